This design comes from an exercise in tuning for small area, a short achievable clock period and few clock cycles on the open sky130 flow, not from production work.
Where RTL was checked, it was by simulation tests only, not by an equivalence proof against the original.
The runs stand in the order in which they began. Some may have run side by side, so a run need not build on the results above it, and the first need not be the original design.
Some runs may be left out. An edit can pass the tests and still lose a function that they never use.
No functional check of the RTL was part of runs 4 to 24, 29 to 32, 41 to 46, 48 to 52, 54, 59, 61 to 64, 81 to 87, 93, 94 and 101 to 107.
The clock cells of runs 55 to 107 come from the design's own scripts or RTL, not from TritonCTS.
The clock input has no modelled driver; a real chip could not lean on it and would need a root buffer or a full tree.
Power figures rest on the tool's default switching activity, not on a simulated workload.

--- design/flow/config.mk ---
export PLATFORM = sky130hd
export DESIGN_NAME = ELA
export DESIGN_NICKNAME = ELA
export VERILOG_FILES = /design/flow/design.v
export SDC_FILE = /design/flow/constraint.sdc
export NUM_CORES = 8
export LEC_CHECK = 0
export CAP_MARGIN = 20
export CORE_MARGIN = 2
export CORE_UTILIZATION = 40
export SLEW_MARGIN = 20
--- design/flow/constraint.sdc ---
create_clock -name core_clock -period 7.0 [get_ports {clk}]
set_input_delay 1.4000 -clock core_clock [delete_from_list [all_inputs] [get_ports {clk}]]
set_output_delay 1.4000 -clock core_clock [all_outputs]
set_load 0.01 [all_outputs]
--- design/flow/design.v ---
`timescale 1ns/10ps
module ELA(clk, rst, in_data, data_rd, req, wen, addr, data_wr, done);
	input				clk;
	input				rst;
	input		[7:0]	in_data;
	input		[7:0]	data_rd;
	output				req;
	output		reg		wen;
	output		reg[9:0]addr;
	output		reg[7:0]data_wr;
	output				done;
	reg [2:0]state, next_state;
	reg [7:0]buff[0:31];
	reg [4:0]row, col;
	reg [1:0]cnt;
	reg [7:0]tmp1, tmp2;
	wire [7:0] d1,d2,d3;
	wire [7:0] a,b,c,d,e,f;
	reg [8:0]out_tmp;
	assign a = buff[0];
	assign b = buff[1];
	assign c = buff[4];
	assign d = buff[2];
	assign e = buff[3];
	assign f = buff[5];
	parameter IDLE =    3'd0; 
	parameter ODD_RD_WR=3'd1; 
	parameter EVEN_RD = 3'd2; 
	parameter EVEN_WR = 3'd3; 
	parameter DONE =    3'd4; 
	always @(posedge clk or posedge rst) begin
		if(rst)
			state <= IDLE;
		else 
			state <= next_state;
	end
	always @(*) begin
		case(state)
			IDLE :begin
				next_state = ODD_RD_WR;
			end
			ODD_RD_WR :begin
				if(&col && row == 30)begin
					next_state = EVEN_RD;
				end
				else begin
					next_state = ODD_RD_WR;
				end
			end
			EVEN_RD :begin
				if((col == 0) && cnt == 3)
					next_state = EVEN_WR;
				else if((col != 0) && cnt == 2)
					next_state = EVEN_WR;
				else 
					next_state = EVEN_RD;
			end
			EVEN_WR :begin
				if(col == 31 && row == 30)
					next_state = DONE;
				else
					next_state = EVEN_RD;
			end
			DONE:
				next_state = DONE;
			default: next_state = IDLE;
		endcase
	end
	assign req = (state == ODD_RD_WR && cnt == 0)?1:0;
	always @(posedge clk) begin
		if(next_state == EVEN_RD || next_state == EVEN_WR)begin
			if(!col) begin
				buff[cnt - 1] <= data_rd;
			end
			else if (~col) begin
				buff[cnt + 3] <= data_rd;
				if(col != 1 && !cnt)begin
					buff[0] <= buff[1];
					buff[1] <= buff[4];
					buff[2] <= buff[3];
					buff[3] <= buff[5];
				end
			end
		end
	end
	always @(posedge clk or posedge rst) begin
		if(rst)begin
			cnt <= 0;
		end
		else if(state == EVEN_RD)begin
			cnt <= cnt + 1;
		end
		else if(state == EVEN_WR)begin
			cnt <= 0;
		end
	end
	always @(posedge clk or posedge rst) begin
		if(rst)begin
			addr <= 0;
		end
		else if(state == ODD_RD_WR)begin
			addr <= {row,col};
		end
		else if(state == EVEN_RD)begin
			if(col == 0)begin
				if(cnt == 0 || cnt == 1)
					addr <= {row,3'd0,cnt};
				else
					addr <= {row +5'd2,3'd0,cnt - 2'd2}; 
			end
			else begin
				if(cnt == 0)
					addr <= {row , col + 5'd1};
				else
					addr <= {row +5'd2, col + 5'd1};
			end
		end
		else if (state == EVEN_WR)begin
			addr <= {row + 5'd1,col};
		end
	end
	assign d1 = (a>f)?a-f:f-a;
	assign d2 = (b>e)?b-e:e-b;
	assign d3 = (c>d)?c-d:d-c;
	always @(*) begin
		if(!col) begin
			out_tmp = buff[0] + buff[2];
		end
		else if(&col)begin   
			out_tmp = (buff[4] + buff[5]);
		end
		else begin
			if(d2 <= d1 && d2 <= d3)
				out_tmp = (b+e);
			else if(d1 <= d2 && d1 <= d3)	
				out_tmp = (a+f);
			else
				out_tmp = (c+d);
		end
	end
	always @(posedge clk) begin
		if(state == ODD_RD_WR)
			data_wr <= in_data;
		else if(state == EVEN_WR)
			data_wr <= out_tmp[8:1];
	end
	always @(posedge clk or posedge rst) begin
		if(rst)
			wen <= 0;
		else if(state == ODD_RD_WR || state == EVEN_WR)
			wen <= 1;
		else
			wen <= 0;
	end
	always @(posedge clk or posedge rst) begin
		if(rst)begin  
			row <= 0;
			col <= 0;
		end
		else if(state == ODD_RD_WR)begin 
			if(col == 31 && state == ODD_RD_WR)
				row <= row + 2;
			col <= col +1;
		end
		else if(state == EVEN_WR)begin
			if(col == 31)begin
				row <= row + 2;
			end
			col <= col + 1;
		end
	end
	assign done = (state == DONE)?1:0;
endmodule
--- design/flow/run.sh ---
#!/bin/bash
# synth_recipe.tcl (not shown) runs the flow's synth.tcl, then flattens the netlist and writes it again
# the make line also repeats each setting of config.mk as NAME=value (left out here)
make -C /OpenROAD-flow-scripts/flow DESIGN_CONFIG=/design/flow/config.mk WORK_HOME=/design/flow/orfs CLKGATE_MAP_FILE= SYNTH_SCRIPT=/design/flow/synth_recipe.tcl finish
==> results of run 1 <==
==> worst register-to-register path: cells and delay by family (launching register included) <==
family | cells | cell delay [ns]
muxes | 2 | 0.53
and+or+nand+nor | 2 | 0.57
AOI/OAI and AO/OA | 12 | 2.45
xor gates and xnor gates | 1 | 0.24
DFF | 1 | 0.47
buffers and inverters | 4 | 0.46
adders and majority gates | 3 | 0.88
==> routing by layer <==
layer | vias to the layer above | part of all wire | GRT usage
met5 | - | 0 | 0
met4 | 0 | 0.042 | 0.0985
met3 | 39 | 0.039 | 0.0312
met2 | 158 | 0.47 | 0.370
met1 | 2971 | 0.44 | 0.292
li1 | 3058 | - | -
==> placed cells by master, fill, tap and decap left out, types with 25 or more instances in the layout <==
cell | netlist | layout
ha_1 | 116 | 116
inv_1 | 96 | 95
nand2_1 | 78 | 78
o21ai_0 | 66 | 66
edfxtp_1 | 56 | 56
a21oi_1 | 55 | 55
xnor2_1 | 47 | 47
nor2_1 | 46 | 46
clkdlybuf4s50_1 | 0 | 38
dfrtp_1 | 25 | 25
==> per-stage QoR <==
step | area [µm²] | cells
floorplan | 7690 | 848
global placement | 8300 | 1102
detailed placement | 8300 | 1102
CTS | 8590 | 1118
global route | 8620 | 1119
finish | 8620 | 1119
==> final cells by class <==
| type | instances | area, µm² | share of cell area |
|---|---|---|---|
| Sequential cell | 81 | 2310 | 0.268 |
| Multi-Input combinational cell | 646 | 4910 | 0.569 |
| Inverter | 96 | 360 | 0.0418 |
| Clock buffer | 12 | 256 | 0.0298 |
| Clock inverter | 4 | 35.0 | 0.00406 |
| Timing Repair Buffer | 46 | 460 | 0.0534 |
| Tap cell | 234 | 293 | 0.0340 |
==> path summary, 6_finish.rpt <==
check	slack, ns	depth (start not counted)	from	to
worst max-delay path	1.17	24	buff[0][0]	data_wr[1]
worst min-delay path	0.48	2	addr[9]	addr[9]
worst max register to register	1.17	24	buff[0][0]	data_wr[1]
worst min register to register	0.48	2	addr[9]	addr[9]
max in group asynchronous	5.38	3	rst	state[0]
min in group asynchronous	1.25	2	rst	wen
==> cell families after synthesis <==
| logic type | count (synthesis) | share of synthesized area |
|---|---|---|
| AOI/OAI and AO/OA | 231 | 0.193 |
| xor gates and xnor gates | 56 | 0.0638 |
| adders and majority gates | 129 | 0.220 |
| buffers and inverters | 121 | 0.0612 |
| DFF | 81 | 0.300 |
| muxes | 27 | 0.0374 |
| and+or+nand+nor | 203 | 0.124 |
==> registers in the layout (all words and copies together) (netlist names) <==
name	flops
col	5
row	4
state	3
addr	10
buff	48
cnt	2
data_wr	8
wen	1
==> notes.md, run 1 <==
Final #Nets: 1,025
share of cells above drive strength 1: 0.0554
sequential element share of the synthesized area: 0.300
worst path cell trace: inv_1 -> ha_1 -> inv_1 -> fa_1 -> nand3_1 -> a21oi_1 -> o21ai_1 -> buf_4 -> mux2_2 -> a21oi_1 -> o21ai_0 -> a311oi_1 -> xnor2_1 -> ha_1 -> a21o_1 -> a21o_1 -> a21o_1 -> a211o_1 -> inv_1 -> a21bo_2 -> a31oi_1 -> or2_1 -> mux2i_1 -> o311a_1
Pins Over Slew Limit: 0
dominant synthesized flop cell: edfxtp_1
endpoints failing setup: 0
Yosys top cell by area: edfxtp_1
min Tclk post-route: 5.83 ns
Core Footprint: 18,800 µm²
most common cell in the netlist: ha_1
Post-synth top cells: 116 x ha_1, 96 x inv_1, 78 x nand2_1
Yosys top cell area share: 0.219
Tightest Pin Transition: 0.862 ns
Post-CTS Setup Inserts: 0
post-route setup TNS: 0 ns
utilization after layout: 0.459
WL per Instance: 19.7 µm
CP bufs+invs: 4
Post-CTS Hold Buffers: 0
Worst-path clk slew: 0.07 ns
mean post-synth cell area: 9.06 µm²
root buffer cell: clkbuf_16
Mapped Area: 7690 µm²
largest net degree at the start of global routing: 43
Die Width: 143 µm
placer congestion estimate: 0.994
Die Y: 143 µm
Mapped Cells: 848
number of remaining DRC errors: 0
status: timing/DRC/antenna clean
PortBufs: 38
ANT nets after route: 0
Maximum Capacitance Violations: 0
slowest stage delay, CP: 0.49 ns
DR iter-0 viols: 437
Syn. warnings: 1
full die area: 20,300 µm²
HP Class: flop to flop
Vias per Instance: 5.56
Crit path max-delay family: compound AO/OA/AOI/OAI gates
Arrival @ worst endpoint: 5.94 ns
Netlist cell types: 72
initial antenna violation count: 0
routed vias: 6,226
first-pass GRT wire length: 34,500 µm
hpwl dp: 18,000 µm
Num CTS Buffers: 9
# IOs: 39
Worst Setup End Kind: flop
grt ovf: 0
dpl ws: 1.25 ns
Critical Path RT: 7.11 ns
Final period util: 0.833
Min Hold Slack: 0.479 ns
PostCTS Resize Cnt: 0
CTS sink count: 81
CTS tree: done
slack of the critical path: 1.17 ns
Area Overhead vs Synth: 12.2%
maximum clock rate: 171 MHz
RSZ-0062 raised after global routing: false
GRT Total Usage: 0.224
CP Max Fanout: 9
ys async rst share: 0.309
clock skew: 0.0108 ns
number of global-route vias before repair: 6,149
clk buf depth: 2
final wirelength: 22,100 µm
Post-synth EDFFs: 56
Startpoint Class: flop
CP max stage cell: a311oi_1
Fin. Hold Viols: 0
DR pass1 iterations: 4
Std-Cell Rows: 50
synth top area cells: edfxtp_1 22%, ha_1 19%, dfrtp_1 8.1%
Synth Register Bits: 81
syn_nets: 993
Fillers: 1,833
H-tree Lvls: 3
Initial Utilization: 0.410
antenna cells: 0
worst skew pair latency: 0.36 ns
Rel. slew slack: 0.422
WS Path Type: flop to flop
Testbench counts, summed over its fixed seeds: cycles 82,496.
Power of run 1 is not shown: the default activity estimate is doubtful for this run.
==> run 2: changes to the inputs <==
==> design/flow/design.v (replaced) <==
`timescale 1ns/10ps
module ELA(clk, rst, in_data, data_rd, req, wen, addr, data_wr, done);
	input				clk;
	input				rst;
	input		[7:0]	in_data;
	input		[7:0]	data_rd;
	output				req;
	output	reg			wen;
	output	reg	[9:0]	addr;
	output	reg	[7:0]	data_wr;
	output				done;
	localparam S_W  = 2'd0;
	localparam S_RT = 2'd1;
	localparam S_RB = 2'd2;
	reg			interp, fin;
	reg	[1:0]	slot;
	reg	[8:0]	g;		 
	reg	[7:0]	t0, t1, t2, b0, b1, b2;
	reg	[1:0]	sel;
	assign req  = ~interp & ~fin;
	assign done = fin;
	wire [8:0] p = g - 9'd2;	 
	wire [7:0] d1 = (t0 > b2) ? t0 - b2 : b2 - t0;
	wire [7:0] d2 = (t1 > b1) ? t1 - b1 : b1 - t1;
	wire [7:0] d3 = (t2 > b0) ? t2 - b0 : b0 - t2;
	wire edge_col = (g[4:0] == 5'd1) || (g[4:0] == 5'd2);
	reg [1:0] sel_n;
	always @(*) begin
		if (edge_col || (d2 <= d1 && d2 <= d3))
			sel_n = 2'd0;
		else if (d1 <= d2 && d1 <= d3)
			sel_n = 2'd1;
		else
			sel_n = 2'd2;
	end
	always @(posedge clk)
		sel <= sel_n;
	reg [7:0] x, y;
	always @(*) begin
		case (sel)
			2'd1:    begin x = t0; y = b2; end
			2'd2:    begin x = t2; y = b0; end
			default: begin x = t1; y = b1; end
		endcase
	end
	wire [8:0] sum = x + y;
	always @(posedge clk or posedge rst) begin
		if (rst) begin
			interp <= 1'b0;
			fin <= 1'b0;
			slot <= S_W;
			g <= 9'd0;
			wen <= 1'b0;
		end else if (fin) begin
			wen <= 1'b0;
		end else if (!interp) begin
			wen <= 1'b1;
			g <= g + 9'd1;
			if (&g) begin
				interp <= 1'b1;
				slot <= S_W;
			end
		end else begin
			case (slot)
				S_W: begin
					slot <= S_RT;
					wen <= 1'b0;
				end
				S_RT: begin
					slot <= S_RB;
					wen <= 1'b0;
				end
				default: begin
					slot <= S_W;
					g <= g + 9'd1;
					wen <= ~(&p[8:1]);
					if (p == 9'd479)
						fin <= 1'b1;
				end
			endcase
		end
	end
	always @(posedge clk) begin
		if (!interp)
			addr <= {g[8:5], 1'b0, g[4:0]};
		else if (slot == S_W)
			addr <= {g[8:5], 1'b0, g[4:0]};
		else if (slot == S_RT)
			addr <= {g[8:5] + 4'd1, 1'b0, g[4:0]};
		else
			addr <= {p[8:5], 1'b1, p[4:0]};
	end
	always @(posedge clk) begin
		if (!interp)
			data_wr <= in_data;
		else if (slot == S_RT)
			data_wr <= sum[8:1];
	end
	always @(posedge clk) begin
		if (interp && slot == S_RT) begin
			t0 <= t1; t1 <= t2; t2 <= data_rd;
		end
		if (interp && slot == S_RB) begin
			b0 <= b1; b1 <= b2; b2 <= data_rd;
		end
	end
endmodule
==> run 2 against run 1 <==
Wire length shrank 35%. Via count shrank 27%. Hold slack lost 0.0028 ns. First-iteration DRC count fell by 47%. Sequential share of layout area grew 5.8 points. Count of clock-buffer cells in the layout fell by 1. Utilization is 0.30 points higher. Critical path depth fell by 3. Critical path type unchanged. Critical endpoint is now sel[0].
==> notes.md, run 2 <==
dominant synthesized flop cell: edfxtp_1
Worst Hold Path Cells: 0 (-2)
Multi-input gate area: 3480 µm² (-29%)
endpoints failing setup: 0 (unchanged)
# IOs: 39 (unchanged)
worst skew pair latency: 0.35 ns (about the same)
max reg flops: 10 (-79%)
dpl ws: 1.96 ns (+0.708 ns)
Fillers: 1,405 (-23%)
syn_nets: 717 (-28%)
H-tree Lvls: 3 (unchanged)
Synth Area in XOR/XNOR: 0.0655 (+0.00167)
CP Launch Point: t1[0]
slowest stage delay, CP: 0.53 ns (+0.04 ns)
antenna cells: 0 (unchanged)
min Tclk post-route: 4.78 ns (-1.05 ns)
Min Hold Slack: 0.476 ns (-0.00279 ns)
Critical Path RT: 7.23 ns (+0.12 ns)
Post-CTS Setup Inserts: 0 (unchanged)
Vias per Instance: 5.47 (-1.7%)
commonest non-fill, non-tap cell in the layout: inv_1
mean post-synth cell area: 10.0 µm² (+11%)
status: timing/DRC/antenna clean
number of global-route vias before repair: 4,615 (-25%)
PortBufs: 38 (unchanged)
mux share of post-synthesis cell area: 0.0532 (+0.0158)
placer congestion estimate: 0.879 (-12%)
Fin. Hold Viols: 0 (unchanged)
CP Max Fanout: 12 (+3)
Synth Area in Compound Gates: 0.155 (-0.0379)
DR pass1 iterations: 8 (+4)
Synth Area in Adders: 0.193 (-0.0267)
Post-CTS Hold Buffers: 0 (unchanged)
final non-filler cell total: 837 (-25%)
[run 2: cell types whose count changed in the layout (fill, tap and decap cells not counted), sizes merged, moves of 11 or more]
cell    before  now
o21ai       68   22
nand2       78   34
ha         116   81
nor2        46   28
o21bai      18    4
inv         97   84
dfxtp        0   12
xnor2       47   35
a21oi       57   46
dfrtp       25   14
[run 2: routing by layer]
layer,vias to the layer above,GRT usage,wire length (µm)
met5,-,0,0
met4,0,0.0743,348
met3,23,0.0280,674
met2,137,0.316,6990
met1,2184,0.235,6320
li1,2232,-,-
[run 2: worst min path at each step]
stage,endpoint,slack (ns)
after floorplan,addr[0],0.41
after global placement,b0[7],0.43
after detailed placement,b0[7],0.45
after CTS,b0[7],0.47
after global routing,addr[0],0.49
final,b0[7],0.48
[run 2: layout make-up]
cell class,count,share of cell area
clock inverters,5,0.00556
flip-flops and latches,82,0.326
inverters,84,0.0452
clock buffers,11,0.0348
repair buffers,40,0.0567
multi-input cells,427,0.498
well taps,188,0.0337
Testbench counts for the RTL of run 2, summed over its fixed seeds: cycles 62,688.
Power of run 2 is not shown: the default activity estimate is doubtful for this run.
==> run 3: changes to the inputs <==
--- a/design/flow/config.mk
+++ b/design/flow/config.mk
@@ -10,2 +10,3 @@
 export CORE_UTILIZATION = 40
+export SETUP_SLACK_MARGIN = 3
 export SLEW_MARGIN = 20
==> run 3 against run 2 <==
Still clean on timing, DRC and antenna. First-iteration DRC count up 9.1%. Flip-flop and latch count unchanged. Clock skew down 0.0022 ns. Final area up 11%. Utilization rose by 5.1 points. Non-clock buffer count grew 46. Via count is 7.6% higher. Count of clock-buffer cells in the layout stayed put. Hold slack got worse by 0.022 ns. Global-route usage up 1.6 points. Critical path depth increased by 1. Critical endpoint is now sel[1]. Highest routed layer unchanged.
==> notes.md, run 3 <==
routed wire length on met2: 7840 µm (+12%)
PortBufs: 38 (unchanged)
mux share of post-synthesis cell area: 0.0532 (unchanged)
Worst Hold Path Cells: 0 (unchanged)
Post-CTS Hold Buffers: 0 (unchanged)
Min Hold Slack: 0.454 ns (-0.0220 ns)
status: timing/DRC/antenna clean
# IOs: 39 (unchanged)
Top Metal Used: met4
Critical Path RT: 7.24 ns (about the same)
CP Launch Point: t1[0]
placer congestion estimate: 0.918 (+4.5%)
commonest non-fill, non-tap cell in the layout: inv_1
dominant synthesized flop cell: edfxtp_1
Synth Area in XOR/XNOR: 0.0655 (unchanged)
Syn. warnings: 1
DR pass1 iterations: 5 (-3)
Fin. Hold Viols: 0 (unchanged)
min Tclk post-route: 4.24 ns (-0.534 ns)
Hold Path Sink: b0[7]
number of global-route vias before repair: 4,973 (+7.8%)
met3 WL post-DR: 633 µm (-6.1%)
max reg flops: 10 (unchanged)
endpoints failing setup: 0 (unchanged)
Synth Area in Adders: 0.193 (unchanged)
CP Max Fanout: 3 (-9)
wl on met1: 7100 µm (+12%)
FF-to-FF Start: t1[0]
mean post-synth cell area: 10.0 µm² (unchanged)
antenna cells: 0 (unchanged)
syn_nets: 717 (unchanged)
slowest stage delay, CP: 0.44 ns (-0.09 ns)
Synth Area in Compound Gates: 0.155 (unchanged)
Vias per Instance: 5.56 (+1.8%)
==> run 3: cell counts after synthesis <==
No cell type changed its count.
==> run 3: stage by stage <==
stage	cells	worst slack (ns)
floorplan	611	3.02
global placement	821	2.26
detailed placement	821	2.18
CTS	878	2.79
global route	885	2.58
finish	885	2.76
==> run 3: repair_timing <==
item,4_1_cts,5_1_grt
buffers inserted,39,7
gates cloned,2,0
hold endpoints to repair,0,0
resized for setup,33,41
endpoints found under the setup margin,2,3
pin swaps,22,19
==> run 3: final cells by class <==
| cell class | count | area (µm²) |
|---|---|---|
| multi-input combinational | 429 | 3910 |
| tap | 188 | 235 |
| sequential | 82 | 2270 |
| timing repair buffer | 86 | 753 |
| fill | 1324 | 7340 |
| clock inverter | 5 | 31.3 |
| inverter | 84 | 315 |
| clock buffer | 11 | 233 |
==> run 3: layer usage <==
layer | global-route usage | vias to the layer above
li1 | - | 2336
met1 | 0.265 | 2440
met2 | 0.339 | 128
met3 | 0.0246 | 21
met4 | 0.0724 | 0
met5 | 0 | -
Power of run 3 is not shown: the default activity estimate is doubtful for this run.
==> run 4: changes to the inputs <==
==> design/flow/design.v (replaced) <==
`timescale 1ns/10ps
module ELA(clk, rst, in_data, data_rd, req, wen, addr, data_wr, done);
	input				clk;
	input				rst;
	input		[7:0]	in_data;
	input		[7:0]	data_rd;
	output				req;
	output	reg			wen;
	output	reg	[9:0]	addr;
	output	reg	[7:0]	data_wr;
	output				done;
	localparam S_RT = 2'd0;
	localparam S_RB = 2'd1;
	localparam S_W  = 2'd2;
	reg			interp, fin;
	reg	[1:0]	slot;
	reg	[8:0]	g;		 
	reg	[7:0]	tn;		 
	reg	[7:0]	t0, t1, t2, b0, b1, b2;
	reg	[7:0]	d1, d2, d3;
	reg	[1:0]	sel;
	assign req  = ~interp & ~fin;
	assign done = fin;
	wire [8:0] p = g - 9'd2;	 
	always @(posedge clk) begin
		d1 <= (t0 > b2) ? t0 - b2 : b2 - t0;
		d2 <= (t1 > b1) ? t1 - b1 : b1 - t1;
		d3 <= (t2 > b0) ? t2 - b0 : b0 - t2;
	end
	wire edge_col = (g[4:0] == 5'd1) || (g[4:0] == 5'd2);
	always @(posedge clk) begin
		if (edge_col || (d2 <= d1 && d2 <= d3))
			sel <= 2'd0;
		else if (d1 <= d3)
			sel <= 2'd1;
		else
			sel <= 2'd2;
	end
	reg [7:0] x, y;
	always @(*) begin
		case (sel)
			2'd1:    begin x = t0; y = b2; end
			2'd2:    begin x = t2; y = b0; end
			default: begin x = t1; y = b1; end
		endcase
	end
	wire [8:0] sum = x + y;
	always @(posedge clk) begin
		if (!interp)
			data_wr <= in_data;
		else
			data_wr <= sum[8:1];
	end
	always @(posedge clk or posedge rst) begin
		if (rst) begin
			interp <= 1'b0;
			fin <= 1'b0;
			slot <= S_W;
			g <= 9'd0;
			wen <= 1'b0;
		end else if (fin) begin
			wen <= 1'b0;
		end else if (!interp) begin
			wen <= 1'b1;
			g <= g + 9'd1;
			if (&g)
				interp <= 1'b1;
		end else begin
			case (slot)
				S_RT: begin
					slot <= S_RB;
					wen <= 1'b0;
				end
				S_RB: begin
					slot <= S_W;
					g <= g + 9'd1;
					wen <= ~(&p[8:1]);
					if (p == 9'd479)
						fin <= 1'b1;
				end
				default: begin
					slot <= S_RT;
					wen <= 1'b0;
				end
			endcase
		end
	end
	always @(posedge clk) begin
		if (!interp || slot == S_W)
			addr <= {g[8:5], 1'b0, g[4:0]};
		else if (slot == S_RT)
			addr <= {g[8:5] + 4'd1, 1'b0, g[4:0]};
		else
			addr <= {p[8:5], 1'b1, p[4:0]};
	end
	always @(posedge clk) begin
		tn <= data_rd;
		if (interp && slot == S_RB) begin
			t0 <= t1; t1 <= t2; t2 <= tn;
			b0 <= b1; b1 <= b2; b2 <= data_rd;
		end
	end
endmodule
--- a/design/flow/config.mk
+++ b/design/flow/config.mk
@@ -10,3 +10,2 @@
 export CORE_UTILIZATION = 40
-export SETUP_SLACK_MARGIN = 3
 export SLEW_MARGIN = 20
==> run 4 against run 3 <==
Synthesized cell count increased by 5.7%. Still clean. Sequential share of layout area increased by 6.8 points. Utilization decreased by 3.5 points. Area after synthesis increased by 8.4%. Fmax increased by 28%.
==> notes.md, run 4 <==
slowest stage delay, CP: 0.87 ns (+0.43 ns)
Fin. Hold Viols: 0 (unchanged)
syn_nets: 757 (+5.6%)
max reg flops: 10 (unchanged)
PostCTS Resize Cnt: 0 (-100%)
met3 WL post-DR: 749 µm (+18%)
Syn. warnings: 1 (unchanged)
FF-to-FF Start: sel[0]
Critical Path RT: 7.29 ns (+0.05 ns)
GRT met1 Usage: 0.224 (-0.0410)
placer congestion estimate: 0.920 (+0.13%)
routed wire length on met2: 6730 µm (-14%)
dominant synthesized flop cell: dfxtp_1
CP Launch Point: sel[0]
CP Max Fanout: 31 (+28)
met2 Use GR: 0.282 (-0.0576)
status: timing/DRC/antenna clean
PortBufs: 38 (unchanged)
dpl ws: 3.69 ns (+1.51 ns)
min Tclk post-route: 3.32 ns (-0.921 ns)
commonest non-fill, non-tap cell in the layout: inv_1
endpoints failing setup: 0 (unchanged)
Worst Hold Path Cells: 0 (unchanged)
number of global-route vias before repair: 4,835 (-2.8%)
Post-CTS Hold Buffers: 0 (unchanged)
Vias per Instance: 5.17 (-7.2%)
DR pass1 iterations: 4 (-1)
mean post-synth cell area: 10.3 µm² (+2.6%)
antenna cells: 0 (unchanged)
Num CTS Buffers: 17
final non-filler cell total: 920 (+4.0%)
Top Metal Used: met4
wl on met1: 6850 µm (-3.5%)
Hold Path Sink: t2[0]
==> run 4: cell count changes in the layout (fill, tap and decap cells not counted), moves of 8 or more <==
cell       before  now
a21oi_1        34   46
a21oi_2        11    1
buf_4          47    1
clkbuf_16       9   17
dfxtp_1        12   52
edfxtp_1       56   48
ha_1           68   86
inv_1          83   91
mux2i_2         8    0
nand2_1        33   24
nor2b_1         2   16
o21ai_0        15   26
==> run 4: final cells by class <==
type / count / area, µm²
well taps: 220 / 275
clock inverters: 14 / 178
multi-input cells: 422 / 3390
repair buffers: 39 / 388
clock buffers: 18 / 429
fillers: 1466 / 8560
inverters: 93 / 349
flip-flops and latches: 114 / 2830
==> run 4: logic make-up (layout without fill, tap and decap cells) <==
group                    after synthesis  in the layout  synth area share
AO/OA/AOI/OAI                        152            152             0.146
XOR/XNOR                              40             40            0.0527
adder cells (fa/ha/maj)               93             93             0.183
buffers and inverters                110            164            0.0655
flip-flops                           114            114             0.426
multiplexers                          22             22            0.0356
AND/OR/NAND/NOR                      115            115            0.0916
Power of run 4 is not shown: the default activity estimate is doubtful for this run.
==> run 5: changes to the inputs <==
--- a/design/flow/design.v
+++ b/design/flow/design.v
@@ -21,3 +21,4 @@
 	reg	[1:0]	sel;
-	assign req  = ~interp & ~fin;
+	reg req_r;
+	assign req  = req_r;
 	assign done = fin;
@@ -56,2 +57,3 @@
 			interp <= 1'b0;
+			req_r <= 1'b1;
 			fin <= 1'b0;
@@ -65,4 +67,6 @@
 			g <= g + 9'd1;
-			if (&g)
+			if (&g) begin
 				interp <= 1'b1;
+				req_r <= 1'b0;
+			end
 		end else begin
--- a/design/flow/config.mk
+++ b/design/flow/config.mk
@@ -10,2 +10,5 @@
 export CORE_UTILIZATION = 40
+export CTS_BUF_LIST = sky130_fd_sc_hd__clkbuf_4
+export CTS_CLUSTER_DIAMETER = 100
+export CTS_CLUSTER_SIZE = 40
 export SLEW_MARGIN = 20
==> run 5 against run 4 <==
Die area is 0.44% lower. Via count decreased by 1.6%. Final area down 3.7%. Fmax decreased by 1.4%. Non-clock buffer count stayed put. Sequential share of layout area up 1.7 points. Still clean. Synthesized cell count decreased by 1.5%. Wire length grew 0.91%. Critical path depth stayed put. Clock skew grew 0.010 ns.
==> notes.md, run 5 <==
Fin. Hold Viols: 0 (unchanged)
GRT met1 Usage: 0.238 (+0.0143)
final non-filler cell total: 911 (-0.98%)
CP Launch Point: sel[0]
Pins Over Slew Limit: 0
DR pass1 iterations: 5 (+1)
Vias per Instance: 5.14 (-0.58%)
most common cell in the netlist: inv_1
Worst-path clk slew: 0.11 ns
commonest non-fill, non-tap cell in the layout: inv_1
Tightest Pin Transition: 0.824 ns
max reg flops: 10 (unchanged)
Worst Hold Path Cells: 0 (unchanged)
Syn. warnings: 1 (unchanged)
syn_nets: 747 (-1.3%)
simple-gate share of the synthesized area: 0.0911 (-0.000529)
routed wire length on met2: 6620 µm (-1.6%)
PortBufs: 38 (unchanged)
Top Metal Used: met4
FF-to-FF Start: sel[0]
mux share of post-synthesis cell area: 0.0346 (-0.000973)
Post-CTS Hold Buffers: 0 (unchanged)
Startpoint Class: flop
number of global-route vias before repair: 4,726 (-2.3%)
status: timing/DRC/antenna clean
endpoints failing setup: 0 (unchanged)
Synth Area in Compound Gates: 0.142 (-0.00350)
largest family of logic cells by synthesized area: adder cells
Synth Area in Adders: 0.184 (+0.000830)
PostCTS Resize Cnt: 0 (unchanged)
dominant synthesized flop cell: dfxtp_1
Critical Path RT: 7.41 ns (+0.12 ns)
min Tclk post-route: 3.37 ns (+0.0474 ns)
met3 WL post-DR: 737 µm (-1.6%)
[run 5: changes by cell type after synthesis, moves of 4 or more]
cell / delta
o21ai_1: -9
nor2_1: -8
o21ai_0: +8
nand2b_1: +7
a21oi_1: -6
nand2_1: +5
a211oi_1: +4
inv_1: -4
nand3_1: -4
nor3_1: +4
[run 5: final cells by class]
class | instances | area (µm²)
fillers | 1483 | 8850
repair buffers | 39 | 388
multi-input cells | 416 | 3360
clock buffers | 21 | 158
clock inverters | 11 | 183
flip-flops and latches | 115 | 2860
diodes | 1 | 2.50
inverters | 88 | 330
well taps | 220 | 275
[run 5: through the flow]
step                      setup slack (ns)  cell area [µm²]  hold slack (ns)   util
after global routing                  3.34             7560            0.420  0.461
after global placement                3.91             7220            0.386  0.440
after CTS                             3.66             7560            0.416  0.461
final                                 3.63             7560            0.412  0.461
after floorplan                       3.76             6620            0.386      -
after detailed placement              3.66             7220            0.391  0.440
Power of run 5 is not shown: the default activity estimate is doubtful for this run.
==> run 6: changes to the inputs <==
--- a/design/flow/config.mk
+++ b/design/flow/config.mk
@@ -13,2 +13,3 @@
 export CTS_CLUSTER_SIZE = 40
+export SETUP_SLACK_MARGIN = 4.3
 export SLEW_MARGIN = 20
==> run 6 against run 5 <==
Global-route usage up 0.58 points. Register-to-register slack improved by 0.69 ns. Wire length increased by 4.8%. Die area unchanged. Hold slack worse by 0.010 ns. Final area is 6.2% higher. Critical path depth increased by 2.
==> notes.md, run 6 <==
well tap count: 220 (unchanged)
Seq area share: 0.357 (-0.0216)
largest class: multi-input combinational cells
Critical Path RT: 7.45 ns (+0.04 ns)
Post-CTS Hold Buffers: 0 (unchanged)
Tightest Pin Transition: 0.816 ns (-0.00753 ns)
largest family of logic cells by synthesized area: adder cells
endpoints failing setup: 0 (unchanged)
invs w/o clock: 88 (unchanged)
Multi-input gate area: 3540 µm² (+5.3%)
most common cell in the netlist: inv_1
PortBufs: 38 (unchanged)
Multi-input comb cells: 416 (unchanged)
Worst-path clk slew: 0.11 ns (about the same)
Synth Area in Adders: 0.184 (unchanged)
FFs & Latches: 115 (unchanged)
Worst Hold Path Cells: 0 (unchanged)
Fillers: 1,489 (+0.40%)
min Tclk post-route: 2.68 ns (-0.691 ns)
Synth Area in Compound Gates: 0.142 (unchanged)
CP Launch Point: sel[0]
buffering overhead: 0.0809 (+0.0296)
multi-input logic portion of the cell area: 0.441 (-0.00381)
antenna cells: 1 (unchanged)
Syn. warnings: 1 (unchanged)
DR pass1 iterations: 5 (unchanged)
Pins Over Slew Limit: 0 (unchanged)
commonest non-fill, non-tap cell in the layout: inv_1
FF-to-FF Start: sel[0]
clock buffer count: 21 (unchanged)
simple-gate share of the synthesized area: 0.0911 (unchanged)
status: timing/DRC/antenna clean
Vias per Instance: 5.21 (+1.4%)
syn_nets: 747 (unchanged)
==> run 6: cell types whose count changed in the layout (fill, tap and decap cells not counted), sizes merged <==
| cell | previous run | this run |
|---|---|---|
| buf | 1 | 36 |
| bufinv | 5 | 6 |
| clkinv | 6 | 4 |
| inv | 88 | 87 |
| clkdlybuf4s15 | 0 | 1 |
| clkinvlp | 0 | 2 |
| dlygate4sd2 | 0 | 19 |
| clkbuf | 21 | 22 |
| clkdlybuf4s50 | 38 | 17 |
==> run 6: timing repair <==
| item | in CTS | in global routing |
|---|---|---|
| setup buffers | 8 | 27 |
| pin swaps | 7 | 22 |
| gates resized for setup | 39 | 28 |
| setup endpoints to repair | 31 | 18 |
==> run 6: through the flow <==
step	setup WS (ns)	instances	hold WS, ns	cell area [µm²]	utilization
after CTS	4.14	918	0.411	7700	0.469
after global placement	3.99	878	0.386	7250	0.442
after global routing	4.22	946	0.410	8030	0.489
final	4.32	946	0.402	8030	0.489
after detailed placement	3.79	878	0.389	7250	0.442
after floorplan	4.31	636	0.386	6680	-
Power of run 6 is not shown: the default activity estimate is doubtful for this run.
==> run 7: changes to the inputs <==
--- a/design/flow/config.mk
+++ b/design/flow/config.mk
@@ -10,5 +10,2 @@
 export CORE_UTILIZATION = 40
-export CTS_BUF_LIST = sky130_fd_sc_hd__clkbuf_4
-export CTS_CLUSTER_DIAMETER = 100
-export CTS_CLUSTER_SIZE = 40
 export SETUP_SLACK_MARGIN = 4.3
==> run 7 against run 6 <==
Non-clock buffer count shrank 9. Hold slack lost 0.0011 ns. Flip-flop and latch count unchanged. Global-route usage increased by 0.14 points. Clock skew shrank 0.011 ns. Synthesized cell count did not move. Area after synthesis is the same. Count of clock-buffer cells in the layout grew 5. Worst setup slack worse by 0.059 ns. First-iteration DRC count unchanged. Critical path type unchanged. Largest cell class unchanged.
==> notes.md, run 7 <==
status: timing/DRC/antenna clean
Critical Path RT: 7.30 ns (-0.15 ns)
Vias per Instance: 5.16 (-0.88%)
Worst-path clk slew: 0.05 ns (-0.06 ns)
Tightest Pin Transition: 0.819 ns (+0.00284 ns)
antenna cells: 0 (-1)
Inst Count DP: 878 (unchanged)
final non-filler cell total: 936 (-1.1%)
most common cell in the netlist: inv_1
PostCTS Resize Cnt: 13 (-67%)
number of global-route vias before repair: 4,874
Multi-input gate area: 3520 µm² (-0.49%)
fin area: 8270 µm² (+3.0%)
CP Launch Point: sel[0]
Post-CTS Hold Buffers: 0 (unchanged)
DR pass1 iterations: 6 (+1)
endpoints failing setup: 0 (unchanged)
Syn. warnings: 1 (unchanged)
HP Start: tn[4]
PortBufs: 38 (unchanged)
Worst Hold Path Cells: 0 (unchanged)
first-pass GRT wire length: 24,700 µm
Pins Over Slew Limit: 0 (unchanged)
Fillers: 1,438 (-3.4%)
utilization after layout: 0.504 (+0.0146)
DP Area: 7250 µm² (unchanged)
syn_nets: 747 (unchanged)
WS Path Type: flop to flop
min Tclk post-route: 2.74 ns (+0.0591 ns)
commonest non-fill, non-tap cell in the layout: inv_1
slack of the critical path: 4.26 ns (-0.0591 ns)
Regs by FF count: addr x10, g x9
Min Hold Slack: 0.400 ns (-0.00112 ns)
hpwl dp: 11,400 µm
-- run 7: area by class of cell --
cell class,instances,share of cell area
multi-input combinational,416,0.426
sequential,115,0.346
timing repair buffer,65,0.0750
clock buffer,26,0.0657
inverter,88,0.0399
tap,220,0.0333
clock inverter,6,0.0133
-- run 7: worst max-delay path, stage by stage, from the launching register on --
cell      delay [ns]
dfxtp_4         0.36
inv_2           0.05
ha_4            0.27
buf_4           0.15
a221oi_2        0.16
a21oi_1         0.07
ha_1            0.37
a21oi_2         0.19
nand2_1         0.11
a311oi_2        0.23
a211oi_2        0.09
a31oi_1         0.23
xnor2_1         0.09
mux2_2          0.26
-- run 7: cells by family after synthesis --
| logic type | synth area share |
|---|---|
| muxes | 0.0346 |
| adders and majority gates | 0.184 |
| xor gates and xnor gates | 0.0556 |
| DFF | 0.432 |
| buffers and inverters | 0.0609 |
| AOI/OAI and AO/OA | 0.142 |
| and+or+nand+nor | 0.0911 |
Power of run 7 is not shown: the default activity estimate is doubtful for this run.
==> run 8: changes to the inputs <==
--- a/design/flow/config.mk
+++ b/design/flow/config.mk
@@ -10,3 +10,2 @@
 export CORE_UTILIZATION = 40
-export SETUP_SLACK_MARGIN = 4.3
 export SLEW_MARGIN = 20
==> run 8 against run 7 <==
Still clean. Fmax is 18% lower. Cell count is 2.8% lower. Global-route usage is 0.51 points lower. Wire length is 3.7% lower. Non-clock buffer count is 26 lower. Area after synthesis stayed put. Count of clock-buffer cells in the layout is 1 higher. Hold slack better by 0.0012 ns. Flip-flop and latch count stayed put. Critical path depth is 1 lower. Utilization is 2.6 points lower. Via count is 3.4% lower.
==> notes.md, run 8 <==
PostCTS Resize Cnt: 0 (-13)
routed vias: 4,670
Fillers: 1,453 (+1.0%)
CP max stage cell: ha_1
antenna cells: 0 (unchanged)
mean post-synth cell area: 10.4 µm²
WL per Instance: 16.4 µm
Min Hold Slack: 0.402 ns (+0.00125 ns)
Vias per Instance: 5.13 (-0.59%)
endpoints failing setup: 0 (unchanged)
Pins Over Slew Limit: 0 (unchanged)
HP Start: tn[4]
Inst Count DP: 878 (unchanged)
Std-Cell Rows: 47
first-pass GRT wire length: 24,100 µm (-2.5%)
commonest non-fill, non-tap cell in the layout: inv_1
Tightest Pin Transition: 0.830 ns (+0.0107 ns)
maximum clock rate: 298 MHz
utilization after layout: 0.478 (-0.0261)
status: timing/DRC/antenna clean
DP Area: 7220 µm² (-0.48%)
hpwl dp: 11,600 µm (+2.3%)
number of global-route vias before repair: 4,739 (-2.8%)
WS Path Type: flop to flop
worst path cell trace: inv_1 -> ha_1 -> o41ai_1 -> a31oi_1 -> fa_1 -> nor2b_1 -> o21ai_0 -> nand2b_1 -> a21o_1 -> a21o_1 -> a2111oi_0 -> nor3_1
most common cell in the netlist: inv_1
syn_nets: 747 (unchanged)
fin area: 7840 µm² (-5.2%)
Worst-path clk slew: 0.05 ns (about the same)
cell mode on critical path: a21o_1
CP Launch Point: sel[0]
Syn. warnings: 1 (unchanged)
slack of the critical path: 3.65 ns (-0.611 ns)
Critical Path RT: 7.29 ns (about the same)
-- run 8: cell type report --
class | count | area [µm²] | area share
clock buffer | 27 | 568 | 0.0724
inverter | 88 | 330 | 0.0421
multi-input combinational | 416 | 3360 | 0.429
tap | 220 | 275 | 0.0351
timing repair buffer | 39 | 388 | 0.0495
clock inverter | 5 | 55.1 | 0.00702
sequential | 115 | 2860 | 0.365
-- run 8: worst max-delay path, delay by kind of cell, from the launching register on --
kind,cells,cell delay (ns)
compound gates,6,1.48
flops,1,0.34
buf+inv,1,0.05
simple gates,3,0.26
fa+ha+maj,2,1.09
-- run 8: cell families after synthesis --
kind of cell | count (synthesis) | synth area share
AO/OA/AOI/OAI | 145 | 0.142
XOR/XNOR | 42 | 0.0556
adder cells (fa/ha/maj) | 93 | 0.184
buffers and inverters | 105 | 0.0609
flip-flops | 115 | 0.432
multiplexers | 21 | 0.0346
AND/OR/NAND/NOR | 115 | 0.0911
Power of run 8 is not shown: the default activity estimate is doubtful for this run.
==> run 9: changes to the inputs <==
--- a/design/flow/design.v
+++ b/design/flow/design.v
@@ -14,3 +14,3 @@
 	localparam S_W  = 2'd2;
-	reg			interp, fin;
+	reg			interp, fin, req_r;
 	reg	[1:0]	slot;
@@ -21,10 +21,40 @@
 	reg	[1:0]	sel;
-	reg req_r;
 	assign req  = req_r;
 	assign done = fin;
-	wire [8:0] p = g - 9'd2;	 
+	function [8:0] inc9;
+		input [8:0] v;
+		integer i; reg c;
+		begin
+			c = 1'b1;
+			for (i = 0; i < 9; i = i + 1) begin inc9[i] = v[i] ^ c; c = c & v[i]; end
+		end
+	endfunction
+	function [3:0] inc4;
+		input [3:0] v;
+		integer i; reg c;
+		begin
+			c = 1'b1;
+			for (i = 0; i < 4; i = i + 1) begin inc4[i] = v[i] ^ c; c = c & v[i]; end
+		end
+	endfunction
+	function [8:0] dec2;
+		input [8:0] v;
+		integer i; reg b;
+		begin
+			dec2[0] = v[0];
+			b = 1'b1;
+			for (i = 1; i < 9; i = i + 1) begin dec2[i] = v[i] ^ b; b = b & ~v[i]; end
+		end
+	endfunction
+	wire [8:0] p = dec2(g);		 
+	wire [8:0] g_inc = inc9(g);
+	wire [3:0] r_inc = inc4(g[8:5]);
+	function [7:0] absd;
+		input [7:0] x, y;
+		absd = (x > y) ? x - y : y - x;
+	endfunction
 	always @(posedge clk) begin
-		d1 <= (t0 > b2) ? t0 - b2 : b2 - t0;
-		d2 <= (t1 > b1) ? t1 - b1 : b1 - t1;
-		d3 <= (t2 > b0) ? t2 - b0 : b0 - t2;
+		d1 <= absd(t0, b2);
+		d2 <= absd(t1, b1);
+		d3 <= absd(t2, b0);
 	end
@@ -39,11 +69,6 @@
 	end
-	reg [7:0] x, y;
-	always @(*) begin
-		case (sel)
-			2'd1:    begin x = t0; y = b2; end
-			2'd2:    begin x = t2; y = b0; end
-			default: begin x = t1; y = b1; end
-		endcase
-	end
+	wire [7:0] x = sel == 2'd1 ? t0 : sel == 2'd2 ? t2 : t1;
+	wire [7:0] y = sel == 2'd1 ? b2 : sel == 2'd2 ? b0 : b1;
 	wire [8:0] sum = x + y;
+	wire [7:0] avg = sum[8:1];
 	always @(posedge clk) begin
@@ -52,3 +77,3 @@
 		else
-			data_wr <= sum[8:1];
+			data_wr <= avg;
 	end
@@ -66,3 +91,3 @@
 			wen <= 1'b1;
-			g <= g + 9'd1;
+			g <= g_inc;
 			if (&g) begin
@@ -79,3 +104,3 @@
 					slot <= S_W;
-					g <= g + 9'd1;
+					g <= g_inc;
 					wen <= ~(&p[8:1]);
@@ -95,3 +120,3 @@
 		else if (slot == S_RT)
-			addr <= {g[8:5] + 4'd1, 1'b0, g[4:0]};
+			addr <= {r_inc, 1'b0, g[4:0]};
 		else
--- a/design/flow/config.mk
+++ b/design/flow/config.mk
@@ -10,2 +10,6 @@
 export CORE_UTILIZATION = 40
+export CTS_BUF_LIST = sky130_fd_sc_hd__clkbuf_4
+export CTS_CLUSTER_DIAMETER = 100
+export CTS_CLUSTER_SIZE = 40
+export SETUP_SLACK_MARGIN = 4.3
 export SLEW_MARGIN = 20
==> run 9 against run 8 <==
Highest routed layer unchanged. Fmax is 28% higher. Die area is 4.4% higher. Count of clock-buffer cells in the layout fell by 7. First-iteration DRC count increased by 6.5%. Still clean. Global-route usage about the same. Sequential share of layout area fell by 0.95 points. Largest cell class unchanged.
==> notes.md, run 9 <==
status: timing/DRC/antenna clean
Worst path depth: 1 (-11)
WL per Instance: 15.7 µm (-4.1%)
well tap count: 225 (+2.3%)
slack of the critical path: 4.37 ns (+0.724 ns)
Final period util: 0.375
PostCTS Resize Cnt: 31 (+31)
first-pass GRT wire length: 25,000 µm (+3.8%)
antenna cells: 1 (+1)
clock network share of area: 0.0420 (-0.0375)
invs w/o clock: 85 (-3.4%)
Multi-input comb cells: 467 (+12%)
Non-clk bufs: 59 (+51%)
Core Footprint: 17,100 µm²
Pins Over Slew Limit: 0 (unchanged)
Critical Path RT: 5.60 ns (-1.69 ns)
Seq area share: 0.355 (-0.00953)
hpwl dp: 11,500 µm (-1.0%)
CP bufs+invs: 1 (unchanged)
Syn. warnings: 1 (unchanged)
most common cell in the netlist: ha_1
Std-Cell Rows: 48 (+2.1%)
GRT Total Usage: 0.176
commonest non-fill, non-tap cell in the layout: ha_1
CP max stage cell: dfstp_2
maximum clock rate: 381 MHz (+28%)
largest class: multi-input combinational cells
Vias per Instance: 5.23 (+2.0%)
Min Hold Slack: 0.410 ns (+0.00797 ns)
Worst Hold Path Cells: 0
HP Start: tn[4]
Multi-input gate area: 3700 µm² (+9.9%)
routed vias: 5,150 (+10%)
Worst-path clk slew: 0.11 ns (+0.06 ns)
PortBufs: 38
full die area: 18,400 µm²
Reg area: 2870 µm² (+0.26%)
WS Path Type: flop to output port
worst path cell trace: clkbuf_2
Fillers: 1,593 (+9.6%)
syn_nets: 807 (+8.0%)
Tightest Pin Transition: 0.680 ns (-0.150 ns)
FFs & Latches: 115 (unchanged)
multi-input logic portion of the cell area: 0.458 (+0.0291)
mean post-synth cell area: 10.1 µm² (-3.3%)
CP Launch Point: req_r
endpoints failing setup: 0 (unchanged)
buffering overhead: 0.0699 (+0.0204)
Post-CTS Setup Inserts: 8
==> run 9: logic make-up (layout without fill, tap and decap cells) <==
family	Yosys count	count (layout)	share of synthesized area
AND/OR/NAND/NOR	144	144	0.105
XOR/XNOR	27	27	0.0342
AO/OA/AOI/OAI	159	159	0.142
other	0	1	0
adder cells (fa/ha/maj)	101	101	0.190
multiplexers	36	36	0.0539
flip-flops	115	115	0.413
buffers and inverters	106	176	0.0616
==> run 9: per-stage QoR <==
stage,instances,area (µm²),utilization
4_1_cts,973,7930,0.464
6_report,984,8070,0.472
2_1_floorplan,688,6930,-
3_5_place_dp,932,7500,0.438
3_3_place_gp,932,7500,0.438
5_1_grt,984,8070,0.472
==> run 9: layer usage <==
layer  wire length [µm]  vias up  global-route usage
met2               7200      143               0.281
met5                  0        -                   0
li1                   -     2517                   -
met3                816       22              0.0355
met4                231        0              0.0689
met1               7190     2468               0.234
Power of run 9 is not shown: the default activity estimate is doubtful for this run.
==> run 10: changes to the inputs <==
--- a/design/flow/design.v
+++ b/design/flow/design.v
@@ -20,33 +20,8 @@
 	reg	[7:0]	d1, d2, d3;
-	reg	[1:0]	sel;
+	reg			sel_af, sel_cd;
 	assign req  = req_r;
 	assign done = fin;
-	function [8:0] inc9;
-		input [8:0] v;
-		integer i; reg c;
-		begin
-			c = 1'b1;
-			for (i = 0; i < 9; i = i + 1) begin inc9[i] = v[i] ^ c; c = c & v[i]; end
-		end
-	endfunction
-	function [3:0] inc4;
-		input [3:0] v;
-		integer i; reg c;
-		begin
-			c = 1'b1;
-			for (i = 0; i < 4; i = i + 1) begin inc4[i] = v[i] ^ c; c = c & v[i]; end
-		end
-	endfunction
-	function [8:0] dec2;
-		input [8:0] v;
-		integer i; reg b;
-		begin
-			dec2[0] = v[0];
-			b = 1'b1;
-			for (i = 1; i < 9; i = i + 1) begin dec2[i] = v[i] ^ b; b = b & ~v[i]; end
-		end
-	endfunction
-	wire [8:0] p = dec2(g);		 
-	wire [8:0] g_inc = inc9(g);
-	wire [3:0] r_inc = inc4(g[8:5]);
+	wire [8:0] p = g - 9'd2;	 
+	wire [8:0] g_inc = g + 9'd1;
+	wire [3:0] r_inc = g[8:5] + 4'd1;
 	function [7:0] absd;
@@ -61,12 +36,11 @@
 	wire edge_col = (g[4:0] == 5'd1) || (g[4:0] == 5'd2);
+	wire be = edge_col || (d2 <= d1 && d2 <= d3);
+	wire af = d1 <= d3;
 	always @(posedge clk) begin
-		if (edge_col || (d2 <= d1 && d2 <= d3))
-			sel <= 2'd0;
-		else if (d1 <= d3)
-			sel <= 2'd1;
-		else
-			sel <= 2'd2;
+		sel_af <= ~be & af;
+		sel_cd <= ~be & ~af;
 	end
-	wire [7:0] x = sel == 2'd1 ? t0 : sel == 2'd2 ? t2 : t1;
-	wire [7:0] y = sel == 2'd1 ? b2 : sel == 2'd2 ? b0 : b1;
+	wire sel_be = ~sel_af & ~sel_cd;
+	wire [7:0] x = ({8{sel_af}} & t0) | ({8{sel_cd}} & t2) | ({8{sel_be}} & t1);
+	wire [7:0] y = ({8{sel_af}} & b2) | ({8{sel_cd}} & b0) | ({8{sel_be}} & b1);
 	wire [8:0] sum = x + y;
==> run 10 against run 9 <==
Flip-flop and latch count unchanged. Hold slack is essentially flat. Worst setup slack better by 0.039 ns. Via count decreased by 7.5%. Count of clock-buffer cells in the layout decreased by 1. Synthesized cell count down 5.1%. First-iteration DRC count fell by 2.6%.
==> notes.md, run 10 <==
status: timing/DRC/antenna clean
final non-filler cell total: 932 (-5.3%)
PortBufs: 38 (unchanged)
met3 Resource Use GR: 0.0354 (-0.000152)
GRT met1 Usage: 0.226 (-0.00822)
mean post-synth cell area: 10.2 µm² (+1.8%)
Std-Cell Rows: 47 (-2.1%)
DP Area: 7270 µm² (-3.0%)
Post-CTS Setup Inserts: 1 (-7)
utilization after layout: 0.462 (-0.00971)
met3 WL post-DR: 567 µm (-31%)
commonest non-fill, non-tap cell in the layout: inv_1
routed vias: 4,765 (-7.5%)
global route hottest layer: met2
most common cell in the netlist: inv_1
CP max stage cell: dfrtp_1
GRT Total Usage: 0.172 (-0.00368)
first-pass GRT wire length: 23,800 µm (-4.9%)
WL per Instance: 15.6 µm (-0.50%)
worst path cell trace: dlygate4sd2_1
Critical Path RT: 5.60 ns (about the same)
Fillers: 1,563 (-1.9%)
Pins Over Slew Limit: 0 (unchanged)
wl on met1: 6740 µm (-6.3%)
fin area: 7610 µm² (-5.8%)
syn_nets: 762 (-5.6%)
endpoints failing setup: 0 (unchanged)
Worst path depth: 1 (unchanged)
Worst-path clk slew: 0.11 ns (about the same)
Multi-input gate area: 3420 µm² (-7.5%)
slack of the critical path: 4.41 ns (+0.0385 ns)
routed wire length on met2: 6970 µm (-3.2%)
CP bufs+invs: 1 (unchanged)
Min Hold Slack: 0.410 ns (-0.0000790 ns)
[run 10: changes by cell type after synthesis, sizes merged, moves of 10 or more]
cell	before	now
o21ai	52	26
xnor2	10	22
a22oi	3	15
ha	94	84
a21oi	45	30
nand2	40	55
[run 10: logic make-up (layout without fill, tap and decap cells)]
logic type | after synthesis | count (layout) | share of synthesized area
XOR/XNOR | 38 | 38 | 0.0498
AO/OA/AOI/OAI | 139 | 139 | 0.140
adder cells (fa/ha/maj) | 91 | 91 | 0.178
flip-flops | 115 | 115 | 0.428
AND/OR/NAND/NOR | 136 | 136 | 0.0979
multiplexers | 29 | 29 | 0.0445
other | 0 | 1 | 0
buffers and inverters | 105 | 163 | 0.0619
[run 10: area by class of cell]
| type | count | area share |
|---|---|---|
| clock inverter | 13 | 0.0243 |
| multi-input combinational | 433 | 0.450 |
| sequential | 115 | 0.376 |
| timing repair buffer | 43 | 0.0510 |
| antenna | 1 | 0.000329 |
| clock buffer | 19 | 0.0188 |
| tap | 220 | 0.0362 |
| inverter | 88 | 0.0434 |
Power of run 10 is not shown: the default activity estimate is doubtful for this run.
==> run 11: changes to the inputs <==
--- a/design/flow/design.v
+++ b/design/flow/design.v
@@ -20,3 +20,3 @@
 	reg	[7:0]	d1, d2, d3;
-	reg			sel_af, sel_cd;
+	reg	[1:0]	sel;
 	assign req  = req_r;
@@ -28,3 +28,7 @@
 		input [7:0] x, y;
-		absd = (x > y) ? x - y : y - x;
+		reg [8:0] u;
+		begin
+			u = {1'b0, x} - {1'b0, y};
+			absd = u[8] ? -u[7:0] : u[7:0];
+		end
 	endfunction
@@ -36,11 +40,12 @@
 	wire edge_col = (g[4:0] == 5'd1) || (g[4:0] == 5'd2);
-	wire be = edge_col || (d2 <= d1 && d2 <= d3);
-	wire af = d1 <= d3;
 	always @(posedge clk) begin
-		sel_af <= ~be & af;
-		sel_cd <= ~be & ~af;
+		if (edge_col || (d2 <= d1 && d2 <= d3))
+			sel <= 2'd0;
+		else if (d1 <= d3)
+			sel <= 2'd1;
+		else
+			sel <= 2'd2;
 	end
-	wire sel_be = ~sel_af & ~sel_cd;
-	wire [7:0] x = ({8{sel_af}} & t0) | ({8{sel_cd}} & t2) | ({8{sel_be}} & t1);
-	wire [7:0] y = ({8{sel_af}} & b2) | ({8{sel_cd}} & b0) | ({8{sel_be}} & b1);
+	wire [7:0] x = sel == 2'd1 ? t0 : sel == 2'd2 ? t2 : t1;
+	wire [7:0] y = sel == 2'd1 ? b2 : sel == 2'd2 ? b0 : b1;
 	wire [8:0] sum = x + y;
==> run 11 against run 10 <==
Critical path depth is the same. Clock skew is 0.0047 ns lower. Fmax is 0.37% lower. Still clean. Cell count shrank 4.3%. Wire length is 4.7% lower. Register-to-register slack worse by 0.11 ns. Utilization up 0.50 points. Area after synthesis is 2.1% lower. Global-route usage shrank 0.79 points. Die area shrank 2.1%. Worst setup slack got worse by 0.0095 ns. Hold slack got worse by 0.00067 ns.
==> notes.md, run 11 <==
mux share of post-synthesis cell area: 0.0400 (-0.00457)
Synth Area in Compound Gates: 0.145 (+0.00477)
PortBufs: 38 (unchanged)
simple-gate share of the synthesized area: 0.118 (+0.0197)
buffering overhead: 0.0607 (+0.00969)
largest class: multi-input combinational cells
most common cell in the netlist: ha_1
final non-filler cell total: 892 (-4.3%)
status: timing/DRC/antenna clean
clock buffer count: 20 (+1)
FFs & Latches: 115 (unchanged)
largest family of logic cells by synthesized area: compound AO/OA/AOI/OAI gates
mean post-synth cell area: 10.7 µm² (+4.3%)
Non-clk bufs: 49 (+14%)
Min Hold Slack: 0.409 ns (-0.000674 ns)
Synth Area in XOR/XNOR: 0.0696 (+0.0198)
CP max stage cell: dfstp_2
CP bufs+invs: 1 (unchanged)
routed vias: 4,524 (-5.1%)
antenna cells: 0 (-1)
Multi-input gate area: 3360 µm² (-1.8%)
multi-input logic portion of the cell area: 0.451 (+0.00142)
Pins Over Slew Limit: 0 (unchanged)
Post-CTS Setup Inserts: 2 (+1)
utilization after layout: 0.467 (+0.00495)
Critical Path RT: 5.60 ns (about the same)
endpoints failing setup: 0 (unchanged)
clock network share of area: 0.0358 (-0.00729)
slack of the critical path: 4.40 ns (-0.00953 ns)
syn_nets: 701 (-8.0%)
Std-Cell Rows: 46 (-2.1%)
Worst-path clk slew: 0.11 ns (about the same)
Seq area share: 0.385 (+0.00906)
Multi-input comb cells: 419 (-3.2%)
## run 11: changes by cell type in the layout (fill, tap and decap cells not counted), moves of 6 or more
| cell | previous run | this run |
|---|---|---|
| xnor2_1 | 22 | 36 |
| ha_1 | 84 | 66 |
| mux2i_1 | 23 | 16 |
| nand2_1 | 55 | 25 |
| a21oi_2 | 0 | 6 |
| inv_1 | 87 | 60 |
| a211oi_1 | 5 | 14 |
| a21o_1 | 19 | 10 |
| a22oi_1 | 15 | 2 |
| nor2_1 | 25 | 48 |
## run 11: routing by layer
metal / global-route usage / part of all wire
met5: 0 / 0
met4: 0.0652 / 0.024
met3: 0.0438 / 0.035
met2: 0.269 / 0.48
met1: 0.207 / 0.46
## run 11: path summary, 6_finish.rpt
| kind | cells after the start | endpoint |
|---|---|---|
| max | 1 | req |
| min reg2reg | 0 | t2[0] |
| max reg2reg | 10 | d1[1] |
| min in group asynchronous | 2 | interp |
| max in group asynchronous | 2 | fin |
| min | 0 | t2[0] |
Power of run 11 is not shown: the default activity estimate is doubtful for this run.
==> run 12: changes to the inputs <==
--- a/design/flow/design.v
+++ b/design/flow/design.v
@@ -20,3 +20,3 @@
 	reg	[7:0]	d1, d2, d3;
-	reg	[1:0]	sel;
+	reg			sel_af, sel_cd;
 	assign req  = req_r;
@@ -31,3 +31,3 @@
 			u = {1'b0, x} - {1'b0, y};
-			absd = u[8] ? -u[7:0] : u[7:0];
+			absd = u[8] ? y - x : u[7:0];
 		end
@@ -40,12 +40,11 @@
 	wire edge_col = (g[4:0] == 5'd1) || (g[4:0] == 5'd2);
+	wire be = edge_col || (d2 <= d1 && d2 <= d3);
+	wire af = d1 <= d3;
 	always @(posedge clk) begin
-		if (edge_col || (d2 <= d1 && d2 <= d3))
-			sel <= 2'd0;
-		else if (d1 <= d3)
-			sel <= 2'd1;
-		else
-			sel <= 2'd2;
+		sel_af <= ~be & af;
+		sel_cd <= ~be & ~af;
 	end
-	wire [7:0] x = sel == 2'd1 ? t0 : sel == 2'd2 ? t2 : t1;
-	wire [7:0] y = sel == 2'd1 ? b2 : sel == 2'd2 ? b0 : b1;
+	wire sel_be = ~sel_af & ~sel_cd;
+	wire [7:0] x = ({8{sel_af}} & t0) | ({8{sel_cd}} & t2) | ({8{sel_be}} & t1);
+	wire [7:0] y = ({8{sel_af}} & b2) | ({8{sel_cd}} & b0) | ({8{sel_be}} & b1);
 	wire [8:0] sum = x + y;
==> run 12 against run 11 <==
First-iteration DRC count rose by 37%. Highest routed layer unchanged. Global-route usage grew 0.57 points. Non-clock buffer count shrank 9. Clock skew is essentially flat. Critical endpoint unchanged. Synthesized cell count increased by 8.6%. Still clean on timing, DRC and antenna. Flip-flop and latch count did not move. Wire length is 5.7% higher.
==> notes.md, run 12 <==
Pins Over Slew Limit: 0 (unchanged)
Post-synth EDFFs: 48
Hold Path Sink: t2[5]
largest class: multi-input combinational cells
most common cell in the netlist: inv_1
Std-Cell Rows: 47 (+2.2%)
Non-clk bufs: 40 (-18%)
final non-filler cell total: 943 (+5.7%)
utilization after layout: 0.459 (-0.00834)
clock network share of area: 0.0335 (-0.00228)
Worst-path clk slew: 0.11 ns (about the same)
mean post-synth cell area: 10.1 µm² (-5.5%)
RR Endpoint: data_wr[5]
Min Hold Slack: 0.409 ns (+0.000159 ns)
Worst path depth: 1 (unchanged)
Critical Path RT: 5.60 ns (about the same)
Worst Hold Path Cells: 0 (unchanged)
routed vias: 4,870 (+7.6%)
PortBufs: 38 (unchanged)
clock skew: 0.0192 ns
GRT Total Usage: 0.170
Reg2Reg Depth: 10 (unchanged)
antenna cells: 1 (+1)
slack of the critical path: 4.40 ns (-0.00115 ns)
FFs & Latches: 115 (unchanged)
Seq area share: 0.378 (-0.00764)
multi-input logic portion of the cell area: 0.460 (+0.00904)
Worst Setup EP: req
clock buffer count: 19 (-5.0%)
syn_nets: 775 (+11%)
dominant synthesized flop cell: dfxtp_1
buffering overhead: 0.0484 (-0.0123)
status: timing/DRC/antenna clean
CP max stage cell: dfstp_2
==> run 12: changes by cell type after synthesis, sizes merged, moves of 14 or more <==
cell | before | now
ha | 66 | 84
inv | 61 | 88
nor2 | 49 | 26
xnor2 | 36 | 20
a211oi | 17 | 3
nand2 | 25 | 51
==> run 12: per-layer routing <==
metal / part of all wire / routed length (µm) / vias up / global-route usage
met5: 0 / 0 / - / 0
met4: 0.012 / 178 / 0 / 0.0526
met3: 0.061 / 892 / 15 / 0.0540
met2: 0.46 / 6790 / 142 / 0.275
met1: 0.46 / 6790 / 2315 / 0.217
li1: - / - / 2398 / -
==> run 12: cell families after synthesis <==
family / count (synthesis) / share of synthesized area
adders and majority gates: 91 / 0.177
AOI/OAI and AO/OA: 148 / 0.142
buffers and inverters: 104 / 0.0594
and+or+nand+nor: 148 / 0.111
DFF: 115 / 0.426
xor gates and xnor gates: 35 / 0.0456
muxes: 25 / 0.0387
Power of run 12 is not shown: the default activity estimate is doubtful for this run.
==> run 13: changes to the inputs <==
--- a/design/flow/design.v
+++ b/design/flow/design.v
@@ -31,3 +31,3 @@
 			u = {1'b0, x} - {1'b0, y};
-			absd = u[8] ? y - x : u[7:0];
+			absd = u[8] ? -u[7:0] : u[7:0];
 		end
@@ -46,7 +46,6 @@
 	end
-	wire sel_be = ~sel_af & ~sel_cd;
-	wire [7:0] x = ({8{sel_af}} & t0) | ({8{sel_cd}} & t2) | ({8{sel_be}} & t1);
-	wire [7:0] y = ({8{sel_af}} & b2) | ({8{sel_cd}} & b0) | ({8{sel_be}} & b1);
-	wire [8:0] sum = x + y;
-	wire [7:0] avg = sum[8:1];
+	wire [8:0] s_be = t1 + b1;
+	wire [8:0] s_af = t0 + b2;
+	wire [8:0] s_cd = t2 + b0;
+	wire [7:0] avg = sel_af ? s_af[8:1] : sel_cd ? s_cd[8:1] : s_be[8:1];
 	always @(posedge clk) begin
==> run 13 against run 12 <==
Still clean on timing, DRC and antenna. Global-route usage up 0.086 points. Cell count down 1.7%. Clock skew up 0.017 ns. Critical path depth unchanged. Die area about the same. First-iteration DRC count down 7.8%. Non-clock buffer count up 4. Via count down 4.2%. Utilization up 0.51 points. Register-to-register slack worse by 0.09 ns. Final area up 0.76%. Synthesized cell count down 3.0%.
==> notes.md, run 13 <==
Worst-path clk slew: 0.09 ns (-0.02 ns)
PortBufs: 38 (unchanged)
Crit path max-delay family: flip-flops
routed vias: 4,665 (-4.2%)
Critical Path RT: 5.60 ns (about the same)
Worst Hold Path Cells: 0 (unchanged)
final non-filler cell total: 927 (-1.7%)
met2 Use GR: 0.288 (+0.0132)
most common cell in the netlist: ha_1
slack of the critical path: 4.35 ns (-0.0540 ns)
GRT met1 Usage: 0.215 (-0.00259)
utilization after layout: 0.464 (+0.00513)
clock skew: 0.0365 ns (+0.0173 ns)
status: timing/DRC/antenna clean
Min Hold Slack: 0.414 ns (+0.00443 ns)
Inst Count DP: 889
Synth Area in Compound Gates: 0.134 (-0.00717)
dominant synthesized flop cell: dfxtp_1
Top Metal Used: met4
syn_nets: 753 (-2.8%)
GRT Total Usage: 0.171 (+0.000864)
Synth Area in XOR/XNOR: 0.0822 (+0.0366)
Reg2Reg Depth: 11 (+1)
Hold Path Sink: t2[2]
Post-synth EDFFs: 48 (unchanged)
mux share of post-synthesis cell area: 0.0162 (-0.0225)
routed wire length on met2: 7020 µm (+3.4%)
WL per Instance: 15.4 µm
mean post-synth cell area: 10.4 µm² (+3.0%)
global route hottest layer: met2
met3 Resource Use GR: 0.0361 (-0.0179)
wl on met1: 6580 µm (-3.1%)
Post-CTS Setup Inserts: 0
Pins Over Slew Limit: 0 (unchanged)
-- run 13: cell count changes in the layout (fill, tap and decap cells not counted), sizes merged, moves of 6 or more --
cell	before	now
o22ai	7	1
inv	91	80
nand2	51	16
o21bai	0	6
o21ai	30	36
a21oi	42	35
nor2b	18	11
or2	1	8
nor3	4	10
and3	1	7
nor2	26	46
a22oi	13	3
mux2i	17	3
xnor2	20	49
-- run 13: worst max-delay path by stage --
stage / from / to / slack, ns / cells after the start
finish: fin / done / 4.35 / 1
global route: t1[0] / d2[4] / 4.30 / 11
CTS: req_r / req / 4.21 / 1
detailed placement: t1[0] / d2[6] / 4.45 / 11
global placement: t1[0] / d2[7] / 4.48 / 11
floorplan: t0[0] / d1[1] / 4.73 / 10
-- run 13: final cells by class --
type	count	area, µm²	area share
antenna	1	2.50	0.000328
clock buffer	19	143	0.0187
clock inverter	13	143	0.0187
inverter	81	304	0.0398
multi-input combinational	434	3510	0.460
sequential	115	2860	0.375
tap	220	275	0.0361
timing repair buffer	44	395	0.0518
Power of run 13 is not shown: the default activity estimate is doubtful for this run.
==> run 14: changes to the inputs <==
--- a/design/flow/design.v
+++ b/design/flow/design.v
@@ -46,6 +46,7 @@
 	end
-	wire [8:0] s_be = t1 + b1;
-	wire [8:0] s_af = t0 + b2;
-	wire [8:0] s_cd = t2 + b0;
-	wire [7:0] avg = sel_af ? s_af[8:1] : sel_cd ? s_cd[8:1] : s_be[8:1];
+	wire sel_be = ~sel_af & ~sel_cd;
+	wire [7:0] x = ({8{sel_af}} & t0) | ({8{sel_cd}} & t2) | ({8{sel_be}} & t1);
+	wire [7:0] y = ({8{sel_af}} & b2) | ({8{sel_cd}} & b0) | ({8{sel_be}} & b1);
+	wire [8:0] sum = x + y;
+	wire [7:0] avg = sum[8:1];
 	always @(posedge clk) begin
==> design/flow/flow/run.sh (new file) <==
#!/bin/bash
# Layout flow: the standard ORFS flow, with two changes:
#  - synthesis does not extract full/half adder cells (ADDER_MAP_FILE empty),
#    so ABC maps all of the arithmetic itself;
#  - the port buffers are sky130_fd_sc_hd__buf_2 cells.
set -euo pipefail
bash standard.sh ADDER_MAP_FILE= \
  "BUFFER_PORTS_ARGS=-buffer_cell sky130_fd_sc_hd__buf_2" \
  finish > make_finish.log 2>&1
==> design/flow/standard.sh (new file) <==
#!/bin/bash
# synth_recipe.tcl (not shown) runs the flow's synth.tcl, then flattens the netlist and writes it again
# the make line also repeats each setting of config.mk as NAME=value (left out here)
make -C /OpenROAD-flow-scripts/flow DESIGN_CONFIG=/design/flow/config.mk WORK_HOME=/design/flow/orfs CLKGATE_MAP_FILE= SYNTH_SCRIPT=/design/flow/synth_recipe.tcl "${@:-finish}"
removed: design/flow/run.sh
==> run 14 against run 13 <==
Still clean on timing, DRC and antenna. Fmax is 2.2% higher. Clock skew is 0.020 ns lower. Die area is 14% lower. Final area is 15% lower. Wire length is 10% lower. Worst setup slack better by 0.057 ns. Critical path type unchanged. Critical endpoint is now req.
==> notes.md, run 14 <==
status: timing/DRC/antenna clean
Final period util: 0.371
mux share of post-synthesis cell area: 0.0217 (+0.00552)
Worst path depth: 1 (unchanged)
Seq area share: 0.440 (+0.0652)
routed wire length on met2: 5670 µm (-19%)
FFs & Latches: 115 (unchanged)
buffering overhead: 0.0361 (-0.0156)
Multi-input comb cells: 386 (-11%)
syn_nets: 573 (-24%)
Maximum Capacitance Violations: 0
Worst Hold Path Cells: 0 (unchanged)
GRT met1 Usage: 0.250 (+0.0352)
PortBufs: 38 (unchanged)
Top Metal Used: met4
multi-input logic portion of the cell area: 0.419 (-0.0408)
dominant synthesized flop cell: dfxtp_1
clock skew: 0.0169 ns (-0.0196 ns)
Synth Area in XOR/XNOR: 0.111 (+0.0289)
Non-clk bufs: 44 (unchanged)
Synth Area in Adders: 0.0526
Pins Over Slew Limit: 0 (unchanged)
Critical Path RT: 5.60 ns (about the same)
Reg area: 2860 µm² (about the same)
Inst Count DP: 758 (-15%)
Crit path max-delay family: flip-flops
routed vias: 4,241 (-9.1%)
most common cell in the netlist: dfxtp_1
wl on met1: 6100 µm (-7.4%)
GRT Total Usage: 0.182 (+0.0109)
mean post-synth cell area: 10.4 µm² (-0.20%)
CP Max Fanout: 2
well tap count: 180 (-18%)
WL per Instance: 16.1 µm (+4.3%)
CP bufs+invs: 1
global route hottest layer: met2
Min Hold Slack: 0.402 ns (-0.0118 ns)
Hold Path Sink: t2[6]
antenna cells: 1 (unchanged)
met3 Resource Use GR: 0.0462 (+0.0101)
invs w/o clock: 38 (-53%)
Reg2Reg Depth: 8 (-3)
Worst-path clk slew: 0.10 ns (about the same)
clock buffer count: 20 (+1)
CP Launch Point: req_r
met2 Use GR: 0.269 (-0.0195)
Multi-input gate area: 2730 µm² (-22%)
Post-synth EDFFs: 48 (unchanged)
Most flops, register: addr
[run 14: changes by cell type in the layout (fill, tap and decap cells not counted), moves of 10 or more]
cell | previous run | this run
a22o_1 | 0 | 15
buf_2 | 0 | 38
clkdlybuf4s50_1 | 17 | 0
dlygate4sd2_1 | 20 | 0
ha_1 | 83 | 0
inv_1 | 79 | 38
maj3_1 | 0 | 16
nand2_1 | 16 | 30
nand2b_1 | 9 | 19
nand4_1 | 10 | 0
o21ai_0 | 31 | 11
xor2_1 | 14 | 27
[run 14: stage by stage]
step                       util  worst slack [ns]
after floorplan               -              4.64
after global placement    0.437              4.29
after detailed placement  0.437              4.14
after CTS                 0.460              4.33
after global routing      0.465              4.26
final                     0.465              4.40
[run 14: timing repair]
action	4_1_cts	5_1_grt
setup buffers	0	5
endpoints found under the hold margin	0	0
gates resized for setup	1	9
setup endpoints to repair	4	13
pin swaps	0	2
Power of run 14 is not shown: the default activity estimate is doubtful for this run.
==> run 15: changes to the inputs <==
--- a/design/flow/config.mk
+++ b/design/flow/config.mk
@@ -13,3 +13,3 @@
 export CTS_CLUSTER_SIZE = 40
-export SETUP_SLACK_MARGIN = 4.3
+export SETUP_SLACK_MARGIN = 4.8
 export SLEW_MARGIN = 20
==> run 15 against run 14 <==
Still clean on timing, DRC and antenna. First-iteration DRC count grew 4.7%. Clock skew grew 0.0031 ns. Sequential share of layout area shrank 4.4 points. Flip-flop and latch count is the same. Critical path type unchanged. Largest cell class is now multi-input combinational cells. Highest routed layer unchanged.
==> notes.md, run 15 <==
Non-clk bufs: 92 (+110%)
Worst-path clk slew: 0.10 ns (about the same)
Reg area: 2880 µm² (+0.70%)
mux share of post-synthesis cell area: 0.0217 (unchanged)
most common cell in the netlist: dfxtp_1
Multi-input comb cells: 386 (unchanged)
status: timing/DRC/antenna clean
WL per Instance: 16.9 µm (+5.1%)
Seq area share: 0.396 (-0.0439)
invs w/o clock: 38 (unchanged)
PortBufs: 38 (unchanged)
Synth Area in Adders: 0.0526 (unchanged)
buffering overhead: 0.0919 (+0.0558)
# IOs: 39
Worst Setup End Kind: output port
FFs & Latches: 115 (unchanged)
mean post-synth cell area: 10.4 µm² (unchanged)
worst path cell trace: buf_6
well tap count: 180 (unchanged)
CP Max Fanout: 2 (unchanged)
Critical Path RT: 5.60 ns (about the same)
dominant synthesized flop cell: dfxtp_1
Multi-input gate area: 3100 µm² (+13%)
full die area: 15,400 µm²
Synth Area in XOR/XNOR: 0.111 (unchanged)
syn_nets: 573 (unchanged)
multi-input logic portion of the cell area: 0.425 (+0.00607)
initial antenna violation count: 0
antenna cells: 0 (-1)
CP bufs+invs: 1 (unchanged)
Pins Over Slew Limit: 0 (unchanged)
Post-synth top cells: 52 x dfxtp_1, 48 x edfxtp_1, 46 x xnor2_1
Std-Cell Rows: 43
Area Overhead vs Synth: 26.5%
dpl ws: 4.05 ns (-0.0902 ns)
utilization after layout: 0.520 (+0.0552)
routed vias: 4,502 (+6.2%)
slack of the critical path: 4.42 ns (+0.0143 ns)
GRT Total Usage: 0.192 (+0.00993)
clock buffer count: 20 (unchanged)
Rel. slew slack: 0.390
Inst Count DP: 758 (unchanged)
Min Hold Slack: 0.407 ns (+0.00540 ns)
Maximum Capacitance Violations: 0 (unchanged)
Most flops, register: addr
Final period util: 0.369 (-0.00205)
Crit path max-delay family: flip-flops
Post-synth EDFFs: 48 (unchanged)
min Tclk post-route: 2.58 ns
[run 15: cell counts after synthesis]
Identical to the previous run, type by type.
[run 15: per-layer routing]
layer / up-vias / share of wire / global-route usage
li1: 2167 / - / -
met1: 2160 / 0.43 / 0.252
met2: 142 / 0.47 / 0.284
met3: 33 / 0.067 / 0.0591
met4: 0 / 0.031 / 0.0976
met5: - / 0 / 0
[run 15: worst paths after layout]
kind	start	to	slack, ns	depth (start not counted)
min reg2reg	tn[6]	t2[6]	0.41	0
min	tn[6]	t2[6]	0.41	0
min in group asynchronous	rst	g[3]	0.91	2
max in group asynchronous	rst	fin	5.69	2
max reg2reg	b0[0]	d3[1]	4.50	9
max	req_r	req	4.42	1
[run 15: repair_timing]
item	CTS	global route
hold buffers	0	0
gates cloned	0	0
pin swaps	33	34
setup endpoints to repair	101	92
setup buffers	33	20
gates resized for setup	58	49
Power of run 15 is not shown: the default activity estimate is doubtful for this run.
==> run 16: changes to the inputs <==
--- a/design/flow/config.mk
+++ b/design/flow/config.mk
@@ -10,6 +10,6 @@
 export CORE_UTILIZATION = 40
-export CTS_BUF_LIST = sky130_fd_sc_hd__clkbuf_4
+export CTS_BUF_LIST = sky130_fd_sc_hd__clkbuf_8
 export CTS_CLUSTER_DIAMETER = 100
-export CTS_CLUSTER_SIZE = 40
-export SETUP_SLACK_MARGIN = 4.8
+export CTS_CLUSTER_SIZE = 30
+export SETUP_SLACK_MARGIN = 4.6
 export SLEW_MARGIN = 20
==> run 16 against run 15 <==
Utilization down 1.3 points. Count of clock-buffer cells in the layout unchanged. Non-clock buffer count down 10. Sequential share of layout area up 0.73 points. Hold slack worse by 0.0075 ns. Critical path depth up 9. Area after synthesis unchanged. Cell count down 1.2%. Die area unchanged. Critical path type is now flop to flop. Critical endpoint is now d2[6]. Highest routed layer unchanged.
==> notes.md, run 16 <==
RR Endpoint: d2[6]
Worst-path clk slew: 0.07 ns (-0.03 ns)
well tap count: 180 (unchanged)
CP bufs+invs: 2 (+1)
invs w/o clock: 38 (unchanged)
most common cell in the netlist: dfxtp_1
CP Max Fanout: 5 (+3)
Non-clk bufs: 82 (-11%)
WL per Instance: 16.5 µm (-2.3%)
Post-CTS Hold Buffers: 0 (unchanged)
Final period util: 0.362 (-0.00621)
HP Start: tn[6]
Multi-input gate area: 2890 µm² (-6.7%)
Seq area share: 0.403 (+0.00730)
FFs & Latches: 115 (unchanged)
# IOs: 39 (unchanged)
Area Overhead vs Synth: 23.5%
Reg2Reg Depth: 10 (+1)
Multi-input comb cells: 386 (unchanged)
Post-synth EDFFs: 48 (unchanged)
Most flops, register: addr
status: timing/DRC/antenna clean
Std-Cell Rows: 43 (unchanged)
slack of the critical path: 4.46 ns (+0.0435 ns)
mux share of post-synthesis cell area: 0.0217 (unchanged)
Synth Area in XOR/XNOR: 0.111 (unchanged)
FF-to-FF Start: t1[0]
dpl ws: 4.14 ns (+0.0902 ns)
Inst Count DP: 758 (unchanged)
Synth Area in Adders: 0.0526 (unchanged)
min Tclk post-route: 2.54 ns (-0.0435 ns)
Rel. slew slack: 0.483 (+0.0932)
Critical Path RT: 7.31 ns (+1.71 ns)
Post-synth top cells: 52 x dfxtp_1, 48 x edfxtp_1, 46 x xnor2_1
[run 16: routing by layer]
| metal | up-vias | GRT usage | part of all wire |
|---|---|---|---|
| li1 | 2136 | - | - |
| met1 | 2097 | 0.259 | 0.45 |
| met2 | 152 | 0.292 | 0.46 |
| met3 | 26 | 0.0467 | 0.062 |
| met4 | 0 | 0.0850 | 0.025 |
| met5 | - | 0 | 0 |
[run 16: stage by stage]
step                      instance area (µm²)   util
after floorplan                          5760      -
after global placement                   6120  0.437
after detailed placement                 6120  0.437
after CTS                                6860  0.490
after global routing                     7110  0.508
final                                    7110  0.508
[run 16: cells by family (layout without fill, tap and decap cells)]
kind of cell    count (synthesis)  count (layout)
simple gates                  155             155
flops                         115             115
xor+xnor                       73              73
buf+inv                        54             152
mux                            12              12
fa+ha+maj                      28              28
compound gates                118             118
[run 16: timing repair]
action | 4_1_cts | 5_1_grt
setup endpoints to repair | 27 | 74
pin swaps | 13 | 20
gates cloned | 0 | 0
setup buffers | 25 | 18
resized for setup | 26 | 26
Power of run 16 is not shown: the default activity estimate is doubtful for this run.
==> run 17: changes to the inputs <==
--- a/design/flow/config.mk
+++ b/design/flow/config.mk
@@ -7,2 +7,3 @@
 export LEC_CHECK = 0
+export ABC_AREA = 1
 export CAP_MARGIN = 20
@@ -10,5 +11,5 @@
 export CORE_UTILIZATION = 40
-export CTS_BUF_LIST = sky130_fd_sc_hd__clkbuf_8
+export CTS_BUF_LIST = sky130_fd_sc_hd__clkbuf_4
 export CTS_CLUSTER_DIAMETER = 100
-export CTS_CLUSTER_SIZE = 30
+export CTS_CLUSTER_SIZE = 40
 export SETUP_SLACK_MARGIN = 4.6
==> run 17 against run 16 <==
Still clean on timing, DRC and antenna. Wire length grew 2.7%. Critical path depth shrank 9. Utilization shrank 4.9 points.
==> notes.md, run 17 <==
Critical Path RT: 5.60 ns (-1.71 ns)
CP Max Fanout: 2 (-3)
Seq area share: 0.392 (-0.0108)
FFs & Latches: 115 (unchanged)
Post-CTS Hold Buffers: 0 (unchanged)
PortBufs: 38
most common cell in the netlist: nand2_1
clock network share of area: 0.0468
Reg2Reg Setup Slack: 4.88 ns
clock buffer count: 17
min Tclk post-route: 2.58 ns (+0.0409 ns)
CTS sink count: 115
Most flops, register: addr
PostCTS Resize Cnt: 3 (-88%)
Final period util: 0.368 (+0.00584)
Post-synth top cells: 315 x nand2_1, 132 x inv_1, 84 x nor2_1
Pins Over Slew Limit: 0
Rel. slew slack: 0.487 (+0.00397)
FF-to-FF Start: interp
Worst-path clk slew: 0.11 ns (+0.04 ns)
Fillers: 1,626
mux share of post-synthesis cell area: 0.00173 (-0.0200)
invs w/o clock: 138 (+260%)
Syn. warnings: 1
Non-clk bufs: 40 (-51%)
RSZ-0062 raised after global routing: true
Synth Area in XOR/XNOR: 0.0416 (-0.0695)
Multi-input comb cells: 642 (+66%)
WL per Instance: 11.9 µm (-28%)
Post-synth EDFFs: 48 (unchanged)
antenna cells: 2
Yosys top cell area share: 0.221
well tap count: 216 (+20%)
Area Overhead vs Synth: 11.9%
Multi-input gate area: 3070 µm² (+6.2%)
# IOs: 39 (unchanged)
Reg2Reg Depth: 6 (-4)
status: timing/DRC/antenna clean
Maximum Capacitance Violations: 0
WS Path Type: flop to output port
Std-Cell Rows: 46 (+7.0%)
Regs by FF count: addr x10, g x9
Post-CTS Setup Inserts: 1 (-96%)
RR Endpoint: addr[3]
ys async rst share: 0.130
HP Start: tn[2]
CP bufs+invs: 1 (-1)
Synth Area in Adders: 0.00153 (-0.0511)
hpwl dp: 11,000 µm
[run 17: cell count changes after synthesis, moves of 9 or more]
cell      before  now
a22o_1        15    0
inv_1         38  132
maj3_1        16    1
maj3_2         9    0
nand2_1       30  315
nand2_2        0   21
nand2b_1      19    0
nand3_1       16   58
nand3b_1       0    9
nor2_1        40   84
nor2_2         0   10
nor2b_1       22    0
o21ai_0       11   30
xnor2_1       46    7
[run 17: routing by layer]
metal  track usage  part of all wire  vias to the layer above
met5             0                 0                        -
met4        0.0767             0.027                        0
met3        0.0313             0.034                       26
met2         0.263              0.44                      101
met1         0.237              0.49                     2461
li1              -                 -                     2961
[run 17: metrics by stage]
stage	instances	instance area (µm²)	util	setup WS (ns)	hold slack (ns)
finish	1185	7300	0.459	4.42	0.416
global route	1185	7300	0.459	4.37	0.421
CTS	1183	7280	0.458	4.37	0.420
detailed placement	1150	6920	0.435	4.94	0.394
global placement	1150	6920	0.435	4.96	0.388
floorplan	905	6530	-	4.80	0.386
Power of run 17 is not shown: the default activity estimate is doubtful for this run.
==> run 18: changes to the inputs <==
--- a/design/flow/config.mk
+++ b/design/flow/config.mk
@@ -7,3 +7,2 @@
 export LEC_CHECK = 0
-export ABC_AREA = 1
 export CAP_MARGIN = 20
==> run 18 against run 17 <==
Via count down 20%. Count of clock-buffer cells in the layout up 3. First-iteration DRC count up 11%. Critical path depth unchanged. Hold slack worse by 0.011 ns. Wire length down 2.3%. Clock skew up 0.0023 ns. Worst setup slack worse by 0.013 ns. Register-to-register slack worse by 0.41 ns. Largest cell class unchanged.
==> notes.md, run 18 <==
status: timing/DRC/antenna clean
mux share of post-synthesis cell area: 0.0217 (+0.0200)
Area Overhead vs Synth: 23.3%
Post-CTS Setup Inserts: 31 (+30)
RR Endpoint: d2[2]
routed wire length on met2: 6360 µm (+1.5%)
WS Path Type: flop to output port
Pins Over Slew Limit: 0 (unchanged)
utilization after layout: 0.507 (+0.0476)
hpwl dp: 9600 µm (-13%)
Most flops, register: addr
Reg2Reg Setup Slack: 4.47 ns (-0.41 ns)
Maximum Capacitance Violations: 0 (unchanged)
CP bufs+invs: 1 (unchanged)
most common cell in the netlist: dfxtp_1
wl on met1: 6200 µm (-11%)
Final period util: 0.370 (+0.00180)
HP Start: tn[6]
Reg2Reg Depth: 9 (+3)
final non-filler cell total: 837 (-29%)
FF-to-FF Start: t1[0]
Post-CTS Hold Buffers: 0 (unchanged)
PortBufs: 38 (unchanged)
Yosys top cell area share: 0.250 (+0.0295)
Synth Area in XOR/XNOR: 0.111 (+0.0695)
Inst Count DP: 758 (-34%)
Post-synth top cells: 52 x dfxtp_1, 48 x edfxtp_1, 46 x xnor2_1
DP Area: 6120 µm² (-12%)
Fillers: 1,290 (-21%)
Critical Path RT: 5.60 ns (about the same)
Top Metal Used: met4
met3 Resource Use GR: 0.0453 (+0.0141)
Std-Cell Rows: 43 (-6.5%)
Synth Area in Adders: 0.0526 (+0.0511)
run 18: changes by cell type in the layout (fill, tap and decap cells not counted), sizes merged, moves of 16 or more:
cell    before  now
buf         40   85
inv        138   40
nand2      338   30
maj3         1   28
o21ai       35   19
nor2b        0   22
nor2        95   40
xnor2        7   46
nand2b       0   22
nand3       63   16
run 18: worst max path at each step:
stage	from	slack (ns)	cells after the start	to
floorplan	t1[0]	4.64	8	d2[4]
global placement	sel_af	4.29	8	data_wr[5]
detailed placement	sel_af	4.14	8	data_wr[5]
CTS	req_r	4.38	1	req
global route	req_r	4.34	1	req
finish	req_r	4.41	1	req
run 18: final cells by class:
cell class | count | area (µm²) | share of cell area
Multi-Input combinational cell | 386 | 2930 | 0.413
Sequential cell | 115 | 2870 | 0.405
Timing Repair Buffer | 85 | 612 | 0.0863
Tap cell | 180 | 225 | 0.0318
Clock inverter | 12 | 161 | 0.0228
Clock buffer | 20 | 150 | 0.0212
Inverter | 38 | 143 | 0.0201
Antenna cell | 1 | 2.50 | 0.000353
Power of run 18 is not shown: the default activity estimate is doubtful for this run.
==> run 19: changes to the inputs <==
--- a/design/flow/design.v
+++ b/design/flow/design.v
@@ -21,13 +21,51 @@
 	reg			sel_af, sel_cd;
-	assign req  = req_r;
+	assign req  = ~req_r;
 	assign done = fin;
-	wire [8:0] p = g - 9'd2;	 
-	wire [8:0] g_inc = g + 9'd1;
-	wire [3:0] r_inc = g[8:5] + 4'd1;
+	function [8:0] inc9;
+		input [8:0] v;
+		integer i; reg c;
+		begin
+			c = 1'b1;
+			for (i = 0; i < 9; i = i + 1) begin inc9[i] = v[i] ^ c; c = c & v[i]; end
+		end
+	endfunction
+	function [3:0] inc4;
+		input [3:0] v;
+		integer i; reg c;
+		begin
+			c = 1'b1;
+			for (i = 0; i < 4; i = i + 1) begin inc4[i] = v[i] ^ c; c = c & v[i]; end
+		end
+	endfunction
+	function [8:0] dec2;
+		input [8:0] v;
+		integer i; reg b;
+		begin
+			dec2[0] = v[0];
+			b = 1'b1;
+			for (i = 1; i < 9; i = i + 1) begin dec2[i] = v[i] ^ b; b = b & ~v[i]; end
+		end
+	endfunction
+	wire [8:0] p = dec2(g);		 
+	wire [8:0] g_inc = inc9(g);
+	wire [3:0] r_inc = inc4(g[8:5]);
 	function [7:0] absd;
 		input [7:0] x, y;
-		reg [8:0] u;
+		reg [7:0] g, e, G1, E1, G2, E2, G3, E3, bo, bo2;
+		integer i;
 		begin
-			u = {1'b0, x} - {1'b0, y};
-			absd = u[8] ? -u[7:0] : u[7:0];
+			g = x & ~y;
+			e = ~(x ^ y);
+			for (i = 0; i < 8; i = i + 1)
+				if (i % 2 == 1) begin G1[i] = g[i] | e[i] & g[i-1]; E1[i] = e[i] & e[i-1]; end
+				else begin G1[i] = g[i]; E1[i] = e[i]; end
+			for (i = 0; i < 8; i = i + 1)
+				if (i % 4 >= 2) begin G2[i] = G1[i] | E1[i] & G1[(i/4)*4+1]; E2[i] = E1[i] & E1[(i/4)*4+1]; end
+				else begin G2[i] = G1[i]; E2[i] = E1[i]; end
+			for (i = 0; i < 8; i = i + 1)
+				if (i >= 4) begin G3[i] = G2[i] | E2[i] & G2[3]; E3[i] = E2[i] & E2[3]; end
+				else begin G3[i] = G2[i]; E3[i] = E2[i]; end
+			bo  = {~(G3[6:0] | E3[6:0]), 1'b0};
+			bo2 = {G3[6:0], 1'b0};
+			absd = G3[7] ? (~e ^ bo) : (~e ^ bo2);
 		end
@@ -39,5 +77,21 @@
 	end
+	function le8;
+		input [7:0] a, b;
+		reg [7:0] g, e;
+		reg g10, e10, g32, e32, g54, e54, g76, e76, g30, e30, g74, e74;
+		begin
+			g = a & ~b;
+			e = ~(a ^ b);
+			g10 = g[1] | e[1] & g[0]; e10 = e[1] & e[0];
+			g32 = g[3] | e[3] & g[2]; e32 = e[3] & e[2];
+			g54 = g[5] | e[5] & g[4]; e54 = e[5] & e[4];
+			g76 = g[7] | e[7] & g[6]; e76 = e[7] & e[6];
+			g30 = g32 | e32 & g10; e30 = e32 & e10;
+			g74 = g76 | e76 & g54; e74 = e76 & e54;
+			le8 = ~(g74 | e74 & g30);
+		end
+	endfunction
 	wire edge_col = (g[4:0] == 5'd1) || (g[4:0] == 5'd2);
-	wire be = edge_col || (d2 <= d1 && d2 <= d3);
-	wire af = d1 <= d3;
+	wire be = edge_col || (le8(d2, d1) && le8(d2, d3));
+	wire af = le8(d1, d3);
 	always @(posedge clk) begin
@@ -46,2 +100,20 @@
 	end
+	function [7:0] avg8;
+		input [7:0] x, y;
+		reg [7:0] g, p, G1, P1, G2, P2, G3, P3;
+		integer i;
+		begin
+			g = x & y; p = x ^ y;
+			for (i = 0; i < 8; i = i + 1)
+				if (i % 2 == 1) begin G1[i] = g[i] | p[i] & g[i-1]; P1[i] = p[i] & p[i-1]; end
+				else begin G1[i] = g[i]; P1[i] = p[i]; end
+			for (i = 0; i < 8; i = i + 1)
+				if (i % 4 >= 2) begin G2[i] = G1[i] | P1[i] & G1[(i/4)*4+1]; P2[i] = P1[i] & P1[(i/4)*4+1]; end
+				else begin G2[i] = G1[i]; P2[i] = P1[i]; end
+			for (i = 0; i < 8; i = i + 1)
+				if (i >= 4) begin G3[i] = G2[i] | P2[i] & G2[3]; P3[i] = P2[i] & P2[3]; end
+				else begin G3[i] = G2[i]; P3[i] = P2[i]; end
+			avg8 = {G3[7], p[7:1] ^ G3[6:0]};
+		end
+	endfunction
 	wire sel_be = ~sel_af & ~sel_cd;
@@ -49,4 +121,3 @@
 	wire [7:0] y = ({8{sel_af}} & b2) | ({8{sel_cd}} & b0) | ({8{sel_be}} & b1);
-	wire [8:0] sum = x + y;
-	wire [7:0] avg = sum[8:1];
+	wire [7:0] avg = avg8(x, y);
 	always @(posedge clk) begin
@@ -60,3 +131,3 @@
 			interp <= 1'b0;
-			req_r <= 1'b1;
+			req_r <= 1'b0;
 			fin <= 1'b0;
@@ -72,3 +143,3 @@
 				interp <= 1'b1;
-				req_r <= 1'b0;
+				req_r <= 1'b1;
 			end
--- a/design/flow/config.mk
+++ b/design/flow/config.mk
@@ -13,3 +13,3 @@
 export CTS_CLUSTER_SIZE = 40
-export SETUP_SLACK_MARGIN = 4.6
+export SETUP_SLACK_MARGIN = 4.3
 export SLEW_MARGIN = 20
==> run 19 against run 18 <==
Still clean. Flip-flop and latch count unchanged. Global-route usage down 2.7 points. Count of clock-buffer cells in the layout unchanged. Largest cell class is now sequential cells. Highest routed layer unchanged.
==> notes.md, run 19 <==
worst skew pair latency: 0.52 ns
Critical Path RT: 7.40 ns (+1.80 ns)
Post-CTS Hold Buffers: 0 (unchanged)
status: timing/DRC/antenna clean
Yosys top cell area share: 0.253 (+0.00203)
antenna cells: 0 (-1)
clock buffer count: 20 (unchanged)
Reg area: 2870 µm² (-0.22%)
Pins Over Slew Limit: 0 (unchanged)
PortBufs: 38 (unchanged)
Most flops, register: addr
utilization after layout: 0.461 (-0.0464)
WS Path Type: flop to flop
Post-synth top cells: 52 x dfxtp_1, 48 x edfxtp_1, 48 x nand2_1
multi-input logic portion of the cell area: 0.413 (about the same)
DP Area: 6070 µm² (-0.82%)
clock network share of area: 0.0378 (-0.00611)
Multi-input gate area: 2650 µm² (-9.4%)
most common cell in the netlist: dfxtp_1
Multi-input comb cells: 378 (-2.1%)
Area Overhead vs Synth: 12.5%
buffering overhead: 0.0425 (-0.0438)
Fillers: 1,290 (unchanged)
Reg2Reg Depth: 8 (-1)
CP bufs+invs: 0 (-1)
mux share of post-synthesis cell area: 0.0399 (+0.0182)
Worst path depth: 8 (+7)
Non-clk bufs: 49 (-42%)
Std-Cell Rows: 43 (unchanged)
Synth Area in Adders: 0.0590 (+0.00635)
Post-CTS Setup Inserts: 0 (-100%)
well tap count: 180 (unchanged)
Synth Area in XOR/XNOR: 0.0905 (-0.0206)
hpwl dp: 8740 µm (-9.0%)
==> run 19: changes by cell type after synthesis, sizes merged, moves of 6 or more <==
cell,change
a22oi,+11
nand2,+18
mux2i,+8
xor2,-9
nor2,-11
nor2b,-7
nand3,-8
o32ai,-6
a22o,-6
==> run 19: routing by layer <==
layer  global-route usage  part of all wire
met1                0.217              0.48
met4               0.0597             0.019
met3               0.0530             0.046
met5                    0                 0
met2                0.254              0.45
==> run 19: worst paths after layout <==
path,slack (ns),endpoint,startpoint
max,4.36,d2[6],t1[0]
min,0.41,t2[2],tn[2]
max reg2reg,4.36,d2[6],t1[0]
min reg2reg,0.41,t2[2],tn[2]
max in group asynchronous,5.70,slot[1],rst
min in group asynchronous,0.91,g[6],rst
==> run 19: cells by family after synthesis <==
logic type               after synthesis
AND/OR/NAND/NOR                      151
multiplexers                          22
flip-flops                           115
buffers and inverters                 58
XOR/XNOR                              59
AO/OA/AOI/OAI                        113
adder cells (fa/ha/maj)               33
Power of run 19 is not shown: the default activity estimate is doubtful for this run.
==> run 20: changes to the inputs <==
--- a/design/flow/config.mk
+++ b/design/flow/config.mk
@@ -13,3 +13,3 @@
 export CTS_CLUSTER_SIZE = 40
-export SETUP_SLACK_MARGIN = 4.3
+export SETUP_SLACK_MARGIN = 4.5
 export SLEW_MARGIN = 20
==> run 20 against run 19 <==
Count of clock-buffer cells in the layout stayed put. Register-to-register slack improved by 0.11 ns. Area after synthesis unchanged. Critical endpoint unchanged. Largest cell class unchanged.
==> notes.md, run 20 <==
Top Metal Used: met4
hpwl dp: 8740 µm (unchanged)
global route hottest layer: met2
clock buffer count: 20 (unchanged)
wl on met1: 5850 µm (+3.1%)
DP Area: 6070 µm² (unchanged)
met3 Resource Use GR: 0.0517 (-0.00138)
met3 WL post-DR: 550 µm (+0.36%)
PortBufs: 38 (unchanged)
status: timing/DRC/antenna clean
met2 Use GR: 0.262 (+0.00790)
Critical Path RT: 7.40 ns (about the same)
WS Path Type: flop to flop
Area Overhead vs Synth: 17.7%
CP bufs+invs: 2 (+2)
most common cell in the netlist: dfxtp_1
worst skew pair latency: 0.52 ns (about the same)
well tap count: 180 (unchanged)
Multi-input gate area: 2750 µm² (+3.6%)
largest class: sequential cells
Pins Over Slew Limit: 0 (unchanged)
clock network share of area: 0.0361 (-0.00168)
utilization after layout: 0.482 (+0.0215)
slowest stage delay, CP: 0.43 ns
Reg area: 2870 µm² (about the same)
multi-input logic portion of the cell area: 0.409 (-0.00422)
Post-synth top cells: 52 x dfxtp_1, 48 x edfxtp_1, 48 x nand2_1
GRT met1 Usage: 0.227 (+0.00979)
buffering overhead: 0.0708 (+0.0283)
number of remaining DRC errors: 0
Post-CTS Hold Buffers: 0 (unchanged)
antenna cells: 0 (unchanged)
Non-clk bufs: 72 (+47%)
Multi-input comb cells: 378 (unchanged)
[run 20: changes by cell type in the layout (fill, tap and decap cells not counted), sizes merged]
cell  previous run  this run
buf             49        72
[run 20: kinds of logic after synthesis]
logic type / after synthesis / synth area share
fa+ha+maj: 33 / 0.0590
buf+inv: 58 / 0.0403
compound gates: 113 / 0.139
simple gates: 151 / 0.130
xor+xnor: 59 / 0.0905
mux: 22 / 0.0399
flops: 115 / 0.501
[run 20: path summary, 6_finish.rpt]
| check | cells past startpoint | from | slack, ns | to |
|---|---|---|---|---|
| worst max register to register | 10 | b1[0] | 4.47 | d2[6] |
| min in group asynchronous | 2 | rst | 0.91 | g[4] |
| worst min register to register | 0 | tn[2] | 0.41 | t2[2] |
| worst min-delay path | 0 | tn[2] | 0.41 | t2[2] |
| max in group asynchronous | 2 | rst | 5.69 | fin |
| worst max-delay path | 10 | b1[0] | 4.47 | d2[6] |
Power of run 20 is not shown: the default activity estimate is doubtful for this run.
==> run 21: changes to the inputs <==
==> design/flow/run.sh (new file) <==
#!/bin/bash
# synth_recipe.tcl (not shown) runs the flow's synth.tcl, then flattens the netlist and writes it again
# the make line also repeats each setting of config.mk as NAME=value (left out here)
make -C /OpenROAD-flow-scripts/flow DESIGN_CONFIG=/design/flow/config.mk WORK_HOME=/design/flow/orfs CLKGATE_MAP_FILE= SYNTH_SCRIPT=/design/flow/synth_recipe.tcl finish
--- a/design/flow/config.mk
+++ b/design/flow/config.mk
@@ -13,3 +13,3 @@
 export CTS_CLUSTER_SIZE = 40
-export SETUP_SLACK_MARGIN = 4.5
+export SETUP_SLACK_MARGIN = 4.3
 export SLEW_MARGIN = 20
removed: design/flow/flow/run.sh
removed: design/flow/standard.sh
==> run 21 against run 20 <==
Fmax fell by 3.8%. Flip-flop and latch count did not move. Clock skew fell by 0.00052 ns. Still clean. Hold slack better by 0.00055 ns.
==> notes.md, run 21 <==
number of remaining DRC errors: 0 (unchanged)
worst skew pair latency: 0.54 ns (+0.02 ns)
Synth Area in Adders: 0.157 (+0.0980)
status: timing/DRC/antenna clean
GRT met1 Usage: 0.211 (-0.0160)
met3 WL post-DR: 466 µm (-15%)
CP bufs+invs: 1 (-1)
PortBufs: 38 (unchanged)
mux share of post-synthesis cell area: 0.0347 (-0.00516)
Top Metal Used: met4
DP Area: 6720 µm² (+11%)
WS Path Type: flop to output port
Hold Path Sink: t2[6]
Post-synth top cells: 72 x ha_1, 69 x inv_1, 55 x nand2_1
Reg2Reg Setup Slack: 4.43 ns (-0.04 ns)
clock network share of area: 0.0484 (+0.0123)
slowest stage delay, CP: 0.42 ns (about the same)
Reg area: 2870 µm² (unchanged)
RR Endpoint: data_wr[4]
largest class: multi-input combinational cells
simple-gate share of the synthesized area: 0.0919 (-0.0380)
multi-input logic portion of the cell area: 0.421 (+0.0125)
clock buffer count: 18 (-10%)
Critical Path RT: 5.60 ns (-1.80 ns)
met3 Resource Use GR: 0.0342 (-0.0174)
Area Overhead vs Synth: 16.1%
antenna cells: 1 (+1)
global route hottest layer: met2
met2 Use GR: 0.266 (+0.00344)
FF-to-FF Start: sel_af
most common cell in the netlist: ha_1
Multi-input comb cells: 376 (-0.53%)
utilization after layout: 0.471 (-0.0109)
Multi-input gate area: 2990 µm² (+9.1%)
[run 21: cells by family (layout without fill, tap and decap cells)]
family / after synthesis / after routing
simple gates: 119 / 119
compound gates: 134 / 134
xor+xnor: 28 / 28
buf+inv: 78 / 146
fa+ha+maj: 75 / 75
other cells: 0 / 1
flops: 115 / 115
mux: 20 / 20
[run 21: worst max-delay path by stage]
stage | from | cells after the start | slack (ns) | endpoint
5_1_grt | req_r | 2 | 4.30 | req
4_1_cts | sel_af | 9 | 4.25 | data_wr[4]
2_1_floorplan | sel_af | 11 | 4.33 | data_wr[4]
6_report | fin | 1 | 4.37 | done
3_3_place_gp | sel_cd | 10 | 3.91 | data_wr[4]
3_5_place_dp | sel_cd | 10 | 3.83 | data_wr[4]
[run 21: what timing repair did]
| item | 4_1_cts | 5_1_grt |
|---|---|---|
| pin swaps | 1 | 0 |
| buffers inserted | 3 | 3 |
| resized for setup | 25 | 4 |
| hold buffers | 0 | 0 |
| endpoints found under the setup margin | 27 | 2 |
Power of run 21 is not shown: the default activity estimate is doubtful for this run.
--- run 22: outline of the changes from run 21 ---
design/flow/design.v: 181 -> 174 lines; modules unchanged: 0
  ELA: edited, 180 -> 173 lines, shown in part
==> module ELA, changes in run 22, first 56 of 237 lines <==
@@ -10,14 +10,69 @@
 	output				done;
-	localparam S_RT = 2'd0;
-	localparam S_RB = 2'd1;
-	localparam S_W  = 2'd2;
-	reg			interp, fin, req_r;
-	reg	[1:0]	slot;
-	reg	[8:0]	g;		 
-	reg	[7:0]	tn;		 
-	reg	[7:0]	t0, t1, t2, b0, b1, b2;
-	reg	[7:0]	d1, d2, d3;
-	reg			sel_af, sel_cd;
-	assign req  = ~req_r;
+	reg			interp, fin, reqn;
+	reg			s_rb, s_w;	 
+	reg	[8:0]	g;			 
+	reg	[7:0]	t0, t1, t2;	 
+	reg	[7:0]	b1, b2;		 
+	reg	[7:0]	dreg, areg;	 
+	reg	[7:0]	m, a;		 
+	reg			tag;		 
+	wire s_rt = ~s_rb & ~s_w;
+	assign req  = ~reqn;
 	assign done = fin;
+	function [7:0] absd;
+		input [7:0] x, y;
+		reg [7:0] g, e, G1, E1, G2, E2, G3, E3, bo, bo2;
+		integer i;
+		begin
+			g = x & ~y;
+			e = ~(x ^ y);
+			for (i = 0; i < 8; i = i + 1)
+				if (i % 2 == 1) begin G1[i] = g[i] | e[i] & g[i-1]; E1[i] = e[i] & e[i-1]; end
+				else begin G1[i] = g[i]; E1[i] = e[i]; end
+			for (i = 0; i < 8; i = i + 1)
+				if (i % 4 >= 2) begin G2[i] = G1[i] | E1[i] & G1[(i/4)*4+1]; E2[i] = E1[i] & E1[(i/4)*4+1]; end
+				else begin G2[i] = G1[i]; E2[i] = E1[i]; end
+			for (i = 0; i < 8; i = i + 1)
+				if (i >= 4) begin G3[i] = G2[i] | E2[i] & G2[3]; E3[i] = E2[i] & E2[3]; end
+				else begin G3[i] = G2[i]; E3[i] = E2[i]; end
+			bo  = {~(G3[6:0] | E3[6:0]), 1'b0};
+			bo2 = {G3[6:0], 1'b0};
+			absd = G3[7] ? (~e ^ bo) : (~e ^ bo2);
+		end
+	endfunction
+	function [7:0] avg8;
+		input [7:0] x, y;
+		reg [7:0] g, p, G1, P1, G2, P2, G3, P3;
+		integer i;
+		begin
+			g = x & y; p = x ^ y;
+			for (i = 0; i < 8; i = i + 1)
+				if (i % 2 == 1) begin G1[i] = g[i] | p[i] & g[i-1]; P1[i] = p[i] & p[i-1]; end
+				else begin G1[i] = g[i]; P1[i] = p[i]; end
+			for (i = 0; i < 8; i = i + 1)
+				if (i % 4 >= 2) begin G2[i] = G1[i] | P1[i] & G1[(i/4)*4+1]; P2[i] = P1[i] & P1[(i/4)*4+1]; end
removed: design/flow/run.sh
==> design/flow/flow/run.sh (new file) <==
#!/bin/bash
# Layout flow: the standard ORFS flow, with two changes:
#  - synthesis does not extract full/half adder cells (ADDER_MAP_FILE empty),
#    so ABC maps all of the arithmetic itself;
#  - the port buffers are sky130_fd_sc_hd__buf_2 cells.
set -euo pipefail
bash standard.sh ADDER_MAP_FILE= \
  "BUFFER_PORTS_ARGS=-buffer_cell sky130_fd_sc_hd__buf_2" \
  finish > make_finish.log 2>&1
==> design/flow/standard.sh (new file) <==
#!/bin/bash
# synth_recipe.tcl (not shown) runs the flow's synth.tcl, then flattens the netlist and writes it again
# the make line also repeats each setting of config.mk as NAME=value (left out here)
make -C /OpenROAD-flow-scripts/flow DESIGN_CONFIG=/design/flow/config.mk WORK_HOME=/design/flow/orfs CLKGATE_MAP_FILE= SYNTH_SCRIPT=/design/flow/synth_recipe.tcl "${@:-finish}"
--- a/design/flow/config.mk
+++ b/design/flow/config.mk
@@ -10,5 +10,5 @@
 export CORE_UTILIZATION = 40
-export CTS_BUF_LIST = sky130_fd_sc_hd__clkbuf_4
+export CTS_BUF_LIST = sky130_fd_sc_hd__clkbuf_8
 export CTS_CLUSTER_DIAMETER = 100
-export CTS_CLUSTER_SIZE = 40
+export CTS_CLUSTER_SIZE = 30
 export SETUP_SLACK_MARGIN = 4.3
==> run 22 against run 21 <==
Still clean on timing, DRC and antenna. Via count decreased by 33%. Worst setup slack better by 0.035 ns. Critical path depth grew 7. Flip-flop and latch count is 9 lower. Wire length fell by 36%. Utilization grew 0.15 points. Critical endpoint is now areg[7].
==> notes.md, run 22 <==
status: timing/DRC/antenna clean
FF-to-FF Start: s_w
most frequent cells in the layout: 64 x edfxtp_1, 38 x buf_2, 27 x dfxtp_1
Critical Path RT: 7.29 ns (+1.69 ns)
GRT met1 Usage: 0.180 (-0.0309)
Top Metal Used: met4
worst skew pair latency: 0.37 ns (-0.17 ns)
CP Launch Point: s_w
mux share of post-synthesis cell area: 0.0850 (+0.0503)
global route hottest layer: met2
Worst Setup End Kind: flop
utilization after layout: 0.473 (+0.00146)
Synth Area in XOR/XNOR: 0.0689
total power: 0.00120 W
Netlist cell types: 57
DP Area: 4970 µm² (-26%)
met2 Use GR: 0.208 (-0.0577)
CP Max Fanout: 5
Arrival @ worst endpoint: 2.88 ns
Reg2Reg Setup Slack: 4.41 ns (-0.02 ns)
root buffer cell: clkbuf_8
register share of total power: 0.575
Synth Area in Adders: 0.0129 (-0.144)
PostCTS Resize Cnt: 8 (-68%)
routed vias: 2,842
syn_nets: 383
Maximum Capacitance Violations: 0
met3 WL post-DR: 276 µm (-41%)
Post-CTS Setup Inserts: 3 (unchanged)
HP Start: t1[4]
Post-CTS Hold Buffers: 0 (unchanged)
WS Path Type: flop to flop
final non-filler cell total: 558
clk buf depth: 2
Worst Setup EP: areg[7]
most common cell in the netlist: edfxtp_1
slowest stage delay, CP: 0.67 ns (+0.25 ns)
number of global-route vias before repair: 2,779
number of remaining DRC errors: 0 (unchanged)
antenna cells: 0 (-1)
met3 Resource Use GR: 0.0272 (-0.00701)
CP max stage cell: dfstp_4
Worst path depth: 8 (+7)
PortBufs: 38 (unchanged)
Post-synth top cells: 64 x edfxtp_1, 27 x dfxtp_1, 25 x nor2_1
commonest non-fill, non-tap cell in the layout: edfxtp_1
Area Overhead vs Synth: 15.7%
CP bufs+invs: 1 (unchanged)
RR Endpoint: areg[7]
run 22: cell types whose count changed in the layout (fill, tap and decap cells not counted), sizes merged, moves of 16 or more:
cell           previous run  this run
nand2                    55        20
edfxtp                   48        64
ha                       72         0
dfxtp                    52        27
buf                       7        50
clkdlybuf4s50            17         0
inv                      71        17
a21oi                    29         8
dlygate4sd2              21         0
run 22: power groups by stage:
stage | Sequential (W) | Combinational [W] | Clock, W
finish | 0.000692 | 0.0000691 | 0.000442
global route | 0.000694 | 0.0000784 | 0.000479
CTS | 0.000691 | 0.0000669 | 0.000453
detailed placement | 0.000704 | 0.0000656 | 0
global placement | 0.000703 | 0.0000647 | 0
floorplan | 0.000702 | 0.0000469 | 0
run 22: cell type report:
type,instances,area (µm²)
multi-input combinational,228,1780
clock inverter,7,114
timing repair buffer,50,305
sequential,106,2840
inverter,15,56.3
clock buffer,9,124
tap,143,179
fill,1049,6020
==> run 23: changes to the inputs <==
--- a/design/flow/config.mk
+++ b/design/flow/config.mk
@@ -10,5 +10,2 @@
 export CORE_UTILIZATION = 40
-export CTS_BUF_LIST = sky130_fd_sc_hd__clkbuf_8
-export CTS_CLUSTER_DIAMETER = 100
-export CTS_CLUSTER_SIZE = 30
 export SETUP_SLACK_MARGIN = 4.3
==> run 23 against run 22 <==
Combinational power about the same. Area after synthesis unchanged. Via count increased by 1.4%. Critical path type unchanged. Critical endpoint is now dreg[6]. Largest cell class unchanged.
==> notes.md, run 23 <==
Netlist cell types: 57 (unchanged)
Area Overhead vs Synth: 17.4%
Worst Setup End Kind: flop
comb pwr: 0.0000688 W (about the same)
utilization after layout: 0.480 (+0.00723)
status: timing/DRC/antenna clean
register share of total power: 0.532 (-0.043)
syn_nets: 383 (unchanged)
met2 Use GR: 0.213 (+0.00444)
total power: 0.00130 W (+8.1%)
met3 WL post-DR: 334 µm (+21%)
Reg2Reg Setup Slack: 4.41 ns (about the same)
PortBufs: 38 (unchanged)
HP Start: t1[4]
Clk. pwr: 0.000540 W (+22%)
CP Max Fanout: 6 (+1)
commonest non-fill, non-tap cell in the layout: edfxtp_1
root buffer cell: clkbuf_16
antenna cells: 0 (unchanged)
most common cell in the netlist: edfxtp_1
PostCTS Resize Cnt: 8 (unchanged)
Post-CTS Setup Inserts: 3 (unchanged)
number of remaining DRC errors: 0 (unchanged)
number of global-route vias before repair: 2,755 (-0.86%)
slowest stage delay, CP: 0.68 ns (about the same)
global route hottest layer: met2
most frequent cells in the layout: 64 x edfxtp_1, 38 x buf_2, 27 x dfxtp_1
met3 Resource Use GR: 0.0289 (+0.00163)
final non-filler cell total: 558 (unchanged)
Top Metal Used: met4
Critical Path RT: 7.22 ns (-0.07 ns)
routed vias: 2,882 (+1.4%)
Maximum Capacitance Violations: 0 (unchanged)
WS Path Type: flop to flop
==> run 23: logic make-up after synthesis <==
| logic type | count (synthesis) | share of synthesized area |
|---|---|---|
| buffers and inverters | 31 | 0.0319 |
| xor gates and xnor gates | 35 | 0.0689 |
| DFF | 106 | 0.608 |
| AOI/OAI and AO/OA | 71 | 0.111 |
| adders and majority gates | 6 | 0.0129 |
| muxes | 34 | 0.0850 |
| and+or+nand+nor | 82 | 0.0818 |
==> run 23: worst max-delay path by stage <==
stage | endpoint | slack, ns | cells past startpoint
after floorplan | t0[0] | 4.42 | 4
after CTS | m[5] | 4.35 | 5
after global routing | dreg[4] | 4.29 | 9
final | dreg[6] | 4.41 | 8
after detailed placement | areg[6] | 4.15 | 6
after global placement | areg[6] | 4.14 | 6
==> run 23: final cells by class <==
cell class | instances | share of cell area
inverters | 15 | 0.0103
clock buffers | 11 | 0.0502
well taps | 143 | 0.0327
multi-input cells | 228 | 0.321
flip-flops and latches | 106 | 0.519
repair buffers | 50 | 0.0569
clock inverters | 5 | 0.00982
==> run 24: changes to the inputs <==
--- a/design/flow/config.mk
+++ b/design/flow/config.mk
@@ -10,2 +10,5 @@
 export CORE_UTILIZATION = 40
+export CTS_BUF_LIST = sky130_fd_sc_hd__clkbuf_8
+export CTS_CLUSTER_DIAMETER = 60
+export CTS_CLUSTER_SIZE = 20
 export SETUP_SLACK_MARGIN = 4.3
==> run 24 against run 23 <==
Wire length fell by 0.15%. Register-to-register slack barely moved. Die area did not move. Critical path depth did not move. Non-clock buffer count did not move. Via count fell by 1.4%. Cell count did not move. Combinational power barely moved. Area after synthesis did not move. Flip-flop and latch count did not move. Critical path type unchanged. Clock power fell by 18%. Largest power group unchanged.
==> notes.md, run 24 <==
status: timing/DRC/antenna clean
Synth Area in Adders: 0.0129 (unchanged)
met3 WL post-DR: 276 µm (-17%)
routed vias: 2,842 (-1.4%)
utilization after layout: 0.473 (-0.00723)
Critical Path RT: 7.29 ns (+0.07 ns)
slowest stage delay, CP: 0.67 ns (about the same)
simple-gate share of the synthesized area: 0.0818 (unchanged)
Post-synth EDFFs: 64
global route hottest layer: met2
Post-CTS Setup Inserts: 3 (unchanged)
Reg2Reg Setup Slack: 4.41 ns (about the same)
register share of total power: 0.575 (+0.043)
Area Overhead vs Synth: 15.7%
PostCTS Resize Cnt: 8 (unchanged)
clock skew: 0.0115 ns
Worst Setup End Kind: flop
final non-filler cell total: 558 (unchanged)
number of global-route vias before repair: 2,779 (+0.87%)
largest family of logic cells by synthesized area: compound AO/OA/AOI/OAI gates
PortBufs: 38 (unchanged)
most frequent cells in the layout: 64 x edfxtp_1, 38 x buf_2, 27 x dfxtp_1
antenna cells: 0 (unchanged)
Maximum Capacitance Violations: 0 (unchanged)
comb pwr: 0.0000691 W (about the same)
dominant synthesized flop cell: edfxtp_1
CP Max Fanout: 5 (-1)
DR iter-0 viols: 178
Top Metal Used: met4
most common cell in the netlist: edfxtp_1
Netlist cell types: 57 (unchanged)
WS Path Type: flop to flop
HP Start: t1[4]
met3 Resource Use GR: 0.0272 (-0.00163)
-- run 24: stage by stage --
stage	instance area, µm²	power [W]
after floorplan	4670	0.000749
after global placement	4970	0.000768
after detailed placement	4970	0.000770
after CTS	5270	0.00121
after global routing	5400	0.00125
final	5400	0.00120
-- run 24: how the worst max path moves through the flow --
stage | from | end | slack (ns) | depth (start not counted)
after floorplan | s_rb | t0[0] | 4.42 | 4
after detailed placement | s_w | areg[6] | 4.15 | 6
final | s_w | areg[7] | 4.41 | 8
after global placement | s_w | areg[6] | 4.14 | 6
after global routing | s_w | dreg[4] | 4.23 | 9
after CTS | g[1] | m[5] | 4.35 | 5
-- run 24: cell type report --
type,count,area share
inverters,15,0.0104
well taps,143,0.0332
flip-flops and latches,106,0.527
repair buffers,50,0.0566
clock inverters,7,0.0211
multi-input cells,228,0.329
clock buffers,9,0.0230
==> run 25: changes to the inputs <==
--- a/design/flow/design.v
+++ b/design/flow/design.v
@@ -14,4 +14,7 @@
 	reg	[8:0]	g;			 
-	reg	[7:0]	t0, t1, t2;	 
-	reg	[7:0]	b1, b2;		 
+	reg	[7:0]	x;	 
+	reg	[7:0]	y;	 
+	reg	[7:0]	pp;	 
+	reg	[7:0]	q;	 
+	reg	[7:0]	r;	 
 	reg	[7:0]	dreg, areg;	 
@@ -106,4 +109,2 @@
 	wire [3:0] r_inc = inc4(g[8:5]);
-	wire [7:0] x = s_w ? t0 : t2;
-	wire [7:0] y = s_rb ? b1 : b2;
 	always @(posedge clk) begin
@@ -167,6 +168,7 @@
 		if (s_rt) begin
-			t0 <= t1; t1 <= t2; t2 <= data_rd;
-		end
-		if (s_rb) begin
-			b1 <= b2; b2 <= data_rd;
+			x <= data_rd; y <= q; q <= x; r <= y;
+		end else if (s_rb) begin
+			x <= pp; y <= data_rd; pp <= q; q <= x;
+		end else begin
+			x <= q; q <= r;
 		end
--- a/design/flow/config.mk
+++ b/design/flow/config.mk
@@ -11,5 +11,3 @@
 export CTS_BUF_LIST = sky130_fd_sc_hd__clkbuf_8
-export CTS_CLUSTER_DIAMETER = 60
-export CTS_CLUSTER_SIZE = 20
-export SETUP_SLACK_MARGIN = 4.3
+export SETUP_SLACK_MARGIN = 4.6
 export SLEW_MARGIN = 20
==> run 25 against run 24 <==
Die area decreased by 4.7%. First-iteration DRC count decreased by 32%. Largest cell class unchanged. Critical path type unchanged. Flip-flop and latch count unchanged. Clock power decreased by 8.4%. Area after synthesis decreased by 4.9%. Cell count increased by 2.0%. Critical path depth decreased by 1. Register-to-register slack improved by 0.17 ns. Sequential power increased by 2%.
==> notes.md, run 25 <==
status: timing/DRC/antenna clean
most frequent cells in the layout: 48 x edfxtp_1, 43 x dfxtp_1, 37 x buf_2
antenna cells: 0 (unchanged)
Worst Setup EP: areg[7]
multi-input logic portion of the cell area: 0.319 (-0.00975)
Worst Setup End Kind: flop
slowest stage delay, CP: 0.47 ns (-0.20 ns)
Area Overhead vs Synth: 16.1%
clock buffer count: 12 (+3)
DR iter-0 viols: 121 (-32%)
PortBufs: 38 (unchanged)
buffering overhead: 0.0689 (+0.0124)
most common cell in the netlist: edfxtp_1
Top Metal Used: met4
clock network share of area: 0.0430 (-0.00108)
register share of total power: 0.577 (+0.002)
Reg2Reg Setup Slack: 4.57 ns (+0.17 ns)
routed vias: 2,743 (-3.5%)
Seq area share: 0.520 (-0.00651)
simple-gate share of the synthesized area: 0.0894 (+0.00758)
CP Launch Point: y[0]
FFs & Latches: 106 (unchanged)
met3 Resource Use GR: 0.0379 (+0.0107)
dominant synthesized flop cell: edfxtp_1
Multi-input comb cells: 230 (+0.88%)
Maximum Capacitance Violations: 0 (unchanged)
well tap count: 140 (-2.1%)
global route hottest layer: met2
PostCTS Resize Cnt: 2 (-6)
clock skew: 0.0108 ns (-0.000709 ns)
Worst path depth: 7 (-1)
WS Path Type: flop to flop
final non-filler cell total: 569 (+2.0%)
Critical Path RT: 7.26 ns (-0.03 ns)
-- run 25: cell types whose count changed after synthesis, moves of 7 or more --
cell      change
dfxtp_1      +16
nand3_1      -11
edfxtp_1     -16
mux2_2        +7
a31oi_1      -12
mux2i_1       +7
nand2_1       +9
-- run 25: power groups by stage --
stage | logic (W) | registers [W] | clock network (W)
finish | 0.000111 | 0.000704 | 0.000405
global route | 0.000123 | 0.000709 | 0.000448
CTS | 0.000109 | 0.000704 | 0.000421
detailed placement | 0.0000967 | 0.000719 | 0
global placement | 0.0000960 | 0.000717 | 0
floorplan | 0.0000770 | 0.000711 | 0
-- run 25: stage by stage --
step,hold slack [ns],util,setup slack (ns),total power (W),cell area (µm²)
after CTS,0.433,0.470,4.52,0.00123,5100
after floorplan,0.408,-,4.60,0.000788,4440
after detailed placement,0.420,0.439,4.46,0.000816,4760
after global routing,0.454,0.475,4.47,0.00128,5150
final,0.438,0.475,4.57,0.00122,5150
after global placement,0.417,0.439,4.51,0.000813,4760
Testbench counts for the RTL of run 25, summed over its fixed seeds: cycles 62,688.
==> run 26: changes to the inputs <==
--- a/design/flow/config.mk
+++ b/design/flow/config.mk
@@ -10,4 +10,4 @@
 export CORE_UTILIZATION = 40
-export CTS_BUF_LIST = sky130_fd_sc_hd__clkbuf_8
-export SETUP_SLACK_MARGIN = 4.6
+export CTS_BUF_LIST = sky130_fd_sc_hd__clkbuf_4 sky130_fd_sc_hd__clkbuf_8
+export SETUP_SLACK_MARGIN = 4.4
 export SLEW_MARGIN = 20
==> run 26 against run 25 <==
Still clean on timing, DRC and antenna. Clock power shrank 11%. Critical path depth is the same. Final area shrank 2.6%. Cell count shrank 1.8%. Worst setup slack lost 0.12 ns. Clock skew grew 0.0064 ns. Fmax shrank 4.5%. Combinational power shrank 5%. Synthesized cell count is the same. Die area is the same. Area after synthesis is the same. Sequential share of layout area grew 1.3 points.
==> notes.md, run 26 <==
status: timing/DRC/antenna clean
Pwr top: registers
buffering overhead: 0.0538 (-0.0151)
slack of the critical path: 4.46 ns (-0.115 ns)
well tap count: 140 (unchanged)
slowest stage delay, CP: 0.49 ns (+0.02 ns)
Clk. pwr: 0.000362 W (-11%)
WS Path Type: flop to flop
CP Launch Point: y[1]
Multi-input comb cells: 230 (unchanged)
PortBufs: 38 (unchanged)
Power Sequential: 0.000704 W (about the same)
FFs & Latches: 106 (unchanged)
clock network share of area: 0.0371 (-0.00583)
multi-input logic portion of the cell area: 0.326 (+0.00627)
Seq area share: 0.534 (+0.0134)
global route hottest layer: met2
most frequent cells in the layout: 48 x edfxtp_1, 43 x dfxtp_1, 38 x buf_2
most common cell in the netlist: edfxtp_1
register share of total power: 0.601 (+0.024)
comb pwr: 0.000105 W (-5%)
routed vias: 2,697 (-1.7%)
Maximum Capacitance Violations: 0 (unchanged)
DR iter-0 viols: 131 (+8.3%)
Worst Setup End Kind: flop
dpl ws: 4.38 ns (-0.0812 ns)
DP Area: 4750 µm² (about the same)
Critical Path RT: 7.26 ns (about the same)
Area Overhead vs Synth: 13.1%
utilization after layout: 0.463 (-0.0124)
total power: 0.00117 W (-4.0%)
clock skew: 0.0172 ns (+0.00638 ns)
Min Hold Slack: 0.442 ns (+0.00473 ns)
antenna cells: 0 (unchanged)
[run 26: cell counts after synthesis]
No cell type changed its count.
[run 26: how the worst max path moves through the flow]
stage,end,slack [ns],depth (start not counted)
CTS,areg[7],4.43,7
global placement,areg[7],4.44,7
detailed placement,areg[7],4.38,7
global route,areg[7],4.38,7
floorplan,areg[7],4.52,7
finish,areg[7],4.46,7
[run 26: kinds of logic (layout without fill, tap and decap cells)]
group / count (synthesis) / after routing / share of synthesized area
AOI/OAI and AO/OA: 54 / 54 / 0.0784
xor gates and xnor gates: 36 / 36 / 0.0710
adders and majority gates: 14 / 14 / 0.0327
buffers and inverters: 36 / 83 / 0.0321
DFF: 106 / 106 / 0.604
muxes: 39 / 39 / 0.0928
and+or+nand+nor: 87 / 87 / 0.0894
[run 26: repair_timing]
action                                  in CTS  in global routing
cloned                                       0                  0
pin swaps                                    0                  3
endpoints found under the setup margin       1                 22
setup buffers                                4                  3
gates resized for setup                      1                  3
==> run 27: changes to the inputs <==
--- a/design/flow/config.mk
+++ b/design/flow/config.mk
@@ -10,4 +10,4 @@
 export CORE_UTILIZATION = 40
-export CTS_BUF_LIST = sky130_fd_sc_hd__clkbuf_4 sky130_fd_sc_hd__clkbuf_8
-export SETUP_SLACK_MARGIN = 4.4
+export CTS_BUF_LIST = sky130_fd_sc_hd__clkbuf_8
+export SETUP_SLACK_MARGIN = 4.3
 export SLEW_MARGIN = 20
==> run 27 against run 26 <==
Clock power up 31%. Worst setup slack worse by 0.058 ns. Global-route usage up 0.32 points. Largest power group unchanged. Highest routed layer unchanged.
==> notes.md, run 27 <==
post-route setup TNS: 0 ns
well tap count: 140 (unchanged)
Post-synth top cells: 48 x edfxtp_1, 43 x dfxtp_1, 29 x nand2_1
Worst Setup End Kind: flop
Area Overhead vs Synth: 13.4%
Seq area share: 0.532 (-0.00159)
PortBufs: 38 (unchanged)
dominant synthesized flop cell: edfxtp_1
number of global-route vias before repair: 2,586
wl on met1: 3920 µm
met2 Use GR: 0.196
Post-CTS Hold Buffers: 0
most common cell in the netlist: edfxtp_1
first-pass GRT wire length: 12,600 µm
clock skew: 0.0138 ns (-0.00336 ns)
Multi-input comb cells: 230 (unchanged)
PostCTS Resize Cnt: 1 (unchanged)
PD cells: 253 nW/µm²
Final period util: 0.371
Mapped Cells: 372
routed wire length on met2: 3130 µm
Critical Path RT: 7.25 ns (about the same)
Tightest Pin Transition: 0.728 ns
dpl ws: 4.12 ns (-0.260 ns)
most frequent cells in the layout: 48 x edfxtp_1, 43 x dfxtp_1, 38 x buf_2
slowest stage delay, CP: 0.49 ns (about the same)
WS Path Type: flop to flop
clock network share of area: 0.0522 (+0.0150)
slack of the critical path: 4.40 ns (-0.0578 ns)
total power: 0.00128 W (+8.9%)
utilization after layout: 0.464 (+0.00139)
routed vias: 2,654 (-1.6%)
worst IR drop on VDD: 0.000140 V
Num CTS Buffers: 9
HP Class: flop to flop
DP Area: 4750 µm² (about the same)
Std-Cell Rows: 38
Post-CTS Setup Inserts: 0 (-4)
Min Hold Slack: 0.433 ns (-0.00947 ns)
global route hottest layer: met1
FFs & Latches: 106 (unchanged)
largest class: sequential cells
buffering overhead: 0.0437 (-0.0101)
DR iter-0 viols: 120 (-8.4%)
multi-input logic portion of the cell area: 0.322 (-0.00321)
Maximum Capacitance Violations: 0 (unchanged)
Most flops, register: addr
antenna cells: 0 (unchanged)
status: timing/DRC/antenna clean
## run 27: path summary, 6_finish.rpt
path / startpoint / end / slack [ns] / cells after the start
setup / recovery: y[0] / areg[7] / 4.40 / 7
hold / removal: dreg[5] / m[5] / 0.43 / 0
setup reg to reg: y[0] / areg[7] / 4.40 / 7
hold reg to reg: dreg[5] / m[5] / 0.43 / 0
max in group asynchronous: rst / s_w / 5.55 / 2
min in group asynchronous: rst / g[0] / 1.07 / 2
## run 27: kinds of logic after synthesis
group	after synthesis	synth area share
adders and majority gates	14	0.0327
xor gates and xnor gates	36	0.0710
and+or+nand+nor	87	0.0894
DFF	106	0.604
AOI/OAI and AO/OA	54	0.0784
muxes	39	0.0928
buffers and inverters	36	0.0321
## run 27: power by group
part / switching (W) / internal (W) / total (W)
registers: 0.0000224 / 0.000682 / 0.000704
clock network: 0.000200 / 0.000274 / 0.000474
logic: 0.0000483 / 0.0000494 / 0.0000977
==> run 28: changes to the inputs <==
--- a/design/flow/config.mk
+++ b/design/flow/config.mk
@@ -11,3 +11,3 @@
 export CTS_BUF_LIST = sky130_fd_sc_hd__clkbuf_8
-export SETUP_SLACK_MARGIN = 4.3
+export SETUP_SLACK_MARGIN = 4.5
 export SLEW_MARGIN = 20
==> run 28 against run 27 <==
Wire length rose by 1.4%. Synthesized cell count did not move. Utilization rose by 0.33 points. Power fell by 8.2%. Critical path depth did not move. Combinational power rose by 13%. Largest cell class unchanged. Register-to-register slack improved by 0.14 ns. Clock skew rose by 0.0031 ns. Hold slack improved by 0.0087 ns. Sequential share of layout area fell by 0.38 points. Cell count rose by 1.8%.
==> notes.md, run 28 <==
WS Path Type: flop to flop
Min Hold Slack: 0.442 ns (+0.00870 ns)
total power: 0.00117 W (-8.2%)
post-route setup TNS: 0 ns (unchanged)
Worst Setup EP: areg[7]
largest family of logic cells by synthesized area: multiplexers
first-pass GRT wire length: 12,400 µm (-1.5%)
antenna cells: 0 (unchanged)
utilization after layout: 0.468 (+0.00335)
Worst Hold Path Cells: 0 (unchanged)
most frequent cells in the layout: 48 x edfxtp_1, 43 x dfxtp_1, 38 x buf_2
mux share of post-synthesis cell area: 0.0928 (unchanged)
FFs & Latches: 106 (unchanged)
worst IR drop on VDD: 0.0000939 V (-33%)
Maximum Capacitance Violations: 0 (unchanged)
status: timing/DRC/antenna clean
Final period util: 0.352 (-0.0194)
Tightest Pin Transition: 0.753 ns (+0.0244 ns)
Seq area share: 0.528 (-0.00381)
dominant synthesized flop cell: edfxtp_1
Num CTS Buffers: 9 (unchanged)
largest class: sequential cells
most common cell in the netlist: edfxtp_1
Multi-input comb cells: 230 (unchanged)
Std-Cell Rows: 38 (unchanged)
Most flops, register: addr
slowest stage delay, CP: 0.49 ns (about the same)
DP Area: 4750 µm² (about the same)
Area Overhead vs Synth: 14.3%
RR Endpoint: areg[7]
FF-to-FF Start: y[1]
Worst Setup End Kind: flop
slack of the critical path: 4.54 ns (+0.136 ns)
Post-CTS Hold Buffers: 0 (unchanged)
## run 28: cell counts after synthesis
Identical to the previous run, type by type.
## run 28: layer usage
layer	track usage	wire length [µm]	part of all wire
met1	0.188	3780	0.50
met4	0.0479	157	0.021
met2	0.202	3350	0.44
met5	0	0	0
met3	0.0356	307	0.040
## run 28: timing repair
item	CTS	global route
gates resized for setup	1	6
endpoints found under the setup margin	17	8
pin swaps	4	7
buffers inserted	9	3
gates cloned	0	0
## run 28: critical path, delay by kind of cell (launching register included)
family	cells	cell delay, ns
flip-flops	1	0.49
AO/OA/AOI/OAI	3	0.62
adder cells (fa/ha/maj)	4	1.24
## run 28: power by group
group,total (W),switching (W),internal [W]
combinational,0.000110,0.0000519,0.0000576
sequential,0.000704,0.0000221,0.000682
clock,0.000357,0.000220,0.000137
==> run 29: changes to the inputs <==
--- a/design/flow/design.v
+++ b/design/flow/design.v
@@ -116,3 +116,3 @@
 	always @(posedge clk) begin
-		if (s_rb || (s_w && take)) begin
+		if (s_rb || take) begin
 			m <= dreg;
@@ -125,4 +125,4 @@
 			data_wr <= in_data;
-		else if (s_rt)
-			data_wr <= take ? areg : a;
+		else
+			data_wr <= a;
 	end
--- a/design/flow/config.mk
+++ b/design/flow/config.mk
@@ -9,3 +9,3 @@
 export CORE_MARGIN = 2
-export CORE_UTILIZATION = 40
+export CORE_UTILIZATION = 60
 export CTS_BUF_LIST = sky130_fd_sc_hd__clkbuf_8
==> run 29 against run 28 <==
Global-route usage grew 5.1 points. Flip-flop and latch count is the same. Register-to-register slack is essentially flat. Power grew 13%. Critical endpoint unchanged.
==> notes.md, run 29 <==
status: timing/DRC/antenna clean
RR Endpoint: areg[7]
Tightest Pin Transition: 0.676 ns (-0.0762 ns)
H-tree Lvls: 3
register share of total power: 0.587 (-0.014)
DP Area: 4650 µm² (-2.1%)
most common cell in the netlist: dfxtp_1
mux share of post-synthesis cell area: 0.0956 (+0.00286)
slowest stage delay, CP: 0.49 ns (about the same)
Worst Hold Path Cells: 0 (unchanged)
antenna cells: 0 (unchanged)
P_sw: 0.000341 W (+16%)
FF-to-FF Start: y[1]
met3 Resource Use GR: 0.0277 (-0.00790)
utilization after layout: 0.684 (+0.217)
Die Width: 89.9 µm
wl on met1: 3720 µm (-1.5%)
Top Metal Used: met4
GRT met1 Usage: 0.274 (+0.0860)
Post-CTS Hold Buffers: 0 (unchanged)
Power Sequential: 0.000779 W (+11%)
CP Max Fanout: 4
routed wire length on met2: 3170 µm (-5.4%)
Most flops, register: addr
Sw Ratio: 0.257 (+0.00528)
CP bufs+invs: 0 (unchanged)
Area Overhead vs Synth: 11.6%
Clock power frac: 0.288 (-0.017)
slack of the critical path: 4.54 ns (+0.00652 ns)
Worst Setup End Kind: flop
global route hottest layer: met2
WS Path Type: flop to flop
Final period util: 0.351 (-0.000931)
Min Hold Slack: 0.412 ns (-0.0291 ns)
worst IR drop on VDD: 0.000115 V (+22%)
Clk. pwr: 0.000382 W (+7.0%)
total power: 0.00133 W (+13%)
Pwr top: registers
Std-Cell Rows: 31 (-18%)
Mapped Cells: 379
Maximum Capacitance Violations: 0 (unchanged)
met3 WL post-DR: 244 µm (-21%)
comb pwr: 0.000166 W (+51%)
largest family of logic cells by synthesized area: simple AND/OR/NAND/NOR gates
Pint: 0.000987 W (+13%)
PostCTS Resize Cnt: 1 (unchanged)
Comb power frac: 0.125 (+0.031)
first-pass GRT wire length: 12,100 µm (-2.3%)
dominant synthesized flop cell: dfxtp_1
run 29: cell count changes after synthesis, sizes merged, moves of 7 or more:
cell / before / now
xnor2: 18 / 25
mux2: 17 / 26
mux2i: 22 / 13
dfxtp: 43 / 51
edfxtp: 48 / 40
nor2: 25 / 18
run 29: cell type report:
| class | instances | area, µm² |
|---|---|---|
| Inverter | 17 | 63.8 |
| Clock buffer | 9 | 124 |
| Timing Repair Buffer | 47 | 258 |
| Sequential cell | 106 | 2600 |
| Fill cell | 578 | 2280 |
| Tap cell | 99 | 124 |
| Clock inverter | 7 | 85.1 |
| Multi-Input combinational cell | 233 | 1680 |
run 29: how the worst max path moves through the flow:
stage,from,to,slack [ns],cells past startpoint
6_report,y[1],areg[7],4.54,7
5_1_grt,y[1],areg[7],4.47,7
2_1_floorplan,y[0],areg[7],4.51,7
3_5_place_dp,y[1],areg[7],4.35,7
3_3_place_gp,y[1],areg[7],4.40,7
4_1_cts,y[1],areg[7],4.49,7
==> run 30: changes to the inputs <==
==> design/flow/flow/run.sh (replaced) <==
#!/bin/bash
# Layout flow: the standard ORFS flow, with two changes:
#  - synthesis does not extract full/half adder cells (ADDER_MAP_FILE empty),
#    so ABC maps all of the arithmetic itself;
#  - the port buffers are sky130_fd_sc_hd__buf_1 cells.
set -euo pipefail
bash standard.sh ADDER_MAP_FILE= \
  "BUFFER_PORTS_ARGS=-buffer_cell sky130_fd_sc_hd__buf_1" \
  finish > make_finish.log 2>&1
==> run 30 against run 29 <==
Flip-flop and latch count is the same. Die area is the same. Power shrank 0.65%. Critical path type unchanged. Final area grew 0.63%. Clock power shrank 3%. Largest power group unchanged. First-iteration DRC count shrank 8.4%. Synthesized cell count is the same. Non-clock buffer count grew 10.
==> notes.md, run 30 <==
Power Sequential: 0.000779 W (about the same)
CP bufs+invs: 0 (unchanged)
slowest stage delay, CP: 0.48 ns (about the same)
Yosys top cell area share: 0.272
Die Width: 89.9 µm (unchanged)
Inst Count DP: 495
Synth Register Bits: 106
Sw Ratio: 0.253 (-0.00411)
Mapped Cells: 379 (unchanged)
Worst-path clk slew: 0.09 ns
Maximum Capacitance Violations: 0 (unchanged)
dominant synthesized flop cell: dfxtp_1
hpwl dp: 5000 µm
Area Overhead vs Synth: 12.3%
Min Hold Slack: 0.413 ns (+0.0000340 ns)
CP Max Fanout: 5 (+1)
most common cell in the netlist: dfxtp_1
Most flops, register: addr
total power: 0.00132 W (-0.65%)
first-pass GRT wire length: 12,400 µm (+2.2%)
utilization after layout: 0.689 (+0.00433)
Pint: 0.000986 W (-0.10%)
Pwr top: registers
Netlist cell types: 50
P_sw: 0.000333 W (-2.2%)
H-tree Lvls: 3 (unchanged)
Leak: 1.89 nW
DP Area: 4610 µm² (-0.86%)
worst IR drop on VDD: 0.000136 V (+19%)
Std-Cell Rows: 31 (unchanged)
antenna cells: 0 (unchanged)
comb pwr: 0.000170 W (+2%)
PostCTS Resize Cnt: 1 (unchanged)
status: timing/DRC/antenna clean
GRT Total Usage: 0.194
mux share of post-synthesis cell area: 0.0956 (unchanged)
Clk. pwr: 0.000370 W (-3%)
register share of total power: 0.591 (+0.004)
Clock power frac: 0.281 (-0.007)
Worst Setup End Kind: flop
Final period util: 0.350 (-0.00123)
Final #Nets: 442
# IOs: 39
slack of the critical path: 4.55 ns (+0.00862 ns)
Post-CTS Hold Buffers: 0 (unchanged)
largest family of logic cells by synthesized area: simple AND/OR/NAND/NOR gates
Tightest Pin Transition: 0.710 ns (+0.0333 ns)
WS Path Type: flop to flop
Comb power frac: 0.129 (+0.004)
run 30: path summary, 6_finish.rpt:
path / from / end / slack (ns) / cells after the start
setup / recovery: y[2] / areg[7] / 4.55 / 7
min in group asynchronous: rst / g[0] / 1.03 / 2
max in group asynchronous: rst / s_w / 5.60 / 2
hold reg to reg: areg[3] / a[3] / 0.41 / 0
setup reg to reg: y[2] / areg[7] / 4.55 / 7
hold / removal: areg[3] / a[3] / 0.41 / 0
run 30: layout make-up:
class | instances | area, µm²
clock buffers | 9 | 124
clock inverters | 7 | 77.6
fillers | 530 | 2250
inverters | 17 | 63.8
multi-input cells | 233 | 1680
flip-flops and latches | 106 | 2600
well taps | 99 | 124
repair buffers | 57 | 298
run 30: per-layer routing:
layer  share of wire  up-vias  GRT usage
li1                -     1413          -
met2            0.45       56      0.292
met3           0.034       10     0.0327
met1            0.49     1280      0.275
met5               0        -          0
met4           0.016        0     0.0936
==> run 31: changes to the inputs <==
==> design/flow/flow/run.sh (replaced) <==
#!/bin/bash
# Layout flow: the standard ORFS flow, with two changes:
#  - synthesis does not extract full/half adder cells (ADDER_MAP_FILE empty),
#    so ABC maps all of the arithmetic itself;
#  - the port buffers are sky130_fd_sc_hd__buf_2 cells.
set -euo pipefail
bash standard.sh ADDER_MAP_FILE= \
  "BUFFER_PORTS_ARGS=-buffer_cell sky130_fd_sc_hd__buf_2" \
  finish > make_finish.log 2>&1
--- a/design/flow/config.mk
+++ b/design/flow/config.mk
@@ -9,3 +9,3 @@
 export CORE_MARGIN = 2
-export CORE_UTILIZATION = 60
+export CORE_UTILIZATION = 40
 export CTS_BUF_LIST = sky130_fd_sc_hd__clkbuf_8
==> run 31 against run 30 <==
Final area is 0.45% higher. Sequential share of layout area down 0.26 points. Die area increased by 48%. Critical endpoint unchanged. Via count is 0.40% lower. Wire length down 0.71%. Still clean on timing, DRC and antenna. Synthesized cell count did not move. Area after synthesis unchanged.
==> notes.md, run 31 <==
invs w/o clock: 17 (unchanged)
Tightest Pin Transition: 0.769 ns (+0.0595 ns)
well tap count: 140 (+41%)
Top Metal Used: met4
Worst Setup End Kind: flop
Worst path depth: 7 (unchanged)
Std-Cell Rows: 38 (+23%)
GRT met1 Usage: 0.185 (-0.0901)
register share of total power: 0.608 (+0.017)
global route hottest layer: met2
utilization after layout: 0.462 (-0.226)
Multi-input comb cells: 233 (unchanged)
CP Max Fanout: 3 (-2)
largest class: sequential cells
multi-input logic portion of the cell area: 0.337 (-0.00153)
slack of the critical path: 4.54 ns (-0.0131 ns)
met3 Resource Use GR: 0.0395 (+0.00676)
met2 Use GR: 0.206 (-0.0854)
antenna cells: 0 (unchanged)
Final period util: 0.352 (+0.00187)
Reg2Reg Depth: 7 (unchanged)
WS Path Type: flop to flop
RR Endpoint: areg[7]
Worst Setup EP: areg[7]
slowest stage delay, CP: 0.49 ns (about the same)
dominant synthesized flop cell: dfxtp_1
FF-to-FF Start: y[0]
Comb power frac: 0.132 (+0.003)
Final #Nets: 438 (-0.90%)
Inst Count DP: 536 (+8.3%)
met3 WL post-DR: 346 µm (+35%)
Min Hold Slack: 0.412 ns (-0.000224 ns)
Sw Ratio: 0.261 (+0.00834)
CP bufs+invs: 0 (unchanged)
HP Start: areg[1]
Pint: 0.000947 W (-4.0%)
clock buffer count: 9 (unchanged)
worst IR drop on VDD: 0.0000970 V (-29%)
most common cell in the netlist: dfxtp_1
first-pass GRT wire length: 12,200 µm (-1.7%)
Clock power frac: 0.261 (-0.020)
Synth Register Bits: 106 (unchanged)
Seq area share: 0.521 (-0.00261)
status: timing/DRC/antenna clean
Die Width: 109 µm (+21%)
routed wire length on met2: 3340 µm (-1.9%)
Yosys top cell area share: 0.272 (unchanged)
FFs & Latches: 106 (unchanged)
Fillers: 1,020 (+92%)
==> run 31: worst min path at each step <==
| stage | end | depth (start not counted) |
|---|---|---|
| finish | a[1] | 0 |
| global route | a[1] | 0 |
| CTS | a[1] | 0 |
| detailed placement | a[1] | 0 |
| global placement | a[4] | 0 |
| floorplan | addr[0] | 0 |
==> run 31: what timing repair did <==
| action | 4_1_cts | 5_1_grt |
|---|---|---|
| pin swaps | 3 | 7 |
| hold buffers | 0 | 0 |
| endpoints found under the setup margin | 3 | 4 |
| buffers inserted | 4 | 9 |
| hold endpoints to repair | 0 | 0 |
| resized for setup | 1 | 3 |
==> run 31: power by group through the flow <==
stage                     Combinational [W]  Sequential, W  Clock (W)
after detailed placement           0.000160       0.000796          0
after global placement             0.000157       0.000791          0
after global routing               0.000188       0.000791   0.000372
final                              0.000169       0.000779   0.000334
after floorplan                    0.000129       0.000780          0
after CTS                          0.000165       0.000780   0.000352
==> run 32: changes to the inputs <==
--- a/design/flow/config.mk
+++ b/design/flow/config.mk
@@ -9,5 +9,5 @@
 export CORE_MARGIN = 2
-export CORE_UTILIZATION = 40
+export CORE_UTILIZATION = 70
 export CTS_BUF_LIST = sky130_fd_sc_hd__clkbuf_8
-export SETUP_SLACK_MARGIN = 4.5
+export SETUP_SLACK_MARGIN = 4.6
 export SLEW_MARGIN = 20
==> run 32 against run 31 <==
Still clean. Worst setup slack lost 0.0070 ns. Sequential share of layout area is essentially flat. Combinational power is essentially flat. Register-to-register slack is essentially flat. Utilization grew 37 points. Non-clock buffer count is the same. Synthesized cell count is the same. Die area shrank 41%. Count of clock-buffer cells in the layout is the same. Critical path depth is the same. Largest power group unchanged.
==> notes.md, run 32 <==
max reg flops: 10
sequential element share of the synthesized area: 0.588
Worst Hold Path Cells: 0 (unchanged)
Reg2Reg Depth: 7 (unchanged)
slack of the critical path: 4.53 ns (-0.00698 ns)
DR pass1 iterations: 4
RSZ-0062 raised after global routing: true
routed vias: 2,801
Hold Path Sink: a[3]
worst IR drop on VDD: 0.000199 V (+110%)
largest class: sequential cells
RR Endpoint: areg[7]
routed wire length on met2: 3390 µm (+1.3%)
Pins Over Slew Limit: 0
Tightest Pin Transition: 0.671 ns (-0.0985 ns)
Final period util: 0.353 (+0.000997)
Yosys top cell area share: 0.272 (unchanged)
multi-input logic portion of the cell area: 0.343 (+0.00574)
met2 Use GR: 0.347 (+0.140)
GRT met1 Usage: 0.328 (+0.142)
Final #Nets: 438 (unchanged)
HP Class: flop to flop
dominant synthesized flop cell: dfxtp_1
Worst Setup EP: areg[7]
Fillers: 367 (-64%)
FFs & Latches: 106 (unchanged)
HP Start: areg[3]
Critical Path RT: 7.26 ns
invs w/o clock: 17 (unchanged)
met3 Resource Use GR: 0.0544 (+0.0150)
global route hottest layer: met2
Worst Setup End Kind: flop
well tap count: 75 (-46%)
CP Launch Point: y[3]
Multi-input comb cells: 233 (unchanged)
most common cell in the netlist: dfxtp_1
FF-to-FF Start: y[3]
antenna cells: 0 (unchanged)
Die Width: 83.5 µm (-24%)
CP Max Fanout: 6 (+3)
status: timing/DRC/antenna clean
Seq area share: 0.520 (about the same)
total power: 0.00136 W
WS Path Type: flop to flop
clock buffer count: 9 (unchanged)
Std-Cell Rows: 28 (-26%)
Min Hold Slack: 0.412 ns (-0.000390 ns)
Synth Register Bits: 106 (unchanged)
utilization after layout: 0.830 (+0.368)
[run 32: cell counts after synthesis]
Identical to the previous run, type by type.
[run 32: power by group]
| part | internal (W) | switching, W | total [W] | leakage, nW |
|---|---|---|---|---|
| combinational | 0.0000764 | 0.0000951 | 0.000172 | 0.873 |
| clock | 0.000204 | 0.000204 | 0.000408 | 0.115 |
| sequential | 0.000742 | 0.0000385 | 0.000780 | 1.01 |
[run 32: worst max-delay path: stages (launching register included)]
cell and delay, ns:
edfxtp_1 0.47, o211ai_1 0.24, o31ai_1 0.11, a211o_1 0.28, maj3_2 0.33, maj3_2 0.33, maj3_2 0.32, maj3_2 0.30
[run 32: what timing repair did]
item	4_1_cts	5_1_grt
hold buffers	0	0
endpoints found under the setup margin	15	9
gates resized for setup	2	17
pin swaps	2	3
setup buffers	9	5
hold endpoints to repair	0	0
==> run 33: changes to the inputs <==
--- a/design/flow/design.v
+++ b/design/flow/design.v
@@ -9,5 +9,5 @@
 	output	reg	[9:0]	addr;
-	output	reg	[7:0]	data_wr;
+	output	reg	[7:0]	data_wr;	 
 	output				done;
-	reg			interp, fin, reqn;
+	reg			interp, fin;
 	reg			s_rb, s_w;	 
@@ -20,6 +20,5 @@
 	reg	[7:0]	dreg, areg;	 
-	reg	[7:0]	m, a;		 
-	reg			tag;		 
+	reg	[7:0]	m;			 
 	wire s_rt = ~s_rb & ~s_w;
-	assign req  = ~reqn;
+	assign req  = ~interp;
 	assign done = fin;
@@ -64,10 +63,9 @@
 	endfunction
-	function gtc;
-		input [7:0] u, v;
-		input ci;
+	function le8;
+		input [7:0] v, u;
 		reg [7:0] g, e;
-		reg g10, e10, g32, e32, g54, e54, g76, e76, g30, e30, g74, e74;
+		reg g10, e10, g32, e32, g54, e54, g76, e76, g30, g74, e74;
 		begin
-			g = u & ~v;
-			e = ~(u ^ v);
+			g = v & ~u;
+			e = ~(v ^ u);
 			g10 = g[1] | e[1] & g[0]; e10 = e[1] & e[0];
@@ -76,5 +74,5 @@
 			g76 = g[7] | e[7] & g[6]; e76 = e[7] & e[6];
-			g30 = g32 | e32 & g10; e30 = e32 & e10;
+			g30 = g32 | e32 & g10;
 			g74 = g76 | e76 & g54; e74 = e76 & e54;
-			gtc = g74 | e74 & (g30 | e30 & ci);
+			le8 = ~(g74 | e74 & g30);
 		end
@@ -114,15 +112,10 @@
 	wire edge_col = (g[4:0] == 5'd1) || (g[4:0] == 5'd2);
-	wire take = ~edge_col & gtc(m, dreg, tag);
+	wire take = s_w | le8(dreg, m) | (s_rb & edge_col);
 	always @(posedge clk) begin
-		if (s_rb || take) begin
+		if (take)
 			m <= dreg;
-			a <= areg;
-		end
-		tag <= s_w & take;
-	end
-	always @(posedge clk) begin
 		if (!interp)
 			data_wr <= in_data;
-		else
-			data_wr <= a;
+		else if (take)
+			data_wr <= areg;
 	end
@@ -131,3 +124,2 @@
 			interp <= 1'b0;
-			reqn <= 1'b0;
 			fin <= 1'b0;
@@ -142,6 +134,4 @@
 			g <= g_inc;
-			if (&g) begin
+			if (&g)
 				interp <= 1'b1;
-				reqn <= 1'b1;
-			end
 		end else begin
@@ -168,7 +158,7 @@
 		if (s_rt) begin
-			x <= data_rd; y <= q; q <= x; r <= y;
+			x <= data_rd; r <= x;
 		end else if (s_rb) begin
-			x <= pp; y <= data_rd; pp <= q; q <= x;
+			x <= r; y <= data_rd; r <= x;
 		end else begin
-			x <= q; q <= r;
+			x <= pp; y <= q; pp <= r; q <= y;
 		end
--- a/design/flow/config.mk
+++ b/design/flow/config.mk
@@ -9,5 +9,5 @@
 export CORE_MARGIN = 2
-export CORE_UTILIZATION = 70
+export CORE_UTILIZATION = 40
 export CTS_BUF_LIST = sky130_fd_sc_hd__clkbuf_8
-export SETUP_SLACK_MARGIN = 4.6
+export SETUP_SLACK_MARGIN = 4.4
 export SLEW_MARGIN = 20
==> run 33 against run 32 <==
Still clean. Non-clock buffer count decreased by 4. Final area shrank 6.3%. Fmax decreased by 4.0%. Worst setup slack got worse by 0.10 ns. Via count shrank 11%. Sequential share of layout area grew 0.79 points. Count of clock-buffer cells in the layout unchanged. Register-to-register slack lost 0.10 ns. Clock power fell by 19%. Clock skew is 0.00058 ns lower. Hold slack improved by 0.029 ns. Critical path type unchanged. Highest routed layer unchanged.
==> notes.md, run 33 <==
Pint: 0.000771 W (-25%)
dominant synthesized flop cell: edfxtp_1
multi-input logic portion of the cell area: 0.326 (-0.0172)
WS Path Type: flop to flop
Synth Register Bits: 96 (-9.4%)
register share of total power: 0.615 (+0.041)
utilization after layout: 0.482 (-0.349)
met2 Use GR: 0.203 (-0.144)
well tap count: 133 (+77%)
Hold Path Sink: m[3]
Sw Ratio: 0.238 (-0.0100)
Tightest Pin Transition: 0.656 ns (-0.0143 ns)
Final period util: 0.367 (+0.0146)
FF-to-FF Start: y[0]
Multi-input comb cells: 203 (-13%)
antenna cells: 0 (unchanged)
Worst Setup EP: dreg[1]
Std-Cell Rows: 36 (+29%)
Worst Hold Path Cells: 0 (unchanged)
Fillers: 904 (+150%)
HP Class: flop to flop
Reg2Reg Depth: 10 (+3)
invs w/o clock: 17 (unchanged)
Min Hold Slack: 0.441 ns (+0.0287 ns)
HP Start: dreg[3]
met3 Resource Use GR: 0.0257 (-0.0287)
global route hottest layer: met1
Pins Over Slew Limit: 0 (unchanged)
max reg flops: 10 (unchanged)
routed vias: 2,495 (-11%)
largest class: sequential cells
most common cell in the netlist: edfxtp_1
Seq area share: 0.528 (+0.00791)
status: timing/DRC/antenna clean
run 33: cell count changes after synthesis, sizes merged, moves of 7 or more:
| cell | before | now |
|---|---|---|
| edfxtp | 40 | 48 |
| mux2 | 26 | 18 |
| a21oi | 13 | 4 |
| dfxtp | 51 | 34 |
| clkbuf | 15 | 7 |
| nor2 | 18 | 11 |
run 33: power by group through the flow:
| stage | Sequential [W] | Clock, W | Combinational [W] |
|---|---|---|---|
| after detailed placement | 0.000635 | 0 | 0.0000482 |
| after CTS | 0.000622 | 0.000348 | 0.0000516 |
| after global routing | 0.000625 | 0.000366 | 0.0000645 |
| after floorplan | 0.000633 | 0 | 0.0000324 |
| after global placement | 0.000634 | 0 | 0.0000473 |
| final | 0.000623 | 0.000332 | 0.0000574 |
run 33: worst max-delay path: stages (launching register included):
cell      delay [ns]
edfxtp_1        0.50
buf_4           0.19
or2b_1          0.26
maj3_2          0.34
o211ai_1        0.19
buf_4           0.16
a41oi_2         0.14
o21ai_2         0.19
buf_6           0.16
mux2i_2         0.22
xor2_1          0.16
Testbench counts for the RTL of run 33, summed over its fixed seeds: cycles 62,688.
==> run 34: changes to the inputs <==
--- a/design/flow/config.mk
+++ b/design/flow/config.mk
@@ -10,4 +10,4 @@
 export CORE_UTILIZATION = 40
-export CTS_BUF_LIST = sky130_fd_sc_hd__clkbuf_8
-export SETUP_SLACK_MARGIN = 4.4
+export CTS_BUF_LIST = sky130_fd_sc_hd__clkbuf_4 sky130_fd_sc_hd__clkbuf_8
+export SETUP_SLACK_MARGIN = 4.5
 export SLEW_MARGIN = 20
==> run 34 against run 33 <==
Count of clock-buffer cells in the layout did not move. Register-to-register slack improved by 0.08 ns. Non-clock buffer count rose by 3. Power rose by 3.4%. Clock power rose by about 10%. First-iteration DRC count fell by 21%. Critical endpoint is now areg[7]. Fmax rose by 3.3%. Largest power group unchanged. Flip-flop and latch count did not move. Area after synthesis did not move. Cell count rose by 0.58%. Critical path type unchanged. Hold slack barely moved. Combinational power barely moved.
==> notes.md, run 34 <==
dominant synthesized flop cell: edfxtp_1
routed vias: 2,490 (-0.20%)
first-pass GRT wire length: 11,600 µm
grt ovf: 0
Min Hold Slack: 0.441 ns (+0.000110 ns)
CTS tree: done
Synth Register Bits: 96 (unchanged)
met2 Use GR: 0.201 (-0.00235)
Power Sequential: 0.000623 W (about the same)
Final period util: 0.356 (-0.0118)
RSZ-0062 raised after global routing: true
slowest stage delay, CP: 0.52 ns (+0.02 ns)
Crit path max-delay family: adder cells
routed wire length on met2: 3090 µm
WS Path Type: flop to flop
max reg flops: 10 (unchanged)
Pwr top: registers
CP max stage cell: edfxtp_1
met3 Resource Use GR: 0.0363 (+0.0107)
Std-Cell Rows: 36 (unchanged)
Pint: 0.000807 W (+4.6%)
HP Class: flop to flop
CP bufs+invs: 0 (-3)
cell mode on critical path: maj3_2
Clk. pwr: 0.000366 W (+10%)
utilization after layout: 0.488 (+0.00656)
worst path cell trace: a21oi_4 -> o31ai_4 -> maj3_2 -> maj3_2 -> maj3_2 -> maj3_2 -> maj3_2
status: timing/DRC/antenna clean
Sw Ratio: 0.229 (-0.00913)
most common cell in the netlist: edfxtp_1
global route hottest layer: met2
Tightest Pin Transition: 0.640 ns (-0.0168 ns)
Pins Over Slew Limit: 0 (unchanged)
comb pwr: 0.0000577 W (about the same)
[run 34: worst paths after layout]
check / start / to / slack [ns] / cells after the start
min in group asynchronous: rst / g[7] / 1.08 / 2
setup reg to reg: y[0] / areg[7] / 4.51 / 7
hold / removal: dreg[3] / m[3] / 0.44 / 0
setup / recovery: y[0] / areg[7] / 4.51 / 7
hold reg to reg: dreg[3] / m[3] / 0.44 / 0
max in group asynchronous: rst / s_rb / 5.52 / 2
[run 34: kinds of logic after synthesis]
family                     after synthesis  synth area share
AOI/OAI and AO/OA                       43            0.0699
muxes                                   33            0.0880
DFF                                     96             0.617
xor gates and xnor gates                30            0.0656
adders and majority gates               11            0.0290
buffers and inverters                   26            0.0244
and+or+nand+nor                         86             0.106
[run 34: area by class of cell]
class | count | area (µm²)
fillers | 913 | 4980
flip-flops and latches | 96 | 2480
well taps | 133 | 166
repair buffers | 52 | 299
multi-input cells | 203 | 1540
clock inverters | 7 | 81.3
inverters | 17 | 63.8
clock buffers | 9 | 124
==> run 35: changes to the inputs <==
--- a/design/flow/config.mk
+++ b/design/flow/config.mk
@@ -10,3 +10,3 @@
 export CORE_UTILIZATION = 40
-export CTS_BUF_LIST = sky130_fd_sc_hd__clkbuf_4 sky130_fd_sc_hd__clkbuf_8
+export CTS_BUF_LIST = sky130_fd_sc_hd__clkbuf_8
 export SETUP_SLACK_MARGIN = 4.5
==> run 35 against run 34 <==
Clock power about the same. Wire length unchanged. Power stayed put. Global-route usage unchanged. Area after synthesis unchanged. Via count unchanged. Critical path depth stayed put. Count of clock-buffer cells in the layout unchanged. Final area stayed put. Utilization did not move. Critical endpoint unchanged. Largest power group unchanged. Highest routed layer unchanged.
==> notes.md, run 35 <==
largest family of logic cells by synthesized area: simple AND/OR/NAND/NOR gates
WS Path Type: flop to flop
largest class: sequential cells
Multi-input comb cells: 203 (unchanged)
met2 Use GR: 0.201 (unchanged)
buffering overhead: 0.0630 (unchanged)
multi-input logic portion of the cell area: 0.324 (unchanged)
grt ovf: 0 (unchanged)
Min Hold Slack: 0.441 ns (unchanged)
routed vias: 2,490 (unchanged)
cell mode on critical path: maj3_2
first-pass GRT wire length: 11,600 µm (unchanged)
status: timing/DRC/antenna clean
clock buffer count: 9 (unchanged)
FFs & Latches: 96 (unchanged)
Pins Over Slew Limit: 0 (unchanged)
slowest stage delay, CP: 0.52 ns (about the same)
Synth Register Bits: 96 (unchanged)
Synth Area in XOR/XNOR: 0.0656 (unchanged)
Tightest Pin Transition: 0.640 ns (unchanged)
worst path cell trace: a21oi_4 -> o31ai_4 -> maj3_2 -> maj3_2 -> maj3_2 -> maj3_2 -> maj3_2
max reg flops: 10 (unchanged)
invs w/o clock: 17 (unchanged)
HP Start: dreg[3]
most common cell in the netlist: edfxtp_1
FF-to-FF Start: y[0]
Seq area share: 0.522 (unchanged)
Reg2Reg Depth: 7 (unchanged)
CTS tree: done
Fillers: 913 (unchanged)
Multi-input gate area: 1540 µm² (unchanged)
CP Launch Point: y[0]
clock network share of area: 0.0432 (unchanged)
HP Class: flop to flop
## run 35: cell counts after synthesis
Identical to the previous run, type by type.
## run 35: critical path: cells and delay by family (launching register included)
kind	cells	cell delay [ns]
adder cells (fa/ha/maj)	5	1.56
flip-flops	1	0.52
AO/OA/AOI/OAI	2	0.31
## run 35: path summary, 6_finish.rpt
check,end,slack (ns)
setup reg to reg,areg[7],4.51
hold reg to reg,m[3],0.44
setup / recovery,areg[7],4.51
max in group asynchronous,s_rb,5.52
min in group asynchronous,g[7],1.08
hold / removal,m[3],0.44
## run 35: where the power goes
| part | switching [W] | internal (W) | leakage [nW] |
|---|---|---|---|
| Sequential | 0.0000113 | 0.000612 | 0.921 |
| Combinational | 0.0000309 | 0.0000267 | 0.858 |
| Clock | 0.000197 | 0.000169 | 0.0936 |
## run 35: repair_timing
item	in CTS	in global routing
setup endpoints to repair	39	24
pin swaps	12	12
gates cloned	0	0
hold buffers	0	0
buffers inserted	9	5
gates resized for setup	7	14
==> run 36: changes to the inputs <==
--- a/design/flow/config.mk
+++ b/design/flow/config.mk
@@ -11,3 +11,3 @@
 export CTS_BUF_LIST = sky130_fd_sc_hd__clkbuf_8
-export SETUP_SLACK_MARGIN = 4.5
+export SETUP_SLACK_MARGIN = 4.6
 export SLEW_MARGIN = 20
==> run 36 against run 35 <==
Still clean on timing, DRC and antenna. Worst setup slack improved by 0.027 ns. Critical path depth is the same. Hold slack gained 0.0031 ns. First-iteration DRC count up 62%.
==> notes.md, run 36 <==
number of remaining DRC errors: 0
Multi-input gate area: 1510 µm² (-2.1%)
CTS sink count: 96
comb pwr: 0.0000580 W (about the same)
HP Class: flop to flop
Clock power frac: 0.346 (-0.004)
routed vias: 2,488 (-0.080%)
Rel. slew slack: 0.542
Hold Path Sink: m[3]
grt ovf: 0 (unchanged)
HP Start: dreg[3]
total power: 0.00104 W
Post-CTS Hold Buffers: 0 (unchanged)
Post-CTS Setup Inserts: 7 (-2)
FF-to-FF Start: y[0]
Pins Over Slew Limit: 0 (unchanged)
first-pass GRT wire length: 12,000 µm (+2.8%)
Comb power frac: 0.056 (about the same)
Pwr top: registers
PostCTS Resize Cnt: 7 (unchanged)
Maximum Capacitance Violations: 0
max reg flops: 10 (unchanged)
register share of total power: 0.599 (+0.004)
CTS tree: done
met2 Use GR: 0.227 (+0.0268)
Mapped Area: 4010 µm²
Fillers: 891 (-2.4%)
Worst Hold Path Cells: 0
WS Path Type: flop to flop
Clk. pwr: 0.000360 W (-2%)
routed wire length on met2: 3550 µm
Yosys top cell by area: edfxtp_1
Synth Area in XOR/XNOR: 0.0656 (unchanged)
Reg2Reg Setup Slack: 4.54 ns (+0.03 ns)
Reg2Reg Depth: 7 (unchanged)
commonest non-fill, non-tap cell in the layout: edfxtp_1
Tightest Pin Transition: 0.683 ns (+0.0432 ns)
status: timing/DRC/antenna clean
most common cell in the netlist: edfxtp_1
Synth Register Bits: 96 (unchanged)
P_sw: 0.000236 W (-1.6%)
antenna cells: 0
Sw Ratio: 0.227 (-0.00237)
Most flops, register: addr
largest family of logic cells by synthesized area: simple AND/OR/NAND/NOR gates
RR Endpoint: areg[7]
Min Hold Slack: 0.444 ns (+0.00310 ns)
Power Sequential: 0.000623 W (about the same)
hpwl dp: 5170 µm
==> run 36: cell counts after synthesis <==
No cell type changed its count.
==> run 36: how the worst max path moves through the flow <==
stage          from       to  slack [ns]
6_report       y[0]  areg[7]        4.54
5_1_grt        y[0]  areg[7]        4.47
4_1_cts        y[0]  areg[7]        4.51
3_5_place_dp   y[0]  dreg[1]        4.44
3_3_place_gp   y[1]  areg[7]        4.52
2_1_floorplan  y[0]  areg[7]        4.61
==> run 36: final cells by class <==
type,instances,share of cell area
Timing Repair Buffer,51,0.0632
Tap cell,133,0.0353
Clock inverter,7,0.0157
Inverter,17,0.0135
Multi-Input combinational cell,203,0.320
Clock buffer,9,0.0263
Sequential cell,96,0.526
==> run 36: worst max-delay path, stage by stage (launching register included) <==
cell      delay [ns]
edfxtp_1        0.47
a31oi_2         0.20
o31ai_2         0.10
maj3_2          0.33
maj3_2          0.33
maj3_2          0.32
maj3_2          0.32
maj3_2          0.30
==> run 37: changes to the inputs <==
--- a/design/flow/config.mk
+++ b/design/flow/config.mk
@@ -11,3 +11,3 @@
 export CTS_BUF_LIST = sky130_fd_sc_hd__clkbuf_8
-export SETUP_SLACK_MARGIN = 4.6
+export SETUP_SLACK_MARGIN = 4.7
 export SLEW_MARGIN = 20
==> run 37 against run 36 <==
Die area unchanged. Register-to-register slack improved by 0.02 ns. Flip-flop and latch count unchanged. Utilization increased by 1.6 points. First-iteration DRC count decreased by 23%. Clock power increased by 13%. Fmax increased by 0.92%. Synthesized cell count unchanged. Via count increased by 4.5%. Cell count increased by 2.7%. Critical endpoint unchanged.
==> notes.md, run 37 <==
Non-clk bufs: 65 (+27%)
most common cell in the netlist: edfxtp_1
well tap count: 133 (unchanged)
routed wire length on met2: 3690 µm (+3.9%)
Worst Setup EP: areg[7]
Mapped Area: 4010 µm² (unchanged)
worst path cell trace: a31oi_2 -> o31ai_2 -> maj3_2 -> maj3_2 -> maj3_2 -> maj3_2 -> maj3_2
FFs & Latches: 96 (unchanged)
Multi-input gate area: 1520 µm² (+1.1%)
slowest stage delay, CP: 0.47 ns (about the same)
FF-to-FF Start: y[0]
commonest non-fill, non-tap cell in the layout: edfxtp_1
invs w/o clock: 17 (unchanged)
Multi-input comb cells: 203 (unchanged)
PostCTS Resize Cnt: 6 (-1)
comb pwr: 0.0000597 W (+3%)
WS Path Type: flop to flop
Post-CTS Setup Inserts: 14 (+7)
clock buffer count: 11 (+2)
CP Launch Point: y[0]
number of remaining DRC errors: 0 (unchanged)
Hold Path Sink: m[4]
Sw Ratio: 0.211 (-0.0157)
status: timing/DRC/antenna clean
met2 Use GR: 0.232 (+0.00423)
Rel. slew slack: 0.572 (+0.0302)
clock network share of area: 0.0473 (+0.00531)
Post-CTS Hold Buffers: 0 (unchanged)
Yosys top cell by area: edfxtp_1
grt ovf: 0 (unchanged)
Reg2Reg Depth: 7 (unchanged)
antenna cells: 0 (unchanged)
register share of total power: 0.571 (-0.028)
CTS sink count: 96 (unchanged)
run 37: cell counts after synthesis:
Identical to the previous run, type by type.
run 37: metrics by stage:
stage | std cells | hold slack [ns] | power [W]
floorplan | 325 | 0.345 | 0.000673
global placement | 487 | 0.428 | 0.000691
detailed placement | 487 | 0.425 | 0.000693
CTS | 517 | 0.446 | 0.00110
global route | 530 | 0.459 | 0.00113
finish | 530 | 0.442 | 0.00109
run 37: cell families after synthesis:
logic type | count (synthesis) | synth area share
AO/OA/AOI/OAI | 43 | 0.0699
XOR/XNOR | 30 | 0.0656
adder cells (fa/ha/maj) | 11 | 0.0290
buffers and inverters | 26 | 0.0244
flip-flops | 96 | 0.617
multiplexers | 33 | 0.0880
AND/OR/NAND/NOR | 86 | 0.106
run 37: critical path: cells and delay by family, from the launching register on:
family                   cells  cell delay (ns)
AO/OA/AOI/OAI                2             0.30
adder cells (fa/ha/maj)      5             1.56
flip-flops                   1             0.47
==> run 38: changes to the inputs <==
--- a/design/flow/config.mk
+++ b/design/flow/config.mk
@@ -11,3 +11,4 @@
 export CTS_BUF_LIST = sky130_fd_sc_hd__clkbuf_8
-export SETUP_SLACK_MARGIN = 4.7
+export GPL_TIMING_DRIVEN = 0
+export SETUP_SLACK_MARGIN = 4.6
 export SLEW_MARGIN = 20
==> run 38 against run 37 <==
Still clean. Combinational power down 3.4%. Clock power down 11%. Hold slack got worse by 0.067 ns. Utilization shrank 0.87 points. Count of clock-buffer cells in the layout decreased by 1. Worst setup slack got worse by 0.086 ns. Critical endpoint unchanged. Largest cell class unchanged.
==> notes.md, run 38 <==
Worst Setup EP: areg[7]
well tap count: 133 (unchanged)
Multi-input comb cells: 203 (unchanged)
Startpoint Class: flop
CTS sink count: 96 (unchanged)
CP Launch Point: y[0]
comb pwr: 0.0000577 W (-3.4%)
Yosys top cell by area: edfxtp_1
synth top area cells: edfxtp_1 36%, dfxtp_1 17%, dfrtp_1 8.1%
Reg2Reg Depth: 7 (unchanged)
clock network share of area: 0.0411 (-0.00622)
PostCTS Resize Cnt: 7 (+1)
largest net degree at the start of global routing: 17
Num CTS Buffers: 9
met2 Use GR: 0.226 (-0.00564)
routed vias: 2,572
DR pass1 iterations: 4
Mapped Area: 4010 µm² (unchanged)
invs w/o clock: 17 (unchanged)
Top Metal Used: met4
Arrival @ worst endpoint: 2.78 ns
dominant synthesized flop cell: edfxtp_1
FF-to-FF Start: y[0]
status: timing/DRC/antenna clean
antenna cells: 0 (unchanged)
Hold Path Sink: addr[0]
Post-CTS Hold Buffers: 0 (unchanged)
number of remaining DRC errors: 0 (unchanged)
min Tclk post-route: 2.53 ns
Rel. slew slack: 0.550 (-0.0219)
Sw Ratio: 0.222 (+0.0108)
largest class: sequential cells
H-tree Lvls: 3
Syn. warnings: 1
grt ovf: 0 (unchanged)
Post-CTS Setup Inserts: 14 (unchanged)
most common cell in the netlist: edfxtp_1
commonest non-fill, non-tap cell in the layout: edfxtp_1
register share of total power: 0.596 (+0.025)
FFs & Latches: 96 (unchanged)
routed wire length on met2: 3480 µm (-5.8%)
WS Path Type: flop to flop
Seq area share: 0.518
Std-Cell Rows: 36
Area Overhead vs Synth: 19.4%
Non-clk bufs: 67 (+3.1%)
clock buffer count: 10 (-1)
Multi-input gate area: 1500 µm² (-1.6%)
CTS tree: done
run 38: cell counts after synthesis:
Identical to the previous run, type by type.
run 38: through the flow:
step                power (W)   util  setup slack (ns)  std cells  hold slack [ns]
floorplan            0.000672      -              4.61        325            0.345
global placement     0.000689  0.453              4.37        496            0.354
detailed placement   0.000691  0.453              4.34        496            0.360
CTS                   0.00106  0.486              4.48        526            0.382
global route          0.00109  0.492              4.42        532            0.390
finish                0.00104  0.492              4.47        532            0.376
run 38: logic make-up (layout without fill, tap and decap cells):
kind of cell	after synthesis	after routing	share of synthesized area
AOI/OAI and AO/OA	43	43	0.0699
xor gates and xnor gates	30	30	0.0656
muxes	33	33	0.0880
DFF	96	96	0.617
and+or+nand+nor	86	86	0.106
buffers and inverters	26	100	0.0244
adders and majority gates	11	11	0.0290
run 38: critical path, cell delays in order (launching register included):
cell and delay (ns):
edfxtp_1 0.48, a31oi_2 0.27, o31ai_2 0.10, maj3_2 0.32, maj3_2 0.33, maj3_2 0.33, maj3_2 0.31, maj3_2 0.29
==> run 39: changes to the inputs <==
--- a/design/flow/config.mk
+++ b/design/flow/config.mk
@@ -8,2 +8,4 @@
 export CAP_MARGIN = 20
+export CELL_PAD_IN_SITES_DETAIL_PLACEMENT = 0
+export CELL_PAD_IN_SITES_GLOBAL_PLACEMENT = 0
 export CORE_MARGIN = 2
@@ -11,3 +13,3 @@
 export CTS_BUF_LIST = sky130_fd_sc_hd__clkbuf_8
-export GPL_TIMING_DRIVEN = 0
+export PLACE_DENSITY = 0.8
 export SETUP_SLACK_MARGIN = 4.6
==> run 39 against run 38 <==
Power shrank 0.76%. Flip-flop and latch count did not move. Register-to-register slack worse by 0.04 ns. Synthesized cell count did not move. Critical path type unchanged. Via count rose by 0.74%. Sequential share of layout area about the same. Utilization grew 0.064 points. Wire length is 4.2% higher. Largest power group unchanged. Largest cell class unchanged. Final area rose by 0.13%.
==> notes.md, run 39 <==
status: timing/DRC/antenna clean
Std-Cell Rows: 36 (unchanged)
CTS tree: done
CTS sink count: 96 (unchanged)
synth top area cells: edfxtp_1 36%, dfxtp_1 17%, dfrtp_1 8.1%
Post-CTS Setup Inserts: 13 (-1)
final non-filler cell total: 522 (-1.9%)
Syn. warnings: 1 (unchanged)
Inst Count DP: 487 (-1.8%)
H-tree Lvls: 3 (unchanged)
dominant synthesized flop cell: edfxtp_1
slowest stage delay, CP: 0.53 ns (+0.05 ns)
utilization after layout: 0.492 (+0.000643)
min Tclk post-route: 2.57 ns (+0.0434 ns)
Hold Path Sink: m[4]
Arrival @ worst endpoint: 2.82 ns (+0.04 ns)
clock buffer count: 9 (-1)
met2 Use GR: 0.243 (+0.0169)
Seq area share: 0.518 (about the same)
PostCTS Resize Cnt: 11 (+4)
well tap count: 133 (unchanged)
routed vias: 2,591 (+0.74%)
WS Path Type: flop to flop
CP bufs+invs: 0 (unchanged)
grt ovf: 0 (unchanged)
cell mode on critical path: maj3_2
Reg2Reg Depth: 7 (unchanged)
DR pass1 iterations: 5 (+1)
Multi-input comb cells: 203 (unchanged)
number of remaining DRC errors: 0 (unchanged)
register share of total power: 0.601 (+0.005)
Top Metal Used: met4
Crit path max-delay family: adder cells
Post-CTS Hold Buffers: 0 (unchanged)
run 39: cells by family after synthesis:
logic type               after synthesis  synth area share
flip-flops                            96             0.617
adder cells (fa/ha/maj)               11            0.0290
multiplexers                          33            0.0880
AND/OR/NAND/NOR                       86             0.106
buffers and inverters                 26            0.0244
AO/OA/AOI/OAI                         43            0.0699
XOR/XNOR                              30            0.0656
run 39: worst max-delay path by stage:
| stage | startpoint | end | slack (ns) | cells after the start |
|---|---|---|---|---|
| after floorplan | y[0] | areg[7] | 4.61 | 7 |
| after global placement | interp | req | 4.47 | 2 |
| after detailed placement | interp | req | 4.44 | 2 |
| after CTS | y[0] | areg[7] | 4.47 | 7 |
| after global routing | y[0] | areg[7] | 4.34 | 7 |
| final | y[0] | areg[7] | 4.43 | 7 |
run 39: through the flow:
stage	hold slack, ns	power [W]	area, µm²
after CTS	0.435	0.00105	4710
after global placement	0.415	0.000687	4370
final	0.436	0.00104	4790
after global routing	0.463	0.00108	4790
after floorplan	0.345	0.000672	4050
after detailed placement	0.414	0.000691	4370
==> run 40: changes to the inputs <==
==> design/flow/config.mk (replaced) <==
export PLATFORM = sky130hd
export DESIGN_NAME = ELA
export DESIGN_NICKNAME = ELA
export VERILOG_FILES = /design/flow/design.v
export SDC_FILE = /design/flow/constraint.sdc
export NUM_CORES = 8
export LEC_CHECK = 0
export CAP_MARGIN = 20
export CORE_MARGIN = 2
export CORE_UTILIZATION = 40
export CTS_BUF_LIST = sky130_fd_sc_hd__clkbuf_8
export SETUP_SLACK_MARGIN = 4.8
export SLEW_MARGIN = 20
==> run 40 against run 39 <==
Area after synthesis is the same. Sequential power is essentially flat. Combinational power is essentially flat. Non-clock buffer count grew 4. Count of clock-buffer cells in the layout grew 2. Die area is the same. Hold slack gained 0.0047 ns. Still clean on timing, DRC and antenna. Power grew 5.8%. Worst setup slack gained 0.13 ns. Flip-flop and latch count is the same. Clock power grew 17%.
==> notes.md, run 40 <==
CP Launch Point: y[0]
Die Width: 104 µm
DP Area: 4400 µm² (+0.54%)
dominant synthesized flop cell: edfxtp_1
Syn. warnings: 1 (unchanged)
total power: 0.00110 W (+5.8%)
Synth Area in XOR/XNOR: 0.0656 (unchanged)
FF-to-FF Start: y[0]
max reg flops: 10
synth top area cells: edfxtp_1 36%, dfxtp_1 17%, dfrtp_1 8.1%
Worst Setup EP: areg[7]
Synth Area in Compound Gates: 0.0699 (unchanged)
Std-Cell Rows: 36 (unchanged)
WS Path Type: flop to flop
number of remaining DRC errors: 0 (unchanged)
simple-gate share of the synthesized area: 0.106 (unchanged)
most common cell in the netlist: edfxtp_1
routed vias: 2,563 (-1.1%)
largest family of logic cells by synthesized area: simple AND/OR/NAND/NOR gates
min Tclk post-route: 2.44 ns (-0.129 ns)
grt ovf: 0 (unchanged)
Inst Count DP: 487 (unchanged)
Min Hold Slack: 0.441 ns (+0.00467 ns)
Post-CTS Setup Inserts: 14 (+1)
mux share of post-synthesis cell area: 0.0880 (unchanged)
PostCTS Resize Cnt: 10 (-1)
utilization after layout: 0.501 (+0.00823)
status: timing/DRC/antenna clean
Reg2Reg Depth: 7 (unchanged)
Synth Area in Adders: 0.0290 (unchanged)
DR pass1 iterations: 4 (-1)
CTS tree: done
Hold Path Sink: m[3]
H-tree Lvls: 3 (unchanged)
run 40: cell counts after synthesis:
No cell type changed its count.
run 40: worst max-delay path, cell delays in order (launching register included):
cell      delay (ns)
edfxtp_1        0.47
a21oi_2         0.21
o31ai_2         0.10
maj3_2          0.31
maj3_2          0.32
maj3_2          0.32
maj3_2          0.32
maj3_2          0.29
run 40: power breakdown:
part / internal (W) / switching [W]
logic: 0.0000277 / 0.0000324
registers: 0.000612 / 0.0000109
clock network: 0.000223 / 0.000191
total: 0.000863 / 0.000234
run 40: metal layers:
layer / global-route usage / up-vias / part of all wire
li1: - / 1268 / -
met1: 0.188 / 1213 / 0.46
met2: 0.230 / 68 / 0.48
met3: 0.0376 / 14 / 0.039
met4: 0.0550 / 0 / 0.017
met5: 0 / - / 0
run 40: layout make-up:
class	count	area share
Sequential cell	96	0.509
Multi-Input combinational cell	203	0.315
Timing Repair Buffer	61	0.0791
Tap cell	133	0.0342
Clock buffer	11	0.0311
Clock inverter	5	0.0177
Inverter	17	0.0139
==> run 41: changes to the inputs <==
--- a/design/flow/design.v
+++ b/design/flow/design.v
@@ -13,3 +13,2 @@
 	reg			s_rb, s_w;	 
-	reg	[8:0]	g;			 
 	reg	[7:0]	x;	 
@@ -79,30 +78,17 @@
 	endfunction
-	function [8:0] inc9;
-		input [8:0] v;
-		integer i; reg c;
+	wire [8:0] ix = {addr[9:6], addr[4:0]};
+	wire [8:0] kst = {s_rb, s_rb, s_rb, s_rt & interp, s_rb, s_rb, s_rb,
+			s_rb | s_w, s_w | ~interp & wen};
+	function [8:0] add9;
+		input [8:0] u, v;
+		integer j; reg c;
 		begin
-			c = 1'b1;
-			for (i = 0; i < 9; i = i + 1) begin inc9[i] = v[i] ^ c; c = c & v[i]; end
+			c = 1'b0;
+			for (j = 0; j < 9; j = j + 1) begin
+				add9[j] = u[j] ^ v[j] ^ c;
+				c = (u[j] & v[j]) | (c & (u[j] ^ v[j]));
+			end
 		end
 	endfunction
-	function [3:0] inc4;
-		input [3:0] v;
-		integer i; reg c;
-		begin
-			c = 1'b1;
-			for (i = 0; i < 4; i = i + 1) begin inc4[i] = v[i] ^ c; c = c & v[i]; end
-		end
-	endfunction
-	function [8:0] dec2;
-		input [8:0] v;
-		integer i; reg b;
-		begin
-			dec2[0] = v[0];
-			b = 1'b1;
-			for (i = 1; i < 9; i = i + 1) begin dec2[i] = v[i] ^ b; b = b & ~v[i]; end
-		end
-	endfunction
-	wire [8:0] p = dec2(g);		 
-	wire [8:0] g_inc = inc9(g);
-	wire [3:0] r_inc = inc4(g[8:5]);
+	wire [8:0] i_next = add9(ix, kst);
 	always @(posedge clk) begin
@@ -111,3 +97,3 @@
 	end
-	wire edge_col = (g[4:0] == 5'd1) || (g[4:0] == 5'd2);
+	wire edge_col = (ix[4:0] == 5'd1) || (ix[4:0] == 5'd2);
 	wire take = s_w | le8(dreg, m) | (s_rb & edge_col);
@@ -126,31 +112,21 @@
 			s_rb <= 1'b0;
-			s_w <= 1'b1;
-			g <= 9'd0;
+			s_w <= 1'b0;
 			wen <= 1'b0;
+			addr <= 10'd0;
 		end else if (fin) begin
 			wen <= 1'b0;
-		end else if (!interp) begin
-			wen <= 1'b1;
-			g <= g_inc;
-			if (&g)
-				interp <= 1'b1;
 		end else begin
-			s_rb <= s_rt;
-			s_w <= s_rb;
-			if (s_rb) begin
-				g <= g_inc;
-				wen <= ~(&p[8:1]);
-				if (p == 9'd479)
+			addr <= {i_next[8:5], interp & s_rb, i_next[4:0]};
+			if (!interp) begin
+				wen <= ~(wen & (&ix));
+				if (wen & (&ix))
+					interp <= 1'b1;
+			end else begin
+				s_rb <= s_rt;
+				s_w <= s_rb;
+				wen <= s_rb & (ix[8:1] != 8'd16);
+				if (s_rb && ix == 9'd1)
 					fin <= 1'b1;
-			end else
-				wen <= 1'b0;
+			end
 		end
-	end
-	always @(posedge clk) begin
-		if (!interp || s_w)
-			addr <= {g[8:5], 1'b0, g[4:0]};
-		else if (s_rt)
-			addr <= {r_inc, 1'b0, g[4:0]};
-		else
-			addr <= {p[8:5], 1'b1, p[4:0]};
 	end
--- a/design/flow/config.mk
+++ b/design/flow/config.mk
@@ -11,3 +11,3 @@
 export CTS_BUF_LIST = sky130_fd_sc_hd__clkbuf_8
-export SETUP_SLACK_MARGIN = 4.8
+export SETUP_SLACK_MARGIN = 4.6
 export SLEW_MARGIN = 20
==> run 41 against run 40 <==
Still clean. Final area decreased by 4.4%. Critical path depth did not move. Non-clock buffer count is 9 lower. Area after synthesis down 2.6%. Synthesized cell count decreased by 0.62%. Clock skew up 0.0031 ns. Utilization shrank 1.8 points. First-iteration DRC count rose by 6.8%. Fmax shrank 5.0%. Via count decreased by 3.9%. Power down 8.3%. Hold slack got worse by 0.0090 ns. Critical path type unchanged. Critical endpoint is now data_wr[6].
==> notes.md, run 41 <==
Pint: 0.000799 W (-7.4%)
routed wire length on met2: 3100 µm (-14%)
Non-clk bufs: 52 (-15%)
DP Area: 4250 µm² (-3.4%)
multi-input logic portion of the cell area: 0.336 (+0.0211)
Die Width: 103 µm (-1.2%)
register share of total power: 0.573 (+0.005)
Clock power frac: 0.366 (-0.012)
Comb power frac: 0.062 (+0.007)
Min Hold Slack: 0.432 ns (-0.00898 ns)
max reg flops: 10 (unchanged)
Std-Cell Rows: 36 (unchanged)
H-tree Lvls: 3 (unchanged)
synth top area cells: edfxtp_1 37%, dfxtp_1 12%, dfrtp_1 9.6%
status: timing/DRC/antenna clean
P_sw: 0.000208 W (-11%)
Multi-input comb cells: 204 (+0.49%)
Pwr top: registers
CTS tree: done
DR pass1 iterations: 4 (unchanged)
Top Metal Used: met4
comb pwr: 0.0000619 W (+3%)
FFs & Latches: 87 (-9.4%)
cell mode on critical path: maj3_2
CP max stage cell: maj3_2
Post-CTS Setup Inserts: 5 (-9)
global route hottest layer: met2
worst path cell trace: nor2b_4 -> maj3_2 -> maj3_2 -> maj3_2 -> maj3_2 -> maj3_2 -> o211ai_4
GRT met1 Usage: 0.205 (+0.0165)
Syn. warnings: 1 (unchanged)
Hold Path Sink: m[0]
Inst Count DP: 485 (-0.41%)
Seq area share: 0.497 (-0.0124)
WS Path Type: flop to flop
run 41: logic make-up (layout without fill, tap and decap cells):
group	after synthesis	after routing	synth area share
mux	32	32	0.0875
buf+inv	32	90	0.0311
simple gates	76	76	0.0945
compound gates	50	50	0.0862
fa+ha+maj	18	18	0.0497
xor+xnor	28	28	0.0628
flops	87	87	0.588
run 41: worst max path at each step:
stage,end,slack [ns],start,depth (start not counted)
global placement,data_wr[5],4.43,dreg[0],7
finish,data_wr[6],4.43,dreg[0],7
CTS,data_wr[6],4.41,dreg[0],7
global route,data_wr[7],4.32,dreg[0],7
floorplan,data_wr[0],4.50,dreg[0],7
detailed placement,data_wr[6],4.41,dreg[0],7
run 41: worst max-delay path, delay by kind of cell, from the launching register on:
family          cells  cell delay [ns]
simple gates        1             0.11
compound gates      1             0.30
fa+ha+maj           5             1.52
flops               1             0.32
==> run 42: changes to the inputs <==
--- a/design/flow/config.mk
+++ b/design/flow/config.mk
@@ -11,3 +11,3 @@
 export CTS_BUF_LIST = sky130_fd_sc_hd__clkbuf_8
-export SETUP_SLACK_MARGIN = 4.6
+export SETUP_SLACK_MARGIN = 4.7
 export SLEW_MARGIN = 20
==> run 42 against run 41 <==
Flip-flop and latch count unchanged. First-iteration DRC count up 20%. Worst setup slack about the same. Largest power group unchanged. Highest routed layer unchanged.
==> notes.md, run 42 <==
Crit path max-delay family: adder cells
Hold Path Sink: m[0]
Top Metal Used: met4
GRT Total Usage: 0.149
Post-CTS Setup Inserts: 18 (+13)
P_sw: 0.000210 W (+0.98%)
DP Area: 4250 µm² (unchanged)
Pint: 0.000800 W (+0.14%)
Std-Cell Rows: 36 (unchanged)
Inst Count DP: 485 (unchanged)
comb pwr: 0.0000639 W (+3%)
Min Hold Slack: 0.432 ns (+0.0000580 ns)
Fin. Hold Viols: 0
WS Path Type: flop to flop
simple-gate share of the synthesized area: 0.0945 (unchanged)
final non-filler cell total: 535
Comb power frac: 0.063 (about the same)
synth top area cells: edfxtp_1 37%, dfxtp_1 12%, dfrtp_1 9.6%
CP max stage cell: maj3_2
routed wire length on met2: 3340 µm (+7.7%)
hpwl dp: 4920 µm
H-tree Lvls: 3 (unchanged)
largest family of logic cells by synthesized area: simple AND/OR/NAND/NOR gates
worst path cell trace: nor2b_4 -> maj3_2 -> maj3_2 -> maj3_2 -> maj3_2 -> maj3_2 -> o211ai_4
cell mode on critical path: maj3_2
status: timing/DRC/antenna clean
CP bufs+invs: 0 (unchanged)
Pwr top: registers
Clock power frac: 0.365 (about the same)
register share of total power: 0.571 (-0.002)
mux share of post-synthesis cell area: 0.0875 (unchanged)
Synth Area in Compound Gates: 0.0862 (unchanged)
DR pass1 iterations: 4 (unchanged)
CTS tree: done
==> run 42: cell counts after synthesis <==
Identical to the previous run, type by type.
==> run 42: final cells by class <==
| class | count | area share |
|---|---|---|
| flip-flops and latches | 87 | 0.471 |
| repair buffers | 73 | 0.105 |
| inverters | 22 | 0.0168 |
| well taps | 133 | 0.0339 |
| clock buffers | 10 | 0.0281 |
| clock inverters | 6 | 0.0158 |
| multi-input cells | 204 | 0.330 |
==> run 42: layer usage <==
metal / GRT usage / vias up
li1: - / 1281
met2: 0.233 / 51
met3: 0.0285 / 10
met1: 0.207 / 1229
met4: 0.0577 / 0
met5: 0 / -
==> run 42: how the worst max path moves through the flow <==
stage	start	end	slack, ns	depth (start not counted)
finish	dreg[0]	data_wr[6]	4.43	7
global route	dreg[0]	data_wr[7]	4.32	7
CTS	dreg[0]	data_wr[6]	4.41	7
detailed placement	dreg[0]	data_wr[6]	4.41	7
global placement	dreg[0]	data_wr[5]	4.43	7
floorplan	dreg[0]	data_wr[0]	4.50	7
==> run 43: changes to the inputs <==
--- a/design/flow/config.mk
+++ b/design/flow/config.mk
@@ -11,3 +11,3 @@
 export CTS_BUF_LIST = sky130_fd_sc_hd__clkbuf_8
-export SETUP_SLACK_MARGIN = 4.7
+export SETUP_SLACK_MARGIN = 4.5
 export SLEW_MARGIN = 20
==> run 43 against run 42 <==
Synthesized cell count stayed put. Critical path type unchanged. Fmax hardly changed. Hold slack hardly changed. Largest cell class unchanged. Worst setup slack hardly changed. Combinational power is 6.3% lower. Cell count is 5.4% lower. Register-to-register slack hardly changed. Via count is 5.5% lower. Non-clock buffer count is 29 lower. Clock power hardly changed. Global-route usage is 0.65 points lower. Largest power group unchanged. Final area is 7.9% lower.
==> notes.md, run 43 <==
simple-gate share of the synthesized area: 0.0945 (unchanged)
status: timing/DRC/antenna clean
Std-Cell Rows: 36 (unchanged)
P_sw: 0.000207 W (-1.4%)
CTS tree: done
Fin. Hold Viols: 0 (unchanged)
met2 Use GR: 0.218 (-0.0151)
CP bufs+invs: 0 (unchanged)
hpwl dp: 4920 µm (unchanged)
H-tree Lvls: 3 (unchanged)
GRT Total Usage: 0.143 (-0.00650)
Mapped Cells: 323
DR pass1 iterations: 4 (unchanged)
Clock power frac: 0.367 (+0.002)
mux share of post-synthesis cell area: 0.0875 (unchanged)
cell mode on critical path: maj3_2
number of remaining DRC errors: 0
GRT met1 Usage: 0.199 (-0.00796)
CP max stage cell: maj3_2
Synth Area in Compound Gates: 0.0862 (unchanged)
worst IR drop on VDD: 0.000133 V
register share of total power: 0.573 (+0.002)
met3 Resource Use GR: 0.0292 (+0.000678)
Min Hold Slack: 0.432 ns (-0.0000690 ns)
synth top area cells: edfxtp_1 37%, dfxtp_1 12%, dfrtp_1 9.6%
largest family of logic cells by synthesized area: simple AND/OR/NAND/NOR gates
Worst Setup EP: data_wr[6]
final non-filler cell total: 506 (-5.4%)
worst path cell trace: nor2b_4 -> maj3_2 -> maj3_2 -> maj3_2 -> maj3_2 -> maj3_2 -> o211ai_4
Netlist cell types: 48
placer congestion estimate: 0.796
DP Area: 4250 µm² (unchanged)
Inst Count DP: 485 (unchanged)
Crit path max-delay family: adder cells
-- run 43: power by group through the flow --
stage | sequential, W | combinational [W] | clock [W]
floorplan | 0.000584 | 0.0000450 | 0
global placement | 0.000586 | 0.0000600 | 0
detailed placement | 0.000587 | 0.0000610 | 0
CTS | 0.000576 | 0.0000613 | 0.000384
global route | 0.000579 | 0.0000674 | 0.000399
finish | 0.000576 | 0.0000599 | 0.000369
-- run 43: final cells by class --
type                            instances  area [µm²]
Clock inverter                          6        77.6
Tap cell                              133         166
Clock buffer                           10         138
Fill cell                             924        5120
Timing Repair Buffer                   44         235
Multi-Input combinational cell        204        1510
Sequential cell                        87        2300
Inverter                               22        82.6
-- run 43: routing by layer --
layer	part of all wire	wire length, µm
met4	0.017	118
met2	0.43	2970
met3	0.045	309
met1	0.51	3510
met5	0	0
-- run 43: timing repair --
action	in CTS	in global routing
pin swaps	1	1
endpoints found under the setup margin	19	20
resized for setup	3	4
buffers inserted	2	3
cloned	0	0
==> run 44: changes to the inputs <==
--- a/design/flow/design.v
+++ b/design/flow/design.v
@@ -83,9 +83,18 @@
 		input [8:0] u, v;
-		integer j; reg c;
+		reg [8:0] g, p, G1, P1, G2, P2, G3, P3, G4;
+		integer j;
 		begin
-			c = 1'b0;
-			for (j = 0; j < 9; j = j + 1) begin
-				add9[j] = u[j] ^ v[j] ^ c;
-				c = (u[j] & v[j]) | (c & (u[j] ^ v[j]));
-			end
+			g = u & v; p = u ^ v;
+			for (j = 0; j < 9; j = j + 1)
+				if (j % 2 == 1) begin G1[j] = g[j] | p[j] & g[j-1]; P1[j] = p[j] & p[j-1]; end
+				else begin G1[j] = g[j]; P1[j] = p[j]; end
+			for (j = 0; j < 9; j = j + 1)
+				if (j % 4 >= 2) begin G2[j] = G1[j] | P1[j] & G1[(j/4)*4+1]; P2[j] = P1[j] & P1[(j/4)*4+1]; end
+				else begin G2[j] = G1[j]; P2[j] = P1[j]; end
+			for (j = 0; j < 9; j = j + 1)
+				if (j % 8 >= 4) begin G3[j] = G2[j] | P2[j] & G2[3]; P3[j] = P2[j] & P2[3]; end
+				else begin G3[j] = G2[j]; P3[j] = P2[j]; end
+			G4 = G3;
+			G4[8] = G3[8] | P3[8] & G3[7];
+			add9 = p ^ {G4[7:0], 1'b0};
 		end
--- a/design/flow/config.mk
+++ b/design/flow/config.mk
@@ -11,3 +11,3 @@
 export CTS_BUF_LIST = sky130_fd_sc_hd__clkbuf_8
-export SETUP_SLACK_MARGIN = 4.5
+export SETUP_SLACK_MARGIN = 4.7
 export SLEW_MARGIN = 20
==> run 44 against run 43 <==
Count of clock-buffer cells in the layout down 1. Via count up 14%. Synthesized cell count up 1.2%. Non-clock buffer count up 41. Hold slack better by 0.024 ns.
==> notes.md, run 44 <==
Multi-input gate area: 1650 µm² (+9.3%)
GRT Total Usage: 0.167 (+0.0240)
Synth Area in Compound Gates: 0.107 (+0.0213)
Min Hold Slack: 0.455 ns (+0.0236 ns)
clock network share of area: 0.0365 (-0.0112)
Std-Cell Rows: 36 (unchanged)
clock buffer count: 9 (-1)
status: timing/DRC/antenna clean
Mapped Cells: 327 (+1.2%)
P_sw: 0.000215 W (+4.0%)
H-tree Lvls: 3 (unchanged)
Seq area share: 0.462 (-0.0481)
synth top area cells: edfxtp_1 37%, dfxtp_1 12%, dfrtp_1 9.5%
Netlist cell types: 51 (+6.3%)
Clk. pwr: 0.000329 W (-11%)
largest family of logic cells by synthesized area: compound AO/OA/AOI/OAI gates
Non-clk bufs: 85 (+93%)
CP max stage cell: edfxtp_1
buffering overhead: 0.121 (+0.0694)
comb pwr: 0.0000621 W (+3.7%)
CTS tree: done
CP bufs+invs: 0 (unchanged)
hpwl dp: 5230 µm (+6.4%)
simple-gate share of the synthesized area: 0.0827 (-0.0118)
Pwr top: registers
multi-input logic portion of the cell area: 0.331 (-0.00450)
Clock power frac: 0.340 (-0.027)
largest class: sequential cells
Inst Count DP: 487 (+0.41%)
mux share of post-synthesis cell area: 0.0887 (+0.00128)
worst path cell trace: a21oi_2 -> nor3_1 -> a211o_1 -> maj3_2 -> maj3_2 -> maj3_2 -> maj3_2
placer congestion estimate: 0.880 (+11%)
final non-filler cell total: 549 (+8.5%)
FFs & Latches: 87 (unchanged)
## run 44: cell count changes after synthesis, sizes merged, moves of 3 or more
cell,before,now
nand2b,9,6
xor2,13,8
nand3,5,1
maj3,18,13
a211o,0,3
xnor2,15,25
nand2,24,27
## run 44: layer usage
| metal | track usage | vias up |
|---|---|---|
| li1 | - | 1345 |
| met1 | 0.224 | 1349 |
| met2 | 0.267 | 62 |
| met3 | 0.0349 | 12 |
| met4 | 0.0628 | 0 |
| met5 | 0 | - |
## run 44: path summary, 6_finish.rpt
kind | from | end | slack (ns) | depth (start not counted)
hold reg to reg | r[5] | pp[5] | 0.46 | 0
max in group asynchronous | rst | interp | 5.49 | 2
min in group asynchronous | rst | addr[2] | 1.09 | 2
setup reg to reg | y[0] | areg[7] | 4.58 | 7
setup / recovery | y[0] | areg[7] | 4.58 | 7
hold / removal | r[5] | pp[5] | 0.46 | 0
## run 44: timing repair
action | in CTS | in global routing
resized for setup | 37 | 15
pin swaps | 19 | 7
buffers inserted | 35 | 11
setup endpoints to repair | 37 | 46
==> run 45: changes to the inputs <==
--- a/design/flow/config.mk
+++ b/design/flow/config.mk
@@ -11,3 +11,3 @@
 export CTS_BUF_LIST = sky130_fd_sc_hd__clkbuf_8
-export SETUP_SLACK_MARGIN = 4.7
+export SETUP_SLACK_MARGIN = 4.6
 export SLEW_MARGIN = 20
==> run 45 against run 44 <==
Via count down 1.6%. Utilization fell by 0.43 points. Global-route usage shrank 0.38 points. Critical path type unchanged.
==> notes.md, run 45 <==
status: timing/DRC/antenna clean
synth top area cells: edfxtp_1 37%, dfxtp_1 12%, dfrtp_1 9.5%
Non-clk bufs: 82 (-3.5%)
register share of total power: 0.541
dpl ws: 4.46 ns
Worst path depth: 7 (unchanged)
hpwl dp: 5290 µm (+1.2%)
largest net degree at the start of global routing: 27
HP Start: dreg[0]
Seq area share: 0.466 (+0.00410)
Power Sequential: 0.000576 W
CP Launch Point: y[0]
Hold Path Sink: m[0]
PostCTS Resize Cnt: 15 (-59%)
Multi-input gate area: 1620 µm² (-2.0%)
clock buffer count: 9 (unchanged)
CP bufs+invs: 0 (unchanged)
Reg2Reg Depth: 7 (unchanged)
grt ovf: 0
clock network share of area: 0.0504 (+0.0139)
FF-to-FF Start: y[0]
CTS tree: done
H-tree Lvls: 3 (unchanged)
largest class: sequential cells
Reg2Reg Setup Slack: 4.53 ns (-0.05 ns)
buffering overhead: 0.107 (-0.0146)
Inst Count DP: 487 (unchanged)
Clock power frac: 0.403 (+0.063)
commonest non-fill, non-tap cell in the layout: edfxtp_1
CP max stage cell: edfxtp_1
P_sw: 0.000231 W (+7.7%)
Worst Hold Path Cells: 0 (unchanged)
placer congestion estimate: 0.888 (+0.91%)
Std-Cell Rows: 36 (unchanged)
Initial Utilization: 0.408
worst path cell trace: a21oi_2 -> o31ai_1 -> a211o_1 -> maj3_2 -> maj3_2 -> maj3_2 -> maj3_2
Netlist cell types: 51 (unchanged)
FFs & Latches: 87 (unchanged)
Pwr top: registers
Clk. pwr: 0.000428 W (+30%)
Die Y: 103 µm
Mapped Cells: 327 (unchanged)
Worst Setup EP: areg[7]
Reg area: 2310 µm²
comb pwr: 0.0000596 W (-4.0%)
GRT Total Usage: 0.163 (-0.00383)
Maximum Capacitance Violations: 0
final non-filler cell total: 546 (-0.55%)
multi-input logic portion of the cell area: 0.327 (-0.00380)
[run 45: metal layers]
| metal | wire length [µm] | GRT usage | vias to the layer above | part of all wire |
|---|---|---|---|---|
| met5 | 0 | 0 | - | 0 |
| met4 | 74 | 0.0486 | 0 | 0.0089 |
| met3 | 210 | 0.0484 | 4 | 0.025 |
| met2 | 4040 | 0.261 | 55 | 0.49 |
| met1 | 3960 | 0.215 | 1325 | 0.48 |
| li1 | - | - | 1340 | - |
[run 45: kinds of logic (layout without fill, tap and decap cells)]
| kind of cell | after synthesis | after routing | synth area share |
|---|---|---|---|
| flops | 87 | 87 | 0.582 |
| fa+ha+maj | 13 | 13 | 0.0352 |
| simple gates | 70 | 70 | 0.0827 |
| compound gates | 59 | 59 | 0.107 |
| xor+xnor | 33 | 33 | 0.0732 |
| mux | 33 | 33 | 0.0887 |
| buf+inv | 32 | 118 | 0.0307 |
==> run 46: changes to the inputs <==
--- a/design/flow/config.mk
+++ b/design/flow/config.mk
@@ -11,3 +11,3 @@
 export CTS_BUF_LIST = sky130_fd_sc_hd__clkbuf_8
-export SETUP_SLACK_MARGIN = 4.6
+export SETUP_SLACK_MARGIN = 4.5
 export SLEW_MARGIN = 20
==> run 46 against run 45 <==
Synthesized cell count stayed put. Clock power shrank 16%. Hold slack better by 0.0095 ns. Critical endpoint unchanged. Critical path depth stayed put. Still clean. Count of clock-buffer cells in the layout is the same.
==> notes.md, run 46 <==
register share of total power: 0.582 (+0.041)
PostCTS Resize Cnt: 3 (-12)
largest family of logic cells by synthesized area: compound AO/OA/AOI/OAI gates
Std-Cell Rows: 36 (unchanged)
mux share of post-synthesis cell area: 0.0887 (unchanged)
Netlist cell types: 51 (unchanged)
simple-gate share of the synthesized area: 0.0827 (unchanged)
hpwl dp: 5290 µm (about the same)
PortBufs: 38
CTS tree: done
Clock power frac: 0.362 (-0.041)
Clk. pwr: 0.000358 W (-16%)
Initial Utilization: 0.408 (unchanged)
Synth Area in Compound Gates: 0.107 (unchanged)
min Tclk post-route: 2.51 ns
placer congestion estimate: 0.826 (-6.9%)
CP bufs+invs: 0 (unchanged)
GRT Total Usage: 0.154 (-0.00937)
CP max stage cell: edfxtp_1
Mapped Cells: 327 (unchanged)
commonest non-fill, non-tap cell in the layout: edfxtp_1
worst skew pair latency: 0.36 ns
comb pwr: 0.0000555 W (-6.9%)
final non-filler cell total: 521 (-4.6%)
full die area: 10,700 µm²
Synth Area in XOR/XNOR: 0.0732 (unchanged)
H-tree Lvls: 3 (unchanged)
grt ovf: 0 (unchanged)
Inst Count DP: 487 (unchanged)
status: timing/DRC/antenna clean
dpl ws: 4.41 ns (-0.0502 ns)
Comb power frac: 0.056
synth top area cells: edfxtp_1 37%, dfxtp_1 12%, dfrtp_1 9.5%
P_sw: 0.000231 W (about the same)
==> run 46: final cells by class <==
class	count	area [µm²]
Clock buffer	9	124
Multi-Input combinational cell	208	1570
Sequential cell	87	2300
Clock inverter	7	78.8
Fill cell	893	5030
Inverter	20	78.8
Tap cell	133	166
Timing Repair Buffer	57	333
==> run 46: layer usage <==
metal | vias up | routed length, µm | track usage
li1 | 1285 | - | -
met1 | 1220 | 3780 | 0.208
met2 | 48 | 3550 | 0.241
met3 | 6 | 286 | 0.0464
met4 | 0 | 85 | 0.0415
met5 | - | 0 | 0
==> run 46: worst paths after layout <==
path	startpoint	to	slack, ns	cells after the start
setup / recovery	y[0]	areg[7]	4.49	7
hold / removal	r[1]	pp[1]	0.46	0
setup reg to reg	y[0]	areg[7]	4.49	7
hold reg to reg	r[1]	pp[1]	0.46	0
max in group asynchronous	rst	addr[1]	5.47	2
min in group asynchronous	rst	addr[3]	1.10	2
==> run 47: changes to the inputs <==
==> design/flow/design.v: back to that of run 33 <==
==> design/flow/flow/run.sh (replaced) <==
#!/bin/bash
# Layout flow: the standard ORFS flow, with these changes:
#  - synthesis does not extract full/half adder cells (ADDER_MAP_FILE empty),
#    so ABC maps all of the arithmetic itself;
#  - the port buffers are sky130_fd_sc_hd__buf_2 cells;
#  - clock tree: large sink clusters driven by clkbuf_16 cells.
set -euo pipefail
bash standard.sh ADDER_MAP_FILE= \
  "BUFFER_PORTS_ARGS=-buffer_cell sky130_fd_sc_hd__buf_2" \
  "CTS_ARGS=-sink_clustering_enable -repair_clock_nets -sink_clustering_size 30 -sink_clustering_max_diameter 200 -buf_list sky130_fd_sc_hd__clkbuf_16 -root_buf sky130_fd_sc_hd__clkbuf_16" \
  finish > make_finish.log 2>&1
--- a/design/flow/config.mk
+++ b/design/flow/config.mk
@@ -10,4 +10,3 @@
 export CORE_UTILIZATION = 40
-export CTS_BUF_LIST = sky130_fd_sc_hd__clkbuf_8
-export SETUP_SLACK_MARGIN = 4.5
+export SETUP_SLACK_MARGIN = 4.6
 export SLEW_MARGIN = 20
==> run 47 against run 46 <==
Still clean. Synthesized cell count is 0.61% lower. Critical path depth did not move. Area after synthesis grew 1.5%. Non-clock buffer count is 5 lower. Largest power group unchanged.
==> notes.md, run 47 <==
status: timing/DRC/antenna clean
Comb power frac: 0.049 (-0.007)
CTS tree: done
final non-filler cell total: 517 (-0.77%)
Initial Utilization: 0.412 (+0.00429)
wl on met1: 3570 µm (-5.5%)
HP Start: dreg[3]
mean post-synth cell area: 12.3 µm²
CP max stage cell: edfxtp_1
routed wire length on met2: 3540 µm (-0.34%)
full die area: 10,800 µm² (+1.5%)
hpwl dp: 5170 µm (-2.3%)
Mapped Cells: 325 (-0.61%)
Worst Hold Path Cells: 0 (unchanged)
total power: 0.00117 W
maximum clock rate: 414 MHz
H-tree Lvls: 3 (unchanged)
global route hottest layer: met2
commonest non-fill, non-tap cell in the layout: edfxtp_1
Hold Path Sink: m[3]
RR Endpoint: areg[7]
fin area: 4810 µm²
simple-gate share of the synthesized area: 0.106 (+0.0231)
PostCTS Resize Cnt: 6 (+3)
Synth Area in Compound Gates: 0.0699 (-0.0375)
Clk. pwr: 0.000488 W (+36%)
met3 Resource Use GR: 0.0326 (-0.0138)
met3 WL post-DR: 250 µm (-13%)
CP bufs+invs: 0 (unchanged)
synth top area cells: edfxtp_1 36%, dfxtp_1 17%, dfrtp_1 8.1%
Inst Count DP: 487 (unchanged)
Std-Cell Rows: 36 (unchanged)
Reg2Reg Setup Slack: 4.59 ns (+0.10 ns)
PortBufs: 38 (unchanged)
Netlist cell types: 45 (-12%)
Synth Area in Adders: 0.0290
P_sw: 0.000252 W (+9.1%)
FF-to-FF Start: y[0]
placer congestion estimate: 0.762 (-7.8%)
slack of the critical path: 4.59 ns
mux share of post-synthesis cell area: 0.0880 (-0.000706)
min Tclk post-route: 2.41 ns (-0.0980 ns)
met2 Use GR: 0.229 (-0.0114)
register share of total power: 0.533 (-0.049)
Clock power frac: 0.417 (+0.055)
grt ovf: 0 (unchanged)
Synth Area in XOR/XNOR: 0.0656 (-0.00765)
Top Metal Used: met4
GRT met1 Usage: 0.190 (-0.0178)
run 47: cell count changes after synthesis, moves of 3 or more:
cell      before  now
dfxtp_1       24   34
nand2b_1       6   12
nor2_1        17   11
a21oi_1        9    4
nand2_1       27   32
or2_2          0    4
xnor2_1       25   21
inv_1         20   17
nand3_1        1    4
run 47: layout make-up:
type,instances,area [µm²]
fillers,866,4910
flip-flops and latches,96,2480
multi-input cells,203,1510
repair buffers,52,299
clock buffers,9,225
well taps,133,166
clock inverters,7,73.8
inverters,17,63.8
run 47: how the worst max path moves through the flow:
stage               start  endpoint  slack, ns  cells past startpoint
floorplan            y[0]   areg[7]       4.61                      7
global placement     y[1]   areg[7]       4.52                      7
detailed placement   y[0]   dreg[1]       4.44                      7
CTS                  y[0]   areg[7]       4.57                      7
global route         y[0]   areg[7]       4.50                      7
finish               y[0]   areg[7]       4.59                      7
Testbench counts for the RTL of run 47, summed over its fixed seeds: cycles 62,688.
==> run 48: changes to the inputs <==
--- a/design/flow/design.v
+++ b/design/flow/design.v
@@ -13,3 +13,2 @@
 	reg			s_rb, s_w;	 
-	reg	[8:0]	g;			 
 	reg	[7:0]	x;	 
@@ -79,30 +78,17 @@
 	endfunction
-	function [8:0] inc9;
-		input [8:0] v;
-		integer i; reg c;
+	wire [8:0] ix = {addr[9:6], addr[4:0]};
+	wire [8:0] kst = {s_rb, s_rb, s_rb, s_rt & interp, s_rb, s_rb, s_rb,
+			s_rb | s_w, s_w | ~interp & wen};
+	function [8:0] add9;
+		input [8:0] u, v;
+		integer j; reg c;
 		begin
-			c = 1'b1;
-			for (i = 0; i < 9; i = i + 1) begin inc9[i] = v[i] ^ c; c = c & v[i]; end
+			c = 1'b0;
+			for (j = 0; j < 9; j = j + 1) begin
+				add9[j] = u[j] ^ v[j] ^ c;
+				c = (u[j] & v[j]) | (c & (u[j] ^ v[j]));
+			end
 		end
 	endfunction
-	function [3:0] inc4;
-		input [3:0] v;
-		integer i; reg c;
-		begin
-			c = 1'b1;
-			for (i = 0; i < 4; i = i + 1) begin inc4[i] = v[i] ^ c; c = c & v[i]; end
-		end
-	endfunction
-	function [8:0] dec2;
-		input [8:0] v;
-		integer i; reg b;
-		begin
-			dec2[0] = v[0];
-			b = 1'b1;
-			for (i = 1; i < 9; i = i + 1) begin dec2[i] = v[i] ^ b; b = b & ~v[i]; end
-		end
-	endfunction
-	wire [8:0] p = dec2(g);		 
-	wire [8:0] g_inc = inc9(g);
-	wire [3:0] r_inc = inc4(g[8:5]);
+	wire [8:0] i_next = add9(ix, kst);
 	always @(posedge clk) begin
@@ -111,3 +97,3 @@
 	end
-	wire edge_col = (g[4:0] == 5'd1) || (g[4:0] == 5'd2);
+	wire edge_col = (ix[4:0] == 5'd1) || (ix[4:0] == 5'd2);
 	wire take = s_w | le8(dreg, m) | (s_rb & edge_col);
@@ -126,31 +112,21 @@
 			s_rb <= 1'b0;
-			s_w <= 1'b1;
-			g <= 9'd0;
+			s_w <= 1'b0;
 			wen <= 1'b0;
+			addr <= 10'd0;
 		end else if (fin) begin
 			wen <= 1'b0;
-		end else if (!interp) begin
-			wen <= 1'b1;
-			g <= g_inc;
-			if (&g)
-				interp <= 1'b1;
 		end else begin
-			s_rb <= s_rt;
-			s_w <= s_rb;
-			if (s_rb) begin
-				g <= g_inc;
-				wen <= ~(&p[8:1]);
-				if (p == 9'd479)
+			addr <= {i_next[8:5], interp & s_rb, i_next[4:0]};
+			if (!interp) begin
+				wen <= ~(wen & (&ix));
+				if (wen & (&ix))
+					interp <= 1'b1;
+			end else begin
+				s_rb <= s_rt;
+				s_w <= s_rb;
+				wen <= s_rb & (ix[8:1] != 8'd16);
+				if (s_rb && ix == 9'd1)
 					fin <= 1'b1;
-			end else
-				wen <= 1'b0;
+			end
 		end
-	end
-	always @(posedge clk) begin
-		if (!interp || s_w)
-			addr <= {g[8:5], 1'b0, g[4:0]};
-		else if (s_rt)
-			addr <= {r_inc, 1'b0, g[4:0]};
-		else
-			addr <= {p[8:5], 1'b1, p[4:0]};
 	end
--- a/design/flow/flow/run.sh
+++ b/design/flow/flow/run.sh
@@ -9,3 +9,3 @@
   "BUFFER_PORTS_ARGS=-buffer_cell sky130_fd_sc_hd__buf_2" \
-  "CTS_ARGS=-sink_clustering_enable -repair_clock_nets -sink_clustering_size 30 -sink_clustering_max_diameter 200 -buf_list sky130_fd_sc_hd__clkbuf_16 -root_buf sky130_fd_sc_hd__clkbuf_16" \
+  "CTS_ARGS=-sink_clustering_enable -repair_clock_nets -sink_clustering_size 24 -sink_clustering_max_diameter 200 -buf_list sky130_fd_sc_hd__clkbuf_8 -root_buf sky130_fd_sc_hd__clkbuf_16" \
   finish > make_finish.log 2>&1
--- a/design/flow/config.mk
+++ b/design/flow/config.mk
@@ -10,3 +10,3 @@
 export CORE_UTILIZATION = 40
-export SETUP_SLACK_MARGIN = 4.6
+export SETUP_SLACK_MARGIN = 4.5
 export SLEW_MARGIN = 20
==> run 48 against run 47 <==
Sequential power fell by 7.7%. Hold slack got worse by 0.011 ns. Via count fell by 2.4%. Utilization fell by 1.2 points. Non-clock buffer count fell by 3. Wire length fell by 6.1%. Fmax fell by 5.9%. Register-to-register slack got worse by 0.15 ns. Clock skew rose by 0.0045 ns. Critical path type unchanged. Highest routed layer unchanged.
==> notes.md, run 48 <==
Fillers: 916 (+5.8%)
largest class: sequential cells
maximum clock rate: 390 MHz (-5.9%)
Reg area: 2310 µm² (-6.9%)
Synth Area in XOR/XNOR: 0.0628 (-0.00276)
Clock power frac: 0.437 (+0.020)
register share of total power: 0.510 (-0.023)
total power: 0.00113 W (-3.3%)
Multi-input gate area: 1510 µm² (+0.25%)
fin area: 4660 µm² (-3.3%)
buffering overhead: 0.0586 (-0.00354)
placer congestion estimate: 0.796 (+4.4%)
full die area: 10,600 µm² (-2.5%)
grt ovf: 0 (unchanged)
Mapped Cells: 323 (-0.62%)
Multi-input comb cells: 204 (+0.49%)
clock network share of area: 0.0680 (+0.00586)
Initial Utilization: 0.405 (-0.00679)
final non-filler cell total: 511 (-1.2%)
Clk. pwr: 0.000494 W (+1%)
Non-clk bufs: 49 (-5.8%)
Synth Area in Adders: 0.0497 (+0.0206)
min Tclk post-route: 2.56 ns (+0.150 ns)
H-tree Lvls: 3 (unchanged)
clock buffer count: 10 (+1)
invs w/o clock: 22 (+5)
Comb power frac: 0.053 (+0.004)
PortBufs: 38 (unchanged)
status: timing/DRC/antenna clean
P_sw: 0.000221 W (-13%)
Netlist cell types: 48 (+6.7%)
Seq area share: 0.495 (-0.0194)
CTS tree: done
FFs & Latches: 87 (-9.4%)
==> run 48: repair_timing <==
| action | CTS | global route |
|---|---|---|
| pin swaps | 1 | 1 |
| endpoints found under the setup margin | 19 | 22 |
| resized for setup | 3 | 6 |
| setup buffers | 0 | 10 |
| cloned | 0 | 0 |
==> run 48: per-layer routing <==
layer	routed length, µm	vias to the layer above	track usage
met1	3640	1159	0.199
met3	228	10	0.0271
met4	134	0	0.0658
met5	0	-	0
met2	2970	45	0.216
li1	-	1240	-
==> run 48: final timing paths <==
path	startpoint	cells past startpoint	to	slack (ns)
hold / removal	dreg[0]	0	m[0]	0.43
setup / recovery	dreg[0]	7	data_wr[6]	4.44
setup reg to reg	dreg[0]	7	data_wr[6]	4.44
hold reg to reg	dreg[0]	0	m[0]	0.43
max in group asynchronous	rst	2	interp	5.46
min in group asynchronous	rst	2	addr[2]	1.11
==> run 49: changes to the inputs <==
--- a/design/flow/flow/run.sh
+++ b/design/flow/flow/run.sh
@@ -9,3 +9,3 @@
   "BUFFER_PORTS_ARGS=-buffer_cell sky130_fd_sc_hd__buf_2" \
-  "CTS_ARGS=-sink_clustering_enable -repair_clock_nets -sink_clustering_size 24 -sink_clustering_max_diameter 200 -buf_list sky130_fd_sc_hd__clkbuf_8 -root_buf sky130_fd_sc_hd__clkbuf_16" \
+  "CTS_ARGS=-sink_clustering_enable -repair_clock_nets -sink_clustering_size 30 -sink_clustering_max_diameter 200 -buf_list sky130_fd_sc_hd__clkbuf_16 -root_buf sky130_fd_sc_hd__clkbuf_16" \
   finish > make_finish.log 2>&1
--- a/design/flow/config.mk
+++ b/design/flow/config.mk
@@ -10,3 +10,3 @@
 export CORE_UTILIZATION = 40
-export SETUP_SLACK_MARGIN = 4.5
+export SETUP_SLACK_MARGIN = 4.7
 export SLEW_MARGIN = 20
==> run 49 against run 48 <==
Still clean on timing, DRC and antenna. Sequential power about the same. Area after synthesis stayed put. Flip-flop and latch count did not move. Clock power shrank 5.3%. Cell count is 3.7% higher. Die area unchanged. Critical path type unchanged.
==> notes.md, run 49 <==
status: timing/DRC/antenna clean
RR Endpoint: data_wr[6]
Synth Area in Adders: 0.0497 (unchanged)
HP Class: flop to flop
H-tree Lvls: 3 (unchanged)
Fillers: 891 (-2.7%)
fin area: 4920 µm² (+5.7%)
CP Launch Point: dreg[0]
Reg2Reg Setup Slack: 4.44 ns (about the same)
Yosys top cell area share: 0.369
Post-CTS Setup Inserts: 17 (+17)
Netlist cell types: 48 (unchanged)
Worst path depth: 7 (unchanged)
total power: 0.00111 W (-1.9%)
Worst Setup EP: data_wr[6]
full die area: 10,600 µm² (unchanged)
worst path cell trace: nor2b_4 -> maj3_2 -> maj3_2 -> maj3_2 -> maj3_2 -> maj3_2 -> o211ai_4
Reg2Reg Depth: 7 (unchanged)
Initial Utilization: 0.405 (unchanged)
slowest stage delay, CP: 0.35 ns
final non-filler cell total: 530 (+3.7%)
PortBufs: 38 (unchanged)
HP Start: dreg[0]
Worst Hold Path Cells: 0 (unchanged)
Clock power frac: 0.422 (-0.015)
register share of total power: 0.521 (+0.011)
syn_nets: 341
slack of the critical path: 4.44 ns
CTS tree: done
maximum clock rate: 390 MHz (about the same)
Synth Area in XOR/XNOR: 0.0628 (unchanged)
min Tclk post-route: 2.56 ns (-0.000560 ns)
endpoints failing setup: 0
Worst-path clk slew: 0.06 ns
clk buf depth: 2
Multi-input gate area: 1620 µm² (+6.8%)
grt ovf: 0 (unchanged)
Hold Path Sink: m[0]
Vias per Instance: 4.79
placer congestion estimate: 0.796 (unchanged)
Std-Cell Rows: 36
simple-gate share of the synthesized area: 0.0945
P_sw: 0.000223 W (+0.94%)
ANT nets after route: 0
Mapped Cells: 323 (unchanged)
FF-to-FF Start: dreg[0]
Reg area: 2310 µm² (+0.22%)
PostCTS Resize Cnt: 22 (+19)
Comb power frac: 0.058 (+0.005)
## run 49: cell counts after synthesis
Identical to the previous run, type by type.
## run 49: cell type report
cell class / count / share of cell area
multi-input cells: 204 / 0.328
repair buffers: 68 / 0.0903
well taps: 133 / 0.0338
flip-flops and latches: 87 / 0.470
clock buffers: 10 / 0.0509
inverters: 22 / 0.0168
clock inverters: 6 / 0.0104
## run 49: power by group through the flow
stage	Sequential [W]	Clock (W)	Combinational [W]
final	0.000577	0.000468	0.0000639
after floorplan	0.000584	0	0.0000450
after global routing	0.000581	0.000499	0.0000713
after detailed placement	0.000587	0	0.0000610
after CTS	0.000577	0.000484	0.0000624
after global placement	0.000586	0	0.0000600
## run 49: per-layer routing
layer  vias to the layer above  track usage  share of wire
met5                         -            0              0
met4                         0       0.0638          0.018
met3                        10       0.0264          0.030
met2                        43        0.229           0.45
met1                      1210        0.207           0.50
li1                       1275            -              -
==> run 50: changes to the inputs <==
--- a/design/flow/config.mk
+++ b/design/flow/config.mk
@@ -10,3 +10,3 @@
 export CORE_UTILIZATION = 40
-export SETUP_SLACK_MARGIN = 4.7
+export SETUP_SLACK_MARGIN = 4.5
 export SLEW_MARGIN = 20
==> run 50 against run 49 <==
Still clean. Final area decreased by 5.7%. Worst setup slack worse by 0.00056 ns. Combinational power fell by 6.6%. Non-clock buffer count down 19. Clock power is essentially flat. Utilization fell by 2.9 points. Cell count decreased by 3.6%. Count of clock-buffer cells in the layout did not move. Critical endpoint unchanged.
==> notes.md, run 50 <==
slowest stage delay, CP: 0.35 ns (about the same)
Vias per Instance: 4.80 (+0.24%)
fin area: 4640 µm² (-5.7%)
total power: 0.00110 W (-0.42%)
full die area: 10,600 µm² (unchanged)
Top Metal Used: met4
Netlist cell types: 48 (unchanged)
comb pwr: 0.0000597 W (-6.6%)
PortBufs: 38 (unchanged)
HP Start: dreg[0]
CTS tree: done
min Tclk post-route: 2.56 ns (+0.000560 ns)
register share of total power: 0.522 (about the same)
global route hottest layer: met2
met2 Use GR: 0.216 (-0.0131)
endpoints failing setup: 0 (unchanged)
clk buf depth: 2 (unchanged)
Yosys top cell area share: 0.369 (unchanged)
Power Sequential: 0.000576 W (about the same)
final non-filler cell total: 511 (-3.6%)
Clk. pwr: 0.000468 W (about the same)
slack of the critical path: 4.44 ns (-0.000560 ns)
Comb power frac: 0.054 (-0.004)
P_sw: 0.000220 W (-1.2%)
Std-Cell Rows: 36 (unchanged)
Clock power frac: 0.424 (+0.002)
met3 Resource Use GR: 0.0271 (+0.000678)
worst path cell trace: nor2b_4 -> maj3_2 -> maj3_2 -> maj3_2 -> maj3_2 -> maj3_2 -> o211ai_4
syn_nets: 341 (unchanged)
HP Class: flop to flop
maximum clock rate: 390 MHz (about the same)
Mapped Cells: 323 (unchanged)
status: timing/DRC/antenna clean
Synth Area in Adders: 0.0497 (unchanged)
run 50: cell counts after synthesis:
Identical to the previous run, type by type.
run 50: logic make-up (layout without fill, tap and decap cells):
family                     after synthesis  after routing
DFF                                     87             87
xor gates and xnor gates                28             28
muxes                                   32             32
and+or+nand+nor                         76             76
buffers and inverters                   32             87
AOI/OAI and AO/OA                       50             50
adders and majority gates               18             18
run 50: final cells by class:
cell class                      instances  area, µm²
Clock buffer                           10        250
Clock inverter                          6       51.3
Fill cell                             916       5000
Inverter                               22       82.6
Multi-Input combinational cell        204       1510
Sequential cell                        87       2310
Tap cell                              133        166
Timing Repair Buffer                   49        273
run 50: worst paths after layout:
| kind | endpoint | slack [ns] | cells past startpoint |
|---|---|---|---|
| setup / recovery | data_wr[6] | 4.44 | 7 |
| setup reg to reg | data_wr[6] | 4.44 | 7 |
| hold / removal | m[0] | 0.43 | 0 |
| min in group asynchronous | addr[2] | 1.11 | 2 |
| max in group asynchronous | interp | 5.46 | 2 |
| hold reg to reg | m[0] | 0.43 | 0 |
==> run 51: changes to the inputs <==
==> design/flow/design.v (replaced) <==
`timescale 1ns/10ps
module ELA(clk, rst, in_data, data_rd, req, wen, addr, data_wr, done);
	input				clk;
	input				rst;
	input		[7:0]	in_data;
	input		[7:0]	data_rd;
	output				req;
	output	reg			wen;
	output	reg	[9:0]	addr;
	output	reg	[7:0]	data_wr;	 
	output				done;
	reg			interp, fin;
	reg			s_rb, s_w;	 
	reg	[7:0]	x;	 
	reg	[7:0]	y;	 
	reg	[7:0]	pp;	 
	reg	[7:0]	q;	 
	reg	[7:0]	r;	 
	reg	[7:0]	dreg, areg;	 
	reg	[7:0]	m;			 
	wire s_rt = ~s_rb & ~s_w;
	assign req  = ~interp;
	assign done = fin;
	wire [8:0] ix = {addr[9:6], addr[4:0]};
	wire [8:0] kst = {s_rb, s_rb, s_rb, s_rt & interp, s_rb, s_rb, s_rb,
			s_rb | s_w, s_w | ~interp & wen};
	wire [8:0] i_next;
	ELA_add9 u_add(.u(ix), .v(kst), .s(i_next));
	wire [7:0] d_xy, a_xy;
	ELA_absd u_absd(.x(x), .y(y), .d(d_xy));
	ELA_avg u_avg(.x(x), .y(y), .a(a_xy));
	always @(posedge clk) begin
		dreg <= d_xy;
		areg <= a_xy;
	end
	wire edge_col = (ix[4:0] == 5'd1) || (ix[4:0] == 5'd2);
	wire le;
	ELA_le8 u_le(.v(dreg), .u(m), .le(le));
	wire take = s_w | le | (s_rb & edge_col);
	always @(posedge clk) begin
		if (take)
			m <= dreg;
		if (!interp)
			data_wr <= in_data;
		else if (take)
			data_wr <= areg;
	end
	always @(posedge clk or posedge rst) begin
		if (rst) begin
			interp <= 1'b0;
			fin <= 1'b0;
			s_rb <= 1'b0;
			s_w <= 1'b0;
			wen <= 1'b0;
			addr <= 10'd0;
		end else if (fin) begin
			wen <= 1'b0;
		end else begin
			addr <= {i_next[8:5], interp & s_rb, i_next[4:0]};
			if (!interp) begin
				wen <= ~(wen & (&ix));
				if (wen & (&ix))
					interp <= 1'b1;
			end else begin
				s_rb <= s_rt;
				s_w <= s_rb;
				wen <= s_rb & (ix[8:1] != 8'd16);
				if (s_rb && ix == 9'd1)
					fin <= 1'b1;
			end
		end
	end
	always @(posedge clk) begin
		if (s_rt) begin
			x <= data_rd; r <= x;
		end else if (s_rb) begin
			x <= r; y <= data_rd; r <= x;
		end else begin
			x <= pp; y <= q; pp <= r; q <= y;
		end
	end
endmodule
module ELA_le8(v, u, le);
	input	[7:0]	v, u;
	output			le;
	wire [7:0] g = v & ~u;
	wire [7:0] e = ~(v ^ u);
	wire g10 = g[1] | e[1] & g[0], e10 = e[1] & e[0];
	wire g32 = g[3] | e[3] & g[2], e32 = e[3] & e[2];
	wire g54 = g[5] | e[5] & g[4], e54 = e[5] & e[4];
	wire g76 = g[7] | e[7] & g[6], e76 = e[7] & e[6];
	wire g30 = g32 | e32 & g10;
	wire g74 = g76 | e76 & g54, e74 = e76 & e54;
	assign le = ~(g74 | e74 & g30);
endmodule
module ELA_absd(x, y, d);
	input	[7:0]	x, y;
	output	reg	[7:0]	d;
	reg [7:0] g, e, G1, E1, G2, E2, G3, E3, bo, bo2;
	integer i;
	always @(*) begin
		g = x & ~y;
		e = ~(x ^ y);
		for (i = 0; i < 8; i = i + 1)
			if (i % 2 == 1) begin G1[i] = g[i] | e[i] & g[i-1]; E1[i] = e[i] & e[i-1]; end
			else begin G1[i] = g[i]; E1[i] = e[i]; end
		for (i = 0; i < 8; i = i + 1)
			if (i % 4 >= 2) begin G2[i] = G1[i] | E1[i] & G1[(i/4)*4+1]; E2[i] = E1[i] & E1[(i/4)*4+1]; end
			else begin G2[i] = G1[i]; E2[i] = E1[i]; end
		for (i = 0; i < 8; i = i + 1)
			if (i >= 4) begin G3[i] = G2[i] | E2[i] & G2[3]; E3[i] = E2[i] & E2[3]; end
			else begin G3[i] = G2[i]; E3[i] = E2[i]; end
		bo  = {~(G3[6:0] | E3[6:0]), 1'b0};
		bo2 = {G3[6:0], 1'b0};
		d = G3[7] ? (~e ^ bo) : (~e ^ bo2);
	end
endmodule
module ELA_avg(x, y, a);
	input	[7:0]	x, y;
	output	reg	[7:0]	a;
	reg [7:0] g, p, G1, P1, G2, P2, G3, P3;
	integer i;
	always @(*) begin
		g = x & y; p = x ^ y;
		for (i = 0; i < 8; i = i + 1)
			if (i % 2 == 1) begin G1[i] = g[i] | p[i] & g[i-1]; P1[i] = p[i] & p[i-1]; end
			else begin G1[i] = g[i]; P1[i] = p[i]; end
		for (i = 0; i < 8; i = i + 1)
			if (i % 4 >= 2) begin G2[i] = G1[i] | P1[i] & G1[(i/4)*4+1]; P2[i] = P1[i] & P1[(i/4)*4+1]; end
			else begin G2[i] = G1[i]; P2[i] = P1[i]; end
		for (i = 0; i < 8; i = i + 1)
			if (i >= 4) begin G3[i] = G2[i] | P2[i] & G2[3]; P3[i] = P2[i] & P2[3]; end
			else begin G3[i] = G2[i]; P3[i] = P2[i]; end
		a = {G3[7], p[7:1] ^ G3[6:0]};
	end
endmodule
module ELA_add9(u, v, s);
	input	[8:0]	u, v;
	output	reg	[8:0]	s;
	reg [8:0] g, p, G1, P1, G2, P2, G3, P3;
	integer j;
	always @(*) begin
		g = u & v; p = u ^ v;
		for (j = 0; j < 9; j = j + 1)
			if (j % 2 == 1) begin G1[j] = g[j] | p[j] & g[j-1]; P1[j] = p[j] & p[j-1]; end
			else begin G1[j] = g[j]; P1[j] = p[j]; end
		for (j = 0; j < 9; j = j + 1)
			if (j % 4 >= 2) begin G2[j] = G1[j] | P1[j] & G1[(j/4)*4+1]; P2[j] = P1[j] & P1[(j/4)*4+1]; end
			else begin G2[j] = G1[j]; P2[j] = P1[j]; end
		for (j = 0; j < 9; j = j + 1)
			if (j % 8 >= 4) begin G3[j] = G2[j] | P2[j] & G2[3]; P3[j] = P2[j] & P2[3]; end
			else begin G3[j] = G2[j]; P3[j] = P2[j]; end
		G3[8] = G3[8] | P3[8] & G3[7];
		s = p ^ {G3[7:0], 1'b0};
	end
endmodule
==> design/flow/flow/run.sh (replaced) <==
#!/bin/bash
# Layout flow: the standard ORFS flow, with two changes:
#  - synthesis does not extract full/half adder cells (ADDER_MAP_FILE empty),
#    so ABC maps all of the arithmetic itself;
#  - the port buffers are sky130_fd_sc_hd__buf_2 cells.
set -euo pipefail
bash standard.sh ADDER_MAP_FILE= \
  "BUFFER_PORTS_ARGS=-buffer_cell sky130_fd_sc_hd__buf_2" \
  finish > make_finish.log 2>&1
--- a/design/flow/config.mk
+++ b/design/flow/config.mk
@@ -10,3 +10,5 @@
 export CORE_UTILIZATION = 40
-export SETUP_SLACK_MARGIN = 4.5
+export CTS_BUF_LIST = sky130_fd_sc_hd__clkbuf_8
+export SETUP_SLACK_MARGIN = 4.8
 export SLEW_MARGIN = 20
+export SYNTH_HIERARCHICAL = 1
==> run 51 against run 50 <==
Synthesized cell count is 7.1% higher. Wire length is 24% higher. Via count is 13% higher. Sequential share of layout area is 4.3 points lower. Count of clock-buffer cells in the layout is 1 lower. Final area is 9.8% higher. Power is 12% lower. Register-to-register slack better by 0.44 ns. Area after synthesis is 8.1% higher. Critical endpoint is now req.
==> notes.md, run 51 <==
status: timing/DRC/antenna clean
Seq area share: 0.454 (-0.0425)
P_sw: 0.000242 W (+10%)
clock network share of area: 0.0339 (-0.0311)
multi-input logic portion of the cell area: 0.377 (+0.0513)
FFs & Latches: 87 (unchanged)
Netlist cell types: 68 (+42%)
HP Class: flop to flop
slack of the critical path: 4.66 ns (+0.220 ns)
total power: 0.000971 W (-12%)
clk buf depth: 2 (unchanged)
Mapped Cells: 346 (+7.1%)
Clk. pwr: 0.000318 W (-32%)
Std-Cell Rows: 37 (+2.8%)
final non-filler cell total: 553 (+8.2%)
Multi-input comb cells: 234 (+15%)
min Tclk post-route: 2.34 ns (-0.220 ns)
CTS tree: done
Clock power frac: 0.328 (-0.096)
Fillers: 953 (+4.0%)
Synth Area in Adders: 0.0207 (-0.0289)
clock buffer count: 9 (-1)
well tap count: 136 (+2.3%)
Power Sequential: 0.000581 W (+0.9%)
largest class: sequential cells
Comb power frac: 0.074 (+0.020)
Core Footprint: 10,300 µm²
comb pwr: 0.0000715 W (+20%)
Reg area: 2320 µm² (+0.43%)
full die area: 11,400 µm² (+7.8%)
fin area: 5100 µm² (+9.8%)
slowest stage delay, CP: 0.43 ns (+0.08 ns)
Synth Area in XOR/XNOR: 0.0910
Pins Over Slew Limit: 0
-- run 51: cell types whose count changed in the layout (fill, tap and decap cells not counted), sizes merged, moves of 3 or more --
cell / change
a31oi: +4
nor2: -7
inv: -3
xnor2: +16
maj3: -10
nand3: -3
a21oi: +9
clkinvlp: +3
mux2i: -3
buf: +13
mux2: +8
-- run 51: layer usage --
metal  GRT usage  vias to the layer above  wire length (µm)
li1            -                     1393                 -
met1       0.216                     1331              4130
met2       0.249                       48              3990
met3      0.0432                        9               409
met4      0.0492                        0                85
met5           0                        -                 0
-- run 51: worst max-delay path, delay by kind of cell (launching register included) --
kind,cells,cell delay [ns]
buffers and inverters,2,0.15
DFF,1,0.43
-- run 51: final timing paths --
path                         start  endpoint  slack [ns]  cells past startpoint
max in group asynchronous      rst      s_rb        5.46                      2
max reg2reg                   y[1]   dreg[6]        4.88                      7
min                        dreg[0]      m[0]        0.43                      0
min reg2reg                dreg[0]      m[0]        0.43                      0
min in group asynchronous      rst       wen        1.09                      2
max                         interp       req        4.66                      2
==> run 52: changes to the inputs <==
--- a/design/flow/config.mk
+++ b/design/flow/config.mk
@@ -11,3 +11,3 @@
 export CTS_BUF_LIST = sky130_fd_sc_hd__clkbuf_8
-export SETUP_SLACK_MARGIN = 4.8
+export SETUP_SLACK_MARGIN = 4.6
 export SLEW_MARGIN = 20
==> run 52 against run 51 <==
Non-clock buffer count down 9. Synthesized cell count unchanged. Critical endpoint is now addr[8]. Global-route usage down 0.062 points.
==> notes.md, run 52 <==
met3 Resource Use GR: 0.0255 (-0.0176)
full die area: 11,400 µm² (unchanged)
clock network share of area: 0.0417 (+0.00786)
multi-input logic portion of the cell area: 0.378 (+0.000415)
PostCTS Resize Cnt: 12
maximum clock rate: 423 MHz
met2 Use GR: 0.235 (-0.0146)
fin area: 4950 µm² (-3.0%)
Synth Area in Adders: 0.0207 (unchanged)
min Tclk post-route: 2.36 ns (+0.0182 ns)
GRT met1 Usage: 0.229 (+0.0129)
HP Class: flop to flop
clk buf depth: 2 (unchanged)
total power: 0.00101 W (+4.2%)
worst IR drop on VDD: 0.0000872 V
Clock power frac: 0.358 (+0.030)
Std-Cell Rows: 37 (unchanged)
Comb power frac: 0.068 (-0.006)
wl on met1: 4130 µm (about the same)
simple-gate share of the synthesized area: 0.0901
Synth Area in XOR/XNOR: 0.0910 (unchanged)
root buffer cell: clkbuf_8
Num CTS Buffers: 9
CP max stage cell: dfrtp_2
Worst Hold Path Cells: 0 (unchanged)
Seq area share: 0.468 (+0.0142)
well tap count: 136 (unchanged)
global route hottest layer: met2
routed wire length on met2: 3750 µm (-6.0%)
status: timing/DRC/antenna clean
CTS tree: done
Yosys top cell by area: edfxtp_1
Mapped Cells: 346 (unchanged)
Reg2Reg Depth: 9 (+2)
slowest stage delay, CP: 0.45 ns (+0.02 ns)
Fillers: 968 (+1.6%)
met3 WL post-DR: 339 µm (-17%)
Crit path max-delay family: flip-flops
clock buffer count: 10 (+1)
PD cells: 205 nW/µm²
Top Metal Used: met4
Post-CTS Hold Buffers: 0
Netlist cell types: 68 (unchanged)
Worst path depth: 1 (-1)
Pins Over Slew Limit: 0 (unchanged)
slack of the critical path: 4.64 ns (-0.0182 ns)
FFs & Latches: 87 (unchanged)
Tightest Pin Transition: 0.635 ns
Reg2Reg Setup Slack: 4.65 ns (-0.23 ns)
run 52: cell counts after synthesis:
Identical to the previous run, type by type.
run 52: final timing paths:
check                         from       to
max                        addr[8]  addr[8]
min                        dreg[5]     m[5]
max reg2reg                   s_rb  addr[8]
min reg2reg                dreg[5]     m[5]
max in group asynchronous      rst      s_w
min in group asynchronous      rst  addr[9]
run 52: power groups by stage:
stage,Sequential [W],Clock (W),Combinational (W)
floorplan,0.000589,0,0.0000470
global placement,0.000592,0,0.0000670
detailed placement,0.000593,0,0.0000678
CTS,0.000581,0.000373,0.0000681
global route,0.000585,0.000390,0.0000768
finish,0.000581,0.000362,0.0000688
run 52: per-module statistics from Yosys (local to each module, per instance):
module,cells,flops+latches,times used,area (µm²)
ELA_add9,47,0,1,354
ELA_le8,20,0,1,151
ELA_avg,32,0,1,251
ELA_absd,75,0,1,526
ELA,172,87,1,2940
==> run 53: changes to the inputs <==
==> design/flow/design.v (replaced) <==
`timescale 1ns/10ps
module ELA(clk, rst, in_data, data_rd, req, wen, addr, data_wr, done);
	input				clk;
	input				rst;
	input		[7:0]	in_data;
	input		[7:0]	data_rd;
	output				req;
	output	reg			wen;
	output	reg	[9:0]	addr;
	output	reg	[7:0]	data_wr;	 
	output				done;
	reg			interp, fin;
	reg			s_rb, s_w;	 
	reg	[7:0]	x;	 
	reg	[7:0]	y;	 
	reg	[7:0]	pp;	 
	reg	[7:0]	q;	 
	reg	[7:0]	r;	 
	reg	[7:0]	dreg, areg;	 
	reg	[7:0]	m;			 
	wire s_rt = ~s_rb & ~s_w;
	assign req  = ~interp;
	assign done = fin;
	function [7:0] absd;
		input [7:0] x, y;
		reg [7:0] g, e, G1, E1, G2, E2, G3, E3, bo, bo2;
		integer i;
		begin
			g = x & ~y;
			e = ~(x ^ y);
			for (i = 0; i < 8; i = i + 1)
				if (i % 2 == 1) begin G1[i] = g[i] | e[i] & g[i-1]; E1[i] = e[i] & e[i-1]; end
				else begin G1[i] = g[i]; E1[i] = e[i]; end
			for (i = 0; i < 8; i = i + 1)
				if (i % 4 >= 2) begin G2[i] = G1[i] | E1[i] & G1[(i/4)*4+1]; E2[i] = E1[i] & E1[(i/4)*4+1]; end
				else begin G2[i] = G1[i]; E2[i] = E1[i]; end
			for (i = 0; i < 8; i = i + 1)
				if (i >= 4) begin G3[i] = G2[i] | E2[i] & G2[3]; E3[i] = E2[i] & E2[3]; end
				else begin G3[i] = G2[i]; E3[i] = E2[i]; end
			bo  = {~(G3[6:0] | E3[6:0]), 1'b0};
			bo2 = {G3[6:0], 1'b0};
			absd = G3[7] ? (~e ^ bo) : (~e ^ bo2);
		end
	endfunction
	function [7:0] avg8;
		input [7:0] x, y;
		reg [7:0] g, p, G1, P1, G2, P2, G3, P3;
		integer i;
		begin
			g = x & y; p = x ^ y;
			for (i = 0; i < 8; i = i + 1)
				if (i % 2 == 1) begin G1[i] = g[i] | p[i] & g[i-1]; P1[i] = p[i] & p[i-1]; end
				else begin G1[i] = g[i]; P1[i] = p[i]; end
			for (i = 0; i < 8; i = i + 1)
				if (i % 4 >= 2) begin G2[i] = G1[i] | P1[i] & G1[(i/4)*4+1]; P2[i] = P1[i] & P1[(i/4)*4+1]; end
				else begin G2[i] = G1[i]; P2[i] = P1[i]; end
			for (i = 0; i < 8; i = i + 1)
				if (i >= 4) begin G3[i] = G2[i] | P2[i] & G2[3]; P3[i] = P2[i] & P2[3]; end
				else begin G3[i] = G2[i]; P3[i] = P2[i]; end
			avg8 = {G3[7], p[7:1] ^ G3[6:0]};
		end
	endfunction
	wire [8:0] ix = {addr[9:6], addr[4:0]};
	wire [8:0] kst = {s_rb, s_rb, s_rb, s_rt & interp, s_rb, s_rb, s_rb,
			s_rb | s_w, s_w | ~interp & wen};
	function [8:0] add9;
		input [8:0] u, v;
		integer j; reg c;
		begin
			c = 1'b0;
			for (j = 0; j < 9; j = j + 1) begin
				add9[j] = u[j] ^ v[j] ^ c;
				c = (u[j] & v[j]) | (c & (u[j] ^ v[j]));
			end
		end
	endfunction
	wire [8:0] i_next = add9(ix, kst);
	always @(posedge clk) begin
		dreg <= absd(x, y);
		areg <= avg8(x, y);
	end
	wire edge_col = (ix[4:0] == 5'd1) || (ix[4:0] == 5'd2);
	wire le;
	ELA_le8 u_le(.v(dreg), .u(m), .le(le));
	wire take = s_w | le | (s_rb & edge_col);
	always @(posedge clk) begin
		if (take)
			m <= dreg;
		if (!interp)
			data_wr <= in_data;
		else if (take)
			data_wr <= areg;
	end
	always @(posedge clk or posedge rst) begin
		if (rst) begin
			interp <= 1'b0;
			fin <= 1'b0;
			s_rb <= 1'b0;
			s_w <= 1'b0;
			wen <= 1'b0;
			addr <= 10'd0;
		end else if (fin) begin
			wen <= 1'b0;
		end else begin
			addr <= {i_next[8:5], interp & s_rb, i_next[4:0]};
			if (!interp) begin
				wen <= ~(wen & (&ix));
				if (wen & (&ix))
					interp <= 1'b1;
			end else begin
				s_rb <= s_rt;
				s_w <= s_rb;
				wen <= s_rb & (ix[8:1] != 8'd16);
				if (s_rb && ix == 9'd1)
					fin <= 1'b1;
			end
		end
	end
	always @(posedge clk) begin
		if (s_rt) begin
			x <= data_rd; r <= x;
		end else if (s_rb) begin
			x <= r; y <= data_rd; r <= x;
		end else begin
			x <= pp; y <= q; pp <= r; q <= y;
		end
	end
endmodule
module ELA_le8(v, u, le);
	input	[7:0]	v, u;
	output			le;
	wire [7:0] g = v & ~u;
	wire [7:0] e = ~(v ^ u);
	wire g10 = g[1] | e[1] & g[0], e10 = e[1] & e[0];
	wire g32 = g[3] | e[3] & g[2], e32 = e[3] & e[2];
	wire g54 = g[5] | e[5] & g[4], e54 = e[5] & e[4];
	wire g76 = g[7] | e[7] & g[6], e76 = e[7] & e[6];
	wire g30 = g32 | e32 & g10;
	wire g74 = g76 | e76 & g54, e74 = e76 & e54;
	assign le = ~(g74 | e74 & g30);
endmodule
==> run 53 against run 52 <==
Still clean. Synthesized cell count fell by 5.8%. Fmax fell by 0.71%. Utilization fell by 0.46 points. Flip-flop and latch count did not move. Global-route usage fell by 1.4 points. Largest cell class unchanged.
==> notes.md, run 53 <==
status: timing/DRC/antenna clean
Pins Over Slew Limit: 0 (unchanged)
Reg2Reg Setup Slack: 4.72 ns (+0.07 ns)
Top Metal Used: met4
clk buf depth: 2 (unchanged)
global route hottest layer: met2
CP max stage cell: dfrtp_2
min Tclk post-route: 2.38 ns (+0.0170 ns)
wl on met1: 3620 µm (-12%)
root buffer cell: clkbuf_8
routed wire length on met2: 3480 µm (-7.0%)
HP Start: dreg[0]
GRT met1 Usage: 0.197 (-0.0321)
met3 Resource Use GR: 0.0327 (+0.00719)
Crit path max-delay family: flip-flops
worst IR drop on VDD: 0.000131 V (+51%)
Netlist cell types: 49 (-28%)
Seq area share: 0.500 (+0.0316)
clock network share of area: 0.0425 (+0.000818)
Worst Setup EP: req
Worst path depth: 2 (+1)
slack of the critical path: 4.62 ns (-0.0170 ns)
FF-to-FF Start: y[0]
Tightest Pin Transition: 0.652 ns (+0.0173 ns)
RR Endpoint: areg[7]
PD cells: 216 nW/µm² (+5.7%)
fin area: 4620 µm² (-6.7%)
FFs & Latches: 87 (unchanged)
CTS tree: done
multi-input logic portion of the cell area: 0.344 (-0.0331)
maximum clock rate: 420 MHz (-0.71%)
CP Launch Point: interp
Reg2Reg Depth: 7 (-2)
slowest stage delay, CP: 0.41 ns (-0.04 ns)
[run 53: kinds of logic after synthesis]
group | after synthesis | synth area share
multiplexers | 32 | 0.0861
XOR/XNOR | 30 | 0.0663
buffers and inverters | 31 | 0.0297
adder cells (fa/ha/maj) | 14 | 0.0398
flip-flops | 87 | 0.579
AO/OA/AOI/OAI | 55 | 0.101
AND/OR/NAND/NOR | 77 | 0.0981
[run 53: where the power goes]
part	switching (W)	internal [W]	leakage, nW	total (W)
clock	0.000180	0.000165	0.0855	0.000345
sequential	0.0000151	0.000566	0.855	0.000581
combinational	0.0000378	0.0000340	0.891	0.0000718
total	0.000233	0.000765	1.83	0.000998
[run 53: per-module statistics from Yosys (local to each module, per instance)]
| module | cell area, µm² | flip-flops and latches | copies in the design | cells inside |
|---|---|---|---|---|
| ELA | 3810 | 87 | 1 | 306 |
| ELA_le8 | 151 | 0 | 1 | 20 |
[run 53: timing repair]
item	in CTS	in global routing
setup buffers	5	5
setup endpoints to repair	6	32
pin swaps	0	4
gates resized for setup	6	9
Testbench counts for the RTL of run 53, summed over its fixed seeds: cycles 62,688.
==> run 54: changes to the inputs <==
--- a/design/flow/design.v
+++ b/design/flow/design.v
@@ -23,41 +23,2 @@
 	assign done = fin;
-	function [7:0] absd;
-		input [7:0] x, y;
-		reg [7:0] g, e, G1, E1, G2, E2, G3, E3, bo, bo2;
-		integer i;
-		begin
-			g = x & ~y;
-			e = ~(x ^ y);
-			for (i = 0; i < 8; i = i + 1)
-				if (i % 2 == 1) begin G1[i] = g[i] | e[i] & g[i-1]; E1[i] = e[i] & e[i-1]; end
-				else begin G1[i] = g[i]; E1[i] = e[i]; end
-			for (i = 0; i < 8; i = i + 1)
-				if (i % 4 >= 2) begin G2[i] = G1[i] | E1[i] & G1[(i/4)*4+1]; E2[i] = E1[i] & E1[(i/4)*4+1]; end
-				else begin G2[i] = G1[i]; E2[i] = E1[i]; end
-			for (i = 0; i < 8; i = i + 1)
-				if (i >= 4) begin G3[i] = G2[i] | E2[i] & G2[3]; E3[i] = E2[i] & E2[3]; end
-				else begin G3[i] = G2[i]; E3[i] = E2[i]; end
-			bo  = {~(G3[6:0] | E3[6:0]), 1'b0};
-			bo2 = {G3[6:0], 1'b0};
-			absd = G3[7] ? (~e ^ bo) : (~e ^ bo2);
-		end
-	endfunction
-	function [7:0] avg8;
-		input [7:0] x, y;
-		reg [7:0] g, p, G1, P1, G2, P2, G3, P3;
-		integer i;
-		begin
-			g = x & y; p = x ^ y;
-			for (i = 0; i < 8; i = i + 1)
-				if (i % 2 == 1) begin G1[i] = g[i] | p[i] & g[i-1]; P1[i] = p[i] & p[i-1]; end
-				else begin G1[i] = g[i]; P1[i] = p[i]; end
-			for (i = 0; i < 8; i = i + 1)
-				if (i % 4 >= 2) begin G2[i] = G1[i] | P1[i] & G1[(i/4)*4+1]; P2[i] = P1[i] & P1[(i/4)*4+1]; end
-				else begin G2[i] = G1[i]; P2[i] = P1[i]; end
-			for (i = 0; i < 8; i = i + 1)
-				if (i >= 4) begin G3[i] = G2[i] | P2[i] & G2[3]; P3[i] = P2[i] & P2[3]; end
-				else begin G3[i] = G2[i]; P3[i] = P2[i]; end
-			avg8 = {G3[7], p[7:1] ^ G3[6:0]};
-		end
-	endfunction
 	wire [8:0] ix = {addr[9:6], addr[4:0]};
@@ -77,5 +38,8 @@
 	wire [8:0] i_next = add9(ix, kst);
+	wire [7:0] d_xy, a_xy;
+	ELA_absd u_absd(.x(x), .y(y), .d(d_xy));
+	ELA_avg u_avg(.x(x), .y(y), .a(a_xy));
 	always @(posedge clk) begin
-		dreg <= absd(x, y);
-		areg <= avg8(x, y);
+		dreg <= d_xy;
+		areg <= a_xy;
 	end
@@ -141 +105,42 @@
 endmodule
+module ELA_absd(x, y, d);
+	input	[7:0]	x, y;
+	output	reg	[7:0]	d;
+	reg [7:0] g, e, G1, E1, G2, E2, G3, E3, bo, bo2;
+	integer i;
+	always @(*) begin
+		g = x & ~y;
+		e = ~(x ^ y);
+		for (i = 0; i < 8; i = i + 1)
+			if (i % 2 == 1) begin G1[i] = g[i] | e[i] & g[i-1]; E1[i] = e[i] & e[i-1]; end
+			else begin G1[i] = g[i]; E1[i] = e[i]; end
+		for (i = 0; i < 8; i = i + 1)
+			if (i % 4 >= 2) begin G2[i] = G1[i] | E1[i] & G1[(i/4)*4+1]; E2[i] = E1[i] & E1[(i/4)*4+1]; end
+			else begin G2[i] = G1[i]; E2[i] = E1[i]; end
+		for (i = 0; i < 8; i = i + 1)
+			if (i >= 4) begin G3[i] = G2[i] | E2[i] & G2[3]; E3[i] = E2[i] & E2[3]; end
+			else begin G3[i] = G2[i]; E3[i] = E2[i]; end
+		bo  = {~(G3[6:0] | E3[6:0]), 1'b0};
+		bo2 = {G3[6:0], 1'b0};
+		d = G3[7] ? (~e ^ bo) : (~e ^ bo2);
+	end
+endmodule
+module ELA_avg(x, y, a);
+	input	[7:0]	x, y;
+	output	reg	[7:0]	a;
+	reg [7:0] g, p, G1, P1, G2, P2, G3, P3;
+	integer i;
+	always @(*) begin
+		g = x & y; p = x ^ y;
+		for (i = 0; i < 8; i = i + 1)
+			if (i % 2 == 1) begin G1[i] = g[i] | p[i] & g[i-1]; P1[i] = p[i] & p[i-1]; end
+			else begin G1[i] = g[i]; P1[i] = p[i]; end
+		for (i = 0; i < 8; i = i + 1)
+			if (i % 4 >= 2) begin G2[i] = G1[i] | P1[i] & G1[(i/4)*4+1]; P2[i] = P1[i] & P1[(i/4)*4+1]; end
+			else begin G2[i] = G1[i]; P2[i] = P1[i]; end
+		for (i = 0; i < 8; i = i + 1)
+			if (i >= 4) begin G3[i] = G2[i] | P2[i] & G2[3]; P3[i] = P2[i] & P2[3]; end
+			else begin G3[i] = G2[i]; P3[i] = P2[i]; end
+		a = {G3[7], p[7:1] ^ G3[6:0]};
+	end
+endmodule
==> run 54 against run 53 <==
Largest cell class unchanged. Sequential share of layout area decreased by 1.4 points. Global-route usage increased by 0.89 points. Still clean. Wire length increased by 7.0%. Critical path type unchanged. Synthesized cell count increased by 5.2%. Worst setup slack improved by 0.0012 ns. Largest power group unchanged. Via count increased by 7.5%. Cell count increased by 3.3%.
==> notes.md, run 54 <==
status: timing/DRC/antenna clean
Crit path max-delay family: flip-flops
largest family of logic cells by synthesized area: compound AO/OA/AOI/OAI gates
CP max stage cell: dfrtp_2
min Tclk post-route: 2.38 ns (-0.00118 ns)
mux share of post-synthesis cell area: 0.0758 (-0.0103)
Sw Ratio: 0.223 (-0.0102)
Clock power frac: 0.379 (+0.033)
wl on met1: 3930 µm (+8.6%)
maximum clock rate: 421 MHz (about the same)
Netlist cell types: 67 (+37%)
Worst Setup EP: req
root buffer cell: clkbuf_8
Post-CTS Setup Inserts: 4 (-1)
Pins Over Slew Limit: 0 (unchanged)
global route hottest layer: met2
worst IR drop on VDD: 0.0000917 V (-30%)
Comb power frac: 0.063 (-0.009)
FF-to-FF Start: m[2]
slowest stage delay, CP: 0.41 ns (about the same)
slack of the critical path: 4.62 ns (+0.00118 ns)
clk buf depth: 2 (unchanged)
Top Metal Used: met4
met3 Resource Use GR: 0.0383 (+0.00562)
P_sw: 0.000233 W (about the same)
PD cells: 219 nW/µm² (+1.5%)
HP Start: dreg[5]
CTS tree: done
Worst path depth: 2 (unchanged)
Clk. pwr: 0.000395 W (+14%)
register share of total power: 0.558 (-0.024)
Synth Area in Compound Gates: 0.125 (+0.0245)
Synth Area in XOR/XNOR: 0.0764 (+0.0102)
Tightest Pin Transition: 0.642 ns (-0.0103 ns)
## run 54: final cells by class
| type | instances | area (µm²) | area share |
|---|---|---|---|
| inverters | 17 | 63.8 | 0.0134 |
| multi-input cells | 227 | 1690 | 0.356 |
| well taps | 133 | 166 | 0.0350 |
| clock buffers | 10 | 138 | 0.0289 |
| flip-flops and latches | 87 | 2310 | 0.486 |
| repair buffers | 51 | 294 | 0.0618 |
| clock inverters | 6 | 91.3 | 0.0192 |
## run 54: stage by stage
| step | power, W | cells | util | hold WS (ns) | cell area, µm² |
|---|---|---|---|---|---|
| finish | 0.00104 | 531 | 0.482 | 0.432 | 4750 |
| global route | 0.00109 | 531 | 0.482 | 0.453 | 4750 |
| CTS | 0.00105 | 523 | 0.475 | 0.434 | 4680 |
| detailed placement | 0.000660 | 503 | 0.447 | 0.414 | 4410 |
| global placement | 0.000657 | 503 | 0.447 | 0.414 | 4410 |
| floorplan | 0.000637 | 343 | - | 0.401 | 4110 |
==> run 55: changes to the inputs <==
==> design/flow/design.v: back to that of run 53 <==
==> design/flow/flow/run.sh (replaced) <==
#!/bin/bash
# Layout flow: the standard ORFS flow, with these changes:
#  - synthesis does not extract full/half adder cells (ADDER_MAP_FILE empty),
#    so ABC maps all of the arithmetic itself;
#  - the port buffers are sky130_fd_sc_hd__buf_2 cells;
#  - the clock tree is one level: the clock port drives four clkbuf_16 cells,
#    one per quarter of the flip-flops (flow/cts.tcl replaces ORFS's cts.tcl,
#    with clock_tree_synthesis replaced by that buffering).
set -euo pipefail
rm -rf scripts_mod
cp -r "$FLOW_HOME/scripts" scripts_mod
cp flow/cts.tcl scripts_mod/cts.tcl
bash standard.sh ADDER_MAP_FILE= \
  "BUFFER_PORTS_ARGS=-buffer_cell sky130_fd_sc_hd__buf_2" \
  "SCRIPTS_DIR=$PWD/scripts_mod" \
  finish > make_finish.log 2>&1
==> design/flow/flow/cts.tcl (new file) <==
utl::set_metrics_stage "cts__{}"
source $::env(SCRIPTS_DIR)/load.tcl
source $::env(SCRIPTS_DIR)/lec_check.tcl
erase_non_stage_variables cts
load_design 3_place.odb 3_place.sdc
source_step_tcl PRE CTS

# Clone clock tree inverters next to register loads
# so cts does not try to buffer the inverted clocks.
repair_clock_inverters

proc save_progress { stage } {
  puts "Run 'make gui_$stage.odb' to load progress snapshot"
  orfs_write_db $::env(RESULTS_DIR)/$stage.odb
  orfs_write_sdc $::env(RESULTS_DIR)/$stage.sdc
}


# Clock tree: the clock port drives NBUF clkbuf_16 cells, each of which
# drives the flip-flops of one region of the core (a balanced one-level tree).
proc manual_clock_tree { nbuf } {
  set db [ord::get_db]
  set block [ord::get_db_block]
  set master [$db findMaster sky130_fd_sc_hd__clkbuf_16]
  set clk_net [$block findNet clk]
  set sinks {}
  foreach it [$clk_net getITerms] {
    if { [[$it getMTerm] getSigType] == "CLOCK" || [[$it getMTerm] getName] == "CLK" } {
      set inst [$it getInst]
      set bb [$inst getBBox]
      lappend sinks [list $it [expr {([$bb xMin] + [$bb xMax]) / 2}] [expr {([$bb yMin] + [$bb yMax]) / 2}]]
    }
  }
  puts "manual_clock_tree: [llength $sinks] sinks, $nbuf buffers"
  # split into two halves by x, then each half into nbuf/2 groups by y
  set sinks [lsort -integer -index 1 $sinks]
  set n [llength $sinks]
  set half [expr {($n + 1) / 2}]
  set groups {}
  set per [expr {$nbuf / 2}]
  foreach part [list [lrange $sinks 0 [expr {$half - 1}]] [lrange $sinks $half end]] {
    set part [lsort -integer -index 2 $part]
    set m [llength $part]
    for {set k 0} {$k < $per} {incr k} {
      set lo [expr {($m * $k) / $per}]
      set hi [expr {($m * ($k + 1)) / $per - 1}]
      lappend groups [lrange $part $lo $hi]
    }
  }
  set k 0
  foreach grp $groups {
    set sx 0
    set sy 0
    foreach s $grp {
      set sx [expr {$sx + [lindex $s 1]}]
      set sy [expr {$sy + [lindex $s 2]}]
    }
    set cnt [llength $grp]
    set inst [odb::dbInst_create $block $master "clkbuf_m_$k"]
    set net [odb::dbNet_create $block "clk_m_$k"]
    $net setSigType CLOCK
    [$inst findITerm A] connect $clk_net
    [$inst findITerm X] connect $net
    foreach s $grp {
      set it [lindex $s 0]
      $it disconnect
      $it connect $net
    }
    $inst setLocation [expr {$sx / $cnt}] [expr {$sy / $cnt}]
    $inst setPlacementStatus PLACED
    puts "manual_clock_tree: clkbuf_m_$k drives $cnt sinks"
    incr k
  }
  set_propagated_clock [all_clocks]
}

# Run CTS
set cts_args [list \
  -sink_clustering_enable \
  -repair_clock_nets]

append_env_var cts_args CTS_BUF_DISTANCE -distance_between_buffers 1
append_env_var cts_args CTS_CLUSTER_SIZE -sink_clustering_size 1
append_env_var cts_args CTS_CLUSTER_DIAMETER -sink_clustering_max_diameter 1
append_env_var cts_args CTS_BUF_LIST -buf_list 1
append_env_var cts_args CTS_LIB_NAME -library 1


if { [env_var_exists_and_non_empty CTS_ARGS] } {
  set cts_args $::env(CTS_ARGS)
}

set_dont_use $::env(DONT_USE_CELLS)

manual_clock_tree 4

utl::push_metrics_stage "cts__{}__pre_repair_timing"
log_cmd estimate_parasitics -placement
if { $::env(DETAILED_METRICS) } {
  report_metrics 4 "cts pre-repair-timing"
}
utl::pop_metrics_stage

set_placement_padding -global \
  -left $::env(CELL_PAD_IN_SITES_DETAIL_PLACEMENT) \
  -right $::env(CELL_PAD_IN_SITES_DETAIL_PLACEMENT)

set result [catch { detailed_placement } msg]
if { $result != 0 } {
  save_progress 4_1_error
  error "Detailed placement failed in CTS: $msg"
}

log_cmd estimate_parasitics -placement

if { $::env(CTS_SNAPSHOTS) } {
  save_progress 4_1_pre_repair_hold_setup
}

if { !$::env(SKIP_CTS_REPAIR_TIMING) } {
  if { $::env(EQUIVALENCE_CHECK) } {
    write_eqy_verilog 4_before_rsz.v
  }
  if { $::env(LEC_CHECK) } {
    write_lec_verilog 4_before_rsz_lec.v
  }

  repair_timing_helper

  if { $::env(EQUIVALENCE_CHECK) } {
    run_equivalence_test
  }
  if { $::env(LEC_CHECK) } {
    write_lec_verilog 4_after_rsz_lec.v
    run_lec_test 4_rsz 4_before_rsz_lec.v 4_after_rsz_lec.v
  }

  set result [catch { detailed_placement } msg]
  if { $result != 0 } {
    save_progress 4_1_error
    error "Detailed placement failed in CTS: $msg"
  }

  check_placement -verbose
}

report_metrics 4 "cts final"

source_step_tcl POST CTS

orfs_write_db $::env(RESULTS_DIR)/4_1_cts.odb
orfs_write_sdc $::env(RESULTS_DIR)/4_cts.sdc
--- a/design/flow/config.mk
+++ b/design/flow/config.mk
@@ -10,3 +10,2 @@
 export CORE_UTILIZATION = 40
-export CTS_BUF_LIST = sky130_fd_sc_hd__clkbuf_8
 export SETUP_SLACK_MARGIN = 4.6
==> run 55 against run 54 <==
Synthesized cell count shrank 5.0%. Global-route usage shrank 2.2 points. Clock power shrank 44%. Largest cell class unchanged. Die area shrank 3.4%.
==> notes.md, run 55 <==
Comb power frac: 0.082 (+0.019)
maximum clock rate: 429 MHz (+1.9%)
worst skew pair latency: 0.15 ns
P_sw: 0.000173 W (-26%)
Crit path max-delay family: adder cells
Netlist cell types: 49 (-27%)
Synth Register Bits: 87
Reg2Reg Setup Slack: 4.67 ns
Maximum Capacitance Violations: 0
simple-gate share of the synthesized area: 0.0981
Pins Over Slew Limit: 0 (unchanged)
Power Sequential: 0.000582 W
utilization after layout: 0.462 (-0.0197)
FF-to-FF Start: y[0]
antenna cells: 0
mux share of post-synthesis cell area: 0.0861 (+0.0103)
Post-synth EDFFs: 48
Initial Utilization: 0.409
CP Max Fanout: 5
Worst path depth: 8 (+6)
final non-filler cell total: 497 (-6.4%)
GRT Total Usage: 0.132
fin area: 4480 µm² (-5.8%)
Min Hold Slack: 0.434 ns (+0.00286 ns)
Tightest Pin Transition: 0.655 ns (+0.0136 ns)
number of remaining DRC errors: 0
post-route setup TNS: 0 ns
Multi-input gate area: 1600 µm² (-5.6%)
min Tclk post-route: 2.33 ns (-0.0447 ns)
Sw Ratio: 0.197 (-0.0264)
Worst Setup EP: areg[7]
worst IR drop on VDD: 0.000143 V (+56%)
slowest stage delay, CP: 0.49 ns (+0.08 ns)
status: timing/DRC/antenna clean
Worst Setup End Kind: flop
total power: 0.000877 W (-16%)
Clk. pwr: 0.000223 W (-44%)
slack of the critical path: 4.67 ns (+0.0447 ns)
CP max stage cell: edfxtp_1
HP Start: dreg[0]
Inst Count DP: 488 (-3.0%)
register share of total power: 0.664 (+0.106)
Rel. slew slack: 0.563
max reg flops: 10
Synth Area in XOR/XNOR: 0.0663 (-0.0102)
DP Area: 4300 µm² (-2.6%)
largest family of logic cells by synthesized area: compound AO/OA/AOI/OAI gates
Clock power frac: 0.255 (-0.124)
PD cells: 196 nW/µm² (-11%)
run 55: cell count changes after synthesis, sizes merged, moves of 3 or more:
cell,delta
a21oi,-8
maj3,+7
nor2,+7
xnor2,-5
a31oi,-4
inv,+4
mux2i,+3
nand2,+3
run 55: layout make-up:
type,count,share of cell area
Multi-Input combinational cell,208,0.356
Buffer,4,0.0224
Inverter,21,0.0176
Sequential cell,87,0.514
Tap cell,133,0.0372
Timing Repair Buffer,44,0.0525
run 55: metal layers:
| metal | routed length, µm | vias to the layer above | GRT usage |
|---|---|---|---|
| met1 | 3630 | 1153 | 0.198 |
| met4 | 121 | 0 | 0.0193 |
| met5 | 0 | - | 0 |
| met2 | 3410 | 33 | 0.218 |
| met3 | 170 | 8 | 0.00692 |
| li1 | - | 1223 | - |
run 55: what timing repair did:
item,CTS,global route
pin swaps,0,3
endpoints found under the setup margin,2,28
resized for setup,2,7
buffers inserted,0,5
Testbench counts for the RTL of run 55, summed over its fixed seeds: cycles 62,688.
==> run 56: changes to the inputs <==
--- a/design/flow/config.mk
+++ b/design/flow/config.mk
@@ -10,3 +10,3 @@
 export CORE_UTILIZATION = 40
-export SETUP_SLACK_MARGIN = 4.6
+export SETUP_SLACK_MARGIN = 4.7
 export SLEW_MARGIN = 20
==> run 56 against run 55 <==
Fmax rose by 1.5%. Critical path depth shrank 6. Still clean on timing, DRC and antenna. Clock power about the same. Power rose by 0.54%. Flip-flop and latch count unchanged. Sequential share of layout area is 1.7 points lower. Hold slack barely moved.
==> notes.md, run 56 <==
FF-to-FF Start: y[0]
final non-filler cell total: 508 (+2.2%)
CP Max Fanout: 5 (unchanged)
Top Metal Used: met4
Inst Count DP: 488 (unchanged)
Netlist cell types: 49 (unchanged)
Comb power frac: 0.085 (+0.003)
global route hottest layer: met2
Reg2Reg Setup Slack: 4.73 ns (+0.06 ns)
worst skew pair latency: 0.15 ns (about the same)
met2 Use GR: 0.221 (+0.00331)
GRT met1 Usage: 0.198 (unchanged)
multi-input logic portion of the cell area: 0.354 (-0.00224)
max reg flops: 10 (unchanged)
antenna cells: 0 (unchanged)
Pins Over Slew Limit: 0 (unchanged)
FFs & Latches: 87 (unchanged)
Synth Register Bits: 87 (unchanged)
maximum clock rate: 435 MHz (+1.5%)
wl on met1: 3670 µm (+1.0%)
Sw Ratio: 0.200 (+0.00242)
well tap count: 133 (unchanged)
Multi-input comb cells: 208 (unchanged)
met3 WL post-DR: 157 µm (-7.6%)
status: timing/DRC/antenna clean
CP max stage cell: dfrtp_2
Seq area share: 0.497 (-0.0169)
Power Sequential: 0.000583 W (about the same)
utilization after layout: 0.479 (+0.0168)
register share of total power: 0.661 (-0.003)
PD cells: 190 nW/µm² (-3.0%)
P_sw: 0.000176 W (+1.8%)
Rel. slew slack: 0.580 (+0.0177)
slowest stage delay, CP: 0.44 ns (-0.05 ns)
[run 56: cell counts after synthesis]
Identical to the previous run, type by type.
[run 56: worst max path at each step]
| stage | start | endpoint | cells past startpoint |
|---|---|---|---|
| floorplan | y[0] | areg[7] | 7 |
| global placement | interp | req | 2 |
| detailed placement | interp | req | 2 |
| CTS | interp | req | 2 |
| global route | interp | req | 2 |
| finish | interp | req | 2 |
[run 56: critical path, delay by kind of cell (launching register included)]
family	cells	cell delay [ns]
buffers and inverters	2	0.31
flip-flops	1	0.44
[run 56: modules after synthesis (local to each module, per instance)]
| module | flops+latches | cells | copies in the design |
|---|---|---|---|
| ELA_le8 | 0 | 20 | 1 |
| ELA | 87 | 306 | 1 |
[run 56: kinds of logic after synthesis]
logic type                 after synthesis  synth area share
AOI/OAI and AO/OA                       55             0.101
DFF                                     87             0.579
adders and majority gates               14            0.0398
and+or+nand+nor                         77            0.0981
xor gates and xnor gates                30            0.0663
muxes                                   32            0.0861
buffers and inverters                   31            0.0297
==> run 57: changes to the inputs <==
--- a/design/flow/config.mk
+++ b/design/flow/config.mk
@@ -10,3 +10,3 @@
 export CORE_UTILIZATION = 40
-export SETUP_SLACK_MARGIN = 4.7
+export SETUP_SLACK_MARGIN = 4.8
 export SLEW_MARGIN = 20
==> run 57 against run 56 <==
Via count decreased by 0.28%. Worst setup slack improved by 0.083 ns. Fmax increased by 3.8%. Combinational power increased by 2.9%. Flip-flop and latch count unchanged. Area after synthesis unchanged. Clock power about the same. Hold slack about the same. Sequential share of layout area increased by 0.51 points. Register-to-register slack improved by 0.06 ns. Wire length decreased by 0.28%. Power increased by 0.15%.
==> notes.md, run 57 <==
met2 Use GR: 0.235 (+0.0137)
FF-to-FF Start: y[0]
Die Width: 104 µm
register share of total power: 0.659 (-0.002)
hpwl dp: 5330 µm
Std-Cell Rows: 36
Tightest Pin Transition: 0.572 ns
status: timing/DRC/antenna clean
CP bufs+invs: 0 (-2)
Final period util: 0.316
Sw Ratio: 0.199 (-0.000675)
Netlist cell types: 49 (unchanged)
Crit path max-delay family: adder cells
worst skew pair latency: 0.15 ns (about the same)
number of remaining DRC errors: 0
largest net degree at the start of global routing: 42
slowest stage delay, CP: 0.49 ns (+0.05 ns)
Pins Over Slew Limit: 0 (unchanged)
first-pass GRT wire length: 12,300 µm
post-route setup TNS: 0 ns
CP Launch Point: y[0]
P_sw: 0.000176 W (-0.19%)
GRT met1 Usage: 0.199 (+0.00171)
PD cells: 192 nW/µm² (+1.0%)
Comb power frac: 0.088 (+0.003)
met3 WL post-DR: 167 µm (+6.4%)
Worst path depth: 7 (+5)
Die Y: 104 µm
HP Start: dreg[0]
antenna cells: 0 (unchanged)
Worst Setup EP: dreg[7]
final non-filler cell total: 508 (unchanged)
wl on met1: 3650 µm (-0.33%)
Rel. slew slack: 0.618 (+0.0376)
Synth Register Bits: 87 (unchanged)
Top Metal Used: met4
Reg2Reg Setup Slack: 4.79 ns (+0.06 ns)
CP Max Fanout: 5 (unchanged)
max reg flops: 10 (unchanged)
cell mode on critical path: maj3_2
PortBufs: 38
Power Sequential: 0.000582 W (about the same)
CP max stage cell: edfxtp_1
# IOs: 39
placer congestion estimate: 0.740
Inst Count DP: 488 (unchanged)
maximum clock rate: 452 MHz (+3.8%)
global route hottest layer: met2
utilization after layout: 0.475 (-0.00414)
run 57: kinds of logic after synthesis:
group	count (synthesis)	synth area share
AOI/OAI and AO/OA	55	0.101
muxes	32	0.0861
xor gates and xnor gates	30	0.0663
adders and majority gates	14	0.0398
buffers and inverters	31	0.0297
DFF	87	0.579
and+or+nand+nor	77	0.0981
run 57: what timing repair did:
| item | 4_1_cts | 5_1_grt |
|---|---|---|
| setup endpoints to repair | 36 | 33 |
| pin swaps | 9 | 2 |
| gates cloned | 0 | 0 |
| gates resized for setup | 16 | 9 |
| setup buffers | 11 | 5 |
| hold buffers | 0 | 0 |
run 57: area by class of cell:
| cell class | count | area, µm² |
|---|---|---|
| fillers | 892 | 5080 |
| flip-flops and latches | 87 | 2310 |
| multi-input cells | 208 | 1620 |
| repair buffers | 55 | 322 |
| well taps | 133 | 166 |
| plain buffers | 4 | 100 |
| inverters | 21 | 85.1 |
==> run 58: changes to the inputs <==
--- a/design/flow/config.mk
+++ b/design/flow/config.mk
@@ -10,3 +10,3 @@
 export CORE_UTILIZATION = 40
-export SETUP_SLACK_MARGIN = 4.8
+export SETUP_SLACK_MARGIN = 5.0
 export SLEW_MARGIN = 20
==> run 58 against run 57 <==
Still clean. Wire length up 5.7%. Critical path depth is 1 higher. Hold slack better by 0.0060 ns. Via count grew 5.6%. Global-route usage grew 0.43 points. Power is 1.0% higher. Final area grew 8.9%. Clock power is essentially flat. First-iteration DRC count is 20% higher. Critical path type unchanged. Largest power group unchanged.
==> notes.md, run 58 <==
status: timing/DRC/antenna clean
Pins Over Slew Limit: 0 (unchanged)
Post-CTS Setup Inserts: 30 (+19)
Rel. slew slack: 0.598 (-0.0200)
CP max stage cell: edfxtp_1
final non-filler cell total: 534 (+5.1%)
Fillers: 841 (-5.7%)
Inst Count DP: 488 (unchanged)
Synth Register Bits: 87 (unchanged)
Reg area: 2310 µm² (+0.16%)
Comb power frac: 0.094 (+0.006)
cell mode on critical path: maj3_2
post-route setup TNS: 0 ns (unchanged)
PD cells: 178 nW/µm² (-7.2%)
Crit path max-delay family: adder cells
first-pass GRT wire length: 12,700 µm (+3.3%)
Synth Area in Compound Gates: 0.101 (unchanged)
Worst Setup EP: areg[7]
largest family of logic cells by synthesized area: compound AO/OA/AOI/OAI gates
# IOs: 39 (unchanged)
simple-gate share of the synthesized area: 0.0981 (unchanged)
hpwl dp: 5100 µm (-4.3%)
largest net degree at the start of global routing: 42 (unchanged)
Std-Cell Rows: 36 (unchanged)
CP Max Fanout: 3 (-2)
Tightest Pin Transition: 0.602 ns (+0.0300 ns)
invs w/o clock: 21 (unchanged)
mux share of post-synthesis cell area: 0.0861 (unchanged)
Synth Area in XOR/XNOR: 0.0663 (unchanged)
Reg2Reg Setup Slack: 4.80 ns (about the same)
CP bufs+invs: 1 (+1)
CP Launch Point: y[0]
Multi-input gate area: 1740 µm² (+7.6%)
FF-to-FF Start: y[0]
==> run 58: cell types whose count changed in the layout (fill, tap and decap cells not counted), moves of 2 or more <==
| cell | before | now |
|---|---|---|
| buf_6 | 1 | 14 |
| mux2i_1 | 15 | 13 |
| xnor2_1 | 14 | 12 |
| nor2_4 | 0 | 2 |
| buf_2 | 38 | 30 |
| xnor2_2 | 1 | 3 |
| buf_4 | 16 | 35 |
| nor2_2 | 0 | 2 |
| mux2i_2 | 0 | 2 |
| nor2_1 | 20 | 16 |
==> run 58: metal layers <==
| metal | track usage | up-vias | part of all wire |
|---|---|---|---|
| met5 | 0 | - | 0 |
| met4 | 0.0222 | 0 | 0.022 |
| met3 | 0.0113 | 10 | 0.038 |
| met2 | 0.233 | 56 | 0.46 |
| met1 | 0.207 | 1238 | 0.48 |
| li1 | - | 1314 | - |
==> run 58: logic make-up after synthesis <==
logic type      count (synthesis)
compound gates                 55
xor+xnor                       30
fa+ha+maj                      14
buf+inv                        31
flops                          87
mux                            32
simple gates                   77
==> run 59: changes to the inputs <==
==> design/flow/design.v: back to that of run 54 <==
--- a/design/flow/config.mk
+++ b/design/flow/config.mk
@@ -10,3 +10,3 @@
 export CORE_UTILIZATION = 40
-export SETUP_SLACK_MARGIN = 5.0
+export SETUP_SLACK_MARGIN = 4.8
 export SLEW_MARGIN = 20
==> run 59 against run 58 <==
Register-to-register slack improved by 0.03 ns. Final area fell by 6.6%. Sequential share of layout area is 3.2 points higher. First-iteration DRC count decreased by 6.7%. Clock power barely moved. Cell count is 1.7% lower. Fmax grew 1.2%. Area after synthesis rose by 3.6%. Hold slack improved by 0.0022 ns. Critical path type unchanged. Critical endpoint unchanged. Largest cell class unchanged.
==> notes.md, run 59 <==
Synth Register Bits: 87 (unchanged)
RSZ-0062 raised after global routing: true
invs w/o clock: 17 (-19%)
Rel. slew slack: 0.617 (+0.0193)
Inst Count DP: 504 (+3.3%)
Pint: 0.000703 W
full die area: 11,100 µm²
Std-Cell Rows: 36 (unchanged)
Fillers: 881 (+4.8%)
Post-synth EDFFs: 48
Multi-input gate area: 1700 µm² (-2.4%)
Yosys top cell by area: edfxtp_1
DR pass1 iterations: 5
Tightest Pin Transition: 0.573 ns (-0.0290 ns)
Mapped Area: 4110 µm²
Seq area share: 0.493
share of cells above drive strength 1: 0.301
fin area: 4680 µm²
largest net degree at the start of global routing: 28 (-33%)
# IOs: 39 (unchanged)
Post-CTS Setup Inserts: 5 (-83%)
first-pass GRT wire length: 13,000 µm (+2.7%)
Reg area: 2310 µm² (-0.16%)
hpwl dp: 5620 µm (+10%)
Sw Ratio: 0.196
post-route setup TNS: 0 ns (unchanged)
PD cells: 187 nW/µm² (+4.8%)
placer congestion estimate: 0.847
CP Max Fanout: 5 (+2)
Comb power frac: 0.078 (-0.016)
Pins Over Slew Limit: 0 (unchanged)
Clock power frac: 0.256
final non-filler cell total: 525 (-1.7%)
status: timing/DRC/antenna clean
-- run 59: critical path, cell delays in order (launching register included) --
cell      delay [ns]
edfxtp_1        0.47
buf_4           0.19
xnor2_1         0.30
nor4_1          0.10
a211o_1         0.37
maj3_2          0.34
maj3_2          0.30
-- run 59: worst paths after layout --
check	startpoint	to	slack (ns)	cells past startpoint
worst max-delay path	y[4]	areg[7]	4.83	6
worst min register to register	dreg[4]	m[4]	0.44	0
worst min-delay path	dreg[4]	m[4]	0.44	0
min in group asynchronous	rst	addr[6]	1.29	2
worst max register to register	y[4]	areg[7]	4.83	6
max in group asynchronous	rst	addr[4]	5.30	2
-- run 59: logic make-up after synthesis --
logic type / synth area share
flops: 0.559
simple gates: 0.114
compound gates: 0.125
xor+xnor: 0.0764
buf+inv: 0.0308
mux: 0.0758
fa+ha+maj: 0.0186
-- run 59: metal layers --
layer  part of all wire  global-route usage
met4              0.012              0.0143
met2               0.47               0.242
met5                  0                   0
met1               0.48               0.198
met3              0.032             0.00928
==> run 60: changes to the inputs <==
==> design/flow/design.v: back to that of run 53 <==
--- a/design/flow/config.mk
+++ b/design/flow/config.mk
@@ -10,3 +10,3 @@
 export CORE_UTILIZATION = 40
-export SETUP_SLACK_MARGIN = 4.8
+export SETUP_SLACK_MARGIN = 4.9
 export SLEW_MARGIN = 20
==> run 60 against run 59 <==
Sequential share of layout area fell by 2.4 points. Synthesized cell count is 5.0% lower. Utilization rose by 3.3 points. Wire length is 0.57% higher. Clock power about the same. Via count decreased by 3.0%. Sequential power about the same. Clock skew shrank 0.00080 ns. Final area up 5.0%. First-iteration DRC count grew 8.4%. Fmax is 4.7% lower. Critical endpoint unchanged.
==> notes.md, run 60 <==
wl on met1: 3840 µm (+0.47%)
full die area: 10,700 µm² (-3.4%)
CP max stage cell: edfxtp_1
global route hottest layer: met2
hpwl dp: 5310 µm (-5.6%)
status: timing/DRC/antenna clean
HP Start: dreg[0]
Yosys top cell by area: edfxtp_1
Post-synth EDFFs: 48 (unchanged)
# IOs: 39 (unchanged)
slowest stage delay, CP: 0.49 ns (+0.02 ns)
Tightest Pin Transition: 0.565 ns (-0.00875 ns)
final non-filler cell total: 536 (+2.1%)
Post-CTS Setup Inserts: 25 (+20)
Top Metal Used: met4
fin area: 4910 µm² (+5.0%)
CP Launch Point: y[0]
met2 Use GR: 0.243 (+0.000745)
Worst Setup EP: areg[7]
Crit path max-delay family: adder cells
Mapped Area: 3970 µm² (-3.5%)
Inst Count DP: 488 (-3.2%)
RR Endpoint: areg[7]
met3 WL post-DR: 175 µm (-31%)
cell mode on critical path: maj3_2
RSZ-0062 raised after global routing: true
Reg2Reg Setup Slack: 4.72 ns (-0.11 ns)
Reg2Reg Depth: 8 (+2)
Pins Over Slew Limit: 0 (unchanged)
PD cells: 180 nW/µm² (-3.6%)
Worst Hold Path Cells: 0 (unchanged)
first-pass GRT wire length: 12,900 µm (-0.69%)
GRT met1 Usage: 0.208 (+0.00998)
Rel. slew slack: 0.623 (+0.00584)
## run 60: kinds of logic (layout without fill, tap and decap cells)
kind of cell,after synthesis,count (layout),synth area share
AOI/OAI and AO/OA,55,55,0.101
xor gates and xnor gates,30,30,0.0663
adders and majority gates,14,14,0.0398
buffers and inverters,31,108,0.0297
DFF,87,87,0.579
muxes,32,32,0.0861
and+or+nand+nor,77,77,0.0981
## run 60: modules after synthesis, one instance, submodules excluded
module,cells inside,cell area (µm²),copies in the design
ELA_le8,20,151,1
ELA,306,3810,1
## run 60: layout make-up
class	count	area (µm²)
plain buffers	4	100
fillers	852	4770
inverters	21	85.1
multi-input cells	208	1660
flip-flops and latches	87	2310
well taps	133	166
repair buffers	83	599
## run 60: report_power, final
part	internal (W)	leakage (nW)	total (W)	switching, W
Combinational	0.0000386	1.08	0.0000767	0.0000381
Clock	0.000104	0.0493	0.000226	0.000122
Sequential	0.000566	0.856	0.000581	0.0000156
Total	0.000709	1.99	0.000884	0.000176
Testbench counts for the RTL of run 60, summed over its fixed seeds: cycles 62,688.
==> run 61: changes to the inputs <==
--- a/design/flow/design.v
+++ b/design/flow/design.v
@@ -120,7 +120,7 @@
 		if (s_rt) begin
-			x <= data_rd; r <= x;
+			x <= y; y <= data_rd; r <= x;
 		end else if (s_rb) begin
-			x <= r; y <= data_rd; r <= x;
+			x <= r; y <= data_rd; r <= y;
 		end else begin
-			x <= pp; y <= q; pp <= r; q <= y;
+			x <= pp; y <= q; pp <= r; q <= y; r <= y;
 		end
--- a/design/flow/config.mk
+++ b/design/flow/config.mk
@@ -10,3 +10,3 @@
 export CORE_UTILIZATION = 40
-export SETUP_SLACK_MARGIN = 4.9
+export SETUP_SLACK_MARGIN = 4.8
 export SLEW_MARGIN = 20
==> run 61 against run 60 <==
Largest cell class unchanged. Highest routed layer unchanged. Worst setup slack worse by 0.064 ns. Still clean on timing, DRC and antenna. Fmax down 2.7%. Critical endpoint unchanged. Area after synthesis down 1.1%. Register-to-register slack worse by 0.06 ns. Power up 16%. Wire length down 5.8%.
==> notes.md, run 61 <==
Top Metal Used: met4
Worst Hold Path Cells: 0 (unchanged)
Comb power frac: 0.172 (+0.085)
Reg2Reg Depth: 7 (-1)
cell mode on critical path: maj3_2
Yosys top cell by area: edfxtp_1
Pins Over Slew Limit: 0 (unchanged)
Pint: 0.000780 W (+10%)
global route hottest layer: met2
GRT met1 Usage: 0.218 (+0.00943)
largest family of logic cells by synthesized area: simple AND/OR/NAND/NOR gates
mux share of post-synthesis cell area: 0.0992 (+0.0131)
Post-CTS Setup Inserts: 11 (-56%)
PD cells: 220 nW/µm² (+22%)
simple-gate share of the synthesized area: 0.123 (+0.0247)
P_sw: 0.000242 W (+38%)
status: timing/DRC/antenna clean
Post-synth EDFFs: 32 (-33%)
met3 WL post-DR: 182 µm (+4.0%)
Clock power frac: 0.221 (-0.035)
CP max stage cell: dfxtp_4
Sw Ratio: 0.237 (+0.0382)
fin area: 4650 µm² (-5.3%)
met2 Use GR: 0.234 (-0.00888)
Inst Count DP: 509 (+4.3%)
Synth Area in XOR/XNOR: 0.0581 (-0.00821)
first-pass GRT wire length: 12,500 µm (-3.0%)
RSZ-0062 raised after global routing: true
# IOs: 39 (unchanged)
Synth Area in Adders: 0.0303 (-0.00946)
Tightest Pin Transition: 0.677 ns (+0.112 ns)
Rel. slew slack: 0.548 (-0.0747)
wl on met1: 3790 µm (-1.2%)
Synth Area in Compound Gates: 0.113 (+0.0126)
==> run 61: worst paths after layout <==
check                           startpoint       to  slack (ns)
max in group asynchronous              rst   interp        5.31
worst max register to register        x[1]  areg[7]        4.65
worst min register to register        r[0]    pp[0]        0.44
worst max-delay path                  x[1]  areg[7]        4.65
min in group asynchronous              rst  addr[5]        1.29
worst min-delay path                  r[0]    pp[0]        0.44
==> run 61: power groups by stage <==
stage               registers, W  logic, W  clock network, W
floorplan               0.000624  0.000120                 0
global placement        0.000630  0.000148                 0
detailed placement      0.000633  0.000148                 0
CTS                     0.000620  0.000158          0.000233
global route            0.000629  0.000197          0.000253
finish                  0.000621  0.000176          0.000226
==> run 61: worst max-delay path: cells and delay by family (launching register included) <==
kind	cells	cell delay, ns
fa+ha+maj	5	1.55
compound gates	2	0.30
flops	1	0.38
==> run 61: area by class of cell <==
class                   count  area (µm²)
multi-input cells         235        1760
well taps                 133         166
repair buffers             65         403
flip-flops and latches     87        2170
inverters                  14        58.8
plain buffers               4         100
fillers                   920        4980
==> run 62: changes to the inputs <==
--- a/design/flow/config.mk
+++ b/design/flow/config.mk
@@ -10,3 +10,3 @@
 export CORE_UTILIZATION = 40
-export SETUP_SLACK_MARGIN = 4.8
+export SETUP_SLACK_MARGIN = 4.7
 export SLEW_MARGIN = 20
==> run 62 against run 61 <==
Utilization decreased by 0.99 points. Via count fell by 0.49%. Sequential share of layout area rose by 0.78 points. Final area decreased by 2.0%. Largest cell class unchanged. Area after synthesis unchanged. Still clean. Clock skew decreased by 0.0040 ns. Combinational power shrank 3%. Flip-flop and latch count unchanged. Hold slack got worse by 0.0060 ns.
==> notes.md, run 62 <==
well tap count: 133 (unchanged)
multi-input logic portion of the cell area: 0.379 (+0.00156)
Yosys top cell by area: edfxtp_1
fin area: 4560 µm² (-2.0%)
Rel. slew slack: 0.335 (-0.214)
Reg2Reg Depth: 7 (unchanged)
Inst Count DP: 509 (unchanged)
Sw Ratio: 0.235 (-0.00237)
Post-CTS Setup Inserts: 9 (-2)
Worst Setup EP: areg[7]
Reg2Reg Setup Slack: 4.63 ns (-0.02 ns)
Tightest Pin Transition: 0.994 ns (+0.318 ns)
Clock power frac: 0.220 (about the same)
P_sw: 0.000238 W (-2.0%)
Pwr top: registers
Hold Path Sink: m[5]
largest class: sequential cells
status: timing/DRC/antenna clean
PD cells: 222 nW/µm² (+1.1%)
Pint: 0.000775 W (-0.65%)
HP Start: dreg[5]
invs w/o clock: 14 (unchanged)
cell mode on critical path: maj3_2
Seq area share: 0.474 (+0.00780)
Worst path depth: 7 (unchanged)
CP max stage cell: dfxtp_4
Reg area: 2160 µm² (-0.40%)
Post-synth EDFFs: 32 (unchanged)
CP bufs+invs: 0 (unchanged)
Clk. pwr: 0.000223 W (about the same)
first-pass GRT wire length: 12,000 µm (-4.5%)
Multi-input gate area: 1730 µm² (-1.6%)
Comb power frac: 0.168 (-0.004)
FF-to-FF Start: y[0]
-- run 62: cell types whose count changed in the layout (fill, tap and decap cells not counted), moves of 3 or more --
| cell | previous run | this run |
|---|---|---|
| dfrtp_1 | 6 | 11 |
| buf_4 | 26 | 20 |
| nor2b_1 | 7 | 10 |
| dfrtp_2 | 9 | 4 |
| nor2b_2 | 3 | 0 |
-- run 62: logic make-up (layout without fill, tap and decap cells) --
kind of cell	Yosys count	in the layout	share of synthesized area
buf+inv	31	77	0.0316
xor+xnor	26	26	0.0581
fa+ha+maj	11	11	0.0303
flops	87	87	0.545
simple gates	97	97	0.123
mux	36	36	0.0992
compound gates	65	65	0.113
-- run 62: routing by layer --
metal,share of wire,vias to the layer above,track usage
li1,-,1337,-
met3,0.030,5,0.0122
met1,0.50,1246,0.208
met5,0,-,0
met4,0.0096,0,0.0121
met2,0.46,36,0.227
-- run 62: Yosys stat by module (local to each module, per instance) --
module   cell area [µm²]  flip-flops and latches  times used
ELA                 3770                      87           1
ELA_le8              151                       0           1
==> run 63: changes to the inputs <==
--- a/design/flow/config.mk
+++ b/design/flow/config.mk
@@ -10,3 +10,3 @@
 export CORE_UTILIZATION = 40
-export SETUP_SLACK_MARGIN = 4.7
+export SETUP_SLACK_MARGIN = 4.9
 export SLEW_MARGIN = 20
==> run 63 against run 62 <==
Still clean on timing, DRC and antenna. Die area is the same. Sequential share of layout area shrank 2.2 points. Clock power is essentially flat. Utilization grew 2.3 points. Register-to-register slack is essentially flat. Worst setup slack gained 0.012 ns. Wire length grew 1.6%. Critical path depth is the same. Power grew 0.98%. Critical path type unchanged. Largest cell class unchanged. Largest power group unchanged.
==> notes.md, run 63 <==
Tightest Pin Transition: 0.657 ns (-0.337 ns)
dominant synthesized flop cell: dfxtp_1
Yosys top cell by area: edfxtp_1
status: timing/DRC/antenna clean
Pwr top: registers
Seq area share: 0.452 (-0.0216)
full die area: 10,600 µm²
Comb power frac: 0.176 (+0.008)
CP bufs+invs: 0 (unchanged)
Post-synth EDFFs: 32 (unchanged)
CP Max Fanout: 6
first-pass GRT wire length: 12,300 µm (+2.6%)
sequential element share of the synthesized area: 0.545
initial antenna violation count: 0
Vias per Instance: 4.98
antenna cells: 0
ys async rst share: 0.172
Arrival @ worst endpoint: 2.40 ns
Mapped Cells: 353
cell mode on critical path: maj3_2
invs w/o clock: 14 (unchanged)
most frequent cells in the layout: 35 x dfxtp_1, 32 x edfxtp_1, 31 x buf_4
Reg2Reg Setup Slack: 4.64 ns (about the same)
CP max stage cell: dfxtp_4
Rel. slew slack: 0.561 (+0.226)
well tap count: 133 (unchanged)
multi-input logic portion of the cell area: 0.373 (-0.00617)
Sw Ratio: 0.236 (+0.000906)
Multi-input gate area: 1780 µm² (+3.3%)
Synth Register Bits: 87
largest class: sequential cells
Inst Count DP: 509 (unchanged)
P_sw: 0.000241 W (+1.4%)
Clock power frac: 0.217 (-0.003)
run 63: cell counts after synthesis:
No cell type changed its count.
run 63: metal layers:
layer  GRT usage  routed length (µm)
met2       0.221                3540
met4      0.0101                  68
met5           0                   0
met3      0.0129                 281
met1       0.224                3740
run 63: cells by family after synthesis:
family,count (synthesis),share of synthesized area
DFF,87,0.545
xor gates and xnor gates,26,0.0581
and+or+nand+nor,97,0.123
AOI/OAI and AO/OA,65,0.113
buffers and inverters,31,0.0316
muxes,36,0.0992
adders and majority gates,11,0.0303
run 63: final timing paths:
path                          from       to  cells after the start
min                        dreg[5]     m[5]                      0
max in group asynchronous      rst      fin                      2
max reg2reg                   y[0]  areg[7]                      7
max                           y[0]  areg[7]                      7
min reg2reg                dreg[5]     m[5]                      0
min in group asynchronous      rst  addr[0]                      2
run 63: timing repair:
item                       4_1_cts  5_1_grt
hold buffers                     0        0
pin swaps                       10       13
cloned                           0        0
buffers inserted                23        8
setup endpoints to repair       44       48
resized for setup               24       27
==> run 64: changes to the inputs <==
--- a/design/flow/config.mk
+++ b/design/flow/config.mk
@@ -10,3 +10,3 @@
 export CORE_UTILIZATION = 40
-export SETUP_SLACK_MARGIN = 4.9
+export SETUP_SLACK_MARGIN = 4.6
 export SLEW_MARGIN = 20
==> run 64 against run 63 <==
First-iteration DRC count grew 7.7%. Sequential share of layout area grew 3.0 points. Power fell by 1.9%. Synthesized cell count unchanged. Clock power hardly changed. Utilization down 3.3 points. Critical path depth did not move. Area after synthesis is the same. Cell count down 3.9%. Largest power group unchanged. Highest routed layer unchanged.
==> notes.md, run 64 <==
wl on met1: 3610 µm (-3.5%)
Sw Ratio: 0.233 (-0.00214)
RR Endpoint: areg[7]
Yosys top cell by area: edfxtp_1
full die area: 10,600 µm² (unchanged)
well tap count: 133 (unchanged)
Hold Path Sink: m[0]
met2 Use GR: 0.213 (-0.00799)
CP Max Fanout: 8 (+2)
Comb power frac: 0.157 (-0.019)
P_sw: 0.000234 W (-2.8%)
first-pass GRT wire length: 11,700 µm (-4.8%)
Clock power frac: 0.224 (+0.007)
Mapped Cells: 353 (unchanged)
Reg2Reg Depth: 7 (unchanged)
cell mode on critical path: maj3_2
CP Launch Point: y[0]
Rel. slew slack: 0.297 (-0.264)
status: timing/DRC/antenna clean
GRT met1 Usage: 0.205 (-0.0187)
routed wire length on met2: 3330 µm (-5.9%)
met3 WL post-DR: 181 µm (-36%)
global route hottest layer: met2
Inst Count DP: 509 (unchanged)
Top Metal Used: met4
Seq area share: 0.482 (+0.0299)
initial antenna violation count: 0 (unchanged)
Worst Setup EP: areg[7]
Vias per Instance: 4.91 (-1.3%)
sequential element share of the synthesized area: 0.545 (unchanged)
most frequent cells in the layout: 38 x buf_2, 35 x dfxtp_1, 32 x edfxtp_1
met3 Resource Use GR: 0.00678 (-0.00610)
Post-CTS Hold Buffers: 0 (unchanged)
Pwr top: registers
==> run 64: cell types whose count changed in the layout (fill, tap and decap cells not counted), sizes merged <==
cell / previous run / this run
buf: 71 / 51
clkinvlp: 1 / 0
dlymetal6s2s: 1 / 0
inv: 13 / 14
==> run 64: cells by family (layout without fill, tap and decap cells) <==
group | after synthesis | after routing | share of synthesized area
muxes | 36 | 36 | 0.0992
DFF | 87 | 87 | 0.545
and+or+nand+nor | 97 | 97 | 0.123
buffers and inverters | 31 | 69 | 0.0316
adders and majority gates | 11 | 11 | 0.0303
AOI/OAI and AO/OA | 65 | 65 | 0.113
xor gates and xnor gates | 26 | 26 | 0.0581
==> run 64: worst max-delay path, delay by kind of cell (launching register included) <==
family                     cells  cell delay, ns
AOI/OAI and AO/OA              2            0.30
adders and majority gates      5            1.59
DFF                            1            0.39
==> run 64: modules after synthesis (local to each module, per instance) <==
module   times used  area (µm²)
ELA_le8           1         151
ELA               1        3770
==> run 65: changes to the inputs <==
--- a/design/flow/design.v
+++ b/design/flow/design.v
@@ -23,41 +23,2 @@
 	assign done = fin;
-	function [7:0] absd;
-		input [7:0] x, y;
-		reg [7:0] g, e, G1, E1, G2, E2, G3, E3, bo, bo2;
-		integer i;
-		begin
-			g = x & ~y;
-			e = ~(x ^ y);
-			for (i = 0; i < 8; i = i + 1)
-				if (i % 2 == 1) begin G1[i] = g[i] | e[i] & g[i-1]; E1[i] = e[i] & e[i-1]; end
-				else begin G1[i] = g[i]; E1[i] = e[i]; end
-			for (i = 0; i < 8; i = i + 1)
-				if (i % 4 >= 2) begin G2[i] = G1[i] | E1[i] & G1[(i/4)*4+1]; E2[i] = E1[i] & E1[(i/4)*4+1]; end
-				else begin G2[i] = G1[i]; E2[i] = E1[i]; end
-			for (i = 0; i < 8; i = i + 1)
-				if (i >= 4) begin G3[i] = G2[i] | E2[i] & G2[3]; E3[i] = E2[i] & E2[3]; end
-				else begin G3[i] = G2[i]; E3[i] = E2[i]; end
-			bo  = {~(G3[6:0] | E3[6:0]), 1'b0};
-			bo2 = {G3[6:0], 1'b0};
-			absd = G3[7] ? (~e ^ bo) : (~e ^ bo2);
-		end
-	endfunction
-	function [7:0] avg8;
-		input [7:0] x, y;
-		reg [7:0] g, p, G1, P1, G2, P2, G3, P3;
-		integer i;
-		begin
-			g = x & y; p = x ^ y;
-			for (i = 0; i < 8; i = i + 1)
-				if (i % 2 == 1) begin G1[i] = g[i] | p[i] & g[i-1]; P1[i] = p[i] & p[i-1]; end
-				else begin G1[i] = g[i]; P1[i] = p[i]; end
-			for (i = 0; i < 8; i = i + 1)
-				if (i % 4 >= 2) begin G2[i] = G1[i] | P1[i] & G1[(i/4)*4+1]; P2[i] = P1[i] & P1[(i/4)*4+1]; end
-				else begin G2[i] = G1[i]; P2[i] = P1[i]; end
-			for (i = 0; i < 8; i = i + 1)
-				if (i >= 4) begin G3[i] = G2[i] | P2[i] & G2[3]; P3[i] = P2[i] & P2[3]; end
-				else begin G3[i] = G2[i]; P3[i] = P2[i]; end
-			avg8 = {G3[7], p[7:1] ^ G3[6:0]};
-		end
-	endfunction
 	wire [8:0] ix = {addr[9:6], addr[4:0]};
@@ -77,5 +38,8 @@
 	wire [8:0] i_next = add9(ix, kst);
+	wire [7:0] d_xy, a_xy;
+	ELA_absd u_absd(.x(x), .y(y), .d(d_xy));
+	ELA_avg u_avg(.x(x), .y(y), .a(a_xy));
 	always @(posedge clk) begin
-		dreg <= absd(x, y);
-		areg <= avg8(x, y);
+		dreg <= d_xy;
+		areg <= a_xy;
 	end
@@ -141 +105,42 @@
 endmodule
+module ELA_absd(x, y, d);
+	input	[7:0]	x, y;
+	output	reg	[7:0]	d;
+	reg [7:0] g, e, G1, E1, G2, E2, G3, E3, bo, bo2;
+	integer i;
+	always @(*) begin
+		g = x & ~y;
+		e = ~(x ^ y);
+		for (i = 0; i < 8; i = i + 1)
+			if (i % 2 == 1) begin G1[i] = g[i] | e[i] & g[i-1]; E1[i] = e[i] & e[i-1]; end
+			else begin G1[i] = g[i]; E1[i] = e[i]; end
+		for (i = 0; i < 8; i = i + 1)
+			if (i % 4 >= 2) begin G2[i] = G1[i] | E1[i] & G1[(i/4)*4+1]; E2[i] = E1[i] & E1[(i/4)*4+1]; end
+			else begin G2[i] = G1[i]; E2[i] = E1[i]; end
+		for (i = 0; i < 8; i = i + 1)
+			if (i >= 4) begin G3[i] = G2[i] | E2[i] & G2[3]; E3[i] = E2[i] & E2[3]; end
+			else begin G3[i] = G2[i]; E3[i] = E2[i]; end
+		bo  = {~(G3[6:0] | E3[6:0]), 1'b0};
+		bo2 = {G3[6:0], 1'b0};
+		d = G3[7] ? (~e ^ bo) : (~e ^ bo2);
+	end
+endmodule
+module ELA_avg(x, y, a);
+	input	[7:0]	x, y;
+	output	reg	[7:0]	a;
+	reg [7:0] g, p, G1, P1, G2, P2, G3, P3;
+	integer i;
+	always @(*) begin
+		g = x & y; p = x ^ y;
+		for (i = 0; i < 8; i = i + 1)
+			if (i % 2 == 1) begin G1[i] = g[i] | p[i] & g[i-1]; P1[i] = p[i] & p[i-1]; end
+			else begin G1[i] = g[i]; P1[i] = p[i]; end
+		for (i = 0; i < 8; i = i + 1)
+			if (i % 4 >= 2) begin G2[i] = G1[i] | P1[i] & G1[(i/4)*4+1]; P2[i] = P1[i] & P1[(i/4)*4+1]; end
+			else begin G2[i] = G1[i]; P2[i] = P1[i]; end
+		for (i = 0; i < 8; i = i + 1)
+			if (i >= 4) begin G3[i] = G2[i] | P2[i] & G2[3]; P3[i] = P2[i] & P2[3]; end
+			else begin G3[i] = G2[i]; P3[i] = P2[i]; end
+		a = {G3[7], p[7:1] ^ G3[6:0]};
+	end
+endmodule
--- a/design/flow/config.mk
+++ b/design/flow/config.mk
@@ -10,3 +10,3 @@
 export CORE_UTILIZATION = 40
-export SETUP_SLACK_MARGIN = 4.6
+export SETUP_SLACK_MARGIN = 4.9
 export SLEW_MARGIN = 20
==> run 65 against run 64 <==
Sequential share of layout area fell by 2.2 points. Critical path depth shrank 5. Register-to-register slack better by 0.38 ns. Worst setup slack better by 0.23 ns. Largest cell class unchanged. Largest power group unchanged.
==> notes.md, run 65 <==
status: timing/DRC/antenna clean
met2 Use GR: 0.223 (+0.00935)
antenna cells: 0
# IOs: 39
grt ovf: 0
GRT met1 Usage: 0.198 (-0.00740)
utilization after layout: 0.475
routed wire length on met2: 3390 µm (+1.9%)
Final #Nets: 422
Synth Register Bits: 87
DR pass1 iterations: 4
well tap count: 133 (unchanged)
initial antenna violation count: 0 (unchanged)
Post-CTS Hold Buffers: 0 (unchanged)
post-route setup TNS: 0 ns
Sw Ratio: 0.232 (-0.00106)
Comb power frac: 0.166 (+0.009)
CP Launch Point: interp
Multi-input gate area: 1820 µm²
Reg2Reg Setup Slack: 4.98 ns
Top Metal Used: met4
Pint: 0.000780 W
Clock power frac: 0.218 (-0.006)
Mapped Cells: 354 (+0.28%)
PortBufs: 38
Reg2Reg Depth: 7 (unchanged)
met3 WL post-DR: 289 µm (+60%)
global route hottest layer: met2
Most flops, register: addr
Rel. slew slack: 0.613 (+0.316)
wl on met1: 3610 µm (+0.14%)
final wirelength: 7350 µm
invs w/o clock: 15
RR Endpoint: dreg[6]
Power Sequential: 0.000627 W
Hold Path Sink: m[0]
sequential element share of the synthesized area: 0.523 (-0.0222)
Seq area share: 0.460 (-0.0217)
most frequent cells in the layout: 32 x dfxtp_1, 32 x edfxtp_1, 30 x buf_2
CP Max Fanout: 5 (-3)
Vias per Instance: 4.95 (+0.76%)
P_sw: 0.000236 W (+0.83%)
Pwr top: registers
Final period util: 0.309
GRT Total Usage: 0.134
PD cells: 217 nW/µm²
synth top area cells: edfxtp_1 24%, dfxtp_1 20%, dfrtp_1 9.2%
Yosys top cell by area: edfxtp_1
FFs & Latches: 87
## run 65: worst max-delay path: stages, from the launching register on
cell     delay (ns)
dfrtp_2        0.44
inv_4          0.08
buf_6          0.10
## run 65: Yosys stat by module, one instance, submodules excluded
module | copies in the design | cell area (µm²) | flops+latches | cells
ELA | 1 | 3160 | 87 | 227
ELA_absd | 1 | 526 | 0 | 75
ELA_avg | 1 | 251 | 0 | 32
ELA_le8 | 1 | 151 | 0 | 20
## run 65: metrics by stage
stage | instances | worst slack (ns)
after detailed placement | 513 | 4.52
after global placement | 513 | 4.56
after CTS | 530 | 4.77
final | 535 | 4.83
after floorplan | 354 | 4.96
after global routing | 535 | 4.80
## run 65: kinds of logic (layout without fill, tap and decap cells)
logic type,Yosys count,after routing,share of synthesized area
compound gates,69,69,0.119
xor+xnor,35,35,0.0768
fa+ha+maj,8,8,0.0214
buf+inv,28,76,0.0386
flops,87,87,0.523
mux,38,38,0.101
simple gates,89,89,0.120
Testbench counts for the RTL of run 65, summed over its fixed seeds: cycles 62,688.
==> run 66: changes to the inputs <==
--- a/design/flow/config.mk
+++ b/design/flow/config.mk
@@ -10,3 +10,3 @@
 export CORE_UTILIZATION = 40
-export SETUP_SLACK_MARGIN = 4.9
+export SETUP_SLACK_MARGIN = 4.6
 export SLEW_MARGIN = 20
==> run 66 against run 65 <==
Global-route usage about the same. Wire length up 1.0%. Die area unchanged. Power down 1.0%. Register-to-register slack worse by 0.28 ns. First-iteration DRC count down 15%. Flip-flop and latch count unchanged. Sequential power about the same. Cell count down 3.6%. Final area down 4.9%. Critical path depth unchanged.
==> notes.md, run 66 <==
status: timing/DRC/antenna clean
met2 Use GR: 0.221 (-0.00139)
Synth Area in Adders: 0.0214 (unchanged)
PD cells: 226 nW/µm² (+4.0%)
routed wire length on met2: 3360 µm (-1.1%)
GRT Total Usage: 0.134 (+0.000468)
CP Max Fanout: 14 (+9)
CP max stage cell: dfrtp_2
Power Sequential: 0.000628 W (about the same)
sequential element share of the synthesized area: 0.523 (unchanged)
synth top area cells: edfxtp_1 24%, dfxtp_1 20%, dfrtp_1 9.2%
Pint: 0.000773 W (-0.93%)
Vias per Instance: 5.02 (+1.4%)
initial antenna violation count: 0 (unchanged)
simple-gate share of the synthesized area: 0.120 (unchanged)
utilization after layout: 0.452 (-0.0232)
Top Metal Used: met4
Clock power frac: 0.218 (about the same)
Pwr top: registers
Final #Nets: 403 (-4.5%)
Mapped Cells: 354 (unchanged)
Worst path depth: 2 (unchanged)
Synth Area in Compound Gates: 0.119 (unchanged)
PortBufs: 38 (unchanged)
mux share of post-synthesis cell area: 0.101 (unchanged)
wl on met1: 3720 µm (+2.9%)
met3 WL post-DR: 206 µm (-29%)
Synth Area in XOR/XNOR: 0.0768 (unchanged)
grt ovf: 0 (unchanged)
Inst Count DP: 512 (-0.19%)
final non-filler cell total: 516 (-3.6%)
# IOs: 39 (unchanged)
CP bufs+invs: 2 (unchanged)
slack of the critical path: 4.64 ns (-0.197 ns)
-- run 66: cell counts after synthesis --
No cell type changed its count.
-- run 66: layout make-up --
| class | instances | share of cell area |
|---|---|---|
| sequential | 87 | 0.480 |
| multi-input combinational | 239 | 0.404 |
| timing repair buffer | 38 | 0.0427 |
| tap | 133 | 0.0373 |
| buffer | 4 | 0.0225 |
| inverter | 15 | 0.0135 |
-- run 66: per-module statistics from Yosys (local to each module, per instance) --
| module | flops+latches | area [µm²] | cells inside | copies in the design |
|---|---|---|---|---|
| ELA | 87 | 3160 | 227 | 1 |
| ELA_absd | 0 | 526 | 75 | 1 |
| ELA_avg | 0 | 251 | 32 | 1 |
| ELA_le8 | 0 | 151 | 20 | 1 |
-- run 66: worst paths after layout --
check	start	end	slack, ns
setup / recovery	interp	req	4.64
max in group asynchronous	rst	s_rb	5.29
setup reg to reg	m[2]	data_wr[7]	4.70
hold / removal	dreg[0]	m[0]	0.44
min in group asynchronous	rst	addr[2]	1.29
hold reg to reg	dreg[0]	m[0]	0.44
==> run 67: changes to the inputs <==
--- a/design/flow/config.mk
+++ b/design/flow/config.mk
@@ -10,3 +10,3 @@
 export CORE_UTILIZATION = 40
-export SETUP_SLACK_MARGIN = 4.6
+export SETUP_SLACK_MARGIN = 4.7
 export SLEW_MARGIN = 20
==> run 67 against run 66 <==
Final area rose by 0.98%. Clock power barely moved. Wire length rose by 1.2%. Largest cell class unchanged.
==> notes.md, run 67 <==
final non-filler cell total: 520 (+0.78%)
Multi-input comb cells: 239 (unchanged)
Syn. warnings: 9
FF-to-FF Start: y[2]
largest class: sequential cells
Comb power frac: 0.160
RR Endpoint: dreg[6]
sequential element share of the synthesized area: 0.523 (unchanged)
CP Max Fanout: 6 (-8)
Pint: 0.000774 W (+0.17%)
slack of the critical path: 4.75 ns (+0.109 ns)
most frequent cells in the layout: 39 x dfxtp_1, 38 x buf_2, 32 x edfxtp_1
CP bufs+invs: 2 (unchanged)
Mapped Area: 4090 µm²
multi-input logic portion of the cell area: 0.401 (-0.00226)
well tap count: 133 (unchanged)
antenna cells: 0
FFs & Latches: 87 (unchanged)
largest net degree at the start of global routing: 31
Reg2Reg Setup Slack: 4.81 ns (+0.11 ns)
initial antenna violation count: 0 (unchanged)
PD cells: 224 nW/µm² (-0.74%)
Vias per Instance: 5.06 (+0.88%)
Die Y: 105 µm
endpoints failing setup: 0
Die Width: 105 µm
synth top area cells: edfxtp_1 24%, dfxtp_1 20%, dfrtp_1 9.2%
utilization after layout: 0.456 (+0.00444)
Worst Setup End Kind: output port
invs w/o clock: 15 (unchanged)
Pins Over Slew Limit: 0
Final #Nets: 407 (+0.99%)
HP Start: r[2]
Std-Cell Rows: 36
# IOs: 39 (unchanged)
Worst Setup EP: req
share of cells above drive strength 1: 0.297
dominant synthesized flop cell: dfxtp_1
status: timing/DRC/antenna clean
Mapped Cells: 354 (unchanged)
CP max stage cell: dfrtp_2
Maximum Capacitance Violations: 0
grt ovf: 0 (unchanged)
CP Launch Point: interp
Inst Count DP: 512 (unchanged)
Worst path depth: 2 (unchanged)
Clock power frac: 0.217 (about the same)
Seq area share: 0.477 (-0.00328)
PortBufs: 38 (unchanged)
## run 67: routing by layer
metal,vias to the layer above,share of wire,track usage,wire length (µm)
met4,0,0.019,0.0219,146
met2,52,0.45,0.222,3400
met5,-,0,0,0
met3,9,0.031,0.00873,233
met1,1231,0.50,0.198,3740
li1,1341,-,-,-
## run 67: kinds of logic (layout without fill, tap and decap cells)
kind of cell	Yosys count	in the layout	share of synthesized area
AO/OA/AOI/OAI	69	69	0.119
buffers and inverters	28	61	0.0386
XOR/XNOR	35	35	0.0768
flip-flops	87	87	0.523
AND/OR/NAND/NOR	89	89	0.120
multiplexers	38	38	0.101
adder cells (fa/ha/maj)	8	8	0.0214
## run 67: power groups by stage
stage                     sequential, W  clock, W  combinational (W)
after floorplan                0.000629         0           0.000128
after global placement         0.000636         0           0.000154
after detailed placement       0.000640         0           0.000157
after CTS                      0.000629  0.000230           0.000162
after global routing           0.000636  0.000245           0.000178
final                          0.000628  0.000219           0.000161
==> run 68: changes to the inputs <==
--- a/design/flow/config.mk
+++ b/design/flow/config.mk
@@ -10,3 +10,3 @@
 export CORE_UTILIZATION = 40
-export SETUP_SLACK_MARGIN = 4.7
+export SETUP_SLACK_MARGIN = 4.8
 export SLEW_MARGIN = 20
==> run 68 against run 67 <==
Still clean on timing, DRC and antenna. Area after synthesis unchanged. Flip-flop and latch count did not move. Final area rose by 1.6%. First-iteration DRC count decreased by 11%. Clock power is essentially flat. Worst setup slack improved by 0.074 ns. Register-to-register slack improved by 0.09 ns. Clock skew is 0.0015 ns lower. Critical path type unchanged. Largest power group unchanged.
==> notes.md, run 68 <==
HP Start: r[1]
Mapped Area: 4090 µm² (unchanged)
final non-filler cell total: 525 (+0.96%)
invs w/o clock: 15 (unchanged)
dominant synthesized flop cell: dfxtp_1
well tap count: 133 (unchanged)
Vias per Instance: 5.04 (-0.50%)
met3 Resource Use GR: 0.00873 (unchanged)
Worst Setup End Kind: output port
sequential element share of the synthesized area: 0.523 (unchanged)
Final #Nets: 412 (+1.2%)
CP Launch Point: interp
most frequent cells in the layout: 37 x buf_2, 35 x dfxtp_1, 32 x edfxtp_1
routed wire length on met2: 3410 µm (+0.44%)
Inst Count DP: 512 (unchanged)
slack of the critical path: 4.82 ns (+0.0742 ns)
Top Metal Used: met4
FFs & Latches: 87 (unchanged)
synth top area cells: edfxtp_1 24%, dfxtp_1 20%, dfrtp_1 9.2%
# IOs: 39 (unchanged)
endpoints failing setup: 0 (unchanged)
antenna cells: 0 (unchanged)
Pins Over Slew Limit: 0 (unchanged)
Syn. warnings: 9 (unchanged)
PortBufs: 38 (unchanged)
global route hottest layer: met2
Maximum Capacitance Violations: 0 (unchanged)
FF-to-FF Start: m[2]
GRT met1 Usage: 0.199 (+0.00111)
CP bufs+invs: 2 (unchanged)
utilization after layout: 0.464 (+0.00748)
status: timing/DRC/antenna clean
CP max stage cell: dfrtp_2
met3 WL post-DR: 211 µm (-9.4%)
## run 68: cell counts after synthesis
No cell type changed its count.
## run 68: cells by family after synthesis
family,share of synthesized area
AND/OR/NAND/NOR,0.120
flip-flops,0.523
AO/OA/AOI/OAI,0.119
multiplexers,0.101
XOR/XNOR,0.0768
buffers and inverters,0.0386
adder cells (fa/ha/maj),0.0214
## run 68: repair_timing
item | CTS | global route
hold buffers | 0 | 0
resized for setup | 15 | 14
setup endpoints to repair | 32 | 33
buffers inserted | 5 | 4
pin swaps | 0 | 1
## run 68: report_power, final
part	switching (W)	internal, W
registers	0.0000378	0.000591
clock network	0.000114	0.000104
logic	0.0000821	0.0000800
total	0.000233	0.000775
## run 68: final timing paths
path | endpoint | slack [ns] | cells past startpoint
hold / removal | pp[1] | 0.44 | 0
setup / recovery | req | 4.82 | 2
setup reg to reg | data_wr[7] | 4.90 | 6
max in group asynchronous | s_rb | 5.29 | 2
min in group asynchronous | addr[3] | 1.30 | 2
hold reg to reg | pp[1] | 0.44 | 0
==> run 69: changes to the inputs <==
--- a/design/flow/config.mk
+++ b/design/flow/config.mk
@@ -9,3 +9,3 @@
 export CORE_MARGIN = 2
-export CORE_UTILIZATION = 40
+export CORE_UTILIZATION = 55
 export SETUP_SLACK_MARGIN = 4.8
==> run 69 against run 68 <==
Critical endpoint unchanged. Synthesized cell count did not move. Fmax up 0.39%. Utilization rose by 16 points. Still clean. Critical path type unchanged. Final area decreased by 1.3%. Flip-flop and latch count stayed put. Global-route usage increased by 4.0 points. First-iteration DRC count down 35%.
==> notes.md, run 69 <==
Comb power frac: 0.158 (-0.003)
CP max stage cell: dfrtp_2
PortBufs: 38 (unchanged)
Inst Count DP: 478 (-6.6%)
FF-to-FF Start: m[2]
Synth Area in Adders: 0.0214 (unchanged)
Clock power frac: 0.222 (+0.006)
Synth Area in Compound Gates: 0.119 (unchanged)
Reg2Reg Depth: 6 (unchanged)
Hold Path Sink: m[5]
Sw Ratio: 0.233 (+0.00138)
Synth Area in XOR/XNOR: 0.0768 (unchanged)
Syn. warnings: 9 (unchanged)
final non-filler cell total: 492 (-6.3%)
synth top area cells: edfxtp_1 24%, dfxtp_1 20%, dfrtp_1 9.2%
simple-gate share of the synthesized area: 0.120 (unchanged)
P_sw: 0.000235 W (+0.75%)
register share of total power: 0.621 (-0.003)
utilization after layout: 0.626 (+0.162)
Worst Hold Path Cells: 0 (unchanged)
mux share of post-synthesis cell area: 0.101 (unchanged)
antenna cells: 0 (unchanged)
CP Launch Point: interp
well tap count: 99 (-26%)
RR Endpoint: data_wr[5]
slack of the critical path: 4.83 ns (+0.00853 ns)
Worst Setup EP: req
Final #Nets: 413 (+0.24%)
endpoints failing setup: 0 (unchanged)
status: timing/DRC/antenna clean
dominant synthesized flop cell: dfxtp_1
Maximum Capacitance Violations: 0 (unchanged)
Vias per Instance: 5.29 (+5.0%)
Worst Setup End Kind: output port
## run 69: cell types whose count changed in the layout (fill, tap and decap cells not counted), sizes merged
| cell | delta |
|---|---|
| inv | +1 |
| clkinvlp | -1 |
| buf | +1 |
## run 69: routing by layer
layer | part of all wire | GRT usage | up-vias
met4 | 0.011 | 0.0154 | 0
li1 | - | - | 1337
met3 | 0.032 | 0.0109 | 6
met2 | 0.45 | 0.296 | 40
met1 | 0.51 | 0.263 | 1219
met5 | 0 | 0 | -
## run 69: power groups by stage
stage	clock (W)	combinational, W	sequential [W]
after floorplan	0	0.000128	0.000629
after global placement	0	0.000153	0.000636
after detailed placement	0	0.000155	0.000638
after CTS	0.000229	0.000159	0.000626
after global routing	0.000250	0.000177	0.000634
final	0.000224	0.000159	0.000627
## run 69: timing repair
action / in CTS / in global routing
endpoints found under the setup margin: 33 / 15
pin swaps: 0 / 1
buffers inserted: 6 / 4
hold endpoints to repair: 0 / 0
hold buffers: 0 / 0
resized for setup: 12 / 12
==> run 70: changes to the inputs <==
--- a/design/flow/flow/run.sh
+++ b/design/flow/flow/run.sh
@@ -5,3 +5,3 @@
 #  - the port buffers are sky130_fd_sc_hd__buf_2 cells;
-#  - the clock tree is one level: the clock port drives four clkbuf_16 cells,
+#  - the clock tree is one level: the clock port drives four clkbuf_8 cells,
 #    one per quarter of the flip-flops (flow/cts.tcl replaces ORFS's cts.tcl,
--- a/design/flow/flow/cts.tcl
+++ b/design/flow/flow/cts.tcl
@@ -18,3 +18,3 @@
 
-# Clock tree: the clock port drives NBUF clkbuf_16 cells, each of which
+# Clock tree: the clock port drives NBUF clkbuf_8 cells, each of which
 # drives the flip-flops of one region of the core (a balanced one-level tree).
@@ -23,3 +23,3 @@
   set block [ord::get_db_block]
-  set master [$db findMaster sky130_fd_sc_hd__clkbuf_16]
+  set master [$db findMaster sky130_fd_sc_hd__clkbuf_8]
   set clk_net [$block findNet clk]
--- a/design/flow/config.mk
+++ b/design/flow/config.mk
@@ -9,3 +9,3 @@
 export CORE_MARGIN = 2
-export CORE_UTILIZATION = 55
+export CORE_UTILIZATION = 40
 export SETUP_SLACK_MARGIN = 4.8
==> run 70 against run 69 <==
Synthesized cell count did not move. Area after synthesis unchanged. Sequential share of layout area decreased by 0.60 points. Hold slack improved by 0.0082 ns. First-iteration DRC count up 85%. Via count rose by 2.3%. Wire length rose by 5.0%. Utilization shrank 16 points. Worst setup slack lost 0.025 ns.
==> notes.md, run 70 <==
status: timing/DRC/antenna clean
Most flops, register: addr
Netlist cell types: 65
Mapped Cells: 354
synth top area cells: edfxtp_1 24%, dfxtp_1 20%, dfrtp_1 9.2%
Clk. pwr: 0.000169 W (-25%)
Rel. slew slack: 0.559
dominant synthesized flop cell: dfxtp_1
endpoints failing setup: 0 (unchanged)
Vias per Instance: 5.01 (-5.2%)
Pwr top: registers
P_sw: 0.000235 W (about the same)
mux share of post-synthesis cell area: 0.101 (unchanged)
most common cell in the netlist: dfxtp_1
Comb power frac: 0.169 (+0.011)
total power: 0.000960 W
Sw Ratio: 0.245 (+0.0121)
Syn. warnings: 9 (unchanged)
well tap count: 133 (+34%)
Synth Area in Adders: 0.0214 (unchanged)
simple-gate share of the synthesized area: 0.120 (unchanged)
comb pwr: 0.000162 W (about the same)
Maximum Capacitance Violations: 0 (unchanged)
Synth Area in XOR/XNOR: 0.0768 (unchanged)
Final #Nets: 418 (+1.2%)
Worst Setup End Kind: output port
invs w/o clock: 15
slack of the critical path: 4.80 ns (-0.0253 ns)
antenna cells: 0 (unchanged)
final non-filler cell total: 531 (+7.9%)
utilization after layout: 0.464 (-0.162)
register share of total power: 0.655 (+0.034)
Power Sequential: 0.000628 W (about the same)
Inst Count DP: 512 (+7.1%)
==> run 70: cell count changes in the layout (fill, tap and decap cells not counted), sizes merged <==
cell	before	now
buf	48	53
clkinvlp	0	1
inv	15	14
==> run 70: per-layer routing <==
metal | part of all wire | wire length [µm] | global-route usage | vias to the layer above
met1 | 0.49 | 3740 | 0.202 | 1241
met3 | 0.037 | 284 | 0.00873 | 8
met2 | 0.45 | 3460 | 0.224 | 57
met5 | 0 | 0 | 0 | -
li1 | - | - | - | 1356
met4 | 0.015 | 116 | 0.0181 | 0
==> run 70: path summary, 6_finish.rpt <==
kind	to	cells past startpoint	from
max	req	2	interp
min	pp[1]	0	r[1]
max reg2reg	data_wr[7]	6	m[2]
min reg2reg	pp[1]	0	r[1]
max in group asynchronous	addr[0]	2	rst
min in group asynchronous	addr[9]	2	rst
==> run 70: repair_timing <==
item                                    4_1_cts  5_1_grt
endpoints found under the hold margin         0        0
gates resized for setup                      17       13
endpoints found under the setup margin       35       33
pin swaps                                     0        1
setup buffers                                 9        6
==> run 71: changes to the inputs <==
--- a/design/flow/flow/run.sh
+++ b/design/flow/flow/run.sh
@@ -4,4 +4,4 @@
 #    so ABC maps all of the arithmetic itself;
-#  - the port buffers are sky130_fd_sc_hd__buf_2 cells;
-#  - the clock tree is one level: the clock port drives four clkbuf_8 cells,
+#  - the port buffers are sky130_fd_sc_hd__buf_1 cells;
+#  - the clock tree is one level: the clock port drives four clkbuf_16 cells,
 #    one per quarter of the flip-flops (flow/cts.tcl replaces ORFS's cts.tcl,
@@ -13,3 +13,3 @@
 bash standard.sh ADDER_MAP_FILE= \
-  "BUFFER_PORTS_ARGS=-buffer_cell sky130_fd_sc_hd__buf_2" \
+  "BUFFER_PORTS_ARGS=-buffer_cell sky130_fd_sc_hd__buf_1" \
   "SCRIPTS_DIR=$PWD/scripts_mod" \
--- a/design/flow/flow/cts.tcl
+++ b/design/flow/flow/cts.tcl
@@ -18,3 +18,3 @@
 
-# Clock tree: the clock port drives NBUF clkbuf_8 cells, each of which
+# Clock tree: the clock port drives NBUF clkbuf_16 cells, each of which
 # drives the flip-flops of one region of the core (a balanced one-level tree).
@@ -23,3 +23,3 @@
   set block [ord::get_db_block]
-  set master [$db findMaster sky130_fd_sc_hd__clkbuf_8]
+  set master [$db findMaster sky130_fd_sc_hd__clkbuf_16]
   set clk_net [$block findNet clk]
==> run 71 against run 70 <==
Largest cell class unchanged. Still clean. Critical endpoint unchanged. Synthesized cell count did not move. Clock skew up 0.0015 ns. Hold slack worse by 0.0084 ns. Wire length fell by 0.89%. Sequential power is essentially flat. Sequential share of layout area is 0.55 points higher. Critical path depth is the same. Worst setup slack better by 0.016 ns. Register-to-register slack is essentially flat. First-iteration DRC count increased by 7.4%. Clock power is 32% higher. Fmax increased by 0.75%.
==> notes.md, run 71 <==
Comb power frac: 0.157 (-0.012)
final non-filler cell total: 525 (-1.1%)
status: timing/DRC/antenna clean
Mapped Cells: 354 (unchanged)
Syn. warnings: 9 (unchanged)
antenna cells: 0 (unchanged)
mux share of post-synthesis cell area: 0.101 (unchanged)
Sw Ratio: 0.234 (-0.0108)
Top Metal Used: met4
met2 Use GR: 0.224 (-0.000464)
Worst Hold Path Cells: 0 (unchanged)
met3 Resource Use GR: 0.00936 (+0.000624)
register share of total power: 0.623 (-0.032)
Clk. pwr: 0.000223 W (+32%)
Maximum Capacitance Violations: 0 (unchanged)
GRT met1 Usage: 0.201 (-0.000474)
Rel. slew slack: 0.609 (+0.0494)
dominant synthesized flop cell: dfxtp_1
CP Launch Point: interp
RR Endpoint: data_wr[7]
Worst Setup EP: req
FF-to-FF Start: m[2]
wl on met1: 3680 µm (-1.6%)
comb pwr: 0.000158 W (-2%)
Most flops, register: addr
synth top area cells: edfxtp_1 24%, dfxtp_1 20%, dfrtp_1 9.2%
routed wire length on met2: 3480 µm (+0.69%)
endpoints failing setup: 0 (unchanged)
Synth Area in XOR/XNOR: 0.0768 (unchanged)
Hold Path Sink: m[4]
global route hottest layer: met2
Final #Nets: 412 (-1.4%)
Reg2Reg Depth: 6 (unchanged)
HP Start: dreg[4]
==> run 71: cell counts after synthesis <==
No cell type changed its count.
==> run 71: stage by stage <==
stage / total power, W / area [µm²] / setup slack (ns) / hold WS, ns / utilization
floorplan: 0.000756 / 4090 / 4.85 / 0.401 / -
global placement: 0.000789 / 4300 / 4.61 / 0.416 / 0.436
detailed placement: 0.000794 / 4300 / 4.57 / 0.418 / 0.436
CTS: 0.00102 / 4470 / 4.74 / 0.440 / 0.453
global route: 0.00106 / 4520 / 4.77 / 0.462 / 0.459
finish: 0.00101 / 4520 / 4.82 / 0.441 / 0.459
==> run 71: final cells by class <==
class,count,area share
multi-input cells,239,0.402
plain buffers,4,0.0221
inverters,15,0.0138
well taps,133,0.0368
flip-flops and latches,87,0.477
repair buffers,47,0.0481
==> run 71: what timing repair did <==
item / 4_1_cts / 5_1_grt
endpoints found under the setup margin: 34 / 33
gates resized for setup: 15 / 14
buffers inserted: 6 / 3
pin swaps: 0 / 1
==> run 72: changes to the inputs <==
--- a/design/flow/design.v
+++ b/design/flow/design.v
@@ -86,5 +86,5 @@
 		end else if (s_rb) begin
-			x <= r; y <= data_rd; r <= y;
+			x <= r; y <= data_rd; r <= pp; pp <= y;
 		end else begin
-			x <= pp; y <= q; pp <= r; q <= y; r <= y;
+			x <= r; y <= q; q <= y; r <= pp;
 		end
--- a/design/flow/config.mk
+++ b/design/flow/config.mk
@@ -10,3 +10,3 @@
 export CORE_UTILIZATION = 40
-export SETUP_SLACK_MARGIN = 4.8
+export SETUP_SLACK_MARGIN = 4.75
 export SLEW_MARGIN = 20
==> run 72 against run 71 <==
Largest cell class unchanged. Worst setup slack got worse by 0.030 ns. Hold slack lost 0.0097 ns. First-iteration DRC count shrank 24%. Clock power is essentially flat. Utilization decreased by 0.90 points. Sequential share of layout area is 1.2 points higher. Combinational power about the same. Still clean. Cell count decreased by 4.0%.
==> notes.md, run 72 <==
DP Area: 4240 µm² (-1.3%)
Mapped Cells: 337 (-4.8%)
comb pwr: 0.000156 W (about the same)
Synth Area in XOR/XNOR: 0.0777 (+0.000880)
Most flops, register: addr
Rel. slew slack: 0.395 (-0.214)
dominant synthesized flop cell: dfxtp_1
antenna cells: 0 (unchanged)
Post-synth top cells: 40 x dfxtp_1, 34 x mux2_2, 32 x edfxtp_1
final non-filler cell total: 504 (-4.0%)
CP Launch Point: addr[6]
register share of total power: 0.623 (about the same)
mux share of post-synthesis cell area: 0.105 (+0.00363)
Syn. warnings: 9 (unchanged)
utilization after layout: 0.450 (-0.00896)
Hold Path Sink: m[5]
slack of the critical path: 4.79 ns (-0.0305 ns)
fin area: 4390 µm² (-2.8%)
synth top area cells: edfxtp_1 24%, dfxtp_1 20%, mux2_2 9.5%
GRT met1 Usage: 0.179 (-0.0223)
Min Hold Slack: 0.432 ns (-0.00968 ns)
Sw Ratio: 0.232 (-0.00238)
met3 Resource Use GR: 0.00998 (+0.000624)
endpoints failing setup: 0 (unchanged)
Worst Hold Path Cells: 0 (unchanged)
Comb power frac: 0.155 (-0.002)
global route hottest layer: met2
Final #Nets: 391 (-5.1%)
Worst Setup EP: addr[6]
total power: 0.00100 W (-0.52%)
status: timing/DRC/antenna clean
FF-to-FF Start: m[2]
HP Start: dreg[5]
RR Endpoint: data_wr[2]
run 72: changes by cell type after synthesis, sizes merged:
cell | previous run | this run
mux2 | 26 | 34
mux2i | 12 | 4
nand2 | 21 | 13
o21ai | 19 | 11
buf | 9 | 4
clkbuf | 4 | 8
run 72: layout make-up:
cell class	count	area [µm²]	share of cell area
Multi-Input combinational cell	223	1740	0.397
Timing Repair Buffer	42	174	0.0396
Sequential cell	87	2150	0.489
Tap cell	133	166	0.0379
Buffer	4	100	0.0228
Inverter	15	58.8	0.0134
run 72: layer usage:
layer  share of wire  wire length (µm)  vias to the layer above
met5               0                 0                        -
met4          0.0073                51                        0
met1            0.47              3310                     1227
li1                -                 -                     1274
met3           0.028               195                        4
met2            0.49              3440                       39
run 72: what timing repair did:
item / in CTS / in global routing
pin swaps: 0 / 1
resized for setup: 10 / 7
buffers inserted: 2 / 2
setup endpoints to repair: 24 / 9
Testbench counts for the RTL of run 72, summed over its fixed seeds: cycles 62,688.
==> run 73: changes to the inputs <==
--- a/design/flow/flow/run.sh
+++ b/design/flow/flow/run.sh
@@ -4,3 +4,3 @@
 #    so ABC maps all of the arithmetic itself;
-#  - the port buffers are sky130_fd_sc_hd__buf_1 cells;
+#  - the port buffers are sky130_fd_sc_hd__buf_2 cells;
 #  - the clock tree is one level: the clock port drives four clkbuf_16 cells,
@@ -13,3 +13,3 @@
 bash standard.sh ADDER_MAP_FILE= \
-  "BUFFER_PORTS_ARGS=-buffer_cell sky130_fd_sc_hd__buf_1" \
+  "BUFFER_PORTS_ARGS=-buffer_cell sky130_fd_sc_hd__buf_2" \
   "SCRIPTS_DIR=$PWD/scripts_mod" \
--- a/design/flow/config.mk
+++ b/design/flow/config.mk
@@ -10,3 +10,3 @@
 export CORE_UTILIZATION = 40
-export SETUP_SLACK_MARGIN = 4.75
+export SETUP_SLACK_MARGIN = 4.8
 export SLEW_MARGIN = 20
==> run 73 against run 72 <==
Fmax rose by 1.9%. First-iteration DRC count rose by 27%. Sequential power barely moved. Die area did not move. Sequential share of layout area fell by 1.1 points. Utilization rose by 1.1 points. Flip-flop and latch count did not move. Worst setup slack improved by 0.042 ns. Register-to-register slack improved by 0.02 ns.
==> notes.md, run 73 <==
status: timing/DRC/antenna clean
met3 Resource Use GR: 0.0112 (+0.00125)
Worst Setup EP: addr[4]
Pwr top: registers
Most flops, register: addr
CP Launch Point: addr[4]
clock skew: 0.00962 ns
Initial Utilization: 0.414
number of remaining DRC errors: 0
placer congestion estimate: 0.779
synth top area cells: edfxtp_1 24%, dfxtp_1 20%, mux2_2 9.5%
Clk. pwr: 0.000225 W
Syn. warnings: 9 (unchanged)
initial antenna violation count: 0
hpwl dp: 5230 µm
Hold Path Sink: m[5]
final non-filler cell total: 511 (+1.4%)
full die area: 10,900 µm²
GRT met1 Usage: 0.181 (+0.00220)
wl on met1: 3420 µm (+3.1%)
Top Metal Used: met4
endpoints failing setup: 0 (unchanged)
antenna cells: 0 (unchanged)
global route hottest layer: met2
Power Sequential: 0.000624 W
sequential element share of the synthesized area: 0.529
utilization after layout: 0.460 (+0.0109)
min Tclk post-route: 2.17 ns
Mapped Cells: 337 (unchanged)
Rel. slew slack: 0.342 (-0.0535)
RR Endpoint: dreg[6]
max reg flops: 10
Worst Hold Path Cells: 0 (unchanged)
routed wire length on met2: 3520 µm (+2.4%)
HP Start: dreg[5]
Sw Ratio: 0.231 (-0.000630)
fin area: 4500 µm² (+2.4%)
met3 WL post-DR: 200 µm (+2.6%)
Final #Nets: 398 (+1.8%)
# IOs: 39
Final period util: 0.310
FF-to-FF Start: y[0]
register share of total power: 0.616 (-0.007)
worst path cell trace: buf_2
Min Hold Slack: 0.434 ns (+0.00267 ns)
dominant synthesized flop cell: dfxtp_1
slack of the critical path: 4.83 ns (+0.0420 ns)
DP Area: 4290 µm² (+1.1%)
total power: 0.00101 W (+0.90%)
==> run 73: cell types whose count changed in the layout (fill, tap and decap cells not counted) <==
cell / delta
dfxtp_2: +1
clkbuf_2: -1
buf_4: +7
dfxtp_1: -1
buf_1: -37
buf_6: +1
buf_2: +37
==> run 73: final cells by class <==
cell class                 instances  area [µm²]
tap                              133         166
timing repair buffer              49         279
fill                             933        5270
multi-input combinational        223        1740
buffer                             4         100
inverter                          15        58.8
sequential                        87        2150
==> run 73: logic make-up after synthesis <==
group / count (synthesis) / share of synthesized area
and+or+nand+nor: 81 / 0.116
DFF: 87 / 0.529
AOI/OAI and AO/OA: 61 / 0.111
buffers and inverters: 27 / 0.0408
muxes: 38 / 0.105
adders and majority gates: 8 / 0.0217
xor gates and xnor gates: 35 / 0.0777
==> run 73: timing repair <==
item | 4_1_cts | 5_1_grt
setup buffers | 6 | 5
hold buffers | 0 | 0
pin swaps | 0 | 1
endpoints found under the setup margin | 49 | 16
gates resized for setup | 11 | 7
==> run 74: changes to the inputs <==
--- a/design/flow/flow/run.sh
+++ b/design/flow/flow/run.sh
@@ -4,3 +4,3 @@
 #    so ABC maps all of the arithmetic itself;
-#  - the port buffers are sky130_fd_sc_hd__buf_2 cells;
+#  - the port buffers are sky130_fd_sc_hd__buf_1 cells;
 #  - the clock tree is one level: the clock port drives four clkbuf_16 cells,
@@ -13,3 +13,3 @@
 bash standard.sh ADDER_MAP_FILE= \
-  "BUFFER_PORTS_ARGS=-buffer_cell sky130_fd_sc_hd__buf_2" \
+  "BUFFER_PORTS_ARGS=-buffer_cell sky130_fd_sc_hd__buf_1" \
   "SCRIPTS_DIR=$PWD/scripts_mod" \
--- a/design/flow/config.mk
+++ b/design/flow/config.mk
@@ -10,3 +10,3 @@
 export CORE_UTILIZATION = 40
-export SETUP_SLACK_MARGIN = 4.8
+export SETUP_SLACK_MARGIN = 4.85
 export SLEW_MARGIN = 20
==> run 74 against run 73 <==
Still clean on timing, DRC and antenna. Critical path depth up 1. Flip-flop and latch count unchanged. Area after synthesis unchanged. Utilization up 0.077 points. Cell count up 0.78%. Die area unchanged. Power about the same. Clock power about the same. Largest cell class unchanged.
==> notes.md, run 74 <==
status: timing/DRC/antenna clean
global route hottest layer: met2
Fillers: 905 (-3.0%)
max reg flops: 10 (unchanged)
antenna cells: 0 (unchanged)
placer congestion estimate: 0.787 (+1.1%)
Min Hold Slack: 0.434 ns (-0.000493 ns)
fin area: 4510 µm² (+0.17%)
Clk. pwr: 0.000224 W (about the same)
RR Endpoint: data_wr[5]
Worst Hold Path Cells: 0 (unchanged)
endpoints failing setup: 0 (unchanged)
routed wire length on met2: 3350 µm (-4.9%)
Post-CTS Hold Buffers: 0 (unchanged)
register share of total power: 0.617 (about the same)
Worst Setup EP: req
Synth Area in Compound Gates: 0.111 (unchanged)
hpwl dp: 5070 µm (-3.1%)
full die area: 10,900 µm² (unchanged)
largest family of logic cells by synthesized area: simple AND/OR/NAND/NOR gates
CP Launch Point: interp
Top Metal Used: met4
worst path cell trace: inv_4 -> buf_6
# IOs: 39 (unchanged)
clock skew: 0.00915 ns (-0.000471 ns)
Initial Utilization: 0.414 (unchanged)
sequential element share of the synthesized area: 0.529 (unchanged)
Final #Nets: 402 (+1.0%)
utilization after layout: 0.461 (+0.000769)
synth top area cells: edfxtp_1 24%, dfxtp_1 20%, mux2_2 9.5%
Synth Area in Adders: 0.0217 (unchanged)
Syn. warnings: 9 (unchanged)
met3 WL post-DR: 196 µm (-2.0%)
number of remaining DRC errors: 0 (unchanged)
-- run 74: what timing repair did --
| item | 4_1_cts | 5_1_grt |
|---|---|---|
| endpoints found under the setup margin | 28 | 8 |
| resized for setup | 11 | 15 |
| setup buffers | 12 | 3 |
| pin swaps | 1 | 0 |
-- run 74: final cells by class --
| cell class | instances | area, µm² | share of cell area |
|---|---|---|---|
| buffer | 4 | 100 | 0.0222 |
| inverter | 15 | 58.8 | 0.0130 |
| sequential | 87 | 2160 | 0.478 |
| tap | 133 | 166 | 0.0369 |
| multi-input combinational | 223 | 1760 | 0.391 |
| timing repair buffer | 53 | 263 | 0.0583 |
-- run 74: Yosys stat by module (local to each module, per instance) --
| module | flops+latches | cells inside |
|---|---|---|
| ELA | 87 | 210 |
| ELA_absd | 0 | 75 |
| ELA_avg | 0 | 32 |
| ELA_le8 | 0 | 20 |
==> run 75: changes to the inputs <==
--- a/design/flow/config.mk
+++ b/design/flow/config.mk
@@ -10,3 +10,3 @@
 export CORE_UTILIZATION = 40
-export SETUP_SLACK_MARGIN = 4.85
+export SETUP_SLACK_MARGIN = 4.8
 export SLEW_MARGIN = 20
==> run 75 against run 74 <==
Critical path type unchanged. Largest cell class unchanged. Critical endpoint is now addr[7]. Register-to-register slack worse by 0.04 ns. Global-route usage up 0.58 points. Flip-flop and latch count unchanged. Hold slack worse by 0.0022 ns. Largest power group unchanged. Die area unchanged. Area after synthesis unchanged.
==> notes.md, run 75 <==
# IOs: 39 (unchanged)
antenna cells: 0 (unchanged)
largest class: sequential cells
Multi-input gate area: 1750 µm² (-0.85%)
Fillers: 920 (+1.7%)
Reg area: 2150 µm² (-0.17%)
status: timing/DRC/antenna clean
clock skew: 0.0119 ns (+0.00279 ns)
RR Endpoint: data_wr[2]
endpoints failing setup: 0 (unchanged)
Initial Utilization: 0.414 (unchanged)
Top Metal Used: met4
hpwl dp: 5190 µm (+2.3%)
largest family of logic cells by synthesized area: simple AND/OR/NAND/NOR gates
multi-input logic portion of the cell area: 0.389 (-0.00171)
number of remaining DRC errors: 0 (unchanged)
CP Launch Point: addr[7]
Clk. pwr: 0.000223 W (about the same)
max reg flops: 10 (unchanged)
Final #Nets: 402 (unchanged)
Synth Area in Adders: 0.0217 (unchanged)
met3 WL post-DR: 188 µm (-4.1%)
invs w/o clock: 15 (unchanged)
synth top area cells: edfxtp_1 24%, dfxtp_1 20%, mux2_2 9.5%
placer congestion estimate: 0.751 (-4.6%)
Synth Area in Compound Gates: 0.111 (unchanged)
worst path cell trace: buf_1
global route hottest layer: met2
Seq area share: 0.480 (+0.00116)
well tap count: 133 (unchanged)
Worst Hold Path Cells: 0 (unchanged)
Syn. warnings: 9 (unchanged)
Post-CTS Hold Buffers: 0 (unchanged)
Multi-input comb cells: 223 (unchanged)
run 75: cells by family after synthesis:
kind of cell | count (synthesis)
adder cells (fa/ha/maj) | 8
multiplexers | 38
XOR/XNOR | 35
flip-flops | 87
AND/OR/NAND/NOR | 81
buffers and inverters | 27
AO/OA/AOI/OAI | 61
run 75: timing repair:
item,in CTS,in global routing
resized for setup,12,10
setup buffers,6,9
pin swaps,1,1
endpoints found under the setup margin,42,19
run 75: per-stage QoR:
| stage | worst slack, ns | cell area, µm² |
|---|---|---|
| floorplan | 4.85 | 4040 |
| global placement | 4.63 | 4240 |
| detailed placement | 4.60 | 4240 |
| CTS | 4.72 | 4400 |
| global route | 4.79 | 4490 |
| finish | 4.84 | 4490 |
run 75: worst max-delay path by stage:
stage | to | slack, ns | cells after the start
floorplan | data_wr[0] | 4.85 | 6
global placement | req | 4.63 | 2
detailed placement | req | 4.60 | 2
CTS | req | 4.72 | 2
global route | dreg[6] | 4.79 | 7
finish | addr[7] | 4.84 | 1
==> run 76: changes to the inputs <==
--- a/design/flow/config.mk
+++ b/design/flow/config.mk
@@ -10,3 +10,3 @@
 export CORE_UTILIZATION = 40
-export SETUP_SLACK_MARGIN = 4.8
+export SETUP_SLACK_MARGIN = 4.9
 export SLEW_MARGIN = 20
==> run 76 against run 75 <==
Area after synthesis unchanged. Still clean on timing, DRC and antenna. Critical path depth increased by 1. Power decreased by 0.63%. Critical endpoint is now req. Sequential share of layout area decreased by 0.60 points. Cell count increased by 0.19%. Sequential power about the same.
==> notes.md, run 76 <==
total power: 0.00101 W
Top Metal Used: met4
met3 WL post-DR: 126 µm (-33%)
RR Endpoint: data_wr[3]
max reg flops: 10 (unchanged)
Syn. warnings: 9 (unchanged)
endpoints failing setup: 0 (unchanged)
Reg area: 2160 µm² (+0.23%)
placer congestion estimate: 0.793 (+5.5%)
slack of the critical path: 4.83 ns (-0.00386 ns)
DP Area: 4250 µm² (about the same)
Worst Hold Path Cells: 0 (unchanged)
number of remaining DRC errors: 0 (unchanged)
Multi-input gate area: 1770 µm² (+1.5%)
clock skew: 0.00789 ns (-0.00405 ns)
# IOs: 39 (unchanged)
Synth Area in XOR/XNOR: 0.0777
largest class: sequential cells
invs w/o clock: 15 (unchanged)
Synth Area in Adders: 0.0217 (unchanged)
CP Launch Point: interp
Seq area share: 0.474 (-0.00601)
Initial Utilization: 0.414 (unchanged)
Synth Area in Compound Gates: 0.111 (unchanged)
synth top area cells: edfxtp_1 24%, dfxtp_1 20%, mux2_2 9.5%
CP max stage cell: dfrtp_2
Multi-input comb cells: 223 (unchanged)
multi-input logic portion of the cell area: 0.389 (about the same)
Post-CTS Hold Buffers: 0 (unchanged)
global route hottest layer: met2
largest family of logic cells by synthesized area: simple AND/OR/NAND/NOR gates
status: timing/DRC/antenna clean
Final #Nets: 403 (+0.25%)
antenna cells: 0 (unchanged)
==> run 76: cell counts after synthesis <==
Identical to the previous run, type by type.
==> run 76: how the worst max path moves through the flow <==
| stage | end | slack [ns] | cells past startpoint |
|---|---|---|---|
| global route | req | 4.80 | 2 |
| global placement | req | 4.64 | 2 |
| floorplan | data_wr[0] | 4.96 | 6 |
| finish | req | 4.83 | 2 |
| detailed placement | req | 4.58 | 2 |
| CTS | req | 4.72 | 2 |
==> run 76: per-module statistics from Yosys (local to each module, per instance) <==
module | cells inside | flip-flops and latches | cell area (µm²)
ELA | 210 | 87 | 3110
ELA_absd | 75 | 0 | 526
ELA_avg | 32 | 0 | 251
ELA_le8 | 20 | 0 | 151
==> run 76: repair_timing <==
| action | CTS | global route |
|---|---|---|
| setup buffers | 13 | 3 |
| pin swaps | 1 | 0 |
| setup endpoints to repair | 49 | 17 |
| gates resized for setup | 16 | 24 |
==> run 76: power by group <==
part	internal (W)	switching, W
clock	0.000104	0.000120
sequential	0.000591	0.0000345
combinational	0.0000836	0.0000811
==> run 77: changes to the inputs <==
--- a/design/flow/config.mk
+++ b/design/flow/config.mk
@@ -10,3 +10,3 @@
 export CORE_UTILIZATION = 40
-export SETUP_SLACK_MARGIN = 4.9
+export SETUP_SLACK_MARGIN = 5.0
 export SLEW_MARGIN = 20
==> run 77 against run 76 <==
Fmax is 0.90% higher. Register-to-register slack about the same. Sequential power is essentially flat. Clock power increased by 2%. Power increased by 2.1%. Hold slack improved by 0.0023 ns. Critical path type unchanged. Synthesized cell count unchanged. Die area is the same. Combinational power rose by 9.7%.
==> notes.md, run 77 <==
status: timing/DRC/antenna clean
final non-filler cell total: 522
P_sw: 0.000250 W (+6.0%)
Worst Hold Path Cells: 0 (unchanged)
worst IR drop on VDD: 0.000164 V
Rel. slew slack: 0.603
endpoints failing setup: 0 (unchanged)
number of remaining DRC errors: 0 (unchanged)
Sw Ratio: 0.241 (+0.00883)
sequential element share of the synthesized area: 0.529
met3 WL post-DR: 191 µm (+52%)
PortBufs: 38
Pwr top: registers
RR Endpoint: data_wr[5]
syn_nets: 355
Top Metal Used: met4
Comb power frac: 0.175 (+0.013)
DP Area: 4250 µm² (unchanged)
Final #Nets: 409 (+1.5%)
Post-CTS Hold Buffers: 0 (unchanged)
post-route setup TNS: 0 ns
Post-CTS Setup Inserts: 15 (+2)
Power Sequential: 0.000625 W (about the same)
Worst Setup EP: req
PostCTS Resize Cnt: 30 (+14)
placer congestion estimate: 0.766 (-3.4%)
clock skew: 0.0116 ns (+0.00370 ns)
register share of total power: 0.604 (-0.013)
antenna cells: 0 (unchanged)
Clock power frac: 0.221 (about the same)
slack of the critical path: 4.85 ns (+0.0193 ns)
first-pass GRT wire length: 12,600 µm
synth top area cells: edfxtp_1 24%, dfxtp_1 20%, mux2_2 9.5%
Syn. warnings: 9 (unchanged)
Pint: 0.000786 W (+0.90%)
# IOs: 39 (unchanged)
Clk. pwr: 0.000229 W (+2%)
max reg flops: 10 (unchanged)
wl on met1: 3510 µm
total power: 0.00104 W (+2.1%)
Initial Utilization: 0.414 (unchanged)
DR iter-0 viols: 125
hpwl dp: 5250 µm
comb pwr: 0.000181 W (+9.7%)
CP Launch Point: interp
Startpoint Class: flop
global route hottest layer: met2
CP max stage cell: dfrtp_2
Arrival @ worst endpoint: 0.75 ns
==> run 77: cell counts after synthesis <==
No cell type changed its count.
==> run 77: layout make-up <==
class	instances	area (µm²)
inverter	15	58.8
sequential	87	2180
timing repair buffer	60	370
fill	914	5060
buffer	4	100
multi-input combinational	223	1840
tap	133	166
==> run 77: cells by family after synthesis <==
family,Yosys count,share of synthesized area
flops,87,0.529
xor+xnor,35,0.0777
buf+inv,27,0.0408
fa+ha+maj,8,0.0217
compound gates,61,0.111
simple gates,81,0.116
mux,38,0.105
==> run 77: modules after synthesis, one instance, submodules excluded <==
module    cells inside  flops+latches  cell area [µm²]  copies in the design
ELA_avg             32              0              251                     1
ELA_absd            75              0              526                     1
ELA                210             87             3110                     1
ELA_le8             20              0              151                     1
==> run 77: worst max-delay path, delay by kind of cell, from the launching register on <==
family / cells / cell delay [ns]
flip-flops: 1 / 0.44
buffers and inverters: 2 / 0.15
==> run 78: changes to the inputs <==
--- a/design/flow/config.mk
+++ b/design/flow/config.mk
@@ -10,3 +10,4 @@
 export CORE_UTILIZATION = 40
-export SETUP_SLACK_MARGIN = 5.0
+export PLACE_DENSITY = 0.7
+export SETUP_SLACK_MARGIN = 4.8
 export SLEW_MARGIN = 20
==> run 78 against run 77 <==
Clock power down 2%. Sequential share of layout area is 1.9 points higher. Fmax down 0.88%. Critical path depth unchanged. Via count is 0.49% lower. Synthesized cell count unchanged. Area after synthesis unchanged. Global-route usage fell by 0.78 points. Final area down 5.0%. Worst setup slack lost 0.019 ns. Clock skew hardly changed. Register-to-register slack got worse by 0.10 ns. Largest cell class unchanged.
==> notes.md, run 78 <==
status: timing/DRC/antenna clean
syn_nets: 355 (unchanged)
Multi-input gate area: 1750 µm² (-5.0%)
placer congestion estimate: 0.861 (+12%)
PortBufs: 38 (unchanged)
register share of total power: 0.610 (+0.006)
Worst path depth: 2 (unchanged)
multi-input logic portion of the cell area: 0.391 (about the same)
DP Area: 4240 µm² (about the same)
PostCTS Resize Cnt: 12 (-60%)
max reg flops: 10 (unchanged)
number of remaining DRC errors: 0 (unchanged)
total power: 0.00103 W (-0.49%)
largest family of logic cells by synthesized area: simple AND/OR/NAND/NOR gates
Rel. slew slack: 0.368 (-0.235)
invs w/o clock: 15 (unchanged)
Post-CTS Setup Inserts: 4 (-11)
synth top area cells: edfxtp_1 24%, dfxtp_1 20%, mux2_2 9.5%
simple-gate share of the synthesized area: 0.116 (unchanged)
DR iter-0 viols: 68 (-46%)
P_sw: 0.000240 W (-4.0%)
Clock power frac: 0.217 (-0.004)
# IOs: 39 (unchanged)
largest class: sequential cells
endpoints failing setup: 0 (unchanged)
CP max stage cell: dfrtp_2
well tap count: 133 (unchanged)
Arrival @ worst endpoint: 0.77 ns (+0.02 ns)
CP bufs+invs: 2 (unchanged)
sequential element share of the synthesized area: 0.529 (unchanged)
first-pass GRT wire length: 11,800 µm (-6.3%)
Comb power frac: 0.173 (-0.002)
Seq area share: 0.481 (+0.0194)
final non-filler cell total: 513 (-1.7%)
run 78: cell types whose count changed in the layout (fill, tap and decap cells not counted), sizes merged:
| cell | delta |
|---|---|
| clkbuf | -14 |
| buf | +5 |
run 78: power groups by stage:
| stage | clock network [W] | logic [W] | registers (W) |
|---|---|---|---|
| finish | 0.000224 | 0.000178 | 0.000628 |
| global route | 0.000248 | 0.000197 | 0.000635 |
| CTS | 0.000231 | 0.000155 | 0.000627 |
| detailed placement | 0 | 0.000153 | 0.000638 |
| global placement | 0 | 0.000149 | 0.000634 |
| floorplan | 0 | 0.000128 | 0.000628 |
run 78: path summary, 6_finish.rpt:
kind                          from       to  slack [ns]
hold reg to reg            dreg[0]     m[0]        0.43
setup / recovery            interp      req        4.83
max in group asynchronous      rst  addr[1]        5.30
setup reg to reg              y[0]  dreg[6]        4.90
hold / removal             dreg[0]     m[0]        0.43
min in group asynchronous      rst      s_w        1.27
==> run 79: changes to the inputs <==
--- a/design/flow/config.mk
+++ b/design/flow/config.mk
@@ -7,2 +7,3 @@
 export LEC_CHECK = 0
+export ABC_AREA = 1
 export CAP_MARGIN = 20
@@ -10,3 +11,2 @@
 export CORE_UTILIZATION = 40
-export PLACE_DENSITY = 0.7
 export SETUP_SLACK_MARGIN = 4.8
==> run 79 against run 78 <==
Synthesized cell count is 68% higher. Sequential power is 2% lower. Global-route usage is 3.0 points higher. Fmax is 1.4% lower. Flip-flop and latch count stayed put. Via count is 32% higher. Cell count is 46% higher. Critical path depth stayed put. Area after synthesis is 7.0% higher. Final area is 8.1% higher. Largest cell class unchanged.
==> notes.md, run 79 <==
DP Area: 4600 µm² (+8.3%)
first-pass GRT wire length: 15,100 µm (+29%)
CP Launch Point: interp
number of remaining DRC errors: 0 (unchanged)
placer congestion estimate: 0.832 (-3.4%)
CP bufs+invs: 2 (unchanged)
syn_nets: 585 (+65%)
max reg flops: 10 (unchanged)
# IOs: 39 (unchanged)
well tap count: 136 (+2.3%)
invs w/o clock: 84 (+69)
Worst path depth: 2 (unchanged)
Worst Setup EP: req
synth top area cells: edfxtp_1 22%, nand2_1 20%, dfxtp_1 19%
endpoints failing setup: 0 (unchanged)
multi-input logic portion of the cell area: 0.382 (-0.00851)
FF-to-FF Start: s_rb
comb pwr: 0.000180 W (about the same)
final non-filler cell total: 750 (+46%)
DR iter-0 viols: 183 (+170%)
RR Endpoint: addr[9]
status: timing/DRC/antenna clean
HP Start: r[0]
Clk. pwr: 0.000229 W (+2%)
Arrival @ worst endpoint: 0.80 ns (+0.03 ns)
CP max stage cell: dfrtp_2
largest class: sequential cells
sequential element share of the synthesized area: 0.494 (-0.0347)
Hold Path Sink: x[0]
Seq area share: 0.444 (-0.0375)
Power Sequential: 0.000616 W (-2%)
P_sw: 0.000272 W (+14%)
Rel. slew slack: 0.536 (+0.168)
Reg2Reg Setup Slack: 4.97 ns (+0.07 ns)
==> run 79: cell types whose count changed after synthesis, sizes merged, moves of 9 or more <==
| cell | change |
|---|---|
| xnor2 | -17 |
| xor2 | -11 |
| mux2 | -34 |
| nor2b | -9 |
| nand3 | +29 |
| nand2 | +257 |
| inv | +69 |
==> run 79: cells by family (layout without fill, tap and decap cells) <==
family | count (synthesis) | in the layout | share of synthesized area
flops | 87 | 87 | 0.494
compound gates | 33 | 33 | 0.0561
simple gates | 347 | 347 | 0.353
buf+inv | 93 | 140 | 0.0830
xor+xnor | 7 | 7 | 0.0142
==> run 79: per-layer routing <==
| layer | track usage | routed length (µm) |
|---|---|---|
| met5 | 0 | 0 |
| met4 | 0.0192 | 99 |
| met3 | 0.00784 | 365 |
| met2 | 0.267 | 3810 |
| met1 | 0.224 | 4410 |
==> run 79: repair_timing <==
item,CTS,global route
gates resized for setup,9,5
hold buffers,0,0
pin swaps,1,0
buffers inserted,5,9
endpoints found under the setup margin,18,7
==> run 80: changes to the inputs <==
--- a/design/flow/config.mk
+++ b/design/flow/config.mk
@@ -7,6 +7,5 @@
 export LEC_CHECK = 0
-export ABC_AREA = 1
 export CAP_MARGIN = 20
 export CORE_MARGIN = 2
-export CORE_UTILIZATION = 40
+export CORE_UTILIZATION = 60
 export SETUP_SLACK_MARGIN = 4.8
==> run 80 against run 79 <==
Utilization increased by 21 points. Sequential power increased by 1%. Still clean on timing, DRC and antenna. Worst setup slack improved by 0.028 ns. First-iteration DRC count decreased by 17%. Combinational power decreased by 13%. Global-route usage increased by 2.5 points. Fmax increased by 1.3%. Flip-flop and latch count unchanged. Sequential share of layout area increased by 5.0 points. Critical path depth unchanged. Clock skew decreased by 0.0041 ns. Largest power group unchanged. Area after synthesis decreased by 6.6%.
==> notes.md, run 80 <==
status: timing/DRC/antenna clean
sequential element share of the synthesized area: 0.529 (+0.0347)
Synth Area in Compound Gates: 0.111 (+0.0547)
DR iter-0 viols: 151 (-17%)
Synth Area in Adders: 0.0217 (+0.0217)
Arrival @ worst endpoint: 0.77 ns (-0.03 ns)
Clk. pwr: 0.000219 W (-4%)
syn_nets: 355 (-39%)
met2 Use GR: 0.288 (+0.0202)
largest family of logic cells by synthesized area: simple AND/OR/NAND/NOR gates
simple-gate share of the synthesized area: 0.116 (-0.237)
Top Metal Used: met4
P_sw: 0.000228 W (-16%)
max reg flops: 10 (unchanged)
Rel. slew slack: 0.381 (-0.155)
GRT met1 Usage: 0.282 (+0.0576)
met3 Resource Use GR: 0.0154 (+0.00756)
endpoints failing setup: 0 (unchanged)
Post-CTS Hold Buffers: 0 (unchanged)
register share of total power: 0.625
synth top area cells: edfxtp_1 24%, dfxtp_1 20%, mux2_2 9.5%
wl on met1: 3350 µm (-24%)
first-pass GRT wire length: 11,000 µm (-27%)
Min Hold Slack: 0.440 ns
DP Area: 4170 µm² (-9.2%)
global route hottest layer: met2
met3 WL post-DR: 240 µm (-34%)
Clock power frac: 0.219
Power Sequential: 0.000625 W (+1%)
placer congestion estimate: 0.819 (-1.5%)
final non-filler cell total: 451 (-40%)
Synth Area in XOR/XNOR: 0.0777 (+0.0635)
routed wire length on met2: 3010 µm (-21%)
mux share of post-synthesis cell area: 0.105 (+0.105)
-- run 80: cell type report --
cell class | count | area, µm²
buffer | 4 | 100
fill | 523 | 2060
inverter | 15 | 58.8
multi-input combinational | 223 | 1750
sequential | 87 | 2150
tap | 77 | 96.3
timing repair buffer | 45 | 203
-- run 80: final timing paths --
path	start	end	slack [ns]	cells past startpoint
setup / recovery	interp	req	4.83	2
hold / removal	dreg[5]	m[5]	0.44	0
setup reg to reg	y[0]	dreg[6]	4.88	7
hold reg to reg	dreg[5]	m[5]	0.44	0
max in group asynchronous	rst	s_rb	5.26	2
min in group asynchronous	rst	addr[5]	1.29	2
-- run 80: worst max-delay path: stages, from the launching register on --
cell and delay (ns):
dfrtp_2 0.43, inv_4 0.09, buf_6 0.10
-- run 80: repair_timing --
item,CTS,global route
gates resized for setup,14,8
buffers inserted,5,2
setup endpoints to repair,27,17
pin swaps,0,1
==> run 81: changes to the inputs <==
--- a/design/flow/design.v
+++ b/design/flow/design.v
@@ -64,3 +64,2 @@
 			wen <= 1'b0;
-			addr <= 10'd0;
 		end else if (fin) begin
@@ -68,3 +67,2 @@
 		end else begin
-			addr <= {i_next[8:5], interp & s_rb, i_next[4:0]};
 			if (!interp) begin
@@ -82,2 +80,4 @@
 	end
+	always @(posedge clk)
+		addr <= (interp | wen) ? {i_next[8:5], interp & s_rb, i_next[4:0]} : 10'd0;
 	always @(posedge clk) begin
--- a/design/flow/config.mk
+++ b/design/flow/config.mk
@@ -10,3 +10,3 @@
 export CORE_UTILIZATION = 60
-export SETUP_SLACK_MARGIN = 4.8
+export SETUP_SLACK_MARGIN = 4.85
 export SLEW_MARGIN = 20
==> run 81 against run 80 <==
Flip-flop and latch count unchanged. Power is 0.14% higher. Critical endpoint unchanged. Sequential power barely moved. Still clean. Largest cell class unchanged.
==> notes.md, run 81 <==
status: timing/DRC/antenna clean
Worst Setup EP: req
Post-CTS Hold Buffers: 0 (unchanged)
GRT met1 Usage: 0.268 (-0.0137)
largest family of logic cells by synthesized area: compound AO/OA/AOI/OAI gates
endpoints failing setup: 0 (unchanged)
Synth Area in Compound Gates: 0.132 (+0.0216)
routed wire length on met2: 3540 µm (+18%)
Reg2Reg Depth: 5 (-2)
max reg flops: 10 (unchanged)
Multi-input gate area: 1830 µm² (+4.6%)
Worst Hold Path Cells: 0 (unchanged)
slowest stage delay, CP: 0.51 ns (+0.08 ns)
Top Metal Used: met4
Min Hold Slack: 0.431 ns (-0.00892 ns)
HP Start: dreg[0]
Worst path depth: 2 (unchanged)
placer congestion estimate: 0.845 (+3.1%)
FF-to-FF Start: y[3]
CP Launch Point: interp
sequential element share of the synthesized area: 0.517 (-0.0114)
met3 WL post-DR: 177 µm (-26%)
Synth Area in XOR/XNOR: 0.0713 (-0.00637)
wl on met1: 3350 µm (+0.21%)
met3 Resource Use GR: 0.00866 (-0.00674)
synth top area cells: dfxtp_1 25%, edfxtp_1 24%, mux2_2 9.2%
Reg area: 2130 µm² (-1.2%)
mux share of post-synthesis cell area: 0.0995 (-0.00508)
met2 Use GR: 0.334 (+0.0465)
CP bufs+invs: 2 (unchanged)
Hold Path Sink: m[0]
Reg2Reg Setup Slack: 4.98 ns (+0.10 ns)
Rel. slew slack: 0.437 (+0.0554)
Fillers: 512 (-2.1%)
run 81: power by group:
group	leakage, nW	total [W]	internal (W)	switching, W
combinational	0.811	0.000156	0.0000750	0.0000807
clock	0.0493	0.000223	0.000104	0.000119
sequential	0.793	0.000623	0.000588	0.0000354
run 81: layout make-up:
type,instances,area share
Multi-Input combinational cell,237,0.414
Sequential cell,87,0.480
Tap cell,77,0.0218
Inverter,18,0.0158
Buffer,4,0.0226
Timing Repair Buffer,44,0.0452
run 81: Yosys stat by module (local to each module, per instance):
module    area [µm²]  flip-flops and latches
ELA_le8          151                       0
ELA_absd         526                       0
ELA             3110                      87
ELA_avg          251                       0
run 81: logic make-up after synthesis:
group | after synthesis
and+or+nand+nor | 89
AOI/OAI and AO/OA | 73
adders and majority gates | 7
buffers and inverters | 29
muxes | 36
DFF | 87
xor gates and xnor gates | 32
run 81: repair_timing:
item / 4_1_cts / 5_1_grt
setup endpoints to repair: 30 / 28
gates resized for setup: 19 / 19
buffers inserted: 3 / 3
==> run 82: changes to the inputs <==
--- a/design/flow/config.mk
+++ b/design/flow/config.mk
@@ -10,3 +10,3 @@
 export CORE_UTILIZATION = 60
-export SETUP_SLACK_MARGIN = 4.85
+export SETUP_SLACK_MARGIN = 4.8
 export SLEW_MARGIN = 20
==> run 82 against run 81 <==
Via count is 0.22% lower. Area after synthesis unchanged. Clock skew decreased by 0.0032 ns. Synthesized cell count is the same. Largest cell class unchanged. Highest routed layer unchanged.
==> notes.md, run 82 <==
status: timing/DRC/antenna clean
Hold Path Sink: m[0]
met2 Use GR: 0.328 (-0.00564)
sequential element share of the synthesized area: 0.517 (unchanged)
wl on met1: 3370 µm (+0.66%)
largest family of logic cells by synthesized area: compound AO/OA/AOI/OAI gates
GRT met1 Usage: 0.271 (+0.00250)
Reg2Reg Setup Slack: 4.94 ns (-0.04 ns)
met3 WL post-DR: 142 µm (-20%)
CP bufs+invs: 2 (unchanged)
synth top area cells: dfxtp_1 25%, edfxtp_1 24%, mux2_2 9.2%
mux share of post-synthesis cell area: 0.0995 (unchanged)
placer congestion estimate: 0.845 (unchanged)
Post-CTS Hold Buffers: 0 (unchanged)
Fillers: 517 (+0.98%)
Worst path depth: 2 (unchanged)
simple-gate share of the synthesized area: 0.128
max reg flops: 10 (unchanged)
PostCTS Resize Cnt: 12 (-7)
routed wire length on met2: 3470 µm (-1.9%)
Pins Over Slew Limit: 0
Reg2Reg Depth: 7 (+2)
HP Start: dreg[0]
CP Launch Point: interp
endpoints failing setup: 0 (unchanged)
Top Metal Used: met4
Min Hold Slack: 0.432 ns (+0.000470 ns)
slowest stage delay, CP: 0.51 ns (about the same)
Synth Area in XOR/XNOR: 0.0713 (unchanged)
Synth Area in Compound Gates: 0.132 (unchanged)
Worst Hold Path Cells: 0 (unchanged)
Worst Setup EP: req
FF-to-FF Start: x[5]
met3 Resource Use GR: 0.00866 (unchanged)
==> run 82: cell counts after synthesis <==
Identical to the previous run, type by type.
==> run 82: kinds of logic (layout without fill, tap and decap cells) <==
| family | Yosys count | in the layout |
|---|---|---|
| AND/OR/NAND/NOR | 89 | 89 |
| XOR/XNOR | 32 | 32 |
| AO/OA/AOI/OAI | 73 | 73 |
| buffers and inverters | 29 | 64 |
| multiplexers | 36 | 36 |
| flip-flops | 87 | 87 |
| adder cells (fa/ha/maj) | 7 | 7 |
==> run 82: layout make-up <==
class,instances,area (µm²),area share
inverter,18,70.1,0.0160
tap,77,96.3,0.0220
sequential,87,2120,0.483
multi-input combinational,237,1820,0.415
buffer,4,100,0.0228
timing repair buffer,42,181,0.0414
==> run 82: report_power, final <==
| group | internal (W) | total, W | switching (W) |
|---|---|---|---|
| registers | 0.000589 | 0.000623 | 0.0000349 |
| logic | 0.0000746 | 0.000154 | 0.0000798 |
| clock network | 0.000104 | 0.000222 | 0.000118 |
==> run 83: changes to the inputs <==
--- a/design/flow/config.mk
+++ b/design/flow/config.mk
@@ -10,3 +10,3 @@
 export CORE_UTILIZATION = 60
-export SETUP_SLACK_MARGIN = 4.8
+export SETUP_SLACK_MARGIN = 4.9
 export SLEW_MARGIN = 20
==> run 83 against run 82 <==
Via count increased by 0.49%. Register-to-register slack better by 0.06 ns. First-iteration DRC count is 4.2% lower. Worst setup slack better by 0.024 ns. Power rose by 0.40%. Sequential power about the same. Combinational power grew 3%. Synthesized cell count unchanged. Critical path depth stayed put. Global-route usage increased by 0.41 points. Largest cell class unchanged.
==> notes.md, run 83 <==
status: timing/DRC/antenna clean
placer congestion estimate: 0.845 (unchanged)
Pwr top: registers
P_sw: 0.000237 W (+1.8%)
synth top area cells: dfxtp_1 25%, edfxtp_1 24%, mux2_2 9.2%
met3 Resource Use GR: 0.00866 (unchanged)
routed vias: 2,681
slowest stage delay, CP: 0.50 ns (about the same)
Worst Hold Path Cells: 0 (unchanged)
GRT met1 Usage: 0.276 (+0.00455)
met3 WL post-DR: 162 µm (+14%)
Reg2Reg Setup Slack: 5.00 ns (+0.06 ns)
wl on met1: 3380 µm (+0.27%)
max reg flops: 10 (unchanged)
Reg2Reg Depth: 7 (unchanged)
Top Metal Used: met4
Pint: 0.000767 W (about the same)
Hold Path Sink: m[0]
comb pwr: 0.000159 W (+3%)
met2 Use GR: 0.338 (+0.00916)
Pins Over Slew Limit: 0 (unchanged)
CP Launch Point: interp
HP Start: dreg[0]
CP bufs+invs: 2 (unchanged)
register share of total power: 0.620 (-0.004)
Worst path depth: 2 (unchanged)
Worst Setup EP: req
Comb power frac: 0.158 (+0.004)
Clock power frac: 0.222 (about the same)
Power Sequential: 0.000622 W (about the same)
Min Hold Slack: 0.431 ns (-0.000454 ns)
sequential element share of the synthesized area: 0.517 (unchanged)
FF-to-FF Start: y[4]
DP Area: 4210 µm²
-- run 83: cell counts after synthesis --
No cell type changed its count.
-- run 83: cell type report --
type | count | area (µm²)
inverter | 18 | 70.1
timing repair buffer | 51 | 259
sequential | 87 | 2140
fill | 501 | 1910
tap | 77 | 96.3
multi-input combinational | 237 | 1850
buffer | 4 | 100
-- run 83: cells by family after synthesis --
logic type,after synthesis,share of synthesized area
AND/OR/NAND/NOR,89,0.128
XOR/XNOR,32,0.0713
buffers and inverters,29,0.0329
multiplexers,36,0.0995
adder cells (fa/ha/maj),7,0.0189
AO/OA/AOI/OAI,73,0.132
flip-flops,87,0.517
-- run 83: repair_timing --
| action | 4_1_cts | 5_1_grt |
|---|---|---|
| hold buffers | 0 | 0 |
| gates resized for setup | 36 | 16 |
| hold endpoints to repair | 0 | 0 |
| endpoints found under the setup margin | 45 | 19 |
| buffers inserted | 11 | 2 |
==> run 84: changes to the inputs <==
--- a/design/flow/design.v
+++ b/design/flow/design.v
@@ -39,4 +39,3 @@
 	wire [7:0] d_xy, a_xy;
-	ELA_absd u_absd(.x(x), .y(y), .d(d_xy));
-	ELA_avg u_avg(.x(x), .y(y), .a(a_xy));
+	ELA_pair u_pair(.x(x), .y(y), .d(d_xy), .a(a_xy));
 	always @(posedge clk) begin
@@ -64,2 +63,3 @@
 			wen <= 1'b0;
+			addr <= 10'd0;
 		end else if (fin) begin
@@ -67,2 +67,3 @@
 		end else begin
+			addr <= {i_next[8:5], interp & s_rb, i_next[4:0]};
 			if (!interp) begin
@@ -80,4 +81,2 @@
 	end
-	always @(posedge clk)
-		addr <= (interp | wen) ? {i_next[8:5], interp & s_rb, i_next[4:0]} : 10'd0;
 	always @(posedge clk) begin
@@ -105,6 +104,7 @@
 endmodule
-module ELA_absd(x, y, d);
+module ELA_pair(x, y, d, a);
 	input	[7:0]	x, y;
-	output	reg	[7:0]	d;
+	output	reg	[7:0]	d, a;
 	reg [7:0] g, e, G1, E1, G2, E2, G3, E3, bo, bo2;
+	reg [7:0] g2, p2, H1, Q1, H2, Q2, H3, Q3;
 	integer i;
@@ -125,22 +125,14 @@
 		d = G3[7] ? (~e ^ bo) : (~e ^ bo2);
-	end
+		g2 = x & y; p2 = x ^ y;
+		for (i = 0; i < 8; i = i + 1)
+			if (i % 2 == 1) begin H1[i] = g2[i] | p2[i] & g2[i-1]; Q1[i] = p2[i] & p2[i-1]; end
+			else begin H1[i] = g2[i]; Q1[i] = p2[i]; end
+		for (i = 0; i < 8; i = i + 1)
+			if (i % 4 >= 2) begin H2[i] = H1[i] | Q1[i] & H1[(i/4)*4+1]; Q2[i] = Q1[i] & Q1[(i/4)*4+1]; end
+			else begin H2[i] = H1[i]; Q2[i] = Q1[i]; end
+		for (i = 0; i < 8; i = i + 1)
+			if (i >= 4) begin H3[i] = H2[i] | Q2[i] & H2[3]; Q3[i] = Q2[i] & Q2[3]; end
+			else begin H3[i] = H2[i]; Q3[i] = Q2[i]; end
+		a = {H3[7], p2[7:1] ^ H3[6:0]};
+		end
 endmodule
-module ELA_avg(x, y, a);
-	input	[7:0]	x, y;
-	output	reg	[7:0]	a;
-	reg [7:0] g, p, G1, P1, G2, P2, G3, P3;
-	integer i;
-	always @(*) begin
-		g = x & y; p = x ^ y;
-		for (i = 0; i < 8; i = i + 1)
-			if (i % 2 == 1) begin G1[i] = g[i] | p[i] & g[i-1]; P1[i] = p[i] & p[i-1]; end
-			else begin G1[i] = g[i]; P1[i] = p[i]; end
-		for (i = 0; i < 8; i = i + 1)
-			if (i % 4 >= 2) begin G2[i] = G1[i] | P1[i] & G1[(i/4)*4+1]; P2[i] = P1[i] & P1[(i/4)*4+1]; end
-			else begin G2[i] = G1[i]; P2[i] = P1[i]; end
-		for (i = 0; i < 8; i = i + 1)
-			if (i >= 4) begin G3[i] = G2[i] | P2[i] & G2[3]; P3[i] = P2[i] & P2[3]; end
-			else begin G3[i] = G2[i]; P3[i] = P2[i]; end
-		a = {G3[7], p[7:1] ^ G3[6:0]};
-	end
-endmodule
--- a/design/flow/config.mk
+++ b/design/flow/config.mk
@@ -9,4 +9,4 @@
 export CORE_MARGIN = 2
-export CORE_UTILIZATION = 60
-export SETUP_SLACK_MARGIN = 4.9
+export CORE_UTILIZATION = 40
+export SETUP_SLACK_MARGIN = 4.8
 export SLEW_MARGIN = 20
==> run 84 against run 83 <==
Still clean. Critical path depth grew 5. Sequential share of layout area up 1.0 points. Sequential power barely moved. Power up 0.64%. Global-route usage shrank 6.8 points. Clock skew decreased by 0.0093 ns. Register-to-register slack worse by 0.34 ns.
==> notes.md, run 84 <==
Clock power frac: 0.218 (-0.004)
invs w/o clock: 16 (-2)
Seq area share: 0.483 (+0.00996)
synth top area cells: edfxtp_1 25%, dfxtp_1 20%, mux2_2 9.8%
Synth Area in Adders: 0.0281 (+0.00917)
sequential element share of the synthesized area: 0.545 (+0.0280)
status: timing/DRC/antenna clean
Power Sequential: 0.000621 W (about the same)
CP bufs+invs: 0 (-2)
Post-CTS Setup Inserts: 12 (+1)
comb pwr: 0.000169 W (+6%)
Synth Area in Compound Gates: 0.101 (-0.0319)
Fillers: 924 (+84%)
PostCTS Resize Cnt: 23 (-36%)
largest class: sequential cells
Comb power frac: 0.167 (+0.009)
max reg flops: 10 (unchanged)
well tap count: 133 (+73%)
Worst Setup End Kind: flop
Pwr top: registers
Synth Area in XOR/XNOR: 0.0626 (-0.00876)
Multi-input comb cells: 208 (-12%)
P_sw: 0.000231 W (-2.4%)
Pint: 0.000779 W (+1.6%)
largest family of logic cells by synthesized area: simple AND/OR/NAND/NOR gates
routed vias: 2,441 (-9.0%)
FFs & Latches: 87 (unchanged)
Pins Over Slew Limit: 0 (unchanged)
multi-input logic portion of the cell area: 0.380 (-0.0308)
placer congestion estimate: 0.770 (-8.9%)
Post-CTS Hold Buffers: 0 (unchanged)
Multi-input gate area: 1700 µm² (-8.3%)
mux share of post-synthesis cell area: 0.108 (+0.00835)
Reg area: 2160 µm² (+1.2%)
==> run 84: per-stage QoR <==
step,power [W],utilization,hold WS [ns]
after floorplan,0.000743,-,0.401
after global placement,0.000773,0.429,0.413
after detailed placement,0.000781,0.429,0.423
after CTS,0.00101,0.453,0.444
after global routing,0.00106,0.465,0.465
final,0.00101,0.465,0.441
==> run 84: routing by layer <==
metal  track usage  wire (µm)  vias to the layer above
met1         0.182       3270                     1164
met4       0.00911         57                        0
met3        0.0102        182                        5
li1              -          -                     1246
met2         0.214       3220                       26
met5             0          0                        -
==> run 84: worst paths after layout <==
| check | startpoint | endpoint | cells past startpoint |
|---|---|---|---|
| min in group asynchronous | rst | addr[2] | 2 |
| max in group asynchronous | rst | s_rb | 2 |
| min | dreg[0] | m[0] | 0 |
| max reg2reg | y[0] | areg[7] | 7 |
| max | y[0] | areg[7] | 7 |
| min reg2reg | dreg[0] | m[0] | 0 |
==> run 85: changes to the inputs <==
--- a/design/flow/config.mk
+++ b/design/flow/config.mk
@@ -9,4 +9,4 @@
 export CORE_MARGIN = 2
-export CORE_UTILIZATION = 40
-export SETUP_SLACK_MARGIN = 4.8
+export CORE_UTILIZATION = 60
+export SETUP_SLACK_MARGIN = 4.85
 export SLEW_MARGIN = 20
==> run 85 against run 84 <==
Utilization grew 25 points. First-iteration DRC count down 1.9%. Combinational power rose by 4%. Flip-flop and latch count unchanged. Register-to-register slack about the same. Global-route usage up 5.5 points. Worst setup slack got worse by 0.0068 ns. Clock skew shrank 0.00097 ns. Clock power hardly changed. Sequential power about the same. Sequential share of layout area is 0.62 points lower. Highest routed layer unchanged.
==> notes.md, run 85 <==
status: timing/DRC/antenna clean
grt ovf: 0
Comb power frac: 0.172 (+0.005)
largest family of logic cells by synthesized area: simple AND/OR/NAND/NOR gates
sequential element share of the synthesized area: 0.545 (unchanged)
GRT met1 Usage: 0.288 (+0.106)
Synth Area in Adders: 0.0281 (unchanged)
Worst Setup End Kind: flop
Synth Area in Compound Gates: 0.101 (unchanged)
P_sw: 0.000232 W (+0.30%)
Power Sequential: 0.000620 W (about the same)
CP Launch Point: y[0]
Pins Over Slew Limit: 0 (unchanged)
PostCTS Resize Cnt: 27 (+17%)
Fillers: 482 (-48%)
Post-CTS Setup Inserts: 16 (+4)
placer congestion estimate: 0.804 (+4.4%)
HP Start: dreg[0]
comb pwr: 0.000175 W (+4%)
max reg flops: 10 (unchanged)
WS Path Type: flop to flop
Pint: 0.000784 W (+0.59%)
routed vias: 2,473 (+1.3%)
met2 Use GR: 0.283 (+0.0690)
full die area: 7200 µm²
hpwl dp: 4590 µm
Post-CTS Hold Buffers: 0 (unchanged)
Top Metal Used: met4
Synth Area in XOR/XNOR: 0.0626 (unchanged)
most frequent cells in the layout: 37 x buf_1, 34 x mux2_2, 33 x dfxtp_1
wl on met1: 3340 µm (+2.1%)
global route hottest layer: met1
Clock power frac: 0.218 (about the same)
Pwr top: registers
## run 85: area by class of cell
cell class	count	area (µm²)	share of cell area
flip-flops and latches	87	2170	0.477
plain buffers	4	100	0.0220
multi-input cells	208	1760	0.386
repair buffers	66	364	0.0800
inverters	16	62.6	0.0138
well taps	77	96.3	0.0212
## run 85: metrics by stage
step | hold slack (ns) | instance area [µm²] | setup slack, ns | power (W) | std cells
after floorplan | 0.401 | 3940 | 4.72 | 0.000744 | 324
after global placement | 0.410 | 4070 | 4.55 | 0.000774 | 426
after detailed placement | 0.413 | 4070 | 4.50 | 0.000777 | 426
final | 0.429 | 4550 | 4.65 | 0.00102 | 458
after global routing | 0.449 | 4550 | 4.59 | 0.00107 | 458
after CTS | 0.433 | 4350 | 4.64 | 0.00100 | 446
## run 85: worst paths after layout
check,end,depth (start not counted)
max in group asynchronous,s_rb,2
setup / recovery,areg[7],7
setup reg to reg,areg[7],7
hold / removal,m[0],0
hold reg to reg,m[0],0
min in group asynchronous,wen,2
==> run 86: changes to the inputs <==
--- a/design/flow/config.mk
+++ b/design/flow/config.mk
@@ -10,3 +10,3 @@
 export CORE_UTILIZATION = 60
-export SETUP_SLACK_MARGIN = 4.85
+export SETUP_SLACK_MARGIN = 4.75
 export SLEW_MARGIN = 20
==> run 86 against run 85 <==
Sequential share of layout area rose by 1.9 points. Area after synthesis unchanged. Flip-flop and latch count unchanged. Final area shrank 4.3%. Highest routed layer unchanged. Wire length shrank 1.7%. Clock power barely moved. Cell count is 2.0% lower. Synthesized cell count did not move. Global-route usage hardly changed. Largest cell class unchanged. Register-to-register slack is essentially flat.
==> notes.md, run 86 <==
final non-filler cell total: 449 (-2.0%)
P_sw: 0.000227 W (-1.9%)
placer congestion estimate: 0.807 (+0.40%)
Pint: 0.000773 W (-1.4%)
Multi-input comb cells: 208 (unchanged)
max reg flops: 10 (unchanged)
WS Path Type: flop to flop
global route hottest layer: met2
DP Area: 4050 µm² (-0.43%)
multi-input logic portion of the cell area: 0.379 (-0.00718)
sequential element share of the synthesized area: 0.545 (unchanged)
Worst Setup End Kind: flop
largest class: sequential cells
Inst Count DP: 426 (unchanged)
FFs & Latches: 87 (unchanged)
Clock power frac: 0.221 (+0.003)
fin area: 4350 µm² (-4.3%)
met2 Use GR: 0.293 (+0.0100)
Fillers: 502 (+4.1%)
Multi-input gate area: 1650 µm² (-6.1%)
status: timing/DRC/antenna clean
Reg area: 2160 µm² (-0.46%)
grt ovf: 0 (unchanged)
full die area: 7200 µm² (unchanged)
hpwl dp: 4650 µm (+1.3%)
wl on met1: 3150 µm (-5.5%)
Post-CTS Hold Buffers: 0 (unchanged)
comb pwr: 0.000158 W (-9.7%)
Min Hold Slack: 0.444 ns (+0.0148 ns)
well tap count: 77 (unchanged)
dpl ws: 4.51 ns (+0.0174 ns)
total power: 0.00100 W (-1.5%)
Top Metal Used: met4
Seq area share: 0.496 (+0.0194)
run 86: cell counts after synthesis:
Identical to the previous run, type by type.
run 86: cell families (layout without fill, tap and decap cells):
family          count (synthesis)  after routing  synth area share
flops                          87             87             0.545
simple gates                   78             78             0.112
compound gates                 54             54             0.101
mux                            38             38             0.108
buf+inv                        29             77            0.0434
xor+xnor                       28             28            0.0626
fa+ha+maj                      10             10            0.0281
run 86: final timing paths:
path / from / to / slack (ns) / cells after the start
max in group asynchronous: rst / s_rb / 5.31 / 2
setup reg to reg: y[0] / areg[7] / 4.67 / 7
hold / removal: dreg[4] / m[4] / 0.44 / 0
min in group asynchronous: rst / addr[3] / 1.27 / 2
hold reg to reg: dreg[4] / m[4] / 0.44 / 0
setup / recovery: y[0] / areg[7] / 4.67 / 7
run 86: Yosys stat by module (local to each module, per instance):
module,cells inside,cell area [µm²]
ELA,210,3110
ELA_pair,94,654
ELA_le8,20,151
==> run 87: changes to the inputs <==
--- a/design/flow/config.mk
+++ b/design/flow/config.mk
@@ -10,3 +10,3 @@
 export CORE_UTILIZATION = 60
-export SETUP_SLACK_MARGIN = 4.75
+export SETUP_SLACK_MARGIN = 4.8
 export SLEW_MARGIN = 20
==> run 87 against run 86 <==
Fmax down 0.90%. Sequential share of layout area down 1.2 points. Largest power group unchanged. Combinational power up 16%. Global-route usage down 0.12 points. Largest cell class unchanged. Utilization up 2.1 points. Hold slack worse by 0.0073 ns. Critical path depth unchanged. Die area unchanged.
==> notes.md, run 87 <==
grt ovf: 0 (unchanged)
Worst Setup End Kind: flop
P_sw: 0.000238 W (+4.8%)
sequential element share of the synthesized area: 0.545 (unchanged)
mux share of post-synthesis cell area: 0.108 (unchanged)
Pint: 0.000788 W (+2.0%)
PostCTS Resize Cnt: 22
Initial Utilization: 0.617
Synth Area in Compound Gates: 0.101 (unchanged)
Reg2Reg Setup Slack: 4.65 ns (-0.02 ns)
Synth Area in XOR/XNOR: 0.0626 (unchanged)
Top Metal Used: met4
global route hottest layer: met1
comb pwr: 0.000184 W (+16%)
wl on met1: 3320 µm (+5.3%)
WS Path Type: flop to flop
max reg flops: 10 (unchanged)
status: timing/DRC/antenna clean
fin area: 4490 µm² (+3.1%)
CP Launch Point: y[0]
HP Start: dreg[0]
total power: 0.00103 W (+2.6%)
DP Area: 4070 µm² (+0.37%)
Inst Count DP: 426 (unchanged)
Post-CTS Hold Buffers: 0 (unchanged)
Synth Area in Adders: 0.0281 (unchanged)
ANT nets after route: 0
Clock power frac: 0.214 (-0.007)
utilization after layout: 0.707
hpwl dp: 4680 µm (+0.59%)
full die area: 7200 µm² (unchanged)
largest family of logic cells by synthesized area: simple AND/OR/NAND/NOR gates
dpl ws: 4.52 ns (+0.00602 ns)
FF-to-FF Start: y[0]
[run 87: cell types whose count changed in the layout (fill, tap and decap cells not counted), sizes merged]
cell / previous run / this run
buf: 56 / 57
clkbuf: 5 / 4
[run 87: layout make-up]
type | instances | area (µm²)
sequential | 87 | 2170
fill | 457 | 1860
multi-input combinational | 208 | 1770
timing repair buffer | 57 | 290
buffer | 4 | 100
tap | 77 | 96.3
inverter | 16 | 62.6
[run 87: final timing paths]
| path | end | cells past startpoint |
|---|---|---|
| max in group asynchronous | addr[1] | 2 |
| min in group asynchronous | addr[5] | 2 |
| max reg2reg | areg[7] | 7 |
| min reg2reg | m[0] | 0 |
| min | m[0] | 0 |
| max | areg[7] | 7 |
[run 87: critical path, cell delays in order, from the launching register on]
cell and delay [ns]:
dfxtp_4 0.35, a22oi_2 0.25, o31ai_4 0.10, maj3_2 0.31
maj3_2 0.32, maj3_2 0.32, maj3_2 0.31, maj3_2 0.28
==> run 88: changes to the inputs <==
--- a/design/flow/design.v
+++ b/design/flow/design.v
@@ -39,3 +39,4 @@
 	wire [7:0] d_xy, a_xy;
-	ELA_pair u_pair(.x(x), .y(y), .d(d_xy), .a(a_xy));
+	ELA_absd u_absd(.x(x), .y(y), .d(d_xy));
+	ELA_avg u_avg(.x(x), .y(y), .a(a_xy));
 	always @(posedge clk) begin
@@ -104,7 +105,6 @@
 endmodule
-module ELA_pair(x, y, d, a);
+module ELA_absd(x, y, d);
 	input	[7:0]	x, y;
-	output	reg	[7:0]	d, a;
+	output	reg	[7:0]	d;
 	reg [7:0] g, e, G1, E1, G2, E2, G3, E3, bo, bo2;
-	reg [7:0] g2, p2, H1, Q1, H2, Q2, H3, Q3;
 	integer i;
@@ -125,14 +125,22 @@
 		d = G3[7] ? (~e ^ bo) : (~e ^ bo2);
-		g2 = x & y; p2 = x ^ y;
+	end
+endmodule
+module ELA_avg(x, y, a);
+	input	[7:0]	x, y;
+	output	reg	[7:0]	a;
+	reg [7:0] g, p, G1, P1, G2, P2, G3, P3;
+	integer i;
+	always @(*) begin
+		g = x & y; p = x ^ y;
 		for (i = 0; i < 8; i = i + 1)
-			if (i % 2 == 1) begin H1[i] = g2[i] | p2[i] & g2[i-1]; Q1[i] = p2[i] & p2[i-1]; end
-			else begin H1[i] = g2[i]; Q1[i] = p2[i]; end
+			if (i % 2 == 1) begin G1[i] = g[i] | p[i] & g[i-1]; P1[i] = p[i] & p[i-1]; end
+			else begin G1[i] = g[i]; P1[i] = p[i]; end
 		for (i = 0; i < 8; i = i + 1)
-			if (i % 4 >= 2) begin H2[i] = H1[i] | Q1[i] & H1[(i/4)*4+1]; Q2[i] = Q1[i] & Q1[(i/4)*4+1]; end
-			else begin H2[i] = H1[i]; Q2[i] = Q1[i]; end
+			if (i % 4 >= 2) begin G2[i] = G1[i] | P1[i] & G1[(i/4)*4+1]; P2[i] = P1[i] & P1[(i/4)*4+1]; end
+			else begin G2[i] = G1[i]; P2[i] = P1[i]; end
 		for (i = 0; i < 8; i = i + 1)
-			if (i >= 4) begin H3[i] = H2[i] | Q2[i] & H2[3]; Q3[i] = Q2[i] & Q2[3]; end
-			else begin H3[i] = H2[i]; Q3[i] = Q2[i]; end
-		a = {H3[7], p2[7:1] ^ H3[6:0]};
-		end
+			if (i >= 4) begin G3[i] = G2[i] | P2[i] & G2[3]; P3[i] = P2[i] & P2[3]; end
+			else begin G3[i] = G2[i]; P3[i] = P2[i]; end
+		a = {G3[7], p[7:1] ^ G3[6:0]};
+	end
 endmodule
--- a/design/flow/config.mk
+++ b/design/flow/config.mk
@@ -9,3 +9,3 @@
 export CORE_MARGIN = 2
-export CORE_UTILIZATION = 60
+export CORE_UTILIZATION = 70
 export SETUP_SLACK_MARGIN = 4.8
==> run 88 against run 87 <==
Still clean. Final area shrank 1.8%. Critical path depth shrank 5. First-iteration DRC count grew 21%. Flip-flop and latch count is the same. Combinational power shrank 9.8%. Area after synthesis grew 3.1%. Hold slack gained 0.0057 ns. Global-route usage grew 3.3 points. Register-to-register slack gained 0.20 ns. Largest power group unchanged.
==> notes.md, run 88 <==
Clock power frac: 0.215 (about the same)
Initial Utilization: 0.730 (+0.112)
Pint: 0.000778 W (-1.3%)
full die area: 6400 µm² (-11%)
WS Path Type: flop to output port
Multi-input gate area: 1750 µm² (-0.92%)
ANT nets after route: 0 (unchanged)
initial antenna violation count: 0
status: timing/DRC/antenna clean
Worst Hold Path Cells: 0 (unchanged)
Crit path max-delay family: flip-flops
slowest stage delay, CP: 0.44 ns (+0.09 ns)
FF-to-FF Start: y[0]
invs w/o clock: 15 (-1)
Worst path depth: 2 (-5)
total power: 0.00101 W (-1.5%)
Worst Setup EP: req
Netlist cell types: 64
largest class: sequential cells
hpwl dp: 4960 µm (+6.1%)
grt ovf: 0 (unchanged)
Pins Over Slew Limit: 0
utilization after layout: 0.795 (+0.0883)
Fillers: 357 (-22%)
Final #Nets: 401
Reg2Reg Depth: 7 (unchanged)
well tap count: 72 (-6.5%)
dpl ws: 4.50 ns (-0.0252 ns)
CP bufs+invs: 2 (+2)
max reg flops: 10 (unchanged)
Reg area: 2150 µm² (-0.98%)
Comb power frac: 0.164
Multi-input comb cells: 223 (+7.2%)
Seq area share: 0.488 (+0.00425)
CP max stage cell: dfrtp_2
worst path cell trace: inv_4 -> buf_6
DP Area: 4170 µm² (+2.5%)
fin area: 4400 µm² (-1.8%)
FFs & Latches: 87 (unchanged)
Hold Path Sink: m[4]
comb pwr: 0.000166 W (-9.8%)
PostCTS Resize Cnt: 13 (-41%)
CP Launch Point: interp
Inst Count DP: 435 (+2.1%)
P_sw: 0.000233 W (-2.0%)
Die Width: 80.0 µm
Most flops, register: addr
routed vias: 2,629
multi-input logic portion of the cell area: 0.397 (+0.00369)
[run 88: layer usage]
metal,track usage,routed length (µm),part of all wire,up-vias
li1,-,-,-,1287
met1,0.319,3330,0.49,1280
met2,0.354,3190,0.46,60
met3,0.0147,302,0.044,2
met4,0.0136,38,0.0055,0
met5,0,0,0,-
[run 88: per-module statistics from Yosys (local to each module, per instance)]
module    flops+latches  cell area [µm²]  times used
ELA_absd              0              526           1
ELA                  87             3110           1
ELA_avg               0              251           1
ELA_le8               0              151           1
[run 88: cell families (layout without fill, tap and decap cells)]
logic type / count (synthesis) / in the layout / share of synthesized area
adder cells (fa/ha/maj): 8 / 8 / 0.0217
AND/OR/NAND/NOR: 81 / 81 / 0.116
flip-flops: 87 / 87 / 0.529
multiplexers: 38 / 38 / 0.105
buffers and inverters: 27 / 71 / 0.0408
AO/OA/AOI/OAI: 61 / 61 / 0.111
XOR/XNOR: 35 / 35 / 0.0777
Testbench counts for the RTL of run 88, summed over its fixed seeds: cycles 62,688.
==> run 89: changes to the inputs <==
--- a/design/flow/config.mk
+++ b/design/flow/config.mk
@@ -9,3 +9,3 @@
 export CORE_MARGIN = 2
-export CORE_UTILIZATION = 70
+export CORE_UTILIZATION = 50
 export SETUP_SLACK_MARGIN = 4.8
==> run 89 against run 88 <==
Highest routed layer unchanged. First-iteration DRC count is 49% lower. Cell count increased by 6.0%. Sequential power barely moved.
==> notes.md, run 89 <==
status: timing/DRC/antenna clean
Most flops, register: addr
Clock power frac: 0.226 (+0.011)
Min Hold Slack: 0.432 ns
Netlist cell types: 64 (unchanged)
Comb power frac: 0.157 (-0.007)
Top Metal Used: met4
fin area: 4430 µm² (+0.57%)
CP max stage cell: dfrtp_2
dpl ws: 4.55 ns (+0.0525 ns)
total power: 0.00101 W (+0.14%)
ANT nets after route: 0 (unchanged)
Synth Area in Compound Gates: 0.111 (unchanged)
grt ovf: 0 (unchanged)
Pins Over Slew Limit: 0 (unchanged)
Reg area: 2150 µm² (unchanged)
Synth Area in Adders: 0.0217 (unchanged)
met3 WL post-DR: 228 µm (-25%)
Fillers: 689 (+93%)
Hold Path Sink: m[0]
max reg flops: 10 (unchanged)
met3 Resource Use GR: 0.0136 (-0.00106)
Crit path max-delay family: flip-flops
initial antenna violation count: 0 (unchanged)
FF-to-FF Start: m[2]
P_sw: 0.000240 W (+2.8%)
Initial Utilization: 0.520 (-0.209)
wl on met1: 3310 µm (-0.63%)
Sw Ratio: 0.237
worst path cell trace: inv_4 -> buf_6
CP bufs+invs: 2 (unchanged)
Inst Count DP: 465 (+6.9%)
Worst Hold Path Cells: 0 (unchanged)
hpwl dp: 4940 µm (-0.55%)
CP Max Fanout: 4
routed wire length on met2: 3330 µm (+4.4%)
Reg2Reg Depth: 6 (-1)
simple-gate share of the synthesized area: 0.116 (unchanged)
slowest stage delay, CP: 0.43 ns (about the same)
mux share of post-synthesis cell area: 0.105 (unchanged)
Multi-input gate area: 1760 µm² (+0.57%)
DP Area: 4200 µm² (+0.90%)
Die Width: 93.9 µm (+17%)
WS Path Type: flop to output port
full die area: 8820 µm² (+38%)
Final #Nets: 398 (-0.75%)
routed vias: 2,563 (-2.5%)
Pint: 0.000773 W (-0.66%)
utilization after layout: 0.570 (-0.225)
==> run 89: final cells by class <==
| cell class | instances | area share |
|---|---|---|
| sequential | 87 | 0.486 |
| multi-input combinational | 223 | 0.397 |
| timing repair buffer | 49 | 0.0525 |
| tap | 102 | 0.0288 |
| buffer | 4 | 0.0226 |
| inverter | 15 | 0.0133 |
==> run 89: cells by family after synthesis <==
family / Yosys count
AO/OA/AOI/OAI: 61
XOR/XNOR: 35
adder cells (fa/ha/maj): 8
buffers and inverters: 27
flip-flops: 87
multiplexers: 38
AND/OR/NAND/NOR: 81
==> run 89: how the worst max path moves through the flow <==
stage	from	to	slack (ns)
after floorplan	m[2]	data_wr[0]	4.85
after global placement	interp	req	4.61
after detailed placement	interp	req	4.55
after CTS	interp	req	4.71
after global routing	y[0]	dreg[6]	4.79
final	interp	req	4.83
==> run 89: timing repair <==
action,4_1_cts,5_1_grt
setup buffers,6,5
resized for setup,11,11
endpoints found under the setup margin,24,17
hold buffers,0,0
pin swaps,0,1
endpoints found under the hold margin,0,0
==> run 90: changes to the inputs <==
--- a/design/flow/config.mk
+++ b/design/flow/config.mk
@@ -9,3 +9,4 @@
 export CORE_MARGIN = 2
-export CORE_UTILIZATION = 50
+export CORE_UTILIZATION = 60
+export GPL_ROUTABILITY_DRIVEN = 0
 export SETUP_SLACK_MARGIN = 4.8
==> run 90 against run 89 <==
Register-to-register slack hardly changed. Flip-flop and latch count did not move. Combinational power about the same. Clock skew fell by 0.0092 ns. Final area down 1.5%. Critical path type unchanged. Via count decreased by 3.1%. Synthesized cell count unchanged. Utilization grew 11 points. Worst setup slack got worse by 0.010 ns. Sequential share of layout area is 0.77 points higher. Power shrank 1.3%. Highest routed layer unchanged. Critical endpoint unchanged. Fmax down 0.47%.
==> notes.md, run 90 <==
Hold Path Sink: m[5]
full die area: 7410 µm² (-16%)
CP Max Fanout: 6 (+2)
Top Metal Used: met4
Comb power frac: 0.156 (about the same)
Min Hold Slack: 0.440 ns (+0.00851 ns)
grt ovf: 0 (unchanged)
Clock power frac: 0.219 (-0.007)
Multi-input gate area: 1750 µm² (-0.36%)
simple-gate share of the synthesized area: 0.116 (unchanged)
Fillers: 525 (-24%)
Reg2Reg Depth: 7 (+1)
Initial Utilization: 0.629 (+0.109)
Die Width: 86.1 µm (-8.3%)
dpl ws: 4.50 ns (-0.0434 ns)
P_sw: 0.000228 W (-5.2%)
WS Path Type: flop to output port
Post-CTS Hold Buffers: 0 (unchanged)
status: timing/DRC/antenna clean
Pint: 0.000773 W (about the same)
met3 Resource Use GR: 0.0154 (+0.00176)
routed vias: 2,484 (-3.1%)
max reg flops: 10 (unchanged)
wl on met1: 3320 µm (+0.18%)
total power: 0.00100 W (-1.3%)
ANT nets after route: 0 (unchanged)
slowest stage delay, CP: 0.43 ns (about the same)
DP Area: 4170 µm² (-0.74%)
Netlist cell types: 64 (unchanged)
Worst Hold Path Cells: 0 (unchanged)
Inst Count DP: 440 (-5.4%)
Pins Over Slew Limit: 0 (unchanged)
Most flops, register: addr
fin area: 4360 µm² (-1.5%)
[run 90: cell counts after synthesis]
Identical to the previous run, type by type.
[run 90: worst max path at each step]
| stage | startpoint | endpoint | slack [ns] |
|---|---|---|---|
| global route | y[0] | dreg[6] | 4.73 |
| finish | interp | req | 4.82 |
| floorplan | m[2] | data_wr[0] | 4.85 |
| CTS | interp | req | 4.75 |
| detailed placement | interp | req | 4.50 |
| global placement | interp | req | 4.53 |
[run 90: timing repair]
action,in CTS,in global routing
setup endpoints to repair,27,16
hold endpoints to repair,0,0
resized for setup,14,8
buffers inserted,6,1
pin swaps,0,1
[run 90: area by class of cell]
cell class              count  area share
plain buffers               4      0.0229
flip-flops and latches     87       0.493
well taps                  77      0.0221
repair buffers             45      0.0465
inverters                  15      0.0135
multi-input cells         223       0.402
[run 90: worst max-delay path, delay by kind of cell, from the launching register on]
family                 cells  cell delay [ns]
buffers and inverters      2             0.20
flip-flops                 1             0.43
==> run 91: changes to the inputs <==
--- a/design/flow/config.mk
+++ b/design/flow/config.mk
@@ -10,3 +10,3 @@
 export CORE_UTILIZATION = 60
-export GPL_ROUTABILITY_DRIVEN = 0
+export PLACE_DENSITY = 0.75
 export SETUP_SLACK_MARGIN = 4.8
==> run 91 against run 90 <==
Area after synthesis unchanged. Final area increased by 0.46%. Die area unchanged. Critical path depth unchanged. Still clean on timing, DRC and antenna. Fmax decreased by 2.0%. Power increased by 2.5%.
==> notes.md, run 91 <==
status: timing/DRC/antenna clean
Die Y: 86.1 µm
RR Endpoint: dreg[6]
CP Launch Point: interp
Startpoint Class: flop
Netlist cell types: 64 (unchanged)
Synth Register Bits: 87
Inst Count DP: 440 (unchanged)
Die Width: 86.1 µm (unchanged)
total power: 0.00103 W (+2.5%)
Post-CTS Hold Buffers: 0 (unchanged)
CP bufs+invs: 2 (unchanged)
full die area: 7410 µm² (unchanged)
largest net degree at the start of global routing: 23
max reg flops: 10 (unchanged)
Power Sequential: 0.000627 W
Clock power frac: 0.216 (-0.003)
grt ovf: 0 (unchanged)
comb pwr: 0.000177 W
worst path cell trace: inv_2 -> clkbuf_2
Most flops, register: addr
met3 Resource Use GR: 0.0144 (-0.000962)
PostCTS Resize Cnt: 11 (-3)
slowest stage delay, CP: 0.42 ns (about the same)
routed vias: 2,549 (+2.6%)
Initial Utilization: 0.629 (unchanged)
Area Overhead vs Synth: 8.42%
Fillers: 489 (-6.9%)
wl on met1: 3270 µm (-1.5%)
Multi-input gate area: 1750 µm² (-0.21%)
WS Path Type: flop to output port
Pint: 0.000790 W (+2.3%)
number of global-route vias before repair: 2,355
Post-CTS Setup Inserts: 5 (-1)
Hold Path Sink: m[4]
initial antenna violation count: 0
Worst path depth: 2 (unchanged)
P_sw: 0.000235 W (+3.3%)
Worst Setup EP: req
first-pass GRT wire length: 11,200 µm
ANT nets after route: 0 (unchanged)
Crit path max-delay family: flip-flops
Worst Hold Path Cells: 0 (unchanged)
CP Max Fanout: 6 (unchanged)
Mapped Area: 4040 µm²
Pins Over Slew Limit: 0 (unchanged)
Top Metal Used: met4
Comb power frac: 0.173 (+0.017)
most common cell in the netlist: dfxtp_1
## run 91: cell counts after synthesis
Identical to the previous run, type by type.
## run 91: per-stage QoR
step | area [µm²] | hold slack [ns] | utilization | setup slack, ns
after global placement | 4170 | 0.414 | 0.650 | 4.53
final | 4380 | 0.446 | 0.682 | 4.78
after global routing | 4380 | 0.459 | 0.682 | 4.75
after floorplan | 4040 | 0.401 | - | 4.85
after CTS | 4330 | 0.452 | 0.674 | 4.70
after detailed placement | 4170 | 0.432 | 0.650 | 4.51
## run 91: kinds of logic after synthesis
group / count (synthesis) / synth area share
xor gates and xnor gates: 35 / 0.0777
AOI/OAI and AO/OA: 61 / 0.111
DFF: 87 / 0.529
buffers and inverters: 27 / 0.0408
adders and majority gates: 8 / 0.0217
and+or+nand+nor: 81 / 0.116
muxes: 38 / 0.105
## run 91: cell type report
class / instances / share of cell area
sequential: 87 / 0.492
multi-input combinational: 223 / 0.399
timing repair buffer: 49 / 0.0517
buffer: 4 / 0.0228
tap: 77 / 0.0220
inverter: 15 / 0.0128
==> run 92: changes to the inputs <==
--- a/design/flow/flow/run.sh
+++ b/design/flow/flow/run.sh
@@ -1,3 +1,3 @@
 #!/bin/bash
-# Layout flow: the standard ORFS flow, with these changes:
+# Layout flow: the standard ORFS flow (standard.sh), with these changes:
 #  - synthesis does not extract full/half adder cells (ADDER_MAP_FILE empty),
@@ -6,4 +6,7 @@
 #  - the clock tree is one level: the clock port drives four clkbuf_16 cells,
-#    one per quarter of the flip-flops (flow/cts.tcl replaces ORFS's cts.tcl,
-#    with clock_tree_synthesis replaced by that buffering).
+#    one per quarter of the flip-flops. flow/cts.tcl (made by gen/make_cts.py
+#    from ORFS's scripts/cts.tcl) replaces ORFS's cts.tcl in a copy of the
+#    scripts folder; clock_tree_synthesis is replaced by that buffering.
+# make's output goes to make_finish.log; each ORFS step writes its own log
+# under orfs/logs/.
 set -euo pipefail
--- a/design/flow/config.mk
+++ b/design/flow/config.mk
@@ -10,3 +10,2 @@
 export CORE_UTILIZATION = 60
-export PLACE_DENSITY = 0.75
 export SETUP_SLACK_MARGIN = 4.8
==> run 92 against run 91 <==
Power fell by 2.4%. Final area shrank 0.46%. Clock power about the same. Utilization shrank 0.31 points. Worst setup slack gained 0.051 ns. Hold slack lost 0.0056 ns. Die area did not move. Cell count is 0.88% lower. Wire length did not move. Critical path depth stayed put. Critical path type unchanged. Highest routed layer unchanged.
==> notes.md, run 92 <==
largest net degree at the start of global routing: 23 (unchanged)
Mapped Area: 4040 µm² (unchanged)
Inst Count DP: 440 (unchanged)
ANT nets after route: 0 (unchanged)
fin area: 4360 µm² (-0.46%)
status: timing/DRC/antenna clean
met3 Resource Use GR: 0.0154 (+0.000962)
WS Path Type: flop to output port
Post-CTS Hold Buffers: 0 (unchanged)
DP Area: 4170 µm² (unchanged)
Pins Over Slew Limit: 0 (unchanged)
Hold Path Sink: m[5]
CP bufs+invs: 2 (unchanged)
initial antenna violation count: 0 (unchanged)
dpl ws: 4.50 ns (-0.00325 ns)
PostCTS Resize Cnt: 14 (+3)
utilization after layout: 0.679 (-0.00312)
grt ovf: 0 (unchanged)
slack of the critical path: 4.83 ns (+0.0510 ns)
full die area: 7410 µm² (unchanged)
Netlist cell types: 64 (unchanged)
total power: 0.00100 W (-2.4%)
Worst path depth: 2 (unchanged)
Worst Hold Path Cells: 0 (unchanged)
Worst Setup EP: req
Min Hold Slack: 0.440 ns (-0.00555 ns)
RR Endpoint: dreg[6]
wl on met1: 3350 µm (+2.3%)
Post-CTS Setup Inserts: 5 (unchanged)
routed vias: 2,479 (-2.7%)
Die Y: 86.1 µm (unchanged)
max reg flops: 10 (unchanged)
Synth Register Bits: 87 (unchanged)
Most flops, register: addr
-- run 92: power by group --
part	leakage [nW]	switching [W]	internal [W]
logic	0.816	0.0000784	0.0000781
registers	0.827	0.0000344	0.000591
clock network	0.0493	0.000115	0.000104
-- run 92: logic make-up after synthesis --
logic type | Yosys count | share of synthesized area
muxes | 38 | 0.105
DFF | 87 | 0.529
xor gates and xnor gates | 35 | 0.0777
AOI/OAI and AO/OA | 61 | 0.111
adders and majority gates | 8 | 0.0217
and+or+nand+nor | 81 | 0.116
buffers and inverters | 27 | 0.0408
-- run 92: per-module statistics from Yosys, one instance, submodules excluded --
module | times used | flops+latches
ELA_le8 | 1 | 0
ELA | 1 | 87
ELA_absd | 1 | 0
ELA_avg | 1 | 0
-- run 92: area by class of cell --
type                            count  area, µm²
Tap cell                           77       96.3
Fill cell                         523       2060
Buffer                              4        100
Timing Repair Buffer               45        203
Sequential cell                    87       2150
Multi-Input combinational cell    223       1750
Inverter                           15       58.8
==> run 93: changes to the inputs <==
--- a/design/flow/design.v
+++ b/design/flow/design.v
@@ -12,2 +12,3 @@
 	reg			interp, fin;
+	reg			reqn;		 
 	reg			s_rb, s_w;	 
@@ -21,3 +22,3 @@
 	wire s_rt = ~s_rb & ~s_w;
-	assign req  = ~interp;
+	assign req  = ~reqn;
 	assign done = fin;
@@ -60,2 +61,3 @@
 			interp <= 1'b0;
+			reqn <= 1'b0;
 			fin <= 1'b0;
@@ -71,4 +73,6 @@
 				wen <= ~(wen & (&ix));
-				if (wen & (&ix))
+				if (wen & (&ix)) begin
 					interp <= 1'b1;
+					reqn <= 1'b1;
+				end
 			end else begin
--- a/design/flow/config.mk
+++ b/design/flow/config.mk
@@ -10,3 +10,3 @@
 export CORE_UTILIZATION = 60
-export SETUP_SLACK_MARGIN = 4.8
+export SETUP_SLACK_MARGIN = 4.9
 export SLEW_MARGIN = 20
==> run 93 against run 92 <==
Highest routed layer unchanged. Largest power group unchanged. Flip-flop and latch count up 1. Synthesized cell count up 4.7%. Still clean. Global-route usage up 2.0 points. Worst setup slack better by 0.056 ns. Final area up 5.9%. Utilization up 0.42 points.
==> notes.md, run 93 <==
Fillers: 540 (+3.3%)
Clk. pwr: 0.000224 W (+2%)
largest family of logic cells by synthesized area: simple AND/OR/NAND/NOR gates
FFs & Latches: 88 (+1.1%)
CP bufs+invs: 1 (-1)
Synth Area in Compound Gates: 0.123 (+0.0121)
status: timing/DRC/antenna clean
Pins Over Slew Limit: 0 (unchanged)
Netlist cell types: 72 (+13%)
Reg area: 2190 µm² (+1.7%)
largest class: sequential cells
WS Path Type: flop to output port
Inst Count DP: 457 (+3.9%)
Multi-input comb cells: 234 (+4.9%)
fin area: 4620 µm² (+5.9%)
multi-input logic portion of the cell area: 0.405 (+0.00326)
met3 Resource Use GR: 0.0161 (+0.000714)
full die area: 7590 µm² (+2.4%)
comb pwr: 0.000171 W (+9%)
Clock power frac: 0.219 (about the same)
Die Y: 87.1 µm (+1.2%)
mux share of post-synthesis cell area: 0.102 (-0.00256)
Pint: 0.000785 W (+1.6%)
Power Sequential: 0.000631 W (+1%)
well tap count: 80 (+3.9%)
Pwr top: registers
total power: 0.00103 W (+2.6%)
Most flops, register: addr
Multi-input gate area: 1870 µm² (+6.7%)
wl on met1: 3630 µm (+8.6%)
P_sw: 0.000241 W (+6.0%)
Mapped Area: 4140 µm² (+2.5%)
max reg flops: 10 (unchanged)
initial antenna violation count: 0 (unchanged)
-- run 93: cell types whose count changed after synthesis, sizes merged, moves of 3 or more --
cell	change
buf	+7
clkbuf	-4
nand2b	+3
nand3b	+4
nor2	-9
nor2b	+3
-- run 93: stage by stage --
stage | worst slack [ns] | hold slack (ns)
final | 4.89 | 0.435
after global placement | 4.75 | 0.416
after CTS | 4.88 | 0.436
after global routing | 4.85 | 0.446
after detailed placement | 4.72 | 0.415
after floorplan | 4.94 | 0.401
-- run 93: path summary, 6_finish.rpt --
check	endpoint	slack, ns	cells after the start
max in group asynchronous	fin	5.26	2
min in group asynchronous	addr[3]	1.29	2
hold reg to reg	m[5]	0.43	0
setup / recovery	addr[0]	4.89	1
hold / removal	m[5]	0.43	0
setup reg to reg	data_wr[5]	4.97	6
-- run 93: timing repair --
action,4_1_cts,5_1_grt
pin swaps,1,0
buffers inserted,13,1
endpoints found under the setup margin,21,30
resized for setup,14,35
==> run 94: changes to the inputs <==
--- a/design/flow/config.mk
+++ b/design/flow/config.mk
@@ -10,3 +10,3 @@
 export CORE_UTILIZATION = 60
-export SETUP_SLACK_MARGIN = 4.9
+export SETUP_SLACK_MARGIN = 4.85
 export SLEW_MARGIN = 20
==> run 94 against run 93 <==
Clock power barely moved. Die area unchanged. Power grew 0.31%. Register-to-register slack got worse by 0.03 ns. Synthesized cell count unchanged. Wire length grew 3.7%. First-iteration DRC count rose by 23%. Sequential share of layout area grew 0.51 points. Hold slack improved by 0.00090 ns. Global-route usage rose by 0.51 points. Cell count fell by 0.42%. Via count increased by 0.37%. Largest power group unchanged.
==> notes.md, run 94 <==
status: timing/DRC/antenna clean
worst skew pair latency: 0.16 ns
fin area: 4570 µm² (-1.0%)
Fillers: 547 (+1.3%)
RR Endpoint: dreg[6]
total power: 0.00103 W (+0.31%)
initial antenna violation count: 0 (unchanged)
WS Path Type: flop to output port
max reg flops: 10 (unchanged)
Worst Setup End Kind: output port
Synth Register Bits: 88
Reg area: 2190 µm² (about the same)
dpl ws: 4.61 ns (-0.110 ns)
Clk. pwr: 0.000224 W (about the same)
PortBufs: 38
Pint: 0.000785 W (about the same)
Worst path depth: 2 (+1)
Die Y: 87.1 µm (unchanged)
Reg2Reg Setup Slack: 4.94 ns (-0.03 ns)
full die area: 7590 µm² (unchanged)
Most flops, register: addr
Sw Ratio: 0.238
Min Hold Slack: 0.436 ns (+0.000899 ns)
Hold Path Sink: m[0]
Multi-input gate area: 1880 µm² (+0.47%)
Pwr top: registers
Worst Setup EP: req
Netlist cell types: 72 (unchanged)
Tightest Pin Transition: 0.653 ns
CP bufs+invs: 2 (+1)
Mapped Area: 4140 µm² (unchanged)
P_sw: 0.000245 W (+1.3%)
Worst Hold Path Cells: 0 (unchanged)
Clock power frac: 0.218 (about the same)
run 94: modules after synthesis (local to each module, per instance):
module,copies in the design,area [µm²],cells
ELA_absd,1,526,75
ELA_le8,1,151,20
ELA_avg,1,251,32
ELA,1,3220,226
run 94: metal layers:
metal  track usage  wire [µm]
met1         0.295       3710
met5             0          0
met3        0.0142        220
met4        0.0238         87
met2         0.355       3810
run 94: repair_timing:
action | 4_1_cts | 5_1_grt
pin swaps | 1 | 1
resized for setup | 16 | 17
setup endpoints to repair | 20 | 8
hold buffers | 0 | 0
buffers inserted | 12 | 0
run 94: layout make-up:
cell class,instances,share of cell area
plain buffers,4,0.0219
multi-input cells,234,0.411
flip-flops and latches,88,0.479
inverters,16,0.0131
repair buffers,51,0.0528
well taps,80,0.0219
run 94: kinds of logic after synthesis:
logic type,after synthesis,share of synthesized area
AOI/OAI and AO/OA,66,0.123
xor gates and xnor gates,34,0.0737
muxes,38,0.102
buffers and inverters,31,0.0344
and+or+nand+nor,89,0.127
adders and majority gates,7,0.0184
DFF,88,0.522
==> run 95: changes to the inputs <==
--- a/design/flow/design.v
+++ b/design/flow/design.v
@@ -66,3 +66,2 @@
 			wen <= 1'b0;
-			addr <= 10'd0;
 		end else if (fin) begin
@@ -70,3 +69,2 @@
 		end else begin
-			addr <= {i_next[8:5], interp & s_rb, i_next[4:0]};
 			if (!interp) begin
@@ -86,2 +84,4 @@
 	end
+	always @(posedge clk)
+		addr <= (interp | wen) ? {i_next[8:5], interp & s_rb, i_next[4:0]} : 10'd0;
 	always @(posedge clk) begin
--- a/design/flow/config.mk
+++ b/design/flow/config.mk
@@ -10,3 +10,3 @@
 export CORE_UTILIZATION = 60
-export SETUP_SLACK_MARGIN = 4.85
+export SETUP_SLACK_MARGIN = 4.9
 export SLEW_MARGIN = 20
==> run 95 against run 94 <==
Combinational power down 9%. Final area down 1.1%. Sequential share of layout area down 0.19 points. Power down 2.2%. Fmax down 0.22%. Flip-flop and latch count unchanged. Utilization about the same. Global-route usage down 2.4 points. Sequential power down 1%. Clock skew about the same. Critical endpoint unchanged. Largest cell class unchanged. Largest power group unchanged.
==> notes.md, run 95 <==
Seq area share: 0.477 (-0.00190)
Worst Hold Path Cells: 0 (unchanged)
met2 Use GR: 0.309 (-0.0455)
largest class: sequential cells
Tightest Pin Transition: 0.776 ns (+0.123 ns)
dpl ws: 4.80 ns (+0.185 ns)
FFs & Latches: 88 (unchanged)
Sw Ratio: 0.234 (-0.00411)
full die area: 7460 µm² (-1.7%)
Fillers: 553 (+1.1%)
Clock power frac: 0.222 (+0.004)
multi-input logic portion of the cell area: 0.406 (-0.00463)
CP bufs+invs: 2 (unchanged)
initial antenna violation count: 0 (unchanged)
Worst path depth: 2 (unchanged)
well tap count: 80 (unchanged)
Post-CTS Setup Inserts: 4 (-8)
global route hottest layer: met2
routed wire length on met2: 3370 µm (-12%)
Most flops, register: addr
P_sw: 0.000235 W (-3.9%)
Worst Setup EP: req
Pint: 0.000772 W (-1.6%)
Synth Register Bits: 88 (unchanged)
total power: 0.00101 W (-2.2%)
PostCTS Resize Cnt: 20 (+4)
status: timing/DRC/antenna clean
Reg2Reg Setup Slack: 4.98 ns (+0.04 ns)
Min Hold Slack: 0.436 ns (+0.0000610 ns)
met3 Resource Use GR: 0.0105 (-0.00374)
RR Endpoint: m[5]
fin area: 4520 µm² (-1.1%)
met3 WL post-DR: 148 µm (-33%)
Top Metal Used: met4
run 95: changes by cell type after synthesis, moves of 3 or more:
| cell | delta |
|---|---|
| buf_2 | -7 |
| buf_6 | +3 |
| dfrtp_1 | -10 |
| dfxtp_1 | +10 |
| nand3b_1 | -3 |
| nor2_1 | +5 |
| nor2b_1 | -3 |
| o21ai_0 | +3 |
| xnor2_1 | +4 |
| xor2_1 | -5 |
run 95: kinds of logic (layout without fill, tap and decap cells):
group,after synthesis,in the layout,share of synthesized area
buf+inv,28,72,0.0366
mux,38,38,0.104
compound gates,67,67,0.125
xor+xnor,33,33,0.0729
flops,88,88,0.519
simple gates,89,89,0.124
fa+ha+maj,7,7,0.0188
run 95: power groups by stage:
stage                     clock, W  combinational [W]  sequential [W]
after floorplan                  0           0.000127        0.000633
after global placement           0           0.000153        0.000639
after detailed placement         0           0.000155        0.000642
after CTS                 0.000233           0.000156        0.000629
after global routing      0.000247           0.000176        0.000635
final                     0.000224           0.000157        0.000627
Testbench counts for the RTL of run 95, summed over its fixed seeds: cycles 62,688.
==> run 96: changes to the inputs <==
--- a/design/flow/config.mk
+++ b/design/flow/config.mk
@@ -9,4 +9,4 @@
 export CORE_MARGIN = 2
-export CORE_UTILIZATION = 60
-export SETUP_SLACK_MARGIN = 4.9
+export CORE_UTILIZATION = 40
+export SETUP_SLACK_MARGIN = 4.85
 export SLEW_MARGIN = 20
==> run 96 against run 95 <==
Clock skew decreased by 0.0088 ns. Via count decreased by 1.1%. Hold slack improved by 0.0047 ns. First-iteration DRC count is 16% lower. Sequential share of layout area decreased by 0.13 points. Critical path depth stayed put. Worst setup slack got worse by 0.011 ns. Flip-flop and latch count unchanged.
==> notes.md, run 96 <==
FFs & Latches: 88 (unchanged)
multi-input logic portion of the cell area: 0.406 (-0.000904)
mean post-synth cell area: 11.6 µm²
Worst path depth: 2 (unchanged)
comb pwr: 0.000156 W (about the same)
invs w/o clock: 18
final wirelength: 7500 µm
Sw Ratio: 0.236 (+0.00279)
Clk. pwr: 0.000227 W (about the same)
Power Sequential: 0.000630 W (about the same)
Mapped Cells: 350
GRT Total Usage: 0.133
RR Endpoint: dreg[6]
Vias per Instance: 5.03
Worst Setup EP: req
maximum clock rate: 472 MHz
CP bufs+invs: 2 (unchanged)
routed vias: 2,619
Yosys top cell area share: 0.246
fin area: 4490 µm² (-0.66%)
PortBufs: 38
Reg2Reg Depth: 7
Fillers: 985 (+78%)
share of cells above drive strength 1: 0.235
commonest non-fill, non-tap cell in the layout: dfxtp_1
Clock power frac: 0.224 (+0.002)
well tap count: 133 (+66%)
Tightest Pin Transition: 0.832 ns (+0.0567 ns)
full die area: 11,000 µm² (+47%)
Crit path max-delay family: flip-flops
Rel. slew slack: 0.445
initial antenna violation count: 0 (unchanged)
total power: 0.00101 W (+0.57%)
Worst Hold Path Cells: 0 (unchanged)
PostCTS Resize Cnt: 13 (-35%)
sequential element share of the synthesized area: 0.519
Synth Register Bits: 88 (unchanged)
Seq area share: 0.476 (-0.00127)
CP Launch Point: reqn
Post-CTS Setup Inserts: 2 (-2)
P_sw: 0.000239 W (+1.8%)
Pwr top: registers
largest class: sequential cells
status: timing/DRC/antenna clean
Most flops, register: addr
Netlist cell types: 69
Reg2Reg Setup Slack: 4.93 ns (-0.05 ns)
Pint: 0.000774 W (+0.20%)
HP Start: dreg[0]
## run 96: kinds of logic (layout without fill, tap and decap cells)
| family | Yosys count | after routing | synth area share |
|---|---|---|---|
| buffers and inverters | 28 | 66 | 0.0366 |
| xor gates and xnor gates | 33 | 33 | 0.0729 |
| AOI/OAI and AO/OA | 67 | 67 | 0.125 |
| and+or+nand+nor | 89 | 89 | 0.124 |
| adders and majority gates | 7 | 7 | 0.0188 |
| muxes | 38 | 38 | 0.104 |
| DFF | 88 | 88 | 0.519 |
## run 96: through the flow
stage          hold WS (ns)  setup slack (ns)
6_report              0.440              4.88
4_1_cts               0.443              4.77
5_1_grt               0.474              4.75
3_3_place_gp          0.413              4.79
3_5_place_dp          0.422              4.64
2_1_floorplan         0.401              5.07
## run 96: layer usage
metal | GRT usage | up-vias | part of all wire
li1 | - | 1341 | -
met1 | 0.192 | 1242 | 0.50
met2 | 0.228 | 30 | 0.47
met3 | 0.00561 | 6 | 0.021
met4 | 0.0181 | 0 | 0.014
met5 | 0 | - | 0
==> run 97: changes to the inputs <==
--- a/design/flow/config.mk
+++ b/design/flow/config.mk
@@ -9,4 +9,4 @@
 export CORE_MARGIN = 2
-export CORE_UTILIZATION = 40
-export SETUP_SLACK_MARGIN = 4.85
+export CORE_UTILIZATION = 60
+export SETUP_SLACK_MARGIN = 4.8
 export SLEW_MARGIN = 20
==> run 97 against run 96 <==
Largest power group unchanged. Die area decreased by 32%. Utilization is 20 points higher. Combinational power about the same. Highest routed layer unchanged. Via count up 0.57%. Critical path type unchanged. Wire length down 11%. Critical path depth fell by 1. Final area fell by 2.3%. Power is 0.77% lower. Clock skew is 0.0075 ns higher.
==> notes.md, run 97 <==
Clk. pwr: 0.000223 W (-2%)
Post-CTS Setup Inserts: 0 (-2)
simple-gate share of the synthesized area: 0.124 (unchanged)
Power Sequential: 0.000629 W (about the same)
Min Hold Slack: 0.436 ns (-0.00476 ns)
PortBufs: 38 (unchanged)
share of cells above drive strength 1: 0.215 (-0.0195)
status: timing/DRC/antenna clean
comb pwr: 0.000153 W (about the same)
Vias per Instance: 5.65 (+12%)
sequential element share of the synthesized area: 0.519 (unchanged)
Pwr top: registers
Synth Area in XOR/XNOR: 0.0729 (unchanged)
dpl ws: 4.80 ns (+0.154 ns)
Clock power frac: 0.222 (-0.002)
Yosys top cell area share: 0.246 (unchanged)
Sw Ratio: 0.231 (-0.00580)
P_sw: 0.000232 W (-3.2%)
Mapped Cells: 350 (unchanged)
Reg2Reg Depth: 7 (unchanged)
Netlist cell types: 69 (unchanged)
routed vias: 2,634 (+0.57%)
Crit path max-delay family: flip-flops
Synth Register Bits: 88 (unchanged)
final wirelength: 6670 µm (-11%)
initial antenna violation count: 0 (unchanged)
PostCTS Resize Cnt: 7 (-6)
Tightest Pin Transition: 0.770 ns (-0.0620 ns)
full die area: 7460 µm² (-32%)
slack of the critical path: 4.84 ns (-0.0437 ns)
Worst Hold Path Cells: 0 (unchanged)
commonest non-fill, non-tap cell in the layout: dfxtp_1
Synth Area in Compound Gates: 0.125 (unchanged)
GRT Total Usage: 0.180 (+0.0466)
## run 97: layer usage
layer | routed length, µm | track usage | vias to the layer above | part of all wire
met3 | 157 | 0.0105 | 7 | 0.024
li1 | - | - | 1333 | -
met2 | 3260 | 0.305 | 32 | 0.49
met1 | 3170 | 0.266 | 1262 | 0.47
met4 | 85 | 0.0199 | 0 | 0.013
met5 | 0 | 0 | - | 0
## run 97: cell type report
type | instances | area (µm²)
Multi-Input combinational cell | 234 | 1810
Tap cell | 80 | 100
Fill cell | 556 | 2290
Timing Repair Buffer | 42 | 173
Inverter | 18 | 67.6
Sequential cell | 88 | 2130
Buffer | 4 | 100
## run 97: worst paths after layout
path	startpoint	endpoint	slack, ns
worst max-delay path	addr[1]	addr[1]	4.84
worst min-delay path	dreg[0]	m[0]	0.44
worst max register to register	x[4]	dreg[6]	4.95
worst min register to register	dreg[0]	m[0]	0.44
max in group asynchronous	rst	fin	5.68
min in group asynchronous	rst	s_w	1.11
==> run 98: changes to the inputs <==
--- a/design/flow/config.mk
+++ b/design/flow/config.mk
@@ -10,3 +10,3 @@
 export CORE_UTILIZATION = 60
-export SETUP_SLACK_MARGIN = 4.8
+export SETUP_SLACK_MARGIN = 4.95
 export SLEW_MARGIN = 20
==> run 98 against run 97 <==
First-iteration DRC count decreased by 34%. Global-route usage increased by 0.29 points. Flip-flop and latch count did not move. Sequential share of layout area shrank 1.8 points. Sequential power is essentially flat. Synthesized cell count did not move. Power grew 0.27%. Utilization increased by 3.2 points. Largest power group unchanged. Final area is 4.8% higher. Via count rose by 1.4%. Combinational power increased by 3%. Still clean.
==> notes.md, run 98 <==
Clk. pwr: 0.000223 W (about the same)
GRT Total Usage: 0.183 (+0.00287)
simple-gate share of the synthesized area: 0.124 (unchanged)
Yosys top cell area share: 0.246 (unchanged)
P_sw: 0.000234 W (+0.80%)
Hold Path Sink: m[0]
Reg2Reg Setup Slack: 5.00 ns (+0.05 ns)
Netlist cell types: 69 (unchanged)
FF-to-FF Start: x[0]
Crit path max-delay family: flip-flops
Vias per Instance: 5.58 (-1.3%)
Tightest Pin Transition: 0.774 ns (+0.00339 ns)
commonest non-fill, non-tap cell in the layout: dfxtp_1
Synth Area in Compound Gates: 0.125 (unchanged)
status: timing/DRC/antenna clean
Synth Area in XOR/XNOR: 0.0729 (unchanged)
Pwr top: registers
initial antenna violation count: 0 (unchanged)
PortBufs: 38 (unchanged)
full die area: 7460 µm² (unchanged)
PostCTS Resize Cnt: 30 (+23)
sequential element share of the synthesized area: 0.519 (unchanged)
Fillers: 533 (-4.1%)
HP Start: dreg[0]
comb pwr: 0.000158 W (+3%)
Worst Setup EP: req
Reg area: 2150 µm² (+0.94%)
Post-CTS Setup Inserts: 11 (+11)
Sw Ratio: 0.232 (+0.00121)
routed vias: 2,672 (+1.4%)
RR Endpoint: dreg[6]
Multi-input gate area: 1830 µm² (+1.1%)
Clock power frac: 0.221 (about the same)
dpl ws: 4.80 ns (unchanged)
-- run 98: cell types whose count changed in the layout (fill, tap and decap cells not counted), sizes merged --
cell / change
clkbuf: +10
buf: +3
-- run 98: per-module statistics from Yosys, one instance, submodules excluded --
| module | area [µm²] | flops+latches | cells | times used |
|---|---|---|---|---|
| ELA_avg | 251 | 0 | 32 | 1 |
| ELA_le8 | 151 | 0 | 20 | 1 |
| ELA_absd | 526 | 0 | 75 | 1 |
| ELA | 3140 | 88 | 223 | 1 |
-- run 98: per-layer routing --
| metal | up-vias | GRT usage | part of all wire |
|---|---|---|---|
| li1 | 1357 | - | - |
| met3 | 5 | 0.00952 | 0.029 |
| met2 | 35 | 0.317 | 0.49 |
| met5 | - | 0 | 0 |
| met1 | 1275 | 0.264 | 0.46 |
| met4 | 0 | 0.0199 | 0.012 |
-- run 98: final cells by class --
type,count,share of cell area
sequential,88,0.468
timing repair buffer,55,0.0751
inverter,18,0.0147
tap,80,0.0218
buffer,4,0.0218
multi-input combinational,234,0.399
==> run 99: changes to the inputs <==
--- a/design/flow/config.mk
+++ b/design/flow/config.mk
@@ -10,3 +10,3 @@
 export CORE_UTILIZATION = 60
-export SETUP_SLACK_MARGIN = 4.95
+export SETUP_SLACK_MARGIN = 5.0
 export SLEW_MARGIN = 20
==> run 99 against run 98 <==
Critical endpoint unchanged. Final area is 1.5% higher. Hold slack hardly changed. Utilization is 1.0 points higher.
==> notes.md, run 99 <==
routed vias: 2,682 (+0.37%)
routed wire length on met2: 3430 µm (+1.2%)
Most flops, register: addr
comb pwr: 0.000164 W (+4%)
wl on met1: 3270 µm (+2.6%)
full die area: 7460 µm² (unchanged)
Fillers: 525 (-1.5%)
dpl ws: 4.80 ns (unchanged)
global route hottest layer: met2
FFs & Latches: 88 (unchanged)
status: timing/DRC/antenna clean
initial antenna violation count: 0 (unchanged)
Tightest Pin Transition: 0.774 ns (-0.0000682 ns)
sequential element share of the synthesized area: 0.519 (unchanged)
met2 Use GR: 0.316 (-0.000699)
well tap count: 80 (unchanged)
syn_nets: 368
commonest non-fill, non-tap cell in the layout: mux2_2
number of global-route vias before repair: 2,422
Fin. Hold Viols: 0
Post-CTS Setup Inserts: 11 (unchanged)
Netlist cell types: 69 (unchanged)
Synth Register Bits: 88
Sw Ratio: 0.234 (+0.00234)
P_sw: 0.000238 W (+1.8%)
Die Y: 86.4 µm
GRT met1 Usage: 0.265 (+0.000457)
met3 WL post-DR: 137 µm (-31%)
Yosys top cell area share: 0.246 (unchanged)
Multi-input gate area: 1880 µm² (+2.7%)
PD cells: 218 nW/µm²
Reg area: 2160 µm² (+0.52%)
invs w/o clock: 18 (unchanged)
Mapped Area: 4070 µm²
Mapped Cells: 350
Top Metal Used: met4
Clk. pwr: 0.000224 W (about the same)
GRT Total Usage: 0.183 (about the same)
met3 Resource Use GR: 0.00952 (unchanged)
Clock power frac: 0.220 (about the same)
Seq area share: 0.464 (-0.00449)
first-pass GRT wire length: 11,300 µm
antenna cells: 0
Post-CTS Hold Buffers: 0
PortBufs: 38 (unchanged)
PostCTS Resize Cnt: 47 (+57%)
largest class: sequential cells
multi-input logic portion of the cell area: 0.404 (+0.00484)
Multi-input comb cells: 234 (unchanged)
==> run 99: cell counts after synthesis <==
No cell type changed its count.
==> run 99: logic make-up after synthesis <==
| kind of cell | synth area share |
|---|---|
| flops | 0.519 |
| mux | 0.104 |
| compound gates | 0.125 |
| fa+ha+maj | 0.0188 |
| buf+inv | 0.0366 |
| xor+xnor | 0.0729 |
| simple gates | 0.124 |
==> run 99: worst max-delay path: stages, from the launching register on <==
cell	delay, ns
dfrtp_1	0.38
inv_2	0.07
buf_6	0.10
==> run 99: worst paths after layout <==
kind,start,end,slack [ns],cells past startpoint
max in group asynchronous,rst,s_rb,5.68,2
min in group asynchronous,rst,s_rb,1.11,2
max,reqn,req,4.90,2
max reg2reg,y[4],dreg[6],5.07,7
min reg2reg,dreg[0],m[0],0.44,0
min,dreg[0],m[0],0.44,0
==> run 99: per-module statistics from Yosys (local to each module, per instance) <==
module	times used	flops+latches	cell area (µm²)
ELA_avg	1	0	251
ELA_absd	1	0	526
ELA	1	88	3140
ELA_le8	1	0	151
==> run 100: changes to the inputs <==
--- a/design/flow/config.mk
+++ b/design/flow/config.mk
@@ -10,3 +10,3 @@
 export CORE_UTILIZATION = 60
-export SETUP_SLACK_MARGIN = 5.0
+export SETUP_SLACK_MARGIN = 4.85
 export SLEW_MARGIN = 20
==> run 100 against run 99 <==
Flip-flop and latch count unchanged. Hold slack hardly changed. Final area decreased by 4.9%. Via count fell by 2.0%. Clock skew down 0.00092 ns. Register-to-register slack worse by 0.09 ns. Sequential share of layout area rose by 1.9 points. Wire length fell by 2.6%.
==> notes.md, run 100 <==
Yosys top cell area share: 0.246 (unchanged)
Reg area: 2140 µm² (-0.98%)
Worst Hold Path Cells: 0 (unchanged)
comb pwr: 0.000155 W (-5%)
global route hottest layer: met2
Most flops, register: addr
P_sw: 0.000234 W (-1.7%)
sequential element share of the synthesized area: 0.519 (unchanged)
Die Y: 86.4 µm (unchanged)
routed wire length on met2: 3260 µm (-5.0%)
met3 WL post-DR: 148 µm (+8.0%)
largest family of logic cells by synthesized area: compound AO/OA/AOI/OAI gates
GRT met1 Usage: 0.266 (+0.000622)
full die area: 7460 µm² (unchanged)
Reg2Reg Depth: 6 (-1)
simple-gate share of the synthesized area: 0.124 (unchanged)
CP bufs+invs: 2 (unchanged)
antenna cells: 0 (unchanged)
CP max stage cell: dfrtp_1
Synth Area in Adders: 0.0188 (unchanged)
Synth Area in XOR/XNOR: 0.0729 (unchanged)
Tightest Pin Transition: 0.777 ns (+0.00313 ns)
Fillers: 556 (+5.9%)
Netlist cell types: 69 (unchanged)
met3 Resource Use GR: 0.0105 (+0.000952)
Mapped Cells: 350 (unchanged)
Sw Ratio: 0.232 (-0.00205)
commonest non-fill, non-tap cell in the layout: dfxtp_1
Post-CTS Setup Inserts: 3 (-8)
Post-CTS Hold Buffers: 0 (unchanged)
status: timing/DRC/antenna clean
Mapped Area: 4070 µm² (unchanged)
Worst path depth: 2 (unchanged)
initial antenna violation count: 0 (unchanged)
[run 100: changes by cell type in the layout (fill, tap and decap cells not counted), sizes merged]
cell,delta
buf,-1
clkbuf,-9
[run 100: area by class of cell]
class	instances	area share
plain buffers	4	0.0225
inverters	18	0.0152
multi-input cells	234	0.412
flip-flops and latches	88	0.483
well taps	80	0.0225
repair buffers	45	0.0448
[run 100: through the flow]
stage	area (µm²)	std cells	setup slack [ns]	hold slack, ns	util
after CTS	4370	465	4.82	0.438	0.654
after global routing	4440	469	4.84	0.444	0.665
after global placement	4230	458	4.81	0.410	0.633
after detailed placement	4230	458	4.80	0.417	0.633
final	4440	469	4.90	0.436	0.665
after floorplan	4070	350	5.07	0.401	-
[run 100: final timing paths]
kind,from,slack [ns],to
max,reqn,4.90,req
min,dreg[0],0.44,m[0]
max reg2reg,m[7],4.98,data_wr[0]
min reg2reg,dreg[0],0.44,m[0]
max in group asynchronous,rst,5.69,interp
min in group asynchronous,rst,1.11,s_w
==> run 101: changes to the inputs <==
--- a/design/flow/design.v
+++ b/design/flow/design.v
@@ -111,21 +111,6 @@
 	input	[7:0]	x, y;
-	output	reg	[7:0]	d;
-	reg [7:0] g, e, G1, E1, G2, E2, G3, E3, bo, bo2;
-	integer i;
-	always @(*) begin
-		g = x & ~y;
-		e = ~(x ^ y);
-		for (i = 0; i < 8; i = i + 1)
-			if (i % 2 == 1) begin G1[i] = g[i] | e[i] & g[i-1]; E1[i] = e[i] & e[i-1]; end
-			else begin G1[i] = g[i]; E1[i] = e[i]; end
-		for (i = 0; i < 8; i = i + 1)
-			if (i % 4 >= 2) begin G2[i] = G1[i] | E1[i] & G1[(i/4)*4+1]; E2[i] = E1[i] & E1[(i/4)*4+1]; end
-			else begin G2[i] = G1[i]; E2[i] = E1[i]; end
-		for (i = 0; i < 8; i = i + 1)
-			if (i >= 4) begin G3[i] = G2[i] | E2[i] & G2[3]; E3[i] = E2[i] & E2[3]; end
-			else begin G3[i] = G2[i]; E3[i] = E2[i]; end
-		bo  = {~(G3[6:0] | E3[6:0]), 1'b0};
-		bo2 = {G3[6:0], 1'b0};
-		d = G3[7] ? (~e ^ bo) : (~e ^ bo2);
-	end
+	output	[7:0]	d;
+	wire [8:0] u = {1'b0, x} - {1'b0, y};
+	wire [7:0] w = y - x;
+	assign d = u[8] ? w : u[7:0];
 endmodule
--- a/design/flow/config.mk
+++ b/design/flow/config.mk
@@ -10,3 +10,3 @@
 export CORE_UTILIZATION = 60
-export SETUP_SLACK_MARGIN = 4.85
+export SETUP_SLACK_MARGIN = 4.9
 export SLEW_MARGIN = 20
==> run 101 against run 100 <==
Register-to-register slack improved by 0.06 ns. Final area is 2.1% higher. Combinational power is essentially flat. Via count rose by 1.2%. Sequential share of layout area fell by 0.79 points. Sequential power hardly changed. Largest cell class unchanged.
==> notes.md, run 101 <==
CP max stage cell: edfxtp_1
Min Hold Slack: 0.435 ns (-0.000690 ns)
Sw Ratio: 0.231 (-0.00135)
Fillers: 522 (-6.1%)
GRT Total Usage: 0.185
met3 Resource Use GR: 0.0162 (+0.00571)
utilization after layout: 0.675 (+0.0104)
dpl ws: 4.80 ns (+0.00207 ns)
WS Path Type: flop to output port
fin area: 4540 µm² (+2.1%)
Worst path depth: 1 (-1)
Inst Count DP: 459 (+0.22%)
Tightest Pin Transition: 0.844 ns (+0.0669 ns)
routed wire length on met2: 3380 µm (+3.6%)
Worst Setup EP: data_wr[1]
CP bufs+invs: 1 (-1)
Yosys top cell area share: 0.244 (-0.00217)
P_sw: 0.000232 W (-0.72%)
GRT met1 Usage: 0.276 (+0.0107)
min Tclk post-route: 2.10 ns
antenna cells: 0 (unchanged)
Die Y: 86.7 µm (+0.42%)
Mapped Cells: 351 (+0.29%)
Reg2Reg Setup Slack: 5.04 ns (+0.06 ns)
CP Launch Point: data_wr[1]
initial antenna violation count: 0 (unchanged)
hpwl dp: 4960 µm
sequential element share of the synthesized area: 0.514 (-0.00459)
Worst Hold Path Cells: 0 (unchanged)
met3 WL post-DR: 202 µm (+36%)
Reg2Reg Depth: 5 (-1)
commonest non-fill, non-tap cell in the layout: dfxtp_1
Final period util: 0.301
comb pwr: 0.000154 W (about the same)
RR Endpoint: areg[7]
Hold Path Sink: m[0]
WL per Instance: 15.0 µm
global route hottest layer: met2
DP Area: 4270 µm² (+1.0%)
Crit path max-delay family: flip-flops
slack of the critical path: 4.90 ns (-0.000260 ns)
Netlist cell types: 71 (+2.9%)
HP Class: flop to flop
Most flops, register: addr
status: timing/DRC/antenna clean
final non-filler cell total: 475 (+1.3%)
full die area: 7520 µm² (+0.85%)
FF-to-FF Start: x[2]
Mapped Area: 4110 µm² (+0.89%)
## run 101: cells by family (layout without fill, tap and decap cells)
logic type,count (synthesis),after routing,synth area share
AND/OR/NAND/NOR,101,101,0.143
flip-flops,88,88,0.514
AO/OA/AOI/OAI,56,56,0.111
multiplexers,41,41,0.110
XOR/XNOR,31,31,0.0680
buffers and inverters,26,70,0.0329
adder cells (fa/ha/maj),8,8,0.0210
## run 101: repair_timing
action	in CTS	in global routing
setup buffers	4	8
setup endpoints to repair	29	32
resized for setup	20	24
hold buffers	0	0
gates cloned	0	0
## run 101: area by class of cell
type / instances / area, µm² / share of cell area
Sequential cell: 88 / 2150 / 0.475
Multi-Input combinational cell: 237 / 1870 / 0.412
Buffer: 4 / 100 / 0.0221
Inverter: 16 / 60.1 / 0.0132
Tap cell: 80 / 100 / 0.0221
Timing Repair Buffer: 50 / 255 / 0.0563
==> run 102: changes to the inputs <==
--- a/design/flow/config.mk
+++ b/design/flow/config.mk
@@ -10,3 +10,3 @@
 export CORE_UTILIZATION = 60
-export SETUP_SLACK_MARGIN = 4.9
+export SETUP_SLACK_MARGIN = 4.85
 export SLEW_MARGIN = 20
==> run 102 against run 101 <==
Still clean. Final area decreased by 1.9%. Utilization decreased by 1.3 points. Clock skew decreased by 0.00087 ns. Register-to-register slack got worse by 0.05 ns. Area after synthesis unchanged. Global-route usage about the same. Wire length decreased by 1.5%. Sequential share of layout area increased by 0.65 points. Worst setup slack got worse by 0.0050 ns. Sequential power about the same. Cell count decreased by 1.3%. Critical path type unchanged. Highest routed layer unchanged.
==> notes.md, run 102 <==
status: timing/DRC/antenna clean
Multi-input gate area: 1860 µm² (-0.47%)
WS Path Type: flop to output port
Min Hold Slack: 0.435 ns (-0.0000550 ns)
Yosys top cell area share: 0.244 (unchanged)
dpl ws: 4.80 ns (unchanged)
Reg area: 2140 µm² (-0.52%)
Final period util: 0.301 (+0.000709)
min Tclk post-route: 2.11 ns (+0.00496 ns)
Synth Area in XOR/XNOR: 0.0680 (unchanged)
Worst Hold Path Cells: 0 (unchanged)
DP Area: 4270 µm² (unchanged)
Worst Setup EP: req
HP Class: flop to flop
Mapped Cells: 351 (unchanged)
Synth Area in Compound Gates: 0.111 (unchanged)
Seq area share: 0.481 (+0.00654)
Post-CTS Hold Buffers: 0 (unchanged)
invs w/o clock: 16 (unchanged)
fin area: 4450 µm² (-1.9%)
Netlist cell types: 71 (unchanged)
Crit path max-delay family: flip-flops
met3 WL post-DR: 234 µm (+16%)
Fillers: 520 (-0.38%)
FF-to-FF Start: x[0]
mux share of post-synthesis cell area: 0.110 (unchanged)
full die area: 7520 µm² (unchanged)
Reg2Reg Depth: 7 (+2)
GRT Total Usage: 0.185 (-0.000202)
global route hottest layer: met2
GRT met1 Usage: 0.276 (unchanged)
met3 Resource Use GR: 0.0162 (unchanged)
Reg2Reg Setup Slack: 4.99 ns (-0.05 ns)
CP bufs+invs: 2 (+1)
[run 102: repair_timing]
item,4_1_cts,5_1_grt
resized for setup,13,10
setup buffers,3,3
gates cloned,0,0
setup endpoints to repair,24,15
[run 102: worst min-delay path by stage]
stage,startpoint,end
after CTS,dreg[4],m[4]
after detailed placement,dreg[4],m[4]
after global placement,dreg[5],m[5]
after floorplan,dreg[0],m[0]
final,dreg[0],m[0]
after global routing,dreg[4],m[4]
[run 102: Yosys stat by module (local to each module, per instance)]
module    copies in the design  cells
ELA_avg                      1     32
ELA                          1    223
ELA_absd                     1     76
ELA_le8                      1     20
[run 102: cell families (layout without fill, tap and decap cells)]
group | after synthesis | after routing
compound gates | 56 | 56
xor+xnor | 31 | 31
fa+ha+maj | 8 | 8
buf+inv | 26 | 64
flops | 88 | 88
mux | 41 | 41
simple gates | 101 | 101
[run 102: power breakdown]
part           switching, W  internal, W
combinational     0.0000759    0.0000760
clock              0.000117     0.000104
sequential        0.0000353     0.000594
==> run 103: changes to the inputs <==
--- a/design/flow/design.v
+++ b/design/flow/design.v
@@ -111,6 +111,21 @@
 	input	[7:0]	x, y;
-	output	[7:0]	d;
-	wire [8:0] u = {1'b0, x} - {1'b0, y};
-	wire [7:0] w = y - x;
-	assign d = u[8] ? w : u[7:0];
+	output	reg	[7:0]	d;
+	reg [7:0] g, e, G1, E1, G2, E2, G3, E3, bo, bo2;
+	integer i;
+	always @(*) begin
+		g = x & ~y;
+		e = ~(x ^ y);
+		for (i = 0; i < 8; i = i + 1)
+			if (i >= 1) begin G1[i] = g[i] | e[i] & g[i-1]; E1[i] = e[i] & e[i-1]; end
+			else begin G1[i] = g[i]; E1[i] = e[i]; end
+		for (i = 0; i < 8; i = i + 1)
+			if (i >= 2) begin G2[i] = G1[i] | E1[i] & G1[i-2]; E2[i] = E1[i] & E1[i-2]; end
+			else begin G2[i] = G1[i]; E2[i] = E1[i]; end
+		for (i = 0; i < 8; i = i + 1)
+			if (i >= 4) begin G3[i] = G2[i] | E2[i] & G2[i-4]; E3[i] = E2[i] & E2[i-4]; end
+			else begin G3[i] = G2[i]; E3[i] = E2[i]; end
+		bo  = {~(G3[6:0] | E3[6:0]), 1'b0};
+		bo2 = {G3[6:0], 1'b0};
+		d = G3[7] ? (~e ^ bo) : (~e ^ bo2);
+	end
 endmodule
==> run 103 against run 102 <==
Power is 0.74% higher. Combinational power is 7% higher. Clock skew is 0.0035 ns higher. Flip-flop and latch count stayed put. Die area hardly changed. Sequential share of layout area is 0.37 points lower. Clock power hardly changed. Worst setup slack better by 0.00082 ns. Synthesized cell count is 0.28% higher. Cell count is 0.85% higher. Via count is 1.9% higher. Hold slack worse by 0.0048 ns. Critical path type unchanged. Critical endpoint is now addr[2].
==> notes.md, run 103 <==
status: timing/DRC/antenna clean
utilization after layout: 0.666
P_sw: 0.000234 W (+2.5%)
PostCTS Resize Cnt: 12 (-1)
Comb power frac: 0.160 (+0.008)
full die area: 7520 µm² (about the same)
Power Sequential: 0.000627 W (about the same)
dpl ws: 4.78 ns (-0.0157 ns)
fin area: 4480 µm² (+0.59%)
comb pwr: 0.000162 W (+7%)
Final period util: 0.301 (about the same)
min Tclk post-route: 2.11 ns (-0.000820 ns)
Multi-input gate area: 1860 µm² (-0.13%)
CP bufs+invs: 1 (-1)
Yosys top cell area share: 0.244 (about the same)
Reg2Reg Setup Slack: 4.97 ns (-0.02 ns)
WS Path Type: flop to output port
met3 WL post-DR: 175 µm (-25%)
Crit path max-delay family: flip-flops
register share of total power: 0.620 (-0.008)
Post-CTS Setup Inserts: 3 (unchanged)
Reg area: 2140 µm² (-0.18%)
Sw Ratio: 0.232 (+0.00391)
Pwr top: registers
Netlist cell types: 71 (unchanged)
GRT Total Usage: 0.183 (-0.00161)
Pint: 0.000776 W (+0.23%)
Mapped Cells: 352 (+0.28%)
Post-CTS Hold Buffers: 0 (unchanged)
DP Area: 4280 µm² (about the same)
Clock power frac: 0.219 (-0.002)
Fillers: 531 (+2.1%)
Min Hold Slack: 0.430 ns (-0.00477 ns)
HP Class: flop to flop
==> run 103: metal layers <==
metal,up-vias,GRT usage
met5,-,0
met4,0,0.0156
met3,7,0.00762
met2,44,0.325
met1,1273,0.262
li1,1347,-
==> run 103: final timing paths <==
path | startpoint | endpoint | cells past startpoint
max in group asynchronous | rst | s_rb | 2
min in group asynchronous | rst | reqn | 2
hold / removal | dreg[0] | m[0] | 0
hold reg to reg | dreg[0] | m[0] | 0
setup reg to reg | m[7] | data_wr[4] | 6
setup / recovery | addr[2] | addr[2] | 1
==> run 103: logic make-up after synthesis <==
logic type      Yosys count  synth area share
mux                      39             0.105
fa+ha+maj                10            0.0262
flops                    88             0.515
buf+inv                  28            0.0345
compound gates           63             0.120
xor+xnor                 34            0.0744
simple gates             90             0.125
==> run 103: final cells by class <==
class / instances / share of cell area
Sequential cell: 88 / 0.478
Multi-Input combinational cell: 236 / 0.414
Timing Repair Buffer: 46 / 0.0472
Buffer: 4 / 0.0224
Tap cell: 80 / 0.0224
Inverter: 19 / 0.0159
==> run 104: changes to the inputs <==
--- a/design/flow/config.mk
+++ b/design/flow/config.mk
@@ -10,3 +10,3 @@
 export CORE_UTILIZATION = 60
-export SETUP_SLACK_MARGIN = 4.85
+export SETUP_SLACK_MARGIN = 4.9
 export SLEW_MARGIN = 20
==> run 104 against run 103 <==
Critical path type unchanged. Flip-flop and latch count unchanged. Die area unchanged. Sequential power barely moved. Clock power about the same. First-iteration DRC count fell by 22%. Combinational power is 2% higher. Still clean. Critical endpoint is now req. Critical path depth rose by 1. Sequential share of layout area is 0.44 points lower. Global-route usage hardly changed.
==> notes.md, run 104 <==
status: timing/DRC/antenna clean
Die Width: 86.7 µm
global route hottest layer: met2
Post-CTS Hold Buffers: 0 (unchanged)
comb pwr: 0.000166 W (+2%)
DP Area: 4280 µm² (unchanged)
most common cell in the netlist: dfxtp_1
Sw Ratio: 0.234 (+0.00229)
met3 WL post-DR: 170 µm (-2.9%)
CP bufs+invs: 2 (+1)
WS Path Type: flop to output port
RR Endpoint: dreg[3]
min Tclk post-route: 2.11 ns (-0.00298 ns)
ys async rst share: 0.0682
Worst Setup End Kind: output port
met3 Resource Use GR: 0.00762 (unchanged)
Fin. Hold Viols: 0
number of global-route vias before repair: 2,433
met2 Use GR: 0.325 (unchanged)
fin area: 4540 µm² (+1.5%)
full die area: 7520 µm² (unchanged)
Pint: 0.000776 W (about the same)
Clock power frac: 0.220 (about the same)
final non-filler cell total: 477
GRT Total Usage: 0.184 (+0.000203)
Tightest Pin Transition: 0.844 ns
Comb power frac: 0.163 (+0.003)
Pwr top: registers
Worst Setup EP: req
post-route setup TNS: 0 ns
Rel. slew slack: 0.437
Final period util: 0.301 (-0.000426)
GRT met1 Usage: 0.263 (+0.000622)
CP Launch Point: reqn
HP Start: dreg[0]
FF-to-FF Start: y[4]
register share of total power: 0.617 (-0.003)
Power Sequential: 0.000626 W (about the same)
P_sw: 0.000237 W (+1.3%)
Hold Path Sink: m[0]
Mapped Cells: 352 (unchanged)
Post-synth top cells: 50 x dfxtp_1, 33 x mux2_2, 32 x edfxtp_1
commonest non-fill, non-tap cell in the layout: dfxtp_1
Reg2Reg Setup Slack: 5.01 ns (+0.04 ns)
Crit path max-delay family: flip-flops
Yosys top cell area share: 0.244 (unchanged)
largest net degree at the start of global routing: 26
Worst Hold Path Cells: 0 (unchanged)
HP Class: flop to flop
-- run 104: changes by cell type in the layout (fill, tap and decap cells not counted), sizes merged --
cell    delta
clkbuf     +7
buf        -3
-- run 104: final cells by class --
cell class,instances,area [µm²]
Fill cell,529,2180
Sequential cell,88,2150
Multi-Input combinational cell,236,1870
Timing Repair Buffer,50,254
Buffer,4,100
Tap cell,80,100
Inverter,19,71.3
-- run 104: cells by family after synthesis --
family / synth area share
AO/OA/AOI/OAI: 0.120
flip-flops: 0.515
multiplexers: 0.105
adder cells (fa/ha/maj): 0.0262
XOR/XNOR: 0.0744
AND/OR/NAND/NOR: 0.125
buffers and inverters: 0.0345
-- run 104: through the flow --
stage / utilization / worst slack, ns
after floorplan: - / 5.10
after global placement: 0.636 / 4.81
after detailed placement: 0.636 / 4.78
after CTS: 0.661 / 4.83
after global routing: 0.676 / 4.87
final: 0.676 / 4.89
==> run 105: changes to the inputs <==
--- a/design/flow/design.v
+++ b/design/flow/design.v
@@ -51,3 +51,3 @@
 	always @(posedge clk) begin
-		if (take)
+		if (s_w | ~s_rb & le)	 
 			m <= dreg;
@@ -79,3 +79,3 @@
 				wen <= s_rb & (ix[8:1] != 8'd16);
-				if (s_rb && ix == 9'd1)
+				if (s_rb && ix[8:5] == 4'd0 && ix[0])
 					fin <= 1'b1;
@@ -118,9 +118,9 @@
 		for (i = 0; i < 8; i = i + 1)
-			if (i >= 1) begin G1[i] = g[i] | e[i] & g[i-1]; E1[i] = e[i] & e[i-1]; end
+			if (i % 2 == 1) begin G1[i] = g[i] | e[i] & g[i-1]; E1[i] = e[i] & e[i-1]; end
 			else begin G1[i] = g[i]; E1[i] = e[i]; end
 		for (i = 0; i < 8; i = i + 1)
-			if (i >= 2) begin G2[i] = G1[i] | E1[i] & G1[i-2]; E2[i] = E1[i] & E1[i-2]; end
+			if (i % 4 >= 2) begin G2[i] = G1[i] | E1[i] & G1[(i/4)*4+1]; E2[i] = E1[i] & E1[(i/4)*4+1]; end
 			else begin G2[i] = G1[i]; E2[i] = E1[i]; end
 		for (i = 0; i < 8; i = i + 1)
-			if (i >= 4) begin G3[i] = G2[i] | E2[i] & G2[i-4]; E3[i] = E2[i] & E2[i-4]; end
+			if (i >= 4) begin G3[i] = G2[i] | E2[i] & G2[3]; E3[i] = E2[i] & E2[3]; end
 			else begin G3[i] = G2[i]; E3[i] = E2[i]; end
==> run 105 against run 104 <==
Area after synthesis is 0.27% lower. Critical endpoint is now done. Worst setup slack better by 0.0058 ns. Die area is 0.27% lower. Synthesized cell count is 0.28% higher. Sequential share of layout area is 0.24 points higher. Still clean on timing, DRC and antenna. Final area is 0.19% higher. Sequential power is 0.6% higher. Highest routed layer unchanged. First-iteration DRC count is 2.0% lower. Global-route usage is 1.3 points higher.
==> notes.md, run 105 <==
status: timing/DRC/antenna clean
dpl ws: 4.69 ns (-0.0898 ns)
utilization after layout: 0.681 (+0.00511)
ys async rst share: 0.0682 (unchanged)
Tightest Pin Transition: 0.820 ns (-0.0237 ns)
register share of total power: 0.625 (+0.008)
Worst Setup EP: done
most common cell in the netlist: dfxtp_1
Fillers: 531 (+0.38%)
Die Width: 86.6 µm (-0.13%)
Post-synth top cells: 50 x dfxtp_1, 33 x mux2_2, 32 x edfxtp_1
Synth Area in Adders: 0.0187 (-0.00757)
Reg area: 2160 µm² (+0.70%)
simple-gate share of the synthesized area: 0.128 (+0.00279)
mux share of post-synthesis cell area: 0.0982 (-0.00705)
Rel. slew slack: 0.453 (+0.0158)
Yosys top cell area share: 0.245 (+0.000671)
GRT Total Usage: 0.196 (+0.0128)
commonest non-fill, non-tap cell in the layout: mux2_2
HP Class: flop to flop
CP bufs+invs: 1 (-1)
RR Endpoint: areg[7]
slack of the critical path: 4.90 ns (+0.00580 ns)
Final period util: 0.300 (-0.000829)
Multi-input gate area: 1860 µm² (-0.20%)
Hold Path Sink: m[0]
HP Start: dreg[0]
Synth Area in Compound Gates: 0.133 (+0.0129)
post-route setup TNS: 0 ns (unchanged)
Comb power frac: 0.154 (-0.009)
number of global-route vias before repair: 2,459 (+1.1%)
Fin. Hold Viols: 0 (unchanged)
Crit path max-delay family: flip-flops
FF-to-FF Start: x[3]
-- run 105: changes by cell type after synthesis, moves of 3 or more --
cell | previous run | this run
nor2b_1 | 7 | 10
o21ai_1 | 0 | 3
o211ai_1 | 1 | 4
buf_2 | 2 | 6
nand3_1 | 4 | 8
or2_2 | 4 | 1
and2b_2 | 5 | 0
mux2i_1 | 6 | 3
-- run 105: layout make-up --
| class | instances | share of cell area |
|---|---|---|
| sequential | 88 | 0.476 |
| inverter | 19 | 0.0157 |
| timing repair buffer | 50 | 0.0553 |
| buffer | 4 | 0.0220 |
| multi-input combinational | 236 | 0.409 |
| tap | 80 | 0.0220 |
-- run 105: layer usage --
metal | wire length [µm] | up-vias | global-route usage
met4 | 117 | 0 | 0.0270
met2 | 3450 | 48 | 0.322
met5 | 0 | - | 0
met1 | 3630 | 1270 | 0.298
li1 | - | 1361 | -
met3 | 227 | 8 | 0.00952
==> run 106: changes to the inputs <==
--- a/design/flow/config.mk
+++ b/design/flow/config.mk
@@ -10,3 +10,3 @@
 export CORE_UTILIZATION = 60
-export SETUP_SLACK_MARGIN = 4.9
+export SETUP_SLACK_MARGIN = 4.85
 export SLEW_MARGIN = 20
==> run 106 against run 105 <==
Still clean. Fmax down 0.82%. Utilization decreased by 1.3 points. Power down 0.16%. Cell count fell by 1.3%. Critical path depth unchanged. Clock power about the same.
==> notes.md, run 106 <==
post-route setup TNS: 0 ns (unchanged)
status: timing/DRC/antenna clean
Synth Area in Adders: 0.0187 (unchanged)
ys async rst share: 0.0682 (unchanged)
Rel. slew slack: 0.402 (-0.0505)
Reg area: 2150 µm² (-0.69%)
mux share of post-synthesis cell area: 0.0982 (unchanged)
most common cell in the netlist: dfxtp_1
Yosys top cell area share: 0.245 (unchanged)
worst IR drop on VDD: 0.000160 V
Tightest Pin Transition: 0.897 ns (+0.0766 ns)
FF-to-FF Start: y[3]
placer congestion estimate: 0.857
slack of the critical path: 4.88 ns (-0.0173 ns)
commonest non-fill, non-tap cell in the layout: dfxtp_1
Synth Area in Compound Gates: 0.133 (unchanged)
multi-input logic portion of the cell area: 0.413 (+0.00404)
Final period util: 0.302 (+0.00247)
largest class: sequential cells
HP Start: dreg[0]
CP bufs+invs: 1 (unchanged)
simple-gate share of the synthesized area: 0.128 (unchanged)
Fin. Hold Viols: 0 (unchanged)
antenna cells: 0
invs w/o clock: 19 (unchanged)
well tap count: 80 (unchanged)
Crit path max-delay family: flip-flops
Multi-input comb cells: 236 (unchanged)
routed vias: 2,675
Worst path depth: 1
HP Class: flop to flop
Multi-input gate area: 1850 µm² (-0.87%)
Post-synth top cells: 50 x dfxtp_1, 33 x mux2_2, 32 x edfxtp_1
Hold Path Sink: m[0]
number of global-route vias before repair: 2,457 (-0.081%)
Fillers: 543 (+2.3%)
RR Endpoint: areg[7]
dpl ws: 4.69 ns (unchanged)
grt ovf: 0
slowest stage delay, CP: 0.39 ns
full die area: 7500 µm²
DR pass1 iterations: 4
sequential element share of the synthesized area: 0.516
FFs & Latches: 88 (unchanged)
utilization after layout: 0.669 (-0.0125)
clock skew: 0.0120 ns
Seq area share: 0.481 (+0.00556)
GRT Total Usage: 0.196 (unchanged)
Die Width: 86.6 µm (unchanged)
[run 106: cell counts after synthesis]
Identical to the previous run, type by type.
[run 106: timing repair]
item | CTS | global route
buffers inserted | 3 | 2
hold buffers | 0 | 0
cloned | 0 | 0
setup endpoints to repair | 28 | 14
resized for setup | 17 | 15
[run 106: routing by layer]
layer / global-route usage / part of all wire / vias up
li1: - / - / 1348
met1: 0.297 / 0.50 / 1276
met2: 0.323 / 0.46 / 43
met3: 0.00952 / 0.022 / 8
met4: 0.0270 / 0.016 / 0
met5: 0 / 0 / -
[run 106: worst max-delay path by stage]
stage                   end  slack (ns)
finish              addr[6]        4.88
global route        dreg[6]        4.83
CTS                 addr[0]        4.75
global placement       q[7]        4.76
detailed placement     q[6]        4.69
floorplan           dreg[6]        5.07
[run 106: power breakdown]
part / internal (W) / total, W / switching, W
clock: 0.000104 / 0.000221 / 0.000117
sequential: 0.000593 / 0.000630 / 0.0000369
combinational: 0.0000755 / 0.000153 / 0.0000778
==> run 107: changes to the inputs <==
--- a/design/flow/config.mk
+++ b/design/flow/config.mk
@@ -9,3 +9,3 @@
 export CORE_MARGIN = 2
-export CORE_UTILIZATION = 60
+export CORE_UTILIZATION = 40
 export SETUP_SLACK_MARGIN = 4.85
==> run 107 against run 106 <==
Critical path type unchanged. Area after synthesis stayed put. Wire length is 5.9% higher. Critical path depth is 1 higher. First-iteration DRC count is 89% higher. Sequential power hardly changed. Worst setup slack worse by 0.011 ns. Fmax is 0.50% lower. Still clean. Combinational power hardly changed. Cell count is 11% higher. Final area is 1.2% higher. Register-to-register slack hardly changed. Clock power is 4% higher.
==> notes.md, run 107 <==
Yosys top cell area share: 0.245 (unchanged)
Multi-input comb cells: 236 (unchanged)
Clock power frac: 0.228 (+0.008)
P_sw: 0.000237 W (+2.1%)
Clk. pwr: 0.000230 W (+4%)
Crit path max-delay family: flip-flops
mux share of post-synthesis cell area: 0.0982 (unchanged)
Rel. slew slack: 0.416 (+0.0140)
post-route setup TNS: 0 ns (unchanged)
antenna cells: 0 (unchanged)
HP Start: dreg[0]
Fin. Hold Viols: 0 (unchanged)
Worst Setup EP: req
simple-gate share of the synthesized area: 0.128 (unchanged)
grt ovf: 0 (unchanged)
FF-to-FF Start: y[0]
multi-input logic portion of the cell area: 0.407 (-0.00630)
Die Width: 105 µm (+21%)
invs w/o clock: 19 (unchanged)
largest class: sequential cells
ys async rst share: 0.0682 (unchanged)
status: timing/DRC/antenna clean
worst IR drop on VDD: 0.000156 V (-2.1%)
Final period util: 0.304 (+0.00152)
HP Class: flop to flop
FFs & Latches: 88 (unchanged)
clock skew: 0.0145 ns (+0.00251 ns)
full die area: 11,100 µm² (+47%)
register share of total power: 0.623 (-0.004)
Synth Area in Adders: 0.0187 (unchanged)
sequential element share of the synthesized area: 0.516 (unchanged)
PostCTS Resize Cnt: 19 (+2)
Pwr top: registers
Power Sequential: 0.000629 W (about the same)
-- run 107: cell counts after synthesis --
No cell type changed its count.
-- run 107: per-module statistics from Yosys (local to each module, per instance) --
module / cells inside / copies in the design / flip-flops and latches
ELA_absd: 75 / 1 / 0
ELA: 226 / 1 / 88
ELA_le8: 20 / 1 / 0
ELA_avg: 32 / 1 / 0
-- run 107: routing by layer --
layer / vias to the layer above / track usage / wire (µm)
li1: 1352 / - / -
met1: 1315 / 0.205 / 3790
met2: 48 / 0.234 / 3680
met3: 10 / 0.00811 / 239
met4: 0 / 0.0143 / 104
met5: - / 0 / 0
-- run 107: per-stage QoR --
step           worst slack (ns)  hold slack (ns)  power (W)   util  cell area, µm²
2_1_floorplan              5.07            0.401   0.000760      -            4090
3_3_place_gp               4.75            0.412   0.000791  0.440            4340
3_5_place_dp               4.72            0.419   0.000796  0.440            4340
4_1_cts                    4.75            0.440    0.00102  0.455            4490
5_1_grt                    4.81            0.466    0.00106  0.458            4520
6_report                   4.87            0.435    0.00101  0.458            4520

afterwards: timing with drivers on the ports:
The results above use ideal ports. As a check the final layouts listed here were re-extracted and re-timed, cells and wires unchanged. Step 1: set_driving_cell puts a clkbuf_16 on clk and a buf_2 on each other input, an assumption about the parent block. Step 2 moves the port delays by t, midway between the first and last clock arrival at a register: inputs arrive t later, outputs are due t later. That takes back most of the time a late clock gives input paths. Three values: ideal ports, drivers, drivers and shift; two values: the first two.
| run | t, ns | setup WS [ns] | clock arrival spread, ns | slew at the worst register clock pin (ns) | cell pins on the clock port's net |
|---|---|---|---|---|---|
| run 1 | 0.394 | 1.167 / 1.167 / 1.167 | 0.011 / 0.011 | 0.07 / 0.07 | 1 |
| run 2 | 0.387 | 2.222 / 2.222 / 2.222 | 0.010 / 0.010 | 0.07 / 0.07 | 1 |
| run 3 | 0.390 | 2.755 / 2.755 / 2.755 | 0.009 / 0.008 | 0.06 / 0.06 | 1 |
| run 4 | 0.456 | 3.676 / 3.676 / 3.676 | 0.012 / 0.012 | 0.06 / 0.06 | 1 |
| run 5 | 0.568 | 3.629 / 3.629 / 3.629 | 0.021 / 0.021 | 0.11 / 0.11 | 1 |
| run 6 | 0.573 | 4.320 / 4.320 / 4.320 | 0.019 / 0.019 | 0.11 / 0.11 | 1 |
| run 7 | 0.456 | 4.260 / 4.260 / 4.260 | 0.008 / 0.007 | 0.05 / 0.05 | 1 |
| run 8 | 0.455 | 3.649 / 3.649 / 3.649 | 0.010 / 0.010 | 0.06 / 0.06 | 1 |
| run 9 | 0.583 | 4.374 / 4.340 / 4.400 | 0.024 / 0.024 | 0.11 / 0.11 | 1 |
| run 10 | 0.549 | 4.412 / 4.376 / 4.568 | 0.024 / 0.024 | 0.12 / 0.12 | 1 |
| run 11 | 0.550 | 4.403 / 4.368 / 4.459 | 0.019 / 0.020 | 0.11 / 0.11 | 1 |
| run 12 | 0.569 | 4.401 / 4.361 / 4.491 | 0.020 / 0.020 | 0.12 / 0.12 | 1 |
| run 13 | 0.576 | 4.348 / 4.311 / 4.401 | 0.037 / 0.037 | 0.12 / 0.12 | 1 |
| run 14 | 0.571 | 4.405 / 4.369 / 4.409 | 0.017 / 0.017 | 0.11 / 0.11 | 1 |
| run 15 | 0.552 | 4.419 / 4.385 / 4.502 | 0.021 / 0.021 | 0.11 / 0.11 | 1 |
| run 16 | 0.467 | 4.463 / 4.463 / 4.463 | 0.008 / 0.008 | 0.07 / 0.07 | 1 |
| run 17 | 0.567 | 4.422 / 4.385 / 4.881 | 0.017 / 0.017 | 0.11 / 0.11 | 1 |
| run 18 | 0.570 | 4.409 / 4.373 / 4.468 | 0.017 / 0.017 | 0.11 / 0.11 | 1 |
| run 19 | 0.543 | 4.360 / 4.360 / 4.360 | 0.021 / 0.020 | 0.11 / 0.11 | 1 |
| run 20 | 0.548 | 4.469 / 4.469 / 4.469 | 0.025 / 0.025 | 0.11 / 0.11 | 1 |
| run 21 | 0.566 | 4.370 / 4.335 / 4.435 | 0.024 / 0.024 | 0.11 / 0.11 | 1 |
| run 22 | 0.400 | 4.405 / 4.405 / 4.405 | 0.012 / 0.013 | 0.10 / 0.10 | 1 |
| run 23 | 0.379 | 4.408 / 4.408 / 4.408 | 0.009 / 0.009 | 0.07 / 0.07 | 1 |
| run 24 | 0.400 | 4.405 / 4.405 / 4.405 | 0.012 / 0.013 | 0.10 / 0.10 | 1 |
| run 25 | 0.393 | 4.573 / 4.573 / 4.573 | 0.015 / 0.015 | 0.10 / 0.10 | 1 |
| run 26 | 0.396 | 4.458 / 4.458 / 4.458 | 0.019 / 0.019 | 0.12 / 0.12 | 1 |
| run 27 | 0.386 | 4.400 / 4.400 / 4.400 | 0.014 / 0.014 | 0.10 / 0.10 | 1 |
| run 28 | 0.397 | 4.535 / 4.536 / 4.536 | 0.019 / 0.019 | 0.12 / 0.12 | 1 |
| run 29 | 0.378 | 4.542 / 4.542 / 4.542 | 0.014 / 0.015 | 0.11 / 0.11 | 1 |
| run 30 | 0.392 | 4.551 / 4.551 / 4.551 | 0.013 / 0.013 | 0.10 / 0.10 | 1 |
| run 31 | 0.392 | 4.538 / 4.538 / 4.538 | 0.014 / 0.014 | 0.10 / 0.10 | 1 |
| run 32 | 0.389 | 4.531 / 4.531 / 4.531 | 0.016 / 0.015 | 0.10 / 0.10 | 1 |
| run 33 | 0.384 | 4.428 / 4.428 / 4.428 | 0.015 / 0.015 | 0.10 / 0.10 | 1 |
| run 34 | 0.391 | 4.511 / 4.511 / 4.511 | 0.012 / 0.012 | 0.10 / 0.10 | 1 |
| run 35 | 0.391 | 4.511 / 4.511 / 4.511 | 0.012 / 0.012 | 0.10 / 0.10 | 1 |
| run 36 | 0.379 | 4.538 / 4.538 / 4.538 | 0.009 / 0.008 | 0.09 / 0.09 | 1 |
| run 37 | 0.377 | 4.560 / 4.560 / 4.560 | 0.010 / 0.010 | 0.09 / 0.09 | 1 |
| run 38 | 0.382 | 4.474 / 4.474 / 4.474 | 0.014 / 0.013 | 0.09 / 0.09 | 1 |
| run 39 | 0.392 | 4.431 / 4.431 / 4.431 | 0.015 / 0.015 | 0.10 / 0.10 | 1 |
| run 40 | 0.382 | 4.560 / 4.560 / 4.560 | 0.011 / 0.011 | 0.10 / 0.10 | 1 |
| run 41 | 0.372 | 4.430 / 4.430 / 4.430 | 0.014 / 0.014 | 0.08 / 0.08 | 1 |
| run 42 | 0.373 | 4.430 / 4.430 / 4.430 | 0.014 / 0.015 | 0.08 / 0.08 | 1 |
| run 43 | 0.374 | 4.429 / 4.429 / 4.429 | 0.015 / 0.015 | 0.08 / 0.08 | 1 |
| run 44 | 0.379 | 4.577 / 4.577 / 4.577 | 0.013 / 0.013 | 0.09 / 0.09 | 1 |
| run 45 | 0.383 | 4.528 / 4.528 / 4.528 | 0.017 / 0.018 | 0.10 / 0.10 | 1 |
| run 46 | 0.385 | 4.488 / 4.488 / 4.488 | 0.014 / 0.014 | 0.10 / 0.10 | 1 |
| run 47 | 0.364 | 4.586 / 4.586 / 4.586 | 0.007 / 0.008 | 0.07 / 0.07 | 1 |
| run 48 | 0.364 | 4.436 / 4.436 / 4.436 | 0.011 / 0.011 | 0.06 / 0.06 | 1 |
| run 49 | 0.362 | 4.436 / 4.436 / 4.436 | 0.011 / 0.011 | 0.06 / 0.06 | 1 |
| run 50 | 0.364 | 4.436 / 4.436 / 4.436 | 0.011 / 0.011 | 0.06 / 0.06 | 1 |
| run 51 | 0.394 | 4.656 / 4.623 / 4.875 | 0.009 / 0.009 | 0.09 / 0.09 | 1 |
| run 52 | 0.387 | 4.638 / 4.606 / 4.649 | 0.014 / 0.013 | 0.10 / 0.10 | 1 |
| run 53 | 0.376 | 4.621 / 4.589 / 4.719 | 0.017 / 0.017 | 0.09 / 0.09 | 1 |
| run 54 | 0.378 | 4.622 / 4.591 / 4.718 | 0.013 / 0.013 | 0.09 / 0.09 | 1 |
| run 55 | 0.224 | 4.667 / 4.627 / 4.667 | 0.006 / 0.007 | 0.08 / 0.08 | 4 |
| run 56 | 0.224 | 4.702 / 4.625 / 4.727 | 0.006 / 0.007 | 0.08 / 0.08 | 4 |
| run 57 | 0.224 | 4.786 / 4.749 / 4.786 | 0.009 / 0.009 | 0.09 / 0.09 | 4 |
| run 58 | 0.228 | 4.799 / 4.749 / 4.799 | 0.007 / 0.008 | 0.09 / 0.09 | 4 |
| run 59 | 0.226 | 4.826 / 4.760 / 4.826 | 0.010 / 0.010 | 0.09 / 0.09 | 4 |
| run 60 | 0.226 | 4.718 / 4.718 / 4.718 | 0.008 / 0.007 | 0.09 / 0.09 | 4 |
| run 61 | 0.224 | 4.654 / 4.654 / 4.654 | 0.011 / 0.010 | 0.09 / 0.09 | 4 |
| run 62 | 0.222 | 4.629 / 4.629 / 4.629 | 0.003 / 0.004 | 0.08 / 0.08 | 4 |
| run 63 | 0.229 | 4.642 / 4.642 / 4.642 | 0.009 / 0.009 | 0.09 / 0.09 | 4 |
| run 64 | 0.229 | 4.602 / 4.602 / 4.602 | 0.007 / 0.006 | 0.09 / 0.09 | 4 |
| run 65 | 0.230 | 4.834 / 4.750 / 4.973 | 0.006 / 0.006 | 0.08 / 0.08 | 4 |
| run 66 | 0.228 | 4.637 / 4.554 / 4.700 | 0.008 / 0.008 | 0.08 / 0.08 | 4 |
| run 67 | 0.229 | 4.746 / 4.663 / 4.813 | 0.008 / 0.007 | 0.08 / 0.08 | 4 |
| run 68 | 0.228 | 4.820 / 4.737 / 4.896 | 0.006 / 0.006 | 0.08 / 0.08 | 4 |
| run 69 | 0.224 | 4.829 / 4.751 / 4.890 | 0.007 / 0.007 | 0.09 / 0.09 | 4 |
| run 70 | 0.233 | 4.803 / 4.741 / 4.899 | 0.008 / 0.008 | 0.12 / 0.12 | 4 |
| run 71 | 0.225 | 4.820 / 4.741 / 4.902 | 0.009 / 0.010 | 0.09 / 0.09 | 4 |
| run 72 | 0.221 | 4.789 / 4.714 / 4.874 | 0.010 / 0.010 | 0.09 / 0.09 | 4 |
| run 73 | 0.223 | 4.831 / 4.756 / 4.890 | 0.010 / 0.010 | 0.09 / 0.09 | 4 |
| run 74 | 0.225 | 4.843 / 4.765 / 4.968 | 0.011 / 0.011 | 0.09 / 0.09 | 4 |
| run 75 | 0.222 | 4.837 / 4.762 / 4.930 | 0.012 / 0.012 | 0.09 / 0.09 | 4 |
| run 76 | 0.224 | 4.833 / 4.756 / 4.980 | 0.008 / 0.008 | 0.09 / 0.09 | 4 |
| run 77 | 0.224 | 4.852 / 4.778 / 4.989 | 0.011 / 0.012 | 0.09 / 0.09 | 4 |
| run 78 | 0.226 | 4.833 / 4.756 / 4.896 | 0.012 / 0.012 | 0.09 / 0.09 | 4 |
| run 79 | 0.228 | 4.801 / 4.723 / 4.951 | 0.009 / 0.008 | 0.09 / 0.09 | 4 |
| run 80 | 0.222 | 4.829 / 4.752 / 4.878 | 0.005 / 0.005 | 0.08 / 0.08 | 4 |
| run 81 | 0.227 | 4.763 / 4.686 / 4.914 | 0.017 / 0.017 | 0.09 / 0.09 | 4 |
| run 82 | 0.227 | 4.772 / 4.693 / 4.920 | 0.014 / 0.014 | 0.09 / 0.09 | 4 |
| run 83 | 0.228 | 4.796 / 4.718 / 4.946 | 0.015 / 0.016 | 0.09 / 0.09 | 4 |
| run 84 | 0.221 | 4.661 / 4.661 / 4.661 | 0.006 / 0.006 | 0.08 / 0.08 | 4 |
| run 85 | 0.218 | 4.655 / 4.655 / 4.655 | 0.005 / 0.005 | 0.08 / 0.08 | 4 |
| run 86 | 0.220 | 4.667 / 4.667 / 4.667 | 0.004 / 0.004 | 0.08 / 0.08 | 4 |
| run 87 | 0.221 | 4.646 / 4.646 / 4.646 | 0.007 / 0.007 | 0.08 / 0.08 | 4 |
| run 88 | 0.219 | 4.822 / 4.747 / 4.848 | 0.008 / 0.008 | 0.08 / 0.08 | 4 |
| run 89 | 0.229 | 4.832 / 4.753 / 4.886 | 0.016 / 0.015 | 0.10 / 0.10 | 4 |
| run 90 | 0.222 | 4.822 / 4.745 / 4.878 | 0.007 / 0.006 | 0.08 / 0.08 | 4 |
| run 91 | 0.221 | 4.778 / 4.703 / 4.909 | 0.004 / 0.003 | 0.08 / 0.08 | 4 |
| run 92 | 0.222 | 4.829 / 4.752 / 4.878 | 0.005 / 0.005 | 0.08 / 0.08 | 4 |
| run 93 | 0.227 | 4.885 / 4.808 / 4.968 | 0.012 / 0.013 | 0.09 / 0.09 | 4 |
| run 94 | 0.222 | 4.899 / 4.826 / 4.943 | 0.013 / 0.013 | 0.09 / 0.09 | 4 |
| run 95 | 0.224 | 4.894 / 4.819 / 4.983 | 0.014 / 0.014 | 0.09 / 0.09 | 4 |
| run 96 | 0.225 | 4.883 / 4.806 / 4.931 | 0.006 / 0.006 | 0.09 / 0.09 | 4 |
| run 97 | 0.223 | 4.839 / 4.764 / 4.946 | 0.012 / 0.012 | 0.09 / 0.09 | 4 |
| run 98 | 0.223 | 4.897 / 4.822 / 5.002 | 0.012 / 0.012 | 0.09 / 0.09 | 4 |
| run 99 | 0.223 | 4.895 / 4.820 / 5.013 | 0.015 / 0.014 | 0.09 / 0.09 | 4 |
| run 100 | 0.224 | 4.896 / 4.821 / 4.981 | 0.013 / 0.013 | 0.09 / 0.09 | 4 |
| run 101 | 0.224 | 4.896 / 4.819 / 4.994 | 0.012 / 0.012 | 0.09 / 0.09 | 4 |
| run 102 | 0.224 | 4.891 / 4.813 / 4.991 | 0.012 / 0.012 | 0.09 / 0.09 | 4 |
| run 103 | 0.220 | 4.891 / 4.820 / 4.965 | 0.015 / 0.015 | 0.09 / 0.09 | 4 |
| run 104 | 0.221 | 4.894 / 4.822 / 4.999 | 0.014 / 0.014 | 0.09 / 0.09 | 4 |
| run 105 | 0.225 | 4.900 / 4.822 / 4.995 | 0.014 / 0.014 | 0.09 / 0.09 | 4 |
| run 106 | 0.225 | 4.883 / 4.805 / 4.941 | 0.014 / 0.014 | 0.09 / 0.09 | 4 |
| run 107 | 0.227 | 4.872 / 4.797 / 4.943 | 0.015 / 0.015 | 0.09 / 0.09 | 4 |
After both steps setup and hold are still met in every run listed.
